From an optimization exercise on the open Yosys and OpenROAD flow, aimed at small area, a short achievable clock period and few clock cycles per item; shortcuts taken in it are not production practice.
At most, simulation tests tie the RTL to the original design; equivalence was not proved.
Order is by start time. A run may have started before the one above it ended, and the first run may already hold edits.
The series may have gaps, and a smaller design here may also do less where the tests do not look.
The RTL of runs 2, 3, 15, 16, 18 to 21, 24, 27, 32, 33, 37, 39 and 42 was laid out without a check of its function.

File: run.sh
#!/bin/bash
# synth_recipe.tcl (not shown) runs the flow's synth.tcl, then flattens the netlist and writes it again
# the make line also repeats each setting of config.mk as NAME=value (left out here)
make -C /OpenROAD-flow-scripts/flow DESIGN_CONFIG=/design/flow/config.mk WORK_HOME=/design/flow/orfs CLKGATE_MAP_FILE= SYNTH_SCRIPT=/design/flow/synth_recipe.tcl finish
File: config.mk
export PLATFORM = sky130hd
export DESIGN_NAME = cordic_sqrt_seq
export DESIGN_NICKNAME = cordic_sqrt_seq
export VERILOG_FILES = /design/flow/design.v
export SDC_FILE = /design/flow/constraint.sdc
export NUM_CORES = 4
export LEC_CHECK = 0
export CAP_MARGIN = 20
export CORE_MARGIN = 2
export CORE_UTILIZATION = 40
export SLEW_MARGIN = 20
File: constraint.sdc
create_clock -name core_clock -period 6.0 [get_ports {clk}]
set_input_delay 1.2000 -clock core_clock [delete_from_list [all_inputs] [get_ports {clk}]]
set_output_delay 1.2000 -clock core_clock [all_outputs]
set_load 0.01 [all_outputs]
File: design.v
module mult(
 clk,
 rstx,
 mcand_is_signed,
 mlier_is_signed,
 start,
 mcand,
 mlier,
 prod,
 busy
);
parameter BW_CNT = 3,    
          BW_MCAND = 3,
          BW_MLIER = 4;
input                          clk;
input                          rstx;
input                          mcand_is_signed;
input                          mlier_is_signed;
input                          start;
input           [BW_MCAND-1:0] mcand;
input           [BW_MLIER-1:0] mlier;
output [BW_MCAND+BW_MLIER-1:0] prod;
output                         busy;
reg [BW_CNT-1:0] cnt;
wire cnt_eq_0 = (cnt == {BW_CNT{1'b0}});
always @(posedge clk or negedge rstx)
  if (~rstx)         cnt <= {BW_CNT{1'b0}};
  else if (start)    cnt <= BW_MLIER;
  else if (cnt_eq_0) cnt <= {BW_CNT{1'b0}};
  else               cnt <= cnt - {{(BW_CNT-1){1'b0}}, 1'd1};
wire cnt_eq_1 = (cnt == {{(BW_CNT-1){1'b0}}, 1'd1});
assign busy = ~cnt_eq_0;
wire last_stage_1 = cnt_eq_1 & mlier_is_signed;
reg [BW_MCAND+BW_MLIER-1:0] prod;
wire [BW_MCAND-1:0] prod1 = (prod[0] ? mcand : {BW_MCAND{1'b0}});
wire [BW_MCAND:0] sum = {   cnt_eq_1
                          ? mcand_is_signed | mlier_is_signed
                          : 1'b0
                        , prod[BW_MCAND+BW_MLIER-1:BW_MLIER] }
                      + { 1'b0
                        ,   {BW_MCAND{last_stage_1}}
                          ^ { prod1[BW_MCAND-1] ^ mcand_is_signed
                            , prod1[BW_MCAND-2:0] } }
                      + {{BW_MCAND{1'b0}}, last_stage_1};
always @(posedge clk or negedge rstx)
  if (~rstx)          prod <= {(BW_MCAND+BW_MLIER){1'b0}};
  else if (start)     prod <= {mcand_is_signed, {(BW_MCAND-1){1'b0}}, mlier};
  else if (~cnt_eq_0) prod <= {sum, prod[BW_MLIER-1:1]};
endmodule
module cordic_sqrt_seq (
 input         rstx,
 input         clk,
 input         start,
 input  [15:0] din,
 output        busy,
 output [15:0] dout
);
reg [3:0] cnt;
wire tracing = (cnt <= 4'd8);
always @(posedge clk or negedge rstx)
  if (!rstx)         cnt <= ~4'd0;
  else if (start)    cnt <=  4'd0;
  else if (!tracing) cnt <= ~4'd0;
  else               cnt <= cnt + 4'd1;
reg [3:0] shamt;
always @(*)
  case (cnt)
  4'd0: shamt = 4'd1;
  4'd1: shamt = 4'd2;
  4'd2: shamt = 4'd3;
  4'd3: shamt = 4'd4;
  4'd4: shamt = 4'd4;
  4'd5: shamt = 4'd5;
  4'd6: shamt = 4'd6;
  4'd7: shamt = 4'd7;
  4'd8: shamt = 4'd8;
  default: shamt = 4'd1;
  endcase
reg [21:0] coordy;
reg [21:0] coordx;
wire [29:0] coordy_shift = {{8{coordy[21]}}, coordy} >> shamt;
wire [29:0] coordx_shift = {{8{coordx[21]}}, coordx} >> shamt;
always @(posedge clk or negedge rstx)
  if (!rstx)        coordy <= 22'd0;
  else if (start)   coordy <= {{2'd0, din} - 18'h02000, 4'd0};
  else if (tracing) coordy <= coordy
                            + ( coordx_shift[21:0] ^ {22{~coordy[21]}} )
                            + {21'd0, ~coordy[21]};
always @(posedge clk or negedge rstx)
  if (!rstx)        coordx <= 22'd0;
  else if (start)   coordx <= {{2'd0, din} + 18'h02000, 4'd0};
  else if (tracing) coordx <= coordx
                            + ( coordy_shift[21:0] ^ {22{~coordy[21]}} )
                            + {21'd0, ~coordy[21]};
wire kick_mult = (cnt == 4'd9);
wire mult_busy;
wire [40:0] prod;
mult #(.BW_CNT(5), .BW_MCAND(22), .BW_MLIER(20)) i_mult (
 .mcand_is_signed (1'b1),
 .mlier_is_signed (1'b0),
 .rstx            (rstx),
 .clk             (clk),
 .start           (kick_mult),
 .mcand           (coordx),
 .mlier           (20'h9A8F3),
 .busy            (mult_busy),
 .prod            (prod)
);
assign busy = tracing | kick_mult | mult_busy;
assign dout = prod[38:23] + {15'd0, prod[22]};
endmodule
==> flow_metrics.tcl, run 1 <==
set metrics [dict create \
    outcome "complete, no violations" \
    layout.nets 1374 \
    dpl_worst_slack_ns 0.434 \
    avgSynthCellArea_sq_um 7.84 \
    critPathBufInv 2 \
    critical_path.max_fanout 14 \
    antenna_found_initial 0 \
    ys_warn_count 3 \
    ys_ff_latch 95 \
    cts_sinks 95 \
    cts_tree "built" \
    dp_hpwl_um 22200 \
    vias_per_cell 5.76 \
    max_slew_margin_pct 41.2 \
    crit_required_ns 6.25 \
    synthArstFlopShare_pct 100 \
    final_common_cell "nand2_1" \
    use_met3_pct 2.43 \
    die_x_um 162 \
    ctsHoldBuffers 0 \
    syn_to_final_growth_pct 9.61 \
    dpl-instance-area_sq_um 10700 \
    crit_arrival_ns 5.79 \
    worst_slack_ns 0.459 \
    setup_viol 0 \
    vias 9247 \
    track_usage_pct 22.8 \
    worst_path_largest_cell_delay_ns 0.59 \
    drtIter0Drc 770 \
    max_cap_violations 0 \
    fp-row-count 57 \
    synth_cells 1278 \
    synth_edf_count 0 \
    routedWlPerCell_um 18.5 \
    worst-setup-path-type "reg2reg" \
    hold_slack_ns 0.495 \
    layout_common_cells "nand2_1, a21oi_1, nor2_1, dfrtp_1, xnor2_1" \
    drv_slew 0 \
    cts-buffers-inserted 9 \
    endpoint_kind "flop" \
    cpMostUsedCell "o21ai_0" \
    ys.flop_type "dfrtp_1" \
    drt_wl_total_um 29700 \
    n_fill_cell 2419 \
    diodes 0 \
    antenna_left 0 \
    grt_overflow_total 0 \
    die_area_sq_um 26300 \
    gp_congestion 0.930 \
    period_share_pct 92.4 \
    pin_count 36 \
    slowest_stage "nand2b_1" \
    final.setup.tns_ns 0 \
    fp.coreArea_sq_um 24500 \
    met2_usage_pct 36.1 \
    root_buffer "clkbuf_16" \
    fmax_mhz 180 \
    finalHoldViolCount 0 \
    clockBufferDepth 2 \
    syn-cell-area_sq_um 10000 \
    hp-class "reg2reg" \
    grt_setup_unrepaired "false" \
    yosysSeqAreaShare_pct 23.8 \
    htreeDepth 3 \
    final_layout_size_suffix_gt1_share_pct 7.10 \
    detail_route.drc_violations 0 \
    initial_utilization_pct 41.0 \
    finClkSkew_ns 0.0156 \
    grt_use_met1_pct 32.4 \
    clk_pin_slew_ns 0.08 \
    portBuffers 35 \
    crit_chain "inv_1 > ha_1 > nand2b_1 > nor2_1 > a211o_1 > o32a_1 > nand2_1 > o21ai_0 > nand2_1 > o21ai_0 > fa_1 > nand3b_1 > a21boi_0 > o21ai_0 > a21boi_0 > o311a_1 > o41ai_1 > buf_4 > o211ai_1 > o211ai_1 > o21ai_0 > xor2_1 > a221o_1" \
    die_y_um 162 \
    finalInstanceArea_sq_um 11000 \
    tightest_slew_ns 0.882 \
    insertion_delay_ns 0.37 \
    grt_pass1_vias 8620 \
    cp-start-kind "flop" \
    grt_max_degree 51 \
    cp_top_family "compound AO/OA/AOI/OAI gates" \
    period_minus_slack_ns 5.54 \
    syn_nets 1376 \
    first_pass_iters 6 \
    grt_pass1_wl_um 47600 \
    yosysUniqueCellTypes 77 \
    top_usage_layer "met2" \
]
kinds of logic after synthesis:
family | synth area share [%]
and+or+nand+nor | 19.5
AOI/OAI and AO/OA | 24.3
xor gates and xnor gates | 9.79
buffers and inverters | 4.51
DFF | 23.8
muxes | 8.06
adders and majority gates | 10.1
stage by stage:
step / instances / utilization [%]
6_report: 1605 / 44.9
3_5_place_dp: 1589 / 43.6
3_3_place_gp: 1589 / 43.6
2_1_floorplan: 1278 / -
4_1_cts: 1605 / 44.9
5_1_grt: 1605 / 44.9
layer usage:
| metal | wire (um) | vias up | share of wire, % |
|---|---|---|---|
| li1 | - | 4603 | - |
| met4 | 858 | 0 | 2.9 |
| met1 | 14400 | 4388 | 49 |
| met3 | 1180 | 42 | 4.0 |
| met5 | 0 | - | 0 |
| met2 | 13300 | 214 | 45 |
cells in the mapped netlist (10+ instances only):
cell | n | area, sq um
nand3_1 | 29 | 145
clkbuf_1 | 58 | 218
xnor2_1 | 89 | 780
a31oi_1 | 10 | 62.6
xor2_1 | 23 | 201
a21o_1 | 34 | 255
dfrtp_1 | 91 | 2280
o221ai_1 | 17 | 149
nor3_1 | 21 | 105
nor2_1 | 111 | 417
ha_1 | 76 | 951
inv_1 | 29 | 109
nand2b_1 | 16 | 100
o22ai_1 | 13 | 81.3
mux2i_1 | 65 | 651
o21ai_0 | 67 | 335
and2_1 | 26 | 163
and3_1 | 12 | 75.1
mux2_2 | 13 | 146
a21oi_1 | 126 | 631
or3_1 | 11 | 68.8
o211ai_1 | 14 | 105
nand2_1 | 168 | 631
a211oi_1 | 20 | 150
worst register-to-register path, stage by stage, from the launching register on:
cell	delay, ns
dfstp_2	0.41
inv_1	0.17
ha_1	0.34
nand2b_1	0.59
nor2_1	0.08
a211o_1	0.34
o32a_1	0.36
nand2_1	0.09
o21ai_0	0.15
nand2_1	0.12
o21ai_0	0.11
fa_1	0.42
nand3b_1	0.20
a21boi_0	0.15
o21ai_0	0.11
a21boi_0	0.33
o311a_1	0.23
o41ai_1	0.07
buf_4	0.15
o211ai_1	0.18
o211ai_1	0.16
o21ai_0	0.23
xor2_1	0.09
a221o_1	0.34
sequential cells by signal, summed over array words and instances (netlist names):
name         count
coordy          22
i_mult.cnt       5
i_mult.prod     42
coordx          22
cnt              4
repair_timing:
action	in CTS	in global routing
resized for setup	0	2
setup endpoints to repair	0	3
setup buffers	0	0
area by class of cell:
cell class | instances | area [sq um] | share of cell area (%)
Clock buffer | 9 | 225 | 2.05
Inverter | 31 | 116 | 1.06
Timing Repair Buffer | 64 | 564 | 5.14
Tap cell | 324 | 405 | 3.69
Multi-Input combinational cell | 1075 | 7210 | 65.6
Clock inverter | 7 | 83.8 | 0.763
Sequential cell | 95 | 2380 | 21.7
final timing paths:
kind / start / to / slack (ns) / cells past startpoint
setup / recovery: cnt[0] / coordy[20] / 0.46 / 23
hold / removal: i_mult.cnt[0] / i_mult.cnt[0] / 0.50 / 1
setup reg to reg: cnt[0] / coordy[20] / 0.46 / 23
hold reg to reg: i_mult.cnt[0] / i_mult.cnt[0] / 0.50 / 1
max in group asynchronous: rstx / coordy[21] / 4.00 / 2
min in group asynchronous: rstx / i_mult.prod[39] / 0.82 / 1
Testbench counts, summed over its fixed seeds: cycles 248,000, items 8,000.
Power of run 1 is not shown: the default activity estimate is doubtful for this run.
==> run 2: changes to the inputs <==
--- a/design.v
+++ b/design.v
@@ -56,56 +56,59 @@
  output [15:0] dout
 );
-reg [3:0] cnt;
-wire tracing = (cnt <= 4'd8);
+reg [4:0] cnt;
 always @(posedge clk or negedge rstx)
-  if (!rstx)         cnt <= ~4'd0;
-  else if (start)    cnt <=  4'd0;
-  else if (!tracing) cnt <= ~4'd0;
-  else               cnt <= cnt + 4'd1;
-reg [3:0] shamt;
-always @(*)
+  if (!rstx)              cnt <= 5'd0;
+  else if (start)         cnt <= 5'd1;
+  else if (cnt == 5'd17)  cnt <= 5'd0;
+  else if (cnt != 5'd0)   cnt <= cnt + 5'd1;
+assign busy = (cnt != 5'd0);
+reg [3:0] sx;    
+reg [3:0] sy;    
+reg       mm;    
+always @(*) begin
+  sy = 4'd1;
   case (cnt)
-  4'd0: shamt = 4'd1;
-  4'd1: shamt = 4'd2;
-  4'd2: shamt = 4'd3;
-  4'd3: shamt = 4'd4;
-  4'd4: shamt = 4'd4;
-  4'd5: shamt = 4'd5;
-  4'd6: shamt = 4'd6;
-  4'd7: shamt = 4'd7;
-  4'd8: shamt = 4'd8;
-  default: shamt = 4'd1;
+  5'd1: sy = 4'd1;
+  5'd2: sy = 4'd2;
+  5'd3: sy = 4'd3;
+  5'd4: sy = 4'd4;
+  5'd5: sy = 4'd4;
+  5'd6: sy = 4'd5;
+  5'd7: sy = 4'd6;
+  5'd8: sy = 4'd7;
+  5'd9: sy = 4'd8;
+  default: sy = 4'd1;
   endcase
-reg [21:0] coordy;
-reg [21:0] coordx;
-wire [29:0] coordy_shift = {{8{coordy[21]}}, coordy} >> shamt;
-wire [29:0] coordx_shift = {{8{coordx[21]}}, coordx} >> shamt;
-always @(posedge clk or negedge rstx)
-  if (!rstx)        coordy <= 22'd0;
-  else if (start)   coordy <= {{2'd0, din} - 18'h02000, 4'd0};
-  else if (tracing) coordy <= coordy
-                            + ( coordx_shift[21:0] ^ {22{~coordy[21]}} )
-                            + {21'd0, ~coordy[21]};
-always @(posedge clk or negedge rstx)
-  if (!rstx)        coordx <= 22'd0;
-  else if (start)   coordx <= {{2'd0, din} + 18'h02000, 4'd0};
-  else if (tracing) coordx <= coordx
-                            + ( coordy_shift[21:0] ^ {22{~coordy[21]}} )
-                            + {21'd0, ~coordy[21]};
-wire kick_mult = (cnt == 4'd9);
-wire mult_busy;
-wire [40:0] prod;
-mult #(.BW_CNT(5), .BW_MCAND(22), .BW_MLIER(20)) i_mult (
- .mcand_is_signed (1'b1),
- .mlier_is_signed (1'b0),
- .rstx            (rstx),
- .clk             (clk),
- .start           (kick_mult),
- .mcand           (coordx),
- .mlier           (20'h9A8F3),
- .busy            (mult_busy),
- .prod            (prod)
-);
-assign busy = tracing | kick_mult | mult_busy;
-assign dout = prod[38:23] + {15'd0, prod[22]};
+  mm = 1'b0;
+  case (cnt)
+  5'd10: begin sx = 4'd1; mm = 1'b0; end
+  5'd11: begin sx = 4'd3; mm = 1'b1; end
+  5'd12: begin sx = 4'd4; mm = 1'b1; end
+  5'd13: begin sx = 4'd3; mm = 1'b0; end
+  5'd14: begin sx = 4'd2; mm = 1'b0; end
+  5'd15: begin sx = 4'd2; mm = 1'b1; end
+  5'd16: begin sx = 4'd2; mm = 1'b1; end
+  5'd17: begin sx = 4'd2; mm = 1'b0; end
+  default: sx = sy;
+  endcase
+end
+wire cordic = (cnt <= 5'd9);
+reg  [20:0] X;
+reg  [20:0] Y;
+wire        yneg = Y[20];
+wire        mx   = cordic ? ~yneg : mm;
+wire        cx   = cordic & ~yneg;
+wire [20:0] ysh  = $signed(Y) >>> sx;
+wire [20:0] xsh  = X >> sy;
+wire [20:0] xsum = X + (ysh ^ {21{mx}}) + {20'd0, cx};
+wire [20:0] ysum = Y + (xsh ^ {21{~yneg}}) + {20'd0, ~yneg};
+always @(posedge clk)
+  if (start) begin
+    X <= {{1'b0, din} + 17'h02000, 4'd0};
+    Y <= {{1'b0, din} - 17'h02000, 4'd0};
+  end else if (cnt != 5'd0) begin
+    if (cordic) X <= xsum;
+    Y <= (cnt >= 5'd9) ? xsum : ysum;
+  end
+assign dout = Y[19:4] + {15'd0, Y[3]};
 endmodule
==> run 2 against run 1 <==
Still clean. Clock skew decreased by 0.0058 ns. Via count decreased by 27%. Global-route usage increased by 2.7 points. First-iteration DRC count increased by 3.8%.
==> flow_metrics.tcl, run 2 <==
set metrics [dict create \
    initial_utilization_pct 40.5 \
    cp-startpoint "cnt[0]" \
    slowest_stage "fa_1" \
    pin_count 36 \
    grt_setup_unrepaired "false" \
    syn_nets 917 \
    reg2reg_from "cnt[0]" \
    antenna_left 0 \
    period_minus_slack_ns 5.71 \
    htreeDepth 2 \
    layout.nets 943 \
    die_y_um 136 \
    diodes 0 \
    outcome "complete, no violations" \
    period_share_pct 95.1 \
    synth_edf_count 34 \
    crit_arrival_ns 5.78 \
    ys_warn_count 1 \
    cp-start-kind "flop" \
    gp_congestion 0.964 \
    synth.most_common_cell "nand2_1" \
    hold_slack_ns 0.531 \
    cts_tree "built" \
    endpoint_kind "flop" \
    max_slew_margin_pct 25.7 \
    crit_required_ns 6.07 \
    vias_per_cell 6.13 \
    layout_common_cells "nand2_1, mux2i_1, a21oi_1, nor2_1, xnor2_1" \
    final_layout_size_suffix_gt1_share_pct 10.9 \
    final_common_cell "nand2_1" \
    cts-buffers-inserted 5 \
    fmax_mhz 175 \
    fp-row-count 48 \
    grt_max_degree 33 \
    drt_wl_total_um 23500 \
    portBuffers 35 \
    ctsHoldBuffers 0 \
    drtIter0Drc 799 \
    grt_pass1_vias 6043 \
    crit_chain "inv_1 > ha_1 > mux2_2 > a211oi_4 > o211ai_2 > buf_12 > mux2i_1 > mux2i_1 > mux2_2 > a21oi_2 > xnor2_1 > fa_1 > fa_1 > nor2b_1 > o21ai_0 > a21oi_1 > o21bai_1 > a211o_1 > a21oi_2 > o31a_1 > a21oi_1 > a221o_1" \
    die_area_sq_um 18500 \
    finalInstanceArea_sq_um 7850 \
    clockBufferDepth 2 \
    worst-setup-path-type "reg2reg" \
    crit_end "Y[18]" \
    drv_slew 0 \
    track_usage_pct 25.4 \
    hp-class "reg2reg" \
    yosysUniqueCellTypes 82 \
    avgSynthCellArea_sq_um 8.21 \
    netlist_top_cells_count "nand2_1, a21oi_1, mux2i_1" \
    cts_sinks 47 \
    first_pass_iters 5 \
    dpl-instance-area_sq_um 7590 \
    syn-cell-area_sq_um 6960 \
    ys.flop_type "edfxtp_1" \
    reg2reg_depth 22 \
    grt_pass1_wl_um 35700 \
    reg_top3 "X x21, Y x21, cnt x5" \
    antenna_found_initial 0 \
    setup_viol 0 \
    max_cap_violations 0 \
    routedWlPerCell_um 21.4 \
    yosysSeqAreaShare_pct 18.8 \
    finClkSkew_ns 0.00971 \
    synthArstFlopShare_pct 10.6 \
    vias 6738 \
    root_buffer "clkbuf_16" \
    synth_top_area_cell "edfxtp_1" \
    finalHoldViolCount 0 \
    worst_path_largest_cell_delay_ns 0.47 \
    syn_to_final_growth_pct 12.8 \
    synthTopCellsByArea "edfxtp_1, mux2i_1, ha_1" \
    ys_ff_latch 47 \
    die_x_um 136 \
    r2r_slack_ns 0.29 \
    synth_top_area_share_pct 14.7 \
    clk_pin_slew_ns 0.08 \
    synth_cells 848 \
    tightest_slew_ns 1.11 \
    fp.coreArea_sq_um 17200 \
    r2r-end "Y[18]" \
    insertion_delay_ns 0.32 \
    dp_hpwl_um 18200 \
    critical_path.max_fanout 22 \
    detail_route.drc_violations 0 \
    grt_overflow_total 0 \
]
## run 2: worst min path at each step
stage | startpoint | endpoint | slack (ns) | cells past startpoint
2_1_floorplan | Y[1] | Y[1] | 0.46 | 2
3_3_place_gp | Y[1] | Y[1] | 0.51 | 2
3_5_place_dp | Y[1] | Y[1] | 0.52 | 2
4_1_cts | Y[1] | Y[1] | 0.53 | 2
5_1_grt | Y[1] | Y[1] | 0.57 | 2
6_report | Y[1] | Y[1] | 0.53 | 2
## run 2: final cells by class
class	instances	area, sq um
Sequential cell	47	1310
Inverter	22	82.6
Fill cell	1704	9320
Timing Repair Buffer	62	578
Clock buffer	5	125
Tap cell	225	282
Multi-Input combinational cell	736	5430
Clock inverter	3	46.3
## run 2: routing by layer
metal / global-route usage (%) / part of all wire [%] / up-vias
li1: - / - / 3190
met1: 37.9 / 47 / 3229
met2: 38.6 / 43 / 291
met3: 3.06 / 7.8 / 28
met4: 6.83 / 2.5 / 0
met5: 0 / 0 / -
## run 2: through the flow
step	utilization (%)	std cells	setup TNS [ns]	setup slack [ns]
after global routing	45.7	1100	0	0.0179
after floorplan	-	848	0	0.817
after CTS	45.2	1097	0	0.0348
after global placement	44.2	1089	0	0.120
final	45.7	1100	0	0.294
after detailed placement	44.2	1089	-0.0143	-0.0143
## run 2: cells by family (layout without fill, tap and decap cells)
family / after synthesis / after routing / share of synthesized area [%]
and+or+nand+nor: 290 / 290 / 20.5
muxes: 90 / 90 / 15.6
DFF: 47 / 47 / 18.8
buffers and inverters: 65 / 92 / 4.19
adders and majority gates: 50 / 50 / 9.31
AOI/OAI and AO/OA: 223 / 223 / 21.2
xor gates and xnor gates: 83 / 83 / 10.4
## run 2: critical path: cells and delay by family (launching register included)
family | cells | cell delay, ns
buffers and inverters | 2 | 0.30
adder cells (fa/ha/maj) | 3 | 1.14
AO/OA/AOI/OAI | 11 | 2.32
multiplexers | 4 | 1.00
XOR/XNOR | 1 | 0.11
flip-flops | 1 | 0.45
AND/OR/NAND/NOR | 1 | 0.13
## run 2: what timing repair did
item,4_1_cts,5_1_grt
setup buffers,0,3
resized for setup,1,16
pin swaps,0,2
endpoints found under the hold margin,0,0
setup endpoints to repair,1,14
Power of run 2 is not shown: default switching activity piles up to over one toggle a cycle in this logic, so the estimate is an artifact.
==> run 3: changes to the inputs <==
--- a/design.v
+++ b/design.v
@@ -56,59 +56,110 @@
  output [15:0] dout
 );
-reg [4:0] cnt;
+reg  [4:0] cnt;
+wire [4:0] ncnt = start ? 5'd1 :
+                  ((cnt == 5'd17) || (cnt == 5'd0)) ? 5'd0 : cnt + 5'd1;
 always @(posedge clk or negedge rstx)
-  if (!rstx)              cnt <= 5'd0;
-  else if (start)         cnt <= 5'd1;
-  else if (cnt == 5'd17)  cnt <= 5'd0;
-  else if (cnt != 5'd0)   cnt <= cnt + 5'd1;
+  if (!rstx) cnt <= 5'd0;
+  else       cnt <= ncnt;
 assign busy = (cnt != 5'd0);
-reg [3:0] sx;    
-reg [3:0] sy;    
-reg       mm;    
+reg [7:0] selx_n;   
+reg [7:0] sely_n;   
+reg       mm_n;     
+reg       cord_n;   
+reg       yx_n;     
 always @(*) begin
-  sy = 4'd1;
-  case (cnt)
-  5'd1: sy = 4'd1;
-  5'd2: sy = 4'd2;
-  5'd3: sy = 4'd3;
-  5'd4: sy = 4'd4;
-  5'd5: sy = 4'd4;
-  5'd6: sy = 4'd5;
-  5'd7: sy = 4'd6;
-  5'd8: sy = 4'd7;
-  5'd9: sy = 4'd8;
-  default: sy = 4'd1;
+  sely_n = 8'b00000001;
+  case (ncnt)
+  5'd1: sely_n = 8'b00000001;
+  5'd2: sely_n = 8'b00000010;
+  5'd3: sely_n = 8'b00000100;
+  5'd4: sely_n = 8'b00001000;
+  5'd5: sely_n = 8'b00001000;
+  5'd6: sely_n = 8'b00010000;
+  5'd7: sely_n = 8'b00100000;
+  5'd8: sely_n = 8'b01000000;
+  5'd9: sely_n = 8'b10000000;
+  default: sely_n = 8'b00000001;
   endcase
-  mm = 1'b0;
-  case (cnt)
-  5'd10: begin sx = 4'd1; mm = 1'b0; end
-  5'd11: begin sx = 4'd3; mm = 1'b1; end
-  5'd12: begin sx = 4'd4; mm = 1'b1; end
-  5'd13: begin sx = 4'd3; mm = 1'b0; end
-  5'd14: begin sx = 4'd2; mm = 1'b0; end
-  5'd15: begin sx = 4'd2; mm = 1'b1; end
-  5'd16: begin sx = 4'd2; mm = 1'b1; end
-  5'd17: begin sx = 4'd2; mm = 1'b0; end
-  default: sx = sy;
+  mm_n = 1'b0;
+  case (ncnt)
+  5'd10: begin selx_n = 8'b00000001; mm_n = 1'b0; end
+  5'd11: begin selx_n = 8'b00000100; mm_n = 1'b1; end
+  5'd12: begin selx_n = 8'b00001000; mm_n = 1'b1; end
+  5'd13: begin selx_n = 8'b00000100; mm_n = 1'b0; end
+  5'd14: begin selx_n = 8'b00000010; mm_n = 1'b0; end
+  5'd15: begin selx_n = 8'b00000010; mm_n = 1'b1; end
+  5'd16: begin selx_n = 8'b00000010; mm_n = 1'b1; end
+  5'd17: begin selx_n = 8'b00000010; mm_n = 1'b0; end
+  default: selx_n = sely_n;
   endcase
+  cord_n = (ncnt != 5'd0) && (ncnt <= 5'd9);
+  yx_n   = (ncnt >= 5'd9);
 end
-wire cordic = (cnt <= 5'd9);
+reg [7:0] selx, sely;
+reg       mm, cord, yx;
+always @(posedge clk) begin
+  selx <= selx_n;
+  sely <= sely_n;
+  mm   <= mm_n;
+  cord <= cord_n;
+  yx   <= yx_n;
+end
 reg  [20:0] X;
 reg  [20:0] Y;
 wire        yneg = Y[20];
-wire        mx   = cordic ? ~yneg : mm;
-wire        cx   = cordic & ~yneg;
-wire [20:0] ysh  = $signed(Y) >>> sx;
-wire [20:0] xsh  = X >> sy;
-wire [20:0] xsum = X + (ysh ^ {21{mx}}) + {20'd0, cx};
-wire [20:0] ysum = Y + (xsh ^ {21{~yneg}}) + {20'd0, ~yneg};
+wire [28:0] yext = {{8{Y[20]}}, Y};
+wire [28:0] xext = {8'd0, X};
+reg  [20:0] ysh, xsh;
+integer i, k;
+always @(*) begin
+  for (i = 0; i < 21; i = i + 1) begin
+    ysh[i] = 1'b0;
+    xsh[i] = 1'b0;
+    for (k = 0; k < 8; k = k + 1) begin
+      ysh[i] = ysh[i] | (selx[k] & yext[i + k + 1]);
+      xsh[i] = xsh[i] | (sely[k] & xext[i + k + 1]);
+    end
+  end
+end
+wire        mx   = cord ? ~yneg : mm;
+wire        cx   = cord & ~yneg;
+wire        my   = ~yneg;
+wire [20:0] xsum, ysum;
+pfx_add #(.W(21)) u_xadd (.a(X), .b(ysh ^ {21{mx}}), .ci(cx), .s(xsum));
+pfx_add #(.W(21)) u_yadd (.a(Y), .b(xsh ^ {21{my}}), .ci(my), .s(ysum));
 always @(posedge clk)
   if (start) begin
     X <= {{1'b0, din} + 17'h02000, 4'd0};
     Y <= {{1'b0, din} - 17'h02000, 4'd0};
-  end else if (cnt != 5'd0) begin
-    if (cordic) X <= xsum;
-    Y <= (cnt >= 5'd9) ? xsum : ysum;
+  end else if (busy) begin
+    if (cord) X <= xsum;
+    Y <= yx ? xsum : ysum;
   end
 assign dout = Y[19:4] + {15'd0, Y[3]};
 endmodule
+module pfx_add #(parameter W = 21) (
+ input  [W-1:0] a,
+ input  [W-1:0] b,
+ input          ci,
+ output [W-1:0] s
+);
+wire [W-1:0] p0 = a ^ b;
+reg  [W:0]   g, p, gn, pn;
+integer i, d;
+always @(*) begin
+  g = {a & b, ci};
+  p = {p0, 1'b0};
+  for (d = 1; d < W + 1; d = d * 2) begin
+    gn = g;
+    pn = p;
+    for (i = d; i < W + 1; i = i + 1) begin
+      gn[i] = g[i] | (p[i] & g[i - d]);
+      pn[i] = p[i] & p[i - d];
+    end
+    g = gn;
+    p = pn;
+  end
+end
+assign s = p0 ^ g[W-1:0];
+endmodule
==> run 3 against run 2 <==
Utilization fell by 0.64 points. Sequential cell count rose by 19. Sequential share of layout area rose by 5.9 points. Via count fell by 1.3%. Non-clock buffer count fell by 20. Register-to-register slack improved by 1.4 ns. Routed wire length fell by 3.1%. Design area fell by 4.8%. Synthesized cell count fell by 1.5%. Area after synthesis fell by 2.7%. Critical path depth fell by 10. Largest cell class unchanged.
==> flow_metrics.tcl, run 3 <==
set metrics [dict create \
    tightest_slew_ns 0.959 \
    crit_required_ns 6.06 \
    crit_arrival_ns 4.36 \
    synthArstFlopShare_pct 7.58 \
    layout.nets 884 \
    antenna_found_initial 0 \
    routedWlPerCell_um 21.9 \
    drtIter0Drc 675 \
    dp_hpwl_um 16600 \
    slowest_stage "mux2i_4" \
    final_common_cell "a22oi_1" \
    synth_top_area_cell "edfxtp_1" \
    fp.coreArea_sq_um 16600 \
    vias_per_cell 6.40 \
    worst-setup-path-type "reg2reg" \
    synth.most_common_cell "a22oi_1" \
    reg2reg_depth 12 \
    die_area_sq_um 18000 \
    synthXorXnorAreaFrac_pct 12.4 \
    cp-start-kind "flop" \
    netlist_top_cells_count "a22oi_1, nand2_1, xnor2_1" \
    syn_to_final_growth_pct 10.4 \
    grt_setup_unrepaired "false" \
    setup_viol 0 \
    regArea_sq_um 1690 \
    endpoint_kind "flop" \
    synthTopCellsByArea "edfxtp_1, a22oi_1, ha_1" \
    layout_common_cells "a22oi_1, nand2_1, xnor2_1, ha_1, nor2_1" \
    grt_overflow_total 0 \
    ys.flop_type "edfxtp_1" \
    synthMuxAreaShare_pct 0.906 \
    vias 6651 \
    cts_resized 0 \
    whs_path_depth 2 \
    finClkSkew_ns 0.00741 \
    ctsHoldBuffers 0 \
    critical_path.max_fanout 20 \
    cts-buffers-inserted 9 \
    syn_nets 904 \
    final_layout_size_suffix_gt1_share_pct 5.12 \
    worst_path_largest_cell_delay_ns 0.87 \
    first_pass_iters 6 \
    outcome "complete, no violations" \
    insertion_delay_ns 0.34 \
    met2_usage_pct 40.2 \
    detail_route.drc_violations 0 \
    synth_simple_gate_area_share_pct 16.9 \
    top_usage_layer "met2" \
    clk_pin_slew_ns 0.06 \
    grt_max_degree 28 \
    max_cap_violations 0 \
    pin_count 36 \
    gp_congestion 0.943 \
    avgSynthCellArea_sq_um 8.11 \
    use_met3_pct 3.33 \
    period_minus_slack_ns 4.30 \
    postCtsSetupBuffers 0 \
    yosysUniqueCellTypes 70 \
    final.setup.tns_ns 0 \
    syn-cell-area_sq_um 6770 \
    cts_sinks 66 \
    hp-class "reg2reg" \
    htreeDepth 3 \
    antenna_left 0 \
    synth_cells 835 \
    initial_utilization_pct 40.8 \
    synthAdderAreaFrac_pct 9.35 \
    drv_slew 0 \
    finalHoldViolCount 0 \
    synth_top_area_share_pct 15.1 \
    ys_warn_count 2 \
    grt_pass1_vias 6394 \
    grt_use_met1_pct 36.5 \
    synth_compound_area_share_pct 30.1 \
    fmax_mhz 233 \
    diodes 0 \
    max_slew_margin_pct 34.7 \
    cts_tree "built" \
    portBuffers 35 \
    drt_wl_total_um 22800 \
    multi_input_area_sq_um 4730 \
    root_buffer "clkbuf_16" \
    die_x_um 134 \
    fp-row-count 47 \
    die_y_um 134 \
    synth_edf_count 34 \
    ys_ff_latch 66 \
    clockBufferDepth 2 \
    crit_chain "mux2i_4 > xnor2_1 > ha_1 > nor2b_1 > o31a_1 > o21ai_2 > a211oi_1 > or3_1 > a21o_1 > a311oi_1 > xor2_1 > o221ai_1" \
    track_usage_pct 25.5 \
    reg_top3 "X x21, Y x21" \
    grt_pass1_wl_um 35700 \
    synth_top_family_by_area "compound AO/OA/AOI/OAI gates" \
    yosysSeqAreaShare_pct 24.9 \
    n_fill_cell 1700 \
    period_share_pct 71.6 \
]
-- run 3: worst paths after layout --
path | start | endpoint | slack [ns]
min in group asynchronous | rstx | cnt[2] | 1.11
min | X[1] | X[1] | 0.52
min reg2reg | X[1] | X[1] | 0.52
max in group asynchronous | rstx | cnt[3] | 4.67
max reg2reg | cord | Y[15] | 1.70
max | cord | Y[15] | 1.70
-- run 3: cells by family (layout without fill, tap and decap cells) --
logic type,count (synthesis),in the layout
multiplexers,6,6
AO/OA/AOI/OAI,288,288
XOR/XNOR,95,95
AND/OR/NAND/NOR,238,238
adder cells (fa/ha/maj),50,50
buffers and inverters,92,77
flip-flops,66,66
-- run 3: layout make-up --
type | count | area share (%)
Multi-Input combinational cell | 677 | 63.3
Inverter | 19 | 0.954
Tap cell | 220 | 3.68
Clock buffer | 12 | 3.72
Clock inverter | 4 | 0.385
Sequential cell | 66 | 22.6
Timing Repair Buffer | 42 | 5.39
-- run 3: layer usage --
layer,vias to the layer above,routed length [um]
li1,3131,-
met1,3199,10200
met2,302,10400
met3,19,1880
met4,0,332
met5,-,0
-- run 3: through the flow --
| stage | util [%] | worst slack [ns] | area [sq um] | hold WS [ns] | cells |
|---|---|---|---|---|---|
| global placement | 43.2 | 1.77 | 7170 | 0.508 | 1024 |
| floorplan | - | 1.84 | 6770 | 0.449 | 835 |
| global route | 45.1 | 1.43 | 7470 | 0.553 | 1040 |
| CTS | 45.1 | 1.70 | 7470 | 0.517 | 1040 |
| finish | 45.1 | 1.70 | 7470 | 0.521 | 1040 |
| detailed placement | 43.2 | 1.73 | 7170 | 0.509 | 1024 |
-- run 3: critical path, delay by kind of cell, from the launching register on --
family | cells | cell delay (ns)
mux | 1 | 0.87
fa+ha+maj | 1 | 0.36
simple gates | 2 | 0.54
compound gates | 6 | 1.28
xor+xnor | 2 | 0.39
flops | 1 | 0.56
Power of run 3 is not shown: the default activity estimate is doubtful for this run.
==> run 4: changes to the inputs <==
--- a/design.v
+++ b/design.v
@@ -108,5 +108,4 @@
 reg  [20:0] X;
 reg  [20:0] Y;
-wire        yneg = Y[20];
 wire [28:0] yext = {{8{Y[20]}}, Y};
 wire [28:0] xext = {8'd0, X};
@@ -123,14 +122,20 @@
   end
 end
-wire        mx   = cord ? ~yneg : mm;
-wire        cx   = cord & ~yneg;
-wire        my   = ~yneg;
+reg         mx, cx, my;
 wire [20:0] xsum, ysum;
 pfx_add #(.W(21)) u_xadd (.a(X), .b(ysh ^ {21{mx}}), .ci(cx), .s(xsum));
 pfx_add #(.W(21)) u_yadd (.a(Y), .b(xsh ^ {21{my}}), .ci(my), .s(ysum));
+wire [20:0] x0 = {{1'b0, din} + 17'h02000, 4'd0};
+wire [20:0] y0 = {{1'b0, din} - 17'h02000, 4'd0};
+wire        ny_pos = start ? ~y0[20] : busy ? ~(yx ? xsum[20] : ysum[20]) : ~Y[20];
+always @(posedge clk) begin
+  mx <= cord_n ? ny_pos : mm_n;
+  cx <= cord_n & ny_pos;
+  my <= ny_pos;
+end
 always @(posedge clk)
   if (start) begin
-    X <= {{1'b0, din} + 17'h02000, 4'd0};
-    Y <= {{1'b0, din} - 17'h02000, 4'd0};
+    X <= x0;
+    Y <= y0;
   end else if (busy) begin
     if (cord) X <= xsum;
--- a/config.mk
+++ b/config.mk
@@ -8,4 +8,5 @@
 export CAP_MARGIN = 20
 export CORE_MARGIN = 2
-export CORE_UTILIZATION = 40
+export CORE_UTILIZATION = 60
+export SETUP_SLACK_MARGIN = 3.0
 export SLEW_MARGIN = 20
==> run 4 against run 3 <==
Non-clock buffer count is 140 higher. Utilization is 37 points higher. Sequential cell count is 2 higher. Area after synthesis is 2.3% higher. Maximum frequency is 15% higher. Via count is 23% higher. Clock skew is 0.0033 ns higher. First-iteration DRC count is 86% higher. Routed wire length is 22% higher. Synthesized cell count is 1.8% higher.
==> flow_metrics.tcl, run 4 <==
set metrics [dict create \
    outcome "complete, no violations" \
    diodes 0 \
    htreeDepth 3 \
    syn_to_final_growth_pct 33.8 \
    cp-start-kind "flop" \
    grt_pass1_wl_um 39400 \
    synthTopCellsByArea "edfxtp_1, a22oi_1, ha_1" \
    root_buffer "clkbuf_16" \
    endpoint_kind "flop" \
    fmax_mhz 268 \
    drtIter0Drc 1258 \
    tightest_slew_ns 0.811 \
    die_area_sq_um 12400 \
    netlist_top_cells_count "a22oi_1, nand2_1, clkbuf_1" \
    avgSynthCellArea_sq_um 8.15 \
    gp_congestion 0.977 \
    synth_top_area_share_pct 14.7 \
    cts-buffers-inserted 9 \
    grt_pass1_vias 7354 \
    first_pass_iters 8 \
    finClkSkew_ns 0.0107 \
    clk_pin_slew_ns 0.06 \
    syn-cell-area_sq_um 6930 \
    worstHoldStart "Y[0]" \
    track_usage_pct 39.9 \
    yosysUniqueCellTypes 68 \
    synth_cells 850 \
    yosysSeqAreaShare_pct 24.9 \
    final_layout_size_suffix_gt1_share_pct 31.1 \
    slowest_stage "edfxtp_1" \
    final.setup.tns_ns 0 \
    grt_setup_unrepaired "true" \
    period_minus_slack_ns 3.73 \
    vias_per_cell 7.35 \
    max_slew_margin_pct 45.9 \
    layout.nets 1033 \
    pin_count 36 \
    insertion_delay_ns 0.35 \
    reg_top3 "X x21, Y x21" \
    crit_required_ns 6.10 \
    clockBufferDepth 2 \
    die_x_um 111 \
    detail_route.drc_violations 0 \
    die_y_um 111 \
    dp_hpwl_um 16400 \
    r2r_slack_ns 2.27 \
    synth.most_common_cell "a22oi_1" \
    reg2reg_from "Y[10]" \
    vias 8186 \
    grt_max_degree 25 \
    drt_wl_total_um 27800 \
    routedWlPerCell_um 24.9 \
    ys.flop_type "edfxtp_1" \
    syn_nets 917 \
    ys_warn_count 2 \
    layout_common_cells "buf_4, a22oi_1, nand2_1, xor2_1, nor2_1" \
    antenna_left 0 \
    period_share_pct 62.2 \
    crit_chain "buf_6 > a22oi_2 > nand4_1 > xor2_1 > ha_1 > o21ai_4 > nor4_2 > nor2_1 > buf_4 > o21ai_4 > a31oi_4 > o21bai_1 > a21oi_2 > xnor2_2 > a221o_1" \
    cts_tree "built" \
    final_common_cell "buf_4" \
    finalHoldViolCount 0 \
    max_cap_violations 0 \
    initial_utilization_pct 61.2 \
    cts_sinks 68 \
    r2r-end "Y[18]" \
    synthArstFlopShare_pct 7.35 \
    drv_slew 0 \
    ys_ff_latch 68 \
    synth_edf_count 34 \
    synth_top_area_cell "edfxtp_1" \
    whs_path_depth 2 \
    fp-row-count 39 \
    critical_path.max_fanout 7 \
    reg2reg_depth 15 \
    grt_overflow_total 0 \
    portBuffers 35 \
    worst-setup-path-type "reg2reg" \
    antenna_found_initial 0 \
    worst_path_largest_cell_delay_ns 0.54 \
    crit_arrival_ns 3.83 \
    whs_endpoint "Y[0]" \
    cpMostUsedCell "o21ai_4" \
    ctsHoldBuffers 0 \
    hp-class "reg2reg" \
    fp.coreArea_sq_um 11300 \
    setup_viol 0 \
    post-route-util_pct 81.9 \
]
==> run 4: cell types whose count changed after synthesis, moves of 6 or more <==
| cell | before | now |
|---|---|---|
| nand2b_1 | 3 | 9 |
| xor2_1 | 26 | 54 |
| xnor2_1 | 68 | 43 |
| a21o_1 | 11 | 19 |
| nor3_1 | 22 | 12 |
==> run 4: stage by stage <==
step	area, sq um	setup WS, ns	hold WS (ns)	cells
2_1_floorplan	7070	2.88	0.449	850
3_3_place_gp	7210	1.81	0.477	954
3_5_place_dp	7210	1.78	0.481	954
4_1_cts	8590	2.55	0.490	1074
5_1_grt	9270	2.22	0.496	1114
6_report	9270	2.27	0.503	1114
==> run 4: layout make-up <==
cell class | count | area [sq um]
Multi-Input combinational cell | 684 | 5490
Fill cell | 682 | 2050
Sequential cell | 68 | 1750
Timing Repair Buffer | 182 | 1490
Clock buffer | 14 | 275
Tap cell | 143 | 179
Inverter | 21 | 81.3
Clock inverter | 2 | 10.0
==> run 4: how the worst max path moves through the flow <==
| stage | startpoint | end | slack (ns) | cells after the start |
|---|---|---|---|---|
| after global placement | start | selx[3] | 1.81 | 5 |
| after floorplan | Y[19] | Y[18] | 2.88 | 15 |
| after detailed placement | start | selx[3] | 1.78 | 5 |
| after CTS | Y[6] | Y[19] | 2.55 | 14 |
| final | Y[10] | Y[18] | 2.27 | 15 |
| after global routing | Y[10] | Y[12] | 2.22 | 16 |
==> run 4: critical path, delay by kind of cell, from the launching register on <==
family	cells	cell delay, ns
simple gates	3	0.53
buf+inv	2	0.37
flops	1	0.54
xor+xnor	2	0.39
compound gates	7	1.29
fa+ha+maj	1	0.37
==> run 4: logic make-up after synthesis <==
group	Yosys count	share of synthesized area (%)
multiplexers	9	1.32
flip-flops	68	24.9
AO/OA/AOI/OAI	306	31.3
buffers and inverters	98	5.54
XOR/XNOR	97	12.3
adder cells (fa/ha/maj)	48	8.78
AND/OR/NAND/NOR	224	15.9
==> run 4: repair_timing <==
action	4_1_cts	5_1_grt
hold endpoints to repair	0	0
buffers inserted	104	40
resized for setup	124	105
pin swaps	51	71
endpoints found under the setup margin	95	64
==> run 4: metal layers <==
layer	GRT usage [%]	vias to the layer above	wire, um
met3	8.06	205	2680
met5	0	-	0
met2	64.8	698	12800
met4	28.2	0	2680
li1	-	3451	-
met1	47.5	3832	9630
Testbench counts for the RTL of run 4, summed over its fixed seeds: cycles 144,000, items 8,000.
Power of run 4 is not shown: default switching activity piles up to over one toggle a cycle in this logic, so the estimate is an artifact.
==> run 5: changes to the inputs <==
--- a/config.mk
+++ b/config.mk
@@ -8,5 +8,6 @@
 export CAP_MARGIN = 20
 export CORE_MARGIN = 2
-export CORE_UTILIZATION = 60
-export SETUP_SLACK_MARGIN = 3.0
+export CORE_UTILIZATION = 70
+export PLACE_DENSITY = 0.8
+export SETUP_SLACK_MARGIN = 3.5
 export SLEW_MARGIN = 20
==> run 5 against run 4 <==
The flow now stops in global routing (5_1_grt). Area after synthesis is the same. Synthesized cell count is the same.
==> flow_metrics.tcl, run 5 <==
set metrics [dict create \
    die_x_um 103 \
    outcome "aborted with a tool error" \
    syn_nets 917 \
    fp-row-count 36 \
    synthTopCellsByArea "edfxtp_1, a22oi_1, ha_1" \
    worstEpCategory "register input" \
    cts_sinks 68 \
    postGrtWorstEndpoint "Y[19]$_DFFE_PP_/D" \
    synth.most_common_cell "a22oi_1" \
    htreeDepth 3 \
    grt_max_degree 24 \
    gp_congestion 1.07 \
    syn-cell-area_sq_um 6930 \
    netlist_top_cells_count "a22oi_1, nand2_1, clkbuf_1" \
    yosysSeqAreaShare_pct 24.9 \
    synth_top_area_share_pct 14.7 \
    root_buffer "clkbuf_8" \
    dp_hpwl_um 16400 \
    die_y_um 103 \
    initial_utilization_pct 71.5 \
    cts-buffers-inserted 9 \
    yosysUniqueCellTypes 68 \
    pin_count 36 \
    clockBufferDepth 2 \
    avgSynthCellArea_sq_um 8.15 \
    ys_ff_latch 68 \
    ctsHoldBuffers 0 \
    synth_edf_count 34 \
    haltStage "global routing (5_1_grt)" \
    portBuffers 35 \
    synth_top_area_cell "edfxtp_1" \
    ys.flop_type "edfxtp_1" \
    ys_warn_count 2 \
    synthArstFlopShare_pct 7.35 \
    synth_cells 850 \
    error "[ERROR DPL-0038] Utilization greater than 100%, impossible to legalize" \
]
==> run 5: cell counts after synthesis <==
Identical to the previous run, type by type.
==> run 5: stage by stage <==
step                hold WS (ns)  cell area [sq um]  cells  setup slack, ns
floorplan                  0.448               7250    850             2.88
global placement           0.473               7300    943             2.30
detailed placement         0.482               7300    943             2.16
CTS                        0.492               8950   1083             2.47
==> run 5: worst max-delay path by stage <==
stage	slack (ns)	end
after global placement	2.30	Y[19]
after CTS	2.47	Y[19]
after floorplan	2.88	Y[18]
after detailed placement	2.16	Y[19]
==> run 5: logic make-up after synthesis <==
logic type               after synthesis  synth area share [%]
XOR/XNOR                              97                  12.3
flip-flops                            68                  24.9
multiplexers                           9                  1.32
AND/OR/NAND/NOR                      224                  15.9
adder cells (fa/ha/maj)               48                  8.78
AO/OA/AOI/OAI                        306                  31.3
buffers and inverters                 98                  5.54
==> run 5: timing repair <==
| item | 4_1_cts |
|---|---|
| cloned | 1 |
| pin swaps | 67 |
| endpoints found under the setup margin | 114 |
| buffers inserted | 123 |
| gates resized for setup | 197 |
==> run 6: changes to the inputs <==
--- a/config.mk
+++ b/config.mk
@@ -8,6 +8,4 @@
 export CAP_MARGIN = 20
 export CORE_MARGIN = 2
-export CORE_UTILIZATION = 70
-export PLACE_DENSITY = 0.8
-export SETUP_SLACK_MARGIN = 3.5
+export CORE_UTILIZATION = 60
 export SLEW_MARGIN = 20
==> run 6 against run 5 <==
Now clean on timing, DRC and antenna. Synthesized cell count did not move. Area after synthesis did not move.
==> flow_metrics.tcl, run 6 <==
set metrics [dict create \
    cts_sinks 68 \
    ys.flop_type "edfxtp_1" \
    period_share_pct 66.3 \
    yosysSeqAreaShare_pct 24.9 \
    routedWlPerCell_um 22.6 \
    cts-buffers-inserted 9 \
    grt_setup_unrepaired "false" \
    initial_utilization_pct 61.2 \
    critical_path.max_fanout 20 \
    reg2reg_depth 14 \
    crit_required_ns 6.08 \
    layout_common_cells "a22oi_1, nand2_1, xor2_1, ha_1, o21ai_0" \
    die_area_sq_um 12400 \
    worst_path_largest_cell_delay_ns 0.83 \
    finalInstanceArea_sq_um 7490 \
    ys_warn_count 2 \
    max_cap_violations 0 \
    crit_arrival_ns 4.06 \
    fp-row-count 39 \
    drv_slew 0 \
    synth_cells 850 \
    netlist_top_cells_count "a22oi_1, nand2_1, clkbuf_1" \
    avgSynthCellArea_sq_um 8.15 \
    max_slew_margin_pct 43.4 \
    clockBufferDepth 2 \
    antenna_left 0 \
    finalHoldViolCount 0 \
    postCtsSetupBuffers 0 \
    fmax_mhz 252 \
    ctsHoldBuffers 0 \
    synthArstFlopShare_pct 7.35 \
    vias_per_cell 7.15 \
    syn_nets 917 \
    vias 6939 \
    dpl-instance-area_sq_um 7170 \
    ys_ff_latch 68 \
    portBuffers 35 \
    root_buffer "clkbuf_16" \
    pin_count 36 \
    endpoint_kind "flop" \
    cp-start-kind "flop" \
    syn_to_final_growth_pct 8.11 \
    synth_top_area_cell "edfxtp_1" \
    dp_hpwl_um 16600 \
    track_usage_pct 35.3 \
    fp.coreArea_sq_um 11300 \
    setup_viol 0 \
    r2r-end "Y[19]" \
    synth_edf_count 34 \
    detail_route.drc_violations 0 \
    drtIter0Drc 1119 \
    post-route-util_pct 66.2 \
    diodes 0 \
    grt_overflow_total 0 \
    finClkSkew_ns 0.00891 \
    period_minus_slack_ns 3.98 \
    tightest_slew_ns 0.847 \
    final_layout_size_suffix_gt1_share_pct 3.99 \
    grt_max_degree 29 \
    cts_resized 0 \
    die_y_um 111 \
    r2r_slack_ns 2.02 \
    synth.most_common_cell "a22oi_1" \
    crit_chain "a22oi_1 > nand4_1 > xor2_1 > inv_1 > fa_1 > nor2b_4 > o31a_2 > nor4_2 > o31ai_2 > o21ai_2 > a31oi_4 > mux2i_1 > a2111oi_2 > o211ai_1" \
    hp-class "reg2reg" \
    whs_endpoint "Y[0]" \
    outcome "complete, no violations" \
    reg2reg_from "selx[1]" \
    worst-setup-path-type "reg2reg" \
    antenna_found_initial 0 \
    whs_path_depth 2 \
    first_pass_iters 6 \
    final_common_cell "a22oi_1" \
    syn-cell-area_sq_um 6930 \
    insertion_delay_ns 0.35 \
    clk_pin_slew_ns 0.06 \
    yosysUniqueCellTypes 68 \
    layout.nets 889 \
    slowest_stage "dfxtp_1" \
    gp_congestion 1.00 \
    die_x_um 111 \
    final.setup.tns_ns 0 \
    grt_pass1_wl_um 35300 \
    grt_pass1_vias 6660 \
    drt_wl_total_um 21900 \
    synthTopCellsByArea "edfxtp_1, a22oi_1, ha_1" \
    reg_top3 "X x21, Y x21" \
    htreeDepth 3 \
    worstHoldStart "Y[0]" \
    hold_slack_ns 0.496 \
    synth_top_area_share_pct 14.7 \
    cts_tree "built" \
]
==> run 6: how the worst max path moves through the flow <==
stage / start / endpoint / cells after the start
6_report: selx[1] / Y[19] / 14
5_1_grt: selx[1] / X[19] / 14
4_1_cts: selx[1] / Y[19] / 14
3_5_place_dp: selx[1] / Y[19] / 14
3_3_place_gp: start / mx / 7
2_1_floorplan: mx / Y[19] / 13
==> run 6: area by class of cell <==
| class | count | area [sq um] |
|---|---|---|
| clock buffers | 9 | 225 |
| clock inverters | 7 | 90.1 |
| flip-flops and latches | 68 | 1730 |
| well taps | 143 | 179 |
| repair buffers | 38 | 373 |
| multi-input cells | 684 | 4820 |
| fillers | 986 | 3830 |
| inverters | 21 | 78.8 |
==> run 6: worst max-delay path, delay by kind of cell (launching register included) <==
family                   cells  cell delay [ns]
AO/OA/AOI/OAI                7             1.73
XOR/XNOR                     1             0.22
adder cells (fa/ha/maj)      1             0.44
buffers and inverters        1             0.08
flip-flops                   1             0.83
multiplexers                 1             0.11
AND/OR/NAND/NOR              3             0.31
==> run 6: logic make-up (layout without fill, tap and decap cells) <==
group	count (synthesis)	in the layout	synth area share (%)
buffers and inverters	98	75	5.54
AND/OR/NAND/NOR	224	224	15.9
XOR/XNOR	97	97	12.3
flip-flops	68	68	24.9
adder cells (fa/ha/maj)	48	48	8.78
AO/OA/AOI/OAI	306	306	31.3
multiplexers	9	9	1.32
==> run 6: per-layer routing <==
| layer | part of all wire [%] | up-vias | GRT usage, % | wire, um |
|---|---|---|---|---|
| met2 | 48 | 391 | 60.0 | 10600 |
| met5 | 0 | - | 0 | 0 |
| met1 | 40 | 3306 | 44.6 | 8820 |
| met3 | 7.6 | 64 | 4.90 | 1670 |
| met4 | 4.1 | 0 | 16.4 | 898 |
| li1 | - | 3178 | - | - |
==> run 6: through the flow <==
stage          instances  worst slack, ns
6_report             970             2.02
2_1_floorplan        850             2.37
5_1_grt              970             1.73
3_5_place_dp         954             2.10
3_3_place_gp         954             2.22
4_1_cts              970             2.10
Power of run 6 is not shown: the default activity estimate is doubtful for this run.
==> run 7: changes to the inputs <==
--- a/config.mk
+++ b/config.mk
@@ -8,4 +8,4 @@
 export CAP_MARGIN = 20
 export CORE_MARGIN = 2
-export CORE_UTILIZATION = 60
-export SLEW_MARGIN = 20
+export CORE_UTILIZATION = 40
+export SLEW_MARGIN = 70
==> run 7 against run 6 <==
Register-to-register slack gained 0.19 ns. Routed wire length rose by 0.85%. Critical path depth decreased by 6. Highest routed layer unchanged. Worst hold slack improved by 0.0053 ns. Clock skew is 0.00082 ns higher. Synthesized cell count did not move. Still clean.
==> flow_metrics.tcl, run 7 <==
set metrics [dict create \
    outcome "complete, no violations" \
    cp-start-kind "flop" \
    finClkSkew_ns 0.00974 \
    grt_setup_unrepaired "false" \
    grt_overflow_total 0 \
    reg_top3 "X x21, Y x21" \
    reg2reg_from "Y[9]" \
    clockBufferDepth 2 \
    synth_edf_count 34 \
    crit_end "dout[15]" \
    yosysSeqAreaShare_pct 24.9 \
    netlist_top_cells_count "a22oi_1, nand2_1, clkbuf_1" \
    clk_pin_slew_ns 0.06 \
    synth_cells 850 \
    drt_wl_total_um 22100 \
    ys_ff_latch 68 \
    vias_per_cell 6.30 \
    diodes 0 \
    detail_route.drc_violations 0 \
    final_common_cell "a22oi_1" \
    endpoint_kind "output port" \
    root_buffer "clkbuf_16" \
    antenna_left 0 \
    fp-row-count 48 \
    fmax_mhz 256 \
    grt_pass1_wl_um 34700 \
    drv_slew 0 \
    grt_pass1_vias 6230 \
    die_area_sq_um 18400 \
    htreeDepth 3 \
    ys_warn_count 2 \
    crit_cells 8 \
    crit_arrival_ns 2.70 \
    dr_wl_met2_um 10300 \
    cp-startpoint "Y[8]" \
    postCtsSetupBuffers 0 \
    critical_path.max_fanout 6 \
    crit_chain "buf_2 > and3_1 > and3_1 > nand2_1 > nor2_1 > nand3_1 > xnor2_1 > clkdlybuf4s50_1" \
    layout.nets 915 \
    final.setup.tns_ns 0 \
    antenna_found_initial 0 \
    topRoutingLayerUsed "met4" \
    avgSynthCellArea_sq_um 8.15 \
    first_pass_iters 8 \
    critPathBufInv 2 \
    tightest_slew_ns 0.435 \
    cp_top_family "simple AND/OR/NAND/NOR gates" \
    vias 6795 \
    synthArstFlopShare_pct 7.35 \
    cpMostUsedCell "and3_1" \
    gp_congestion 0.905 \
    period_share_pct 65.1 \
    insertion_delay_ns 0.35 \
    cts_sinks 68 \
    reg2reg_depth 14 \
    syn-cell-area_sq_um 6930 \
    die_x_um 136 \
    ys.flop_type "edfxtp_1" \
    initial_utilization_pct 40.5 \
    ctsHoldBuffers 0 \
    cts_tree "built" \
    r2r_slack_ns 2.21 \
    r2r-end "X[19]" \
    finalHoldViolCount 0 \
    n_fill_cell 1704 \
    syn_nets 917 \
    dr_wl_met3_um 1440 \
    track_usage_pct 24.4 \
    final_layout_size_suffix_gt1_share_pct 10.8 \
    period_minus_slack_ns 3.90 \
    dpl-instance-area_sq_um 7440 \
    dp_hpwl_um 16700 \
    die_y_um 136 \
    cts-buffers-inserted 9 \
    routedWlPerCell_um 20.5 \
    slowest_stage "clkdlybuf4s50_1" \
    yosysUniqueCellTypes 68 \
    max_slew_margin_pct 71.0 \
    layout_common_cells "a22oi_1, nand2_1, xor2_1, ha_1, o21ai_0" \
    wl_met1_um 9870 \
    pin_count 36 \
    worst-setup-path-type "reg2out" \
    fp.coreArea_sq_um 17100 \
    synth_top_area_cell "edfxtp_1" \
    worst_path_largest_cell_delay_ns 0.56 \
    synth_top_area_share_pct 14.7 \
    finalInstanceArea_sq_um 7890 \
    max_cap_violations 0 \
    crit_required_ns 4.80 \
    syn_to_final_growth_pct 13.9 \
    drtIter0Drc 748 \
    setup_viol 0 \
    synthTopCellsByArea "edfxtp_1, a22oi_1, ha_1" \
    portBuffers 35 \
    cts_resized 0 \
    synth.most_common_cell "a22oi_1" \
    grt_max_degree 29 \
    hp-class "reg2reg" \
]
## run 7: layer usage
metal  track usage (%)  vias to the layer above
li1                  -                     3224
met1              33.6                     3219
met2              38.8                      321
met3              4.12                       31
met4              7.99                        0
met5                 0                        -
## run 7: layout make-up
| type | instances | area (sq um) | area share (%) |
|---|---|---|---|
| inverter | 21 | 82.6 | 1.05 |
| sequential | 68 | 1750 | 22.2 |
| multi-input combinational | 684 | 4900 | 62.1 |
| timing repair buffer | 64 | 536 | 6.79 |
| tap | 225 | 282 | 3.57 |
| clock inverter | 6 | 113 | 1.43 |
| clock buffer | 10 | 229 | 2.90 |
## run 7: worst min path at each step
stage / from / to / slack (ns) / depth (start not counted)
floorplan: Y[0] / Y[0] / 0.45 / 2
global placement: Y[0] / Y[0] / 0.49 / 2
detailed placement: Y[0] / Y[0] / 0.49 / 2
CTS: Y[0] / Y[0] / 0.50 / 2
global route: Y[0] / Y[0] / 0.53 / 2
finish: Y[0] / Y[0] / 0.50 / 2
## run 7: logic make-up (layout without fill, tap and decap cells)
kind of cell | count (synthesis) | count (layout) | synth area share [%]
flip-flops | 68 | 68 | 24.9
XOR/XNOR | 97 | 97 | 12.3
AND/OR/NAND/NOR | 224 | 224 | 15.9
multiplexers | 9 | 9 | 1.32
adder cells (fa/ha/maj) | 48 | 48 | 8.78
AO/OA/AOI/OAI | 306 | 306 | 31.3
buffers and inverters | 98 | 101 | 5.54
## run 7: tightest hold or removal path, stage by stage, from the launching register on
cell	delay [ns]
dfxtp_1	0.33
nand2_1	0.07
a21oi_1	0.05
## run 7: per-stage QoR
step / hold slack (ns) / worst slack, ns / util, % / instances
5_1_grt: 0.530 / 1.88 / 46.1 / 1078
4_1_cts: 0.503 / 2.13 / 45.5 / 1068
3_3_place_gp: 0.492 / 2.13 / 42.5 / 1036
3_5_place_dp: 0.492 / 2.22 / 43.5 / 1052
2_1_floorplan: 0.449 / 2.37 / - / 850
6_report: 0.501 / 2.10 / 46.1 / 1078
Power of run 7 is not shown: the default activity estimate is doubtful for this run.
==> run 8: changes to the inputs <==
--- a/config.mk
+++ b/config.mk
@@ -9,3 +9,3 @@
 export CORE_MARGIN = 2
 export CORE_UTILIZATION = 40
-export SLEW_MARGIN = 70
+export SLEW_MARGIN = 20
==> run 8 against run 7 <==
Largest cell class unchanged. Setup slack better by 0.0028 ns. Area after synthesis unchanged. Worst hold slack worse by 0.014 ns. Die area stayed put. First-iteration DRC count shrank 0.40%.
==> flow_metrics.tcl, run 8 <==
set metrics [dict create \
    synth_top_area_cell "edfxtp_1" \
    cts_resized 0 \
    cts_sinks 68 \
    syn-cell-area_sq_um 6930 \
    crit_required_ns 6.07 \
    final_common_cell "a22oi_1" \
    netlist_top_cells_count "a22oi_1, nand2_1, clkbuf_1" \
    synthTopCellsByArea "edfxtp_1, a22oi_1, ha_1" \
    ys_ff_latch 68 \
    dr_wl_met2_um 10100 \
    clk_pin_slew_ns 0.06 \
    detail_route.drc_violations 0 \
    vias_per_cell 6.29 \
    cts_tree "built" \
    postCtsSetupBuffers 0 \
    initial_utilization_pct 40.5 \
    hold_slack_ns 0.487 \
    period_share_pct 65.0 \
    reg_top3 "X x21, Y x21" \
    wl_met1_um 9990 \
    antenna_found_initial 0 \
    diodes 0 \
    final.setup.tns_ns 0 \
    insertion_delay_ns 0.34 \
    grt_max_degree 29 \
    cp-startpoint "selx[1]" \
    finalHoldViolCount 0 \
    synth.most_common_cell "a22oi_1" \
    routedWlPerCell_um 21.0 \
    fmax_mhz 256 \
    yosysUniqueCellTypes 68 \
    outcome "complete, no violations" \
    topRoutingLayerUsed "met4" \
    grt_pass1_vias 6218 \
    cts-buffers-inserted 9 \
    slowest_stage "dfxtp_1" \
    reg2reg_from "selx[1]" \
    synth_edf_count 34 \
    hp-class "reg2reg" \
    max_slew_margin_pct 29.6 \
    worst-setup-path-type "reg2reg" \
    layout.nets 889 \
    ys_warn_count 2 \
    die_y_um 136 \
    n_fill_cell 1744 \
    max_cap_violations 0 \
    regArea_sq_um 1730 \
    first_pass_iters 7 \
    root_buffer "clkbuf_16" \
    track_usage_pct 24.4 \
    endpoint_kind "flop" \
    drt_wl_total_um 22100 \
    clockBufferDepth 2 \
    worstHoldStart "Y[0]" \
    synth_top_area_share_pct 14.7 \
    tightest_slew_ns 1.05 \
    period_minus_slack_ns 3.90 \
    synth_cells 850 \
    fp.coreArea_sq_um 17100 \
    crit_arrival_ns 3.97 \
    antenna_left 0 \
    drtIter0Drc 745 \
    grt_setup_unrepaired "false" \
    grt_overflow_total 0 \
    dr_wl_met3_um 1350 \
    setup_viol 0 \
    syn_nets 917 \
    htreeDepth 3 \
    avgSynthCellArea_sq_um 8.15 \
    grt_pass1_wl_um 34700 \
    multi_input_area_sq_um 4820 \
    gp_congestion 0.905 \
    pin_count 36 \
    yosysSeqAreaShare_pct 24.9 \
    drv_slew 0 \
    synthArstFlopShare_pct 7.35 \
    cp-start-kind "flop" \
    portBuffers 35 \
    crit_chain "a22oi_1 > nand4_1 > xor2_1 > inv_1 > fa_1 > nor2b_4 > o31a_2 > nor4_2 > o31ai_2 > o21ai_2 > a31oi_4 > mux2i_1 > a2111oi_2 > o21ai_0" \
    dp_hpwl_um 16400 \
    layout_common_cells "a22oi_1, nand2_1, xor2_1, ha_1, o21ai_0" \
    die_area_sq_um 18400 \
    fp-row-count 48 \
    vias 6617 \
    worst_path_largest_cell_delay_ns 0.82 \
    final_layout_size_suffix_gt1_share_pct 4.11 \
    die_x_um 136 \
    finClkSkew_ns 0.00941 \
    critical_path.max_fanout 20 \
    ys.flop_type "edfxtp_1" \
    syn_to_final_growth_pct 9.93 \
    ctsHoldBuffers 0 \
]
run 8: stage by stage:
stage | setup slack, ns | std cells | utilization (%) | area (sq um)
global route | 1.79 | 1052 | 44.5 | 7620
global placement | 2.13 | 1036 | 42.5 | 7280
detailed placement | 2.12 | 1036 | 42.5 | 7280
floorplan | 2.37 | 850 | - | 6930
CTS | 2.13 | 1052 | 44.5 | 7620
finish | 2.10 | 1052 | 44.5 | 7620
run 8: metal layers:
metal / global-route usage, % / vias to the layer above
met1: 33.7 / 3166
met3: 4.90 / 35
met4: 7.64 / 0
li1: - / 3161
met5: 0 / -
met2: 38.2 / 255
run 8: layout make-up:
| cell class | count | share of cell area (%) |
|---|---|---|
| Clock buffer | 10 | 3.01 |
| Clock inverter | 6 | 1.45 |
| Inverter | 21 | 1.03 |
| Multi-Input combinational cell | 684 | 63.2 |
| Sequential cell | 68 | 22.7 |
| Tap cell | 225 | 3.70 |
| Timing Repair Buffer | 38 | 4.90 |
run 8: path summary, 6_finish.rpt:
path	end	slack, ns	depth (start not counted)
min in group asynchronous	cnt[3]	1.07	1
worst min register to register	Y[0]	0.49	2
worst max-delay path	X[19]	2.10	14
max in group asynchronous	cnt[4]	4.75	1
worst min-delay path	Y[0]	0.49	2
worst max register to register	X[19]	2.10	14
run 8: logic make-up (layout without fill, tap and decap cells):
logic type	Yosys count	after routing	synth area share [%]
compound gates	306	306	31.3
xor+xnor	97	97	12.3
fa+ha+maj	48	48	8.78
buf+inv	98	75	5.54
flops	68	68	24.9
mux	9	9	1.32
simple gates	224	224	15.9
run 8: critical path, delay by kind of cell, from the launching register on:
kind,cells,cell delay [ns]
flip-flops,1,0.82
adder cells (fa/ha/maj),1,0.43
AO/OA/AOI/OAI,7,1.65
AND/OR/NAND/NOR,3,0.31
multiplexers,1,0.12
XOR/XNOR,1,0.22
buffers and inverters,1,0.08
Power of run 8 is not shown: the default activity estimate is doubtful for this run.
==> run 9: changes to the inputs <==
--- a/config.mk
+++ b/config.mk
@@ -6,6 +6,7 @@
 export NUM_CORES = 4
 export LEC_CHECK = 0
-export CAP_MARGIN = 20
+export CAP_MARGIN = 60
 export CORE_MARGIN = 2
 export CORE_UTILIZATION = 40
-export SLEW_MARGIN = 20
+export SETUP_SLACK_MARGIN = 2.0
+export SLEW_MARGIN = 75
==> run 9 against run 8 <==
Sequential share of layout area decreased by 0.75 points. Still clean. Via count increased by 4.5%. Register-to-register slack improved by 0.13 ns. Clock skew about the same. Design area increased by 6.4%. Routed wire length increased by 1.2%. Sequential cell count unchanged. Largest cell class unchanged. Critical path depth decreased by 5. Setup slack improved by 0.11 ns.
==> flow_metrics.tcl, run 9 <==
set metrics [dict create \
    layout.nets 939 \
    vias_per_cell 6.28 \
    cp-startpoint "Y[8]" \
    reg2reg_from "X[13]" \
    cts_sinks 68 \
    setup_viol 0 \
    r2r-end "Y[19]" \
    final_layout_size_suffix_gt1_share_pct 14.5 \
    synth_cells 850 \
    routedWlPerCell_um 20.3 \
    first_pass_iters 8 \
    drv_slew 0 \
    crit_end "dout[15]" \
    period_minus_slack_ns 3.80 \
    layout_common_cells "a22oi_1, nand2_1, xor2_1, ha_1, buf_2" \
    htreeDepth 3 \
    final_common_cell "a22oi_1" \
    reg2reg_depth 15 \
    max_slew_margin_pct 75.9 \
    grt_max_degree 29 \
    drtIter0Drc 811 \
    dpl_worst_slack_ns 2.21 \
    synth_edf_count 34 \
    max_cap_violations 0 \
    crit_required_ns 4.80 \
    initial_utilization_pct 40.5 \
    cts-buffers-inserted 9 \
    grt_pass1_vias 6283 \
    endpoint_kind "output port" \
    insertion_delay_ns 0.35 \
    clockBufferDepth 2 \
    synth_top_area_share_pct 14.7 \
    drt_wl_total_um 22400 \
    yosysUniqueCellTypes 68 \
    fp-row-count 48 \
    synthArstFlopShare_pct 7.35 \
    crit_arrival_ns 2.60 \
    pin_count 36 \
    reg_top3 "X x21, Y x21" \
    place_inst 1086 \
    period_share_pct 63.3 \
    root_buffer "clkbuf_16" \
    tightest_slew_ns 0.360 \
    synthTopCellsByArea "edfxtp_1, a22oi_1, ha_1" \
    portBuffers 35 \
    synth_top_area_cell "edfxtp_1" \
    avgSynthCellArea_sq_um 8.15 \
    ys_warn_count 2 \
    grt_overflow_total 0 \
    syn-cell-area_sq_um 6930 \
    worst_slack_ns 2.20 \
    vias 6916 \
    antenna_found_initial 0 \
    post-route-util_pct 47.3 \
    finClkSkew_ns 0.00940 \
    critical_path.max_fanout 6 \
    ys_ff_latch 68 \
    hp-class "reg2reg" \
    netlist_top_cells_count "a22oi_1, nand2_1, clkbuf_1" \
    fin_cells 1102 \
    die_area_sq_um 18400 \
    track_usage_pct 24.3 \
    grt_pass1_wl_um 34500 \
    syn_to_final_growth_pct 17.0 \
    final.setup.tns_ns 0 \
    dp_hpwl_um 17100 \
    clk_pin_slew_ns 0.06 \
    yosysSeqAreaShare_pct 24.9 \
    r2r_slack_ns 2.23 \
    gp_congestion 0.905 \
    die_y_um 136 \
    finalHoldViolCount 0 \
    outcome "complete, no violations" \
    antenna_left 0 \
    synth.most_common_cell "a22oi_1" \
    diodes 0 \
    detail_route.drc_violations 0 \
    ys.flop_type "edfxtp_1" \
    cts_tree "built" \
    fp.coreArea_sq_um 17100 \
    postCtsSetupBuffers 0 \
    die_x_um 136 \
    grt_setup_unrepaired "false" \
    fmax_mhz 263 \
    cp-start-kind "flop" \
    worst-setup-path-type "reg2out" \
    syn_nets 917 \
]
run 9: what timing repair did:
| item | 4_1_cts | 5_1_grt |
|---|---|---|
| setup endpoints to repair | 0 | 3 |
| gates resized for setup | 0 | 2 |
| hold buffers | 0 | 0 |
run 9: worst min path at each step:
stage / from / endpoint / slack, ns / cells past startpoint
after global placement: Y[0] / Y[0] / 0.49 / 2
after detailed placement: Y[0] / Y[0] / 0.49 / 2
after CTS: Y[0] / Y[0] / 0.50 / 2
after floorplan: Y[0] / Y[0] / 0.45 / 2
after global routing: Y[0] / Y[0] / 0.53 / 2
final: Y[0] / Y[0] / 0.49 / 2
run 9: cells by family (layout without fill, tap and decap cells):
| family | count (synthesis) | in the layout | synth area share, % |
|---|---|---|---|
| mux | 9 | 9 | 1.32 |
| buf+inv | 98 | 125 | 5.54 |
| flops | 68 | 68 | 24.9 |
| fa+ha+maj | 48 | 48 | 8.78 |
| compound gates | 306 | 306 | 31.3 |
| simple gates | 224 | 224 | 15.9 |
| xor+xnor | 97 | 97 | 12.3 |
run 9: area by class of cell:
cell class              count  area [sq um]
multi-input cells         684          5010
inverters                  21          85.1
clock inverters             6          87.6
fillers                  1685          9010
repair buffers             88           627
flip-flops and latches     68          1780
clock buffers              10           239
well taps                 225           282
run 9: critical path: stages, from the launching register on:
cell and delay (ns):
edfxtp_1 0.37, buf_2 0.19, buf_2 0.20, and3_1 0.19, and3_1 0.23, nand2_1 0.11
nor2_4 0.15, nand3_1 0.10, xnor2_1 0.15, clkdlybuf4s50_1 0.56
run 9: routing by layer:
metal / routed length (um) / GRT usage (%) / part of all wire (%)
met5: 0 / 0 / 0
met4: 745 / 10.2 / 3.3
met1: 9560 / 33.3 / 43
met3: 1730 / 4.64 / 7.7
met2: 10300 / 37.6 / 46
run 9: per-stage QoR:
| step | hold WS [ns] | area, sq um |
|---|---|---|
| 3_3_place_gp | 0.492 | 7280 |
| 5_1_grt | 0.529 | 8100 |
| 3_5_place_dp | 0.492 | 7670 |
| 4_1_cts | 0.501 | 7990 |
| 6_report | 0.490 | 8100 |
| 2_1_floorplan | 0.449 | 6930 |
Power of run 9 is not shown: the default activity estimate is doubtful for this run.
==> run 10: changes to the inputs <==
--- a/design.v
+++ b/design.v
@@ -98,11 +98,11 @@
 end
 reg [7:0] selx, sely;
-reg       mm, cord, yx;
+reg       cord, yx, rnd;
 always @(posedge clk) begin
   selx <= selx_n;
   sely <= sely_n;
-  mm   <= mm_n;
   cord <= cord_n;
   yx   <= yx_n;
+  rnd  <= (ncnt == 5'd11);
 end
 reg  [20:0] X;
@@ -121,4 +121,5 @@
     end
   end
+  ysh[18] = ysh[18] | rnd;
 end
 reg         mx, cx, my;
@@ -142,5 +143,5 @@
     Y <= yx ? xsum : ysum;
   end
-assign dout = Y[19:4] + {15'd0, Y[3]};
+assign dout = Y[19:4];
 endmodule
 module pfx_add #(parameter W = 21) (
--- a/config.mk
+++ b/config.mk
@@ -6,7 +6,6 @@
 export NUM_CORES = 4
 export LEC_CHECK = 0
-export CAP_MARGIN = 60
+export CAP_MARGIN = 20
 export CORE_MARGIN = 2
 export CORE_UTILIZATION = 40
-export SETUP_SLACK_MARGIN = 2.0
-export SLEW_MARGIN = 75
+export SLEW_MARGIN = 20
==> run 10 against run 9 <==
Still clean. Critical path depth increased by 3. Area after synthesis is 2.5% lower. Non-clock buffer count fell by 49. Register-to-register slack got worse by 0.32 ns. Maximum frequency is 7.2% lower. Design area decreased by 9.6%. Synthesized cell count fell by 3.6%. Worst hold slack better by 0.0034 ns. Cell count shrank 8.3%. Sequential share of layout area grew 1.9 points. Critical path type is now reg2reg. Highest routed layer unchanged.
==> flow_metrics.tcl, run 10 <==
set metrics [dict create \
    insertion_delay_ns 0.35 \
    dpl_worst_slack_ns 2.00 \
    worst-setup-path-type "reg2reg" \
    synthArstFlopShare_pct 7.25 \
    period_share_pct 68.2 \
    vias 6680 \
    synthAdderAreaFrac_pct 8.64 \
    cp-start-kind "flop" \
    grt_max_degree 25 \
    synth_compound_area_share_pct 32.6 \
    vias_per_cell 6.61 \
    synth.most_common_cell "a22oi_1" \
    synth_top_family_by_area "compound AO/OA/AOI/OAI gates" \
    die_x_um 134 \
    synth_top_area_share_pct 15.1 \
    track_usage_pct 24.2 \
    cts_sinks 69 \
    routedWlPerCell_um 22.1 \
    portBuffers 35 \
    diodes 0 \
    grt_pass1_wl_um 33800 \
    endpoint_kind "flop" \
    netlist_top_cells_count "a22oi_1, nand2_1, xor2_1" \
    postCtsSetupBuffers 0 \
    critical_path.max_fanout 20 \
    clockBufferDepth 2 \
    reg2reg_depth 12 \
    cts_tree "built" \
    syn_to_final_growth_pct 8.49 \
    yosysUniqueCellTypes 69 \
    dp_hpwl_um 16700 \
    whs_path_depth 2 \
    reg_top3 "X x21, Y x21" \
    post-route-util_pct 44.3 \
    synth_simple_gate_area_share_pct 13.9 \
    ys.flop_type "edfxtp_1" \
    max_slew_margin_pct 44.7 \
    antenna_found_initial 0 \
    die_area_sq_um 17900 \
    ctsHoldBuffers 0 \
    grt_overflow_total 0 \
    yosysSeqAreaShare_pct 25.9 \
    drv_slew 0 \
    synth_cells 819 \
    pin_count 36 \
    crit_chain "a22oi_1 > nand4_1 > xor2_1 > ha_1 > o21a_1 > o21ai_0 > a21oi_1 > a2111oi_2 > a211oi_1 > o22ai_1 > xor2_1 > o211ai_1" \
    synthXorXnorAreaFrac_pct 11.6 \
    syn_nets 884 \
    fmax_mhz 245 \
    drtIter0Drc 949 \
    root_buffer "clkbuf_16" \
    gp_congestion 0.943 \
    synth_edf_count 34 \
    outcome "complete, no violations" \
    worst_slack_ns 1.91 \
    grt_setup_unrepaired "false" \
    final_common_cell "a22oi_1" \
    worst_path_largest_cell_delay_ns 0.85 \
    ys_ff_latch 69 \
    hp-class "reg2reg" \
    layout.nets 850 \
    max_cap_violations 0 \
    finClkSkew_ns 0.00761 \
    fp.coreArea_sq_um 16500 \
    crit_arrival_ns 4.16 \
    cts-buffers-inserted 9 \
    layout_common_cells "a22oi_1, nand2_1, xor2_1, a21oi_1, nor2_1" \
    period_minus_slack_ns 4.09 \
    first_pass_iters 6 \
    finalHoldViolCount 0 \
    synth_top_area_cell "edfxtp_1" \
    syn-cell-area_sq_um 6750 \
    detail_route.drc_violations 0 \
    setup_viol 0 \
    grt_pass1_vias 6088 \
    synthMuxAreaShare_pct 0.760 \
    initial_utilization_pct 40.9 \
    drt_wl_total_um 22300 \
    final.setup.tns_ns 0 \
    final_layout_size_suffix_gt1_share_pct 4.68 \
    die_y_um 134 \
    ys_warn_count 2 \
    antenna_left 0 \
    tightest_slew_ns 0.827 \
    slowest_stage "dfxtp_1" \
    htreeDepth 3 \
    cpMostUsedCell "xor2_1" \
    avgSynthCellArea_sq_um 8.24 \
    clk_pin_slew_ns 0.06 \
    synthTopCellsByArea "edfxtp_1, a22oi_1, dfxtp_1" \
    cts_resized 0 \
    crit_required_ns 6.07 \
    fp-row-count 47 \
]
-- run 10: final timing paths --
| check | startpoint | endpoint | slack (ns) |
|---|---|---|---|
| worst max-delay path | selx[0] | Y[18] | 1.91 |
| worst min-delay path | Y[0] | Y[0] | 0.49 |
| worst max register to register | selx[0] | Y[18] | 1.91 |
| worst min register to register | Y[0] | Y[0] | 0.49 |
| max in group asynchronous | rstx | cnt[0] | 4.75 |
| min in group asynchronous | rstx | cnt[1] | 1.07 |
-- run 10: cell families after synthesis --
family                     Yosys count
and+or+nand+nor                    194
buffers and inverters              103
DFF                                 69
muxes                                5
adders and majority gates           46
AOI/OAI and AO/OA                  314
xor gates and xnor gates            88
-- run 10: stage by stage --
stage                     std cells  area [sq um]  hold WS [ns]
after floorplan                 819          6750         0.459
after global placement          994          7030         0.492
after detailed placement        994          7030         0.486
after CTS                      1010          7320         0.494
after global routing           1010          7320         0.535
final                          1010          7320         0.494
-- run 10: final cells by class --
type / count / area [sq um]
clock buffers: 11 / 254
flip-flops and latches: 69 / 1750
repair buffers: 39 / 380
clock inverters: 5 / 38.8
inverters: 19 / 71.3
multi-input cells: 647 / 4560
fillers: 1619 / 9200
well taps: 220 / 275
-- run 10: worst max-delay path: cells and delay by family (launching register included) --
family | cells | cell delay, ns
XOR/XNOR | 2 | 0.53
AO/OA/AOI/OAI | 8 | 1.96
AND/OR/NAND/NOR | 1 | 0.15
flip-flops | 1 | 0.85
adder cells (fa/ha/maj) | 1 | 0.33
-- run 10: layer usage --
| layer | GRT usage (%) | vias to the layer above | part of all wire (%) |
|---|---|---|---|
| met2 | 40.9 | 390 | 48 |
| met1 | 30.9 | 3199 | 41 |
| li1 | - | 3049 | - |
| met3 | 4.38 | 42 | 7.7 |
| met4 | 8.69 | 0 | 3.3 |
| met5 | 0 | - | 0 |
Testbench counts for the RTL of run 10, summed over its fixed seeds: cycles 144,000, items 8,000.
Power of run 10 is not shown: the default activity estimate is doubtful for this run.
==> run 11: changes to the inputs <==
--- a/config.mk
+++ b/config.mk
@@ -9,3 +9,4 @@
 export CORE_MARGIN = 2
 export CORE_UTILIZATION = 40
+export SETUP_SLACK_MARGIN = 2.3
 export SLEW_MARGIN = 20
==> run 11 against run 10 <==
Cell count increased by 4.0%. Register-to-register slack improved by 0.44 ns. Design area increased by 5.3%. Synthesized cell count unchanged. Critical endpoint is now Y[20]. Sequential share of layout area decreased by 0.88 points. Maximum frequency increased by 12%. Critical path type unchanged. Via count increased by 3.1%. Largest cell class unchanged.
==> flow_metrics.tcl, run 11 <==
set metrics [dict create \
    reg2reg_from "X[8]" \
    track_usage_pct 24.5 \
    synthTopCellsByArea "edfxtp_1, a22oi_1, dfxtp_1" \
    cts_sinks 69 \
    ctsHoldBuffers 0 \
    die_y_um 134 \
    synth.most_common_cell "a22oi_1" \
    initial_utilization_pct 40.9 \
    syn_nets 884 \
    finClkSkew_ns 0.00682 \
    drt_wl_total_um 23100 \
    outcome "complete, no violations" \
    multi_input_area_sq_um 4620 \
    root_buffer "clkbuf_16" \
    clk_pin_slew_ns 0.06 \
    final.setup.tns_ns 0 \
    whs_path_depth 2 \
    grt_overflow_total 0 \
    synth_top_area_share_pct 15.1 \
    fmax_mhz 274 \
    yosysSeqAreaShare_pct 25.9 \
    period_minus_slack_ns 3.65 \
    cp-start-kind "flop" \
    htreeDepth 3 \
    syn-cell-area_sq_um 6750 \
    crit_arrival_ns 3.72 \
    endpoint_kind "flop" \
    drv_slew 0 \
    grt_max_degree 25 \
    ys.flop_type "edfxtp_1" \
    avgSynthCellArea_sq_um 8.24 \
    hp-class "reg2reg" \
    vias_per_cell 6.56 \
    final_layout_size_suffix_gt1_share_pct 12.3 \
    n_fill_cell 1598 \
    tightest_slew_ns 0.843 \
    die_x_um 134 \
    synthArstFlopShare_pct 7.25 \
    pin_count 36 \
    grt_setup_unrepaired "true" \
    worst-setup-path-type "reg2reg" \
    portBuffers 35 \
    cts_tree "built" \
    reg_top3 "X x21, Y x21" \
    grt_pass1_wl_um 34200 \
    dp_hpwl_um 16700 \
    clockBufferDepth 2 \
    insertion_delay_ns 0.35 \
    cts-buffers-inserted 9 \
    gp_congestion 0.943 \
    met2_usage_pct 41.5 \
    cp-startpoint "X[8]" \
    drtIter0Drc 877 \
    routedWlPerCell_um 22.0 \
    critical_path.max_fanout 9 \
    synth_edf_count 34 \
    antenna_left 0 \
    post-route-util_pct 46.7 \
    final_common_cell "a22oi_1" \
    regArea_sq_um 1770 \
    reg2reg_depth 11 \
    detail_route.drc_violations 0 \
    first_pass_iters 7 \
    top_usage_layer "met2" \
    synth_cells 819 \
    yosysUniqueCellTypes 69 \
    diodes 0 \
    period_share_pct 60.8 \
    crit_required_ns 6.08 \
    netlist_top_cells_count "a22oi_1, nand2_1, xor2_1" \
    layout.nets 890 \
    max_slew_margin_pct 43.7 \
    fp-row-count 47 \
    finalHoldViolCount 0 \
    r2r_slack_ns 2.35 \
    r2r-end "Y[20]" \
    syn_to_final_growth_pct 14.3 \
    max_cap_violations 0 \
    ys_ff_latch 69 \
    grt_use_met1_pct 31.6 \
    antenna_found_initial 0 \
    setup_viol 0 \
    ys_warn_count 2 \
    crit_end "Y[20]" \
    die_area_sq_um 17900 \
    synth_top_area_cell "edfxtp_1" \
    fp.coreArea_sq_um 16500 \
    grt_pass1_vias 6123 \
    use_met3_pct 4.31 \
    layout_common_cells "a22oi_1, nand2_1, xor2_1, a21oi_1, nor2_1" \
    vias 6884 \
]
run 11: cell types whose count changed in the layout (fill, tap and decap cells not counted), sizes merged:
cell  change
buf      +40
run 11: what timing repair did:
| item | CTS | global route |
|---|---|---|
| setup endpoints to repair | 13 | 19 |
| buffers inserted | 9 | 31 |
| resized for setup | 10 | 25 |
| pin swaps | 0 | 7 |
| cloned | 0 | 0 |
run 11: metal layers:
layer,vias up,routed length (um)
met5,-,0
met4,0,820
met3,56,1730
met2,394,11200
met1,3307,9360
li1,3127,-
run 11: cell type report:
type | instances | share of cell area, %
timing repair buffer | 79 | 8.82
inverter | 19 | 0.924
multi-input combinational | 647 | 59.9
sequential | 69 | 23.0
tap | 220 | 3.57
clock buffer | 11 | 3.29
clock inverter | 5 | 0.503
run 11: how the worst min path moves through the flow:
| stage | start | end | slack [ns] |
|---|---|---|---|
| 4_1_cts | Y[0] | Y[0] | 0.49 |
| 5_1_grt | Y[0] | Y[0] | 0.53 |
| 6_report | Y[0] | Y[0] | 0.49 |
| 3_5_place_dp | Y[0] | Y[0] | 0.49 |
| 3_3_place_gp | Y[0] | Y[0] | 0.49 |
| 2_1_floorplan | Y[0] | Y[0] | 0.46 |
run 11: kinds of logic after synthesis:
logic type,Yosys count,synth area share [%]
muxes,5,0.760
adders and majority gates,46,8.64
xor gates and xnor gates,88,11.6
DFF,69,25.9
and+or+nand+nor,194,13.9
buffers and inverters,103,6.63
AOI/OAI and AO/OA,314,32.6
run 11: through the flow:
stage | instance area [sq um] | worst slack (ns) | instances | hold WS [ns]
2_1_floorplan | 6750 | 2.31 | 819 | 0.459
3_5_place_dp | 7030 | 2.00 | 994 | 0.486
3_3_place_gp | 7030 | 2.06 | 994 | 0.492
5_1_grt | 7710 | 2.18 | 1050 | 0.535
6_report | 7710 | 2.35 | 1050 | 0.492
4_1_cts | 7410 | 2.30 | 1019 | 0.494
run 11: critical path, cell delays in order, from the launching register on:
cell	delay, ns
edfxtp_1	0.58
a22oi_1	0.31
nand4_1	0.23
xor2_1	0.20
ha_1	0.32
a21o_1	0.14
nand4_1	0.14
a2111oi_0	0.63
o31a_1	0.20
a211oi_1	0.06
mux2i_1	0.14
or3b_4	0.42
Power of run 11 is not shown: the default activity estimate is doubtful for this run.
==> run 12: changes to the inputs <==
--- a/config.mk
+++ b/config.mk
@@ -6,7 +6,7 @@
 export NUM_CORES = 4
 export LEC_CHECK = 0
+export ABC_AREA = 1
 export CAP_MARGIN = 20
 export CORE_MARGIN = 2
 export CORE_UTILIZATION = 40
-export SETUP_SLACK_MARGIN = 2.3
 export SLEW_MARGIN = 20
==> run 12 against run 11 <==
Global-route usage is 5.4 points higher. Clock skew hardly changed. First-iteration DRC count is 48% higher. Routed wire length is 31% higher. Worst hold slack better by 0.035 ns. Synthesized cell count is 48% higher. Design area is 8.9% higher. Sequential cell count stayed put.
==> flow_metrics.tcl, run 12 <==
set metrics [dict create \
    syn_nets 1278 \
    insertion_delay_ns 0.34 \
    dp_hpwl_um 23400 \
    worst_slack_ns 2.12 \
    critical_path.max_fanout 14 \
    avgSynthCellArea_sq_um 6.39 \
    grt_setup_unrepaired "false" \
    reg_top3 "X x21, Y x21" \
    syn_to_final_growth_pct 8.43 \
    die_x_um 143 \
    grt_max_degree 24 \
    finalInstanceArea_sq_um 8400 \
    period_share_pct 64.7 \
    fp-row-count 50 \
    diodes 0 \
    grt_pass1_vias 8011 \
    dpl_worst_slack_ns 2.03 \
    ctsHoldBuffers 0 \
    drtIter0Drc 1297 \
    grt_overflow_total 0 \
    worst-setup-path-type "reg2reg" \
    hp-class "reg2reg" \
    pin_count 36 \
    layout_common_cells "nand2_1, inv_1, nor2_1, nand3_1, o21ai_0" \
    max_slew_margin_pct 36.7 \
    ys_ff_latch 69 \
    postCtsSetupBuffers 0 \
    multi_input_area_sq_um 5130 \
    cts-buffers-inserted 9 \
    fmax_mhz 258 \
    yosysSeqAreaShare_pct 22.5 \
    regArea_sq_um 1750 \
    grt_pass1_wl_um 45900 \
    setup_viol 0 \
    synth_edf_count 34 \
    n_fill_cell 2005 \
    antenna_left 0 \
    gp_congestion 1.01 \
    ys.flop_type "edfxtp_1" \
    final_common_cell "nand2_1" \
    endpoint_kind "flop" \
    vias_per_cell 5.82 \
    crit_arrival_ns 3.96 \
    track_usage_pct 29.9 \
    synthArstFlopShare_pct 7.25 \
    ys_warn_count 2 \
    netlist_top_cells_count "nand2_1, inv_1, nor2_1" \
    dpl-instance-area_sq_um 8130 \
    clk_pin_slew_ns 0.06 \
    tightest_slew_ns 0.949 \
    synth.most_common_cell "nand2_1" \
    drv_slew 0 \
    synthTopCellsByArea "nand2_1, edfxtp_1, dfxtp_1" \
    die_area_sq_um 20500 \
    synth_cells 1213 \
    synth_top_area_share_pct 18.1 \
    cts_sinks 69 \
    htreeDepth 3 \
    yosysUniqueCellTypes 58 \
    finClkSkew_ns 0.00661 \
    final.setup.tns_ns 0 \
    cts_tree "built" \
    detail_route.drc_violations 0 \
    layout.nets 1263 \
    final_layout_size_suffix_gt1_share_pct 3.99 \
    crit_required_ns 6.08 \
    initial_utilization_pct 41.1 \
    vias 8515 \
    cp-start-kind "flop" \
    fp.coreArea_sq_um 18800 \
    portBuffers 35 \
    outcome "complete, no violations" \
    antenna_found_initial 0 \
    max_cap_violations 0 \
    routedWlPerCell_um 20.6 \
    synth_top_area_cell "nand2_1" \
    die_y_um 143 \
    root_buffer "clkbuf_16" \
    drt_wl_total_um 30200 \
    finalHoldViolCount 0 \
    period_minus_slack_ns 3.88 \
    syn-cell-area_sq_um 7750 \
    first_pass_iters 8 \
    post-route-util_pct 44.6 \
    clockBufferDepth 2 \
    cts_resized 0 \
]
-- run 12: kinds of logic after synthesis --
| family | after synthesis | share of synthesized area (%) |
|---|---|---|
| AND/OR/NAND/NOR | 608 | 33.9 |
| adder cells (fa/ha/maj) | 46 | 7.53 |
| AO/OA/AOI/OAI | 220 | 18.1 |
| flip-flops | 69 | 22.5 |
| XOR/XNOR | 59 | 6.67 |
| buffers and inverters | 211 | 11.3 |
-- run 12: final timing paths --
kind / from / endpoint / slack, ns / cells past startpoint
hold / removal: X[1] / X[1] / 0.53 / 2
setup reg to reg: selx[0] / Y[13] / 2.12 / 19
min in group asynchronous: rstx / cnt[1] / 1.07 / 1
hold reg to reg: X[1] / X[1] / 0.53 / 2
max in group asynchronous: rstx / cnt[3] / 4.75 / 1
setup / recovery: selx[0] / Y[13] / 2.12 / 19
-- run 12: per-layer routing --
metal  global-route usage (%)  share of wire [%]  wire length [um]  up-vias
met5                        0                  0                 0        -
met4                     14.0                4.8              1460        0
met3                     4.83                9.6              2880       94
met2                     46.7                 44             13300      543
met1                     40.5                 41             12500     3858
li1                         -                  -                 -     4020
-- run 12: metrics by stage --
| step | hold WS, ns | instances |
|---|---|---|
| 4_1_cts | 0.530 | 1463 |
| 3_5_place_dp | 0.522 | 1447 |
| 3_3_place_gp | 0.527 | 1447 |
| 2_1_floorplan | 0.468 | 1213 |
| 6_report | 0.527 | 1463 |
| 5_1_grt | 0.552 | 1463 |
-- run 12: cell type report --
type                    instances  area share (%)
multi-input cells             933            61.0
clock inverters                 5           0.387
flip-flops and latches         69            20.8
well taps                     260            3.87
repair buffers                 38            4.44
inverters                     147            6.60
clock buffers                  11            2.89
-- run 12: worst max-delay path, cell delays in order, from the launching register on --
cell and delay, ns:
dfxtp_1 0.75, inv_1 0.33, o21ai_0 0.23, a221oi_1 0.06
o21ai_0 0.12, a21oi_1 0.08, nand3_1 0.16, xor2_1 0.19
ha_1 0.34, nand3_1 0.12, nand2_1 0.14, a21boi_1 0.29
nand3b_1 0.18, nand2_1 0.06, nand2_1 0.05, nand2_1 0.13
o21ai_0 0.19, inv_1 0.06, nand2_1 0.06, nand2_1 0.08
Power of run 12 is left out: the tool's default activity adds up to more than one toggle a clock period on the data nets, which glitch-free logic cannot reach.
==> run 13: changes to the inputs <==
--- a/config.mk
+++ b/config.mk
@@ -6,7 +6,7 @@
 export NUM_CORES = 4
 export LEC_CHECK = 0
-export ABC_AREA = 1
 export CAP_MARGIN = 20
 export CORE_MARGIN = 2
 export CORE_UTILIZATION = 40
+export SETUP_SLACK_MARGIN = 2.6
 export SLEW_MARGIN = 20
==> run 13 against run 12 <==
Via count down 14%. Setup slack better by 0.38 ns. Design area up 3.3%. Maximum frequency up 11%. Utilization up 7.9 points. Worst hold slack worse by 0.028 ns. Die area down 13%. Register-to-register slack better by 0.38 ns. Critical endpoint is now Y[20]. Routed wire length down 12%. Critical path type unchanged. Still clean on timing, DRC and antenna. Sequential share of layout area down 0.30 points.
==> flow_metrics.tcl, run 13 <==
set metrics [dict create \
    worst_path_largest_cell_delay_ns 0.49 \
    layout.nets 962 \
    reg_top3 "X x21, Y x21" \
    max_slew_margin_pct 39.8 \
    cp-start-kind "flop" \
    ys_ff_latch 69 \
    final.setup.tns_ns 0 \
    die_y_um 134 \
    critical_path.max_fanout 4 \
    yosysSeqAreaShare_pct 25.9 \
    grt_pass1_vias 6948 \
    tightest_slew_ns 0.900 \
    post-route-util_pct 52.5 \
    antenna_left 0 \
    worstHoldStart "Y[0]" \
    vias_per_cell 6.52 \
    synth.most_common_cell "a22oi_1" \
    n_fill_cell 1537 \
    drt_wl_total_um 26400 \
    dpl-instance-area_sq_um 7020 \
    avgSynthCellArea_sq_um 8.24 \
    track_usage_pct 28.4 \
    synthTopCellsByArea "edfxtp_1, a22oi_1, dfxtp_1" \
    htreeDepth 3 \
    die_x_um 134 \
    initial_utilization_pct 40.9 \
    clockBufferDepth 2 \
    reg2reg_depth 13 \
    routedWlPerCell_um 23.5 \
    reg2reg_from "Y[5]" \
    crit_arrival_ns 3.57 \
    syn_to_final_growth_pct 28.5 \
    hold_slack_ns 0.499 \
    yosysUniqueCellTypes 69 \
    cp-startpoint "Y[5]" \
    synth_top_area_cell "edfxtp_1" \
    period_minus_slack_ns 3.50 \
    cts_tree "built" \
    synth_edf_count 34 \
    diodes 0 \
    pin_count 36 \
    portBuffers 35 \
    ys_warn_count 2 \
    grt_max_degree 25 \
    root_buffer "clkbuf_16" \
    finalHoldViolCount 0 \
    antenna_found_initial 0 \
    r2r-end "Y[20]" \
    syn_nets 884 \
    layout_common_cells "a22oi_1, buf_4, nand2_1, xor2_1, nor2_1" \
    worst-setup-path-type "reg2reg" \
    crit_chain "buf_6 > a22oi_1 > nand4_1 > xor2_1 > ha_1 > o21a_1 > o21ai_2 > a21oi_2 > a2111oi_4 > buf_4 > a211oi_4 > o211ai_1 > or3b_4" \
    endpoint_kind "flop" \
    syn-cell-area_sq_um 6750 \
    whs_path_depth 2 \
    die_area_sq_um 17900 \
    ys.flop_type "edfxtp_1" \
    setup_viol 0 \
    drtIter0Drc 1030 \
    first_pass_iters 14 \
    grt_overflow_total 0 \
    fp-row-count 47 \
    cts-buffers-inserted 9 \
    r2r_slack_ns 2.50 \
    synthArstFlopShare_pct 7.25 \
    synth_top_area_share_pct 15.1 \
    clk_pin_slew_ns 0.06 \
    netlist_top_cells_count "a22oi_1, nand2_1, xor2_1" \
    outcome "complete, no violations" \
    grt_pass1_wl_um 39200 \
    detail_route.drc_violations 0 \
    vias 7313 \
    slowest_stage "edfxtp_1" \
    finalInstanceArea_sq_um 8670 \
    drv_slew 0 \
    grt_setup_unrepaired "true" \
    final_common_cell "a22oi_1" \
    synth_cells 819 \
    cts_sinks 69 \
    final_layout_size_suffix_gt1_share_pct 25.5 \
    whs_endpoint "Y[0]" \
    crit_required_ns 6.07 \
    period_share_pct 58.3 \
    finClkSkew_ns 0.00833 \
    fp.coreArea_sq_um 16500 \
    gp_congestion 0.962 \
    max_cap_violations 0 \
    hp-class "reg2reg" \
    insertion_delay_ns 0.34 \
    dp_hpwl_um 17600 \
    fmax_mhz 286 \
]
-- run 13: cell types whose count changed in the layout (fill, tap and decap cells not counted), moves of 34 or more --
cell / before / now
a22oi_1: 0 / 111
o21ai_0: 65 / 31
a221oi_1: 38 / 2
nand3_1: 81 / 11
nor2_1: 82 / 44
inv_1: 138 / 17
nand2_1: 374 / 60
buf_4: 3 / 102
-- run 13: kinds of logic after synthesis --
kind of cell / synth area share [%]
buf+inv: 6.63
fa+ha+maj: 8.64
simple gates: 13.9
mux: 0.760
compound gates: 32.6
flops: 25.9
xor+xnor: 11.6
-- run 13: through the flow --
step                      std cells  setup slack [ns]
final                          1122              2.50
after global routing           1122              2.38
after CTS                      1091              2.50
after detailed placement        993              1.78
after global placement          993              1.90
after floorplan                 819              2.57
-- run 13: metal layers --
| layer | global-route usage [%] | wire length [um] |
|---|---|---|
| met3 | 5.82 | 2280 |
| met2 | 48.6 | 12600 |
| met4 | 16.4 | 1660 |
| met1 | 33.0 | 9840 |
| met5 | 0 | 0 |
-- run 13: critical path, delay by kind of cell (launching register included) --
family	cells	cell delay (ns)
buffers and inverters	2	0.36
AOI/OAI and AO/OA	7	1.26
and+or+nand+nor	2	0.58
adders and majority gates	1	0.36
xor gates and xnor gates	1	0.17
DFF	1	0.49
-- run 13: worst max path at each step --
stage               depth (start not counted)  endpoint  slack (ns)
floorplan                                  13     Y[20]        2.57
global placement                            5        mx        1.90
detailed placement                          5        mx        1.78
CTS                                        10     Y[20]        2.50
global route                               12     Y[11]        2.38
finish                                     13     Y[20]        2.50
-- run 13: timing repair --
action                     in CTS  in global routing
setup endpoints to repair      69                 36
hold buffers                    0                  0
gates resized for setup        60                 74
pin swaps                      17                 58
setup buffers                  82                 31
-- run 13: layout make-up --
type | instances | area [sq um] | area share (%)
Clock inverter | 3 | 22.5 | 0.260
Sequential cell | 69 | 1780 | 20.5
Clock buffer | 13 | 292 | 3.36
Tap cell | 220 | 275 | 3.17
Inverter | 19 | 71.3 | 0.822
Multi-Input combinational cell | 647 | 4990 | 57.5
Timing Repair Buffer | 151 | 1250 | 14.4
Power of run 13 is left out for the same reason.
==> run 14: changes to the inputs <==
--- a/config.mk
+++ b/config.mk
@@ -9,4 +9,4 @@
 export CORE_MARGIN = 2
 export CORE_UTILIZATION = 40
-export SETUP_SLACK_MARGIN = 2.6
+export SETUP_SLACK_MARGIN = 2.9
 export SLEW_MARGIN = 20
==> run 14 against run 13 <==
Clock-buffer cell count decreased by 4. Setup slack got worse by 0.084 ns. Routed wire length increased by 0.51%. Clock skew increased by 0.0027 ns. Cell count unchanged. Sequential share of layout area decreased by 0.24 points. Synthesized cell count unchanged. Area after synthesis unchanged. Critical path depth decreased by 3. Global-route usage about the same. Sequential cell count unchanged. Critical path type unchanged. Critical endpoint unchanged. Highest routed layer unchanged.
==> flow_metrics.tcl, run 14 <==
set metrics [dict create \
    outcome "complete, no violations" \
    clk_pin_slew_ns 0.06 \
    fp.coreArea_sq_um 16500 \
    grt_pass1_wl_um 39600 \
    fmax_mhz 279 \
    layout.nets 962 \
    die_y_um 134 \
    met2_usage_pct 48.5 \
    top_usage_layer "met2" \
    initial_utilization_pct 40.9 \
    setup_viol 0 \
    period_share_pct 59.7 \
    syn_nets 884 \
    fin_cells 1122 \
    synthTopCellsByArea "edfxtp_1, a22oi_1, dfxtp_1" \
    pin_count 36 \
    cts_sinks 69 \
    finClkSkew_ns 0.0110 \
    dp_hpwl_um 17300 \
    n_fill_cell 1501 \
    synth_top_area_share_pct 15.1 \
    synth_top_area_cell "edfxtp_1" \
    endpoint_kind "flop" \
    ys_warn_count 2 \
    worst_path_largest_cell_delay_ns 0.54 \
    synthArstFlopShare_pct 7.25 \
    synth.most_common_cell "a22oi_1" \
    antenna_left 0 \
    drv_slew 0 \
    root_buffer "clkbuf_16" \
    multi_input_area_sq_um 5080 \
    synth_cells 819 \
    crit_required_ns 6.07 \
    grt_pass1_vias 6981 \
    avgSynthCellArea_sq_um 8.24 \
    crit_arrival_ns 3.65 \
    insertion_delay_ns 0.34 \
    regArea_sq_um 1780 \
    finalHoldViolCount 0 \
    drt_wl_total_um 26500 \
    routedWlPerCell_um 23.7 \
    fp-row-count 47 \
    clockBufferDepth 2 \
    slowest_stage "or4_4" \
    netlist_top_cells_count "a22oi_1, nand2_1, xor2_1" \
    detail_route.drc_violations 0 \
    diodes 0 \
    period_minus_slack_ns 3.58 \
    portBuffers 35 \
    yosysSeqAreaShare_pct 25.9 \
    ctsHoldBuffers 0 \
    crit_chain "or4_4 > or4_4 > a221oi_2 > xnor2_1 > ha_1 > and4_4 > a21oi_1 > nand2_1 > o211ai_1 > or3b_4" \
    cp-start-kind "flop" \
    grt_use_met1_pct 33.8 \
    grt_setup_unrepaired "true" \
    die_x_um 134 \
    use_met3_pct 6.39 \
    cts-buffers-inserted 9 \
    vias_per_cell 6.52 \
    die_area_sq_um 17900 \
    place_inst 993 \
    hp-class "reg2reg" \
    synth_edf_count 34 \
    critical_path.max_fanout 4 \
    final.setup.tns_ns 0 \
    drtIter0Drc 881 \
    gp_congestion 0.996 \
    syn_to_final_growth_pct 30.1 \
    final_common_cell "a22oi_1" \
    vias 7313 \
    max_cap_violations 0 \
    yosysUniqueCellTypes 69 \
    tightest_slew_ns 0.828 \
    htreeDepth 3 \
    cpMostUsedCell "or4_4" \
    grt_overflow_total 0 \
    final_layout_size_suffix_gt1_share_pct 26.7 \
    grt_max_degree 25 \
    layout_common_cells "a22oi_1, buf_4, nand2_1, xor2_1, nor2_1" \
    syn-cell-area_sq_um 6750 \
    cts_tree "built" \
    worst-setup-path-type "reg2reg" \
    max_slew_margin_pct 44.7 \
    track_usage_pct 28.5 \
    reg_top3 "X x21, Y x21" \
    first_pass_iters 6 \
    antenna_found_initial 0 \
    ys_ff_latch 69 \
    ys.flop_type "edfxtp_1" \
]
[run 14: changes by cell type in the layout (fill, tap and decap cells not counted), sizes merged]
cell           previous run  this run
clkdlybuf4s50            34        33
clkinvlp                  1         2
bufinv                    0         1
inv                      20        18
dlygate4sd2               0         1
clkbuf                   14        10
clkinv                    1         5
[run 14: metrics by stage]
step / instance area (sq um) / setup WS [ns] / hold WS, ns / utilization (%)
floorplan: 6920 / 2.74 / 0.459 / -
global placement: 7070 / 2.09 / 0.486 / 42.8
detailed placement: 7070 / 1.98 / 0.500 / 42.8
CTS: 8430 / 2.46 / 0.508 / 51.0
global route: 8780 / 2.25 / 0.563 / 53.2
finish: 8780 / 2.42 / 0.514 / 53.2
[run 14: cells by family (layout without fill, tap and decap cells)]
| group | after synthesis | after routing | synth area share [%] |
|---|---|---|---|
| and+or+nand+nor | 194 | 194 | 13.9 |
| adders and majority gates | 46 | 46 | 8.64 |
| muxes | 5 | 5 | 0.760 |
| xor gates and xnor gates | 88 | 88 | 11.6 |
| buffers and inverters | 103 | 186 | 6.63 |
| DFF | 69 | 69 | 25.9 |
| AOI/OAI and AO/OA | 314 | 314 | 32.6 |
[run 14: cell type report]
class | count | share of cell area (%)
Timing Repair Buffer | 151 | 14.7
Inverter | 19 | 0.812
Clock buffer | 9 | 2.56
Sequential cell | 69 | 20.3
Multi-Input combinational cell | 647 | 57.8
Clock inverter | 7 | 0.755
Tap cell | 220 | 3.13
[run 14: timing repair]
| action | 4_1_cts | 5_1_grt |
|---|---|---|
| setup endpoints to repair | 92 | 65 |
| gates cloned | 0 | 0 |
| buffers inserted | 96 | 17 |
| pin swaps | 60 | 50 |
| gates resized for setup | 100 | 53 |
| hold endpoints to repair | 0 | 0 |
[run 14: path summary, 6_finish.rpt]
| path | depth (start not counted) | slack, ns | start | to |
|---|---|---|---|---|
| min in group asynchronous | 1 | 1.09 | rstx | cnt[2] |
| max in group asynchronous | 1 | 4.72 | rstx | cnt[3] |
| max reg2reg | 10 | 2.42 | selx[4] | Y[20] |
| min | 2 | 0.51 | Y[0] | Y[0] |
| min reg2reg | 2 | 0.51 | Y[0] | Y[0] |
| max | 10 | 2.42 | selx[4] | Y[20] |
[run 14: critical path: cells and delay by family, from the launching register on]
family          cells  cell delay, ns
flops               1            0.37
simple gates        5            1.80
xor+xnor            1            0.11
fa+ha+maj           1            0.37
compound gates      3            0.65
[run 14: per-layer routing]
metal,vias up,part of all wire [%]
met2,413,48
met4,0,5.9
met5,-,0
met3,98,8.3
met1,3538,38
li1,3264,-
Power of run 14 is left out for the same reason.
==> run 15: changes to the inputs <==
--- a/design.v
+++ b/design.v
@@ -63,45 +63,35 @@
   else       cnt <= ncnt;
 assign busy = (cnt != 5'd0);
-reg [7:0] selx_n;   
-reg [7:0] sely_n;   
+reg [7:0] sel_n;    
 reg       mm_n;     
-reg       cord_n;   
-reg       yx_n;     
 always @(*) begin
-  sely_n = 8'b00000001;
-  case (ncnt)
-  5'd1: sely_n = 8'b00000001;
-  5'd2: sely_n = 8'b00000010;
-  5'd3: sely_n = 8'b00000100;
-  5'd4: sely_n = 8'b00001000;
-  5'd5: sely_n = 8'b00001000;
-  5'd6: sely_n = 8'b00010000;
-  5'd7: sely_n = 8'b00100000;
-  5'd8: sely_n = 8'b01000000;
-  5'd9: sely_n = 8'b10000000;
-  default: sely_n = 8'b00000001;
-  endcase
   mm_n = 1'b0;
   case (ncnt)
-  5'd10: begin selx_n = 8'b00000001; mm_n = 1'b0; end
-  5'd11: begin selx_n = 8'b00000100; mm_n = 1'b1; end
-  5'd12: begin selx_n = 8'b00001000; mm_n = 1'b1; end
-  5'd13: begin selx_n = 8'b00000100; mm_n = 1'b0; end
-  5'd14: begin selx_n = 8'b00000010; mm_n = 1'b0; end
-  5'd15: begin selx_n = 8'b00000010; mm_n = 1'b1; end
-  5'd16: begin selx_n = 8'b00000010; mm_n = 1'b1; end
-  5'd17: begin selx_n = 8'b00000010; mm_n = 1'b0; end
-  default: selx_n = sely_n;
+  5'd2:  sel_n = 8'b00000010;
+  5'd3:  sel_n = 8'b00000100;
+  5'd4:  sel_n = 8'b00001000;
+  5'd5:  sel_n = 8'b00001000;
+  5'd6:  sel_n = 8'b00010000;
+  5'd7:  sel_n = 8'b00100000;
+  5'd8:  sel_n = 8'b01000000;
+  5'd9:  sel_n = 8'b10000000;
+  5'd10: begin sel_n = 8'b00000001; mm_n = 1'b0; end
+  5'd11: begin sel_n = 8'b00000100; mm_n = 1'b1; end
+  5'd12: begin sel_n = 8'b00001000; mm_n = 1'b1; end
+  5'd13: begin sel_n = 8'b00000100; mm_n = 1'b0; end
+  5'd14: begin sel_n = 8'b00000010; mm_n = 1'b0; end
+  5'd15: begin sel_n = 8'b00000010; mm_n = 1'b1; end
+  5'd16: begin sel_n = 8'b00000010; mm_n = 1'b1; end
+  5'd17: begin sel_n = 8'b00000010; mm_n = 1'b0; end
+  default: sel_n = 8'b00000001;
   endcase
-  cord_n = (ncnt != 5'd0) && (ncnt <= 5'd9);
-  yx_n   = (ncnt >= 5'd9);
 end
-reg [7:0] selx, sely;
+wire cord_n = (ncnt != 5'd0) && (ncnt <= 5'd9);
+reg [7:0] sel;
 reg       cord, yx, rnd;
 always @(posedge clk) begin
-  selx <= selx_n;
-  sely <= sely_n;
+  sel  <= sel_n;
   cord <= cord_n;
-  yx   <= yx_n;
+  yx   <= (ncnt >= 5'd9);
   rnd  <= (ncnt == 5'd11);
 end
@@ -117,6 +107,6 @@
     xsh[i] = 1'b0;
     for (k = 0; k < 8; k = k + 1) begin
-      ysh[i] = ysh[i] | (selx[k] & yext[i + k + 1]);
-      xsh[i] = xsh[i] | (sely[k] & xext[i + k + 1]);
+      ysh[i] = ysh[i] | (sel[k] & yext[i + k + 1]);
+      xsh[i] = xsh[i] | (sel[k] & xext[i + k + 1]);
     end
   end
--- a/config.mk
+++ b/config.mk
@@ -9,4 +9,4 @@
 export CORE_MARGIN = 2
 export CORE_UTILIZATION = 40
-export SETUP_SLACK_MARGIN = 2.9
+export SETUP_SLACK_MARGIN = 2.3
 export SLEW_MARGIN = 20
==> run 15 against run 14 <==
Critical endpoint unchanged. Largest cell class unchanged. Non-clock buffer count fell by 54. Area after synthesis rose by 0.35%. Design area fell by 11%. Sequential share of layout area rose by 0.29 points. Still clean on timing, DRC and antenna. Sequential cell count fell by 8. Cell count fell by 4.7%. Register-to-register slack got worse by 0.02 ns.
==> flow_metrics.tcl, run 15 <==
set metrics [dict create \
    slowest_stage "edfxtp_1" \
    finalInstanceArea_sq_um 7860 \
    place_inst 1000 \
    cp-start-kind "flop" \
    finClkSkew_ns 0.00723 \
    critPathBufInv 0 \
    worst_path_largest_cell_delay_ns 0.56 \
    pin_count 36 \
    max_slew_margin_pct 36.9 \
    syn_to_final_growth_pct 16.0 \
    final_layout_size_suffix_gt1_share_pct 14.6 \
    synth.most_common_cell "a22oi_1" \
    htreeDepth 3 \
    synth_cells 823 \
    layout_common_cells "a22oi_1, nand2_1, xor2_1, buf_4, ha_1" \
    die_area_sq_um 18000 \
    ys.flop_type "edfxtp_1" \
    portBuffers 35 \
    finalHoldViolCount 0 \
    critical_path.max_fanout 9 \
    die_x_um 134 \
    grt_overflow_total 0 \
    cp_top_family "compound AO/OA/AOI/OAI gates" \
    die_y_um 134 \
    final_common_cell "a22oi_1" \
    fp-row-count 47 \
    first_pass_iters 8 \
    cts_tree "built" \
    initial_utilization_pct 40.9 \
    crit_chain "a22oi_2 > nand4_2 > xor2_1 > ha_1 > a21o_1 > a221oi_4 > o21ai_4 > a21oi_1 > o31a_1 > o21ai_2 > mux2i_1 > and3_4 > or2_1" \
    worst-setup-path-type "reg2reg" \
    ctsHoldBuffers 0 \
    ys_ff_latch 61 \
    dp_hpwl_um 16100 \
    regArea_sq_um 1610 \
    vias_per_cell 6.49 \
    grt_setup_unrepaired "true" \
    ys_warn_count 2 \
    synth_top_area_share_pct 15.1 \
    routedWlPerCell_um 21.8 \
    root_buffer "clkbuf_16" \
    grt_pass1_wl_um 34600 \
    avgSynthCellArea_sq_um 8.23 \
    multi_input_area_sq_um 4740 \
    endpoint_kind "flop" \
    yosysSeqAreaShare_pct 23.4 \
    antenna_left 0 \
    reg2reg_from "X[8]" \
    fmax_mhz 278 \
    synthTopCellsByArea "edfxtp_1, a22oi_1, ha_1" \
    netlist_top_cells_count "a22oi_1, nand2_1, xor2_1" \
    dpl-instance-area_sq_um 7050 \
    syn-cell-area_sq_um 6780 \
    syn_nets 892 \
    gp_congestion 0.959 \
    drtIter0Drc 1102 \
    fp.coreArea_sq_um 16600 \
    n_fill_cell 1579 \
    cts_sinks 61 \
    worstHoldStart "Y[0]" \
    drt_wl_total_um 23300 \
    antenna_found_initial 0 \
    synth_top_area_cell "edfxtp_1" \
    detail_route.drc_violations 0 \
    track_usage_pct 24.5 \
    tightest_slew_ns 0.945 \
    yosysUniqueCellTypes 74 \
    grt_max_degree 41 \
    crit_required_ns 6.10 \
    layout.nets 913 \
    crit_arrival_ns 3.70 \
    insertion_delay_ns 0.34 \
    outcome "complete, no violations" \
    fin_cells 1069 \
    vias 6941 \
    setup_viol 0 \
    period_minus_slack_ns 3.60 \
    reg_top3 "X x21, Y x21, sel x8" \
    synthArstFlopShare_pct 8.20 \
    grt_pass1_vias 6279 \
    max_cap_violations 0 \
    diodes 0 \
    final.setup.tns_ns 0 \
    period_share_pct 60.0 \
    drv_slew 0 \
    post-route-util_pct 47.4 \
    hp-class "reg2reg" \
    clk_pin_slew_ns 0.06 \
    cts-buffers-inserted 9 \
    synth_edf_count 34 \
    cp-startpoint "X[8]" \
    clockBufferDepth 2 \
]
## run 15: cell count changes in the layout (fill, tap and decap cells not counted), moves of 7 or more
| cell | previous run | this run |
|---|---|---|
| a21oi_2 | 12 | 3 |
| inv_1 | 17 | 26 |
| a22oi_2 | 10 | 1 |
| buf_4 | 96 | 54 |
| o21ai_0 | 29 | 43 |
| nand3_1 | 10 | 18 |
| a22oi_1 | 105 | 119 |
| buf_6 | 20 | 4 |
| nand2_1 | 57 | 67 |
| a21o_1 | 22 | 15 |
| dfxtp_2 | 14 | 1 |
## run 15: final cells by class
type	count	share of cell area, %
clock inverter	4	0.382
clock buffer	12	3.28
multi-input combinational	648	60.3
sequential	61	20.5
tap	220	3.50
timing repair buffer	97	10.7
inverter	27	1.32
## run 15: final timing paths
path	to	slack, ns	cells after the start
max in group asynchronous	cnt[4]	4.76	1
max reg2reg	Y[20]	2.40	13
min	Y[0]	0.51	2
min reg2reg	Y[0]	0.51	2
min in group asynchronous	cnt[0]	1.07	1
max	Y[20]	2.40	13
## run 15: per-layer routing
layer	track usage (%)	up-vias	routed length (um)
met3	3.74	56	2190
met2	39.5	411	10800
met4	8.95	0	590
met1	33.4	3336	9730
li1	-	3138	-
met5	0	-	0
## run 15: worst register-to-register path: stages (launching register included)
cell and delay, ns:
edfxtp_1 0.56, a22oi_2 0.27, nand4_2 0.20, xor2_1 0.19, ha_1 0.32, a21o_1 0.22
a221oi_4 0.30, o21ai_4 0.12, a21oi_1 0.19, o31a_1 0.31, o21ai_2 0.11, mux2i_1 0.17
and3_4 0.19, or2_1 0.22
## run 15: kinds of logic after synthesis
group                      share of synthesized area (%)
adders and majority gates                           9.34
and+or+nand+nor                                     14.3
DFF                                                 23.4
xor gates and xnor gates                            11.1
muxes                                               1.46
AOI/OAI and AO/OA                                   32.8
buffers and inverters                               7.66
## run 15: metrics by stage
| stage | setup WS [ns] | hold slack (ns) |
|---|---|---|
| after floorplan | 2.52 | 0.462 |
| after detailed placement | 1.82 | 0.505 |
| after global placement | 1.94 | 0.493 |
| after global routing | 2.26 | 0.525 |
| final | 2.40 | 0.513 |
| after CTS | 2.31 | 0.513 |
## run 15: timing repair
item                                    in CTS  in global routing
setup buffers                                2                 51
pin swaps                                    0                 12
gates resized for setup                     14                 20
endpoints found under the setup margin      24                 13
Power of run 15 is left out for the same reason.
==> run 16: changes to the inputs <==
--- a/design.v
+++ b/design.v
@@ -57,5 +57,6 @@
 );
 reg  [4:0] cnt;
-wire [4:0] ncnt = start ? 5'd1 :
+wire       pre  = (din[15:13] != 3'd0);
+wire [4:0] ncnt = start ? {3'd0, pre, ~pre} :
                   ((cnt == 5'd17) || (cnt == 5'd0)) ? 5'd0 : cnt + 5'd1;
 always @(posedge clk or negedge rstx)
@@ -63,35 +64,45 @@
   else       cnt <= ncnt;
 assign busy = (cnt != 5'd0);
-reg [7:0] sel_n;    
+reg [7:0] selx_n;   
+reg [7:0] sely_n;   
 reg       mm_n;     
+reg       cord_n;   
+reg       yx_n;     
 always @(*) begin
+  sely_n = 8'b00000001;
+  case (ncnt)
+  5'd1: sely_n = 8'b00000001;
+  5'd2: sely_n = 8'b00000010;
+  5'd3: sely_n = 8'b00000100;
+  5'd4: sely_n = 8'b00001000;
+  5'd5: sely_n = 8'b00001000;
+  5'd6: sely_n = 8'b00010000;
+  5'd7: sely_n = 8'b00100000;
+  5'd8: sely_n = 8'b01000000;
+  5'd9: sely_n = 8'b10000000;
+  default: sely_n = 8'b00000001;
+  endcase
   mm_n = 1'b0;
   case (ncnt)
-  5'd2:  sel_n = 8'b00000010;
-  5'd3:  sel_n = 8'b00000100;
-  5'd4:  sel_n = 8'b00001000;
-  5'd5:  sel_n = 8'b00001000;
-  5'd6:  sel_n = 8'b00010000;
-  5'd7:  sel_n = 8'b00100000;
-  5'd8:  sel_n = 8'b01000000;
-  5'd9:  sel_n = 8'b10000000;
-  5'd10: begin sel_n = 8'b00000001; mm_n = 1'b0; end
-  5'd11: begin sel_n = 8'b00000100; mm_n = 1'b1; end
-  5'd12: begin sel_n = 8'b00001000; mm_n = 1'b1; end
-  5'd13: begin sel_n = 8'b00000100; mm_n = 1'b0; end
-  5'd14: begin sel_n = 8'b00000010; mm_n = 1'b0; end
-  5'd15: begin sel_n = 8'b00000010; mm_n = 1'b1; end
-  5'd16: begin sel_n = 8'b00000010; mm_n = 1'b1; end
-  5'd17: begin sel_n = 8'b00000010; mm_n = 1'b0; end
-  default: sel_n = 8'b00000001;
+  5'd10: begin selx_n = 8'b00000001; mm_n = 1'b0; end
+  5'd11: begin selx_n = 8'b00000100; mm_n = 1'b1; end
+  5'd12: begin selx_n = 8'b00001000; mm_n = 1'b1; end
+  5'd13: begin selx_n = 8'b00000100; mm_n = 1'b0; end
+  5'd14: begin selx_n = 8'b00000010; mm_n = 1'b0; end
+  5'd15: begin selx_n = 8'b00000010; mm_n = 1'b1; end
+  5'd16: begin selx_n = 8'b00000010; mm_n = 1'b1; end
+  5'd17: begin selx_n = 8'b00000010; mm_n = 1'b0; end
+  default: selx_n = sely_n;
   endcase
+  cord_n = (ncnt != 5'd0) && (ncnt <= 5'd9);
+  yx_n   = (ncnt >= 5'd9);
 end
-wire cord_n = (ncnt != 5'd0) && (ncnt <= 5'd9);
-reg [7:0] sel;
+reg [7:0] selx, sely;
 reg       cord, yx, rnd;
 always @(posedge clk) begin
-  sel  <= sel_n;
+  selx <= selx_n;
+  sely <= sely_n;
   cord <= cord_n;
-  yx   <= (ncnt >= 5'd9);
+  yx   <= yx_n;
   rnd  <= (ncnt == 5'd11);
 end
@@ -107,6 +118,6 @@
     xsh[i] = 1'b0;
     for (k = 0; k < 8; k = k + 1) begin
-      ysh[i] = ysh[i] | (sel[k] & yext[i + k + 1]);
-      xsh[i] = xsh[i] | (sel[k] & xext[i + k + 1]);
+      ysh[i] = ysh[i] | (selx[k] & yext[i + k + 1]);
+      xsh[i] = xsh[i] | (sely[k] & xext[i + k + 1]);
     end
   end
@@ -117,6 +128,8 @@
 pfx_add #(.W(21)) u_xadd (.a(X), .b(ysh ^ {21{mx}}), .ci(cx), .s(xsum));
 pfx_add #(.W(21)) u_yadd (.a(Y), .b(xsh ^ {21{my}}), .ci(my), .s(ysum));
-wire [20:0] x0 = {{1'b0, din} + 17'h02000, 4'd0};
-wire [20:0] y0 = {{1'b0, din} - 17'h02000, 4'd0};
+wire [17:0] dx = pre ? {2'd0, din} + 18'h06000 : {1'b0, din, 1'b0} + 18'h04000;
+wire [17:0] dy = pre ? {2'd0, din} - 18'h06000 : {1'b0, din, 1'b0} - 18'h04000;
+wire [20:0] x0 = {dx, 3'd0};
+wire [20:0] y0 = {dy[17], dy, 3'd0};
 wire        ny_pos = start ? ~y0[20] : busy ? ~(yx ? xsum[20] : ysum[20]) : ~Y[20];
 always @(posedge clk) begin
==> run 16 against run 15 <==
Still clean. Design area grew 9.6%. Die area grew 6.2%. Via count grew 10%. Non-clock buffer count grew 18. Routed wire length grew 17%. Cell count grew 9.3%. Clock-buffer cell count shrank 3. Critical endpoint unchanged. Largest cell class unchanged.
==> flow_metrics.tcl, run 16 <==
set metrics [dict create \
    worst_slack_ns 2.25 \
    finalHoldViolCount 0 \
    worst-setup-path-type "reg2reg" \
    detail_route.drc_violations 0 \
    fmax_mhz 266 \
    cp-start-kind "flop" \
    dpl_worst_slack_ns 1.50 \
    grt_pass1_wl_um 40500 \
    dp_hpwl_um 18500 \
    die_x_um 138 \
    final.setup.tns_ns 0 \
    syn_to_final_growth_pct 19.4 \
    antenna_found_initial 0 \
    final_layout_size_suffix_gt1_share_pct 18.0 \
    crit_required_ns 6.11 \
    clk_pin_slew_ns 0.07 \
    synthTopCellsByArea "edfxtp_1, a22oi_1, ha_1" \
    yosysUniqueCellTypes 73 \
    hp-class "reg2reg" \
    cts_tree "built" \
    ys_warn_count 2 \
    antenna_left 0 \
    syn_nets 967 \
    synth.most_common_cell "a22oi_1" \
    grt_setup_unrepaired "true" \
    synth_cells 901 \
    die_y_um 138 \
    tightest_slew_ns 1.07 \
    finClkSkew_ns 0.00820 \
    crit_arrival_ns 3.87 \
    period_share_pct 62.6 \
    portBuffers 35 \
    synthArstFlopShare_pct 7.25 \
    drt_wl_total_um 27300 \
    fp-row-count 49 \
    avgSynthCellArea_sq_um 8.00 \
    synth_edf_count 36 \
    clockBufferDepth 2 \
    yosysSeqAreaShare_pct 24.5 \
    synth_top_area_share_pct 15.0 \
    insertion_delay_ns 0.36 \
    outcome "complete, no violations" \
    place_inst 1079 \
    ys.flop_type "edfxtp_1" \
    critical_path.max_fanout 8 \
    endpoint_kind "flop" \
    layout.nets 1000 \
    htreeDepth 3 \
    cts-buffers-inserted 9 \
    diodes 0 \
    netlist_top_cells_count "a22oi_1, nand2_1, a21oi_1" \
    first_pass_iters 6 \
    die_area_sq_um 19100 \
    cts_sinks 69 \
    period_minus_slack_ns 3.75 \
    routedWlPerCell_um 23.4 \
    reg_top3 "X x21, Y x21" \
    drv_slew 0 \
    synth_top_area_cell "edfxtp_1" \
    final_common_cell "a22oi_1" \
    ctsHoldBuffers 0 \
    layout_common_cells "a22oi_1, nand2_1, buf_4, a21oi_1, nor2_1" \
    setup_viol 0 \
    grt_overflow_total 0 \
    root_buffer "clkbuf_16" \
    grt_pass1_vias 6919 \
    grt_max_degree 22 \
    initial_utilization_pct 40.4 \
    vias_per_cell 6.54 \
    vias 7639 \
    pin_count 36 \
    gp_congestion 0.935 \
    ys_ff_latch 69 \
    track_usage_pct 27.0 \
    syn-cell-area_sq_um 7210 \
    max_cap_violations 0 \
    fin_cells 1168 \
    max_slew_margin_pct 28.2 \
    drtIter0Drc 1167 \
    n_fill_cell 1750 \
    fp.coreArea_sq_um 17800 \
]
-- run 16: cell types whose count changed after synthesis, sizes merged, moves of 8 or more --
| cell | before | now |
|---|---|---|
| a21oi | 38 | 56 |
| a22o | 11 | 3 |
| clkbuf | 48 | 58 |
| nand2 | 67 | 91 |
| xnor2 | 28 | 43 |
| xor2 | 57 | 31 |
-- run 16: cell type report --
type	instances	area [sq um]	share of cell area, %
Clock inverter	7	61.3	0.712
Inverter	23	93.8	1.09
Clock buffer	9	225	2.62
Timing Repair Buffer	115	970	11.3
Sequential cell	69	1800	20.9
Tap cell	229	287	3.33
Multi-Input combinational cell	716	5180	60.1
-- run 16: routing by layer --
metal | GRT usage, % | up-vias | part of all wire, %
li1 | - | 3486 | -
met1 | 38.1 | 3647 | 42
met2 | 41.0 | 443 | 45
met3 | 5.82 | 63 | 9.4
met4 | 9.40 | 0 | 3.7
met5 | 0 | - | 0
-- run 16: stage by stage --
step | utilization [%] | hold WS, ns | cell area, sq um
after detailed placement | 41.9 | 0.479 | 7480
after global placement | 41.9 | 0.474 | 7480
after CTS | 45.3 | 0.490 | 8090
after global routing | 48.3 | 0.535 | 8610
final | 48.3 | 0.497 | 8610
after floorplan | - | 0.446 | 7210
-- run 16: final timing paths --
path                       startpoint     end  slack (ns)  cells past startpoint
max reg2reg                   selx[6]   Y[20]        2.25                     14
min in group asynchronous        rstx  cnt[3]        1.06                      1
min                              Y[0]    Y[0]        0.50                      2
max in group asynchronous        rstx  cnt[1]        4.75                      1
min reg2reg                      Y[0]    Y[0]        0.50                      2
max                           selx[6]   Y[20]        2.25                     14
-- run 16: repair_timing --
action                     4_1_cts  5_1_grt
setup buffers                   33       40
pin swaps                        4       25
gates resized for setup         28       58
setup endpoints to repair       41       30
-- run 16: cell families (layout without fill, tap and decap cells) --
logic type | after synthesis | count (layout) | share of synthesized area, %
xor gates and xnor gates | 74 | 74 | 9.10
and+or+nand+nor | 247 | 247 | 16.8
adders and majority gates | 48 | 48 | 8.40
AOI/OAI and AO/OA | 337 | 337 | 32.7
buffers and inverters | 116 | 154 | 7.03
muxes | 10 | 10 | 1.46
DFF | 69 | 69 | 24.5
-- run 16: critical path: stages, from the launching register on --
cell and delay [ns]:
dfxtp_2 0.32, buf_8 0.14, or4_4 0.54, or4_4 0.46
a221oi_2 0.26, xnor2_1 0.11, ha_2 0.41, nand4_1 0.17
nor3_2 0.23, a21oi_1 0.10, o211ai_1 0.11, a21oi_2 0.08
xnor2_2 0.27, o21ai_2 0.08, or2_1 0.21
Power of run 16 is left out for the same reason.
==> run 17: changes to the inputs <==
--- a/design.v
+++ b/design.v
@@ -57,6 +57,5 @@
 );
 reg  [4:0] cnt;
-wire       pre  = (din[15:13] != 3'd0);
-wire [4:0] ncnt = start ? {3'd0, pre, ~pre} :
+wire [4:0] ncnt = start ? 5'd1 :
                   ((cnt == 5'd17) || (cnt == 5'd0)) ? 5'd0 : cnt + 5'd1;
 always @(posedge clk or negedge rstx)
@@ -128,8 +127,6 @@
 pfx_add #(.W(21)) u_xadd (.a(X), .b(ysh ^ {21{mx}}), .ci(cx), .s(xsum));
 pfx_add #(.W(21)) u_yadd (.a(Y), .b(xsh ^ {21{my}}), .ci(my), .s(ysum));
-wire [17:0] dx = pre ? {2'd0, din} + 18'h06000 : {1'b0, din, 1'b0} + 18'h04000;
-wire [17:0] dy = pre ? {2'd0, din} - 18'h06000 : {1'b0, din, 1'b0} - 18'h04000;
-wire [20:0] x0 = {dx, 3'd0};
-wire [20:0] y0 = {dy[17], dy, 3'd0};
+wire [20:0] x0 = {{1'b0, din} + 17'h02000, 4'd0};
+wire [20:0] y0 = {{1'b0, din} - 17'h02000, 4'd0};
 wire        ny_pos = start ? ~y0[20] : busy ? ~(yx ? xsum[20] : ysum[20]) : ~Y[20];
 always @(posedge clk) begin
==> flow/run.sh (new file) <==
#!/bin/bash
# Standard layout, with the port buffers made of buf_1 cells instead of the default.
set -euo pipefail
bash standard.sh "BUFFER_PORTS_ARGS=-buffer_cell sky130_fd_sc_hd__buf_1" finish > standard_flow.log 2>&1
==> standard.sh (new file) <==
#!/bin/bash
# synth_recipe.tcl (not shown) runs the flow's synth.tcl, then flattens the netlist and writes it again
# the make line also repeats each setting of config.mk as NAME=value (left out here)
make -C /OpenROAD-flow-scripts/flow DESIGN_CONFIG=/design/flow/config.mk WORK_HOME=/design/flow/orfs CLKGATE_MAP_FILE= SYNTH_SCRIPT=/design/flow/synth_recipe.tcl "${@:-finish}"
--- a/config.mk
+++ b/config.mk
@@ -9,4 +9,5 @@
 export CORE_MARGIN = 2
 export CORE_UTILIZATION = 40
-export SETUP_SLACK_MARGIN = 2.3
+export SETUP_SLACK_MARGIN = 2.6
 export SLEW_MARGIN = 20
+export TNS_END_PERCENT = 10
removed: run.sh
==> run 17 against run 16 <==
Cell count shrank 7.1%. Global-route usage grew 0.19 points. Critical endpoint is now Y[19]. Synthesized cell count shrank 9.1%. Highest routed layer unchanged. Sequential share of layout area grew 1.8 points. Largest cell class unchanged. Design area shrank 8.9%. Routed wire length shrank 9.4%.
==> flow_metrics.tcl, run 17 <==
set metrics [dict create \
    outcome "complete, no violations" \
    crit_arrival_ns 3.65 \
    synth_top_area_share_pct 15.1 \
    clk_pin_slew_ns 0.06 \
    clockBufferDepth 2 \
    first_pass_iters 7 \
    finalHoldViolCount 0 \
    final_layout_size_suffix_gt1_share_pct 17.1 \
    finClkSkew_ns 0.00531 \
    final.setup.tns_ns 0 \
    yosysUniqueCellTypes 69 \
    tightest_slew_ns 1.08 \
    diodes 0 \
    top_usage_layer "met2" \
    yosysSeqAreaShare_pct 25.9 \
    period_minus_slack_ns 3.56 \
    pin_count 36 \
    initial_utilization_pct 40.9 \
    ys.flop_type "edfxtp_1" \
    netlist_top_cells_count "a22oi_1, nand2_1, xor2_1" \
    vias_per_cell 6.45 \
    drt_wl_total_um 24800 \
    die_area_sq_um 17900 \
    fin_cells 1085 \
    fp.coreArea_sq_um 16500 \
    max_cap_violations 0 \
    final_common_cell "a22oi_1" \
    synth_cells 819 \
    cts_tree "built" \
    grt_setup_unrepaired "true" \
    cp-start-kind "flop" \
    worst-setup-path-type "reg2reg" \
    ys_ff_latch 69 \
    dpl_worst_slack_ns 1.95 \
    vias 6995 \
    grt_max_degree 25 \
    cts-buffers-inserted 9 \
    grt_overflow_total 0 \
    use_met3_pct 4.31 \
    track_usage_pct 27.2 \
    ys_warn_count 2 \
    detail_route.drc_violations 0 \
    root_buffer "clkbuf_16" \
    endpoint_kind "flop" \
    fmax_mhz 281 \
    max_slew_margin_pct 28.0 \
    htreeDepth 3 \
    grt_pass1_wl_um 37600 \
    hp-class "reg2reg" \
    synthTopCellsByArea "edfxtp_1, a22oi_1, dfxtp_1" \
    antenna_found_initial 0 \
    layout_common_cells "a22oi_1, buf_4, nand2_1, xor2_1, nor2_1" \
    critical_path.max_fanout 6 \
    layout.nets 925 \
    synthArstFlopShare_pct 7.25 \
    synth_edf_count 34 \
    cts_sinks 69 \
    met2_usage_pct 43.5 \
    die_x_um 134 \
    insertion_delay_ns 0.35 \
    period_share_pct 59.3 \
    dp_hpwl_um 16500 \
    reg_top3 "X x21, Y x21" \
    antenna_left 0 \
    setup_viol 0 \
    drv_slew 0 \
    syn_to_final_growth_pct 16.2 \
    gp_congestion 0.931 \
    routedWlPerCell_um 22.8 \
    syn_nets 884 \
    synth_top_area_cell "edfxtp_1" \
    avgSynthCellArea_sq_um 8.24 \
    ctsHoldBuffers 0 \
    synth.most_common_cell "a22oi_1" \
    fp-row-count 47 \
    syn-cell-area_sq_um 6750 \
    drtIter0Drc 1144 \
    grt_pass1_vias 6521 \
    crit_required_ns 6.09 \
    grt_use_met1_pct 36.1 \
    worst_slack_ns 2.44 \
    place_inst 995 \
    die_y_um 134 \
    portBuffers 35 \
]
-- run 17: changes by cell type in the layout (fill, tap and decap cells not counted), sizes merged, moves of 6 or more --
cell           before  now
a21oi              56   49
buf                79  113
clkdlybuf4s50      35    0
inv                28   20
nand2              91   61
nor2b              10    3
o221ai              2    8
xnor2              43   27
xor2               31   61
-- run 17: layer usage --
metal / routed length [um] / vias up
li1: - / 3192
met1: 10500 / 3370
met2: 11300 / 377
met3: 1910 / 56
met4: 1140 / 0
met5: 0 / -
-- run 17: metrics by stage --
stage	hold WS (ns)	instance area [sq um]	util, %
finish	0.500	7850	47.5
detailed placement	0.491	6820	41.3
CTS	0.499	7800	47.2
floorplan	0.459	6760	-
global placement	0.488	6820	41.3
global route	0.526	7850	47.5
-- run 17: area by class of cell --
cell class | instances | area [sq um]
Clock buffer | 13 | 272
Clock inverter | 3 | 23.8
Fill cell | 1651 | 8680
Inverter | 19 | 71.3
Multi-Input combinational cell | 647 | 4690
Sequential cell | 69 | 1780
Tap cell | 220 | 275
Timing Repair Buffer | 114 | 738
-- run 17: worst max-delay path, stage by stage (launching register included) --
cell	delay, ns
edfxtp_1	0.50
clkbuf_2	0.20
a22oi_1	0.21
nand4_1	0.14
xor2_1	0.17
ha_1	0.39
nand3_2	0.15
a31o_2	0.28
a31oi_1	0.19
a2bb2oi_2	0.25
a311oi_2	0.16
a21oi_1	0.22
xor2_1	0.10
a221o_1	0.35
-- run 17: what timing repair did --
action                                  CTS  global route
endpoints found under the setup margin   27            25
buffers inserted                         68             5
cloned                                    1             0
resized for setup                        55             3
pin swaps                                26             5
-- run 17: cells by family after synthesis --
family / share of synthesized area (%)
AOI/OAI and AO/OA: 32.6
DFF: 25.9
xor gates and xnor gates: 11.6
muxes: 0.760
buffers and inverters: 6.63
adders and majority gates: 8.64
and+or+nand+nor: 13.9
-- run 17: worst paths after layout --
kind,cells after the start,start,slack (ns),to
hold reg to reg,2,Y[0],0.50,Y[0]
setup reg to reg,13,X[9],2.44,Y[19]
min in group asynchronous,1,rstx,0.69,cnt[4]
max in group asynchronous,1,rstx,5.10,cnt[2]
hold / removal,2,Y[0],0.50,Y[0]
setup / recovery,13,X[9],2.44,Y[19]
Testbench counts for the RTL of run 17, summed over its fixed seeds: cycles 144,000, items 8,000.
Power of run 17 is left out for the same reason.
==> run 18: changes to the inputs <==
--- a/design.v
+++ b/design.v
@@ -56,54 +56,20 @@
  output [15:0] dout
 );
-reg  [4:0] cnt;
-wire [4:0] ncnt = start ? 5'd1 :
-                  ((cnt == 5'd17) || (cnt == 5'd0)) ? 5'd0 : cnt + 5'd1;
+reg [17:1] st;
 always @(posedge clk or negedge rstx)
-  if (!rstx) cnt <= 5'd0;
-  else       cnt <= ncnt;
-assign busy = (cnt != 5'd0);
-reg [7:0] selx_n;   
-reg [7:0] sely_n;   
-reg       mm_n;     
-reg       cord_n;   
-reg       yx_n;     
-always @(*) begin
-  sely_n = 8'b00000001;
-  case (ncnt)
-  5'd1: sely_n = 8'b00000001;
-  5'd2: sely_n = 8'b00000010;
-  5'd3: sely_n = 8'b00000100;
-  5'd4: sely_n = 8'b00001000;
-  5'd5: sely_n = 8'b00001000;
-  5'd6: sely_n = 8'b00010000;
-  5'd7: sely_n = 8'b00100000;
-  5'd8: sely_n = 8'b01000000;
-  5'd9: sely_n = 8'b10000000;
-  default: sely_n = 8'b00000001;
-  endcase
-  mm_n = 1'b0;
-  case (ncnt)
-  5'd10: begin selx_n = 8'b00000001; mm_n = 1'b0; end
-  5'd11: begin selx_n = 8'b00000100; mm_n = 1'b1; end
-  5'd12: begin selx_n = 8'b00001000; mm_n = 1'b1; end
-  5'd13: begin selx_n = 8'b00000100; mm_n = 1'b0; end
-  5'd14: begin selx_n = 8'b00000010; mm_n = 1'b0; end
-  5'd15: begin selx_n = 8'b00000010; mm_n = 1'b1; end
-  5'd16: begin selx_n = 8'b00000010; mm_n = 1'b1; end
-  5'd17: begin selx_n = 8'b00000010; mm_n = 1'b0; end
-  default: selx_n = sely_n;
-  endcase
-  cord_n = (ncnt != 5'd0) && (ncnt <= 5'd9);
-  yx_n   = (ncnt >= 5'd9);
-end
-reg [7:0] selx, sely;
-reg       cord, yx, rnd;
-always @(posedge clk) begin
-  selx <= selx_n;
-  sely <= sely_n;
-  cord <= cord_n;
-  yx   <= yx_n;
-  rnd  <= (ncnt == 5'd11);
-end
+  if (!rstx) st <= 17'd0;
+  else       st <= {st[16:1], start};
+assign busy = |st;
+wire cord = |st[9:1];     
+wire yx   = |st[17:9];    
+wire [7:0] selx = {st[9], st[8], st[7], st[6],
+                   st[5] | st[4] | st[12],
+                   st[3] | st[11] | st[13],
+                   st[2] | st[14] | st[15] | st[16] | st[17],
+                   st[1] | st[10]};
+wire [7:0] sely = {st[9], st[8], st[7], st[6], st[5] | st[4], st[3], st[2], st[1]};
+wire       mm_n = st[10] | st[11] | st[14] | st[15];
+wire       cord_n = |st[8:1];
+wire       rnd  = st[11];
 reg  [20:0] X;
 reg  [20:0] Y;
@@ -129,8 +95,8 @@
 wire [20:0] x0 = {{1'b0, din} + 17'h02000, 4'd0};
 wire [20:0] y0 = {{1'b0, din} - 17'h02000, 4'd0};
-wire        ny_pos = start ? ~y0[20] : busy ? ~(yx ? xsum[20] : ysum[20]) : ~Y[20];
+wire        ny_pos = start ? ~y0[20] : ~(yx ? xsum[20] : ysum[20]);
 always @(posedge clk) begin
-  mx <= cord_n ? ny_pos : mm_n;
-  cx <= cord_n & ny_pos;
+  mx <= (start | cord_n) ? ny_pos : mm_n;
+  cx <= (start | cord_n) & ny_pos;
   my <= ny_pos;
 end
--- a/config.mk
+++ b/config.mk
@@ -9,5 +9,4 @@
 export CORE_MARGIN = 2
 export CORE_UTILIZATION = 40
-export SETUP_SLACK_MARGIN = 2.6
+export SETUP_SLACK_MARGIN = 2.3
 export SLEW_MARGIN = 20
-export TNS_END_PERCENT = 10
==> run 18 against run 17 <==
Still clean on timing, DRC and antenna. Global-route usage down 0.49 points. Setup slack worse by 0.54 ns. Area after synthesis down 1.9%. Clock-buffer cell count up 2. Sequential share of layout area down 1.0 points. Sequential cell count down 7. Register-to-register slack worse by 0.54 ns. Via count down 0.69%. Utilization down 0.14 points. Routed wire length down 1.6%. Synthesized cell count down 1.5%. Cell count down 3.8%. Highest routed layer unchanged.
==> flow_metrics.tcl, run 18 <==
set metrics [dict create \
    setup_viol 0 \
    layout_common_cells "a22oi_1, nand2_1, a21oi_1, buf_4" \
    cts_tree "built" \
    use_met3_pct 5.36 \
    synthArstFlopShare_pct 27.4 \
    top_usage_layer "met2" \
    syn_nets 870 \
    clockBufferDepth 2 \
    cts_sinks 62 \
    cts-buffers-inserted 9 \
    grt_pass1_wl_um 36700 \
    slowest_stage "or4_4" \
    die_x_um 133 \
    syn_to_final_growth_pct 17.2 \
    worst_path_largest_cell_delay_ns 0.57 \
    period_minus_slack_ns 4.10 \
    final_layout_size_suffix_gt1_share_pct 17.4 \
    die_area_sq_um 17600 \
    grt_overflow_total 0 \
    synth_top_area_share_pct 15.4 \
    tightest_slew_ns 1.18 \
    insertion_delay_ns 0.35 \
    die_y_um 133 \
    cp-start-kind "flop" \
    crit_arrival_ns 4.20 \
    root_buffer "clkbuf_16" \
    grt_pass1_vias 6504 \
    synthTopCellsByArea "edfxtp_1, ha_1, a22oi_1" \
    track_usage_pct 26.7 \
    hp-class "reg2reg" \
    cp_top_family "compound AO/OA/AOI/OAI gates" \
    layout.nets 882 \
    vias 6947 \
    drv_slew 0 \
    htreeDepth 3 \
    outcome "complete, no violations" \
    routedWlPerCell_um 23.3 \
    met2_usage_pct 41.5 \
    grt_max_degree 41 \
    pin_count 36 \
    synth_cells 807 \
    initial_utilization_pct 40.4 \
    crit_chain "or4_4 > or2_4 > buf_6 > a222oi_1 > nand4_1 > xor2_1 > ha_2 > a21o_1 > nor2b_4 > a2111oi_4 > o21ai_2 > a311oi_2 > o21ba_4 > nor2_2 > a31o_1" \
    ys.flop_type "edfxtp_1" \
    vias_per_cell 6.65 \
    dp_hpwl_um 16900 \
    finClkSkew_ns 0.0113 \
    final.setup.tns_ns 0 \
    crit_required_ns 6.09 \
    grt_setup_unrepaired "true" \
    synth_top_area_cell "edfxtp_1" \
    ctsHoldBuffers 0 \
    diodes 0 \
    period_share_pct 68.3 \
    synth_edf_count 34 \
    netlist_top_cells_count "nand2_1, a21oi_1, a22oi_1" \
    endpoint_kind "flop" \
    max_cap_violations 0 \
    critPathBufInv 1 \
    reg_top3 "X x21, Y x21, st x17" \
    gp_congestion 0.921 \
    final_common_cell "a22oi_1" \
    syn-cell-area_sq_um 6620 \
    drtIter0Drc 1342 \
    portBuffers 35 \
    max_slew_margin_pct 20.3 \
    yosysSeqAreaShare_pct 25.2 \
    fmax_mhz 244 \
    synth.most_common_cell "nand2_1" \
    detail_route.drc_violations 0 \
    fp.coreArea_sq_um 16400 \
    drt_wl_total_um 24400 \
    fp-row-count 47 \
    avgSynthCellArea_sq_um 8.21 \
    n_fill_cell 1617 \
    grt_use_met1_pct 35.0 \
    first_pass_iters 12 \
    yosysUniqueCellTypes 68 \
    clk_pin_slew_ns 0.05 \
    worst-setup-path-type "reg2reg" \
    antenna_left 0 \
    critical_path.max_fanout 6 \
    ys_warn_count 2 \
    ys_ff_latch 62 \
    finalHoldViolCount 0 \
    antenna_found_initial 0 \
]
[run 18: final cells by class]
class | count | area, sq um | area share [%]
clock buffer | 15 | 279 | 3.59
inverter | 21 | 78.8 | 1.01
sequential | 62 | 1680 | 21.6
clock inverter | 1 | 5.00 | 0.0644
multi-input combinational | 639 | 4890 | 63.0
tap | 220 | 275 | 3.54
timing repair buffer | 86 | 554 | 7.14
[run 18: final timing paths]
| path | startpoint | to | slack, ns | depth (start not counted) |
|---|---|---|---|---|
| max reg2reg | st[15] | Y[20] | 1.90 | 15 |
| max in group asynchronous | rstx | st[7] | 4.93 | 2 |
| min | st[16] | st[17] | 0.40 | 0 |
| min reg2reg | st[16] | st[17] | 0.40 | 0 |
| max | st[15] | Y[20] | 1.90 | 15 |
| min in group asynchronous | rstx | st[8] | 0.82 | 2 |
[run 18: per-stage QoR]
stage | std cells | util [%] | hold WS, ns | cell area [sq um] | setup slack (ns)
final | 1044 | 47.3 | 0.403 | 7770 | 1.90
after global routing | 1044 | 47.3 | 0.419 | 7770 | 1.72
after CTS | 1028 | 45.3 | 0.407 | 7430 | 1.94
after detailed placement | 990 | 41.3 | 0.386 | 6780 | 1.49
after global placement | 990 | 41.3 | 0.374 | 6780 | 1.50
after floorplan | 807 | - | 0.352 | 6690 | 1.99
[run 18: cells by family after synthesis]
logic type      after synthesis  share of synthesized area (%)
compound gates              305                           33.0
xor+xnor                     73                           9.90
fa+ha+maj                    44                           8.42
buf+inv                     108                           7.39
flops                        62                           25.2
mux                           4                          0.604
simple gates                211                           15.6
[run 18: per-layer routing]
metal	wire (um)	up-vias
li1	-	3133
met1	9840	3287
met2	10900	424
met3	2240	103
met4	1410	0
met5	0	-
[run 18: repair_timing]
action                                 4_1_cts  5_1_grt
buffers inserted                            21       15
pin swaps                                   42       26
resized for setup                           53       47
cloned                                       1        1
setup endpoints to repair                   35       35
endpoints found under the hold margin        0        0
Power of run 18 is not shown: the default activity estimate is doubtful for this run.
==> run 19: changes to the inputs <==
--- a/design.v
+++ b/design.v
@@ -90,10 +90,11 @@
 end
 reg         mx, cx, my;
-wire [20:0] xsum, ysum;
+wire [20:0] xsum;
+wire [19:0] ysum;
 pfx_add #(.W(21)) u_xadd (.a(X), .b(ysh ^ {21{mx}}), .ci(cx), .s(xsum));
-pfx_add #(.W(21)) u_yadd (.a(Y), .b(xsh ^ {21{my}}), .ci(my), .s(ysum));
+pfx_add #(.W(20)) u_yadd (.a(Y[19:0]), .b(xsh[19:0] ^ {20{my}}), .ci(my), .s(ysum));
 wire [20:0] x0 = {{1'b0, din} + 17'h02000, 4'd0};
 wire [20:0] y0 = {{1'b0, din} - 17'h02000, 4'd0};
-wire        ny_pos = start ? ~y0[20] : ~(yx ? xsum[20] : ysum[20]);
+wire        ny_pos = start ? ~y0[20] : ~(yx ? xsum[20] : ysum[19]);
 always @(posedge clk) begin
   mx <= (start | cord_n) ? ny_pos : mm_n;
@@ -107,5 +108,5 @@
   end else if (busy) begin
     if (cord) X <= xsum;
-    Y <= yx ? xsum : ysum;
+    Y <= yx ? xsum : {ysum[19], ysum};
   end
 assign dout = Y[19:4];
==> run 19 against run 18 <==
Cell count down 3.4%. Design area decreased by 3.0%. Register-to-register slack worse by 0.14 ns. Routed wire length fell by 3.6%. Clock skew rose by 0.0042 ns. Utilization up 0.59 points. Maximum frequency is 3.3% lower. Die area shrank 4.1%. Sequential share of layout area increased by 0.80 points. Via count shrank 4.0%. Non-clock buffer count up 2.
==> flow_metrics.tcl, run 19 <==
set metrics [dict create \
    initial_utilization_pct 40.4 \
    fp.coreArea_sq_um 15700 \
    critical_path.max_fanout 5 \
    final_layout_size_suffix_gt1_share_pct 18.2 \
    cp-start-kind "flop" \
    grt_overflow_total 0 \
    portBuffers 35 \
    syn-cell-area_sq_um 6340 \
    synth_top_area_share_pct 16.1 \
    cts_sinks 62 \
    synth_top_area_cell "edfxtp_1" \
    reg2reg_depth 16 \
    ys_warn_count 3 \
    pin_count 36 \
    fmax_mhz 236 \
    worst-setup-path-type "reg2reg" \
    n_fill_cell 1511 \
    drv_slew 0 \
    vias_per_cell 6.62 \
    cp-startpoint "st[16]" \
    period_share_pct 70.7 \
    yosysSeqAreaShare_pct 26.3 \
    crit_end "Y[18]" \
    crit_required_ns 6.19 \
    htreeDepth 3 \
    hold_slack_ns 0.414 \
    first_pass_iters 7 \
    syn_to_final_growth_pct 18.7 \
    tightest_slew_ns 1.09 \
    vias 6671 \
    period_minus_slack_ns 4.24 \
    reg2reg_from "st[16]" \
    final_common_cell "nand2_1" \
    fp-row-count 46 \
    gp_congestion 0.945 \
    avgSynthCellArea_sq_um 8.19 \
    max_slew_margin_pct 26.9 \
    yosysUniqueCellTypes 66 \
    netlist_top_cells_count "nand2_1, a21oi_1, a22oi_1" \
    crit_arrival_ns 4.43 \
    layout.nets 849 \
    insertion_delay_ns 0.36 \
    synth_edf_count 34 \
    max_cap_violations 0 \
    syn_nets 836 \
    dp_hpwl_um 15100 \
    die_area_sq_um 16900 \
    grt_max_degree 42 \
    diodes 0 \
    outcome "complete, no violations" \
    die_y_um 130 \
    ys_ff_latch 62 \
    synthTopCellsByArea "edfxtp_1, ha_1, a22oi_1" \
    grt_pass1_wl_um 34200 \
    r2r_slack_ns 1.76 \
    die_x_um 130 \
    synth.most_common_cell "nand2_1" \
    root_buffer "clkbuf_16" \
    drt_wl_total_um 23500 \
    finalHoldViolCount 0 \
    multi_input_area_sq_um 4590 \
    finClkSkew_ns 0.0155 \
    track_usage_pct 26.9 \
    synth_cells 774 \
    final.setup.tns_ns 0 \
    layout_common_cells "nand2_1, a22oi_1, a21oi_1, buf_4, xnor2_1" \
    setup_viol 0 \
    antenna_left 0 \
    cts-buffers-inserted 9 \
    regArea_sq_um 1690 \
    grt_pass1_vias 6176 \
    clockBufferDepth 2 \
    ys.flop_type "edfxtp_1" \
    cts_tree "built" \
    endpoint_kind "flop" \
    hp-class "reg2reg" \
    grt_setup_unrepaired "true" \
    routedWlPerCell_um 23.3 \
    r2r-end "Y[18]" \
    antenna_found_initial 0 \
    synthArstFlopShare_pct 27.4 \
    clk_pin_slew_ns 0.06 \
    drtIter0Drc 1259 \
    reg_top3 "X x21, Y x21, st x17" \
    detail_route.drc_violations 0 \
]
run 19: layout make-up:
cell class	count	area share, %
Sequential cell	62	22.4
Multi-Input combinational cell	603	61.0
Inverter	23	1.18
Tap cell	216	3.59
Timing Repair Buffer	88	7.66
Clock buffer	12	3.84
Clock inverter	4	0.316
run 19: through the flow:
step / setup slack [ns] / area [sq um] / instances / utilization (%)
final: 1.76 / 7530 / 1008 / 47.9
after global routing: 1.64 / 7530 / 1008 / 47.9
after CTS: 1.93 / 7160 / 991 / 45.6
after detailed placement: 1.44 / 6460 / 946 / 41.1
after global placement: 1.52 / 6460 / 946 / 41.1
after floorplan: 2.17 / 6420 / 774 / -
run 19: worst min path at each step:
stage / startpoint / end / slack [ns] / depth (start not counted)
after CTS: st[4] / st[5] / 0.40 / 0
after global placement: st[16] / st[17] / 0.36 / 0
final: st[4] / st[5] / 0.41 / 0
after detailed placement: st[16] / st[17] / 0.37 / 0
after floorplan: st[16] / st[17] / 0.35 / 0
after global routing: st[13] / st[14] / 0.43 / 0
run 19: routing by layer:
metal	up-vias	global-route usage (%)	share of wire, %
met5	-	0	0
met3	95	6.27	11
li1	2985	-	-
met2	473	42.5	46
met4	0	12.3	3.9
met1	3118	35.1	39
run 19: timing repair:
action,CTS,global route
gates resized for setup,47,47
hold buffers,0,0
hold endpoints to repair,0,0
pin swaps,41,41
cloned,1,0
setup buffers,28,17
endpoints found under the setup margin,39,38
run 19: worst max-delay path, cell delays in order, from the launching register on:
cell	delay (ns)
dfrtp_1	0.40
nor2_4	0.16
buf_12	0.11
or4b_4	0.51
a222oi_1	0.36
nand4_1	0.17
xor2_1	0.20
ha_4	0.36
nand3_4	0.11
nor4_4	0.31
nand4_1	0.22
a21boi_2	0.32
o311ai_4	0.14
nand2b_1	0.11
a21oi_2	0.08
or4_1	0.42
o2111ai_1	0.09
run 19: kinds of logic after synthesis:
logic type,synth area share [%]
compound gates,31.6
xor+xnor,10.8
fa+ha+maj,8.60
buf+inv,7.73
flops,26.3
mux,0.473
simple gates,14.5
Power of run 19 is not shown: the default activity estimate is doubtful for this run.
==> run 20: changes to the inputs <==
--- a/design.v
+++ b/design.v
@@ -89,24 +89,33 @@
   ysh[18] = ysh[18] | rnd;
 end
+reg         act;
+always @(posedge clk or negedge rstx)
+  if (!rstx) act <= 1'b0;
+  else       act <= start | (|st[16:1]);
 reg         mx, cx, my;
 wire [20:0] xsum;
 wire [19:0] ysum;
-pfx_add #(.W(21)) u_xadd (.a(X), .b(ysh ^ {21{mx}}), .ci(cx), .s(xsum));
-pfx_add #(.W(20)) u_yadd (.a(Y[19:0]), .b(xsh[19:0] ^ {20{my}}), .ci(my), .s(ysum));
 wire [20:0] x0 = {{1'b0, din} + 17'h02000, 4'd0};
 wire [20:0] y0 = {{1'b0, din} - 17'h02000, 4'd0};
-wire        ny_pos = start ? ~y0[20] : ~(yx ? xsum[20] : ysum[19]);
-always @(posedge clk) begin
-  mx <= (start | cord_n) ? ny_pos : mm_n;
-  cx <= (start | cord_n) & ny_pos;
+wire [20:0] xa = act ? X : x0;
+wire [19:0] ya = act ? Y[19:0] : y0[19:0];
+pfx_add #(.W(21)) u_xadd (.a(xa), .b(ysh ^ {21{mx}}), .ci(cx), .s(xsum));
+pfx_add #(.W(20)) u_yadd (.a(ya), .b(xsh[19:0] ^ {20{my}}), .ci(my), .s(ysum));
+wire        ysgn = act ? ysum[19] : y0[20];
+wire        ny_pos = ~(yx ? xsum[20] : ysgn);
+always @(posedge clk or negedge rstx)
+  if (!rstx) begin
+    mx <= 1'b0;
+    cx <= 1'b0;
+  end else begin
+    mx <= (start | cord_n) ? ny_pos : mm_n;
+    cx <= (start | cord_n) & ny_pos;
+  end
+always @(posedge clk)
   my <= ny_pos;
-end
 always @(posedge clk)
-  if (start) begin
-    X <= x0;
-    Y <= y0;
-  end else if (busy) begin
-    if (cord) X <= xsum;
-    Y <= yx ? xsum : {ysum[19], ysum};
+  if (start | busy) begin
+    if (start | cord) X <= xsum;
+    Y <= yx ? xsum : {ysgn, ysum};
   end
 assign dout = Y[19:4];
==> run 20 against run 19 <==
Non-clock buffer count up 33. Worst hold slack better by 0.00086 ns. Maximum frequency up 9.7%. Largest cell class unchanged. Highest routed layer unchanged.
==> flow_metrics.tcl, run 20 <==
set metrics [dict create \
    initial_utilization_pct 41.2 \
    portBuffers 35 \
    cpMostUsedCell "nand2_1" \
    dp_hpwl_um 15400 \
    htreeDepth 3 \
    synthTopCellsByArea "edfxtp_1, ha_1, dfrtp_1" \
    crit_arrival_ns 4.08 \
    antenna_left 0 \
    vias_per_cell 6.36 \
    fp.coreArea_sq_um 15900 \
    netlist_top_cells_count "nand2_1, a22oi_1, clkbuf_1" \
    drv_slew 0 \
    crit_required_ns 6.21 \
    critPathBufInv 1 \
    layout_common_cells "nand2_1, buf_4, a22oi_1, edfxtp_1, xnor2_1" \
    period_share_pct 64.5 \
    slowest_stage "dfrtp_4" \
    cp_top_family "compound AO/OA/AOI/OAI gates" \
    syn_to_final_growth_pct 23.6 \
    syn_nets 865 \
    fmax_mhz 258 \
    layout.nets 905 \
    period_minus_slack_ns 3.87 \
    grt_overflow_total 0 \
    outcome "complete, no violations" \
    die_area_sq_um 17500 \
    final_common_cell "nand2_1" \
    vias 6763 \
    final_layout_size_suffix_gt1_share_pct 24.2 \
    yosysUniqueCellTypes 62 \
    worst_path_largest_cell_delay_ns 0.49 \
    yosysSeqAreaShare_pct 27.1 \
    avgSynthCellArea_sq_um 8.18 \
    die_y_um 132 \
    first_pass_iters 10 \
    drt_wl_total_um 23600 \
    finClkSkew_ns 0.0111 \
    die_x_um 132 \
    synthAdderAreaFrac_pct 8.31 \
    ys.flop_type "edfxtp_1" \
    reg_top3 "X x21, Y x21, st x17" \
    critical_path.max_fanout 8 \
    tightest_slew_ns 1.14 \
    cp-start-kind "flop" \
    drtIter0Drc 1030 \
    finalHoldViolCount 0 \
    antenna_found_initial 0 \
    max_slew_margin_pct 24.3 \
    multi_input_area_sq_um 4860 \
    final.setup.tns_ns 0 \
    grt_setup_unrepaired "true" \
    clockBufferDepth 2 \
    endpoint_kind "flop" \
    grt_pass1_vias 6384 \
    synth_top_area_cell "edfxtp_1" \
    track_usage_pct 26.1 \
    synth_edf_count 42 \
    clk_pin_slew_ns 0.06 \
    ctsHoldBuffers 0 \
    synthXorXnorAreaFrac_pct 10.5 \
    pin_count 36 \
    crit_chain "or3_4 > buf_6 > a222oi_1 > nand4_1 > xor2_1 > ha_2 > nand2_1 > o21ai_2 > nand2_1 > a32oi_2 > o41ai_2 > xnor2_2 > a2bb2oi_4 > mux2i_1" \
    syn-cell-area_sq_um 6570 \
    synth_cells 803 \
    routedWlPerCell_um 22.2 \
    cts_tree "built" \
    grt_max_degree 53 \
    grt_pass1_wl_um 35700 \
    ys_warn_count 3 \
    hp-class "reg2reg" \
    worst-setup-path-type "reg2reg" \
    ys_ff_latch 63 \
    synth_simple_gate_area_share_pct 18.0 \
    detail_route.drc_violations 0 \
    setup_viol 0 \
    synthArstFlopShare_pct 31.7 \
    max_cap_violations 0 \
    cts_sinks 63 \
    insertion_delay_ns 0.36 \
    cts-buffers-inserted 9 \
    n_fill_cell 1469 \
    diodes 0 \
    synthMuxAreaShare_pct 1.32 \
    synth_top_family_by_area "compound AO/OA/AOI/OAI gates" \
    synth_compound_area_share_pct 27.0 \
    synth.most_common_cell "nand2_1" \
    regArea_sq_um 1800 \
    fp-row-count 46 \
    gp_congestion 0.994 \
    root_buffer "clkbuf_16" \
    synth_top_area_share_pct 19.2 \
]
==> run 20: cell types whose count changed in the layout (fill, tap and decap cells not counted), sizes merged, moves of 8 or more <==
cell / previous run / this run
nand2: 65 / 108
buf: 87 / 120
o21ai: 55 / 35
a21oi: 64 / 49
nand2b: 6 / 19
dfxtp: 11 / 1
and2: 1 / 9
edfxtp: 34 / 42
==> run 20: cell families after synthesis <==
| logic type | Yosys count |
|---|---|
| xor gates and xnor gates | 78 |
| and+or+nand+nor | 249 |
| buffers and inverters | 115 |
| adders and majority gates | 43 |
| DFF | 63 |
| muxes | 8 |
| AOI/OAI and AO/OA | 247 |
==> run 20: area by class of cell <==
type / count / area share, %
multi-input combinational: 627 / 59.9
inverter: 21 / 0.971
clock buffer: 9 / 2.77
clock inverter: 7 / 0.678
sequential: 63 / 22.2
timing repair buffer: 121 / 10.1
tap: 216 / 3.33
==> run 20: worst paths after layout <==
kind                         from     end  slack [ns]  depth (start not counted)
setup / recovery            st[3]      mx        2.13                         14
hold reg to reg            st[14]  st[15]        0.42                          0
min in group asynchronous    rstx  st[17]        0.80                          1
hold / removal             st[14]  st[15]        0.42                          0
max in group asynchronous    rstx   st[7]        4.81                          1
setup reg to reg            st[3]      mx        2.13                         14
==> run 20: per-stage QoR <==
step | area (sq um) | instances | worst slack [ns] | hold slack, ns | util (%)
global placement | 6610 | 968 | 1.51 | 0.374 | 41.5
floorplan | 6570 | 803 | 2.20 | 0.352 | -
global route | 8120 | 1064 | 1.97 | 0.425 | 50.9
finish | 8120 | 1064 | 2.13 | 0.415 | 50.9
CTS | 7570 | 1031 | 2.27 | 0.421 | 47.5
detailed placement | 6610 | 968 | 1.32 | 0.383 | 41.5
==> run 20: what timing repair did <==
| item | 4_1_cts | 5_1_grt |
|---|---|---|
| pin swaps | 37 | 35 |
| endpoints found under the setup margin | 37 | 20 |
| resized for setup | 77 | 58 |
| gates cloned | 2 | 0 |
| buffers inserted | 45 | 33 |
==> run 20: routing by layer <==
layer	GRT usage [%]	vias up	wire, um
li1	-	3060	-
met1	34.0	3252	9470
met2	41.6	382	11100
met3	5.61	69	2290
met4	11.4	0	748
met5	1.94	-	0
Power of run 20 is not shown: default switching activity piles up to over one toggle a cycle in this logic, so the estimate is an artifact.
==> run 21: changes to the inputs <==
--- a/design.v
+++ b/design.v
@@ -56,20 +56,60 @@
  output [15:0] dout
 );
-reg [17:1] st;
+reg  [4:0] cnt;
+wire [4:0] ncnt = start ? 5'd1 :
+                  ((cnt == 5'd17) || (cnt == 5'd0)) ? 5'd0 : cnt + 5'd1;
 always @(posedge clk or negedge rstx)
-  if (!rstx) st <= 17'd0;
-  else       st <= {st[16:1], start};
-assign busy = |st;
-wire cord = |st[9:1];     
-wire yx   = |st[17:9];    
-wire [7:0] selx = {st[9], st[8], st[7], st[6],
-                   st[5] | st[4] | st[12],
-                   st[3] | st[11] | st[13],
-                   st[2] | st[14] | st[15] | st[16] | st[17],
-                   st[1] | st[10]};
-wire [7:0] sely = {st[9], st[8], st[7], st[6], st[5] | st[4], st[3], st[2], st[1]};
-wire       mm_n = st[10] | st[11] | st[14] | st[15];
-wire       cord_n = |st[8:1];
-wire       rnd  = st[11];
+  if (!rstx) cnt <= 5'd0;
+  else       cnt <= ncnt;
+assign busy = (cnt != 5'd0);
+reg [7:0] selx_n;   
+reg [7:0] sely_n;   
+reg       mm_n;     
+always @(*) begin
+  sely_n = 8'b00000000;
+  case (ncnt)
+  5'd1: sely_n = 8'b00000001;
+  5'd2: sely_n = 8'b00000010;
+  5'd3: sely_n = 8'b00000100;
+  5'd4: sely_n = 8'b00001000;
+  5'd5: sely_n = 8'b00001000;
+  5'd6: sely_n = 8'b00010000;
+  5'd7: sely_n = 8'b00100000;
+  5'd8: sely_n = 8'b01000000;
+  5'd9: sely_n = 8'b10000000;
+  default: sely_n = 8'b00000000;
+  endcase
+  mm_n = 1'b0;
+  case (ncnt)
+  5'd10: begin selx_n = 8'b00000001; mm_n = 1'b0; end
+  5'd11: begin selx_n = 8'b00000100; mm_n = 1'b1; end
+  5'd12: begin selx_n = 8'b00001000; mm_n = 1'b1; end
+  5'd13: begin selx_n = 8'b00000100; mm_n = 1'b0; end
+  5'd14: begin selx_n = 8'b00000010; mm_n = 1'b0; end
+  5'd15: begin selx_n = 8'b00000010; mm_n = 1'b1; end
+  5'd16: begin selx_n = 8'b00000010; mm_n = 1'b1; end
+  5'd17: begin selx_n = 8'b00000010; mm_n = 1'b0; end
+  default: selx_n = sely_n;
+  endcase
+end
+wire cord_n = (ncnt != 5'd0) && (ncnt <= 5'd9);
+reg [7:0] selx, sely;
+reg       cord, yx, rnd, act;
+always @(posedge clk or negedge rstx)
+  if (!rstx) begin
+    selx <= 8'd0;
+    sely <= 8'd0;
+    cord <= 1'b0;
+    yx   <= 1'b0;
+    rnd  <= 1'b0;
+    act  <= 1'b0;
+  end else begin
+    selx <= selx_n;
+    sely <= sely_n;
+    cord <= cord_n;
+    yx   <= (ncnt >= 5'd9);
+    rnd  <= (ncnt == 5'd11);
+    act  <= (ncnt != 5'd0);
+  end
 reg  [20:0] X;
 reg  [20:0] Y;
@@ -89,18 +129,14 @@
   ysh[18] = ysh[18] | rnd;
 end
-reg         act;
-always @(posedge clk or negedge rstx)
-  if (!rstx) act <= 1'b0;
-  else       act <= start | (|st[16:1]);
 reg         mx, cx, my;
-wire [20:0] xsum;
-wire [19:0] ysum;
 wire [20:0] x0 = {{1'b0, din} + 17'h02000, 4'd0};
 wire [20:0] y0 = {{1'b0, din} - 17'h02000, 4'd0};
 wire [20:0] xa = act ? X : x0;
 wire [19:0] ya = act ? Y[19:0] : y0[19:0];
+wire [20:0] xsum;
+wire [19:0] ysum;
 pfx_add #(.W(21)) u_xadd (.a(xa), .b(ysh ^ {21{mx}}), .ci(cx), .s(xsum));
 pfx_add #(.W(20)) u_yadd (.a(ya), .b(xsh[19:0] ^ {20{my}}), .ci(my), .s(ysum));
-wire        ysgn = act ? ysum[19] : y0[20];
+wire        ysgn   = act ? ysum[19] : y0[20];
 wire        ny_pos = ~(yx ? xsum[20] : ysgn);
 always @(posedge clk or negedge rstx)
@@ -109,14 +145,13 @@
     cx <= 1'b0;
   end else begin
-    mx <= (start | cord_n) ? ny_pos : mm_n;
-    cx <= (start | cord_n) & ny_pos;
+    mx <= cord_n ? ny_pos : mm_n;
+    cx <= cord_n & ny_pos;
   end
 always @(posedge clk)
   my <= ny_pos;
-always @(posedge clk)
-  if (start | busy) begin
-    if (start | cord) X <= xsum;
-    Y <= yx ? xsum : {ysgn, ysum};
-  end
+always @(posedge clk) begin
+  if (start | cord) X <= xsum;
+  if (start | busy) Y <= yx ? xsum : {ysgn, ysum};
+end
 assign dout = Y[19:4];
 endmodule
==> run 21 against run 20 <==
First-iteration DRC count decreased by 15%. Maximum frequency increased by 4.5%. Highest routed layer unchanged. Area after synthesis increased by 6.1%. Clock skew decreased by 0.0032 ns. Still clean. Cell count about the same.
==> flow_metrics.tcl, run 21 <==
set metrics [dict create \
    grt_pass1_wl_um 34500 \
    synthArstFlopShare_pct 38.6 \
    fmax_mhz 270 \
    avgSynthCellArea_sq_um 8.24 \
    grt_max_degree 46 \
    portBuffers 35 \
    syn-cell-area_sq_um 6960 \
    root_buffer "clkbuf_16" \
    fp.coreArea_sq_um 17200 \
    reg_top3 "X x21, Y x21" \
    layout_common_cells "a22oi_1, nand2_1, nor2_1, xor2_1, ha_1" \
    dpl_worst_slack_ns 2.02 \
    clockBufferDepth 2 \
    max_cap_violations 0 \
    max_slew_margin_pct 37.4 \
    netlist_top_cells_count "a22oi_1, nand2_1, nor2_1" \
    synth_top_area_share_pct 18.1 \
    synthTopCellsByArea "edfxtp_1, a22oi_1, dfrtp_1" \
    htreeDepth 3 \
    ctsHoldBuffers 0 \
    die_y_um 136 \
    final_layout_size_suffix_gt1_share_pct 11.0 \
    syn_nets 909 \
    finalHoldViolCount 0 \
    ys_warn_count 3 \
    drtIter0Drc 872 \
    drv_slew 0 \
    antenna_left 0 \
    synth_cells 845 \
    initial_utilization_pct 40.5 \
    crit_chain "or4_4 > or3_4 > or2_1 > a221oi_2 > xnor2_1 > ha_1 > a21o_1 > and2_4 > o21a_1 > a31oi_2 > a31oi_1 > a31oi_2 > o221ai_2" \
    die_x_um 136 \
    first_pass_iters 9 \
    vias_per_cell 6.25 \
    pin_count 36 \
    setup_viol 0 \
    routedWlPerCell_um 21.0 \
    crit_arrival_ns 3.92 \
    finClkSkew_ns 0.00791 \
    worst_path_largest_cell_delay_ns 0.56 \
    ys_ff_latch 70 \
    grt_overflow_total 0 \
    dpl-instance-area_sq_um 7040 \
    critPathBufInv 0 \
    final_common_cell "a22oi_1" \
    gp_congestion 0.904 \
    endpoint_kind "flop" \
    synth_top_area_cell "edfxtp_1" \
    grt_setup_unrepaired "true" \
    yosysUniqueCellTypes 65 \
    die_area_sq_um 18500 \
    cpMostUsedCell "a31oi_2" \
    cp-start-kind "flop" \
    antenna_found_initial 0 \
    period_minus_slack_ns 3.70 \
    outcome "complete, no violations" \
    vias 6651 \
    ys.flop_type "edfxtp_1" \
    dp_hpwl_um 15800 \
    cts_tree "built" \
    drt_wl_total_um 22400 \
    detail_route.drc_violations 0 \
    period_share_pct 61.7 \
    cp_top_family "compound AO/OA/AOI/OAI gates" \
    diodes 0 \
    synth_edf_count 42 \
    insertion_delay_ns 0.35 \
    grt_pass1_vias 6293 \
    clk_pin_slew_ns 0.06 \
    yosysSeqAreaShare_pct 28.1 \
    syn_to_final_growth_pct 9.25 \
    slowest_stage "or4_4" \
    tightest_slew_ns 0.939 \
    cts-buffers-inserted 9 \
    worst-setup-path-type "reg2reg" \
    worst_slack_ns 2.30 \
    synth.most_common_cell "a22oi_1" \
    track_usage_pct 24.2 \
    crit_required_ns 6.22 \
    final.setup.tns_ns 0 \
    finalInstanceArea_sq_um 7610 \
    layout.nets 899 \
    critical_path.max_fanout 4 \
    cts_sinks 70 \
    hp-class "reg2reg" \
    fp-row-count 48 \
]
-- run 21: cells by family (layout without fill, tap and decap cells) --
group | count (synthesis) | in the layout | share of synthesized area (%)
compound gates | 277 | 277 | 28.4
xor+xnor | 81 | 81 | 10.4
fa+ha+maj | 45 | 45 | 8.19
buf+inv | 112 | 107 | 7.06
flops | 70 | 70 | 28.1
mux | 6 | 6 | 0.898
simple gates | 254 | 254 | 16.9
-- run 21: path summary, 6_finish.rpt --
kind	startpoint	endpoint	slack [ns]	cells after the start
hold / removal	cnt[4]	selx[6]	0.72	2
min in group asynchronous	rstx	cnt[4]	0.84	2
max in group asynchronous	rstx	sely[3]	4.87	2
setup reg to reg	selx[7]	mx	2.30	13
setup / recovery	selx[7]	mx	2.30	13
hold reg to reg	cnt[4]	selx[6]	0.72	2
-- run 21: area by class of cell --
class | count | area (sq um)
Clock buffer | 11 | 254
Inverter | 26 | 98.8
Fill cell | 1753 | 9570
Timing Repair Buffer | 65 | 369
Sequential cell | 70 | 1980
Multi-Input combinational cell | 663 | 4590
Tap cell | 225 | 282
Clock inverter | 5 | 40.0
-- run 21: repair_timing --
action                                  CTS  global route
resized for setup                        15            18
buffers inserted                          9            13
endpoints found under the setup margin    7            11
pin swaps                                 2            13
hold endpoints to repair                  0             0
-- run 21: per-stage QoR --
step           std cells  utilization [%]  hold WS [ns]
2_1_floorplan        845                -         0.628
3_5_place_dp        1027             41.0         0.707
3_3_place_gp        1027             41.0         0.709
4_1_cts             1052             43.2         0.718
6_report            1065             44.3         0.723
5_1_grt             1065             44.3         0.775
-- run 21: layer usage --
layer / routed length (um) / GRT usage (%)
met5: 0 / 0
met2: 10100 / 38.0
met3: 1640 / 4.62
met4: 621 / 7.23
met1: 10100 / 33.8
-- run 21: worst min-delay path: cells and delay by family (launching register included) --
kind | cells | cell delay, ns
DFF | 1 | 0.38
and+or+nand+nor | 1 | 0.09
xor gates and xnor gates | 1 | 0.21
Power of run 21 is left out for the same reason.
==> run 22: changes to the inputs <==
==> design.v: back to that of run 10 <==
==> run 22 against run 21 <==
Still clean. Cell count fell by 1.5%. Clock-buffer cell count down 1. Non-clock buffer count is 13 higher. Maximum frequency is 0.81% higher.
==> flow_metrics.tcl, run 22 <==
set metrics [dict create \
    drtIter0Drc 890 \
    period_minus_slack_ns 3.67 \
    portBuffers 35 \
    tightest_slew_ns 0.922 \
    detail_route.drc_violations 0 \
    synthTopCellsByArea "edfxtp_1, a22oi_1, dfxtp_1" \
    synthArstFlopShare_pct 7.25 \
    worstHoldStart "Y[0]" \
    synth.most_common_cell "a22oi_1" \
    clockBufferDepth 2 \
    slowest_stage "edfxtp_1" \
    routedWlPerCell_um 21.4 \
    dpl-instance-area_sq_um 6810 \
    drv_slew 0 \
    cts_tree "built" \
    dp_hpwl_um 16400 \
    yosysUniqueCellTypes 69 \
    gp_congestion 0.928 \
    drt_wl_total_um 22400 \
    endpoint_kind "flop" \
    ys_ff_latch 69 \
    synth_top_area_share_pct 15.1 \
    yosysSeqAreaShare_pct 25.9 \
    grt_pass1_vias 6094 \
    antenna_found_initial 0 \
    finClkSkew_ns 0.00599 \
    r2r_slack_ns 2.33 \
    outcome "complete, no violations" \
    synth_cells 819 \
    layout_common_cells "a22oi_1, nand2_1, xor2_1, nor2_1, a21oi_1" \
    grt_overflow_total 0 \
    diodes 0 \
    clk_pin_slew_ns 0.06 \
    antenna_left 0 \
    root_buffer "clkbuf_16" \
    synth_edf_count 34 \
    die_x_um 134 \
    r2r-end "Y[20]" \
    layout.nets 889 \
    first_pass_iters 6 \
    crit_required_ns 6.08 \
    avgSynthCellArea_sq_um 8.24 \
    final_common_cell "a22oi_1" \
    grt_max_degree 21 \
    reg_top3 "X x21, Y x21" \
    n_fill_cell 1633 \
    synth_top_area_cell "edfxtp_1" \
    final.setup.tns_ns 0 \
    fp-row-count 47 \
    worst-setup-path-type "reg2reg" \
    ys_warn_count 2 \
    ys.flop_type "edfxtp_1" \
    whs_path_depth 2 \
    crit_arrival_ns 3.75 \
    cts-buffers-inserted 9 \
    syn-cell-area_sq_um 6750 \
    setup_viol 0 \
    hp-class "reg2reg" \
    pin_count 36 \
    finalHoldViolCount 0 \
    die_y_um 134 \
    critPathBufInv 2 \
    cpMostUsedCell "a21o_1" \
    vias 6635 \
    initial_utilization_pct 40.9 \
    grt_setup_unrepaired "true" \
    track_usage_pct 24.5 \
    cts_sinks 69 \
    netlist_top_cells_count "a22oi_1, nand2_1, xor2_1" \
    insertion_delay_ns 0.34 \
    final_layout_size_suffix_gt1_share_pct 12.7 \
    whs_endpoint "Y[0]" \
    finalInstanceArea_sq_um 7480 \
    cp_top_family "compound AO/OA/AOI/OAI gates" \
    grt_pass1_wl_um 34100 \
    htreeDepth 3 \
    cp-start-kind "flop" \
    vias_per_cell 6.33 \
    syn_nets 884 \
    crit_chain "buf_4 > a22oi_1 > nand4_1 > xor2_1 > ha_1 > a21o_1 > a21o_1 > a21o_1 > a2111oi_4 > buf_4 > a211oi_2 > o211ai_1 > or3b_4" \
    hold_slack_ns 0.503 \
    reg2reg_from "Y[9]" \
    max_slew_margin_pct 38.2 \
    die_area_sq_um 17900 \
    period_share_pct 61.2 \
    critical_path.max_fanout 6 \
    max_cap_violations 0 \
    syn_to_final_growth_pct 10.7 \
    fp.coreArea_sq_um 16500 \
    reg2reg_depth 13 \
    fmax_mhz 272 \
    worst_path_largest_cell_delay_ns 0.53 \
]
## run 22: cell types whose count changed after synthesis, moves of 9 or more
cell     change
xnor2_1     -10
dfxtp_1     +29
a21o_1       +9
nand2_1     -46
dfrtp_1     -22
o21ai_0     +21
buf_2        -9
xor2_1      +16
## run 22: area by class of cell
type / instances / area, sq um / area share [%]
Timing Repair Buffer: 78 / 449 / 6.01
Inverter: 19 / 71.3 / 0.954
Multi-Input combinational cell: 647 / 4640 / 62.0
Clock inverter: 6 / 33.8 / 0.452
Clock buffer: 10 / 239 / 3.20
Tap cell: 220 / 275 / 3.68
Sequential cell: 69 / 1770 / 23.7
## run 22: how the worst max path moves through the flow
stage | end | depth (start not counted) | startpoint | slack, ns
2_1_floorplan | Y[20] | 11 | mx | 2.31
3_3_place_gp | X[18] | 12 | selx[0] | 2.14
3_5_place_dp | Y[20] | 10 | selx[0] | 2.07
4_1_cts | Y[20] | 11 | selx[6] | 2.29
5_1_grt | Y[20] | 13 | Y[9] | 2.27
6_report | Y[20] | 13 | Y[9] | 2.33
## run 22: per-stage QoR
stage               instances  util [%]  setup slack (ns)
floorplan                 819         -              2.31
global placement          993      41.2              2.14
detailed placement        993      41.2              2.07
CTS                      1009      43.0              2.29
global route             1049      45.2              2.27
finish                   1049      45.2              2.33
## run 22: cell families (layout without fill, tap and decap cells)
logic type	after synthesis	count (layout)	share of synthesized area, %
DFF	69	69	25.9
and+or+nand+nor	194	194	13.9
AOI/OAI and AO/OA	314	314	32.6
muxes	5	5	0.760
buffers and inverters	103	113	6.63
xor gates and xnor gates	88	88	11.6
adders and majority gates	46	46	8.64
## run 22: what timing repair did
item,CTS,global route
buffers inserted,0,40
hold buffers,0,0
setup endpoints to repair,10,20
pin swaps,0,5
gates resized for setup,9,30
## run 22: routing by layer
metal  routed length (um)  GRT usage, %  share of wire (%)
met5                    0             0                  0
met4                  582          8.22                2.6
met3                 1430          3.82                6.4
met2                10800          41.3                 48
met1                 9610          32.1                 43
## run 22: tightest hold or removal path, cell delays in order (launching register included)
cell and delay, ns:
dfxtp_1 0.33, nand2_1 0.07, a21oi_1 0.05
Testbench counts for the RTL of run 22, summed over its fixed seeds: cycles 144,000, items 8,000.
Power of run 22 is not shown: the default activity estimate is doubtful for this run.
==> run 23: changes to the inputs <==
--- a/config.mk
+++ b/config.mk
@@ -9,4 +9,5 @@
 export CORE_MARGIN = 2
 export CORE_UTILIZATION = 40
+export CTS_BUF_LIST = sky130_fd_sc_hd__clkbuf_8
 export SETUP_SLACK_MARGIN = 2.3
 export SLEW_MARGIN = 20
==> run 23 against run 22 <==
Worst hold slack improved by 0.0037 ns. Via count rose by 0.69%. Non-clock buffer count grew 3. Largest cell class unchanged. Utilization shrank 0.49 points. Cell count up 0.29%. Synthesized cell count did not move.
==> flow_metrics.tcl, run 23 <==
set metrics [dict create \
    fmax_mhz 276 \
    period_minus_slack_ns 3.63 \
    endpoint_kind "flop" \
    drv_slew 0 \
    crit_chain "buf_2 > buf_4 > a22oi_1 > nand4_1 > xor2_1 > ha_1 > a21o_1 > a21o_1 > a21o_1 > a2111oi_4 > buf_4 > a211oi_2 > o211ai_1 > or3b_4" \
    synth_top_area_cell "edfxtp_1" \
    ys_warn_count 2 \
    crit_arrival_ns 3.74 \
    finalInstanceArea_sq_um 7400 \
    outcome "complete, no violations" \
    worst-setup-path-type "reg2reg" \
    fin_cells 1052 \
    synthTopCellsByArea "edfxtp_1, a22oi_1, dfxtp_1" \
    r2r-end "Y[20]" \
    ys.flop_type "edfxtp_1" \
    die_y_um 134 \
    cts-buffers-inserted 9 \
    period_share_pct 60.4 \
    hp-class "reg2reg" \
    track_usage_pct 24.5 \
    gp_congestion 0.928 \
    syn_to_final_growth_pct 9.54 \
    insertion_delay_ns 0.38 \
    antenna_found_initial 0 \
    layout_common_cells "a22oi_1, nand2_1, xor2_1, nor2_1, a21oi_1" \
    place_inst 993 \
    detail_route.drc_violations 0 \
    worst_path_largest_cell_delay_ns 0.52 \
    finClkSkew_ns 0.0107 \
    slowest_stage "edfxtp_1" \
    grt_pass1_wl_um 34100 \
    first_pass_iters 7 \
    setup_viol 0 \
    crit_end "Y[20]" \
    netlist_top_cells_count "a22oi_1, nand2_1, xor2_1" \
    vias 6681 \
    crit_required_ns 6.11 \
    cts_tree "built" \
    routedWlPerCell_um 21.3 \
    cp-start-kind "flop" \
    portBuffers 35 \
    antenna_left 0 \
    cpMostUsedCell "a21o_1" \
    max_cap_violations 0 \
    ctsHoldBuffers 0 \
    worst_slack_ns 2.37 \
    fp.coreArea_sq_um 16500 \
    synthArstFlopShare_pct 7.25 \
    ys_ff_latch 69 \
    clk_pin_slew_ns 0.08 \
    tightest_slew_ns 0.925 \
    dpl_worst_slack_ns 2.07 \
    yosysSeqAreaShare_pct 25.9 \
    drtIter0Drc 959 \
    reg2reg_from "Y[8]" \
    diodes 0 \
    die_x_um 134 \
    htreeDepth 3 \
    dp_hpwl_um 16400 \
    synth.most_common_cell "a22oi_1" \
    synth_top_area_share_pct 15.1 \
    root_buffer "clkbuf_8" \
    reg2reg_depth 14 \
    syn_nets 884 \
    final_layout_size_suffix_gt1_share_pct 13.0 \
    initial_utilization_pct 40.9 \
    pin_count 36 \
    reg_top3 "X x21, Y x21" \
    avgSynthCellArea_sq_um 8.24 \
    r2r_slack_ns 2.37 \
    grt_pass1_vias 6091 \
    fp-row-count 47 \
    grt_overflow_total 0 \
    n_fill_cell 1654 \
    yosysUniqueCellTypes 69 \
    clockBufferDepth 2 \
    syn-cell-area_sq_um 6750 \
    cp-startpoint "Y[8]" \
    dpl-instance-area_sq_um 6810 \
    die_area_sq_um 17900 \
    finalHoldViolCount 0 \
    drt_wl_total_um 22400 \
    synth_cells 819 \
    grt_setup_unrepaired "true" \
    layout.nets 892 \
    grt_max_degree 21 \
    critical_path.max_fanout 6 \
    cts_sinks 69 \
    max_slew_margin_pct 38.0 \
    final.setup.tns_ns 0 \
    final_common_cell "a22oi_1" \
    synth_edf_count 34 \
    vias_per_cell 6.35 \
]
-- run 23: cell counts after synthesis --
No cell type changed its count.
-- run 23: critical path, delay by kind of cell (launching register included) --
family                     cells  cell delay, ns
AOI/OAI and AO/OA              7            1.24
and+or+nand+nor                2            0.58
buffers and inverters          3            0.57
DFF                            1            0.52
adders and majority gates      1            0.26
xor gates and xnor gates       1            0.18
-- run 23: logic make-up (layout without fill, tap and decap cells) --
group                      after synthesis  after routing  share of synthesized area [%]
buffers and inverters                  103            116                           6.63
and+or+nand+nor                        194            194                           13.9
muxes                                    5              5                          0.760
adders and majority gates               46             46                           8.64
xor gates and xnor gates                88             88                           11.6
AOI/OAI and AO/OA                      314            314                           32.6
DFF                                     69             69                           25.9
-- run 23: layout make-up --
| class | instances | area [sq um] | share of cell area [%] |
|---|---|---|---|
| Clock buffer | 10 | 138 | 1.86 |
| Sequential cell | 69 | 1770 | 24.0 |
| Tap cell | 220 | 275 | 3.72 |
| Timing Repair Buffer | 81 | 469 | 6.34 |
| Multi-Input combinational cell | 647 | 4640 | 62.7 |
| Clock inverter | 6 | 33.8 | 0.457 |
| Inverter | 19 | 71.3 | 0.964 |
-- run 23: per-stage QoR --
stage	util (%)	hold WS [ns]
after global routing	44.8	0.525
after global placement	41.2	0.485
after detailed placement	41.2	0.490
final	44.8	0.506
after floorplan	-	0.459
after CTS	42.4	0.501
-- run 23: timing repair --
action	in CTS	in global routing
hold endpoints to repair	0	0
setup endpoints to repair	10	19
gates cloned	0	0
pin swaps	0	4
setup buffers	0	43
resized for setup	10	30
-- run 23: metal layers --
metal | global-route usage [%] | routed length (um)
met5 | 0 | 0
met4 | 8.75 | 597
met3 | 3.70 | 1510
met2 | 41.2 | 10800
met1 | 32.0 | 9540
-- run 23: worst min-delay path by stage --
stage	cells past startpoint	slack, ns	endpoint	start
4_1_cts	2	0.50	Y[0]	Y[0]
3_3_place_gp	2	0.48	Y[0]	Y[0]
5_1_grt	2	0.53	Y[0]	Y[0]
2_1_floorplan	2	0.46	Y[0]	Y[0]
3_5_place_dp	2	0.49	Y[0]	Y[0]
6_report	2	0.51	Y[0]	Y[0]
Power of run 23 is not shown: the default activity estimate is doubtful for this run.
==> run 24: changes to the inputs <==
--- a/design.v
+++ b/design.v
@@ -56,58 +56,25 @@
  output [15:0] dout
 );
-reg  [4:0] cnt;
-wire [4:0] ncnt = start ? 5'd1 :
-                  ((cnt == 5'd17) || (cnt == 5'd0)) ? 5'd0 : cnt + 5'd1;
+reg [17:1] st;
 always @(posedge clk or negedge rstx)
-  if (!rstx) cnt <= 5'd0;
-  else       cnt <= ncnt;
-assign busy = (cnt != 5'd0);
-reg [7:0] selx_n;   
-reg [7:0] sely_n;   
-reg       mm_n;     
-reg       cord_n;   
-reg       yx_n;     
-always @(*) begin
-  sely_n = 8'b00000001;
-  case (ncnt)
-  5'd1: sely_n = 8'b00000001;
-  5'd2: sely_n = 8'b00000010;
-  5'd3: sely_n = 8'b00000100;
-  5'd4: sely_n = 8'b00001000;
-  5'd5: sely_n = 8'b00001000;
-  5'd6: sely_n = 8'b00010000;
-  5'd7: sely_n = 8'b00100000;
-  5'd8: sely_n = 8'b01000000;
-  5'd9: sely_n = 8'b10000000;
-  default: sely_n = 8'b00000001;
-  endcase
-  mm_n = 1'b0;
-  case (ncnt)
-  5'd10: begin selx_n = 8'b00000001; mm_n = 1'b0; end
-  5'd11: begin selx_n = 8'b00000100; mm_n = 1'b1; end
-  5'd12: begin selx_n = 8'b00001000; mm_n = 1'b1; end
-  5'd13: begin selx_n = 8'b00000100; mm_n = 1'b0; end
-  5'd14: begin selx_n = 8'b00000010; mm_n = 1'b0; end
-  5'd15: begin selx_n = 8'b00000010; mm_n = 1'b1; end
-  5'd16: begin selx_n = 8'b00000010; mm_n = 1'b1; end
-  5'd17: begin selx_n = 8'b00000010; mm_n = 1'b0; end
-  default: selx_n = sely_n;
-  endcase
-  cord_n = (ncnt != 5'd0) && (ncnt <= 5'd9);
-  yx_n   = (ncnt >= 5'd9);
-end
-reg [7:0] selx, sely;
-reg       cord, yx, rnd;
-always @(posedge clk) begin
-  selx <= selx_n;
-  sely <= sely_n;
-  cord <= cord_n;
-  yx   <= yx_n;
-  rnd  <= (ncnt == 5'd11);
-end
+  if (!rstx) st <= 17'd0;
+  else       st <= {st[16:1], start};
+assign busy = |st;
+reg act;
+always @(posedge clk or negedge rstx)
+  if (!rstx) act <= 1'b0;
+  else       act <= start | (|st[16:1]);
+wire mulx = |st[17:11];             
+wire [7:0] sxy = {st[9], st[8], st[7], st[6], st[5] | st[4], st[3], st[2], st[1]};
+wire [3:0] sxx = {st[12], st[11] | st[13], st[14] | st[15] | st[16] | st[17], st[10]};
+wire [7:0] sely = sxy;
+wire       mm_n   = st[10] | st[11] | st[14] | st[15];
+wire       cord_n = |st[8:1];
+wire       rnd    = st[11];
 reg  [20:0] X;
 reg  [20:0] Y;
 wire [28:0] yext = {{8{Y[20]}}, Y};
 wire [28:0] xext = {8'd0, X};
+wire [28:0] aext = {{8{X[20]}}, X};
 reg  [20:0] ysh, xsh;
 integer i, k;
@@ -117,31 +84,38 @@
     xsh[i] = 1'b0;
     for (k = 0; k < 8; k = k + 1) begin
-      ysh[i] = ysh[i] | (selx[k] & yext[i + k + 1]);
+      ysh[i] = ysh[i] | (sxy[k] & yext[i + k + 1]);
       xsh[i] = xsh[i] | (sely[k] & xext[i + k + 1]);
     end
+    for (k = 0; k < 4; k = k + 1)
+      ysh[i] = ysh[i] | (sxx[k] & aext[i + k + 1]);
   end
   ysh[18] = ysh[18] | rnd;
 end
 reg         mx, cx, my;
-wire [20:0] xsum, ysum;
-pfx_add #(.W(21)) u_xadd (.a(X), .b(ysh ^ {21{mx}}), .ci(cx), .s(xsum));
-pfx_add #(.W(21)) u_yadd (.a(Y), .b(xsh ^ {21{my}}), .ci(my), .s(ysum));
+wire [20:0] xsum;
+wire [19:0] ysum;
 wire [20:0] x0 = {{1'b0, din} + 17'h02000, 4'd0};
 wire [20:0] y0 = {{1'b0, din} - 17'h02000, 4'd0};
-wire        ny_pos = start ? ~y0[20] : busy ? ~(yx ? xsum[20] : ysum[20]) : ~Y[20];
+wire [20:0] xa = !act ? x0 : mulx ? {1'b0, Y[19:0]} : X;
+wire [19:0] ya = !act ? y0[19:0] : st[10] ? X[19:0] : Y[19:0];
+pfx_add #(.W(21)) u_xadd (.a(xa), .b(ysh ^ {21{mx}}), .ci(cx), .s(xsum));
+pfx_add #(.W(20)) u_yadd (.a(ya), .b(xsh[19:0] ^ {20{my}}), .ci(my), .s(ysum));
+wire        ysgn = act ? ysum[19] : y0[20];
+wire        ny_pos = ~ysgn;
+always @(posedge clk or negedge rstx)
+  if (!rstx) begin
+    mx <= 1'b0;
+    cx <= 1'b0;
+  end else begin
+    mx <= (start | cord_n) ? ny_pos : mm_n;
+    cx <= (start | cord_n) & ny_pos;
+  end
+always @(posedge clk)
+  my <= ny_pos;
 always @(posedge clk) begin
-  mx <= cord_n ? ny_pos : mm_n;
-  cx <= cord_n & ny_pos;
-  my <= ny_pos;
+  if (start | busy) X <= xsum;
+  if (start | (|st[10:1])) Y <= {ysgn, ysum};
 end
-always @(posedge clk)
-  if (start) begin
-    X <= x0;
-    Y <= y0;
-  end else if (busy) begin
-    if (cord) X <= xsum;
-    Y <= yx ? xsum : ysum;
-  end
-assign dout = Y[19:4];
+assign dout = X[19:4];
 endmodule
 module pfx_add #(parameter W = 21) (
--- a/config.mk
+++ b/config.mk
@@ -9,5 +9,4 @@
 export CORE_MARGIN = 2
 export CORE_UTILIZATION = 40
-export CTS_BUF_LIST = sky130_fd_sc_hd__clkbuf_8
 export SETUP_SLACK_MARGIN = 2.3
 export SLEW_MARGIN = 20
==> run 24 against run 23 <==
Sequential share of layout area is 0.77 points lower. Highest routed layer unchanged. Sequential cell count is 6 lower. Largest cell class unchanged. Via count is 4.6% higher.
==> flow_metrics.tcl, run 24 <==
set metrics [dict create \
    initial_utilization_pct 41.0 \
    ys_ff_latch 63 \
    ys_warn_count 3 \
    grt_pass1_wl_um 36500 \
    vias_per_cell 6.58 \
    avgSynthCellArea_sq_um 8.11 \
    place_inst 1007 \
    finClkSkew_ns 0.00580 \
    gp_congestion 0.924 \
    outcome "complete, no violations" \
    fin_cells 1062 \
    synth_top_area_cell "edfxtp_1" \
    cp-start-kind "flop" \
    grt_overflow_total 0 \
    clk_pin_slew_ns 0.06 \
    fp-row-count 47 \
    max_cap_violations 0 \
    n_fill_cell 1644 \
    portBuffers 35 \
    synth_cells 841 \
    finalHoldViolCount 0 \
    tightest_slew_ns 0.972 \
    cts-buffers-inserted 9 \
    htreeDepth 3 \
    period_minus_slack_ns 4.01 \
    synth_top_area_share_pct 18.5 \
    final_common_cell "nand2_1" \
    clockBufferDepth 2 \
    die_y_um 135 \
    worst-setup-path-type "reg2reg" \
    syn_to_final_growth_pct 13.5 \
    grt_setup_unrepaired "true" \
    dp_hpwl_um 15100 \
    period_share_pct 66.8 \
    track_usage_pct 25.7 \
    synthTopCellsByArea "edfxtp_1, ha_1, dfrtp_1" \
    critical_path.max_fanout 3 \
    fmax_mhz 249 \
    netlist_top_cells_count "nand2_1, clkbuf_1, a21oi_1" \
    synth_edf_count 42 \
    layout.nets 898 \
    reg_top3 "X x21, Y x21, st x17" \
    endpoint_kind "flop" \
    post-route-util_pct 46.5 \
    synth.most_common_cell "nand2_1" \
    crit_required_ns 6.10 \
    detail_route.drc_violations 0 \
    drv_slew 0 \
    die_x_um 135 \
    die_area_sq_um 18100 \
    antenna_found_initial 0 \
    final_layout_size_suffix_gt1_share_pct 14.0 \
    yosysUniqueCellTypes 58 \
    vias 6988 \
    first_pass_iters 10 \
    insertion_delay_ns 0.35 \
    drt_wl_total_um 23500 \
    max_slew_margin_pct 35.1 \
    fp.coreArea_sq_um 16600 \
    ys.flop_type "edfxtp_1" \
    layout_common_cells "nand2_1, a21oi_1, xnor2_1, a22oi_1, a222oi_1" \
    cts_sinks 63 \
    grt_pass1_vias 6550 \
    crit_arrival_ns 4.11 \
    root_buffer "clkbuf_16" \
    syn_nets 902 \
    diodes 0 \
    final.setup.tns_ns 0 \
    yosysSeqAreaShare_pct 26.1 \
    cts_tree "built" \
    synthArstFlopShare_pct 31.7 \
    drtIter0Drc 1202 \
    antenna_left 0 \
    grt_max_degree 43 \
    pin_count 36 \
    setup_viol 0 \
    routedWlPerCell_um 22.1 \
    ctsHoldBuffers 0 \
    syn-cell-area_sq_um 6820 \
    hp-class "reg2reg" \
]
## run 24: final timing paths
kind / startpoint / slack, ns / cells after the start / end
worst max-delay path: st[14] / 1.99 / 15 / X[20]
worst min-delay path: st[16] / 0.38 / 0 / st[17]
worst max register to register: st[14] / 1.99 / 15 / X[20]
worst min register to register: st[16] / 0.38 / 0 / st[17]
max in group asynchronous: rstx / 4.90 / 2 / act
min in group asynchronous: rstx / 0.83 / 2 / st[2]
## run 24: stage by stage
step | worst slack [ns] | area, sq um | hold slack, ns
after CTS | 1.98 | 7480 | 0.381
after floorplan | 2.15 | 6890 | 0.346
after global placement | 1.60 | 6920 | 0.350
after detailed placement | 1.57 | 6930 | 0.358
final | 1.99 | 7740 | 0.384
after global routing | 1.83 | 7740 | 0.396
## run 24: cell type report
cell class / count / area (sq um) / share of cell area (%)
multi-input cells: 657 / 4720 / 61.0
flip-flops and latches: 63 / 1800 / 23.2
repair buffers: 86 / 559 / 7.22
well taps: 220 / 275 / 3.56
clock buffers: 10 / 250 / 3.23
inverters: 20 / 75.1 / 0.970
clock inverters: 6 / 65.1 / 0.840
## run 24: worst max-delay path, stage by stage (launching register included)
cell      delay (ns)
dfrtp_1         0.39
or3_4           0.40
or4_4           0.55
mux2i_1         0.17
nand2b_4        0.15
inv_2           0.05
ha_4            0.21
a211oi_2        0.17
o21ai_1         0.11
or2_1           0.25
a41oi_4         0.22
o31ai_4         0.09
a311o_1         0.40
a211o_1         0.31
o31ai_2         0.20
xnor2_1         0.09
## run 24: what timing repair did
action | in CTS | in global routing
pin swaps | 20 | 16
buffers inserted | 17 | 19
resized for setup | 25 | 19
endpoints found under the setup margin | 22 | 22
cloned | 2 | 1
## run 24: cells by family after synthesis
kind of cell | Yosys count | synth area share, %
AOI/OAI and AO/OA | 271 | 29.0
xor gates and xnor gates | 82 | 10.6
adders and majority gates | 42 | 7.81
buffers and inverters | 123 | 7.78
DFF | 63 | 26.1
muxes | 10 | 1.47
and+or+nand+nor | 250 | 17.2
## run 24: per-layer routing
layer / GRT usage, % / vias to the layer above / share of wire [%]
met5: 0 / - / 0
met4: 11.3 / 0 / 3.5
met3: 6.68 / 76 / 11
met2: 38.4 / 469 / 44
met1: 35.1 / 3280 / 42
li1: - / 3163 / -
Power of run 24 is not shown: the default activity estimate is doubtful for this run.
==> run 25: changes to the inputs <==
==> design.v: back to that of run 10 <==
--- a/config.mk
+++ b/config.mk
@@ -9,4 +9,5 @@
 export CORE_MARGIN = 2
 export CORE_UTILIZATION = 40
-export SETUP_SLACK_MARGIN = 2.3
+export CTS_BUF_LIST = sky130_fd_sc_hd__clkbuf_8
+export SETUP_SLACK_MARGIN = 2.5
 export SLEW_MARGIN = 20
==> run 25 against run 24 <==
Area after synthesis shrank 1.0%. Utilization grew 1.5 points. Critical path depth shrank 3. Still clean. Critical path type unchanged. Setup slack gained 0.41 ns. Maximum frequency grew 11%. Clock-buffer cell count shrank 1.
==> flow_metrics.tcl, run 25 <==
set metrics [dict create \
    outcome "complete, no violations" \
    synth_top_area_share_pct 15.1 \
    htreeDepth 3 \
    finalHoldViolCount 0 \
    grt_pass1_wl_um 36400 \
    cp_top_family "compound AO/OA/AOI/OAI gates" \
    period_share_pct 60.0 \
    grt_overflow_total 0 \
    layout_common_cells "a22oi_1, buf_4, nand2_1, xor2_1, nor2_1" \
    dr_wl_met3_um 2110 \
    yosysSeqAreaShare_pct 25.9 \
    finClkSkew_ns 0.00973 \
    grt_max_degree 25 \
    ys.flop_type "edfxtp_1" \
    ys_warn_count 2 \
    cts_tree "built" \
    portBuffers 35 \
    dp_hpwl_um 16500 \
    worst-setup-path-type "reg2reg" \
    detail_route.drc_violations 0 \
    syn_to_final_growth_pct 17.6 \
    wl_met1_um 10200 \
    first_pass_iters 10 \
    fmax_mhz 278 \
    cts-buffers-inserted 9 \
    grt_pass1_vias 6458 \
    vias_per_cell 6.42 \
    grt_setup_unrepaired "true" \
    worst_path_largest_cell_delay_ns 0.54 \
    max_slew_margin_pct 29.4 \
    critical_path.max_fanout 6 \
    hp-class "reg2reg" \
    synthArstFlopShare_pct 7.25 \
    regArea_sq_um 1780 \
    root_buffer "clkbuf_8" \
    drt_wl_total_um 24400 \
    period_minus_slack_ns 3.60 \
    endpoint_kind "flop" \
    die_x_um 134 \
    final_layout_size_suffix_gt1_share_pct 20.4 \
    multi_input_area_sq_um 4750 \
    fp.coreArea_sq_um 16500 \
    antenna_left 0 \
    pin_count 36 \
    n_fill_cell 1601 \
    die_area_sq_um 17900 \
    track_usage_pct 26.3 \
    dr_wl_met2_um 10800 \
    critPathBufInv 1 \
    vias 7052 \
    max_cap_violations 0 \
    post-route-util_pct 48.0 \
    routedWlPerCell_um 22.2 \
    gp_congestion 0.886 \
    fp-row-count 47 \
    die_y_um 134 \
    initial_utilization_pct 40.9 \
    antenna_found_initial 0 \
    insertion_delay_ns 0.38 \
    synth_edf_count 34 \
    drtIter0Drc 932 \
    clk_pin_slew_ns 0.08 \
    yosysUniqueCellTypes 69 \
    cts_sinks 69 \
    clockBufferDepth 2 \
    topRoutingLayerUsed "met4" \
    cp-start-kind "flop" \
    netlist_top_cells_count "a22oi_1, nand2_1, xor2_1" \
    drv_slew 0 \
    diodes 0 \
    ys_ff_latch 69 \
    tightest_slew_ns 1.05 \
    slowest_stage "edfxtp_1" \
    reg_top3 "X x21, Y x21" \
    syn-cell-area_sq_um 6750 \
    synth.most_common_cell "a22oi_1" \
    synth_top_area_cell "edfxtp_1" \
    synth_cells 819 \
    synthTopCellsByArea "edfxtp_1, a22oi_1, dfxtp_1" \
    crit_arrival_ns 3.72 \
    final.setup.tns_ns 0 \
    crit_required_ns 6.11 \
    syn_nets 884 \
    avgSynthCellArea_sq_um 8.24 \
    setup_viol 0 \
    final_common_cell "a22oi_1" \
    crit_chain "buf_6 > a22oi_1 > nand4_1 > xor2_1 > ha_1 > o21a_1 > o21ai_2 > a21oi_2 > a2111oi_4 > a211oi_2 > o211ai_1 > or3b_4" \
    layout.nets 938 \
]
run 25: per-layer routing:
metal,GRT usage [%],vias up
li1,-,3221
met1,35.3,3338
met2,40.9,414
met3,4.50,79
met4,13.1,0
met5,0,-
run 25: final cells by class:
cell class                      count  area share (%)
Timing Repair Buffer              127            10.5
Multi-Input combinational cell    647            59.9
Clock buffer                        9            1.56
Tap cell                          220            3.47
Inverter                           19           0.898
Clock inverter                      7            1.26
Sequential cell                    69            22.4
run 25: per-stage QoR:
step	hold WS [ns]	std cells	instance area [sq um]	setup slack (ns)
floorplan	0.459	819	6760	2.50
global placement	0.490	993	6800	1.87
detailed placement	0.492	993	6800	1.94
CTS	0.502	1057	7510	2.45
global route	0.530	1098	7940	2.28
finish	0.501	1098	7940	2.40
run 25: worst register-to-register path, stage by stage, from the launching register on:
cell	delay (ns)
edfxtp_1	0.54
buf_6	0.19
a22oi_1	0.15
nand4_1	0.14
xor2_1	0.19
ha_1	0.33
o21a_1	0.19
o21ai_2	0.19
a21oi_2	0.12
a2111oi_4	0.46
a211oi_2	0.15
o211ai_1	0.24
or3b_4	0.45
run 25: worst paths after layout:
kind	startpoint	to	slack (ns)	cells after the start
max	Y[9]	Y[20]	2.40	12
min	Y[0]	Y[0]	0.50	2
max reg2reg	Y[9]	Y[20]	2.40	12
min reg2reg	Y[0]	Y[0]	0.50	2
max in group asynchronous	rstx	cnt[0]	5.12	1
min in group asynchronous	rstx	cnt[2]	0.67	1
run 25: timing repair:
| item | CTS | global route |
|---|---|---|
| setup buffers | 48 | 41 |
| hold buffers | 0 | 0 |
| resized for setup | 42 | 37 |
| pin swaps | 15 | 35 |
| setup endpoints to repair | 25 | 23 |
run 25: cells by family (layout without fill, tap and decap cells):
kind of cell | after synthesis | count (layout) | synth area share [%]
AO/OA/AOI/OAI | 314 | 314 | 32.6
AND/OR/NAND/NOR | 194 | 194 | 13.9
buffers and inverters | 103 | 162 | 6.63
XOR/XNOR | 88 | 88 | 11.6
flip-flops | 69 | 69 | 25.9
adder cells (fa/ha/maj) | 46 | 46 | 8.64
multiplexers | 5 | 5 | 0.760
Testbench counts for the RTL of run 25, summed over its fixed seeds: cycles 144,000, items 8,000.
Power of run 25 is not shown: default switching activity piles up to over one toggle a cycle in this logic, so the estimate is an artifact.
==> run 26: changes to the inputs <==
==> flow/run.sh (replaced) <==
#!/bin/bash
# Standard layout, with the port buffers made of buf_1 cells instead of the
# default, and timing repair without gate cloning.
set -euo pipefail
bash standard.sh "BUFFER_PORTS_ARGS=-buffer_cell sky130_fd_sc_hd__buf_1" "SKIP_GATE_CLONING=1" finish > standard_flow.log 2>&1
--- a/config.mk
+++ b/config.mk
@@ -10,4 +10,4 @@
 export CORE_UTILIZATION = 40
 export CTS_BUF_LIST = sky130_fd_sc_hd__clkbuf_8
-export SETUP_SLACK_MARGIN = 2.5
+export SETUP_SLACK_MARGIN = 2.3
 export SLEW_MARGIN = 20
==> run 26 against run 25 <==
Critical endpoint unchanged. Still clean on timing, DRC and antenna. Clock skew is 0.0010 ns higher. Routed wire length down 8.1%. Setup slack lost 0.024 ns. Area after synthesis is the same. Critical path depth increased by 2. Via count decreased by 5.3%.
==> flow_metrics.tcl, run 26 <==
set metrics [dict create \
    outcome "complete, no violations" \
    diodes 0 \
    cp-startpoint "Y[8]" \
    insertion_delay_ns 0.38 \
    antenna_left 0 \
    finClkSkew_ns 0.0107 \
    layout_common_cells "a22oi_1, nand2_1, xor2_1, nor2_1, a21oi_1" \
    critPathBufInv 3 \
    synth.most_common_cell "a22oi_1" \
    ys_ff_latch 69 \
    grt_pass1_wl_um 34100 \
    netlist_top_cells_count "a22oi_1, nand2_1, xor2_1" \
    first_pass_iters 7 \
    reg2reg_from "Y[8]" \
    layout.nets 892 \
    vias 6681 \
    worst_slack_ns 2.37 \
    regArea_sq_um 1770 \
    reg_top3 "X x21, Y x21" \
    synth_edf_count 34 \
    period_minus_slack_ns 3.63 \
    slowest_stage "edfxtp_1" \
    htreeDepth 3 \
    grt_overflow_total 0 \
    final_layout_size_suffix_gt1_share_pct 13.0 \
    cts-buffers-inserted 9 \
    ys_warn_count 2 \
    antenna_found_initial 0 \
    period_share_pct 60.4 \
    finalHoldViolCount 0 \
    synthTopCellsByArea "edfxtp_1, a22oi_1, dfxtp_1" \
    synth_top_area_share_pct 15.1 \
    dpl_worst_slack_ns 2.07 \
    track_usage_pct 24.5 \
    synth_top_area_cell "edfxtp_1" \
    gp_congestion 0.928 \
    syn_to_final_growth_pct 9.54 \
    whs_path_depth 2 \
    setup_viol 0 \
    routedWlPerCell_um 21.3 \
    fp.coreArea_sq_um 16500 \
    final.setup.tns_ns 0 \
    dp_hpwl_um 16400 \
    n_fill_cell 1654 \
    crit_required_ns 6.11 \
    multi_input_area_sq_um 4640 \
    max_cap_violations 0 \
    r2r-end "Y[20]" \
    die_y_um 134 \
    synthArstFlopShare_pct 7.25 \
    grt_setup_unrepaired "true" \
    endpoint_kind "flop" \
    die_x_um 134 \
    fmax_mhz 276 \
    yosysSeqAreaShare_pct 25.9 \
    hold_slack_ns 0.506 \
    clk_pin_slew_ns 0.08 \
    drv_slew 0 \
    root_buffer "clkbuf_8" \
    vias_per_cell 6.35 \
    worst-setup-path-type "reg2reg" \
    clockBufferDepth 2 \
    reg2reg_depth 14 \
    grt_pass1_vias 6091 \
    syn-cell-area_sq_um 6750 \
    tightest_slew_ns 0.925 \
    r2r_slack_ns 2.37 \
    detail_route.drc_violations 0 \
    crit_arrival_ns 3.74 \
    initial_utilization_pct 40.9 \
    whs_endpoint "Y[0]" \
    cts_sinks 69 \
    max_slew_margin_pct 38.0 \
    crit_chain "buf_2 > buf_4 > a22oi_1 > nand4_1 > xor2_1 > ha_1 > a21o_1 > a21o_1 > a21o_1 > a2111oi_4 > buf_4 > a211oi_2 > o211ai_1 > or3b_4" \
    syn_nets 884 \
    synth_cells 819 \
    die_area_sq_um 17900 \
    cp-start-kind "flop" \
    grt_max_degree 21 \
    cts_tree "built" \
    worstHoldStart "Y[0]" \
    portBuffers 35 \
    hp-class "reg2reg" \
    yosysUniqueCellTypes 69 \
    ys.flop_type "edfxtp_1" \
    avgSynthCellArea_sq_um 8.24 \
    cpMostUsedCell "a21o_1" \
    cp_top_family "compound AO/OA/AOI/OAI gates" \
    fp-row-count 47 \
    worst_path_largest_cell_delay_ns 0.52 \
    drt_wl_total_um 22400 \
    pin_count 36 \
    critical_path.max_fanout 6 \
    drtIter0Drc 959 \
    final_common_cell "a22oi_1" \
]
-- run 26: kinds of logic after synthesis --
group,synth area share [%]
simple gates,13.9
mux,0.760
flops,25.9
fa+ha+maj,8.64
xor+xnor,11.6
compound gates,32.6
buf+inv,6.63
-- run 26: final cells by class --
class                      count  area share (%)
tap                          220            3.72
multi-input combinational    647            62.7
timing repair buffer          81            6.34
clock buffer                  10            1.86
clock inverter                 6           0.457
inverter                      19           0.964
sequential                    69            24.0
-- run 26: timing repair --
action,CTS,global route
resized for setup,10,30
buffers inserted,0,43
pin swaps,0,4
endpoints found under the setup margin,10,19
hold buffers,0,0
-- run 26: worst max path at each step --
stage                        to  slack [ns]  cells after the start
after global routing      Y[20]        2.28                     11
after global placement    X[18]        2.14                     12
final                     Y[20]        2.37                     14
after CTS                 Y[20]        2.28                     10
after floorplan           Y[20]        2.31                     11
after detailed placement  Y[20]        2.07                     10
-- run 26: per-stage QoR --
| stage | cells | area [sq um] | utilization (%) |
|---|---|---|---|
| after floorplan | 819 | 6750 | - |
| after global placement | 993 | 6810 | 41.2 |
| after detailed placement | 993 | 6810 | 41.2 |
| after global routing | 1052 | 7400 | 44.8 |
| after CTS | 1009 | 7010 | 42.4 |
| final | 1052 | 7400 | 44.8 |
-- run 26: worst min-delay path: stages, from the launching register on --
cell and delay, ns:
dfxtp_1 0.34, nand2_1 0.07, a21oi_1 0.05
-- run 26: per-layer routing --
layer / track usage (%) / part of all wire, % / wire [um] / vias to the layer above
li1: - / - / - / 3132
met1: 32.0 / 43 / 9540 / 3162
met2: 41.2 / 48 / 10800 / 345
met3: 3.70 / 6.8 / 1510 / 42
met4: 8.75 / 2.7 / 597 / 0
met5: 0 / 0 / 0 / -
Power of run 26 is not shown: the default activity estimate is doubtful for this run.
==> run 27: changes to the inputs <==
--- a/design.v
+++ b/design.v
@@ -124,10 +124,11 @@
 end
 reg         mx, cx, my;
-wire [20:0] xsum, ysum;
+wire [20:0] xsum;
+wire [19:0] ysum;
 pfx_add #(.W(21)) u_xadd (.a(X), .b(ysh ^ {21{mx}}), .ci(cx), .s(xsum));
-pfx_add #(.W(21)) u_yadd (.a(Y), .b(xsh ^ {21{my}}), .ci(my), .s(ysum));
+pfx_add #(.W(20)) u_yadd (.a(Y[19:0]), .b(xsh[19:0] ^ {20{my}}), .ci(my), .s(ysum));
 wire [20:0] x0 = {{1'b0, din} + 17'h02000, 4'd0};
 wire [20:0] y0 = {{1'b0, din} - 17'h02000, 4'd0};
-wire        ny_pos = start ? ~y0[20] : busy ? ~(yx ? xsum[20] : ysum[20]) : ~Y[20];
+wire        ny_pos = start ? ~y0[20] : busy ? ~(yx ? xsum[20] : ysum[19]) : ~Y[20];
 always @(posedge clk) begin
   mx <= cord_n ? ny_pos : mm_n;
@@ -141,5 +142,5 @@
   end else if (busy) begin
     if (cord) X <= xsum;
-    Y <= yx ? xsum : ysum;
+    Y <= yx ? xsum : {ysum[19], ysum};
   end
 assign dout = Y[19:4];
==> flow/run.sh (replaced) <==
#!/bin/bash
# Standard layout, with the port buffers made of buf_1 cells instead of the default.
set -euo pipefail
bash standard.sh "BUFFER_PORTS_ARGS=-buffer_cell sky130_fd_sc_hd__buf_1" finish > standard_flow.log 2>&1
--- a/config.mk
+++ b/config.mk
@@ -10,4 +10,4 @@
 export CORE_UTILIZATION = 40
 export CTS_BUF_LIST = sky130_fd_sc_hd__clkbuf_8
-export SETUP_SLACK_MARGIN = 2.3
+export SETUP_SLACK_MARGIN = 2.1
 export SLEW_MARGIN = 20
==> run 27 against run 26 <==
Cell count grew 0.19%. Area after synthesis grew 1.6%. Worst hold slack gained 0.025 ns. Non-clock buffer count shrank 22. Die area grew 1.5%. Critical endpoint unchanged. Highest routed layer unchanged. Via count grew 3.9%.
==> flow_metrics.tcl, run 27 <==
set metrics [dict create \
    endpoint_kind "flop" \
    antenna_found_initial 0 \
    yosysSeqAreaShare_pct 25.5 \
    crit_required_ns 6.16 \
    synth_cells 843 \
    yosysUniqueCellTypes 69 \
    ys_warn_count 3 \
    layout_common_cells "a22oi_1, nand2_1, o21ai_0, xor2_1, nor2_1" \
    cts_sinks 69 \
    htreeDepth 3 \
    clk_pin_slew_ns 0.10 \
    tightest_slew_ns 1.02 \
    synth_edf_count 34 \
    drt_wl_total_um 23100 \
    outcome "complete, no violations" \
    finClkSkew_ns 0.0167 \
    synthTopCellsByArea "edfxtp_1, a22oi_1, dfxtp_1" \
    drtIter0Drc 1216 \
    period_minus_slack_ns 3.74 \
    vias_per_cell 6.59 \
    cp-start-kind "flop" \
    crit_chain "buf_4 > a22oi_1 > nand4_1 > xor2_1 > ha_1 > a211oi_1 > nand2_1 > or3_1 > a21oi_2 > nor2_1 > o221ai_1 > mux2i_2 > or3_1" \
    grt_setup_unrepaired "true" \
    layout.nets 893 \
    avgSynthCellArea_sq_um 8.13 \
    ys.flop_type "edfxtp_1" \
    portBuffers 35 \
    final.setup.tns_ns 0 \
    cp_top_family "simple AND/OR/NAND/NOR gates" \
    root_buffer "clkbuf_8" \
    grt_overflow_total 0 \
    pin_count 36 \
    finalHoldViolCount 0 \
    die_area_sq_um 18200 \
    antenna_left 0 \
    routedWlPerCell_um 21.9 \
    final_layout_size_suffix_gt1_share_pct 9.23 \
    n_fill_cell 1688 \
    worst_path_largest_cell_delay_ns 0.53 \
    hp-class "reg2reg" \
    critPathBufInv 1 \
    period_share_pct 62.3 \
    finalInstanceArea_sq_um 7300 \
    vias 6941 \
    grt_pass1_vias 6131 \
    synth.most_common_cell "a22oi_1" \
    gp_congestion 0.922 \
    insertion_delay_ns 0.40 \
    track_usage_pct 25.3 \
    detail_route.drc_violations 0 \
    ctsHoldBuffers 0 \
    dpl-instance-area_sq_um 6940 \
    ys_ff_latch 69 \
    netlist_top_cells_count "a22oi_1, nand2_1, o21ai_0" \
    diodes 0 \
    cpMostUsedCell "or3_1" \
    slowest_stage "edfxtp_1" \
    cts_tree "built" \
    fmax_mhz 267 \
    syn_to_final_growth_pct 6.50 \
    cts-buffers-inserted 9 \
    grt_max_degree 27 \
    syn_nets 907 \
    synth_top_area_share_pct 14.9 \
    synthArstFlopShare_pct 7.25 \
    first_pass_iters 6 \
    drv_slew 0 \
    max_cap_violations 0 \
    syn-cell-area_sq_um 6860 \
    worst-setup-path-type "reg2reg" \
    reg_top3 "X x21, Y x21" \
    initial_utilization_pct 41.2 \
    fp.coreArea_sq_um 16600 \
    dp_hpwl_um 16600 \
    fp-row-count 47 \
    crit_arrival_ns 3.90 \
    setup_viol 0 \
    synth_top_area_cell "edfxtp_1" \
    critical_path.max_fanout 6 \
    final_common_cell "a22oi_1" \
    max_slew_margin_pct 31.9 \
    die_y_um 135 \
    clockBufferDepth 2 \
    die_x_um 135 \
    grt_pass1_wl_um 35500 \
]
## run 27: kinds of logic after synthesis
logic type                 synth area share, %
AOI/OAI and AO/OA                         31.9
and+or+nand+nor                           16.0
buffers and inverters                     7.01
xor gates and xnor gates                  10.2
DFF                                       25.5
adders and majority gates                 8.32
muxes                                     1.13
## run 27: per-stage QoR
step | setup WS, ns | hold slack, ns | util, % | std cells
after detailed placement | 2.02 | 0.510 | 41.7 | 1022
after global placement | 2.02 | 0.507 | 41.7 | 1022
after CTS | 2.08 | 0.523 | 43.0 | 1040
after floorplan | 2.18 | 0.459 | - | 843
after global routing | 2.02 | 0.570 | 43.9 | 1054
final | 2.26 | 0.531 | 43.9 | 1054
## run 27: final timing paths
path / start / endpoint / slack (ns) / cells past startpoint
setup / recovery: Y[14] / Y[20] / 2.26 / 13
hold / removal: Y[0] / Y[0] / 0.53 / 2
setup reg to reg: Y[14] / Y[20] / 2.26 / 13
hold reg to reg: Y[0] / Y[0] / 0.53 / 2
max in group asynchronous: rstx / cnt[4] / 5.16 / 1
min in group asynchronous: rstx / cnt[1] / 0.64 / 1
## run 27: final cells by class
class	instances	area [sq um]	share of cell area, %
repair buffers	59	312	4.27
multi-input cells	664	4660	63.8
clock inverters	7	68.8	0.942
inverters	26	97.6	1.34
well taps	220	275	3.77
flip-flops and latches	69	1770	24.2
clock buffers	9	124	1.70
## run 27: repair_timing
action	4_1_cts	5_1_grt
endpoints found under the setup margin	6	13
resized for setup	5	18
setup buffers	2	14
## run 27: routing by layer
metal / vias to the layer above / wire length, um / GRT usage, %
li1: 3199 / - / -
met1: 3291 / 10100 / 36.0
met2: 416 / 10200 / 38.6
met3: 35 / 2340 / 4.05
met4: 0 / 464 / 9.18
met5: - / 0 / 0
## run 27: worst reg2reg max path: cells and delay by family, from the launching register on
kind                     cells  cell delay [ns]
AO/OA/AOI/OAI                4             1.00
XOR/XNOR                     1             0.20
adder cells (fa/ha/maj)      1             0.38
buffers and inverters        1             0.20
flip-flops                   1             0.53
multiplexers                 1             0.15
AND/OR/NAND/NOR              5             1.04
Power of run 27 is not shown: the default activity estimate is doubtful for this run.
==> run 28: changes to the inputs <==
--- a/design.v
+++ b/design.v
@@ -124,11 +124,10 @@
 end
 reg         mx, cx, my;
-wire [20:0] xsum;
-wire [19:0] ysum;
+wire [20:0] xsum, ysum;
 pfx_add #(.W(21)) u_xadd (.a(X), .b(ysh ^ {21{mx}}), .ci(cx), .s(xsum));
-pfx_add #(.W(20)) u_yadd (.a(Y[19:0]), .b(xsh[19:0] ^ {20{my}}), .ci(my), .s(ysum));
+pfx_add #(.W(21)) u_yadd (.a(Y), .b(xsh ^ {21{my}}), .ci(my), .s(ysum));
 wire [20:0] x0 = {{1'b0, din} + 17'h02000, 4'd0};
 wire [20:0] y0 = {{1'b0, din} - 17'h02000, 4'd0};
-wire        ny_pos = start ? ~y0[20] : busy ? ~(yx ? xsum[20] : ysum[19]) : ~Y[20];
+wire        ny_pos = start ? ~y0[20] : busy ? ~(yx ? xsum[20] : ysum[20]) : ~Y[20];
 always @(posedge clk) begin
   mx <= cord_n ? ny_pos : mm_n;
@@ -142,5 +141,5 @@
   end else if (busy) begin
     if (cord) X <= xsum;
-    Y <= yx ? xsum : {ysum[19], ysum};
+    Y <= yx ? xsum : ysum;
   end
 assign dout = Y[19:4];
--- a/config.mk
+++ b/config.mk
@@ -10,4 +10,4 @@
 export CORE_UTILIZATION = 40
 export CTS_BUF_LIST = sky130_fd_sc_hd__clkbuf_8
-export SETUP_SLACK_MARGIN = 2.1
+export SETUP_SLACK_MARGIN = 2.0
 export SLEW_MARGIN = 20
==> run 28 against run 27 <==
Still clean. Sequential cell count is the same. Die area fell by 1.5%. Worst hold slack worse by 0.028 ns. Global-route usage fell by 0.91 points. Non-clock buffer count decreased by 21. Utilization fell by 1.5 points. Sequential share of layout area rose by 0.90 points. Critical path type unchanged. Highest routed layer unchanged.
==> flow_metrics.tcl, run 28 <==
set metrics [dict create \
    insertion_delay_ns 0.38 \
    synthTopCellsByArea "edfxtp_1, a22oi_1, dfxtp_1" \
    synth_edf_count 34 \
    initial_utilization_pct 40.9 \
    reg2reg_depth 12 \
    crit_arrival_ns 3.94 \
    syn_to_final_growth_pct 3.76 \
    fp-row-count 47 \
    die_area_sq_um 17900 \
    antenna_left 0 \
    htreeDepth 3 \
    synth_top_area_cell "edfxtp_1" \
    ys_ff_latch 69 \
    top_usage_layer "met2" \
    critPathBufInv 0 \
    worst-setup-path-type "reg2reg" \
    period_minus_slack_ns 3.81 \
    reg_top3 "X x21, Y x21" \
    final_common_cell "a22oi_1" \
    finalHoldViolCount 0 \
    slowest_stage "dfxtp_1" \
    reg2reg_from "sely[3]" \
    dpl_worst_slack_ns 2.07 \
    pin_count 36 \
    postCtsSetupBuffers 0 \
    crit_required_ns 6.12 \
    clk_pin_slew_ns 0.07 \
    gp_congestion 0.928 \
    netlist_top_cells_count "a22oi_1, nand2_1, xor2_1" \
    first_pass_iters 6 \
    critical_path.max_fanout 17 \
    antenna_found_initial 0 \
    vias 6427 \
    finClkSkew_ns 0.0106 \
    n_fill_cell 1664 \
    drtIter0Drc 825 \
    ys_warn_count 2 \
    crit_chain "a22oi_1 > nand4_1 > xor2_1 > ha_1 > nand3_1 > a31o_2 > a31oi_1 > a2bb2oi_1 > a311oi_1 > a21oi_1 > xor2_1 > a221o_1" \
    fp.coreArea_sq_um 16500 \
    hold_slack_ns 0.503 \
    die_y_um 134 \
    grt_setup_unrepaired "false" \
    endpoint_kind "flop" \
    cp_top_family "compound AO/OA/AOI/OAI gates" \
    grt_overflow_total 0 \
    detail_route.drc_violations 0 \
    grt_max_degree 21 \
    synth_top_area_share_pct 15.1 \
    cts_sinks 69 \
    grt_pass1_vias 6085 \
    drv_slew 0 \
    routedWlPerCell_um 21.8 \
    yosysSeqAreaShare_pct 25.9 \
    worst_path_largest_cell_delay_ns 0.76 \
    period_share_pct 63.5 \
    r2r_slack_ns 2.19 \
    cts_tree "built" \
    portBuffers 35 \
    die_x_um 134 \
    ys.flop_type "edfxtp_1" \
    synth.most_common_cell "a22oi_1" \
    met2_usage_pct 41.2 \
    layout_common_cells "a22oi_1, nand2_1, xor2_1, a21oi_1, nor2_1" \
    tightest_slew_ns 0.929 \
    cts-buffers-inserted 9 \
    crit_cells 12 \
    max_cap_violations 0 \
    worst_slack_ns 2.19 \
    syn-cell-area_sq_um 6750 \
    cpMostUsedCell "xor2_1" \
    track_usage_pct 24.4 \
    cp-startpoint "sely[3]" \
    fmax_mhz 262 \
    root_buffer "clkbuf_8" \
    final.setup.tns_ns 0 \
    final_layout_size_suffix_gt1_share_pct 5.58 \
    cp-start-kind "flop" \
    synth_cells 819 \
    max_slew_margin_pct 37.7 \
    drt_wl_total_um 22000 \
    r2r-end "Y[19]" \
    avgSynthCellArea_sq_um 8.24 \
    hp-class "reg2reg" \
    dp_hpwl_um 16400 \
    layout.nets 849 \
    yosysUniqueCellTypes 69 \
    diodes 0 \
    clockBufferDepth 2 \
    vias_per_cell 6.37 \
    crit_end "Y[19]" \
    setup_viol 0 \
    syn_nets 884 \
    grt_use_met1_pct 31.8 \
    outcome "complete, no violations" \
    use_met3_pct 3.70 \
    synthArstFlopShare_pct 7.25 \
    grt_pass1_wl_um 34000 \
]
run 28: timing repair:
action                                  4_1_cts  5_1_grt
endpoints found under the setup margin        0       13
gates resized for setup                       0       11
hold buffers                                  0        0
run 28: per-layer routing:
layer  vias to the layer above  part of all wire [%]
met5                         -                     0
met3                        36                   5.5
li1                       3040                     -
met2                       277                    48
met1                      3074                    44
met4                         0                   2.8
run 28: how the worst min path moves through the flow:
stage / startpoint / end / slack [ns] / cells past startpoint
floorplan: Y[0] / Y[0] / 0.46 / 2
global placement: Y[0] / Y[0] / 0.48 / 2
detailed placement: Y[0] / Y[0] / 0.49 / 2
CTS: Y[0] / Y[0] / 0.50 / 2
global route: Y[0] / Y[0] / 0.53 / 2
finish: Y[0] / Y[0] / 0.50 / 2
run 28: cells by family (layout without fill, tap and decap cells):
group | count (synthesis) | count (layout) | share of synthesized area (%)
mux | 5 | 5 | 0.760
xor+xnor | 88 | 88 | 11.6
compound gates | 314 | 314 | 32.6
flops | 69 | 69 | 25.9
fa+ha+maj | 46 | 46 | 8.64
buf+inv | 103 | 73 | 6.63
simple gates | 194 | 194 | 13.9
run 28: worst reg2reg max path, stage by stage, from the launching register on:
cell and delay, ns:
dfxtp_1 0.76, a22oi_1 0.19, nand4_1 0.15, xor2_1 0.07, ha_1 0.43, nand3_1 0.22
a31o_2 0.30, a31oi_1 0.15, a2bb2oi_1 0.44, a311oi_1 0.23, a21oi_1 0.20, xor2_1 0.09
a221o_1 0.34
run 28: layout make-up:
| type | instances | area [sq um] | area share, % |
|---|---|---|---|
| Clock buffer | 10 | 138 | 1.96 |
| Clock inverter | 6 | 33.8 | 0.482 |
| Inverter | 19 | 71.3 | 1.02 |
| Multi-Input combinational cell | 647 | 4580 | 65.3 |
| Sequential cell | 69 | 1760 | 25.1 |
| Tap cell | 220 | 275 | 3.93 |
| Timing Repair Buffer | 38 | 154 | 2.20 |
run 28: through the flow:
stage	cell area, sq um	instances	util (%)
finish	7010	1009	42.4
CTS	6980	1009	42.2
global placement	6810	993	41.2
floorplan	6750	819	-
global route	7010	1009	42.4
detailed placement	6810	993	41.2
Testbench counts for the RTL of run 28, summed over its fixed seeds: cycles 144,000, items 8,000.
Power of run 28 is not shown: the default activity estimate is doubtful for this run.
==> run 29: changes to the inputs <==
--- a/config.mk
+++ b/config.mk
@@ -10,4 +10,4 @@
 export CORE_UTILIZATION = 40
 export CTS_BUF_LIST = sky130_fd_sc_hd__clkbuf_8
-export SETUP_SLACK_MARGIN = 2.0
+export SETUP_SLACK_MARGIN = 2.2
 export SLEW_MARGIN = 20
==> run 29 against run 28 <==
Register-to-register slack better by 0.13 ns. Setup slack better by 0.13 ns. Via count up 2.6%.
==> flow_metrics.tcl, run 29 <==
set metrics [dict create \
    synth.most_common_cell "a22oi_1" \
    grt_overflow_total 0 \
    final_common_cell "a22oi_1" \
    crit_arrival_ns 3.80 \
    finalHoldViolCount 0 \
    setup_viol 0 \
    portBuffers 35 \
    critical_path.max_fanout 16 \
    clk_pin_slew_ns 0.08 \
    synthTopCellsByArea "edfxtp_1, a22oi_1, dfxtp_1" \
    cp-start-kind "flop" \
    period_share_pct 61.4 \
    first_pass_iters 5 \
    grt_pass1_vias 6085 \
    hp-class "reg2reg" \
    netlist_top_cells_count "a22oi_1, nand2_1, xor2_1" \
    die_x_um 134 \
    crit_required_ns 6.12 \
    detail_route.drc_violations 0 \
    yosysUniqueCellTypes 69 \
    reg_top3 "X x21, Y x21" \
    endpoint_kind "flop" \
    synth_top_area_cell "edfxtp_1" \
    ys_ff_latch 69 \
    cts_tree "built" \
    synth_top_area_share_pct 15.1 \
    cts-buffers-inserted 9 \
    htreeDepth 3 \
    period_minus_slack_ns 3.68 \
    final_layout_size_suffix_gt1_share_pct 9.72 \
    insertion_delay_ns 0.38 \
    fp.coreArea_sq_um 16500 \
    outcome "complete, no violations" \
    antenna_found_initial 0 \
    hold_slack_ns 0.505 \
    finClkSkew_ns 0.0116 \
    grt_setup_unrepaired "true" \
    clockBufferDepth 2 \
    worst-setup-path-type "reg2reg" \
    vias 6591 \
    ys_warn_count 2 \
    avgSynthCellArea_sq_um 8.24 \
    antenna_left 0 \
    ys.flop_type "edfxtp_1" \
    yosysSeqAreaShare_pct 25.9 \
    drtIter0Drc 809 \
    routedWlPerCell_um 21.6 \
    final.setup.tns_ns 0 \
    grt_max_degree 21 \
    root_buffer "clkbuf_8" \
    layout.nets 873 \
    pin_count 36 \
    synth_cells 819 \
    max_cap_violations 0 \
    diodes 0 \
    fp-row-count 47 \
    initial_utilization_pct 40.9 \
    fmax_mhz 271 \
    fin_cells 1033 \
    die_y_um 134 \
    synthArstFlopShare_pct 7.25 \
    grt_pass1_wl_um 34100 \
    place_inst 993 \
    tightest_slew_ns 0.934 \
    cts_sinks 69 \
    drt_wl_total_um 22300 \
    syn_nets 884 \
    layout_common_cells "a22oi_1, nand2_1, xor2_1, nor2_1, a21oi_1" \
    syn-cell-area_sq_um 6750 \
    track_usage_pct 24.5 \
    dp_hpwl_um 16400 \
    vias_per_cell 6.38 \
    gp_congestion 0.928 \
    max_slew_margin_pct 37.3 \
    synth_edf_count 34 \
    die_area_sq_um 17900 \
    syn_to_final_growth_pct 6.80 \
    drv_slew 0 \
    ctsHoldBuffers 0 \
]
==> run 29: changes by cell type in the layout (fill, tap and decap cells not counted), sizes merged <==
cell / previous run / this run
buf: 38 / 62
==> run 29: worst paths after layout <==
path / from / to / slack, ns / depth (start not counted)
hold reg to reg: Y[0] / Y[0] / 0.50 / 2
setup reg to reg: selx[4] / Y[20] / 2.32 / 11
max in group asynchronous: rstx / cnt[4] / 5.16 / 1
min in group asynchronous: rstx / cnt[1] / 0.64 / 1
setup / recovery: selx[4] / Y[20] / 2.32 / 11
hold / removal: Y[0] / Y[0] / 0.50 / 2
==> run 29: per-stage QoR <==
| stage | area (sq um) | util, % | setup slack (ns) |
|---|---|---|---|
| detailed placement | 6810 | 41.2 | 2.07 |
| finish | 7210 | 43.6 | 2.32 |
| CTS | 7000 | 42.4 | 2.21 |
| global route | 7210 | 43.6 | 2.15 |
| floorplan | 6750 | - | 2.31 |
| global placement | 6810 | 41.2 | 2.14 |
==> run 29: timing repair <==
action	CTS	global route
pin swaps	0	1
resized for setup	6	20
endpoints found under the setup margin	8	17
setup buffers	0	24
hold endpoints to repair	0	0
==> run 29: cells by family after synthesis <==
group           Yosys count  synth area share (%)
compound gates          314                  32.6
xor+xnor                 88                  11.6
fa+ha+maj                46                  8.64
buf+inv                 103                  6.63
flops                    69                  25.9
mux                       5                 0.760
simple gates            194                  13.9
==> run 29: area by class of cell <==
class                   instances  area, sq um
fillers                      1659         9310
repair buffers                 62          329
clock buffers                  10          138
flip-flops and latches         69         1770
multi-input cells             647         4600
clock inverters                 6         33.8
inverters                      19         71.3
well taps                     220          275
==> run 29: per-layer routing <==
metal  wire length (um)  GRT usage, %  up-vias
met1               9600          32.0     3150
met2              10600          41.1      315
met4                650          8.75        0
met3               1390          3.70       40
li1                   -             -     3086
met5                  0             0        -
==> run 29: critical path: stages (launching register included) <==
cell      delay, ns
dfxtp_2        0.42
or4_4          0.58
or4_4          0.44
o21ai_2        0.17
xor2_2         0.23
inv_1          0.07
ha_1           0.32
and4_1         0.23
a21oi_1        0.15
nand2_1        0.13
o211ai_1       0.24
or3b_4         0.44
Power of run 29 is not shown: the default activity estimate is doubtful for this run.
==> run 30: changes to the inputs <==
--- a/config.mk
+++ b/config.mk
@@ -8,6 +8,6 @@
 export CAP_MARGIN = 20
 export CORE_MARGIN = 2
-export CORE_UTILIZATION = 40
+export CORE_UTILIZATION = 65
 export CTS_BUF_LIST = sky130_fd_sc_hd__clkbuf_8
-export SETUP_SLACK_MARGIN = 2.2
+export SETUP_SLACK_MARGIN = 2.1
 export SLEW_MARGIN = 20
==> run 30 against run 29 <==
Sequential share of layout area rose by 0.28 points. Highest routed layer unchanged. Via count is 5.6% higher. Global-route usage grew 16 points. Still clean on timing, DRC and antenna.
==> flow_metrics.tcl, run 30 <==
set metrics [dict create \
    die_y_um 106 \
    ys_warn_count 2 \
    finClkSkew_ns 0.0169 \
    max_cap_violations 0 \
    grt_pass1_vias 6371 \
    n_fill_cell 849 \
    fp.coreArea_sq_um 10200 \
    dp_hpwl_um 16200 \
    clockBufferDepth 2 \
    crit_required_ns 6.09 \
    syn_to_final_growth_pct 6.02 \
    cts_tree "built" \
    cts-buffers-inserted 9 \
    fmax_mhz 264 \
    antenna_left 0 \
    synth_edf_count 34 \
    cp-start-kind "flop" \
    final_common_cell "a22oi_1" \
    synth_cells 819 \
    syn_nets 884 \
    endpoint_kind "flop" \
    detail_route.drc_violations 0 \
    ys_ff_latch 69 \
    setup_viol 0 \
    antenna_found_initial 0 \
    regArea_sq_um 1770 \
    period_share_pct 63.2 \
    htreeDepth 3 \
    grt_pass1_wl_um 34800 \
    multi_input_area_sq_um 4590 \
    ys.flop_type "edfxtp_1" \
    first_pass_iters 11 \
    r2r_slack_ns 2.21 \
    drtIter0Drc 1498 \
    period_minus_slack_ns 3.79 \
    grt_setup_unrepaired "true" \
    finalHoldViolCount 0 \
    gp_congestion 0.992 \
    netlist_top_cells_count "a22oi_1, nand2_1, xor2_1" \
    diodes 0 \
    critical_path.max_fanout 7 \
    grt_overflow_total 0 \
    synth_top_area_share_pct 15.1 \
    reg_top3 "X x21, Y x21" \
    post-route-util_pct 70.3 \
    tightest_slew_ns 0.987 \
    initial_utilization_pct 66.3 \
    whs_path_depth 2 \
    insertion_delay_ns 0.38 \
    max_slew_margin_pct 34.0 \
    portBuffers 35 \
    synth_top_area_cell "edfxtp_1" \
    final.setup.tns_ns 0 \
    layout_common_cells "a22oi_1, nand2_1, xor2_1, a21oi_1, nor2_1" \
    track_usage_pct 40.0 \
    synthTopCellsByArea "edfxtp_1, a22oi_1, dfxtp_1" \
    hp-class "reg2reg" \
    die_area_sq_um 11200 \
    grt_max_degree 25 \
    reg2reg_depth 14 \
    root_buffer "clkbuf_8" \
    yosysUniqueCellTypes 69 \
    synth.most_common_cell "a22oi_1" \
    die_x_um 106 \
    routedWlPerCell_um 23.7 \
    cts_sinks 69 \
    avgSynthCellArea_sq_um 8.24 \
    ctsHoldBuffers 0 \
    vias 6960 \
    pin_count 36 \
    crit_arrival_ns 3.88 \
    fp-row-count 37 \
    layout.nets 876 \
    final_layout_size_suffix_gt1_share_pct 10.0 \
    synthArstFlopShare_pct 7.25 \
    vias_per_cell 7.31 \
    syn-cell-area_sq_um 6750 \
    worst-setup-path-type "reg2reg" \
    yosysSeqAreaShare_pct 25.9 \
    outcome "complete, no violations" \
    drv_slew 0 \
    drt_wl_total_um 22500 \
    clk_pin_slew_ns 0.09 \
]
==> run 30: layer usage <==
layer	up-vias	wire length, um	share of wire, %	track usage, %
met5	-	0	0	0
met4	0	813	3.6	16.0
met3	83	3390	15	11.4
met2	583	9410	42	58.2
met1	3204	8910	40	56.0
li1	3090	-	-	-
==> run 30: layout make-up <==
| cell class | count | area share [%] |
|---|---|---|
| Clock buffer | 9 | 1.73 |
| Sequential cell | 69 | 24.8 |
| Timing Repair Buffer | 65 | 4.98 |
| Multi-Input combinational cell | 647 | 64.1 |
| Clock inverter | 7 | 1.03 |
| Inverter | 19 | 0.996 |
| Tap cell | 136 | 2.38 |
==> run 30: cell families after synthesis <==
| kind of cell | Yosys count | synth area share (%) |
|---|---|---|
| adder cells (fa/ha/maj) | 46 | 8.64 |
| AND/OR/NAND/NOR | 194 | 13.9 |
| AO/OA/AOI/OAI | 314 | 32.6 |
| XOR/XNOR | 88 | 11.6 |
| buffers and inverters | 103 | 6.63 |
| multiplexers | 5 | 0.760 |
| flip-flops | 69 | 25.9 |
==> run 30: final timing paths <==
check,start,endpoint
max,Y[11],Y[18]
max reg2reg,Y[11],Y[18]
max in group asynchronous,rstx,cnt[2]
min in group asynchronous,rstx,cnt[3]
min reg2reg,Y[0],Y[0]
min,Y[0],Y[0]
==> run 30: stage by stage <==
stage,hold slack [ns],setup WS [ns],instance area [sq um],cells
global placement,0.494,2.02,6720,912
detailed placement,0.529,2.00,6720,912
finish,0.548,2.21,7160,952
CTS,0.540,2.18,6940,928
global route,0.558,2.05,7160,952
floorplan,0.459,2.31,6750,819
==> run 30: worst max-delay path, stage by stage (launching register included) <==
cell and delay (ns):
edfxtp_1 0.54, buf_4 0.22, a22oi_1 0.19, nand4_1 0.13, xor2_1 0.16, ha_1 0.35, a21o_1 0.23, a21o_1 0.17
a21o_1 0.22, a2111oi_4 0.35, buf_4 0.20, a211oi_1 0.10, o22ai_1 0.24, xor2_1 0.26, o211ai_1 0.14
==> run 30: timing repair <==
action / CTS / global route
setup endpoints to repair: 7 / 14
gates resized for setup: 9 / 14
buffers inserted: 0 / 24
pin swaps: 0 / 1
Power of run 30 is left out: the tool's default activity adds up to more than one toggle a clock period on the data nets, which glitch-free logic cannot reach.
==> run 31: changes to the inputs <==
--- a/config.mk
+++ b/config.mk
@@ -8,5 +8,5 @@
 export CAP_MARGIN = 20
 export CORE_MARGIN = 2
-export CORE_UTILIZATION = 65
+export CORE_UTILIZATION = 40
 export CTS_BUF_LIST = sky130_fd_sc_hd__clkbuf_8
 export SETUP_SLACK_MARGIN = 2.1
==> run 31 against run 30 <==
Via count shrank 6.6%. Die area grew 60%. Area after synthesis unchanged. Critical endpoint is now Y[20]. First-iteration DRC count is 42% lower. Maximum frequency grew 1.8%. Cell count is 7.2% higher. Clock-buffer cell count grew 1.
==> flow_metrics.tcl, run 31 <==
set metrics [dict create \
    syn_nets 884 \
    synthArstFlopShare_pct 7.25 \
    final.setup.tns_ns 0 \
    cp-start-kind "flop" \
    fp-row-count 47 \
    slowest_stage "edfxtp_1" \
    period_share_pct 62.1 \
    cp-startpoint "Y[6]" \
    r2r-end "Y[20]" \
    yosysUniqueCellTypes 69 \
    layout.nets 861 \
    drtIter0Drc 873 \
    fp.coreArea_sq_um 16500 \
    yosysSeqAreaShare_pct 25.9 \
    routedWlPerCell_um 21.5 \
    finalInstanceArea_sq_um 7110 \
    die_x_um 134 \
    netlist_top_cells_count "a22oi_1, nand2_1, xor2_1" \
    ys.flop_type "edfxtp_1" \
    cts_tree "built" \
    insertion_delay_ns 0.38 \
    drv_slew 0 \
    clockBufferDepth 2 \
    avgSynthCellArea_sq_um 8.24 \
    crit_arrival_ns 3.84 \
    synth_edf_count 34 \
    regArea_sq_um 1760 \
    portBuffers 35 \
    die_y_um 134 \
    fmax_mhz 268 \
    synth_cells 819 \
    n_fill_cell 1666 \
    outcome "complete, no violations" \
    ys_warn_count 2 \
    dpl-instance-area_sq_um 6810 \
    antenna_left 0 \
    detail_route.drc_violations 0 \
    cts-buffers-inserted 9 \
    die_area_sq_um 17900 \
    drt_wl_total_um 21900 \
    pin_count 36 \
    endpoint_kind "flop" \
    syn-cell-area_sq_um 6750 \
    layout_common_cells "a22oi_1, nand2_1, xor2_1, a21oi_1, nor2_1" \
    grt_pass1_vias 6081 \
    gp_congestion 0.928 \
    reg_top3 "X x21, Y x21" \
    max_slew_margin_pct 36.1 \
    r2r_slack_ns 2.27 \
    initial_utilization_pct 40.9 \
    multi_input_area_sq_um 4580 \
    critPathBufInv 0 \
    fin_cells 1021 \
    reg2reg_from "Y[6]" \
    reg2reg_depth 10 \
    grt_setup_unrepaired "false" \
    diodes 0 \
    final_layout_size_suffix_gt1_share_pct 7.74 \
    synth_top_area_share_pct 15.1 \
    max_cap_violations 0 \
    grt_pass1_wl_um 34100 \
    syn_to_final_growth_pct 5.28 \
    synth.most_common_cell "a22oi_1" \
    finalHoldViolCount 0 \
    crit_required_ns 6.12 \
    track_usage_pct 24.5 \
    grt_overflow_total 0 \
    finClkSkew_ns 0.0104 \
    crit_cells 10 \
    period_minus_slack_ns 3.73 \
    place_inst 993 \
    dp_hpwl_um 16400 \
    hp-class "reg2reg" \
    synth_top_area_cell "edfxtp_1" \
    worst_path_largest_cell_delay_ns 0.58 \
    clk_pin_slew_ns 0.08 \
    cts_sinks 69 \
    grt_max_degree 21 \
    critical_path.max_fanout 8 \
    root_buffer "clkbuf_8" \
    htreeDepth 3 \
    tightest_slew_ns 0.952 \
    vias 6504 \
    crit_chain "a22oi_1 > nand4_1 > xor2_1 > ha_1 > a2111oi_0 > o21ai_1 > a2111oi_4 > a211oi_2 > o211ai_1 > or3b_4" \
    synthTopCellsByArea "edfxtp_1, a22oi_1, dfxtp_1" \
    ys_ff_latch 69 \
    antenna_found_initial 0 \
    cp_top_family "compound AO/OA/AOI/OAI gates" \
    setup_viol 0 \
    final_common_cell "a22oi_1" \
    post-route-util_pct 43.0 \
    crit_end "Y[20]" \
    vias_per_cell 6.37 \
    worst-setup-path-type "reg2reg" \
    first_pass_iters 6 \
]
[run 31: cell counts after synthesis]
Identical to the previous run, type by type.
[run 31: cell families (layout without fill, tap and decap cells)]
kind of cell               after synthesis  in the layout  synth area share [%]
muxes                                    5              5                 0.760
buffers and inverters                  103             85                  6.63
xor gates and xnor gates                88             88                  11.6
AOI/OAI and AO/OA                      314            314                  32.6
DFF                                     69             69                  25.9
and+or+nand+nor                        194            194                  13.9
adders and majority gates               46             46                  8.64
[run 31: cell type report]
type	count	share of cell area, %
clock inverters	6	0.475
inverters	19	1.00
well taps	220	3.87
flip-flops and latches	69	24.8
repair buffers	50	3.43
multi-input cells	647	64.5
clock buffers	10	1.94
[run 31: through the flow]
stage	setup WS (ns)	hold WS [ns]
3_5_place_dp	2.07	0.490
4_1_cts	2.10	0.501
5_1_grt	2.07	0.525
3_3_place_gp	2.14	0.485
2_1_floorplan	2.31	0.459
6_report	2.27	0.506
[run 31: worst reg2reg max path: stages, from the launching register on]
cell	delay, ns
edfxtp_1	0.58
a22oi_1	0.26
nand4_1	0.14
xor2_1	0.17
ha_1	0.36
a2111oi_0	0.39
o21ai_1	0.25
a2111oi_4	0.50
a211oi_2	0.17
o211ai_1	0.22
or3b_4	0.44
[run 31: worst min-delay path by stage]
stage          startpoint  endpoint  slack [ns]  cells after the start
2_1_floorplan        Y[0]      Y[0]        0.46                      2
3_3_place_gp         Y[0]      Y[0]        0.48                      2
3_5_place_dp         Y[0]      Y[0]        0.49                      2
4_1_cts              Y[0]      Y[0]        0.50                      2
5_1_grt              Y[0]      Y[0]        0.53                      2
6_report             Y[0]      Y[0]        0.51                      2
[run 31: repair_timing]
item                                    4_1_cts  5_1_grt
buffers inserted                              0       12
hold buffers                                  0        0
gates resized for setup                       2       16
pin swaps                                     0        0
endpoints found under the setup margin        4       17
[run 31: per-layer routing]
layer | global-route usage (%) | routed length, um | up-vias
met5 | 0 | 0 | -
li1 | - | - | 3068
met3 | 3.70 | 1310 | 37
met1 | 32.0 | 9620 | 3101
met4 | 8.75 | 571 | 0
met2 | 41.1 | 10400 | 298
Power of run 31 is not shown: the default activity estimate is doubtful for this run.
==> run 32: changes to the inputs <==
--- a/design.v
+++ b/design.v
@@ -97,7 +97,13 @@
   yx_n   = (ncnt >= 5'd9);
 end
-reg [7:0] selx, sely;
+reg [7:0] gex_n;
+integer m;
+always @(*)
+  for (m = 0; m < 8; m = m + 1)
+    gex_n[m] = |(selx_n >> m);
+reg [7:0] selx, sely, gex;
 reg       cord, yx, rnd;
 always @(posedge clk) begin
+  gex  <= gex_n;
   selx <= selx_n;
   sely <= sely_n;
@@ -108,5 +114,4 @@
 reg  [20:0] X;
 reg  [20:0] Y;
-wire [28:0] yext = {{8{Y[20]}}, Y};
 wire [28:0] xext = {8'd0, X};
 reg  [20:0] ysh, xsh;
@@ -117,7 +122,12 @@
     xsh[i] = 1'b0;
     for (k = 0; k < 8; k = k + 1) begin
-      ysh[i] = ysh[i] | (selx[k] & yext[i + k + 1]);
+      if (i + k + 1 < 20)
+        ysh[i] = ysh[i] | (selx[k] & Y[i + k + 1]);
       xsh[i] = xsh[i] | (sely[k] & xext[i + k + 1]);
     end
+    if (i == 20)
+      ysh[i] = ysh[i] | (gex[0] & Y[20]);
+    else if (i >= 12)
+      ysh[i] = ysh[i] | (gex[19 - i] & Y[20]);
   end
   ysh[18] = ysh[18] | rnd;
--- a/config.mk
+++ b/config.mk
@@ -10,4 +10,4 @@
 export CORE_UTILIZATION = 40
 export CTS_BUF_LIST = sky130_fd_sc_hd__clkbuf_8
-export SETUP_SLACK_MARGIN = 2.1
+export SETUP_SLACK_MARGIN = 2.2
 export SLEW_MARGIN = 20
==> run 32 against run 31 <==
Largest cell class unchanged. Routed wire length is 4.0% higher. Clock-buffer cell count shrank 1. Still clean on timing, DRC and antenna. Utilization grew 2.8 points. Design area rose by 7.3%.
==> flow_metrics.tcl, run 32 <==
set metrics [dict create \
    antenna_left 0 \
    finClkSkew_ns 0.0161 \
    period_minus_slack_ns 3.72 \
    worst_slack_ns 2.28 \
    worst-setup-path-type "reg2reg" \
    track_usage_pct 24.5 \
    critical_path.max_fanout 7 \
    synth_top_area_share_pct 14.9 \
    gp_congestion 0.931 \
    crit_required_ns 6.09 \
    first_pass_iters 6 \
    cp_top_family "compound AO/OA/AOI/OAI gates" \
    ctsHoldBuffers 0 \
    vias 6839 \
    syn-cell-area_sq_um 6850 \
    fp-row-count 47 \
    portBuffers 35 \
    synth_edf_count 34 \
    hp-class "reg2reg" \
    syn_to_final_growth_pct 11.3 \
    drv_slew 0 \
    root_buffer "clkbuf_8" \
    ys.flop_type "dfxtp_1" \
    yosysSeqAreaShare_pct 27.5 \
    fin_cells 1072 \
    layout.nets 912 \
    netlist_top_cells_count "a22oi_1, nand2_1, xor2_1" \
    pin_count 36 \
    final_common_cell "a22oi_1" \
    crit_arrival_ns 3.81 \
    worst_path_largest_cell_delay_ns 0.58 \
    critPathBufInv 0 \
    synth_cells 822 \
    place_inst 997 \
    synth.most_common_cell "a22oi_1" \
    clockBufferDepth 2 \
    fmax_mhz 269 \
    slowest_stage "edfxtp_1" \
    max_slew_margin_pct 33.9 \
    final_layout_size_suffix_gt1_share_pct 14.0 \
    dpl_worst_slack_ns 1.93 \
    outcome "complete, no violations" \
    avgSynthCellArea_sq_um 8.34 \
    cts-buffers-inserted 9 \
    dp_hpwl_um 16600 \
    cts_sinks 76 \
    period_share_pct 62.0 \
    antenna_found_initial 0 \
    reg_top3 "X x21, Y x21" \
    syn_nets 887 \
    finalHoldViolCount 0 \
    die_x_um 135 \
    die_y_um 135 \
    yosysUniqueCellTypes 71 \
    endpoint_kind "flop" \
    initial_utilization_pct 41.2 \
    grt_setup_unrepaired "true" \
    clk_pin_slew_ns 0.09 \
    drt_wl_total_um 22800 \
    synth_top_area_cell "edfxtp_1" \
    routedWlPerCell_um 21.3 \
    final.setup.tns_ns 0 \
    ys_warn_count 2 \
    insertion_delay_ns 0.38 \
    diodes 0 \
    grt_overflow_total 0 \
    synthTopCellsByArea "edfxtp_1, a22oi_1, dfxtp_1" \
    fp.coreArea_sq_um 16600 \
    grt_pass1_wl_um 34000 \
    drtIter0Drc 1294 \
    die_area_sq_um 18200 \
    ys_ff_latch 76 \
    crit_chain "a222oi_1 > nand3_1 > xor2_1 > ha_1 > a211oi_2 > nor2_1 > or4_1 > a221o_1 > a21oi_2 > xnor2_1 > a221o_2" \
    setup_viol 0 \
    cp-start-kind "flop" \
    grt_max_degree 27 \
    synthArstFlopShare_pct 6.58 \
    max_cap_violations 0 \
    vias_per_cell 6.38 \
    layout_common_cells "a22oi_1, buf_4, nand2_1, xor2_1" \
    tightest_slew_ns 0.992 \
    htreeDepth 3 \
    n_fill_cell 1641 \
    cts_tree "built" \
    detail_route.drc_violations 0 \
    post-route-util_pct 45.8 \
    grt_pass1_vias 5954 \
]
==> run 32: kinds of logic (layout without fill, tap and decap cells) <==
logic type	Yosys count	count (layout)	share of synthesized area (%)
compound gates	299	299	30.9
xor+xnor	88	88	11.2
fa+ha+maj	46	46	8.51
buf+inv	109	139	7.07
flops	76	76	27.5
mux	3	3	0.475
other cells	1	1	0.0547
simple gates	200	200	14.3
==> run 32: worst min-delay path: cells and delay by family (launching register included) <==
kind	cells	cell delay (ns)
flops	1	0.35
simple gates	1	0.07
compound gates	1	0.05
==> run 32: stage by stage <==
step	area (sq um)	hold slack [ns]
2_1_floorplan	6850	0.459
3_3_place_gp	6900	0.490
3_5_place_dp	6900	0.494
4_1_cts	7140	0.508
5_1_grt	7630	0.560
6_report	7630	0.509
==> run 32: cell type report <==
type	count	area, sq um	share of cell area (%)
Clock buffer	9	124	1.62
Clock inverter	7	97.6	1.28
Inverter	25	93.8	1.23
Multi-Input combinational cell	637	4530	59.4
Sequential cell	76	1910	25.0
Tap cell	220	275	3.61
Timing Repair Buffer	98	604	7.92
==> run 32: what timing repair did <==
item | CTS | global route
setup endpoints to repair | 6 | 11
pin swaps | 0 | 10
gates resized for setup | 11 | 14
buffers inserted | 0 | 59
==> run 32: final timing paths <==
path / startpoint / end / slack [ns] / depth (start not counted)
setup reg to reg: Y[16] / Y[20] / 2.28 / 11
hold reg to reg: Y[0] / Y[0] / 0.51 / 2
hold / removal: Y[0] / Y[0] / 0.51 / 2
min in group asynchronous: rstx / cnt[1] / 0.67 / 1
max in group asynchronous: rstx / cnt[0] / 5.12 / 1
setup / recovery: Y[16] / Y[20] / 2.28 / 11
==> run 32: per-layer routing <==
metal | up-vias | share of wire, % | GRT usage (%)
met5 | - | 0 | 0
met4 | 0 | 3.6 | 11.2
met1 | 3248 | 43 | 34.8
met2 | 389 | 44 | 36.8
li1 | 3161 | - | -
met3 | 41 | 9.6 | 3.23
Power of run 32 is not shown: default switching activity piles up to over one toggle a cycle in this logic, so the estimate is an artifact.
==> run 33: changes to the inputs <==
--- a/design.v
+++ b/design.v
@@ -57,5 +57,6 @@
 );
 reg  [4:0] cnt;
-wire [4:0] ncnt = start ? 5'd1 :
+wire       pre  = (din[15:13] != 3'd0);
+wire [4:0] ncnt = start ? {3'd0, pre, ~pre} :
                   ((cnt == 5'd17) || (cnt == 5'd0)) ? 5'd0 : cnt + 5'd1;
 always @(posedge clk or negedge rstx)
@@ -97,13 +98,7 @@
   yx_n   = (ncnt >= 5'd9);
 end
-reg [7:0] gex_n;
-integer m;
-always @(*)
-  for (m = 0; m < 8; m = m + 1)
-    gex_n[m] = |(selx_n >> m);
-reg [7:0] selx, sely, gex;
+reg [7:0] selx, sely;
 reg       cord, yx, rnd;
 always @(posedge clk) begin
-  gex  <= gex_n;
   selx <= selx_n;
   sely <= sely_n;
@@ -114,4 +109,5 @@
 reg  [20:0] X;
 reg  [20:0] Y;
+wire [28:0] yext = {{8{Y[20]}}, Y};
 wire [28:0] xext = {8'd0, X};
 reg  [20:0] ysh, xsh;
@@ -122,12 +118,7 @@
     xsh[i] = 1'b0;
     for (k = 0; k < 8; k = k + 1) begin
-      if (i + k + 1 < 20)
-        ysh[i] = ysh[i] | (selx[k] & Y[i + k + 1]);
+      ysh[i] = ysh[i] | (selx[k] & yext[i + k + 1]);
       xsh[i] = xsh[i] | (sely[k] & xext[i + k + 1]);
     end
-    if (i == 20)
-      ysh[i] = ysh[i] | (gex[0] & Y[20]);
-    else if (i >= 12)
-      ysh[i] = ysh[i] | (gex[19 - i] & Y[20]);
   end
   ysh[18] = ysh[18] | rnd;
@@ -137,6 +128,8 @@
 pfx_add #(.W(21)) u_xadd (.a(X), .b(ysh ^ {21{mx}}), .ci(cx), .s(xsum));
 pfx_add #(.W(21)) u_yadd (.a(Y), .b(xsh ^ {21{my}}), .ci(my), .s(ysum));
-wire [20:0] x0 = {{1'b0, din} + 17'h02000, 4'd0};
-wire [20:0] y0 = {{1'b0, din} - 17'h02000, 4'd0};
+wire [17:0] dx = pre ? {2'd0, din} + 18'h06000 : {1'b0, din, 1'b0} + 18'h04000;
+wire [17:0] dy = pre ? {2'd0, din} - 18'h06000 : {1'b0, din, 1'b0} - 18'h04000;
+wire [20:0] x0 = {dx, 3'd0};
+wire [20:0] y0 = {dy[17], dy, 3'd0};
 wire        ny_pos = start ? ~y0[20] : busy ? ~(yx ? xsum[20] : ysum[20]) : ~Y[20];
 always @(posedge clk) begin
==> run 33 against run 32 <==
Maximum frequency is 0.67% lower. Critical path depth is 2 higher. Cell count is 6.8% higher. Register-to-register slack worse by 0.03 ns. Highest routed layer unchanged. Still clean on timing, DRC and antenna. Via count is 8.2% higher. Global-route usage is 1.3 points higher. Largest cell class unchanged.
==> flow_metrics.tcl, run 33 <==
set metrics [dict create \
    root_buffer "clkbuf_8" \
    first_pass_iters 6 \
    max_slew_margin_pct 27.5 \
    crit_required_ns 6.12 \
    crit_end "Y[19]" \
    dp_hpwl_um 18500 \
    critical_path.max_fanout 20 \
    htreeDepth 3 \
    grt_pass1_vias 6662 \
    finalHoldViolCount 0 \
    grt_pass1_wl_um 38800 \
    cts-buffers-inserted 9 \
    cts_sinks 69 \
    cp-start-kind "flop" \
    r2r-end "Y[19]" \
    r2r_slack_ns 2.26 \
    dpl_worst_slack_ns 1.90 \
    vias 7402 \
    layout.nets 977 \
    ctsHoldBuffers 0 \
    worst_slack_ns 2.26 \
    vias_per_cell 6.46 \
    synth_top_area_cell "edfxtp_1" \
    drv_slew 0 \
    tightest_slew_ns 1.08 \
    ys_ff_latch 69 \
    period_share_pct 62.4 \
    regArea_sq_um 1790 \
    routedWlPerCell_um 22.4 \
    syn_nets 967 \
    slowest_stage "dfxtp_2" \
    final_common_cell "a22oi_1" \
    ys.flop_type "edfxtp_1" \
    syn_to_final_growth_pct 10.5 \
    insertion_delay_ns 0.40 \
    synth.most_common_cell "a22oi_1" \
    synth_cells 901 \
    drt_wl_total_um 25700 \
    reg2reg_from "selx[0]" \
    setup_viol 0 \
    portBuffers 35 \
    layout_common_cells "a22oi_1, nand2_1, buf_4, a21oi_1, ha_1" \
    antenna_found_initial 0 \
    die_y_um 138 \
    crit_chain "a22oi_1 > nand4_1 > xor2_1 > inv_1 > fa_1 > nor2b_1 > o31a_1 > o31a_1 > a31oi_4 > o311ai_0 > a21oi_1 > xor2_1 > o221ai_1" \
    yosysSeqAreaShare_pct 24.5 \
    fp-row-count 49 \
    clk_pin_slew_ns 0.09 \
    pin_count 36 \
    cp-startpoint "selx[0]" \
    fmax_mhz 267 \
    reg_top3 "X x21, Y x21" \
    clockBufferDepth 2 \
    reg2reg_depth 13 \
    synthTopCellsByArea "edfxtp_1, a22oi_1, ha_1" \
    cts_tree "built" \
    antenna_left 0 \
    track_usage_pct 25.8 \
    synth_top_area_share_pct 15.0 \
    grt_setup_unrepaired "true" \
    diodes 0 \
    die_area_sq_um 19100 \
    fp.coreArea_sq_um 17800 \
    syn-cell-area_sq_um 7210 \
    final_layout_size_suffix_gt1_share_pct 12.8 \
    finClkSkew_ns 0.0164 \
    grt_max_degree 24 \
    detail_route.drc_violations 0 \
    initial_utilization_pct 40.4 \
    endpoint_kind "flop" \
    synthArstFlopShare_pct 7.25 \
    period_minus_slack_ns 3.74 \
    multi_input_area_sq_um 5010 \
    outcome "complete, no violations" \
    final.setup.tns_ns 0 \
    netlist_top_cells_count "a22oi_1, nand2_1, a21oi_1" \
    fin_cells 1145 \
    die_x_um 138 \
    crit_arrival_ns 3.86 \
    avgSynthCellArea_sq_um 8.00 \
    max_cap_violations 0 \
    gp_congestion 0.981 \
    n_fill_cell 1778 \
    ys_warn_count 2 \
    worst-setup-path-type "reg2reg" \
    synth_edf_count 36 \
    drtIter0Drc 1031 \
    place_inst 1079 \
    grt_overflow_total 0 \
    yosysUniqueCellTypes 73 \
    hp-class "reg2reg" \
    worst_path_largest_cell_delay_ns 0.66 \
]
==> run 33: cell count changes after synthesis, moves of 7 or more <==
cell / previous run / this run
xor2_1: 61 / 31
or3_1: 1 / 8
nor2b_1: 3 / 10
a21o_1: 9 / 19
o21ai_0: 38 / 46
clkbuf_1: 46 / 54
nand2_1: 62 / 91
dfxtp_1: 37 / 28
o221ai_1: 9 / 2
a21oi_1: 45 / 56
xnor2_1: 27 / 42
==> run 33: layout make-up <==
cell class,instances,area share [%]
clock inverter,7,1.30
inverter,23,1.08
sequential,69,22.5
timing repair buffer,92,6.99
tap,229,3.60
clock buffer,9,1.56
multi-input combinational,716,63.0
==> run 33: worst min-delay path by stage <==
stage	slack, ns	to	startpoint	cells after the start
after floorplan	0.45	Y[0]	Y[0]	2
after global placement	0.47	Y[0]	Y[0]	2
after detailed placement	0.48	Y[0]	Y[0]	2
after CTS	0.49	Y[0]	Y[0]	2
after global routing	0.52	Y[0]	Y[0]	2
final	0.49	Y[0]	Y[0]	2
==> run 33: timing repair <==
item | in CTS | in global routing
gates resized for setup | 12 | 24
setup buffers | 0 | 50
pin swaps | 1 | 7
endpoints found under the setup margin | 15 | 21
==> run 33: kinds of logic (layout without fill, tap and decap cells) <==
kind of cell,Yosys count,in the layout,synth area share [%]
multiplexers,10,10,1.46
XOR/XNOR,74,74,9.10
AND/OR/NAND/NOR,247,247,16.8
flip-flops,69,69,24.5
buffers and inverters,116,131,7.03
adder cells (fa/ha/maj),48,48,8.40
AO/OA/AOI/OAI,337,337,32.7
==> run 33: per-layer routing <==
| layer | global-route usage [%] | routed length [um] | up-vias |
|---|---|---|---|
| met5 | 0 | 0 | - |
| met4 | 12.9 | 1260 | 0 |
| met3 | 4.50 | 2300 | 76 |
| met2 | 40.1 | 11500 | 427 |
| met1 | 34.7 | 10600 | 3463 |
| li1 | - | - | 3436 |
==> run 33: worst max-delay path: cells and delay by family (launching register included) <==
kind                       cells  cell delay [ns]
AOI/OAI and AO/OA              7             1.54
xor gates and xnor gates       2             0.47
adders and majority gates      1             0.40
buffers and inverters          1             0.09
DFF                            1             0.66
and+or+nand+nor                2             0.30
==> run 33: through the flow <==
| stage | utilization [%] | instance area [sq um] | hold slack [ns] |
|---|---|---|---|
| 2_1_floorplan | - | 7210 | 0.446 |
| 3_3_place_gp | 40.7 | 7260 | 0.468 |
| 3_5_place_dp | 40.7 | 7260 | 0.478 |
| 4_1_cts | 42.1 | 7510 | 0.495 |
| 5_1_grt | 44.6 | 7960 | 0.524 |
| 6_report | 44.6 | 7960 | 0.487 |
Power of run 33 is not shown: the default activity estimate is doubtful for this run.
==> run 34: changes to the inputs <==
--- a/design.v
+++ b/design.v
@@ -57,6 +57,5 @@
 );
 reg  [4:0] cnt;
-wire       pre  = (din[15:13] != 3'd0);
-wire [4:0] ncnt = start ? {3'd0, pre, ~pre} :
+wire [4:0] ncnt = start ? 5'd1 :
                   ((cnt == 5'd17) || (cnt == 5'd0)) ? 5'd0 : cnt + 5'd1;
 always @(posedge clk or negedge rstx)
@@ -128,8 +127,6 @@
 pfx_add #(.W(21)) u_xadd (.a(X), .b(ysh ^ {21{mx}}), .ci(cx), .s(xsum));
 pfx_add #(.W(21)) u_yadd (.a(Y), .b(xsh ^ {21{my}}), .ci(my), .s(ysum));
-wire [17:0] dx = pre ? {2'd0, din} + 18'h06000 : {1'b0, din, 1'b0} + 18'h04000;
-wire [17:0] dy = pre ? {2'd0, din} - 18'h06000 : {1'b0, din, 1'b0} - 18'h04000;
-wire [20:0] x0 = {dx, 3'd0};
-wire [20:0] y0 = {dy[17], dy, 3'd0};
+wire [20:0] x0 = {{1'b0, din} + 17'h02000, 4'd0};
+wire [20:0] y0 = {{1'b0, din} - 17'h02000, 4'd0};
 wire        ny_pos = start ? ~y0[20] : busy ? ~(yx ? xsum[20] : ysum[20]) : ~Y[20];
 always @(posedge clk) begin
--- a/config.mk
+++ b/config.mk
@@ -10,4 +10,5 @@
 export CORE_UTILIZATION = 40
 export CTS_BUF_LIST = sky130_fd_sc_hd__clkbuf_8
+export PLACE_DENSITY = 0.6
 export SETUP_SLACK_MARGIN = 2.2
 export SLEW_MARGIN = 20
==> run 34 against run 33 <==
Critical path depth down 2. Sequential cell count unchanged. Critical endpoint is now Y[20]. Maximum frequency up 1.6%. Utilization down 1.0 points. First-iteration DRC count down 22%.
==> flow_metrics.tcl, run 34 <==
set metrics [dict create \
    outcome "complete, no violations" \
    vias_per_cell 6.38 \
    htreeDepth 3 \
    portBuffers 35 \
    ys_ff_latch 69 \
    first_pass_iters 5 \
    cts_tree "built" \
    reg2reg_depth 11 \
    ctsHoldBuffers 0 \
    grt_overflow_total 0 \
    max_slew_margin_pct 37.3 \
    n_fill_cell 1659 \
    synthTopCellsByArea "edfxtp_1, a22oi_1, dfxtp_1" \
    period_minus_slack_ns 3.68 \
    critical_path.max_fanout 16 \
    tightest_slew_ns 0.934 \
    endpoint_kind "flop" \
    period_share_pct 61.4 \
    syn_to_final_growth_pct 6.80 \
    drv_slew 0 \
    crit_required_ns 6.12 \
    finalHoldViolCount 0 \
    dp_hpwl_um 16400 \
    initial_utilization_pct 40.9 \
    insertion_delay_ns 0.38 \
    synth_cells 819 \
    drt_wl_total_um 22300 \
    final_layout_size_suffix_gt1_share_pct 9.72 \
    fmax_mhz 271 \
    syn-cell-area_sq_um 6750 \
    grt_max_degree 21 \
    reg2reg_from "selx[4]" \
    finClkSkew_ns 0.0116 \
    track_usage_pct 24.5 \
    pin_count 36 \
    grt_pass1_vias 6085 \
    r2r_slack_ns 2.32 \
    worst-setup-path-type "reg2reg" \
    hp-class "reg2reg" \
    vias 6591 \
    avgSynthCellArea_sq_um 8.24 \
    drtIter0Drc 809 \
    die_area_sq_um 17900 \
    antenna_found_initial 0 \
    synth_top_area_cell "edfxtp_1" \
    synth_edf_count 34 \
    synth_top_area_share_pct 15.1 \
    yosysUniqueCellTypes 69 \
    gp_congestion 0.928 \
    worstHoldStart "Y[0]" \
    die_y_um 134 \
    fp.coreArea_sq_um 16500 \
    clockBufferDepth 2 \
    fp-row-count 47 \
    ys.flop_type "edfxtp_1" \
    cts_sinks 69 \
    cp-startpoint "selx[4]" \
    reg_top3 "X x21, Y x21" \
    layout.nets 873 \
    die_x_um 134 \
    diodes 0 \
    crit_arrival_ns 3.80 \
    synthArstFlopShare_pct 7.25 \
    ys_warn_count 2 \
    final_common_cell "a22oi_1" \
    clk_pin_slew_ns 0.08 \
    synth.most_common_cell "a22oi_1" \
    yosysSeqAreaShare_pct 25.9 \
    syn_nets 884 \
    layout_common_cells "a22oi_1, nand2_1, xor2_1, nor2_1, a21oi_1" \
    r2r-end "Y[20]" \
    final.setup.tns_ns 0 \
    cp-start-kind "flop" \
    detail_route.drc_violations 0 \
    routedWlPerCell_um 21.6 \
    netlist_top_cells_count "a22oi_1, nand2_1, xor2_1" \
    cts-buffers-inserted 9 \
    setup_viol 0 \
    crit_end "Y[20]" \
    grt_pass1_wl_um 34100 \
    root_buffer "clkbuf_8" \
    antenna_left 0 \
    max_cap_violations 0 \
    grt_setup_unrepaired "true" \
]
run 34: cell types whose count changed after synthesis, moves of 7 or more:
cell and change:
nand2_1 -30, xor2_1 +28, xnor2_1 -15, a21oi_1 -7, nor2b_1 -7
run 34: what timing repair did:
item                                    4_1_cts  5_1_grt
pin swaps                                     0        1
setup buffers                                 0       24
gates resized for setup                       6       20
endpoints found under the setup margin        8       17
hold endpoints to repair                      0        0
run 34: worst max-delay path, stage by stage (launching register included):
cell,delay [ns]
dfxtp_2,0.42
or4_4,0.58
or4_4,0.44
o21ai_2,0.17
xor2_2,0.23
inv_1,0.07
ha_1,0.32
and4_1,0.23
a21oi_1,0.15
nand2_1,0.13
o211ai_1,0.24
or3b_4,0.44
run 34: cells by family after synthesis:
logic type | Yosys count | share of synthesized area (%)
AOI/OAI and AO/OA | 314 | 32.6
xor gates and xnor gates | 88 | 11.6
adders and majority gates | 46 | 8.64
buffers and inverters | 103 | 6.63
DFF | 69 | 25.9
muxes | 5 | 0.760
and+or+nand+nor | 194 | 13.9
run 34: layout make-up:
| cell class | count | area [sq um] | share of cell area, % |
|---|---|---|---|
| multi-input cells | 647 | 4600 | 63.8 |
| flip-flops and latches | 69 | 1770 | 24.5 |
| repair buffers | 62 | 329 | 4.56 |
| well taps | 220 | 275 | 3.82 |
| clock buffers | 10 | 138 | 1.91 |
| inverters | 19 | 71.3 | 0.989 |
| clock inverters | 6 | 33.8 | 0.469 |
run 34: stage by stage:
step                worst slack [ns]  util (%)  hold slack [ns]  area, sq um  cells
detailed placement              2.07      41.2            0.490         6810    993
finish                          2.32      43.6            0.505         7210   1033
CTS                             2.21      42.4            0.501         7000   1009
global route                    2.15      43.6            0.525         7210   1033
floorplan                       2.31         -            0.459         6750    819
global placement                2.14      41.2            0.485         6810    993
run 34: worst min-delay path by stage:
stage	end	slack [ns]	cells past startpoint
final	Y[0]	0.50	2
after global routing	Y[0]	0.53	2
after CTS	Y[0]	0.50	2
after detailed placement	Y[0]	0.49	2
after global placement	Y[0]	0.48	2
after floorplan	Y[0]	0.46	2
run 34: metal layers:
layer	up-vias	wire length, um	GRT usage (%)
li1	3086	-	-
met1	3150	9600	32.0
met2	315	10600	41.1
met3	40	1390	3.70
met4	0	650	8.75
met5	-	0	0
Testbench counts for the RTL of run 34, summed over its fixed seeds: cycles 144,000, items 8,000.
Power of run 34 is not shown: the default activity estimate is doubtful for this run.
==> run 35: changes to the inputs <==
--- a/config.mk
+++ b/config.mk
@@ -10,5 +10,5 @@
 export CORE_UTILIZATION = 40
 export CTS_BUF_LIST = sky130_fd_sc_hd__clkbuf_8
-export PLACE_DENSITY = 0.6
+export GPL_ROUTABILITY_DRIVEN = 0
 export SETUP_SLACK_MARGIN = 2.2
 export SLEW_MARGIN = 20
==> run 35 against run 34 <==
Sequential cell count stayed put. Global-route usage is 0.10 points lower. Largest cell class unchanged. Design area is 2.4% higher. Utilization increased by 1.0 points. Clock skew up 0.0047 ns. Maximum frequency increased by 0.38%. Register-to-register slack barely moved. Cell count increased by 0.87%. Synthesized cell count unchanged.
==> flow_metrics.tcl, run 35 <==
set metrics [dict create \
    outcome "complete, no violations" \
    whs_endpoint "Y[0]" \
    cts_tree "built" \
    finClkSkew_ns 0.0163 \
    antenna_left 0 \
    ys_warn_count 2 \
    die_x_um 134 \
    multi_input_area_sq_um 4640 \
    pin_count 36 \
    synth_cells 819 \
    dp_hpwl_um 16400 \
    syn_to_final_growth_pct 9.34 \
    die_y_um 134 \
    r2r_slack_ns 2.33 \
    avgSynthCellArea_sq_um 8.24 \
    reg2reg_depth 11 \
    final_common_cell "a22oi_1" \
    synth_top_area_cell "edfxtp_1" \
    setup_viol 0 \
    grt_max_degree 21 \
    reg2reg_from "selx[4]" \
    detail_route.drc_violations 0 \
    root_buffer "clkbuf_8" \
    yosysSeqAreaShare_pct 25.9 \
    cts_sinks 69 \
    max_cap_violations 0 \
    syn-cell-area_sq_um 6750 \
    worstHoldStart "Y[0]" \
    final_layout_size_suffix_gt1_share_pct 11.6 \
    regArea_sq_um 1770 \
    synth.most_common_cell "a22oi_1" \
    vias_per_cell 6.47 \
    fp-row-count 47 \
    first_pass_iters 6 \
    synthArstFlopShare_pct 7.25 \
    ys_ff_latch 69 \
    hp-class "reg2reg" \
    synthTopCellsByArea "edfxtp_1, a22oi_1, dfxtp_1" \
    initial_utilization_pct 40.9 \
    cp-start-kind "flop" \
    period_share_pct 61.2 \
    n_fill_cell 1657 \
    synth_edf_count 34 \
    layout.nets 882 \
    crit_arrival_ns 3.79 \
    grt_pass1_vias 6064 \
    clk_pin_slew_ns 0.09 \
    fmax_mhz 272 \
    syn_nets 884 \
    clockBufferDepth 2 \
    whs_path_depth 2 \
    insertion_delay_ns 0.37 \
    drtIter0Drc 806 \
    reg_top3 "X x21, Y x21" \
    routedWlPerCell_um 21.5 \
    synth_top_area_share_pct 15.1 \
    critical_path.max_fanout 16 \
    portBuffers 35 \
    tightest_slew_ns 1.01 \
    final.setup.tns_ns 0 \
    die_area_sq_um 17900 \
    yosysUniqueCellTypes 69 \
    r2r-end "Y[20]" \
    netlist_top_cells_count "a22oi_1, nand2_1, xor2_1" \
    diodes 0 \
    grt_setup_unrepaired "false" \
    ctsHoldBuffers 0 \
    ys.flop_type "edfxtp_1" \
    endpoint_kind "flop" \
    crit_required_ns 6.12 \
    worst-setup-path-type "reg2reg" \
    period_minus_slack_ns 3.67 \
    layout_common_cells "a22oi_1, nand2_1, xor2_1, nor2_1, a21oi_1" \
    cts-buffers-inserted 9 \
    finalHoldViolCount 0 \
    max_slew_margin_pct 31.9 \
    post-route-util_pct 44.7 \
    grt_pass1_wl_um 34200 \
    antenna_found_initial 0 \
    htreeDepth 3 \
    drt_wl_total_um 22400 \
    drv_slew 0 \
    track_usage_pct 24.4 \
    grt_overflow_total 0 \
    vias 6743 \
    fp.coreArea_sq_um 16500 \
]
==> run 35: cell counts after synthesis <==
No cell type changed its count.
==> run 35: per-stage QoR <==
step	hold slack (ns)	area, sq um	setup slack, ns	instances
detailed placement	0.490	6810	2.07	993
finish	0.502	7380	2.33	1042
global placement	0.485	6810	2.15	993
global route	0.548	7380	2.18	1042
CTS	0.503	7050	2.24	1009
floorplan	0.459	6750	2.31	819
==> run 35: per-layer routing <==
metal	track usage [%]	share of wire, %	vias to the layer above
met4	6.74	1.6	0
li1	-	-	3109
met2	41.9	49	339
met5	0	0	-
met3	3.02	6.1	31
met1	32.3	44	3264
==> run 35: critical path, cell delays in order, from the launching register on <==
cell and delay [ns]:
dfxtp_2 0.43, or4_4 0.59, or4_4 0.44, o21ai_2 0.16, xor2_2 0.24, inv_1 0.07
ha_1 0.33, and4_1 0.24, a21oi_1 0.17, nand2_1 0.12, o211ai_1 0.17, or3b_4 0.45
==> run 35: layout make-up <==
type	instances	area share (%)
multi-input cells	647	62.9
flip-flops and latches	69	23.9
repair buffers	71	5.44
well taps	220	3.73
clock buffers	9	1.68
clock inverters	7	1.34
inverters	19	0.966
==> run 35: how the worst max path moves through the flow <==
stage,start,to,slack [ns],cells after the start
6_report,selx[4],Y[20],2.33,11
5_1_grt,Y[13],Y[20],2.18,13
4_1_cts,selx[4],my,2.24,12
3_5_place_dp,selx[0],Y[18],2.07,12
3_3_place_gp,selx[0],Y[18],2.15,12
2_1_floorplan,mx,Y[20],2.31,11
==> run 35: timing repair <==
action | CTS | global route
pin swaps | 0 | 5
setup buffers | 0 | 33
gates resized for setup | 6 | 25
setup endpoints to repair | 8 | 13
==> run 35: cell families after synthesis <==
family / after synthesis / synth area share, %
AO/OA/AOI/OAI: 314 / 32.6
AND/OR/NAND/NOR: 194 / 13.9
buffers and inverters: 103 / 6.63
XOR/XNOR: 88 / 11.6
flip-flops: 69 / 25.9
adder cells (fa/ha/maj): 46 / 8.64
multiplexers: 5 / 0.760
Power of run 35 is not shown: the default activity estimate is doubtful for this run.
==> run 36: changes to the inputs <==
--- a/config.mk
+++ b/config.mk
@@ -10,5 +10,5 @@
 export CORE_UTILIZATION = 40
 export CTS_BUF_LIST = sky130_fd_sc_hd__clkbuf_8
-export GPL_ROUTABILITY_DRIVEN = 0
 export SETUP_SLACK_MARGIN = 2.2
 export SLEW_MARGIN = 20
+export TNS_END_PERCENT = 50
==> run 36 against run 35 <==
Still clean on timing, DRC and antenna. Via count down 2.3%. Setup slack worse by 0.014 ns. Register-to-register slack about the same. Synthesized cell count did not move. Sequential cell count did not move. Global-route usage increased by 0.10 points. Sequential share of layout area increased by 0.55 points. Critical path type unchanged. Highest routed layer unchanged.
==> flow_metrics.tcl, run 36 <==
set metrics [dict create \
    vias_per_cell 6.38 \
    yosysUniqueCellTypes 69 \
    post-route-util_pct 43.6 \
    antenna_found_initial 0 \
    max_cap_violations 0 \
    grt_pass1_wl_um 34100 \
    avgSynthCellArea_sq_um 8.24 \
    antenna_left 0 \
    critical_path.max_fanout 16 \
    diodes 0 \
    crit_required_ns 6.12 \
    grt_max_degree 21 \
    outcome "complete, no violations" \
    period_share_pct 61.4 \
    die_y_um 134 \
    final_layout_size_suffix_gt1_share_pct 9.72 \
    final.setup.tns_ns 0 \
    synth_top_area_cell "edfxtp_1" \
    initial_utilization_pct 40.9 \
    first_pass_iters 5 \
    finalHoldViolCount 0 \
    dp_hpwl_um 16400 \
    finClkSkew_ns 0.0116 \
    grt_pass1_vias 6085 \
    tightest_slew_ns 0.934 \
    cp-start-kind "flop" \
    syn_to_final_growth_pct 6.80 \
    layout.nets 873 \
    endpoint_kind "flop" \
    crit_arrival_ns 3.80 \
    setup_viol 0 \
    r2r_slack_ns 2.32 \
    yosysSeqAreaShare_pct 25.9 \
    ys_ff_latch 69 \
    netlist_top_cells_count "a22oi_1, nand2_1, xor2_1" \
    drv_slew 0 \
    fp.coreArea_sq_um 16500 \
    routedWlPerCell_um 21.6 \
    syn-cell-area_sq_um 6750 \
    synthTopCellsByArea "edfxtp_1, a22oi_1, dfxtp_1" \
    vias 6591 \
    cts_sinks 69 \
    cts_tree "built" \
    htreeDepth 3 \
    drt_wl_total_um 22300 \
    grt_overflow_total 0 \
    portBuffers 35 \
    insertion_delay_ns 0.38 \
    drtIter0Drc 809 \
    die_area_sq_um 17900 \
    detail_route.drc_violations 0 \
    cts-buffers-inserted 9 \
    n_fill_cell 1659 \
    clk_pin_slew_ns 0.08 \
    synth_top_area_share_pct 15.1 \
    die_x_um 134 \
    layout_common_cells "a22oi_1, nand2_1, xor2_1, nor2_1, a21oi_1" \
    track_usage_pct 24.5 \
    pin_count 36 \
    final_common_cell "a22oi_1" \
    max_slew_margin_pct 37.3 \
    period_minus_slack_ns 3.68 \
    root_buffer "clkbuf_8" \
    fp-row-count 47 \
    grt_setup_unrepaired "true" \
    syn_nets 884 \
    ys.flop_type "edfxtp_1" \
    clockBufferDepth 2 \
    synth_edf_count 34 \
    synth_cells 819 \
    synth.most_common_cell "a22oi_1" \
    ys_warn_count 2 \
    ctsHoldBuffers 0 \
    synthArstFlopShare_pct 7.25 \
    reg_top3 "X x21, Y x21" \
    hp-class "reg2reg" \
    fmax_mhz 271 \
    gp_congestion 0.928 \
    worst-setup-path-type "reg2reg" \
]
-- run 36: per-layer routing --
layer / part of all wire, % / wire length, um / GRT usage [%]
met1: 43 / 9600 / 32.0
met3: 6.2 / 1390 / 3.70
met5: 0 / 0 / 0
met4: 2.9 / 650 / 8.75
met2: 48 / 10600 / 41.1
-- run 36: metrics by stage --
step | hold slack [ns] | std cells | setup slack (ns) | area (sq um)
2_1_floorplan | 0.459 | 819 | 2.31 | 6750
3_3_place_gp | 0.485 | 993 | 2.14 | 6810
3_5_place_dp | 0.490 | 993 | 2.07 | 6810
4_1_cts | 0.501 | 1009 | 2.21 | 7000
5_1_grt | 0.525 | 1033 | 2.15 | 7210
6_report | 0.505 | 1033 | 2.32 | 7210
-- run 36: cell type report --
cell class                      instances  area [sq um]  share of cell area, %
Clock buffer                           10           138                   1.91
Timing Repair Buffer                   62           329                   4.56
Multi-Input combinational cell        647          4600                   63.8
Clock inverter                          6          33.8                  0.469
Tap cell                              220           275                   3.82
Sequential cell                        69          1770                   24.5
Inverter                               19          71.3                  0.989
-- run 36: kinds of logic after synthesis --
logic type / count (synthesis) / share of synthesized area (%)
mux: 5 / 0.760
compound gates: 314 / 32.6
fa+ha+maj: 46 / 8.64
buf+inv: 103 / 6.63
xor+xnor: 88 / 11.6
simple gates: 194 / 13.9
flops: 69 / 25.9
-- run 36: path summary, 6_finish.rpt --
kind / to / from / depth (start not counted)
hold reg to reg: Y[0] / Y[0] / 2
setup / recovery: Y[20] / selx[4] / 11
max in group asynchronous: cnt[4] / rstx / 1
hold / removal: Y[0] / Y[0] / 2
min in group asynchronous: cnt[1] / rstx / 1
setup reg to reg: Y[20] / selx[4] / 11
-- run 36: worst max-delay path, stage by stage (launching register included) --
cell	delay, ns
dfxtp_2	0.42
or4_4	0.58
or4_4	0.44
o21ai_2	0.17
xor2_2	0.23
inv_1	0.07
ha_1	0.32
and4_1	0.23
a21oi_1	0.15
nand2_1	0.13
o211ai_1	0.24
or3b_4	0.44
-- run 36: repair_timing --
action | CTS | global route
setup buffers | 0 | 24
pin swaps | 0 | 1
resized for setup | 6 | 20
endpoints found under the setup margin | 8 | 17
Power of run 36 is not shown: the default activity estimate is doubtful for this run.
==> run 37: changes to the inputs <==
--- a/design.v
+++ b/design.v
@@ -152,19 +152,19 @@
 );
 wire [W-1:0] p0 = a ^ b;
-reg  [W:0]   g, p, gn, pn;
+reg  [W:0]   g, p;
 integer i, d;
 always @(*) begin
   g = {a & b, ci};
   p = {p0, 1'b0};
-  for (d = 1; d < W + 1; d = d * 2) begin
-    gn = g;
-    pn = p;
-    for (i = d; i < W + 1; i = i + 1) begin
-      gn[i] = g[i] | (p[i] & g[i - d]);
-      pn[i] = p[i] & p[i - d];
+  for (d = 1; d < W + 1; d = d * 2)
+    for (i = 2 * d - 1; i < W + 1; i = i + 2 * d) begin
+      g[i] = g[i] | (p[i] & g[i - d]);
+      p[i] = p[i] & p[i - d];
     end
-    g = gn;
-    p = pn;
-  end
+  for (d = 16; d >= 1; d = d / 2)
+    for (i = 3 * d - 1; i < W + 1; i = i + 2 * d) begin
+      g[i] = g[i] | (p[i] & g[i - d]);
+      p[i] = p[i] & p[i - d];
+    end
 end
 assign s = p0 ^ g[W-1:0];
--- a/config.mk
+++ b/config.mk
@@ -12,3 +12,2 @@
 export SETUP_SLACK_MARGIN = 2.2
 export SLEW_MARGIN = 20
-export TNS_END_PERCENT = 50
==> run 37 against run 36 <==
Critical path type unchanged. Clock skew is 0.00074 ns higher. Clock-buffer cell count is 1 lower. Sequential share of layout area is 2.1 points lower. Via count is 3.9% lower. Routed wire length is 1.8% higher. Utilization is 5.7 points higher. Highest routed layer unchanged. Critical path depth is 3 higher. Design area is 9.6% higher. Maximum frequency is 8.6% lower. Still clean.
==> flow_metrics.tcl, run 37 <==
set metrics [dict create \
    antenna_found_initial 0 \
    slowest_stage "edfxtp_1" \
    vias 6333 \
    max_slew_margin_pct 25.6 \
    outcome "complete, no violations" \
    grt_pass1_vias 6100 \
    fmax_mhz 248 \
    fp.coreArea_sq_um 16000 \
    final_common_cell "a22oi_1" \
    reg2reg_depth 14 \
    synthArstFlopShare_pct 7.25 \
    cp-start-kind "flop" \
    netlist_top_cells_count "a22oi_1, nand2_1, xor2_1" \
    crit_chain "buf_4 > a22oi_1 > nand4_1 > xor2_1 > ha_1 > and3_1 > a31oi_4 > o31ai_4 > a31o_2 > fa_2 > xor2_1 > xnor3_1 > nor2_4 > or2_1" \
    drtIter0Drc 956 \
    synth_edf_count 34 \
    routedWlPerCell_um 22.6 \
    vias_per_cell 6.32 \
    cp_top_family "XOR/XNOR gates" \
    avgSynthCellArea_sq_um 8.93 \
    cts_tree "built" \
    reg_top3 "X x21, Y x21" \
    grt_setup_unrepaired "true" \
    hp-class "reg2reg" \
    detail_route.drc_violations 0 \
    clk_pin_slew_ns 0.09 \
    period_minus_slack_ns 4.03 \
    crit_arrival_ns 4.18 \
    cts_sinks 69 \
    layout_common_cells "a22oi_1, buf_4, nand2_1, xor2_1, ha_1" \
    final_layout_size_suffix_gt1_share_pct 26.7 \
    yosysSeqAreaShare_pct 26.5 \
    cts-buffers-inserted 9 \
    grt_pass1_wl_um 34400 \
    htreeDepth 3 \
    die_area_sq_um 17500 \
    max_cap_violations 0 \
    endpoint_kind "flop" \
    syn_to_final_growth_pct 20.0 \
    die_y_um 132 \
    drv_slew 0 \
    yosysUniqueCellTypes 73 \
    synth.most_common_cell "a22oi_1" \
    portBuffers 35 \
    finClkSkew_ns 0.0124 \
    tightest_slew_ns 1.12 \
    period_share_pct 67.2 \
    setup_viol 0 \
    ys_ff_latch 69 \
    crit_required_ns 6.15 \
    grt_max_degree 38 \
    die_x_um 132 \
    critPathBufInv 1 \
    crit_cells 14 \
    root_buffer "clkbuf_8" \
    antenna_left 0 \
    insertion_delay_ns 0.39 \
    ys.flop_type "edfxtp_1" \
    final.setup.tns_ns 0 \
    worst-setup-path-type "reg2reg" \
    cpMostUsedCell "xor2_1" \
    track_usage_pct 25.2 \
    syn-cell-area_sq_um 6580 \
    n_fill_cell 1513 \
    pin_count 36 \
    critical_path.max_fanout 6 \
    drt_wl_total_um 22700 \
    whs_path_depth 2 \
    synth_top_area_cell "edfxtp_1" \
    gp_congestion 0.936 \
    synthTopCellsByArea "edfxtp_1, a22oi_1, dfxtp_1" \
    diodes 0 \
    first_pass_iters 8 \
    ys_warn_count 2 \
    finalHoldViolCount 0 \
    syn_nets 818 \
    initial_utilization_pct 41.1 \
    dp_hpwl_um 14800 \
    layout.nets 862 \
    synth_cells 737 \
    synth_top_area_share_pct 15.5 \
    fp-row-count 46 \
    grt_overflow_total 0 \
    worst_path_largest_cell_delay_ns 0.56 \
    clockBufferDepth 2 \
]
## run 37: per-layer routing
metal | track usage (%) | up-vias | wire (um)
met5 | 0 | - | 0
met4 | 13.5 | 0 | 1170
met3 | 5.77 | 73 | 1750
met2 | 40.9 | 368 | 10600
met1 | 31.2 | 3072 | 9100
li1 | - | 2820 | -
## run 37: timing repair
item | 4_1_cts | 5_1_grt
hold buffers | 0 | 0
pin swaps | 18 | 42
buffers inserted | 67 | 20
endpoints found under the setup margin | 22 | 21
resized for setup | 46 | 50
endpoints found under the hold margin | 0 | 0
## run 37: path summary, 6_finish.rpt
check,slack [ns],startpoint,endpoint
max in group asynchronous,5.13,rstx,cnt[0]
min reg2reg,0.55,Y[0],Y[0]
max,1.97,Y[11],Y[20]
max reg2reg,1.97,Y[11],Y[20]
min in group asynchronous,0.66,rstx,cnt[3]
min,0.55,Y[0],Y[0]
## run 37: worst reg2reg max path, delay by kind of cell, from the launching register on
kind | cells | cell delay (ns)
AO/OA/AOI/OAI | 4 | 0.80
buffers and inverters | 1 | 0.24
adder cells (fa/ha/maj) | 2 | 0.69
flip-flops | 1 | 0.56
AND/OR/NAND/NOR | 4 | 0.62
XOR/XNOR | 3 | 0.88
## run 37: per-stage QoR
stage                     setup WS [ns]  utilization, %  cell area (sq um)  std cells  hold slack (ns)
after floorplan                    2.20               -               6680        737            0.463
after global placement             1.68            41.3               6610        899            0.510
after detailed placement           1.60            41.3               6610        899            0.529
after CTS                          1.97            47.2               7550        982            0.556
after global routing               1.82            49.4               7900       1002            0.577
final                              1.97            49.4               7900       1002            0.550
## run 37: kinds of logic after synthesis
kind of cell	Yosys count	synth area share, %
buf+inv	111	7.76
mux	11	1.77
flops	69	26.5
xor+xnor	69	9.90
compound gates	243	26.6
fa+ha+maj	62	14.2
simple gates	172	13.3
## run 37: final cells by class
| cell class | instances | area (sq um) | share of cell area, % |
|---|---|---|---|
| Tap cell | 216 | 270 | 3.42 |
| Clock buffer | 9 | 124 | 1.57 |
| Timing Repair Buffer | 125 | 856 | 10.8 |
| Clock inverter | 7 | 101 | 1.28 |
| Inverter | 19 | 71.3 | 0.903 |
| Sequential cell | 69 | 1770 | 22.4 |
| Multi-Input combinational cell | 557 | 4710 | 59.6 |
Power of run 37 is not shown: the default activity estimate is doubtful for this run.
==> run 38: changes to the inputs <==
--- a/design.v
+++ b/design.v
@@ -152,19 +152,22 @@
 );
 wire [W-1:0] p0 = a ^ b;
-reg  [W:0]   g, p;
-integer i, d;
+reg  [W:0]   g, p, gn, pn;
+integer i, d, j;
 always @(*) begin
   g = {a & b, ci};
   p = {p0, 1'b0};
-  for (d = 1; d < W + 1; d = d * 2)
-    for (i = 2 * d - 1; i < W + 1; i = i + 2 * d) begin
-      g[i] = g[i] | (p[i] & g[i - d]);
-      p[i] = p[i] & p[i - d];
+  for (d = 1; d < W + 1; d = d * 2) begin
+    gn = g;
+    pn = p;
+    for (i = 0; i < W + 1; i = i + 1) begin
+      if ((i / d) % 2 == 1) begin
+        j = (i / d) * d - 1;
+        gn[i] = g[i] | (p[i] & g[j]);
+        pn[i] = p[i] & p[j];
+      end
     end
-  for (d = 16; d >= 1; d = d / 2)
-    for (i = 3 * d - 1; i < W + 1; i = i + 2 * d) begin
-      g[i] = g[i] | (p[i] & g[i - d]);
-      p[i] = p[i] & p[i - d];
-    end
+    g = gn;
+    p = pn;
+  end
 end
 assign s = p0 ^ g[W-1:0];
--- a/config.mk
+++ b/config.mk
@@ -10,4 +10,4 @@
 export CORE_UTILIZATION = 40
 export CTS_BUF_LIST = sky130_fd_sc_hd__clkbuf_8
-export SETUP_SLACK_MARGIN = 2.2
+export SETUP_SLACK_MARGIN = 2.5
 export SLEW_MARGIN = 20
==> run 38 against run 37 <==
Maximum frequency rose by 13%. Clock skew rose by 0.0025 ns. Synthesized cell count rose by 3.4%. Critical path depth did not move. Die area fell by 1.4%. Utilization fell by 1.8 points. Non-clock buffer count fell by 19. Sequential share of layout area rose by 1.1 points. Cell count rose by 1.1%. Worst hold slack improved by 0.035 ns. Global-route usage barely moved. Critical endpoint is now Y[15]. Largest cell class unchanged. Highest routed layer unchanged.
==> flow_metrics.tcl, run 38 <==
set metrics [dict create \
    outcome "complete, no violations" \
    tightest_slew_ns 0.901 \
    track_usage_pct 25.2 \
    syn_to_final_growth_pct 16.6 \
    root_buffer "clkbuf_8" \
    slowest_stage "fa_2" \
    reg2reg_depth 14 \
    synth_compound_area_share_pct 29.3 \
    detail_route.drc_violations 0 \
    drv_slew 0 \
    syn_nets 833 \
    setup_viol 0 \
    wl_met1_um 9290 \
    period_share_pct 59.5 \
    grt_overflow_total 0 \
    vias 6638 \
    diodes 0 \
    ys_warn_count 2 \
    reg2reg_from "X[8]" \
    endpoint_kind "flop" \
    avgSynthCellArea_sq_um 8.51 \
    yosysUniqueCellTypes 67 \
    synth_simple_gate_area_share_pct 13.4 \
    critical_path.max_fanout 6 \
    synth_top_area_cell "edfxtp_1" \
    vias_per_cell 6.55 \
    max_cap_violations 0 \
    finalInstanceArea_sq_um 7560 \
    htreeDepth 3 \
    n_fill_cell 1540 \
    synth_cells 762 \
    dp_hpwl_um 15600 \
    hp-class "reg2reg" \
    max_slew_margin_pct 39.9 \
    post-route-util_pct 47.6 \
    dr_wl_met3_um 2400 \
    r2r_slack_ns 2.43 \
    netlist_top_cells_count "a22oi_1, nand2_1, clkbuf_1" \
    grt_pass1_vias 6044 \
    layout_common_cells "a22oi_1, buf_4, nand2_1, xor2_1, ha_1" \
    critPathBufInv 1 \
    initial_utilization_pct 40.8 \
    ys.flop_type "edfxtp_1" \
    die_y_um 131 \
    synth_edf_count 34 \
    syn-cell-area_sq_um 6480 \
    crit_chain "buf_6 > a22oi_2 > nand4_1 > xor2_2 > ha_1 > nand4_1 > a211oi_2 > mux2i_2 > nand2_2 > a31oi_4 > fa_2 > nor2_1 > a21oi_1 > o21ai_1" \
    dpl-instance-area_sq_um 6530 \
    synth.most_common_cell "a22oi_1" \
    pin_count 36 \
    synthAdderAreaFrac_pct 11.1 \
    finClkSkew_ns 0.0148 \
    yosysSeqAreaShare_pct 26.9 \
    regArea_sq_um 1780 \
    drtIter0Drc 1180 \
    worstHoldStart "X[2]" \
    grt_pass1_wl_um 34200 \
    finalHoldViolCount 0 \
    period_minus_slack_ns 3.57 \
    worst-setup-path-type "reg2reg" \
    antenna_found_initial 0 \
    synthMuxAreaShare_pct 1.91 \
    cp-start-kind "flop" \
    final_layout_size_suffix_gt1_share_pct 20.1 \
    first_pass_iters 9 \
    crit_arrival_ns 3.69 \
    fp-row-count 46 \
    routedWlPerCell_um 22.6 \
    synthArstFlopShare_pct 7.25 \
    fp.coreArea_sq_um 15900 \
    final.setup.tns_ns 0 \
    multi_input_area_sq_um 4580 \
    die_area_sq_um 17200 \
    cts_tree "built" \
    final_common_cell "a22oi_1" \
    whs_path_depth 2 \
    r2r-end "Y[15]" \
    dr_wl_met2_um 10500 \
    gp_congestion 0.960 \
    synth_top_family_by_area "compound AO/OA/AOI/OAI gates" \
    clk_pin_slew_ns 0.08 \
    grt_setup_unrepaired "true" \
    synth_top_area_share_pct 15.7 \
    cts_sinks 69 \
    cp_top_family "adder cells" \
    cts-buffers-inserted 9 \
    portBuffers 35 \
    die_x_um 131 \
    synthXorXnorAreaFrac_pct 9.97 \
    topRoutingLayerUsed "met4" \
    synthTopCellsByArea "edfxtp_1, a22oi_1, dfxtp_1" \
    fmax_mhz 280 \
    antenna_left 0 \
    layout.nets 863 \
    worst_path_largest_cell_delay_ns 0.56 \
    grt_max_degree 31 \
    cpMostUsedCell "nand4_1" \
    crit_required_ns 6.13 \
    insertion_delay_ns 0.38 \
    ctsHoldBuffers 0 \
    drt_wl_total_um 22900 \
    whs_endpoint "X[2]" \
    ys_ff_latch 69 \
    clockBufferDepth 2 \
    reg_top3 "X x21, Y x21" \
]
-- run 38: changes by cell type after synthesis, moves of 4 or more --
cell      change
nand4_1       +4
a211oi_1      +4
clkbuf_2      +5
fa_1         -12
a21oi_1      +12
nand2b_1      +6
xnor2_1       +9
o221ai_1      +4
nand2_1       -5
nor2_1        +8
-- run 38: per-layer routing --
layer,global-route usage [%],up-vias
li1,-,2922
met1,34.0,3202
met2,39.9,448
met3,5.32,66
met4,8.76,0
met5,0,-
-- run 38: cell families after synthesis --
logic type / after synthesis
multiplexers: 12
AND/OR/NAND/NOR: 178
XOR/XNOR: 73
adder cells (fa/ha/maj): 52
buffers and inverters: 109
flip-flops: 69
AO/OA/AOI/OAI: 269
-- run 38: what timing repair did --
action	CTS	global route
gates resized for setup	30	51
pin swaps	6	35
setup buffers	36	31
endpoints found under the setup margin	23	23
-- run 38: worst max-delay path by stage --
| stage | startpoint | end | slack [ns] | depth (start not counted) |
|---|---|---|---|---|
| finish | X[8] | Y[15] | 2.43 | 14 |
| CTS | X[8] | Y[16] | 2.49 | 16 |
| floorplan | selx[0] | Y[16] | 2.56 | 15 |
| detailed placement | selx[0] | Y[16] | 2.10 | 13 |
| global placement | selx[4] | Y[20] | 2.13 | 10 |
| global route | X[8] | Y[15] | 2.32 | 14 |
-- run 38: through the flow --
stage | worst slack, ns | hold slack (ns) | instances
3_5_place_dp | 2.10 | 0.567 | 930
2_1_floorplan | 2.56 | 0.469 | 762
5_1_grt | 2.32 | 0.601 | 1013
4_1_cts | 2.49 | 0.577 | 982
6_report | 2.43 | 0.585 | 1013
3_3_place_gp | 2.13 | 0.546 | 930
-- run 38: area by class of cell --
type / instances / area share [%]
Inverter: 22 / 1.09
Multi-Input combinational cell: 584 / 60.5
Sequential cell: 69 / 23.5
Timing Repair Buffer: 106 / 9.02
Clock inverter: 5 / 0.281
Tap cell: 216 / 3.57
Clock buffer: 11 / 2.00
-- run 38: worst reg2reg max path: stages (launching register included) --
cell and delay, ns:
edfxtp_1 0.54, buf_6 0.19, a22oi_2 0.14, nand4_1 0.17, xor2_2 0.20, ha_1 0.32
nand4_1 0.22, a211oi_2 0.30, mux2i_2 0.14, nand2_2 0.15, a31oi_4 0.12, fa_2 0.56
nor2_1 0.04, a21oi_1 0.14, o21ai_1 0.10
Testbench counts for the RTL of run 38, summed over its fixed seeds: cycles 144,000, items 8,000.
Power of run 38 is not shown: the default activity estimate is doubtful for this run.
==> run 39: changes to the inputs <==
--- a/design.v
+++ b/design.v
@@ -153,21 +153,34 @@
 wire [W-1:0] p0 = a ^ b;
 reg  [W:0]   g, p, gn, pn;
-integer i, d, j;
+integer i, d;
 always @(*) begin
   g = {a & b, ci};
   p = {p0, 1'b0};
-  for (d = 1; d < W + 1; d = d * 2) begin
+  gn = g;
+  pn = p;
+  for (i = 1; i < W + 1; i = i + 2) begin
+    gn[i] = g[i] | (p[i] & g[i - 1]);
+    pn[i] = p[i] & p[i - 1];
+  end
+  g = gn;
+  p = pn;
+  for (d = 2; d < W + 1; d = d * 2) begin
     gn = g;
     pn = p;
-    for (i = 0; i < W + 1; i = i + 1) begin
-      if ((i / d) % 2 == 1) begin
-        j = (i / d) * d - 1;
-        gn[i] = g[i] | (p[i] & g[j]);
-        pn[i] = p[i] & p[j];
-      end
+    for (i = d + 1; i < W + 1; i = i + 2) begin
+      gn[i] = g[i] | (p[i] & g[i - d]);
+      pn[i] = p[i] & p[i - d];
     end
     g = gn;
     p = pn;
   end
+  gn = g;
+  pn = p;
+  for (i = 2; i < W + 1; i = i + 2) begin
+    gn[i] = g[i] | (p[i] & g[i - 1]);
+    pn[i] = p[i] & p[i - 1];
+  end
+  g = gn;
+  p = pn;
 end
 assign s = p0 ^ g[W-1:0];
--- a/config.mk
+++ b/config.mk
@@ -10,4 +10,4 @@
 export CORE_UTILIZATION = 40
 export CTS_BUF_LIST = sky130_fd_sc_hd__clkbuf_8
-export SETUP_SLACK_MARGIN = 2.5
+export SETUP_SLACK_MARGIN = 2.2
 export SLEW_MARGIN = 20
==> run 39 against run 38 <==
Sequential cell count stayed put. Design area is 1.4% lower. Cell count is 1.8% lower. Clock skew is 0.0051 ns higher. Via count is 4.8% lower. Routed wire length is 1.2% lower. Maximum frequency is 18% lower. First-iteration DRC count is 28% lower. Synthesized cell count is 2.9% lower. Register-to-register slack worse by 0.76 ns. Setup slack worse by 0.76 ns. Global-route usage is 0.53 points higher.
==> flow_metrics.tcl, run 39 <==
set metrics [dict create \
    outcome "complete, no violations" \
    die_y_um 131 \
    period_minus_slack_ns 4.33 \
    ys_warn_count 2 \
    yosysUniqueCellTypes 52 \
    track_usage_pct 25.7 \
    die_area_sq_um 17100 \
    layout.nets 855 \
    synthTopCellsByArea "edfxtp_1, a22oi_1, dfxtp_1" \
    post-route-util_pct 47.1 \
    final_layout_size_suffix_gt1_share_pct 19.0 \
    reg2reg_depth 17 \
    ys_ff_latch 69 \
    synth.most_common_cell "a22oi_1" \
    syn-cell-area_sq_um 6440 \
    period_share_pct 72.1 \
    max_slew_margin_pct 30.2 \
    antenna_found_initial 0 \
    antenna_left 0 \
    vias 6318 \
    clk_pin_slew_ns 0.09 \
    finClkSkew_ns 0.0199 \
    synth_edf_count 34 \
    regArea_sq_um 1760 \
    crit_arrival_ns 4.60 \
    synth_cells 740 \
    cts_sinks 69 \
    die_x_um 131 \
    pin_count 36 \
    synthArstFlopShare_pct 7.25 \
    multi_input_area_sq_um 4480 \
    cp-start-kind "flop" \
    routedWlPerCell_um 22.7 \
    drt_wl_total_um 22600 \
    final.setup.tns_ns 0 \
    tightest_slew_ns 1.05 \
    insertion_delay_ns 0.40 \
    r2r-end "mx" \
    final_common_cell "a22oi_1" \
    reg_top3 "X x21, Y x21" \
    detail_route.drc_violations 0 \
    grt_setup_unrepaired "true" \
    finalHoldViolCount 0 \
    r2r_slack_ns 1.67 \
    clockBufferDepth 2 \
    endpoint_kind "flop" \
    hp-class "reg2reg" \
    dp_hpwl_um 15100 \
    first_pass_iters 8 \
    syn_to_final_growth_pct 15.7 \
    n_fill_cell 1537 \
    grt_pass1_wl_um 33200 \
    fp-row-count 46 \
    fmax_mhz 231 \
    cts-buffers-inserted 9 \
    htreeDepth 3 \
    setup_viol 0 \
    initial_utilization_pct 40.7 \
    synth_top_area_cell "edfxtp_1" \
    reg2reg_from "X[10]" \
    grt_pass1_vias 5863 \
    cts_tree "built" \
    worstHoldStart "Y[0]" \
    critical_path.max_fanout 6 \
    crit_required_ns 6.28 \
    drv_slew 0 \
    netlist_top_cells_count "a22oi_1, nand2_1, xor2_1" \
    ctsHoldBuffers 0 \
    avgSynthCellArea_sq_um 8.71 \
    vias_per_cell 6.35 \
    ys.flop_type "edfxtp_1" \
    yosysSeqAreaShare_pct 27.1 \
    synth_top_area_share_pct 15.8 \
    gp_congestion 0.961 \
    worst-setup-path-type "reg2reg" \
    root_buffer "clkbuf_8" \
    portBuffers 35 \
    fp.coreArea_sq_um 15800 \
    diodes 0 \
    whs_path_depth 2 \
    syn_nets 821 \
    grt_overflow_total 0 \
    grt_max_degree 35 \
    whs_endpoint "Y[0]" \
    layout_common_cells "a22oi_1, nand2_1, buf_4, xor2_1, ha_1" \
    max_cap_violations 0 \
    drtIter0Drc 851 \
]
-- run 39: cell count changes after synthesis, moves of 5 or more --
cell / previous run / this run
a211oi_1: 9 / 2
a21oi_1: 35 / 28
buf_1: 14 / 20
clkbuf_1: 49 / 43
fa_1: 9 / 21
nand2_1: 64 / 72
nand3_1: 11 / 18
nor2_1: 32 / 24
nor3_1: 7 / 13
o221ai_1: 5 / 0
o31ai_1: 5 / 0
-- run 39: area by class of cell --
cell class / count / share of cell area, %
Multi-Input combinational cell: 567 / 60.0
Sequential cell: 69 / 23.7
Timing Repair Buffer: 106 / 9.14
Tap cell: 216 / 3.62
Clock buffer: 9 / 1.66
Inverter: 21 / 1.06
Clock inverter: 7 / 0.856
-- run 39: logic make-up after synthesis --
| kind of cell | count (synthesis) | synth area share, % |
|---|---|---|
| compound gates | 234 | 25.4 |
| simple gates | 190 | 14.3 |
| buf+inv | 104 | 7.11 |
| flops | 69 | 27.1 |
| xor+xnor | 67 | 9.32 |
| fa+ha+maj | 62 | 14.5 |
| mux | 14 | 2.21 |
-- run 39: how the worst max path moves through the flow --
stage	start	to	slack, ns
floorplan	X[13]	mx	2.12
global placement	sely[0]	mx	1.34
detailed placement	sely[0]	mx	1.25
CTS	X[7]	mx	1.59
global route	X[7]	mx	1.53
finish	X[10]	mx	1.67
-- run 39: routing by layer --
layer	vias to the layer above	part of all wire [%]	wire length, um	track usage [%]
met5	-	0	0	0
met4	0	3.3	735	9.07
met3	71	8.8	1990	4.97
met2	410	47	10500	41.9
met1	3031	41	9340	34.1
li1	2806	-	-	-
-- run 39: what timing repair did --
item | in CTS | in global routing
gates resized for setup | 19 | 51
pin swaps | 10 | 28
endpoints found under the setup margin | 16 | 17
setup buffers | 23 | 38
-- run 39: worst max-delay path, cell delays in order (launching register included) --
cell and delay (ns):
edfxtp_1 0.54, a22oi_1 0.24, nand4_1 0.16, xor2_1 0.19, ha_1 0.37, a211oi_4 0.30, nand4_1 0.20, mux2i_4 0.29
nor3_4 0.09, nor4_2 0.19, o21ai_2 0.10, fa_2 0.34, xor2_1 0.18, xnor2_1 0.14, or3_1 0.34, o211ai_2 0.09
a221oi_2 0.07, or3_1 0.38
-- run 39: through the flow --
step / std cells / instance area, sq um / hold WS (ns) / setup slack [ns]
after floorplan: 740 / 6500 / 0.462 / 2.12
after global placement: 918 / 6550 / 0.479 / 1.34
after detailed placement: 918 / 6550 / 0.490 / 1.25
after CTS: 957 / 6960 / 0.502 / 1.59
after global routing: 995 / 7460 / 0.525 / 1.53
final: 995 / 7460 / 0.496 / 1.67
Power of run 39 is not shown: the default activity estimate is doubtful for this run.
==> run 40: changes to the inputs <==
--- a/design.v
+++ b/design.v
@@ -153,34 +153,21 @@
 wire [W-1:0] p0 = a ^ b;
 reg  [W:0]   g, p, gn, pn;
-integer i, d;
+integer i, d, j;
 always @(*) begin
   g = {a & b, ci};
   p = {p0, 1'b0};
-  gn = g;
-  pn = p;
-  for (i = 1; i < W + 1; i = i + 2) begin
-    gn[i] = g[i] | (p[i] & g[i - 1]);
-    pn[i] = p[i] & p[i - 1];
-  end
-  g = gn;
-  p = pn;
-  for (d = 2; d < W + 1; d = d * 2) begin
+  for (d = 1; d < W + 1; d = d * 2) begin
     gn = g;
     pn = p;
-    for (i = d + 1; i < W + 1; i = i + 2) begin
-      gn[i] = g[i] | (p[i] & g[i - d]);
-      pn[i] = p[i] & p[i - d];
+    for (i = 0; i < W + 1; i = i + 1) begin
+      if ((i / d) % 2 == 1) begin
+        j = (i / d) * d - 1;
+        gn[i] = g[i] | (p[i] & g[j]);
+        pn[i] = p[i] & p[j];
+      end
     end
     g = gn;
     p = pn;
   end
-  gn = g;
-  pn = p;
-  for (i = 2; i < W + 1; i = i + 2) begin
-    gn[i] = g[i] | (p[i] & g[i - 1]);
-    pn[i] = p[i] & p[i - 1];
-  end
-  g = gn;
-  p = pn;
 end
 assign s = p0 ^ g[W-1:0];
--- a/config.mk
+++ b/config.mk
@@ -10,4 +10,4 @@
 export CORE_UTILIZATION = 40
 export CTS_BUF_LIST = sky130_fd_sc_hd__clkbuf_8
-export SETUP_SLACK_MARGIN = 2.2
+export SETUP_SLACK_MARGIN = 2.0
 export SLEW_MARGIN = 20
==> run 40 against run 39 <==
Still clean. Global-route usage is 0.82 points lower. Die area is 0.63% higher. Sequential share of layout area is 2.2 points higher. Maximum frequency is 12% higher. Setup slack better by 0.46 ns. Register-to-register slack better by 0.46 ns. Area after synthesis is 0.64% higher. Utilization is 4.1 points lower. First-iteration DRC count is 7.3% lower. Synthesized cell count is 3.0% higher. Critical endpoint is now Y[15].
==> flow_metrics.tcl, run 40 <==
set metrics [dict create \
    period_share_pct 64.5 \
    antenna_left 0 \
    finalInstanceArea_sq_um 6830 \
    layout.nets 806 \
    die_x_um 131 \
    synth_cells 762 \
    yosysSeqAreaShare_pct 26.9 \
    max_slew_margin_pct 36.4 \
    cpMostUsedCell "nand4_1" \
    crit_chain "a22oi_1 > nand4_1 > xor2_1 > ha_1 > nand4_1 > a211oi_1 > mux2i_2 > nand2_1 > a31oi_1 > fa_1 > nor2_1 > a21oi_1 > o21ai_0" \
    synth_edf_count 34 \
    grt_overflow_total 0 \
    root_buffer "clkbuf_8" \
    grt_pass1_vias 5953 \
    antenna_found_initial 0 \
    setup_viol 0 \
    vias_per_cell 6.51 \
    die_y_um 131 \
    portBuffers 35 \
    initial_utilization_pct 40.8 \
    ys.flop_type "edfxtp_1" \
    syn_to_final_growth_pct 5.31 \
    track_usage_pct 24.9 \
    worst_path_largest_cell_delay_ns 0.73 \
    ys_ff_latch 69 \
    tightest_slew_ns 0.954 \
    insertion_delay_ns 0.38 \
    layout_common_cells "a22oi_1, nand2_1, xor2_1, ha_1, o21ai_0" \
    avgSynthCellArea_sq_um 8.51 \
    clockBufferDepth 2 \
    cp_top_family "adder cells" \
    routedWlPerCell_um 22.5 \
    drt_wl_total_um 21500 \
    dpl-instance-area_sq_um 6520 \
    first_pass_iters 6 \
    synth_top_area_cell "edfxtp_1" \
    ys_warn_count 2 \
    final_layout_size_suffix_gt1_share_pct 7.97 \
    synthArstFlopShare_pct 7.25 \
    clk_pin_slew_ns 0.08 \
    grt_setup_unrepaired "false" \
    worst-setup-path-type "reg2reg" \
    grt_pass1_wl_um 33800 \
    finalHoldViolCount 0 \
    reg_top3 "X x21, Y x21" \
    cts_sinks 69 \
    hold_slack_ns 0.539 \
    yosysUniqueCellTypes 67 \
    critical_path.max_fanout 15 \
    gp_congestion 0.915 \
    crit_required_ns 6.22 \
    finClkSkew_ns 0.0185 \
    drtIter0Drc 789 \
    htreeDepth 3 \
    die_area_sq_um 17200 \
    cts-buffers-inserted 9 \
    worst_slack_ns 2.13 \
    critPathBufInv 0 \
    slowest_stage "dfxtp_1" \
    cts_tree "built" \
    synth_top_area_share_pct 15.7 \
    netlist_top_cells_count "a22oi_1, nand2_1, clkbuf_1" \
    ctsHoldBuffers 0 \
    max_cap_violations 0 \
    fp.coreArea_sq_um 15900 \
    syn_nets 833 \
    crit_arrival_ns 4.09 \
    drv_slew 0 \
    cp-start-kind "flop" \
    endpoint_kind "flop" \
    outcome "complete, no violations" \
    final.setup.tns_ns 0 \
    final_common_cell "a22oi_1" \
    syn-cell-area_sq_um 6480 \
    grt_max_degree 31 \
    vias 6224 \
    fmax_mhz 258 \
    fp-row-count 46 \
    diodes 0 \
    pin_count 36 \
    detail_route.drc_violations 0 \
    hp-class "reg2reg" \
    dpl_worst_slack_ns 1.88 \
    period_minus_slack_ns 3.87 \
    synth.most_common_cell "a22oi_1" \
    dp_hpwl_um 15500 \
    synthTopCellsByArea "edfxtp_1, a22oi_1, dfxtp_1" \
]
[run 40: worst reg2reg max path, stage by stage, from the launching register on]
cell and delay [ns]:
dfxtp_1 0.73, a22oi_1 0.18, nand4_1 0.14, xor2_1 0.37
ha_1 0.34, nand4_1 0.18, a211oi_1 0.09, mux2i_2 0.35
nand2_1 0.22, a31oi_1 0.32, fa_1 0.47, nor2_1 0.10
a21oi_1 0.05, o21ai_0 0.16
[run 40: final timing paths]
check	cells after the start	to	slack, ns	start
worst max-delay path	13	Y[15]	2.13	sely[5]
worst min-delay path	2	X[2]	0.54	X[2]
worst max register to register	13	Y[15]	2.13	sely[5]
worst min register to register	2	X[2]	0.54	X[2]
max in group asynchronous	1	cnt[2]	5.14	rstx
min in group asynchronous	1	cnt[1]	0.65	rstx
[run 40: through the flow]
stage | std cells | util (%)
finish | 956 | 43.0
global route | 956 | 43.0
CTS | 946 | 42.4
detailed placement | 930 | 41.0
global placement | 930 | 41.0
floorplan | 762 | -
[run 40: cells by family after synthesis]
| group | Yosys count | synth area share, % |
|---|---|---|
| AO/OA/AOI/OAI | 269 | 29.3 |
| XOR/XNOR | 73 | 9.97 |
| adder cells (fa/ha/maj) | 52 | 11.1 |
| buffers and inverters | 109 | 7.39 |
| flip-flops | 69 | 26.9 |
| multiplexers | 12 | 1.91 |
| AND/OR/NAND/NOR | 178 | 13.4 |
[run 40: repair_timing]
| item | 4_1_cts | 5_1_grt |
|---|---|---|
| setup buffers | 0 | 10 |
| gates resized for setup | 9 | 7 |
| gates cloned | 0 | 0 |
| setup endpoints to repair | 5 | 11 |
[run 40: layout make-up]
cell class                 count  area, sq um
sequential                    69         1760
fill                        1584         9060
tap                          216          270
multi-input combinational    584         4280
clock buffer                  10          138
timing repair buffer          49          236
inverter                      22         82.6
clock inverter                 6         61.3
[run 40: per-layer routing]
layer	routed length [um]	vias to the layer above	global-route usage (%)
li1	-	2819	-
met1	9140	3024	33.9
met2	9870	339	39.2
met3	1930	42	4.01
met4	600	0	10.3
met5	0	-	0
Testbench counts for the RTL of run 40, summed over its fixed seeds: cycles 144,000, items 8,000.
Power of run 40 is not shown: the default activity estimate is doubtful for this run.
==> run 41: changes to the inputs <==
--- a/config.mk
+++ b/config.mk
@@ -10,4 +10,4 @@
 export CORE_UTILIZATION = 40
 export CTS_BUF_LIST = sky130_fd_sc_hd__clkbuf_8
-export SETUP_SLACK_MARGIN = 2.0
+export SETUP_SLACK_MARGIN = 2.2
 export SLEW_MARGIN = 20
==> run 41 against run 40 <==
Area after synthesis unchanged. Synthesized cell count stayed put. Design area rose by 2.8%. Clock-buffer cell count did not move. Critical path type unchanged. Critical endpoint is now Y[16]. Highest routed layer unchanged.
==> flow_metrics.tcl, run 41 <==
set metrics [dict create \
    ys_warn_count 2 \
    syn-cell-area_sq_um 6480 \
    whs_endpoint "X[2]" \
    top_usage_layer "met2" \
    dpl-instance-area_sq_um 6520 \
    grt_pass1_vias 5970 \
    hp-class "reg2reg" \
    grt_setup_unrepaired "false" \
    clockBufferDepth 2 \
    fmax_mhz 277 \
    antenna_found_initial 0 \
    layout_common_cells "a22oi_1, nand2_1, xor2_1, ha_1, o21ai_0" \
    finClkSkew_ns 0.0170 \
    syn_nets 833 \
    final.setup.tns_ns 0 \
    drtIter0Drc 849 \
    yosysUniqueCellTypes 67 \
    synthArstFlopShare_pct 7.25 \
    routedWlPerCell_um 22.4 \
    reg_top3 "X x21, Y x21" \
    endpoint_kind "flop" \
    drt_wl_total_um 21900 \
    synthTopCellsByArea "edfxtp_1, a22oi_1, dfxtp_1" \
    die_area_sq_um 17200 \
    drv_slew 0 \
    met2_usage_pct 39.4 \
    layout.nets 826 \
    hold_slack_ns 0.536 \
    n_fill_cell 1576 \
    cts-buffers-inserted 9 \
    max_cap_violations 0 \
    synth_top_area_share_pct 15.7 \
    vias_per_cell 6.44 \
    period_share_pct 60.2 \
    grt_overflow_total 0 \
    synth_cells 762 \
    critical_path.max_fanout 7 \
    synth.most_common_cell "a22oi_1" \
    clk_pin_slew_ns 0.08 \
    worst-setup-path-type "reg2reg" \
    cts_sinks 69 \
    r2r-end "Y[16]" \
    gp_congestion 0.915 \
    use_met3_pct 4.40 \
    multi_input_area_sq_um 4320 \
    diodes 0 \
    finalHoldViolCount 0 \
    outcome "complete, no violations" \
    detail_route.drc_violations 0 \
    setup_viol 0 \
    cp-start-kind "flop" \
    finalInstanceArea_sq_um 7020 \
    htreeDepth 3 \
    reg2reg_from "X[15]" \
    max_slew_margin_pct 37.2 \
    tightest_slew_ns 0.942 \
    syn_to_final_growth_pct 8.28 \
    crit_required_ns 6.13 \
    crit_arrival_ns 3.74 \
    grt_pass1_wl_um 34000 \
    initial_utilization_pct 40.8 \
    insertion_delay_ns 0.38 \
    track_usage_pct 25.1 \
    root_buffer "clkbuf_8" \
    portBuffers 35 \
    worstHoldStart "X[2]" \
    regArea_sq_um 1770 \
    first_pass_iters 7 \
    reg2reg_depth 15 \
    antenna_left 0 \
    netlist_top_cells_count "a22oi_1, nand2_1, clkbuf_1" \
    fp.coreArea_sq_um 15900 \
    final_layout_size_suffix_gt1_share_pct 11.8 \
    vias 6283 \
    yosysSeqAreaShare_pct 26.9 \
    period_minus_slack_ns 3.61 \
    die_y_um 131 \
    whs_path_depth 2 \
    pin_count 36 \
    final_common_cell "a22oi_1" \
    dp_hpwl_um 15500 \
    grt_use_met1_pct 34.2 \
    synth_top_area_cell "edfxtp_1" \
    die_x_um 131 \
    avgSynthCellArea_sq_um 8.51 \
    r2r_slack_ns 2.39 \
    synth_edf_count 34 \
    ys.flop_type "edfxtp_1" \
    ys_ff_latch 69 \
    cts_tree "built" \
    fp-row-count 46 \
    grt_max_degree 31 \
]
==> run 41: cell types whose count changed in the layout (fill, tap and decap cells not counted), moves of 2 or more <==
cell,previous run,this run
buf_4,14,34
dfxtp_1,17,14
dfxtp_2,13,16
a21oi_1,35,33
a21oi_2,1,3
o21ai_0,38,36
o21ai_1,2,4
==> run 41: worst max-delay path, stage by stage, from the launching register on <==
cell	delay [ns]
edfxtp_1	0.53
a22oi_1	0.25
nand4_1	0.14
xor2_1	0.18
ha_2	0.42
nand4_1	0.21
a211oi_1	0.33
mux2i_2	0.20
nand2_2	0.16
a31oi_2	0.13
fa_1	0.39
xnor2_1	0.14
nand2_1	0.07
o21ai_0	0.09
nand2_1	0.08
nand2_1	0.06
==> run 41: worst max-delay path by stage <==
stage	from	endpoint	slack, ns
floorplan	mx	Y[16]	2.24
global placement	mx	Y[16]	1.96
detailed placement	mx	Y[16]	1.88
CTS	selx[4]	Y[16]	2.20
global route	Y[6]	Y[16]	2.20
finish	X[15]	Y[16]	2.39
==> run 41: logic make-up after synthesis <==
logic type / count (synthesis) / share of synthesized area (%)
adder cells (fa/ha/maj): 52 / 11.1
flip-flops: 69 / 26.9
multiplexers: 12 / 1.91
XOR/XNOR: 73 / 9.97
buffers and inverters: 109 / 7.39
AND/OR/NAND/NOR: 178 / 13.4
AO/OA/AOI/OAI: 269 / 29.3
==> run 41: layer usage <==
layer	wire (um)	part of all wire, %
met5	0	0
met1	9230	42
met2	10100	46
met3	2000	9.2
met4	580	2.7
==> run 41: stage by stage <==
stage          setup slack [ns]  instances  util, %
6_report                   2.39        976     44.2
5_1_grt                    2.20        976     44.2
4_1_cts                    2.20        951     42.7
3_5_place_dp               1.88        930     41.0
3_3_place_gp               1.96        930     41.0
2_1_floorplan              2.24        762        -
==> run 41: timing repair <==
| action | 4_1_cts | 5_1_grt |
|---|---|---|
| hold buffers | 0 | 0 |
| setup endpoints to repair | 18 | 19 |
| buffers inserted | 5 | 25 |
| resized for setup | 12 | 17 |
| pin swaps | 0 | 2 |
==> run 41: layout make-up <==
type / instances / area share (%)
clock inverter: 6 / 0.873
tap: 216 / 3.85
timing repair buffer: 69 / 5.51
inverter: 22 / 1.18
sequential: 69 / 25.2
clock buffer: 10 / 1.96
multi-input combinational: 584 / 61.5
Power of run 41 is not shown: the default activity estimate is doubtful for this run.
==> run 42: changes to the inputs <==
--- a/design.v
+++ b/design.v
@@ -124,10 +124,11 @@
 end
 reg         mx, cx, my;
-wire [20:0] xsum, ysum;
+wire [20:0] xsum;
+wire [19:0] ysum;
 pfx_add #(.W(21)) u_xadd (.a(X), .b(ysh ^ {21{mx}}), .ci(cx), .s(xsum));
-pfx_add #(.W(21)) u_yadd (.a(Y), .b(xsh ^ {21{my}}), .ci(my), .s(ysum));
+pfx_add #(.W(20)) u_yadd (.a(Y[19:0]), .b(xsh[19:0] ^ {20{my}}), .ci(my), .s(ysum));
 wire [20:0] x0 = {{1'b0, din} + 17'h02000, 4'd0};
 wire [20:0] y0 = {{1'b0, din} - 17'h02000, 4'd0};
-wire        ny_pos = start ? ~y0[20] : busy ? ~(yx ? xsum[20] : ysum[20]) : ~Y[20];
+wire        ny_pos = start ? ~y0[20] : busy ? ~(yx ? xsum[20] : ysum[19]) : ~Y[20];
 always @(posedge clk) begin
   mx <= cord_n ? ny_pos : mm_n;
@@ -141,5 +142,5 @@
   end else if (busy) begin
     if (cord) X <= xsum;
-    Y <= yx ? xsum : ysum;
+    Y <= yx ? xsum : {ysum[19], ysum};
   end
 assign dout = Y[19:4];
==> run 42 against run 41 <==
Still clean on timing, DRC and antenna. Setup slack got worse by 0.11 ns. Clock-buffer cell count did not move. Routed wire length fell by 0.33%. Clock skew fell by 0.0032 ns. Sequential cell count did not move. Synthesized cell count fell by 1.7%. Maximum frequency fell by 2.9%. Cell count rose by 0.92%. Design area rose by 1.9%. Critical path type unchanged. Critical endpoint is now Y[18]. Highest routed layer unchanged.
==> flow_metrics.tcl, run 42 <==
set metrics [dict create \
    outcome "complete, no violations" \
    synth_top_family_by_area "compound AO/OA/AOI/OAI gates" \
    crit_arrival_ns 3.83 \
    root_buffer "clkbuf_8" \
    die_area_sq_um 17000 \
    synth.most_common_cell "a22oi_1" \
    syn_to_final_growth_pct 11.7 \
    fp.coreArea_sq_um 15800 \
    max_cap_violations 0 \
    synth_top_area_cell "edfxtp_1" \
    worst_path_largest_cell_delay_ns 0.51 \
    first_pass_iters 8 \
    period_minus_slack_ns 3.72 \
    track_usage_pct 25.4 \
    vias 6227 \
    fp-row-count 46 \
    cp-start-kind "flop" \
    die_y_um 131 \
    layout_common_cells "a22oi_1, nand2_1, xor2_1, buf_4, nor2_1" \
    reg_top3 "X x21, Y x21" \
    finalHoldViolCount 0 \
    cpMostUsedCell "o211ai_1" \
    pin_count 36 \
    antenna_found_initial 0 \
    routedWlPerCell_um 22.1 \
    die_x_um 131 \
    grt_max_degree 25 \
    yosysUniqueCellTypes 67 \
    critPathBufInv 0 \
    syn_nets 819 \
    dp_hpwl_um 15100 \
    synth_compound_area_share_pct 28.8 \
    htreeDepth 3 \
    worst-setup-path-type "reg2reg" \
    final.setup.tns_ns 0 \
    diodes 0 \
    yosysSeqAreaShare_pct 27.3 \
    synthMuxAreaShare_pct 1.02 \
    synth_simple_gate_area_share_pct 13.9 \
    period_share_pct 61.9 \
    clk_pin_slew_ns 0.08 \
    tightest_slew_ns 1.04 \
    synthXorXnorAreaFrac_pct 10.8 \
    final_layout_size_suffix_gt1_share_pct 14.8 \
    cts_sinks 69 \
    hp-class "reg2reg" \
    synthAdderAreaFrac_pct 11.0 \
    ys.flop_type "edfxtp_1" \
    grt_pass1_wl_um 32700 \
    final_common_cell "a22oi_1" \
    ctsHoldBuffers 0 \
    portBuffers 35 \
    fmax_mhz 269 \
    endpoint_kind "flop" \
    n_fill_cell 1554 \
    initial_utilization_pct 40.6 \
    finClkSkew_ns 0.0138 \
    synth_top_area_share_pct 15.9 \
    r2r_slack_ns 2.28 \
    avgSynthCellArea_sq_um 8.55 \
    gp_congestion 0.969 \
    grt_overflow_total 0 \
    drt_wl_total_um 21800 \
    grt_setup_unrepaired "true" \
    synth_cells 749 \
    crit_chain "a22oi_1 > nand4_1 > xor2_2 > ha_1 > a211oi_4 > o21ai_4 > o31a_1 > o211ai_1 > o211ai_1 > a21oi_1 > xor2_1 > o22ai_1 > o21bai_1" \
    vias_per_cell 6.32 \
    clockBufferDepth 2 \
    critical_path.max_fanout 5 \
    cp_top_family "compound AO/OA/AOI/OAI gates" \
    synthArstFlopShare_pct 7.25 \
    regArea_sq_um 1780 \
    drv_slew 0 \
    max_slew_margin_pct 30.2 \
    detail_route.drc_violations 0 \
    slowest_stage "edfxtp_1" \
    ys_ff_latch 69 \
    cts_tree "built" \
    insertion_delay_ns 0.39 \
    multi_input_area_sq_um 4350 \
    netlist_top_cells_count "a22oi_1, nand2_1, xor2_1" \
    ys_warn_count 3 \
    synthTopCellsByArea "edfxtp_1, a22oi_1, dfxtp_1" \
    syn-cell-area_sq_um 6400 \
    synth_edf_count 34 \
    setup_viol 0 \
    antenna_left 0 \
    crit_required_ns 6.11 \
    drtIter0Drc 946 \
    layout.nets 834 \
    grt_pass1_vias 5760 \
    cts-buffers-inserted 9 \
]
-- run 42: cell types whose count changed after synthesis, sizes merged, moves of 5 or more --
| cell | change |
|---|---|
| nor2 | +9 |
| nand3 | +6 |
| nand2b | -5 |
| clkbuf | -8 |
| a211oi | -6 |
-- run 42: metal layers --
layer / track usage (%) / vias up / share of wire, %
li1: - / 2831 / -
met1: 33.5 / 2981 / 41
met2: 38.8 / 358 / 46
met3: 6.64 / 57 / 9.4
met4: 12.1 / 0 / 3.6
met5: 0 / - / 0
-- run 42: final timing paths --
path | from | end | cells past startpoint
min in group asynchronous | rstx | cnt[4] | 1
worst min-delay path | X[0] | X[0] | 1
worst max-delay path | Y[7] | Y[18] | 13
worst max register to register | Y[7] | Y[18] | 13
worst min register to register | X[0] | X[0] | 1
max in group asynchronous | rstx | cnt[3] | 1
-- run 42: worst register-to-register path, cell delays in order, from the launching register on --
cell,delay (ns)
edfxtp_1,0.51
a22oi_1,0.23
nand4_1,0.17
xor2_2,0.20
ha_1,0.36
a211oi_4,0.30
o21ai_4,0.11
o31a_1,0.37
o211ai_1,0.29
o211ai_1,0.19
a21oi_1,0.21
xor2_1,0.23
o22ai_1,0.11
o21bai_1,0.18
-- run 42: cell type report --
cell class	instances	area share [%]
multi-input combinational	580	60.8
clock buffer	10	1.92
timing repair buffer	86	7.40
clock inverter	6	0.350
tap	216	3.78
sequential	69	24.8
inverter	18	0.945
-- run 42: kinds of logic (layout without fill, tap and decap cells) --
logic type	count (synthesis)	after routing
and+or+nand+nor	185	185
AOI/OAI and AO/OA	259	259
adders and majority gates	51	51
muxes	6	6
buffers and inverters	100	120
DFF	69	69
xor gates and xnor gates	79	79
-- run 42: repair_timing --
| action | 4_1_cts | 5_1_grt |
|---|---|---|
| gates resized for setup | 15 | 41 |
| setup endpoints to repair | 22 | 19 |
| pin swaps | 0 | 19 |
| setup buffers | 14 | 32 |
-- run 42: through the flow --
step | setup WS (ns) | hold slack, ns | cell area (sq um) | util (%) | instances
finish | 2.28 | 0.525 | 7150 | 45.4 | 985
CTS | 2.20 | 0.521 | 6750 | 42.8 | 953
detailed placement | 1.59 | 0.502 | 6450 | 40.9 | 923
global route | 2.09 | 0.540 | 7150 | 45.4 | 985
floorplan | 2.31 | 0.463 | 6410 | - | 749
global placement | 1.59 | 0.505 | 6450 | 40.9 | 923
Power of run 42 is not shown: the default activity estimate is doubtful for this run.
==> run 43: changes to the inputs <==
--- a/design.v
+++ b/design.v
@@ -124,11 +124,10 @@
 end
 reg         mx, cx, my;
-wire [20:0] xsum;
-wire [19:0] ysum;
+wire [20:0] xsum, ysum;
 pfx_add #(.W(21)) u_xadd (.a(X), .b(ysh ^ {21{mx}}), .ci(cx), .s(xsum));
-pfx_add #(.W(20)) u_yadd (.a(Y[19:0]), .b(xsh[19:0] ^ {20{my}}), .ci(my), .s(ysum));
+pfx_add #(.W(21)) u_yadd (.a(Y), .b(xsh ^ {21{my}}), .ci(my), .s(ysum));
 wire [20:0] x0 = {{1'b0, din} + 17'h02000, 4'd0};
 wire [20:0] y0 = {{1'b0, din} - 17'h02000, 4'd0};
-wire        ny_pos = start ? ~y0[20] : busy ? ~(yx ? xsum[20] : ysum[19]) : ~Y[20];
+wire        ny_pos = start ? ~y0[20] : busy ? ~(yx ? xsum[20] : ysum[20]) : ~Y[20];
 always @(posedge clk) begin
   mx <= cord_n ? ny_pos : mm_n;
@@ -142,5 +141,5 @@
   end else if (busy) begin
     if (cord) X <= xsum;
-    Y <= yx ? xsum : {ysum[19], ysum};
+    Y <= yx ? xsum : ysum;
   end
 assign dout = Y[19:4];
--- a/config.mk
+++ b/config.mk
@@ -10,4 +10,4 @@
 export CORE_UTILIZATION = 40
 export CTS_BUF_LIST = sky130_fd_sc_hd__clkbuf_8
-export SETUP_SLACK_MARGIN = 2.2
+export SETUP_SLACK_MARGIN = 2.3
 export SLEW_MARGIN = 20
==> run 43 against run 42 <==
Still clean on timing, DRC and antenna. Setup slack gained 0.083 ns. Non-clock buffer count shrank 5. Maximum frequency grew 2.3%. Routed wire length grew 1.9%. Worst hold slack gained 0.014 ns. Area after synthesis grew 1.3%. Cell count grew 0.30%. Design area grew 0.26%. Utilization shrank 0.21 points. Sequential cell count is the same. Synthesized cell count grew 1.7%. Critical path type unchanged.
==> flow_metrics.tcl, run 43 <==
set metrics [dict create \
    die_y_um 131 \
    outcome "complete, no violations" \
    yosysSeqAreaShare_pct 26.9 \
    setup_viol 0 \
    synth_top_family_by_area "compound AO/OA/AOI/OAI gates" \
    slowest_stage "edfxtp_1" \
    reg2reg_from "X[15]" \
    n_fill_cell 1601 \
    grt_max_degree 31 \
    drv_slew 0 \
    max_slew_margin_pct 38.5 \
    period_share_pct 60.6 \
    avgSynthCellArea_sq_um 8.51 \
    synthMuxAreaShare_pct 1.91 \
    final.setup.tns_ns 0 \
    cp_top_family "adder cells" \
    dpl_worst_slack_ns 1.80 \
    syn-cell-area_sq_um 6480 \
    max_cap_violations 0 \
    fp.coreArea_sq_um 15900 \
    crit_arrival_ns 3.79 \
    grt_pass1_wl_um 34500 \
    cpMostUsedCell "nand2_1" \
    synth_top_area_cell "edfxtp_1" \
    tightest_slew_ns 0.922 \
    synthAdderAreaFrac_pct 11.1 \
    fmax_mhz 275 \
    synthArstFlopShare_pct 7.25 \
    layout.nets 838 \
    htreeDepth 3 \
    ys_warn_count 2 \
    synth_cells 762 \
    syn_to_final_growth_pct 10.6 \
    drtIter0Drc 951 \
    synth.most_common_cell "a22oi_1" \
    crit_chain "a22oi_1 > nand4_1 > xor2_1 > ha_1 > nand4_1 > a211oi_2 > mux2i_4 > nand2_2 > a31oi_2 > fa_1 > xnor2_1 > nand2_1 > o21ai_0 > nand2_1 > nand2_1" \
    worst_path_largest_cell_delay_ns 0.53 \
    reg_top3 "X x21, Y x21" \
    syn_nets 833 \
    antenna_left 0 \
    initial_utilization_pct 40.8 \
    fp-row-count 46 \
    critPathBufInv 0 \
    hp-class "reg2reg" \
    final_common_cell "a22oi_1" \
    root_buffer "clkbuf_8" \
    clk_pin_slew_ns 0.09 \
    synthXorXnorAreaFrac_pct 9.97 \
    yosysUniqueCellTypes 67 \
    cts_sinks 69 \
    worst-setup-path-type "reg2reg" \
    gp_congestion 0.974 \
    grt_setup_unrepaired "true" \
    track_usage_pct 25.5 \
    dpl-instance-area_sq_um 6520 \
    detail_route.drc_violations 0 \
    r2r-end "Y[16]" \
    period_minus_slack_ns 3.63 \
    routedWlPerCell_um 22.5 \
    antenna_found_initial 0 \
    ys.flop_type "edfxtp_1" \
    netlist_top_cells_count "a22oi_1, nand2_1, clkbuf_1" \
    grt_overflow_total 0 \
    drt_wl_total_um 22200 \
    reg2reg_depth 15 \
    pin_count 36 \
    die_area_sq_um 17200 \
    first_pass_iters 9 \
    critical_path.max_fanout 6 \
    cts_tree "built" \
    cp-start-kind "flop" \
    cts-buffers-inserted 9 \
    ys_ff_latch 69 \
    synth_compound_area_share_pct 29.3 \
    synth_top_area_share_pct 15.7 \
    finalInstanceArea_sq_um 7170 \
    final_layout_size_suffix_gt1_share_pct 14.6 \
    diodes 0 \
    synthTopCellsByArea "edfxtp_1, a22oi_1, dfxtp_1" \
    worst_slack_ns 2.37 \
    r2r_slack_ns 2.37 \
    grt_pass1_vias 5988 \
    vias_per_cell 6.44 \
    synth_simple_gate_area_share_pct 13.4 \
    crit_required_ns 6.15 \
    whs_path_depth 2 \
    layout_common_cells "a22oi_1, nand2_1, xor2_1, buf_4, ha_1" \
    endpoint_kind "flop" \
    dp_hpwl_um 15600 \
    clockBufferDepth 2 \
    hold_slack_ns 0.540 \
    finalHoldViolCount 0 \
    insertion_delay_ns 0.39 \
    ctsHoldBuffers 0 \
    vias 6363 \
    whs_endpoint "X[2]" \
    worstHoldStart "X[2]" \
    die_x_um 131 \
    finClkSkew_ns 0.0147 \
    portBuffers 35 \
    synth_edf_count 34 \
]
[run 43: per-stage QoR]
step	utilization (%)	std cells
2_1_floorplan	-	762
3_3_place_gp	41.0	930
3_5_place_dp	41.0	930
4_1_cts	43.3	963
5_1_grt	45.1	988
6_report	45.1	988
[run 43: repair_timing]
| action | 4_1_cts | 5_1_grt |
|---|---|---|
| endpoints found under the setup margin | 20 | 21 |
| setup buffers | 17 | 25 |
| pin swaps | 0 | 15 |
| resized for setup | 22 | 22 |
[run 43: logic make-up (layout without fill, tap and decap cells)]
| logic type | Yosys count | in the layout |
|---|---|---|
| AO/OA/AOI/OAI | 269 | 269 |
| XOR/XNOR | 73 | 73 |
| adder cells (fa/ha/maj) | 52 | 52 |
| buffers and inverters | 109 | 119 |
| flip-flops | 69 | 69 |
| multiplexers | 12 | 12 |
| AND/OR/NAND/NOR | 178 | 178 |
[run 43: worst max path at each step]
stage               startpoint     to  slack [ns]  cells after the start
global route             X[12]  Y[15]        2.19                     15
finish                   X[15]  Y[16]        2.37                     15
detailed placement     selx[0]  Y[16]        1.80                     13
CTS                      X[16]  Y[16]        2.30                     15
global placement            mx  Y[16]        1.93                     11
floorplan                   mx  Y[16]        2.41                     13
[run 43: worst min-delay path: cells and delay by family, from the launching register on]
kind	cells	cell delay, ns
flip-flops	1	0.35
AND/OR/NAND/NOR	1	0.07
AO/OA/AOI/OAI	1	0.07
[run 43: area by class of cell]
cell class              instances  area (sq um)  area share (%)
flip-flops and latches         69          1770            24.7
inverters                      22          82.6            1.15
multi-input cells             584          4390            61.2
well taps                     216           270            3.77
clock inverters                 6          43.8           0.611
clock buffers                  10           138            1.92
repair buffers                 81           477            6.65
[run 43: per-layer routing]
metal  part of all wire (%)  wire length (um)  up-vias  track usage, %
met5                      0                 0        -               0
met4                    1.9               420        0            7.43
met3                    8.1              1790       41            4.51
met2                     47             10400      326            41.2
met1                     43              9580     3125            35.1
li1                       -                 -     2871               -
Testbench counts for the RTL of run 43, summed over its fixed seeds: cycles 144,000, items 8,000.
Power of run 43 is not shown: the default activity estimate is doubtful for this run.

[port drivers added, routing unchanged]
No port has a modelled driver above. Below, the same layouts with a new extraction and two added sets of constraints. Step 1, drivers: a clkbuf_16 drives clk and a buf_2 each remaining input, both assumed. Step 2 times the ports against the registers' clock, not the clock port: input delays grow and output delays shrink by t, the midpoint of the rising clock arrivals with the driver on. a / b / c = no drivers / after step 1 / after step 2; a / b = the first two.
run	shift t [ns]	setup WS [ns]	hold WS [ns]
run 1	0.409	0.459 / 0.459 / 0.459	0.495 / 0.495 / 0.495
run 2	0.354	0.294 / 0.294 / 0.294	0.531 / 0.531 / 0.531
run 3	0.381	1.704 / 1.704 / 1.704	0.521 / 0.521 / 0.521
run 4	0.380	2.266 / 2.266 / 2.266	0.503 / 0.503 / 0.503
run 6	0.380	2.025 / 2.025 / 2.025	0.496 / 0.496 / 0.496
run 7	0.381	2.096 / 2.057 / 2.208	0.501 / 0.501 / 0.501
run 8	0.383	2.099 / 2.069 / 1.987	0.487 / 0.487 / 0.487
run 9	0.390	2.205 / 2.161 / 2.229	0.490 / 0.490 / 0.490
run 10	0.388	1.910 / 1.910 / 1.910	0.494 / 0.494 / 0.494
run 11	0.391	2.354 / 2.354 / 2.258	0.492 / 0.492 / 0.492
run 12	0.377	2.120 / 2.120 / 1.972	0.527 / 0.527 / 0.527
run 13	0.386	2.503 / 2.503 / 2.503	0.499 / 0.499 / 0.499
run 14	0.376	2.420 / 2.420 / 2.420	0.514 / 0.514 / 0.514
run 15	0.377	2.400 / 2.400 / 2.119	0.513 / 0.513 / 0.513
run 16	0.398	2.246 / 2.246 / 2.086	0.497 / 0.497 / 0.497
run 17	0.386	2.440 / 2.440 / 2.178	0.500 / 0.500 / 0.500
run 18	0.386	1.900 / 1.900 / 1.900	0.403 / 0.403 / 0.403
run 19	0.396	1.758 / 1.758 / 1.758	0.414 / 0.414 / 0.414
run 20	0.395	2.131 / 2.131 / 1.902	0.415 / 0.415 / 0.415
run 21	0.387	2.298 / 2.298 / 2.157	0.723 / 0.723 / 0.723
run 22	0.385	2.328 / 2.328 / 2.324	0.503 / 0.503 / 0.503
run 23	0.409	2.375 / 2.375 / 2.314	0.506 / 0.506 / 0.506
run 24	0.391	1.989 / 1.989 / 1.976	0.384 / 0.384 / 0.384
run 25	0.409	2.398 / 2.398 / 2.267	0.501 / 0.501 / 0.501
run 26	0.409	2.375 / 2.375 / 2.314	0.506 / 0.506 / 0.506
run 27	0.431	2.261 / 2.261 / 2.172	0.531 / 0.531 / 0.531
run 28	0.411	2.188 / 2.188 / 2.188	0.503 / 0.503 / 0.503
run 29	0.414	2.315 / 2.315 / 2.315	0.505 / 0.505 / 0.505
run 30	0.403	2.208 / 2.208 / 2.208	0.548 / 0.548 / 0.548
run 31	0.411	2.274 / 2.274 / 2.274	0.506 / 0.506 / 0.506
run 32	0.409	2.280 / 2.280 / 2.268	0.509 / 0.509 / 0.509
run 33	0.427	2.255 / 2.255 / 2.162	0.487 / 0.487 / 0.487
run 34	0.414	2.315 / 2.315 / 2.315	0.505 / 0.505 / 0.505
run 35	0.403	2.329 / 2.329 / 2.229	0.502 / 0.502 / 0.502
run 36	0.414	2.315 / 2.315 / 2.315	0.505 / 0.505 / 0.505
run 37	0.417	1.970 / 1.970 / 1.970	0.550 / 0.550 / 0.550
run 38	0.409	2.432 / 2.432 / 2.374	0.585 / 0.585 / 0.585
run 39	0.421	1.673 / 1.673 / 1.673	0.496 / 0.496 / 0.496
run 40	0.413	2.130 / 2.130 / 2.130	0.539 / 0.539 / 0.539
run 41	0.413	2.391 / 2.391 / 2.391	0.536 / 0.536 / 0.536
run 42	0.419	2.284 / 2.284 / 2.128	0.525 / 0.525 / 0.525
run 43	0.418	2.367 / 2.367 / 2.367	0.540 / 0.540 / 0.540
After both steps every run listed still meets setup and hold. For run 15, which loses most, drivers alone change the setup slack by 0.000 ns; drivers and shift together by -0.281 ns.
